Source: an optimization exercise on an open RTL-to-GDS flow (aim: small area, a short achievable clock period and few clock cycles). Production flows keep margins and buffers that such runs may drop. At most, simulation tests tie the RTL to the original design; equivalence was not proved. Order is by start time. A run may have started before the one above it ended, and the first run may already hold edits. The series may have gaps, and a smaller design here may also do less where the tests do not look. Function not checked in run 2: the RTL went through the layout flow alone. No activity file was given, so power comes from the tool's default toggle rates.

### flow/design.v
module alu(input [31:0]      in1,
	   input [31:0]      in2,
	   input [ 3:0]      ctl,
	   output reg [31:0] out);
   parameter [3:0] ALU_LUI = 4'b0000;
   parameter [3:0] ALU_EQ  = 4'b0010;
   parameter [3:0] ALU_NE  = 4'b0011;
   parameter [3:0] ALU_LT  = 4'b0100;
   parameter [3:0] ALU_GE  = 4'b0101;
   parameter [3:0] ALU_LTU = 4'b0110;
   parameter [3:0] ALU_GEU = 4'b0111;
   parameter [3:0] ALU_ADD = 4'b1000;
   parameter [3:0] ALU_SUB = 4'b1001;
   parameter [3:0] ALU_XOR = 4'b1010;
   parameter [3:0] ALU_OR  = 4'b1011;
   parameter [3:0] ALU_AND = 4'b1100;
   parameter [3:0] ALU_SLL = 4'b1101;
   parameter [3:0] ALU_SRL = 4'b1110;
   parameter [3:0] ALU_SRA = 4'b1111;
   wire signed [31:0] 	 sin1 = in1;
   wire signed [31:0] 	 sin2 = in2;
   always @ ( * ) begin
      case ( ctl )
	ALU_LUI: out = in2;
	ALU_EQ:  out = (in1 == in2) ?  32'b1 : 32'b0;
	ALU_NE:  out = (in1 == in2) ?  32'b0 : 32'b1;
	ALU_LT:  out = (sin1 < sin2) ? 32'b1 : 32'b0;
	ALU_GE:  out = (sin1 < sin2) ? 32'b0 : 32'b1;
	ALU_LTU: out = (in1 < in2) ?   32'b1 : 32'b0;
	ALU_GEU: out = (in1 < in2) ?   32'b0 : 32'b1;
	ALU_ADD: out = sin1 + sin2;
	ALU_SUB: out = sin1 - sin2;
	ALU_XOR: out = in1 ^ in2;
	ALU_OR:  out = in1 | in2;
	ALU_AND: out = in1 & in2;
	ALU_SLL: out = in1 << in2[4:0];
	ALU_SRL: out = in1 >> in2[4:0];
	ALU_SRA: out = sin1 >>> in2[4:0];
	default: out = in2;
      endcase  
   end
endmodule  
module controller(input [3:0]   cstate,
		  input [31:0] 	ir,
		  input [31:0]  addr,
		  input [31:0] 	alu_out,
		  output 	pc_sel,
		  output 	pc_ld,
		  output 	mem_sel,
		  output 	mem_read,
		  output 	mem_write,
		  output [3:0] 	mem_wrbits,
		  output 	ir_ld,
		  output [4:0] 	rs1_addr,
		  output [4:0] 	rs2_addr,
		  output [4:0] 	rd_addr,
		  output [1:0] 	rd_sel,
		  output 	rd_ld,
		  output 	a_ld,
		  output 	b_ld,
		  output 	a_sel,
		  output 	b_sel,
		  output [31:0] imm,
		  output [3:0] 	alu_ctl,
		  output 	c_ld);
	wire [6:0] opcode;
	wire [2:0] funct3;
	wire [6:0] funct7;
	assign opcode = ir[6:0];
	assign funct3 = ir[14:12];
	assign funct7 = ir[31:25];
	wire cs_wb, cs_ex, cs_de, cs_if;
	assign {cs_wb, cs_ex, cs_de, cs_if} = cstate;
	function handle_pc_sel(input [6:0] op, input alu);
		casex(op)
		7'b110X111: handle_pc_sel = 1;
		7'b1100011: handle_pc_sel = alu;
		default:    handle_pc_sel = 0;
		endcase
	endfunction
	assign pc_sel = handle_pc_sel(opcode, alu_out[0]);
	assign pc_ld = cs_wb;
	function handle_mem_sel(input is_cs_if, is_cs_wb, is_ls);
		if (is_cs_if) handle_mem_sel = 0;
		else if (is_cs_wb && is_ls) handle_mem_sel = 1;
	endfunction
	function [3:0] handle_mem_wrbits(input [2:0] f3, input [1:0] mem_l2b);
		case (f3)
		3'b000: handle_mem_wrbits = 4'b0001 << mem_l2b; 
		3'b001: handle_mem_wrbits = 4'b0011 << mem_l2b; 
		3'b010: handle_mem_wrbits = 4'b1111;  
		endcase
	endfunction
	assign mem_sel = handle_mem_sel(cs_if, cs_wb, (opcode == 7'b0000011 || opcode == 7'b0100011));
	assign mem_read = cs_if || (cs_wb && opcode == 7'b0000011);
	assign mem_write = cs_wb && opcode == 7'b0100011;
	assign mem_wrbits = handle_mem_wrbits(funct3, addr[1:0]);
	assign ir_ld = cs_if;
	assign {a_ld, b_ld} = {cs_de, cs_de};
	function [2:0] handle_rd_ld_sel(input is_cs_wb, input [6:0] op);
		if (is_cs_wb) 
			casex (op)
			7'b0X10X11: handle_rd_ld_sel = {1'b1, 2'b10};  
			7'b0000011: handle_rd_ld_sel = {1'b1, 2'b00};  
			7'b110X111: handle_rd_ld_sel = {1'b1, 2'b01};  
			default:    handle_rd_ld_sel = {1'b0, 2'bXX};
			endcase
		else handle_rd_ld_sel = {1'b0, 2'bXX};
	endfunction
	assign rs1_addr = ir[19:15];
	assign rs2_addr = ir[24:20];
	assign rd_addr = ir[11:7];
	assign {rd_ld, rd_sel} = handle_rd_ld_sel(cs_wb, opcode);
	function [31:0] handle_imm(input [31:0] f_ir);
		casex(f_ir[6:0])  
		7'b0010011: if (funct3 == 3'b001 || funct3 == 3'b101) handle_imm = f_ir[31:20] & 5'b11111; 
						else handle_imm = {{20{f_ir[31]}}, f_ir[31:20]};
		7'b0000011: handle_imm = {{20{f_ir[31]}}, f_ir[31:20]};  
		7'b1100111: handle_imm = {{20{f_ir[31]}}, f_ir[31:20]};  
		7'b1110011: handle_imm = {{20{f_ir[31]}}, f_ir[31:20]};  
		7'b0100011: handle_imm = {{20{f_ir[31]}}, f_ir[31:25], f_ir[11:7]};  
		7'b1100011: handle_imm = {{20{f_ir[31]}}, f_ir[31], f_ir[7], f_ir[30:25], f_ir[11:8], 1'b0};  
		7'b0X10111: handle_imm = f_ir[31:12] << 12;  
		7'b1101111: handle_imm = {{11{f_ir[31]}}, f_ir[31], f_ir[19:12], f_ir[20], f_ir[30:21], 1'b0};  
		endcase
	endfunction
	assign imm = handle_imm(ir);
	function [5:0] handle_alu(input is_cs_ex, is_cs_wb, input [6:0] op, input [2:0] f3, input [6:0] f7);
		if (is_cs_ex)
			casex (op)
				7'b0110011: case (f3)
								3'b000: handle_alu = {1'b0, 1'b0, 4'b1000 | f7[5]};  
								3'b100: handle_alu = {1'b0, 1'b0, 4'b1010};  
								3'b110: handle_alu = {1'b0, 1'b0, 4'b1011};  
								3'b111: handle_alu = {1'b0, 1'b0, 4'b1100};  
								3'b001: handle_alu = {1'b0, 1'b0, 4'b1101};  
								3'b101: handle_alu = {1'b0, 1'b0, 4'b1110 | f7[5]};  
								3'b010: handle_alu = {1'b0, 1'b0, 4'b0100};  
								3'b011: handle_alu = {1'b0, 1'b0, 4'b0110};  
								endcase
				7'b0010011: case (f3)
								3'b000: handle_alu = {1'b0, 1'b1, 4'b1000};  
								3'b100: handle_alu = {1'b0, 1'b1, 4'b1010};  
								3'b110: handle_alu = {1'b0, 1'b1, 4'b1011};  
								3'b111: handle_alu = {1'b0, 1'b1, 4'b1100};  
								3'b001: handle_alu = {1'b0, 1'b1, 4'b1101};  
								3'b101: handle_alu = {1'b0, 1'b1, 4'b1110 | f7[5]};  
								3'b010: handle_alu = {1'b0, 1'b1, 4'b0100};  
								3'b011: handle_alu = {1'b0, 1'b1, 4'b0110};  
								endcase
				7'b0X00011: handle_alu = {1'b0, 1'b1, 4'b1000};
				7'b1100011: handle_alu = {1'b1, 1'b1, 4'b1000};
				7'b110X111: handle_alu = {op[3], 1'b1, 4'b1000};
				7'b0110111: handle_alu = {1'bX, 1'b1, 4'b0000};
				7'b0010111: handle_alu = {1'b1, 1'b1, 4'b1000};
			endcase
		else if (is_cs_wb)
			case (f3)
			3'b000: handle_alu = {1'b0, 1'b0, 4'b0010};  
			3'b001: handle_alu = {1'b0, 1'b0, 4'b0011};  
			3'b100: handle_alu = {1'b0, 1'b0, 4'b0100};  
			3'b101: handle_alu = {1'b0, 1'b0, 4'b0101};  
			3'b110: handle_alu = {1'b0, 1'b0, 4'b0110};  
			3'b111: handle_alu = {1'b0, 1'b0, 4'b0111};  
			endcase;
	endfunction
	assign {a_sel, b_sel, alu_ctl} = handle_alu(cs_ex, cs_wb, opcode, funct3, funct7);
	assign c_ld = cs_ex;
endmodule  
module reg32(input             clock,
	     input 	       reset,
	     input [31:0]      in,
	     input 	       ld,
	     output reg [31:0] out,
	     input 	       dbg_mode,
	     input [31:0]      dbg_in,
	     input 	       dbg_ld);
   always @ ( posedge clock or negedge reset )
     if ( !reset )
       out <= 32'h0;
     else if ( dbg_mode && dbg_ld )
       out <= dbg_in;
     else if ( !dbg_mode && ld )
       out <= in;
endmodule  
module regfile(input 	     clock,
	       input 	     reset,
	       input [4:0]   rs1_addr,
	       input [4:0]   rs2_addr,
	       input [4:0]   rd_addr,
	       input [31:0]  in,
	       input 	     ld,
	       output [31:0] rs1_out,
	       output [31:0] rs2_out,
	       input 	     dbg_mode,
	       input [31:0]  dbg_in,
	       input [4:0]   dbg_addr,
	       input 	     dbg_ld,
	       output [31:0] dbg_out);
   reg [31:0] reg01;
   reg [31:0] reg02;
   reg [31:0] reg03;
   reg [31:0] reg04;
   reg [31:0] reg05;
   reg [31:0] reg06;
   reg [31:0] reg07;
   reg [31:0] reg08;
   reg [31:0] reg09;
   reg [31:0] reg10;
   reg [31:0] reg11;
   reg [31:0] reg12;
   reg [31:0] reg13;
   reg [31:0] reg14;
   reg [31:0] reg15;
   reg [31:0] reg16;
   reg [31:0] reg17;
   reg [31:0] reg18;
   reg [31:0] reg19;
   reg [31:0] reg20;
   reg [31:0] reg21;
   reg [31:0] reg22;
   reg [31:0] reg23;
   reg [31:0] reg24;
   reg [31:0] reg25;
   reg [31:0] reg26;
   reg [31:0] reg27;
   reg [31:0] reg28;
   reg [31:0] reg29;
   reg [31:0] reg30;
   reg [31:0] reg31;
   function [31:0] select_reg(input [4:0] addr,
			      input [31:0] reg01,
			      input [31:0] reg02,
			      input [31:0] reg03,
			      input [31:0] reg04,
			      input [31:0] reg05,
			      input [31:0] reg06,
			      input [31:0] reg07,
			      input [31:0] reg08,
			      input [31:0] reg09,
			      input [31:0] reg10,
			      input [31:0] reg11,
			      input [31:0] reg12,
			      input [31:0] reg13,
			      input [31:0] reg14,
			      input [31:0] reg15,
			      input [31:0] reg16,
			      input [31:0] reg17,
			      input [31:0] reg18,
			      input [31:0] reg19,
			      input [31:0] reg20,
			      input [31:0] reg21,
			      input [31:0] reg22,
			      input [31:0] reg23,
			      input [31:0] reg24,
			      input [31:0] reg25,
			      input [31:0] reg26,
			      input [31:0] reg27,
			      input [31:0] reg28,
			      input [31:0] reg29,
			      input [31:0] reg30,
			      input [31:0] reg31);
      begin
	 case ( addr )
	   0:  select_reg = 32'b0000_0000_0000_0000_0000_0000_0000_0000;
	   1:  select_reg = reg01;
	   2:  select_reg = reg02;
	   3:  select_reg = reg03;
	   4:  select_reg = reg04;
	   5:  select_reg = reg05;
	   6:  select_reg = reg06;
	   7:  select_reg = reg07;
	   8:  select_reg = reg08;
	   9:  select_reg = reg09;
	   10: select_reg = reg10;
	   11: select_reg = reg11;
	   12: select_reg = reg12;
	   13: select_reg = reg13;
	   14: select_reg = reg14;
	   15: select_reg = reg15;
	   16: select_reg = reg16;
	   17: select_reg = reg17;
	   18: select_reg = reg18;
	   19: select_reg = reg19;
	   20: select_reg = reg20;
	   21: select_reg = reg21;
	   22: select_reg = reg22;
	   23: select_reg = reg23;
	   24: select_reg = reg24;
	   25: select_reg = reg25;
	   26: select_reg = reg26;
	   27: select_reg = reg27;
	   28: select_reg = reg28;
	   29: select_reg = reg29;
	   30: select_reg = reg30;
	   31: select_reg = reg31;
	 endcase  
      end
   endfunction  
   always @ ( negedge reset or posedge clock ) begin
      if ( !reset ) begin
	 reg01 <= 32'h0;
	 reg02 <= 32'h0;
	 reg03 <= 32'h0;
	 reg04 <= 32'h0;
	 reg05 <= 32'h0;
	 reg06 <= 32'h0;
	 reg07 <= 32'h0;
	 reg08 <= 32'h0;
	 reg09 <= 32'h0;
	 reg10 <= 32'h0;
	 reg11 <= 32'h0;
	 reg12 <= 32'h0;
	 reg13 <= 32'h0;
	 reg14 <= 32'h0;
	 reg15 <= 32'h0;
	 reg16 <= 32'h0;
	 reg17 <= 32'h0;
	 reg18 <= 32'h0;
	 reg19 <= 32'h0;
	 reg20 <= 32'h0;
	 reg21 <= 32'h0;
	 reg22 <= 32'h0;
	 reg23 <= 32'h0;
	 reg24 <= 32'h0;
	 reg25 <= 32'h0;
	 reg26 <= 32'h0;
	 reg27 <= 32'h0;
	 reg28 <= 32'h0;
	 reg29 <= 32'h0;
	 reg30 <= 32'h0;
	 reg31 <= 32'h0;
      end
      else if ( dbg_mode && dbg_ld ) begin
	 case ( dbg_addr )
	   0:  ;  
	   1:  reg01 <= dbg_in;
	   2:  reg02 <= dbg_in;
	   3:  reg03 <= dbg_in;
	   4:  reg04 <= dbg_in;
	   5:  reg05 <= dbg_in;
	   6:  reg06 <= dbg_in;
	   7:  reg07 <= dbg_in;
	   8:  reg08 <= dbg_in;
	   9:  reg09 <= dbg_in;
	   10: reg10 <= dbg_in;
	   11: reg11 <= dbg_in;
	   12: reg12 <= dbg_in;
	   13: reg13 <= dbg_in;
	   14: reg14 <= dbg_in;
	   15: reg15 <= dbg_in;
	   16: reg16 <= dbg_in;
	   17: reg17 <= dbg_in;
	   18: reg18 <= dbg_in;
	   19: reg19 <= dbg_in;
	   20: reg20 <= dbg_in;
	   21: reg21 <= dbg_in;
	   22: reg22 <= dbg_in;
	   23: reg23 <= dbg_in;
	   24: reg24 <= dbg_in;
	   25: reg25 <= dbg_in;
	   26: reg26 <= dbg_in;
	   27: reg27 <= dbg_in;
	   28: reg28 <= dbg_in;
	   29: reg29 <= dbg_in;
	   30: reg30 <= dbg_in;
	   31: reg31 <= dbg_in;
	 endcase  
      end
      else if ( !dbg_mode && ld ) begin
	 case ( rd_addr )
	   0:  ;  
	   1:  reg01 <= in;
	   2:  reg02 <= in;
	   3:  reg03 <= in;
	   4:  reg04 <= in;
	   5:  reg05 <= in;
	   6:  reg06 <= in;
	   7:  reg07 <= in;
	   8:  reg08 <= in;
	   9:  reg09 <= in;
	   10: reg10 <= in;
	   11: reg11 <= in;
	   12: reg12 <= in;
	   13: reg13 <= in;
	   14: reg14 <= in;
	   15: reg15 <= in;
	   16: reg16 <= in;
	   17: reg17 <= in;
	   18: reg18 <= in;
	   19: reg19 <= in;
	   20: reg20 <= in;
	   21: reg21 <= in;
	   22: reg22 <= in;
	   23: reg23 <= in;
	   24: reg24 <= in;
	   25: reg25 <= in;
	   26: reg26 <= in;
	   27: reg27 <= in;
	   28: reg28 <= in;
	   29: reg29 <= in;
	   30: reg30 <= in;
	   31: reg31 <= in;
	 endcase  
      end
   end
   assign rs1_out = select_reg(rs1_addr,
			       reg01, reg02, reg03, reg04, reg05, reg06, reg07,
			       reg08, reg09, reg10, reg11, reg12, reg13, reg14,
			       reg15, reg16, reg17, reg18, reg19, reg20, reg21,
			       reg22, reg23, reg24, reg25, reg26, reg27, reg28,
			       reg29, reg30, reg31);
   assign rs2_out = select_reg(rs2_addr,
			       reg01, reg02, reg03, reg04, reg05, reg06, reg07,
			       reg08, reg09, reg10, reg11, reg12, reg13, reg14,
			       reg15, reg16, reg17, reg18, reg19, reg20, reg21,
			       reg22, reg23, reg24, reg25, reg26, reg27, reg28,
			       reg29, reg30, reg31);
   assign dbg_out = select_reg(dbg_addr,
			       reg01, reg02, reg03, reg04, reg05, reg06, reg07,
			       reg08, reg09, reg10, reg11, reg12, reg13, reg14,
			       reg15, reg16, reg17, reg18, reg19, reg20, reg21,
			       reg22, reg23, reg24, reg25, reg26, reg27, reg28,
			       reg29, reg30, reg31);
endmodule  
module ldconv(input [31:0] in,
				  input [31:0] ir,
				  input [1:0] offset,
				  output [31:0] out);
	wire [4:0] shamt_byte = offset << 3;  
	wire [4:0] shamt_half = offset[1] << 4;  
	wire [7:0] byte_v = in >> shamt_byte;
	wire [15:0] half = in >> shamt_half;
	function [31:0] conv(input [2:0] funct3,
								input [7:0] f_byte,
								input [15:0] f_half,
								input [31:0] f_word);
		case(funct3)
		3'b000: conv = {{24{f_byte[7]}}, f_byte[7:0]};    
		3'b001: conv = {{16{f_half[15]}}, f_half[15:0]};  
		3'b010: conv = f_word;  
		3'b100: conv = {24'b0, f_byte};  
		3'b101: conv = {16'b0, f_half};  
		endcase
	endfunction
	assign out = conv(ir[14:12], byte_v, half, in);
endmodule  
module stconv(input [31:0] in,
				  input [31:0] ir,
				  output [31:0] out);
	function [31:0] conv(input [2:0] funct3,
								input [31:0] f_in);
		case(funct3)
		3'b000: conv = {4{f_in[7:0]}};   
		3'b001: conv = {2{f_in[15:0]}};  
		3'b010: conv = f_in;             
		endcase
	endfunction
	assign out = conv(ir[14:12], in);
endmodule  
module kappa3_light_core(input         clock,
			 input 	       reset,
			 output [31:0] mem_addr,
			 output        mem_read,
			 output        mem_write,
			 output [31:0] mem_wrdata,
			 output [3:0]  mem_wrbits,
			 input [31:0]  mem_rddata);
   wire 			       dbg_mode = 1'b0;
   wire [31:0] 			       dbg_in = 32'h0;
   reg 				       cs_wb, cs_ex, cs_de, cs_if;
   always @ ( posedge clock or negedge reset )
     if ( !reset )
       {cs_wb, cs_ex, cs_de, cs_if} <= 4'b0001;
     else
       {cs_wb, cs_ex, cs_de, cs_if} <= {cs_ex, cs_de, cs_if, cs_wb};
   wire [3:0] 			       cstate = {cs_wb, cs_ex, cs_de, cs_if};
   wire [31:0] 			pc_in;        
   wire 			pc_ld;        
   wire [31:0] 			pc;           
   wire [31:0] 			creg;         
   reg32 pc_inst(.clock(clock),
		 .reset(reset),
		 .in(pc_in),
		 .ld(pc_ld),
		 .out(pc),
		 .dbg_mode(dbg_mode),
		 .dbg_in(dbg_in),
		 .dbg_ld(1'b0));
	wire [31:0] pc4;
	assign pc4 = pc + 4;
	wire pc_sel;
	wire [31:0] pc_sel_out;
	assign pc_sel_out = pc_sel == 0 ? pc4 : creg;
	assign pc_in = pc_sel_out;
   wire [31:0] 		 ir_in;       
   wire 		 ir_ld;       
   wire [31:0] 		 ir;          
   reg32 ir_inst(.clock(clock),
		 .reset(reset),
		 .in(ir_in),
		 .ld(ir_ld),
		 .out(ir),
		 .dbg_mode(dbg_mode),
		 .dbg_in(dbg_in),
		 .dbg_ld(1'b0));
   wire [31:0] mem_rddata_w = mem_rddata;
	wire mem_sel;
	wire [31:0] mem_sel_out;
	assign mem_sel_out = (mem_sel == 0) ? pc : creg;
	assign mem_addr = mem_sel_out;
	assign ir_in = mem_rddata_w;
   wire [4:0] 		 rs1_addr;      
   wire [4:0] 		 rs2_addr;      
   wire [4:0] 		 rd_addr;       
   wire [31:0] 		 rd_in;         
   wire                  rd_ld;         
   wire [31:0] 		 rs1;           
   wire [31:0] 		 rs2;           
   wire [31:0] 		 dbg_reg_out;
   regfile regfile_inst(.clock(clock),
			.reset(reset),
			.rs1_addr(rs1_addr),
			.rs2_addr(rs2_addr),
			.rd_addr(rd_addr),
			.in(rd_in),
			.ld(rd_ld),
			.rs1_out(rs1),
			.rs2_out(rs2),
			.dbg_mode(dbg_mode),
			.dbg_in(dbg_in),
			.dbg_addr(5'd0),
			.dbg_ld(1'b0),
			.dbg_out(dbg_reg_out));
   wire                  a_ld;          
   wire [31:0] 		 areg;          
   reg32 areg_inst(.clock(clock),
		   .reset(reset),
		   .in(rs1),
		   .ld(a_ld),
		   .out(areg),
		   .dbg_mode(dbg_mode),
		   .dbg_in(dbg_in),
		   .dbg_ld(1'b0));
   wire                  b_ld;          
   wire [31:0] 		 breg;          
   reg32 breg_inst(.clock(clock),
		   .reset(reset),
		   .in(rs2),
		   .ld(b_ld),
		   .out(breg),
		   .dbg_mode(dbg_mode),
		   .dbg_in(dbg_in),
		   .dbg_ld(1'b0));
	wire a_sel;
	wire [31:0] a_sel_out;
	assign a_sel_out = (a_sel == 0) ? areg : pc;
	wire b_sel;
	wire [31:0] imm;
	wire [31:0] b_sel_out;
	assign b_sel_out = (b_sel == 0) ? breg : imm;
	wire [3:0] alu_ctl;
   wire [31:0] alu_out;       
   alu alu_inst(.in1(a_sel_out), .in2(b_sel_out), .ctl(alu_ctl), .out(alu_out));
   wire                  c_ld;          
   reg32 creg_inst(.clock(clock),
		   .reset(reset),
		   .in(alu_out),
		   .ld(c_ld),
		   .out(creg),
		   .dbg_mode(dbg_mode),
		   .dbg_in(dbg_in),
		   .dbg_ld(1'b0));
	stconv stconv_inst(.in(breg), .ir(ir), .out(mem_wrdata));
	wire [31:0] ldconv_out;
	wire [1:0] offset;
	ldconv ldconv_inst(.in(mem_rddata_w), .ir(ir), .offset(offset), .out(ldconv_out));
	assign offset = mem_sel_out[1:0];
	wire [1:0] rd_sel;
	wire [31:0] rd_sel_out;
	function [31:0] handle_rd_sel_out(input [1:0] sel, input [31:0] f_ldconv_out, f_pc4, f_creg);
	case(sel)
	2'b00: handle_rd_sel_out = f_ldconv_out;
	2'b01: handle_rd_sel_out = f_pc4;
	2'b10: handle_rd_sel_out = f_creg;
	endcase
	endfunction
	assign rd_sel_out = handle_rd_sel_out(rd_sel, ldconv_out, pc4, creg);
	assign rd_in = rd_sel_out;
	controller controller_inst(
		.cstate(cstate),
		.ir(ir),
		.addr(creg),
		.alu_out(alu_out),
		.pc_sel(pc_sel),
		.pc_ld(pc_ld),
		.mem_sel(mem_sel),
		.mem_read(mem_read),
		.mem_write(mem_write),
		.mem_wrbits(mem_wrbits),
		.ir_ld(ir_ld),
		.rs1_addr(rs1_addr),
		.rs2_addr(rs2_addr),
		.rd_addr(rd_addr),
		.rd_sel(rd_sel),
		.rd_ld(rd_ld),
		.a_ld(a_ld),
		.b_ld(b_ld),
		.a_sel(a_sel),
		.b_sel(b_sel),
		.imm(imm),
		.alu_ctl(alu_ctl),
		.c_ld(c_ld));
endmodule  
### flow/run.sh
#!/bin/bash
# synth_recipe.tcl (not shown) runs the flow's synth.tcl, then flattens the netlist and writes it again
# the make line also repeats each setting of config.mk as NAME=value (left out here)
make -C /OpenROAD-flow-scripts/flow DESIGN_CONFIG=/design/flow/config.mk WORK_HOME=/design/flow/orfs CLKGATE_MAP_FILE= SYNTH_SCRIPT=/design/flow/synth_recipe.tcl finish
### flow/config.mk
export PLATFORM = sky130hd
export DESIGN_NAME = kappa3_light_core
export DESIGN_NICKNAME = kappa3_light_core
export VERILOG_FILES = /design/flow/design.v
export SDC_FILE = /design/flow/constraint.sdc
export NUM_CORES = 8
export LEC_CHECK = 0
export CAP_MARGIN = 20
export CORE_MARGIN = 2
export CORE_UTILIZATION = 40
export SLEW_MARGIN = 20
### flow/constraint.sdc
create_clock -name core_clock -period 10.0 [get_ports {clock}]
set_input_delay 2.0000 -clock core_clock [delete_from_list [all_inputs] [get_ports {clock}]]
set_output_delay 2.0000 -clock core_clock [all_outputs]
set_load 0.01 [all_outputs]
==> flow_metrics.py, run 1 <==
metrics = {
    "grt": {
        "grt_max_degree": 159,
        "overflow": 0,
        "grt_pass1_vias": 62468,
        "grt_pass1_wl_um": 506000,
        "grtUsageTotal": 0.429,
        "antenna_found_initial": 22,
    },
    "cts": {
        "clk_pin_slew_ns": 0.06,
        "cts_hold_buf": 0,
        "cts_root_buffer": "clkbuf_16",
        "clk_path_buf_depth": 3,
        "cts.sinks": 1156,
        "cts_tree": "built",
        "cts_buffers": 133,
        "insertion_delay_ns": 0.82,
        "post-cts-setup-buffers": 0,
        "cts-resized-gates": 0,
        "cts_htree_levels": 4,
    },
    "timing": {
        "rsz0062_at_grt": "no",
        "layout_setup_ws_ns": 1.85,
        "fin_crit_sh": 0.815,
        "finalSetupViolCount": 0,
        "finalMaxSlewViolations": 0,
        "period_needed_ns": 8.15,
        "worstMarginPinSlew_ns": 1.38,
        "max_freq_mhz": 123,
        "skew_ns": 0.0675,
        "hold_viol": 0,
        "setup_tns_ns": 0,
        "maxSlewHeadroom": 0.0682,
    },
    "yosys": {
        "yosysMostFrequentCell": "nand2_1",
        "synth_cells": 7456,
        "synthArstFlopShare": 1.00,
        "synth_area_um2": 65100,
        "ys_top_cells_by_count": "1,296 x nand2_1, 1,164 x o21ai_0, 1,155 x dfrtp_1",
        "yosysSeqAreaShare": 0.444,
        "synth_top_cell_by_area": "dfrtp_1",
        "postSynthRegisterBits": 1156,
        "avgSynthCellArea_um2": 8.74,
        "synth_cell_types": 89,
        "ys_top_cells_by_area": "dfrtp_1 44%, o21ai_0 8.9%, nand2_1 7.5%",
        "synth_flop_cell": "dfrtp_1",
        "ys_warn_count": 7,
        "yosysTopAreaCellShare": 0.444,
        "synth_edf_count": 0,
    },
    "critical_path": {
        "arrival_ns": 8.84,
        "crit_type": "register to register",
        "crit_fanout": 21,
        "start_kind": "register",
        "cp_data_required_time_ns": 10.69,
        "worstSetupEndpointType": "register",
    },
    "drt": {
        "wirelength_um": 369000,
        "detail-route-antenna-nets": 0,
        "dr.pass1.iters": 10,
        "route.vias.total": 68642,
        "wl_per_cell_um": 38.8,
        "viasPerCell": 7.23,
        "route.detailed.drc": 0,
        "drt_iter0_drc": 13904,
    },
    "finish": {
        "area_growth_pct": 12.8,
        "fillers": 15813,
        "drive_above_1_share": 0.0905,
        "final_util": 0.453,
        "final_nets": 7325,
    },
    "die": {
        "num_rows": 148,
        "dieArea_um2": 166000,
        "initial_core_util": 0.402,
        "die_w_um": 408,
        "core_um2": 162000,
        "ios": 104,
        "die_h_um": 408,
    },
    "placement": {
        "gp_congestion": 1.05,
        "dpl.hpwl_um": 226000,
        "port_buffers": 103,
        "place_ws_ns": 2.02,
    },
    "status": {
        "status": "complete, no violations",
    },
    "flow_run": {
        "cap_viol_max_count": 0,
    },
    "hold_path": {
        "hold_path_class": "register to register",
    },
}
-- layout by cell type, fill, tap and decap left out, types with 17 or more instances in the layout --
| cell | count |
|---|---|
| clkbuf_8 | 24 |
| o221ai_1 | 22 |
| nand2_1 | 1265 |
| o22ai_1 | 87 |
| and3_1 | 28 |
| and2_1 | 21 |
| nand3_1 | 187 |
| a221oi_1 | 291 |
| dfrtp_1 | 1153 |
| nand2b_1 | 23 |
| a21o_1 | 39 |
| mux2_2 | 61 |
| nor2b_1 | 17 |
| nor2_1 | 151 |
| diode_2 | 20 |
| clkbuf_16 | 135 |
| a222oi_1 | 65 |
| mux2i_1 | 196 |
| xnor2_1 | 40 |
| a22oi_1 | 444 |
| nand4_1 | 119 |
| nor4_1 | 26 |
| nor2_4 | 63 |
| o211ai_1 | 47 |
| inv_1 | 180 |
| clkdlybuf4s50_1 | 102 |
| a21oi_1 | 223 |
| a211oi_1 | 33 |
| a31oi_1 | 38 |
| clkinv_2 | 22 |
| buf_4 | 199 |
| clkbuf_1 | 28 |
| ha_1 | 100 |
| nand2_4 | 31 |
| a22o_1 | 259 |
| nor3_1 | 91 |
| o21ai_0 | 1156 |
-- critical path: stages, from the launching register on --
cell	delay, ns
dfrtp_1	0.77
and4b_1	0.48
and3_1	0.34
or2_2	0.27
o21bai_1	0.15
a21bo_2	0.32
a21oi_1	0.39
a21oi_1	0.12
a21oi_1	0.30
inv_1	0.10
ha_1	0.44
nor4_1	0.82
nand3b_1	0.26
nor4_1	0.76
o22ai_1	0.14
o21a_1	0.21
a311o_1	0.34
a211o_1	0.31
o21ai_2	0.92
a21oi_2	0.25
mux2_1	0.37
-- layout make-up --
| type | instances | area, um^2 | share of cell area |
|---|---|---|---|
| Multi-Input combinational cell | 5397 | 33700 | 0.458 |
| Sequential cell | 1156 | 28900 | 0.394 |
| Clock buffer | 187 | 3810 | 0.0519 |
| Tap cell | 2175 | 2720 | 0.0370 |
| Timing Repair Buffer | 313 | 2710 | 0.0368 |
| Clock inverter | 53 | 842 | 0.0115 |
| Inverter | 188 | 706 | 0.00961 |
| Antenna cell | 20 | 50.0 | 0.000681 |
-- path summary, 6_finish.rpt --
kind                                               startpoint                                 end  slack [ns]  cells past startpoint
setup / recovery                   ir_inst.out[2]$_DFFE_PN0P_          pc_inst.out[0]$_DFFE_PN0P_        1.85                     20
hold / removal             regfile_inst.reg16[19]$_DFFE_PN0P_  regfile_inst.reg16[19]$_DFFE_PN0P_        0.51                      2
setup reg to reg                   ir_inst.out[2]$_DFFE_PN0P_          pc_inst.out[0]$_DFFE_PN0P_        1.85                     20
hold reg to reg            regfile_inst.reg16[19]$_DFFE_PN0P_  regfile_inst.reg16[19]$_DFFE_PN0P_        0.51                      2
max in group asynchronous                               reset  regfile_inst.reg29[28]$_DFFE_PN0P_        6.65                      3
min in group asynchronous                               reset  regfile_inst.reg30[20]$_DFFE_PN0P_        1.16                      1
-- cell families (layout without fill, tap and decap cells) --
logic type	Yosys count	after routing	synth area share
fa+ha+maj	102	102	0.0198
buf+inv	903	741	0.0534
mux	272	272	0.0448
flops	1156	1156	0.444
compound gates	2871	2871	0.292
other cells	0	20	0
simple gates	2104	2104	0.140
xor+xnor	48	48	0.00645
-- per-layer routing --
layer / vias to the layer above / wire length [um] / track usage
met2: 6430 / 143000 / 0.575
li1: 27089 / - / -
met5: - / 149 / 0.00172
met3: 1768 / 57100 / 0.179
met4: 20 / 30000 / 0.272
met1: 33335 / 138000 / 0.563
-- stage by stage --
stage | hold WS (ns) | instance area [um^2] | cells
5_1_grt | 0.533 | 73400 | 9469
3_5_place_dp | 0.495 | 68700 | 9227
3_3_place_gp | 0.486 | 68600 | 9224
2_1_floorplan | 0.353 | 65100 | 7456
6_report | 0.508 | 73500 | 9489
4_1_cts | 0.509 | 73400 | 9467
Testbench counts, summed over its fixed seeds: cycles 2,195,520.
Power of run 1 is not shown: the default activity estimate is doubtful for this run.
==> run 2, diff against run 1 <==
==> flow/design.v (replaced) <==
module alu(input [31:0]      in1,
	   input [31:0]      in2,
	   input [2:0] 	     f3,
	   input 	     alt,
	   input 	     sub_cmp,
	   output reg [31:0] out,
	   output 	     eq,
	   output 	     lt,
	   output 	     ltu);
   wire 		     sub = sub_cmp | alt;
   wire [32:0] 		     sum = {1'b0, in1} + {1'b0, in2 ^ {32{sub}}} + {32'h0, sub};
   assign eq = (in1 == in2);
   assign ltu = ~sum[32];
   assign lt = (in1[31] ^ in2[31]) ? in1[31] : sum[31];
   wire [31:0] 		     shl = in1 << in2[4:0];
   wire [31:0] 		     shr = $signed({alt & in1[31], in1}) >>> in2[4:0];
   always @ ( * )
     case ( f3 )
       3'b000: out = sum[31:0];
       3'b001: out = shl;
       3'b010: out = {31'h0, lt};
       3'b011: out = {31'h0, ltu};
       3'b100: out = in1 ^ in2;
       3'b101: out = shr;
       3'b110: out = in1 | in2;
       default: out = in1 & in2;
     endcase
endmodule  
module controller(input [31:0]  ir,
		  output 	is_r,       
		  output 	is_i,       
		  output 	is_ld,      
		  output 	is_st,      
		  output 	is_br,      
		  output 	is_jal,     
		  output 	is_jalr,    
		  output 	is_lui,     
		  output 	is_auipc,   
		  output 	use_rs1,    
		  output 	use_rs2,    
		  output 	wr_rd,      
		  output [31:0] imm_b_op,   
		  output [11:0] imm_agu,    
		  output [2:0] 	f3,         
		  output 	alt,        
		  output [13:0] br_off,     
		  output 	pred);      
   wire [4:0] op = ir[6:2];
   assign is_r     = (op == 5'b01100);
   assign is_i     = (op == 5'b00100);
   assign is_ld    = (op == 5'b00000);
   assign is_st    = (op == 5'b01000);
   assign is_br    = (op == 5'b11000);
   assign is_jal   = (op == 5'b11011);
   assign is_jalr  = (op == 5'b11001);
   assign is_lui   = (op == 5'b01101);
   assign is_auipc = (op == 5'b00101);
   assign use_rs1 = is_r | is_i | is_ld | is_st | is_br | is_jalr;
   assign use_rs2 = is_r | is_st | is_br;
   assign wr_rd = (is_r | is_i | is_lui | is_auipc | is_jal | is_jalr) & (ir[11:7] != 5'd0);
   wire [31:0] imm_i = {{20{ir[31]}}, ir[31:20]};
   wire [31:0] imm_u = {ir[31:12], 12'h0};
   assign imm_b_op = (is_lui | is_auipc) ? imm_u : imm_i;
   assign imm_agu = is_st ? {ir[31:25], ir[11:7]} : ir[31:20];
   assign f3 = (is_lui | is_auipc) ? 3'b000 : ir[14:12];
   assign alt = ir[30] & (is_r | (is_i & (ir[14:12] == 3'b101)));
   wire [13:0] off_b = {{4{ir[31]}}, ir[7], ir[30:25], ir[11:9]};
   wire [13:0] off_j = {ir[15:12], ir[20], ir[30:22]};
   assign br_off = ir[2] ? off_j : off_b;
   assign pred = is_jal | (is_br & ir[31]);
endmodule  
module reg32(input             clock,
	     input 	       reset,
	     input [31:0]      in,
	     input 	       ld,
	     output reg [31:0] out);
   always @ ( posedge clock or negedge reset )
     if ( !reset )
       out <= 32'h0;
     else if ( ld )
       out <= in;
endmodule  
module regfile(input         clock,
	       input [4:0]   rs1_addr,
	       input [4:0]   rs2_addr,
	       input [4:0]   rd_addr,
	       input [31:0]  in,
	       input 	     ld,
	       output [31:0] rs1_out,
	       output [31:0] rs2_out);
   reg [31:0] regs [1:31];
   genvar i;
   generate
      for (i = 1; i < 32; i = i + 1) begin : g_reg
	 always @ ( posedge clock )
	   if ( ld && rd_addr == i )
	     regs[i] <= in;
      end
   endgenerate
   reg [31:0] r1, r2;
   integer j;
   always @ ( * ) begin
      r1 = 32'h0;
      r2 = 32'h0;
      for (j = 1; j < 32; j = j + 1) begin
	 r1 = r1 | ({32{rs1_addr == j}} & regs[j]);
	 r2 = r2 | ({32{rs2_addr == j}} & regs[j]);
      end
   end
   assign rs1_out = r1;
   assign rs2_out = r2;
endmodule  
module ldconv(input [31:0]  in,
	      input [2:0]   f3,
	      input [1:0]   offset,
	      output [31:0] out);
   wire [7:0]  byte_v = offset[1] ? (offset[0] ? in[31:24] : in[23:16])
			          : (offset[0] ? in[15:8] : in[7:0]);
   wire [15:0] half = offset[1] ? in[31:16] : in[15:0];
   wire        bsign = byte_v[7] & ~f3[2];
   wire        hsign = half[15] & ~f3[2];
   assign out = f3[1] ? in :
		f3[0] ? {{16{hsign}}, half} :
		{{24{bsign}}, byte_v};
endmodule  
module stconv(input [31:0]  in,
	      input [1:0]   f3,
	      output [31:0] out);
   assign out = f3[1] ? in : f3[0] ? {2{in[15:0]}} : {4{in[7:0]}};
endmodule  
module stbits(input [1:0]  f3,
	      input [1:0]  offset,
	      output [3:0] bits);
   assign bits = f3[1] ? 4'b1111 :
		 f3[0] ? (offset[1] ? 4'b1100 : 4'b0011) :
		 (4'b0001 << offset);
endmodule  
module kappa3_light_core(input         clock,
			 input 	       reset,
			 output [31:0] mem_addr,
			 output        mem_read,
			 output        mem_write,
			 output [31:0] mem_wrdata,
			 output [3:0]  mem_wrbits,
			 input [31:0]  mem_rddata);
   reg 		init;           
   reg [4:0] 	clr;            
   reg 		m_ld, m_st;     
   reg [15:2] 	fpc;            
   reg 		e_valid;        
   reg [31:0] 	e_a, e_b;
   reg [11:0] 	e_imm;
   reg [2:0] 	e_f3;
   reg 		e_alt, e_cmp;
   reg [4:0] 	e_rd, e_rs1, e_rs2;
   reg 		e_wr, e_ld, e_st, e_br, e_jalr, e_link, e_pred;
   reg [15:2] 	e_altpc;
   reg [31:0] 	daddr;
   reg [31:0] 	wdata;
   reg [2:0] 	m_f3;
   reg [4:0] 	m_rd;
   wire 	m_cyc = m_ld | m_st;
   wire 	fd_go = ~init & ~m_cyc;
   wire 	e_go = e_valid & fd_go;
   wire [31:0] 	ir = mem_rddata;
   wire 	is_r, is_i, is_ld, is_st, is_br, is_jal, is_jalr, is_lui, is_auipc;
   wire 	use_rs1, use_rs2, wr_rd, alt, pred;
   wire [31:0] 	imm_b_op;
   wire [11:0] 	imm_agu;
   wire [2:0] 	f3;
   wire [13:0] 	br_off;
   controller controller_inst(.ir(ir),
			      .is_r(is_r), .is_i(is_i), .is_ld(is_ld), .is_st(is_st),
			      .is_br(is_br), .is_jal(is_jal), .is_jalr(is_jalr),
			      .is_lui(is_lui), .is_auipc(is_auipc),
			      .use_rs1(use_rs1), .use_rs2(use_rs2), .wr_rd(wr_rd),
			      .imm_b_op(imm_b_op), .imm_agu(imm_agu),
			      .f3(f3), .alt(alt), .br_off(br_off), .pred(pred));
   wire [4:0] 	rs1_addr = ir[19:15];
   wire [4:0] 	rs2_addr = ir[24:20];
   wire [31:0] 	rf_rs1, rf_rs2;
   wire [4:0] 	rf_waddr;
   wire [31:0] 	rf_wdata;
   wire 	rf_we;
   regfile regfile_inst(.clock(clock),
			.rs1_addr(rs1_addr), .rs2_addr(rs2_addr),
			.rd_addr(rf_waddr), .in(rf_wdata), .ld(rf_we),
			.rs1_out(rf_rs1), .rs2_out(rf_rs2));
   wire [31:0] 	alu_out;
   wire 	eq, lt, ltu;
   alu alu_inst(.in1(e_a), .in2(e_b), .f3(e_f3), .alt(e_alt), .sub_cmp(e_cmp),
		.out(alu_out), .eq(eq), .lt(lt), .ltu(ltu));
   wire [31:0] 	e_result = e_link ? {16'h0, e_altpc, 2'b00} : alu_out;
   wire [31:0] 	agu = e_a + {{20{e_imm[11]}}, e_imm};
   wire 	taken = e_f3[2] ? ((e_f3[1] ? ltu : lt) ^ e_f3[0]) : (eq ^ e_f3[0]);
   wire 	mispredict = e_go & e_br & (taken ^ e_pred);
   wire 	jump_reg = e_go & e_jalr;
   wire 	redirect = mispredict | jump_reg;
   wire 	fwd_ok = e_go & e_wr;
   wire [31:0] 	op1 = (fwd_ok && e_rd == rs1_addr) ? e_result : rf_rs1;
   wire [31:0] 	op2 = (fwd_ok && e_rd == rs2_addr) ? e_result : rf_rs2;
   wire [15:2] 	fpc_inc = fpc + 14'd1;
   wire [15:2] 	fpc_tgt = fpc + br_off;
   wire [31:0] 	ld_data;
   ldconv ldconv_inst(.in(mem_rddata), .f3(m_f3), .offset(daddr[1:0]), .out(ld_data));
   wire 	ld_wr = m_ld & (m_rd != 5'd0);
   assign rf_we = init | ld_wr | (e_go & e_wr);
   assign rf_waddr = init ? clr : m_ld ? m_rd : e_rd;
   assign rf_wdata = m_ld ? ld_data : init ? 32'h0 : e_result;
   always @ ( posedge clock or negedge reset )
     if ( !reset ) begin
	init <= 1'b1;
	clr <= 5'd31;
	m_ld <= 1'b0;
	m_st <= 1'b0;
	fpc <= 14'h0;
	e_valid <= 1'b0;
     end
     else begin
	if ( init ) begin
	   clr <= clr - 5'd1;
	   if ( clr == 5'd1 )
	     init <= 1'b0;
	end
	m_ld <= e_go & e_ld;
	m_st <= e_go & e_st;
	if ( redirect )
	  fpc <= e_jalr ? agu[15:2] : e_altpc;
	else if ( fd_go )
	  fpc <= pred ? fpc_tgt : fpc_inc;
	if ( fd_go )
	  e_valid <= ~redirect;
     end
   always @ ( posedge clock ) begin
      if ( fd_go ) begin
	 e_a <= use_rs1 ? op1 : is_auipc ? {16'h0, fpc, 2'b00} : 32'h0;
	 e_b <= use_rs2 ? op2 : imm_b_op;
	 e_imm <= imm_agu;
	 e_f3 <= f3;
	 e_alt <= alt;
	 e_cmp <= is_br | ((is_r | is_i) & (f3[2:1] == 2'b01));
	 e_rd <= ir[11:7];
	 e_rs1 <= use_rs1 ? rs1_addr : 5'd0;
	 e_rs2 <= use_rs2 ? rs2_addr : 5'd0;
	 e_wr <= wr_rd;
	 e_ld <= is_ld;
	 e_st <= is_st;
	 e_br <= is_br;
	 e_jalr <= is_jalr;
	 e_link <= is_jal | is_jalr;
	 e_pred <= pred;
	 e_altpc <= (is_br & ~ir[31]) ? fpc_tgt : fpc_inc;
      end
      else if ( ld_wr ) begin
	 if ( e_rs1 == m_rd )
	   e_a <= ld_data;
	 if ( e_rs2 == m_rd )
	   e_b <= ld_data;
      end
      if ( e_go ) begin
	 daddr <= agu;
	 wdata <= e_b;
	 m_f3 <= e_f3;
	 m_rd <= e_rd;
      end
   end
   wire [31:0] 	st_data;
   stconv stconv_inst(.in(wdata), .f3(m_f3[1:0]), .out(st_data));
   stbits stbits_inst(.f3(m_f3[1:0]), .offset(daddr[1:0]), .bits(mem_wrbits));
   assign mem_addr = m_cyc ? daddr : {16'h0, fpc, 2'b00};
   assign mem_read = ~init & ~m_st;
   assign mem_write = m_st;
   assign mem_wrdata = st_data;
endmodule  
==> run 2 against run 1 <==
  * First-iteration DRC count fell by 9.4%
  * Worst hold slack got worse by 0.028 ns
  * Worst setup slack better by 2.0 ns
  * Wire length fell by 15%
  * Highest routed layer unchanged
  * Synthesized cell count decreased by 31%
  * Register-to-register slack better by 2.4 ns
  * Utilization grew 0.87 points
  * Sequential share of layout area is 11 points higher
  * Area after synthesis decreased by 4.4%
  * Non-clock buffer count down 2
  * Sequential cell count increased by 48
==> flow_metrics.py, run 2 <==
metrics = {
    "finish": {
        "largest_reg_flops": 992,
        "fin_cells": 7406,
        "area_growth_pct": 14.4,
        "drive_above_1_share": 0.128,
        "final_cell_mix": "1,181 x edfxtp_1, 754 x a22oi_1, 379 x nand2_1, 301 x nor2_1, 235 x a21oi_1",
        "layout_commonest_cell": "edfxtp_1",
        "final_nets": 5433,
        "top_register": "regfile_inst.regs",
    },
    "drt": {
        "dr_wl_met2_um": 128000,
        "wl_met3_um": 51700,
        "wirelength_um": 314000,
        "detail-route-antenna-nets": 0,
        "topRoutingLayerUsed": "met5",
        "route.vias.total": 54991,
        "drt_iter0_drc": 12594,
        "wl_per_cell_um": 42.3,
        "viasPerCell": 7.43,
        "met1Wirelength_um": 104000,
        "dr.pass1.iters": 13,
        "route.detailed.drc": 0,
    },
    "cts": {
        "cts_root_buffer": "clkbuf_16",
        "cts_buffers": 131,
        "clk_pin_slew_ns": 0.05,
        "cts.sinks": 1204,
        "insertion_delay_ns": 0.82,
        "cts_tree": "built",
        "cts-resized-gates": 0,
        "clk_path_buf_depth": 3,
        "cts_hold_buf": 0,
        "post-cts-setup-buffers": 0,
        "cts_htree_levels": 4,
    },
    "placement": {
        "dpl.hpwl_um": 188000,
        "port_buffers": 103,
        "dp.cells": 7162,
        "gp_congestion": 1.02,
    },
    "yosys": {
        "yosysMostFrequentCell": "edfxtp_1",
        "synth_flop_cell": "edfxtp_1",
        "synth_mux_area_frac": 0.0433,
        "synth_cell_types": 88,
        "yosysTopAreaCellShare": 0.569,
        "postSynthRegisterBits": 1204,
        "ys_top_cells_by_area": "edfxtp_1 57%, a22oi_1 9.1%, ha_1 2.9%",
        "synth_top_cell_by_area": "edfxtp_1",
        "synth_top_family_by_area": "compound AO/OA/AOI/OAI gates",
        "synth_cells": 5181,
        "synth_compound_area_frac": 0.204,
        "synthAdderAreaFrac": 0.0297,
        "avgSynthCellArea_um2": 12.0,
        "ys_warn_count": 4,
        "yosysSeqAreaShare": 0.579,
        "synth-xor-area-share": 0.0184,
        "synth_edf_count": 1181,
        "synth_simple_gate_area_frac": 0.0952,
        "synth_area_um2": 62300,
        "synthArstFlopShare": 0.0191,
        "ys_top_cells_by_count": "1,181 x edfxtp_1, 754 x a22oi_1, 398 x nor2_1",
    },
    "critical_path": {
        "worstReg2RegStart": "e_alt$_DFFE_PP_",
        "crit_type": "input port to register",
        "arrival_ns": 6.64,
        "crit_top_cell": "o21ai_0",
        "start_kind": "input port",
        "cp_top_family": "simple AND/OR/NAND/NOR gates",
        "reg2reg_setup_slack_ns": 4.22,
        "worst-path-stages": 11,
        "reg2regPathDepth": 14,
        "worstSetupEndpointType": "register",
        "crit_buf_inv": 2,
        "path_cells": "clkdlybuf4s50_1, nand2b_1, nor2_4, buf_4, a22o_1, a221oi_1, nand4_1, nor4_1, nand2_1, o21ai_0, o21ai_0",
        "cpPeakStageDelay_ns": 1.02,
        "cp_data_required_time_ns": 10.51,
        "r2r_end": "regfile_inst.regs[14][28]$_DFFE_PP_",
        "crit_fanout": 19,
        "crit_slowest_cell": "nor4_1",
    },
    "timing": {
        "finalSetupViolCount": 0,
        "skew_ns": 0.0558,
        "holdWs_ns": 0.481,
        "hold_viol": 0,
        "max_freq_mhz": 163,
        "maxSlewHeadroom": 0.0954,
        "worstMarginPinSlew_ns": 1.34,
        "rsz0062_at_grt": "no",
        "period_needed_ns": 6.13,
        "fin_crit_sh": 0.613,
        "setup_tns_ns": 0,
        "finalMaxSlewViolations": 0,
    },
    "grt": {
        "grt_max_degree": 74,
        "antenna_found_initial": 13,
        "grt_pass1_vias": 51922,
        "overflow": 0,
        "grt_pass1_wl_um": 423000,
        "grtUsageTotal": 0.385,
    },
    "die": {
        "num_rows": 144,
        "die_w_um": 399,
        "ios": 104,
        "core_um2": 154000,
        "initial_core_util": 0.403,
        "die_h_um": 399,
        "dieArea_um2": 159000,
    },
    "power": {
        "vdd_ir_drop_max_v": 0.000204,
        "power_mw": 23.0,
        "p_leak_nw": 24.2,
        "powerDensity_nw_per_um2": 322,
    },
    "hold_path": {
        "hold_path_class": "register to register",
        "whs_endpoint": "m_st$_DFF_PN0_",
        "holdPathStages": 1,
        "hold_start": "e_st$_DFFE_PP_",
    },
    "status": {
        "status": "complete, no violations",
    },
    "flow_run": {
        "cap_viol_max_count": 0,
    },
}
==> run 2: changes by cell type in the layout (fill, tap and decap cells not counted), moves of 58 or more <==
cell / before / now
edfxtp_1: 0 / 1181
dfrtp_1: 1153 / 17
o21ai_0: 1156 / 183
nand2_1: 1265 / 379
a22oi_1: 444 / 754
a221oi_1: 291 / 110
a22o_1: 259 / 92
nor2_1: 151 / 301
mux2i_1: 196 / 69
inv_1: 180 / 104
o22ai_1: 87 / 11
nand3_1: 187 / 117
mux4_2: 8 / 66
==> run 2: stage by stage <==
stage / setup WS [ns] / area (um^2) / util
CTS: 4.23 / 71200 / 0.461
global route: 4.01 / 71300 / 0.461
floorplan: 4.65 / 62300 / -
detailed placement: 3.53 / 66800 / 0.432
global placement: 3.52 / 66800 / 0.432
finish: 3.87 / 71300 / 0.462
==> run 2: kinds of logic after synthesis <==
| kind of cell | after synthesis |
|---|---|
| xor gates and xnor gates | 131 |
| muxes | 181 |
| and+or+nand+nor | 1279 |
| AOI/OAI and AO/OA | 1759 |
| buffers and inverters | 481 |
| DFF | 1204 |
| adders and majority gates | 146 |
==> run 2: area by class of cell <==
cell class                      count  area [um^2]
Tap cell                         2044         2560
Inverter                          109          412
Clock inverter                     82          995
Clock buffer                      154         3400
Timing Repair Buffer              311         2600
Multi-Input combinational cell   3496        25300
Sequential cell                  1204        36000
Fill cell                       13839        83100
Antenna cell                        6         15.0
==> run 2: power breakdown <==
part	total, mW	internal (mW)	switching [mW]	leakage (nW)
sequential	8.19	7.31	0.878	11.2
clock	5.05	2.88	2.17	2.10
combinational	9.73	3.19	6.54	10.9
total	23.0	13.4	9.59	24.2
==> run 2: how the worst max path moves through the flow <==
stage / start / to / slack (ns)
final: mem_rddata[15] / e_a[23]$_DFFE_PP_ / 3.87
after global routing: mem_rddata[15] / e_a[23]$_DFFE_PP_ / 4.01
after CTS: e_alt$_DFFE_PP_ / regfile_inst.regs[17][28]$_DFFE_PP_ / 4.23
after detailed placement: mem_rddata[15] / e_a[23]$_DFFE_PP_ / 3.53
after global placement: mem_rddata[15] / e_a[23]$_DFFE_PP_ / 3.52
after floorplan: e_b[1]$_DFFE_PP_ / regfile_inst.regs[10][14]$_DFFE_PP_ / 4.65
==> run 2: metal layers <==
layer	track usage	vias to the layer above
met1	0.460	26420
met2	0.554	5775
met4	0.269	16
li1	-	20987
met3	0.168	1793
met5	0.00151	-
==> run 3, diff against run 2 <==
==> flow/design.v (replaced) <==
module alu(input [31:0]  in1,
	   input [31:0]  in2,
	   input 	 cin,
	   input [4:0] 	 shamt,
	   input [8:0] 	 op,      
	   input 	 sra,     
	   input [31:0]  link,    
	   output [31:0] out,
	   output 	 eq,
	   output 	 lt,
	   output 	 ltu);
   wire [32:0] 	 sum = {1'b0, in1} + {1'b0, in2} + {32'h0, cin};
   assign eq = &(in1 ^ in2);
   assign ltu = ~sum[32];
   assign lt = (in1[31] ^ ~in2[31]) ? in1[31] : sum[31];
   wire [31:0] 	 shl = in1 << shamt;
   wire signed [32:0] sx = {sra & in1[31], in1};
   wire [32:0] 	 shr33 = sx >>> shamt;
   wire [31:0] 	 shr = shr33[31:0];
   assign out = ({32{op[0]}} & sum[31:0])
     | ({32{op[1]}} & shl)
     | {31'h0, op[2] & lt}
     | {31'h0, op[3] & ltu}
     | ({32{op[4]}} & (in1 ^ in2))
     | ({32{op[5]}} & shr)
     | ({32{op[6]}} & (in1 | in2))
     | ({32{op[7]}} & (in1 & in2))
     | ({32{op[8]}} & link);
endmodule  
module controller(input [31:0]  ir,
		  output 	is_ld,      
		  output 	is_st,      
		  output 	is_br,      
		  output 	is_jal,     
		  output 	is_jalr,    
		  output 	is_auipc,   
		  output 	use_rs1,    
		  output 	use_rs2,    
		  output 	wr_rd,      
		  output [31:0] imm_b_op,   
		  output [11:0] imm_agu,    
		  output [8:0] 	alu_op,     
		  output 	inv_b,      
		  output 	sra,        
		  output [5:0] 	mis,        
		  output [13:0] br_off,     
		  output 	pred);      
   wire [4:0] op = ir[6:2];
   wire [2:0] f3 = ir[14:12];
   wire       is_r     = (op == 5'b01100);
   wire       is_i     = (op == 5'b00100);
   wire       is_lui   = (op == 5'b01101);
   assign is_ld    = (op == 5'b00000);
   assign is_st    = (op == 5'b01000);
   assign is_br    = (op == 5'b11000);
   assign is_jal   = (op == 5'b11011);
   assign is_jalr  = (op == 5'b11001);
   assign is_auipc = (op == 5'b00101);
   assign use_rs1 = is_r | is_i | is_ld | is_st | is_br | is_jalr;
   assign use_rs2 = is_r | is_st | is_br;
   assign wr_rd = (is_r | is_i | is_lui | is_auipc | is_jal | is_jalr) & (ir[11:7] != 5'd0);
   wire [31:0] imm_i = {{20{ir[31]}}, ir[31:20]};
   wire [31:0] imm_u = {ir[31:12], 12'h0};
   assign imm_b_op = (is_lui | is_auipc) ? imm_u : imm_i;
   assign imm_agu = is_st ? {ir[31:25], ir[11:7]} : ir[31:20];
   wire       alu = is_r | is_i;
   wire       sub = is_r & ir[30] & (f3 == 3'b000);
   assign inv_b = sub | is_br | (alu & f3[2:1] == 2'b01);
   assign alu_op[0] = (alu & f3 == 3'b000) | is_lui | is_auipc;
   assign alu_op[1] = alu & f3 == 3'b001;
   assign alu_op[2] = alu & f3 == 3'b010;
   assign alu_op[3] = alu & f3 == 3'b011;
   assign alu_op[4] = alu & f3 == 3'b100;
   assign alu_op[5] = alu & f3 == 3'b101;
   assign alu_op[6] = alu & f3 == 3'b110;
   assign alu_op[7] = alu & f3 == 3'b111;
   assign alu_op[8] = is_jal | is_jalr;
   assign sra = ir[30];
   assign pred = is_jal | (is_br & ir[31]);
   wire       bt = is_br & ir[31];     
   wire       bn = is_br & ~ir[31];    
   assign mis[0] = (f3 == 3'b000 & bn) | (f3 == 3'b001 & bt);   
   assign mis[1] = (f3 == 3'b000 & bt) | (f3 == 3'b001 & bn);   
   assign mis[2] = (f3 == 3'b100 & bn) | (f3 == 3'b101 & bt);   
   assign mis[3] = (f3 == 3'b100 & bt) | (f3 == 3'b101 & bn);   
   assign mis[4] = (f3 == 3'b110 & bn) | (f3 == 3'b111 & bt);   
   assign mis[5] = (f3 == 3'b110 & bt) | (f3 == 3'b111 & bn);   
   wire [13:0] off_b = {{4{ir[31]}}, ir[7], ir[30:25], ir[11:9]};
   wire [13:0] off_j = {ir[15:12], ir[20], ir[30:22]};
   assign br_off = ir[2] ? off_j : off_b;
endmodule  
module reg32(input             clock,
	     input 	       reset,
	     input [31:0]      in,
	     input 	       ld,
	     output reg [31:0] out);
   always @ ( posedge clock or negedge reset )
     if ( !reset )
       out <= 32'h0;
     else if ( ld )
       out <= in;
endmodule  
module regfile(input         clock,
	       input [4:0]   rs1_addr,
	       input [4:0]   rs2_addr,
	       input [4:0]   rd_addr,
	       input [31:0]  in,
	       input 	     ld,
	       output [31:0] rs1_out,
	       output [31:0] rs2_out);
   reg [31:0] regs [1:31];
   genvar i;
   generate
      for (i = 1; i < 32; i = i + 1) begin : g_reg
	 always @ ( posedge clock )
	   if ( ld && rd_addr == i )
	     regs[i] <= in;
      end
   endgenerate
   reg [31:0] r1, r2;
   integer j;
   always @ ( * ) begin
      r1 = 32'h0;
      r2 = 32'h0;
      for (j = 1; j < 32; j = j + 1) begin
	 r1 = r1 | ({32{rs1_addr == j}} & regs[j]);
	 r2 = r2 | ({32{rs2_addr == j}} & regs[j]);
      end
   end
   assign rs1_out = r1;
   assign rs2_out = r2;
endmodule  
module ldconv(input [31:0]  in,
	      input [2:0]   f3,
	      input [1:0]   offset,
	      output [31:0] out);
   wire [7:0]  byte_v = offset[1] ? (offset[0] ? in[31:24] : in[23:16])
			          : (offset[0] ? in[15:8] : in[7:0]);
   wire [15:0] half = offset[1] ? in[31:16] : in[15:0];
   wire        bsign = byte_v[7] & ~f3[2];
   wire        hsign = half[15] & ~f3[2];
   assign out = f3[1] ? in :
		f3[0] ? {{16{hsign}}, half} :
		{{24{bsign}}, byte_v};
endmodule  
module stconv(input [31:0]  in,
	      input [1:0]   f3,
	      output [31:0] out);
   assign out = f3[1] ? in : f3[0] ? {2{in[15:0]}} : {4{in[7:0]}};
endmodule  
module stbits(input [1:0]  f3,
	      input [1:0]  offset,
	      output [3:0] bits);
   assign bits = f3[1] ? 4'b1111 :
		 f3[0] ? (offset[1] ? 4'b1100 : 4'b0011) :
		 (4'b0001 << offset);
endmodule  
module kappa3_light_core(input         clock,
			 input 	       reset,
			 output [31:0] mem_addr,
			 output        mem_read,
			 output        mem_write,
			 output [31:0] mem_wrdata,
			 output [3:0]  mem_wrbits,
			 input [31:0]  mem_rddata);
   reg 		init;           
   reg [4:0] 	clr;            
   reg 		m_ld, m_st;     
   reg [15:2] 	fpc;            
   reg 		e_valid;        
   reg [31:0] 	e_a, e_b;
   reg [11:0] 	e_imm;
   reg [8:0] 	e_op;
   reg 		e_cin;
   reg [4:0] 	e_shamt;
   reg 		e_sra;
   reg [5:0] 	e_mis;
   reg [2:0] 	e_f3;
   reg [4:0] 	e_rd, e_rs1, e_rs2;
   reg 		e_wr, e_ld, e_st, e_jalr;
   reg [15:2] 	e_altpc;
   reg [16:0] 	maddr;
   reg 		mread;
   reg [31:0] 	wdata;
   reg [3:0] 	wbits;
   reg [2:0] 	m_f3;
   reg [4:0] 	m_rd;
   wire 	m_cyc = m_ld | m_st;
   wire 	fd_go = ~init & ~m_cyc;
   wire 	e_go = e_valid & fd_go;
   wire [31:0] 	ir = mem_rddata;
   wire 	is_ld, is_st, is_br, is_jal, is_jalr, is_auipc;
   wire 	use_rs1, use_rs2, wr_rd, sra, pred;
   wire [31:0] 	imm_b_op;
   wire [11:0] 	imm_agu;
   wire [8:0] 	alu_op;
   wire 	inv_b;
   wire [5:0] 	mis;
   wire [13:0] 	br_off;
   controller controller_inst(.ir(ir),
			      .is_ld(is_ld), .is_st(is_st), .is_br(is_br),
			      .is_jal(is_jal), .is_jalr(is_jalr), .is_auipc(is_auipc),
			      .use_rs1(use_rs1), .use_rs2(use_rs2), .wr_rd(wr_rd),
			      .imm_b_op(imm_b_op), .imm_agu(imm_agu),
			      .alu_op(alu_op), .inv_b(inv_b), .sra(sra), .mis(mis),
			      .br_off(br_off), .pred(pred));
   wire [4:0] 	rs1_addr = ir[19:15];
   wire [4:0] 	rs2_addr = ir[24:20];
   wire [31:0] 	rf_rs1, rf_rs2;
   wire [4:0] 	rf_waddr;
   wire [31:0] 	rf_wdata;
   wire 	rf_we;
   regfile regfile_inst(.clock(clock),
			.rs1_addr(rs1_addr), .rs2_addr(rs2_addr),
			.rd_addr(rf_waddr), .in(rf_wdata), .ld(rf_we),
			.rs1_out(rf_rs1), .rs2_out(rf_rs2));
   wire [31:0] 	e_result;
   wire 	eq, lt, ltu;
   alu alu_inst(.in1(e_a), .in2(e_b), .cin(e_cin), .shamt(e_shamt), .op(e_op), .sra(e_sra),
		.link({16'h0, e_altpc, 2'b00}),
		.out(e_result), .eq(eq), .lt(lt), .ltu(ltu));
   wire [16:0] 	agu = e_a[16:0] + {{5{e_imm[11]}}, e_imm};
   wire 	mispredict = e_go & ((e_mis[0] & eq) | (e_mis[1] & ~eq) |
				     (e_mis[2] & lt) | (e_mis[3] & ~lt) |
				     (e_mis[4] & ltu) | (e_mis[5] & ~ltu));
   wire 	jump_reg = e_go & e_jalr;
   wire 	fwd_ok = e_go & e_wr;
   wire [31:0] 	op1 = (fwd_ok && e_rd == rs1_addr) ? e_result : rf_rs1;
   wire [31:0] 	op2 = (fwd_ok && e_rd == rs2_addr) ? e_result : rf_rs2;
   wire [15:2] 	fpc_inc = fpc + 14'd1;
   wire [15:2] 	fpc_tgt = fpc + br_off;
   wire [31:0] 	ld_data;
   ldconv ldconv_inst(.in(mem_rddata), .f3(m_f3), .offset(maddr[1:0]), .out(ld_data));
   wire 	ld_wr = m_ld & (m_rd != 5'd0);
   assign rf_we = init | ld_wr | (e_go & e_wr);
   assign rf_waddr = init ? clr : m_ld ? m_rd : e_rd;
   assign rf_wdata = m_ld ? ld_data : init ? 32'h0 : e_result;
   wire 	m_next_ld = e_go & e_ld;
   wire 	m_next_st = e_go & e_st;
   wire [15:2] 	fpc_seq = jump_reg ? agu[15:2] :
		fd_go ? (pred ? fpc_tgt : fpc_inc) : fpc;
   wire [16:0] 	maddr_seq = (m_next_ld | m_next_st) ? agu : {1'b0, fpc_seq, 2'b00};
   wire [15:2] 	fpc_next = mispredict ? e_altpc : fpc_seq;
   wire [16:0] 	maddr_next = mispredict ? {1'b0, e_altpc, 2'b00} : maddr_seq;
   wire [31:0] 	st_data;
   wire [3:0] 	st_bits;
   stconv stconv_inst(.in(e_b), .f3(e_f3[1:0]), .out(st_data));
   stbits stbits_inst(.f3(e_f3[1:0]), .offset(agu[1:0]), .bits(st_bits));
   always @ ( posedge clock or negedge reset )
     if ( !reset ) begin
	init <= 1'b1;
	clr <= 5'd31;
	m_ld <= 1'b0;
	m_st <= 1'b0;
	mread <= 1'b0;
	maddr <= 17'h0;
	fpc <= 14'h0;
	e_valid <= 1'b0;
     end
     else begin
	if ( init ) begin
	   clr <= clr - 5'd1;
	   if ( clr == 5'd1 )
	     init <= 1'b0;
	end
	m_ld <= m_next_ld;
	m_st <= m_next_st;
	mread <= ~m_next_st & (~init | clr == 5'd1);
	fpc <= fpc_next;
	maddr <= maddr_next;
	if ( fd_go )
	  e_valid <= ~(mispredict | jump_reg);
     end
   always @ ( posedge clock ) begin
      if ( fd_go ) begin
	 e_a <= use_rs1 ? op1 : is_auipc ? {16'h0, fpc, 2'b00} : 32'h0;
	 e_b <= use_rs2 ? (inv_b ? ~op2 : op2) : (inv_b ? ~imm_b_op : imm_b_op);
	 e_shamt <= use_rs2 ? op2[4:0] : imm_b_op[4:0];
	 e_cin <= inv_b;
	 e_imm <= imm_agu;
	 e_op <= alu_op;
	 e_sra <= sra;
	 e_mis <= mis;
	 e_f3 <= ir[14:12];
	 e_rd <= ir[11:7];
	 e_rs1 <= use_rs1 ? rs1_addr : 5'd0;
	 e_rs2 <= use_rs2 ? rs2_addr : 5'd0;
	 e_wr <= wr_rd;
	 e_ld <= is_ld;
	 e_st <= is_st;
	 e_jalr <= is_jalr;
	 e_altpc <= (is_br & ~ir[31]) ? fpc_tgt : fpc_inc;
      end
      else if ( ld_wr ) begin
	 if ( e_rs1 == m_rd )
	   e_a <= ld_data;
	 if ( e_rs2 == m_rd ) begin
	    e_b <= e_cin ? ~ld_data : ld_data;
	    e_shamt <= ld_data[4:0];
	 end
      end
      if ( e_go ) begin
	 wdata <= st_data;
	 wbits <= st_bits;
	 m_f3 <= e_f3;
	 m_rd <= e_rd;
      end
   end
   assign mem_addr = {15'h0, maddr};
   assign mem_read = mread;
   assign mem_write = m_st;
   assign mem_wrdata = wdata;
   assign mem_wrbits = wbits;
endmodule  
==> flow/flow/run.sh (new file) <==
#!/bin/bash
# Layout flow: the standard synthesis (standard.sh synth, unchanged), then
# the standard ORFS steps (standard.sh) with two changes:
#  - the port buffers are buf_4 cells instead of the cell buffer_ports picks
#    by default (a slow delay cell on this platform);
#  - timing repair aims for a larger setup margin, on the worst endpoints only.
# make's output goes to flow_synth.log and flow_layout.log, each ORFS step's
# to orfs/logs/.
set -euo pipefail
cd "$(dirname "$0")/.."
bash standard.sh synth > flow_synth.log 2>&1
bash standard.sh "BUFFER_PORTS_ARGS=-buffer_cell sky130_fd_sc_hd__buf_4" \
     SETUP_SLACK_MARGIN=6.5 TNS_END_PERCENT=5 finish > flow_layout.log 2>&1
==> flow/standard.sh (new file) <==
#!/bin/bash
# synth_recipe.tcl (not shown) runs the flow's synth.tcl, then flattens the netlist and writes it again
# the make line also repeats each setting of config.mk as NAME=value (left out here)
make -C /OpenROAD-flow-scripts/flow DESIGN_CONFIG=/design/flow/config.mk WORK_HOME=/design/flow/orfs CLKGATE_MAP_FILE= SYNTH_SCRIPT=/design/flow/synth_recipe.tcl "${@:-finish}"
removed: flow/run.sh
==> run 3 against run 2 <==
  * Cell count increased by 4.3%
  * Cell area increased by 7.9%
  * Die area decreased by 0.55%
  * Largest cell class unchanged
  * Clock skew rose by 0.0034 ns
  * Still clean on timing, DRC and antenna
  * Critical path type is now register to register
  * Register-to-register slack better by 1.3 ns
  * Sequential cell count up 6
==> flow_metrics.py, run 3 <==
metrics = {
    "yosys": {
        "ys_top_cells_by_count": "1,169 x edfxtp_1, 879 x a22oi_1, 507 x nand2_1",
        "postSynthRegisterBits": 1210,
        "yosysTopAreaCellShare": 0.567,
        "synth_edf_count": 1169,
        "synthArstFlopShare": 0.0339,
        "synth_cells": 5191,
        "synth_area_um2": 61900,
        "ys_top_cells_by_area": "edfxtp_1 57%, a22oi_1 11%, nand2_1 3.1%",
        "avgSynthCellArea_um2": 11.9,
        "synth_cell_types": 87,
        "ys_warn_count": 3,
        "synth_flop_cell": "edfxtp_1",
        "yosysMostFrequentCell": "edfxtp_1",
        "synth_top_cell_by_area": "edfxtp_1",
        "yosysSeqAreaShare": 0.583,
    },
    "placement": {
        "dp.cells": 7124,
        "dpl.hpwl_um": 178000,
        "dpl-instance-area_um2": 66000,
        "gp_congestion": 1.00,
        "port_buffers": 88,
    },
    "cts": {
        "cts_buffers": 130,
        "cts_root_buffer": "clkbuf_16",
        "insertion_delay_ns": 0.82,
        "clk_pin_slew_ns": 0.07,
        "cts_htree_levels": 4,
        "cts_hold_buf": 0,
        "cts.sinks": 1210,
        "clk_path_buf_depth": 3,
        "cts_tree": "built",
    },
    "critical_path": {
        "cp_data_required_time_ns": 10.66,
        "crit_type": "register to register",
        "r2r_end": "maddr[13]$_DFF_PN0_",
        "start_kind": "register",
        "cpPeakStageDelay_ns": 0.43,
        "crit_slowest_cell": "fa_2",
        "worstReg2RegStart": "e_b[4]$_DFFE_PP_",
        "cp_top_family": "compound AO/OA/AOI/OAI gates",
        "reg2regPathDepth": 20,
        "crit_top_cell": "o211ai_1",
        "worstSetupEndpointType": "register",
        "reg2reg_setup_slack_ns": 5.50,
        "crit_start": "e_b[4]$_DFFE_PP_",
        "arrival_ns": 5.16,
        "crit_fanout": 8,
        "crit_buf_inv": 4,
        "path_cells": "buf_6, buf_8, ha_4, o211ai_1, o211ai_1, a32oi_2, a211oi_4, o311a_1, or2_4, a21oi_2, o21ai_1, nand3_1, nand2_2, fa_2, buf_4, mux2i_2, nand2_1, o21a_4, buf_12, mux2_2",
    },
    "finish": {
        "top_register": "regfile_inst.regs",
        "design_area_um2": 76900,
        "layout_commonest_cell": "edfxtp_1",
        "area_growth_pct": 24.1,
        "drive_above_1_share": 0.236,
        "final_nets": 5700,
        "largest_reg_flops": 992,
        "fin_cells": 7725,
        "final_cell_mix": "1,169 x edfxtp_1, 862 x a22oi_1, 495 x nand2_1, 415 x buf_4, 213 x nor2_1",
        "fillers": 13260,
    },
    "die": {
        "num_rows": 144,
        "core_um2": 154000,
        "die_w_um": 398,
        "initial_core_util": 0.403,
        "ios": 104,
        "dieArea_um2": 158000,
        "die_h_um": 398,
    },
    "timing": {
        "setup_tns_ns": 0,
        "finalSetupViolCount": 0,
        "holdWs_ns": 0.431,
        "fin_crit_sh": 0.450,
        "finalMaxSlewViolations": 0,
        "max_freq_mhz": 222,
        "skew_ns": 0.0593,
        "maxSlewHeadroom": 0.191,
        "worstMarginPinSlew_ns": 1.21,
        "period_needed_ns": 4.50,
        "rsz0062_at_grt": "yes",
        "hold_viol": 0,
    },
    "drt": {
        "wl_per_cell_um": 41.3,
        "detail-route-antenna-nets": 0,
        "drt_iter0_drc": 13723,
        "viasPerCell": 7.42,
        "dr.pass1.iters": 31,
        "route.detailed.drc": 0,
        "wirelength_um": 319000,
        "route.vias.total": 57346,
    },
    "grt": {
        "overflow": 0,
        "antenna_found_initial": 13,
        "grtUsageTotal": 0.376,
        "grt_pass1_vias": 51242,
        "grt_pass1_wl_um": 414000,
        "grt_max_degree": 68,
    },
    "flow_run": {
        "cap_viol_max_count": 0,
    },
    "hold_path": {
        "holdPathStages": 0,
        "whs_endpoint": "m_f3[2]$_DFFE_PP_",
        "hold_path_class": "register to register",
        "hold_start": "e_f3[2]$_DFFE_PP_",
    },
    "power": {
        "p_leak_nw": 26.6,
        "powerDensity_nw_per_um2": 324,
        "power_mw": 24.9,
        "vdd_ir_drop_max_v": 0.000219,
    },
    "status": {
        "status": "complete, no violations",
    },
}
==> run 3: cell count changes in the layout (fill, tap and decap cells not counted), sizes merged, moves of 66 or more <==
cell / delta
a22o: -72
a22oi: +124
nand2: +128
nor2: -81
buf: +395
a221oi: -66
clkdlybuf4s50: -103
==> run 3: layout make-up <==
class	instances	area [um^2]	area share
antenna	13	32.5	0.000423
clock buffer	146	3330	0.0434
clock inverter	89	1160	0.0151
inverter	105	424	0.00552
multi-input combinational	3491	26300	0.342
sequential	1210	36100	0.470
tap	2044	2560	0.0333
timing repair buffer	626	6910	0.0899
timing repair inverter	1	11.3	0.000146
==> run 3: worst max-delay path by stage <==
| stage | endpoint | slack (ns) | cells after the start |
|---|---|---|---|
| 2_1_floorplan | maddr[15]$_DFF_PN0_ | 5.30 | 15 |
| 3_3_place_gp | e_b[8]$_DFFE_PP_ | 3.97 | 11 |
| 3_5_place_dp | e_b[8]$_DFFE_PP_ | 4.02 | 11 |
| 4_1_cts | e_a[10]$_DFFE_PP_ | 5.63 | 13 |
| 5_1_grt | maddr[13]$_DFF_PN0_ | 5.41 | 20 |
| 6_report | maddr[13]$_DFF_PN0_ | 5.50 | 20 |
==> run 3: metal layers <==
metal	vias up	global-route usage	wire (um)
met3	2081	0.169	55200
li1	21409	-	-
met1	27371	0.459	104000
met2	6454	0.535	127000
met4	31	0.250	31500
met5	-	0.00726	957
==> run 3: power by group <==
group          internal (mW)  switching, mW
combinational           3.88           7.36
clock                   2.90           2.23
sequential              7.91          0.629
total                   14.7           10.2
==> run 3: logic make-up after synthesis <==
group,synth area share
xor gates and xnor gates,0.0178
AOI/OAI and AO/OA,0.195
and+or+nand+nor,0.0977
adders and majority gates,0.0210
DFF,0.583
buffers and inverters,0.0329
muxes,0.0523
other,0.0000605
==> run 3: timing repair <==
action | 4_1_cts | 5_1_grt
setup buffers | 118 | 204
gates resized for setup | 177 | 468
endpoints found under the setup margin | 2137 | 2139
gates cloned | 5 | 26
pin swaps | 55 | 127
==> run 3: through the flow <==
stage	utilization	worst slack [ns]
after floorplan	-	5.30
after global placement	0.429	3.97
after detailed placement	0.429	4.02
after CTS	0.470	5.63
after global routing	0.499	5.41
final	0.500	5.50
Testbench counts for the RTL of run 3, summed over its fixed seeds: cycles 656,146.
==> run 4, diff against run 3 <==
--- a/flow/design.v
+++ b/flow/design.v
@@ -10,13 +10,14 @@
 	   output 	 lt,
 	   output 	 ltu);
-   wire [32:0] 	 sum = {1'b0, in1} + {1'b0, in2} + {32'h0, cin};
+   wire [33:0] 	 sum2;
+   adder34 add_inst(.a({1'b0, in1, 1'b1}), .b({1'b0, in2, cin}), .s(sum2));
+   wire [31:0] 	 sum = sum2[32:1];
+   wire 	 cout = sum2[33];
    assign eq = &(in1 ^ in2);
-   assign ltu = ~sum[32];
+   assign ltu = ~cout;
    assign lt = (in1[31] ^ ~in2[31]) ? in1[31] : sum[31];
-   wire [31:0] 	 shl = in1 << shamt;
-   wire signed [32:0] sx = {sra & in1[31], in1};
-   wire [32:0] 	 shr33 = sx >>> shamt;
-   wire [31:0] 	 shr = shr33[31:0];
-   assign out = ({32{op[0]}} & sum[31:0])
+   wire [31:0] 	 shl, shr;
+   shifter shift_inst(.in(in1), .shamt(shamt), .sra(sra), .shl(shl), .shr(shr));
+   assign out = ({32{op[0]}} & sum)
      | ({32{op[1]}} & shl)
      | {31'h0, op[2] & lt}
@@ -28,4 +29,19 @@
      | ({32{op[8]}} & link);
 endmodule  
+module adder34(input [33:0]  a,
+	       input [33:0]  b,
+	       output [33:0] s);
+   assign s = a + b;
+endmodule  
+module shifter(input [31:0]  in,
+	       input [4:0]   shamt,
+	       input 	     sra,
+	       output [31:0] shl,
+	       output [31:0] shr);
+   wire signed [32:0] sx = {sra & in[31], in};
+   wire [32:0] 	      r = sx >>> shamt;
+   assign shl = in << shamt;
+   assign shr = r[31:0];
+endmodule  
 module controller(input [31:0]  ir,
 		  output 	is_ld,      
@@ -107,28 +123,79 @@
 	       input [31:0]  in,
 	       input 	     ld,
-	       output [31:0] rs1_out,
-	       output [31:0] rs2_out);
-   reg [31:0] regs [1:31];
-   genvar i;
+	       output [31:0] rs1_out_n,
+	       output [31:0] rs2_out_n);
+   wire [32*32-1:0]  q;
+   wire [31:1] 	     we, sel1, sel2;
+   decode5 wdec(.a(rd_addr), .en(ld), .y(we));
+   decode5 r1dec(.a(rs1_addr), .en(1'b1), .y(sel1));
+   decode5 r2dec(.a(rs2_addr), .en(1'b1), .y(sel2));
+   genvar i, b;
    generate
       for (i = 1; i < 32; i = i + 1) begin : g_reg
-	 always @ ( posedge clock )
-	   if ( ld && rd_addr == i )
-	     regs[i] <= in;
+	 reg32e r(.clock(clock), .ld(we[i]), .in(in), .out(q[32*i +: 32]));
+      end
+      for (b = 0; b < 32; b = b + 1) begin : g_rd
+	 wire [31:1] d;
+	 for (i = 1; i < 32; i = i + 1) begin : g_d
+	    assign d[i] = q[32*i + b];
+	 end
+	 rdmux31 m1(.d(d), .s(sel1), .y_n(rs1_out_n[b]));
+	 rdmux31 m2(.d(d), .s(sel2), .y_n(rs2_out_n[b]));
+      end
+   endgenerate
+endmodule  
+module reg32e(input             clock,
+	      input 		ld,
+	      input [31:0] 	in,
+	      output reg [31:0] out);
+   always @ ( posedge clock )
+     if ( ld )
+       out <= in;
+endmodule  
+module decode5(input [4:0]   a,
+	       input 	     en,
+	       output [31:1] y);
+   wire [3:0] lo = {a[1] & a[0], a[1] & ~a[0], ~a[1] & a[0], ~a[1] & ~a[0]};
+   wire [7:0] hi = {8{en}} & (8'h01 << a[4:2]);
+   genvar i;
+   generate
+      for (i = 1; i < 32; i = i + 1) begin : g_y
+	 assign y[i] = hi[i / 4] & lo[i % 4];
       end
    endgenerate
-   reg [31:0] r1, r2;
-   integer j;
-   always @ ( * ) begin
-      r1 = 32'h0;
-      r2 = 32'h0;
-      for (j = 1; j < 32; j = j + 1) begin
-	 r1 = r1 | ({32{rs1_addr == j}} & regs[j]);
-	 r2 = r2 | ({32{rs2_addr == j}} & regs[j]);
+endmodule  
+module rdmux31(input [31:1] d,
+	       input [31:1] s,
+	       output 	    y_n);
+   wire [10:0] t;
+   genvar k;
+   generate
+      for (k = 0; k < 10; k = k + 1) begin : g_t
+	 aoi222 g(.a0(s[3*k+1]), .b0(d[3*k+1]), .a1(s[3*k+2]), .b1(d[3*k+2]),
+		  .a2(s[3*k+3]), .b2(d[3*k+3]), .y(t[k]));
       end
-   end
-   assign rs1_out = r1;
-   assign rs2_out = r2;
+   endgenerate
+   nand2g g10(.a(s[31]), .b(d[31]), .y(t[10]));
+   wire [2:0] u;
+   nand4g g11(.a(t[0]), .b(t[1]), .c(t[2]), .d(t[3]), .y(u[0]));
+   nand4g g12(.a(t[4]), .b(t[5]), .c(t[6]), .d(t[7]), .y(u[1]));
+   nand3g g13(.a(t[8]), .b(t[9]), .c(t[10]), .y(u[2]));
+   nor3g g14(.a(u[0]), .b(u[1]), .c(u[2]), .y(y_n));
 endmodule  
+module aoi222(input a0, b0, a1, b1, a2, b2, output y);
+   assign y = ~((a0 & b0) | (a1 & b1) | (a2 & b2));
+endmodule
+module nand2g(input a, b, output y);
+   assign y = ~(a & b);
+endmodule
+module nand3g(input a, b, c, output y);
+   assign y = ~(a & b & c);
+endmodule
+module nand4g(input a, b, c, d, output y);
+   assign y = ~(a & b & c & d);
+endmodule
+module nor3g(input a, b, c, output y);
+   assign y = ~(a | b | c);
+endmodule
 module ldconv(input [31:0]  in,
 	      input [2:0]   f3,
@@ -207,5 +274,5 @@
    wire [4:0] 	rs1_addr = ir[19:15];
    wire [4:0] 	rs2_addr = ir[24:20];
-   wire [31:0] 	rf_rs1, rf_rs2;
+   wire [31:0] 	rf_rs1_n, rf_rs2_n;
    wire [4:0] 	rf_waddr;
    wire [31:0] 	rf_wdata;
@@ -214,5 +281,7 @@
 			.rs1_addr(rs1_addr), .rs2_addr(rs2_addr),
 			.rd_addr(rf_waddr), .in(rf_wdata), .ld(rf_we),
-			.rs1_out(rf_rs1), .rs2_out(rf_rs2));
+			.rs1_out_n(rf_rs1_n), .rs2_out_n(rf_rs2_n));
+   wire [31:0] 	rf_rs1 = ~rf_rs1_n;
+   wire [31:0] 	rf_rs2 = ~rf_rs2_n;
    wire [31:0] 	e_result;
    wire 	eq, lt, ltu;
@@ -220,5 +289,6 @@
 		.link({16'h0, e_altpc, 2'b00}),
 		.out(e_result), .eq(eq), .lt(lt), .ltu(ltu));
-   wire [16:0] 	agu = e_a[16:0] + {{5{e_imm[11]}}, e_imm};
+   wire [16:0] 	agu;
+   add17 agu_inst(.a(e_a[16:0]), .b({{5{e_imm[11]}}, e_imm}), .s(agu));
    wire 	mispredict = e_go & ((e_mis[0] & eq) | (e_mis[1] & ~eq) |
 				     (e_mis[2] & lt) | (e_mis[3] & ~lt) |
@@ -229,5 +299,6 @@
    wire [31:0] 	op2 = (fwd_ok && e_rd == rs2_addr) ? e_result : rf_rs2;
    wire [15:2] 	fpc_inc = fpc + 14'd1;
-   wire [15:2] 	fpc_tgt = fpc + br_off;
+   wire [15:2] 	fpc_tgt;
+   add14 tgt_inst(.a(fpc), .b(br_off), .s(fpc_tgt));
    wire [31:0] 	ld_data;
    ldconv ldconv_inst(.in(mem_rddata), .f3(m_f3), .offset(maddr[1:0]), .out(ld_data));
@@ -253,6 +324,4 @@
 	m_ld <= 1'b0;
 	m_st <= 1'b0;
-	mread <= 1'b0;
-	maddr <= 17'h0;
 	fpc <= 14'h0;
 	e_valid <= 1'b0;
@@ -266,11 +335,13 @@
 	m_ld <= m_next_ld;
 	m_st <= m_next_st;
-	mread <= ~m_next_st & (~init | clr == 5'd1);
 	fpc <= fpc_next;
-	maddr <= maddr_next;
 	if ( fd_go )
 	  e_valid <= ~(mispredict | jump_reg);
      end
    always @ ( posedge clock ) begin
+      mread <= ~m_next_st & (~init | clr == 5'd1);
+      maddr <= maddr_next;
+   end
+   always @ ( posedge clock ) begin
       if ( fd_go ) begin
 	 e_a <= use_rs1 ? op1 : is_auipc ? {16'h0, fpc, 2'b00} : 32'h0;
@@ -313,2 +384,12 @@
    assign mem_wrbits = wbits;
 endmodule  
+module add14(input [13:0]  a,
+	     input [13:0]  b,
+	     output [13:0] s);
+   assign s = a + b;
+endmodule  
+module add17(input [16:0]  a,
+	     input [16:0]  b,
+	     output [16:0] s);
+   assign s = a + b;
+endmodule  
--- a/flow/config.mk
+++ b/flow/config.mk
@@ -9,3 +9,7 @@
 export CORE_MARGIN = 2
 export CORE_UTILIZATION = 40
+export CTS_BUF_LIST = sky130_fd_sc_hd__clkbuf_16
+export CTS_CLUSTER_DIAMETER = 80
+export CTS_CLUSTER_SIZE = 24
 export SLEW_MARGIN = 20
+export SYNTH_HIERARCHICAL = 1
==> run 4 against run 3 <==
  * Still clean
  * Maximum frequency grew 6.2%
  * Utilization down 2.4 points
  * Sequential power down 4.9%
  * Cell count fell by 5.8%
  * Cell area shrank 3.5%
  * First-iteration DRC count down 11%
  * Via count decreased by 6.7%
  * Clock skew is 0.0081 ns lower
  * Non-clock buffer count is 56 lower
  * Worst hold slack better by 0.0058 ns
  * Critical path type is now input port to register
  * Largest cell class unchanged
==> flow_metrics.py, run 4 <==
metrics = {
    "critical_path": {
        "reg2reg_setup_slack_ns": 5.84,
        "cpPeakStageDelay_ns": 0.56,
        "crit_buf_inv": 3,
        "worstSetupEndpointType": "register",
        "crit_type": "input port to register",
        "crit_fanout": 32,
        "cp_top_family": "simple AND/OR/NAND/NOR gates",
        "r2r_end": "e_b[4]$_DFFE_PP_",
        "start_kind": "input port",
        "crit_slowest_cell": "a222oi_1",
        "worstReg2RegStart": "e_a[20]$_DFFE_PP_",
        "reg2regPathDepth": 13,
        "path_cells": "buf_16, or2_4, buf_4, nor2_4, buf_12, a222oi_1, nand4_1, nor3_2, xor2_1, a221o_1, o21ai_1",
        "cp_data_required_time_ns": 10.45,
        "arrival_ns": 4.69,
    },
    "yosys": {
        "avgSynthCellArea_um2": 13.3,
        "ys_warn_count": 8,
        "synth_cells": 4722,
        "synth_area_um2": 62700,
    },
    "cts": {
        "cts_buffers": 69,
        "cts_tree": "built",
        "cts_hold_buf": 0,
        "cts_root_buffer": "clkbuf_16",
        "clk_path_buf_depth": 3,
        "insertion_delay_ns": 0.75,
        "clk_pin_slew_ns": 0.10,
        "cts.sinks": 1211,
        "cts_htree_levels": 3,
    },
    "timing": {
        "finalMaxSlewViolations": 0,
        "hold_viol": 0,
        "maxSlewHeadroom": 0.309,
        "worstMarginPinSlew_ns": 1.04,
        "period_needed_ns": 4.23,
        "max_freq_mhz": 236,
        "setup_tns_ns": 0,
        "finalSetupViolCount": 0,
        "skew_ns": 0.0511,
        "fin_crit_sh": 0.423,
        "rsz0062_at_grt": "yes",
    },
    "drt": {
        "route.detailed.drc": 0,
        "dr.pass1.iters": 14,
        "viasPerCell": 7.36,
        "wirelength_um": 281000,
        "route.vias.total": 53521,
        "drt_iter0_drc": 12262,
        "detail-route-antenna-nets": 0,
        "wl_per_cell_um": 38.6,
    },
    "power": {
        "power_mw": 23.6,
        "p_leak_nw": 25.0,
        "vdd_ir_drop_max_v": 0.000236,
        "powerDensity_nw_per_um2": 319,
    },
    "grt": {
        "grtUsageTotal": 0.331,
        "grt_max_degree": 84,
        "grt_pass1_vias": 48577,
        "overflow": 0,
        "grt_pass1_wl_um": 375000,
        "antenna_found_initial": 12,
    },
    "die": {
        "die_w_um": 400,
        "die_h_um": 400,
        "dieArea_um2": 160000,
        "num_rows": 145,
        "ios": 104,
        "core_um2": 156000,
        "initial_core_util": 0.402,
    },
    "placement": {
        "gp_congestion": 0.999,
        "dp.cells": 6829,
        "dpl-instance-area_um2": 66900,
        "dpl.hpwl_um": 161000,
        "port_buffers": 88,
    },
    "finish": {
        "area_growth_pct": 18.3,
        "layout_commonest_cell": "edfxtp_1",
        "design_area_um2": 74200,
        "final_cell_mix": "1,170 x edfxtp_1, 649 x a222oi_1, 420 x buf_4, 297 x nand2_1, 166 x nand4_1",
        "final_nets": 5342,
        "fin_cells": 7274,
        "fillers": 13562,
        "largest_reg_flops": 992,
        "top_register": "regfile_inst.g.r.out",
        "drive_above_1_share": 0.220,
    },
    "flow_run": {
        "cap_viol_max_count": 0,
    },
    "hold_path": {
        "hold_start": "e_f3[2]$_DFFE_PN_",
        "whs_endpoint": "m_f3[2]$_DFFE_PN_",
        "holdPathStages": 0,
        "hold_path_class": "register to register",
    },
    "status": {
        "status": "complete, no violations",
    },
}
## run 4: through the flow
step | util | setup WS [ns] | hold slack (ns)
after global routing | 0.476 | 5.76 | 0.446
after floorplan | - | 5.53 | 0.400
after global placement | 0.428 | 4.51 | 0.403
after detailed placement | 0.429 | 4.45 | 0.410
after CTS | 0.464 | 6.05 | 0.433
final | 0.476 | 5.77 | 0.436
## run 4: power by group
group	switching (mW)	internal [mW]	total, mW
Combinational	7.96	4.38	12.3
Clock	1.82	1.36	3.18
Sequential	0.585	7.53	8.12
## run 4: worst reg2reg max path, delay by kind of cell (launching register included)
family          cells  cell delay (ns)
compound gates      6             1.92
buf+inv             2             0.32
mux                 4             1.14
simple gates        1             0.15
flops               1             0.48
## run 4: worst max-delay path by stage
stage / startpoint / end / slack (ns) / cells after the start
floorplan: mem_rddata[2] / fpc[12]$_DFF_PN0_ / 5.53 / 14
global placement: mem_rddata[23] / e_shamt[1]$_DFFE_PP_ / 4.51 / 10
detailed placement: mem_rddata[23] / e_b[14]$_DFFE_PP_ / 4.45 / 9
CTS: mem_rddata[2] / fpc[12]$_DFF_PN0_ / 6.05 / 14
global route: e_b[0]$_DFFE_PP_ / e_b[0]$_DFFE_PP_ / 5.76 / 20
finish: mem_rddata[22] / e_b[24]$_DFFE_PP_ / 5.77 / 11
## run 4: area by class of cell
cell class                 count  area [um^2]  share of cell area
clock buffer                  71         1780              0.0239
inverter                     136          528             0.00711
antenna                        3         7.51            0.000101
timing repair buffer         570         6030              0.0812
sequential                  1211        36100               0.486
tap                         2058         2570              0.0347
clock inverter                37          410             0.00553
multi-input combinational   3188        26800               0.361
## run 4: routing by layer
metal	wire, um	vias up	track usage
met5	52	-	0.00121
met4	26200	10	0.237
met2	118000	4882	0.491
li1	-	21123	-
met3	42700	1070	0.0995
met1	93400	26436	0.410
## run 4: what timing repair did
action | 4_1_cts | 5_1_grt
cloned | 26 | 20
endpoints found under the setup margin | 2092 | 2090
buffers inserted | 184 | 104
pin swaps | 114 | 93
gates resized for setup | 241 | 126
Testbench counts for the RTL of run 4, summed over its fixed seeds: cycles 656,146.
==> run 5, diff against run 4 <==
--- a/flow/design.v
+++ b/flow/design.v
@@ -5,4 +5,5 @@
 	   input [8:0] 	 op,      
 	   input 	 sra,     
+	   input 	 left,    
 	   input [31:0]  link,    
 	   output [31:0] out,
@@ -18,5 +19,5 @@
    assign lt = (in1[31] ^ ~in2[31]) ? in1[31] : sum[31];
    wire [31:0] 	 shl, shr;
-   shifter shift_inst(.in(in1), .shamt(shamt), .sra(sra), .shl(shl), .shr(shr));
+   shifter shift_inst(.in(in1), .shamt(shamt), .sra(sra), .left(left), .shl(shl), .shr(shr));
    assign out = ({32{op[0]}} & sum)
      | ({32{op[1]}} & shl)
@@ -37,10 +38,33 @@
 	       input [4:0]   shamt,
 	       input 	     sra,
+	       input 	     left,
 	       output [31:0] shl,
 	       output [31:0] shr);
-   wire signed [32:0] sx = {sra & in[31], in};
-   wire [32:0] 	      r = sx >>> shamt;
-   assign shl = in << shamt;
-   assign shr = r[31:0];
+   wire [31:0] x [0:5];
+   wire        sfill = sra & in[31];    
+   genvar i, k;
+   generate
+      for (i = 0; i < 32; i = i + 1) begin : g_in
+	 mux2ig m(.a0(in[i]), .a1(in[31 - i]), .s(left), .y(x[0][i]));
+      end
+      for (k = 0; k < 5; k = k + 1) begin : g_lvl
+	 wire fill = ((k % 2) == 0) ? ~sfill : sfill;
+	 for (i = 0; i < 32; i = i + 1) begin : g_bit
+	    if (i + (1 << k) < 32) begin : g_m
+	       mux2ig m(.a0(x[k][i]), .a1(x[k][i + (1 << k)]), .s(shamt[k]), .y(x[k+1][i]));
+	    end
+	    else begin : g_f
+	       mux2ig m(.a0(x[k][i]), .a1(fill), .s(shamt[k]), .y(x[k+1][i]));
+	    end
+	 end
+      end
+      for (i = 0; i < 32; i = i + 1) begin : g_out
+	 assign shr[i] = x[5][i];
+	 assign shl[i] = x[5][31 - i];
+      end
+   endgenerate
+endmodule  
+module mux2ig(input a0, a1, s, output y);
+   assign y = ~(s ? a1 : a0);
 endmodule  
 module controller(input [31:0]  ir,
@@ -92,5 +116,5 @@
    assign alu_op[7] = alu & f3 == 3'b111;
    assign alu_op[8] = is_jal | is_jalr;
-   assign sra = ir[30];
+   assign sra = ir[30] & f3[2];
    assign pred = is_jal | (is_br & ir[31]);
    wire       bt = is_br & ir[31];     
@@ -123,6 +147,6 @@
 	       input [31:0]  in,
 	       input 	     ld,
-	       output [31:0] rs1_out_n,
-	       output [31:0] rs2_out_n);
+	       output [31:0] rs1_out,
+	       output [31:0] rs2_out);
    wire [32*32-1:0]  q;
    wire [31:1] 	     we, sel1, sel2;
@@ -140,6 +164,6 @@
 	    assign d[i] = q[32*i + b];
 	 end
-	 rdmux31 m1(.d(d), .s(sel1), .y_n(rs1_out_n[b]));
-	 rdmux31 m2(.d(d), .s(sel2), .y_n(rs2_out_n[b]));
+	 rdmux31 m1(.d(d), .s(sel1), .y(rs1_out[b]));
+	 rdmux31 m2(.d(d), .s(sel2), .y(rs2_out[b]));
       end
    endgenerate
@@ -167,5 +191,5 @@
 module rdmux31(input [31:1] d,
 	       input [31:1] s,
-	       output 	    y_n);
+	       output 	    y);
    wire [10:0] t;
    genvar k;
@@ -177,9 +201,17 @@
    endgenerate
    nand2g g10(.a(s[31]), .b(d[31]), .y(t[10]));
-   wire [2:0] u;
-   nand4g g11(.a(t[0]), .b(t[1]), .c(t[2]), .d(t[3]), .y(u[0]));
-   nand4g g12(.a(t[4]), .b(t[5]), .c(t[6]), .d(t[7]), .y(u[1]));
-   nand3g g13(.a(t[8]), .b(t[9]), .c(t[10]), .y(u[2]));
-   nor3g g14(.a(u[0]), .b(u[1]), .c(u[2]), .y(y_n));
+   wire [5:0] u;    
+   wire [2:0] v;    
+   genvar j;
+   generate
+      for (j = 0; j < 5; j = j + 1) begin : g_u
+	 nand2g g(.a(t[2*j]), .b(t[2*j+1]), .y(u[j]));
+      end
+   endgenerate
+   inv1g g15(.a(t[10]), .y(u[5]));
+   nor2g g16(.a(u[0]), .b(u[1]), .y(v[0]));
+   nor2g g17(.a(u[2]), .b(u[3]), .y(v[1]));
+   nor2g g18(.a(u[4]), .b(u[5]), .y(v[2]));
+   nand3g g19(.a(v[0]), .b(v[1]), .c(v[2]), .y(y));
 endmodule  
 module aoi222(input a0, b0, a1, b1, a2, b2, output y);
@@ -195,4 +227,10 @@
    assign y = ~(a & b & c & d);
 endmodule
+module nor2g(input a, b, output y);
+   assign y = ~(a | b);
+endmodule
+module inv1g(input a, output y);
+   assign y = ~a;
+endmodule
 module nor3g(input a, b, c, output y);
    assign y = ~(a | b | c);
@@ -241,5 +279,5 @@
    reg 		e_cin;
    reg [4:0] 	e_shamt;
-   reg 		e_sra;
+   reg 		e_sra, e_left;
    reg [5:0] 	e_mis;
    reg [2:0] 	e_f3;
@@ -247,4 +285,9 @@
    reg 		e_wr, e_ld, e_st, e_jalr;
    reg [15:2] 	e_altpc;
+   reg 		e_fa;           
+   reg 		e_fbt, e_fbn;   
+   reg [31:0] 	r_q;            
+   reg [4:0] 	w_rd;
+   reg 		w_valid;        
    reg [16:0] 	maddr;
    reg 		mread;
@@ -274,5 +317,5 @@
    wire [4:0] 	rs1_addr = ir[19:15];
    wire [4:0] 	rs2_addr = ir[24:20];
-   wire [31:0] 	rf_rs1_n, rf_rs2_n;
+   wire [31:0] 	rf_rs1, rf_rs2;
    wire [4:0] 	rf_waddr;
    wire [31:0] 	rf_wdata;
@@ -281,21 +324,25 @@
 			.rs1_addr(rs1_addr), .rs2_addr(rs2_addr),
 			.rd_addr(rf_waddr), .in(rf_wdata), .ld(rf_we),
-			.rs1_out_n(rf_rs1_n), .rs2_out_n(rf_rs2_n));
-   wire [31:0] 	rf_rs1 = ~rf_rs1_n;
-   wire [31:0] 	rf_rs2 = ~rf_rs2_n;
+			.rs1_out(rf_rs1), .rs2_out(rf_rs2));
    wire [31:0] 	e_result;
    wire 	eq, lt, ltu;
-   alu alu_inst(.in1(e_a), .in2(e_b), .cin(e_cin), .shamt(e_shamt), .op(e_op), .sra(e_sra),
+   wire [31:0] 	a_in = e_fa ? r_q : e_a;
+   wire [31:0] 	b_in = ({32{e_fbt}} & r_q) | ({32{e_fbn}} & ~r_q) |
+		({32{~(e_fbt | e_fbn)}} & e_b);
+   wire [4:0] 	sh_in = (e_fbt | e_fbn) ? r_q[4:0] : e_shamt;
+   alu alu_inst(.in1(a_in), .in2(b_in), .cin(e_cin), .shamt(sh_in), .op(e_op), .sra(e_sra), .left(e_left),
 		.link({16'h0, e_altpc, 2'b00}),
 		.out(e_result), .eq(eq), .lt(lt), .ltu(ltu));
    wire [16:0] 	agu;
-   add17 agu_inst(.a(e_a[16:0]), .b({{5{e_imm[11]}}, e_imm}), .s(agu));
+   add17 agu_inst(.a(a_in[16:0]), .b({{5{e_imm[11]}}, e_imm}), .s(agu));
    wire 	mispredict = e_go & ((e_mis[0] & eq) | (e_mis[1] & ~eq) |
 				     (e_mis[2] & lt) | (e_mis[3] & ~lt) |
 				     (e_mis[4] & ltu) | (e_mis[5] & ~ltu));
    wire 	jump_reg = e_go & e_jalr;
+   wire 	wbf1 = w_valid & (w_rd == rs1_addr);
+   wire 	wbf2 = w_valid & (w_rd == rs2_addr);
    wire 	fwd_ok = e_go & e_wr;
-   wire [31:0] 	op1 = (fwd_ok && e_rd == rs1_addr) ? e_result : rf_rs1;
-   wire [31:0] 	op2 = (fwd_ok && e_rd == rs2_addr) ? e_result : rf_rs2;
+   wire 	fa = fwd_ok & use_rs1 & (e_rd == rs1_addr);
+   wire 	fb = fwd_ok & use_rs2 & (e_rd == rs2_addr);
    wire [15:2] 	fpc_inc = fpc + 14'd1;
    wire [15:2] 	fpc_tgt;
@@ -304,17 +351,26 @@
    ldconv ldconv_inst(.in(mem_rddata), .f3(m_f3), .offset(maddr[1:0]), .out(ld_data));
    wire 	ld_wr = m_ld & (m_rd != 5'd0);
-   assign rf_we = init | ld_wr | (e_go & e_wr);
-   assign rf_waddr = init ? clr : m_ld ? m_rd : e_rd;
-   assign rf_wdata = m_ld ? ld_data : init ? 32'h0 : e_result;
+   assign rf_we = init | ld_wr | w_valid;
+   assign rf_waddr = init ? clr : m_ld ? m_rd : w_rd;
+   assign rf_wdata = m_ld ? ld_data : init ? 32'h0 : r_q;
    wire 	m_next_ld = e_go & e_ld;
    wire 	m_next_st = e_go & e_st;
-   wire [15:2] 	fpc_seq = jump_reg ? agu[15:2] :
-		fd_go ? (pred ? fpc_tgt : fpc_inc) : fpc;
-   wire [16:0] 	maddr_seq = (m_next_ld | m_next_st) ? agu : {1'b0, fpc_seq, 2'b00};
+   wire 	s_jr = jump_reg;
+   wire 	s_hold = ~jump_reg & ~fd_go;
+   wire 	s_tgt = ~jump_reg & fd_go & pred;
+   wire 	s_inc = ~jump_reg & fd_go & ~pred;
+   wire [15:2] 	fpc_seq = ({14{s_jr}} & agu[15:2]) | ({14{s_hold}} & fpc) |
+		({14{s_tgt}} & fpc_tgt) | ({14{s_inc}} & fpc_inc);
+   wire 	m_next = m_next_ld | m_next_st;
+   wire 	a_agu = m_next | jump_reg;
+   wire [16:0] 	maddr_seq = ({17{a_agu}} & agu) |
+		({17{~m_next & s_hold}} & {1'b0, fpc, 2'b00}) |
+		({17{~m_next & s_tgt}} & {1'b0, fpc_tgt, 2'b00}) |
+		({17{~m_next & s_inc}} & {1'b0, fpc_inc, 2'b00});
    wire [15:2] 	fpc_next = mispredict ? e_altpc : fpc_seq;
    wire [16:0] 	maddr_next = mispredict ? {1'b0, e_altpc, 2'b00} : maddr_seq;
    wire [31:0] 	st_data;
    wire [3:0] 	st_bits;
-   stconv stconv_inst(.in(e_b), .f3(e_f3[1:0]), .out(st_data));
+   stconv stconv_inst(.in(b_in), .f3(e_f3[1:0]), .out(st_data));
    stbits stbits_inst(.f3(e_f3[1:0]), .offset(agu[1:0]), .bits(st_bits));
    always @ ( posedge clock or negedge reset )
@@ -344,12 +400,37 @@
    end
    always @ ( posedge clock ) begin
+      r_q <= e_result;
+      w_rd <= e_rd;
+      w_valid <= e_go & e_wr;
+   end
+   wire 	fix_a = ~fd_go & ld_wr & (e_rs1 == m_rd);
+   wire 	fix_b = ~fd_go & ld_wr & (e_rs2 == m_rd);
+   wire 	sa_rf = fd_go & use_rs1 & ~wbf1;
+   wire [31:0] 	a_other = fd_go ? (use_rs1 ? r_q : (is_auipc ? {16'h0, fpc, 2'b00} : 32'h0)) : ld_data;
+   wire [31:0] 	a_next = sa_rf ? rf_rs1 : a_other;
+   wire 	sb_rf = fd_go & use_rs2 & ~wbf2;
+   wire 	sb_rft = sb_rf & ~inv_b;
+   wire 	sb_rfn = sb_rf & inv_b;
+   wire [31:0] 	b_oth0 = fd_go ? (use_rs2 ? r_q : imm_b_op) : ld_data;
+   wire 	b_oth_inv = fd_go ? inv_b : e_cin;
+   wire [31:0] 	b_other = b_oth0 ^ {32{b_oth_inv}};
+   wire [31:0] 	b_next = ({32{sb_rft}} & rf_rs2) | ({32{sb_rfn}} & ~rf_rs2) |
+		({32{~sb_rf}} & b_other);
+   wire [4:0] 	sh_next = sb_rf ? rf_rs2[4:0] : b_oth0[4:0];
+   always @ ( posedge clock ) begin
+      if ( fd_go | fix_a )
+	e_a <= a_next;
+      if ( fd_go | fix_b ) begin
+	 e_b <= b_next;
+	 e_shamt <= sh_next;
+      end
+   end
+   always @ ( posedge clock ) begin
       if ( fd_go ) begin
-	 e_a <= use_rs1 ? op1 : is_auipc ? {16'h0, fpc, 2'b00} : 32'h0;
-	 e_b <= use_rs2 ? (inv_b ? ~op2 : op2) : (inv_b ? ~imm_b_op : imm_b_op);
-	 e_shamt <= use_rs2 ? op2[4:0] : imm_b_op[4:0];
 	 e_cin <= inv_b;
 	 e_imm <= imm_agu;
 	 e_op <= alu_op;
 	 e_sra <= sra;
+	 e_left <= alu_op[1];
 	 e_mis <= mis;
 	 e_f3 <= ir[14:12];
@@ -362,12 +443,7 @@
 	 e_jalr <= is_jalr;
 	 e_altpc <= (is_br & ~ir[31]) ? fpc_tgt : fpc_inc;
-      end
-      else if ( ld_wr ) begin
-	 if ( e_rs1 == m_rd )
-	   e_a <= ld_data;
-	 if ( e_rs2 == m_rd ) begin
-	    e_b <= e_cin ? ~ld_data : ld_data;
-	    e_shamt <= ld_data[4:0];
-	 end
+	 e_fa <= fa;
+	 e_fbt <= fb & ~inv_b;
+	 e_fbn <= fb & inv_b;
       end
       if ( e_go ) begin
--- a/flow/flow/run.sh
+++ b/flow/flow/run.sh
@@ -11,3 +11,3 @@
 bash standard.sh synth > flow_synth.log 2>&1
 bash standard.sh "BUFFER_PORTS_ARGS=-buffer_cell sky130_fd_sc_hd__buf_4" \
-     SETUP_SLACK_MARGIN=6.5 TNS_END_PERCENT=5 finish > flow_layout.log 2>&1
+     SETUP_SLACK_MARGIN=6.0 TNS_END_PERCENT=5 finish > flow_layout.log 2>&1
--- a/flow/config.mk
+++ b/flow/config.mk
@@ -6,10 +6,10 @@
 export NUM_CORES = 8
 export LEC_CHECK = 0
-export CAP_MARGIN = 20
+export CAP_MARGIN = 25
 export CORE_MARGIN = 2
-export CORE_UTILIZATION = 40
+export CORE_UTILIZATION = 50
 export CTS_BUF_LIST = sky130_fd_sc_hd__clkbuf_16
 export CTS_CLUSTER_DIAMETER = 80
 export CTS_CLUSTER_SIZE = 24
-export SLEW_MARGIN = 20
+export SLEW_MARGIN = 25
 export SYNTH_HIERARCHICAL = 1
==> run 5 against run 4 <==
  * Via count down 5.4%
  * Count of clock-buffer cells in the layout up 4
  * Wire length down 8.7%
  * Largest cell class unchanged
  * Highest routed layer unchanged
==> flow_metrics.py, run 5 <==
metrics = {
    "grt": {
        "grt_pass1_vias": 47391,
        "overflow": 0,
        "grt_max_degree": 79,
        "met1_usage": 0.482,
        "met3_usage": 0.0871,
        "antenna_found_initial": 9,
        "grtUsageTotal": 0.388,
        "grt-busiest-layer": "met2",
        "met2_usage": 0.597,
        "grt_pass1_wl_um": 353000,
    },
    "cts": {
        "clk_pin_slew_ns": 0.10,
        "cts_root_buffer": "clkbuf_16",
        "cts_tree": "built",
        "cts_buffers": 74,
        "cts_hold_buf": 0,
        "insertion_delay_ns": 0.74,
        "clk_path_buf_depth": 3,
        "cts_htree_levels": 3,
        "cts.sinks": 1252,
    },
    "placement": {
        "dpl.hpwl_um": 159000,
        "port_buffers": 88,
        "dp.cells": 6709,
        "place_ws_ns": 2.75,
        "gp_congestion": 0.968,
    },
    "hold_path": {
        "hold_path_class": "register to register",
    },
    "timing": {
        "finalSetupViolCount": 0,
        "rsz0062_at_grt": "yes",
        "skew_ns": 0.0444,
        "max_freq_mhz": 221,
        "fin_crit_sh": 0.452,
        "holdWs_ns": 0.434,
        "period_needed_ns": 4.52,
        "setup_tns_ns": 0,
        "hold_viol": 0,
        "maxSlewHeadroom": 0.282,
        "worstMarginPinSlew_ns": 1.07,
        "layout_setup_ws_ns": 5.48,
        "finalMaxSlewViolations": 0,
    },
    "critical_path": {
        "cp_data_required_time_ns": 10.44,
        "arrival_ns": 4.96,
        "start_kind": "input port",
        "crit_fanout": 31,
        "worstSetupEndpointType": "register",
        "crit_type": "input port to register",
    },
    "drt": {
        "viasPerCell": 7.27,
        "route.detailed.drc": 0,
        "wirelength_um": 256000,
        "wl_per_cell_um": 36.8,
        "route.vias.total": 50650,
        "detail-route-antenna-nets": 0,
        "drt_iter0_drc": 10398,
        "dr.pass1.iters": 13,
    },
    "finish": {
        "fin_cells": 6970,
        "final_nets": 5438,
        "largest_reg_flops": 992,
        "top_register": "regfile_inst.g.r.out",
        "final_cell_mix": "1,172 x edfxtp_1, 650 x a222oi_1, 584 x nand2_1, 351 x buf_4, 291 x nor2_1",
        "drive_above_1_share": 0.188,
        "area_growth_pct": 13.5,
        "layout_commonest_cell": "edfxtp_1",
    },
    "die": {
        "dieArea_um2": 129000,
        "initial_core_util": 0.502,
        "die_w_um": 359,
        "core_um2": 125000,
        "ios": 104,
        "die_h_um": 359,
        "num_rows": 130,
    },
    "power": {
        "p_leak_nw": 26.4,
        "vdd_ir_drop_max_v": 0.000186,
        "powerDensity_nw_per_um2": 301,
    },
    "yosys": {
        "synth_area_um2": 62900,
        "ys_warn_count": 9,
        "synth_cells": 4976,
        "avgSynthCellArea_um2": 12.6,
    },
    "flow_run": {
        "cap_viol_max_count": 0,
    },
    "status": {
        "status": "complete, no violations",
    },
}
-- run 5: final cells by class --
cell class / count / area (um^2)
Multi-Input combinational cell: 3387 / 26200
Timing Repair inverter: 2 / 15.0
Antenna cell: 9 / 22.5
Timing Repair Buffer: 391 / 3270
Fill cell: 10344 / 53800
Tap cell: 1650 / 2060
Sequential cell: 1252 / 36900
Inverter: 164 / 629
Clock buffer: 75 / 1880
Clock inverter: 40 / 455
-- run 5: final timing paths --
check / startpoint / to / slack, ns / cells past startpoint
setup / recovery: mem_rddata[20] / e_b[11]$_DFFE_PP_ / 5.48 / 10
hold / removal: e_f3[2]$_DFFE_PP_ / m_f3[2]$_DFFE_PN_ / 0.43 / 0
setup reg to reg: e_fbn$_DFFE_PP_ / maddr[6]$_DFF_P_ / 5.68 / 20
hold reg to reg: e_f3[2]$_DFFE_PP_ / m_f3[2]$_DFFE_PN_ / 0.43 / 0
max in group asynchronous: reset / fpc[8]$_DFF_PN0_ / 8.47 / 1
min in group asynchronous: reset / m_ld$_DFF_PN0_ / 1.21 / 1
-- run 5: timing repair --
action / 4_1_cts / 5_1_grt
endpoints found under the setup margin: 129 / 165
resized for setup: 225 / 106
gates cloned: 7 / 0
pin swaps: 44 / 63
setup buffers: 87 / 41
-- run 5: power by group --
group          internal (mW)  switching, mW
sequential              6.73          0.606
combinational           4.26           6.51
clock                   1.49           1.89
-- run 5: worst max-delay path, cell delays in order --
cell,delay [ns]
buf_4,0.39
nand4bb_2,0.31
nor2_2,0.11
buf_4,0.30
a222oi_1,0.39
nand2_1,0.12
nor2_1,0.69
nand3_1,0.31
xnor2_1,0.20
o21ai_0,0.08
-- run 5: per-layer routing --
metal  wire (um)  share of wire
met2      114000           0.45
met1       89400           0.35
met3       30600           0.12
met5          38        0.00015
met4       22200          0.087
-- run 5: stage by stage --
step                power [mW]  instance area, um^2  utilization
finish                    21.5                71400        0.570
global route              22.2                71400        0.570
CTS                       20.7                70500        0.563
detailed placement        16.2                66400        0.530
global placement          16.2                66400        0.530
floorplan                 13.3                63300            -
Testbench counts for the RTL of run 5, summed over its fixed seeds: cycles 656,146.
==> run 6, diff against run 5 <==
--- a/flow/flow/run.sh
+++ b/flow/flow/run.sh
@@ -11,3 +11,3 @@
 bash standard.sh synth > flow_synth.log 2>&1
 bash standard.sh "BUFFER_PORTS_ARGS=-buffer_cell sky130_fd_sc_hd__buf_4" \
-     SETUP_SLACK_MARGIN=6.0 TNS_END_PERCENT=5 finish > flow_layout.log 2>&1
+     SETUP_SLACK_MARGIN=6.5 TNS_END_PERCENT=5 finish > flow_layout.log 2>&1
--- a/flow/config.mk
+++ b/flow/config.mk
@@ -8,5 +8,5 @@
 export CAP_MARGIN = 25
 export CORE_MARGIN = 2
-export CORE_UTILIZATION = 50
+export CORE_UTILIZATION = 40
 export CTS_BUF_LIST = sky130_fd_sc_hd__clkbuf_16
 export CTS_CLUSTER_DIAMETER = 80
==> run 6 against run 5 <==
  * Largest power group unchanged
  * Critical path depth up 11
  * Register-to-register slack worse by 0.04 ns
  * Clock skew is 0.0077 ns higher
  * Highest routed layer unchanged
  * Combinational power is essentially flat
  * Sequential power grew 1%
==> flow_metrics.py, run 6 <==
metrics = {
    "die": {
        "die_h_um": 401,
        "dieArea_um2": 160000,
        "ios": 104,
        "initial_core_util": 0.403,
        "die_w_um": 401,
        "num_rows": 145,
        "core_um2": 156000,
    },
    "grt": {
        "grt_max_degree": 83,
        "grt_pass1_vias": 47623,
        "met3_usage": 0.0953,
        "antenna_found_initial": 16,
        "grtUsageTotal": 0.321,
        "grt-busiest-layer": "met2",
        "grt_pass1_wl_um": 368000,
        "met2_usage": 0.467,
        "overflow": 0,
        "met1_usage": 0.419,
    },
    "critical_path": {
        "crit_type": "register to register",
        "arrival_ns": 4.97,
        "reg2reg_setup_slack_ns": 5.64,
        "cpPeakStageDelay_ns": 0.57,
        "start_kind": "register",
        "reg2regPathDepth": 21,
        "cp_data_required_time_ns": 10.61,
        "worst-path-stages": 21,
        "crit_slowest_cell": "or4b_4",
        "path_cells": "buf_12, clkinvlp_4, buf_4, buf_6, a21oi_1, a21oi_2, ha_4, nand4_1, nor2b_1, or4b_4, a31oi_4, o21ai_2, a21oi_2, xnor2_2, inv_2, mux2i_2, nand3_4, nand2_8, buf_12, nand2_1, o32a_1",
        "crit_buf_inv": 6,
        "cp_top_family": "simple AND/OR/NAND/NOR gates",
        "crit_fanout": 11,
        "worstSetupEndpointType": "register",
        "worstReg2RegStart": "e_fbn$_DFFE_PP_",
        "crit_start": "e_fbn$_DFFE_PP_",
        "r2r_end": "fpc[9]$_DFF_PN0_",
    },
    "placement": {
        "port_buffers": 88,
        "gp_congestion": 0.962,
        "place_ws_ns": 3.61,
        "dpl.hpwl_um": 159000,
    },
    "drt": {
        "route.detailed.drc": 0,
        "viasPerCell": 6.99,
        "detail-route-antenna-nets": 0,
        "route.vias.total": 51730,
        "dr.pass1.iters": 14,
        "wirelength_um": 268000,
        "drt_iter0_drc": 11418,
        "wl_per_cell_um": 36.2,
    },
    "finish": {
        "area_growth_pct": 17.3,
        "final_cell_mix": "1,172 x edfxtp_1, 650 x a222oi_1, 579 x nand2_1, 297 x nor2_1, 276 x buf_4",
        "largest_reg_flops": 992,
        "layout_commonest_cell": "edfxtp_1",
        "final_nets": 5463,
        "top_register": "regfile_inst.g.r.out",
        "drive_above_1_share": 0.195,
    },
    "flow_run": {
        "cap_viol_max_count": 0,
    },
    "cts": {
        "cts_tree": "built",
        "cts_htree_levels": 3,
        "cts.sinks": 1252,
        "cts_root_buffer": "clkbuf_16",
        "cts_hold_buf": 0,
        "cts_buffers": 79,
        "clk_pin_slew_ns": 0.09,
        "clk_path_buf_depth": 3,
        "insertion_delay_ns": 0.74,
    },
    "timing": {
        "hold_viol": 0,
        "finalMaxSlewViolations": 0,
        "maxSlewHeadroom": 0.257,
        "max_freq_mhz": 229,
        "worstMarginPinSlew_ns": 1.10,
        "rsz0062_at_grt": "yes",
        "fin_crit_sh": 0.436,
        "period_needed_ns": 4.36,
        "setup_tns_ns": 0,
        "finalSetupViolCount": 0,
        "skew_ns": 0.0520,
        "layout_setup_ws_ns": 5.64,
    },
    "power": {
        "p_leak_nw": 27.0,
        "powerDensity_nw_per_um2": 297,
        "vdd_ir_drop_max_v": 0.000229,
    },
    "hold_path": {
        "whs_endpoint": "m_f3[2]$_DFFE_PN_",
        "hold_path_class": "register to register",
        "holdPathStages": 0,
        "hold_start": "e_f3[2]$_DFFE_PP_",
    },
    "status": {
        "status": "complete, no violations",
    },
    "yosys": {
        "synth_area_um2": 62900,
        "synth_cells": 4976,
        "avgSynthCellArea_um2": 12.6,
        "ys_warn_count": 9,
    },
}
-- run 6: metal layers --
| layer | routed length, um | up-vias |
|---|---|---|
| li1 | - | 20970 |
| met1 | 95600 | 25706 |
| met2 | 112000 | 4275 |
| met3 | 39700 | 769 |
| met4 | 20800 | 10 |
| met5 | 59 | - |
-- run 6: report_power, final --
group	switching [mW]	internal [mW]	leakage [nW]
clock	1.95	1.61	1.26
combinational	6.66	4.25	14.0
sequential	0.680	6.73	11.7
total	9.29	12.6	27.0
-- run 6: timing repair --
action / in CTS / in global routing
pin swaps: 141 / 24
gates cloned: 35 / 1
buffers inserted: 115 / 19
resized for setup: 442 / 62
endpoints found under the setup margin: 861 / 909
-- run 6: final cells by class --
cell class,instances,area [um^2]
Sequential cell,1252,36900
Tap cell,2058,2570
Fill cell,13658,82400
Inverter,164,637
Timing Repair Buffer,395,4210
Clock inverter,45,513
Multi-Input combinational cell,3405,26900
Antenna cell,3,7.51
Clock buffer,82,2050
-- run 6: worst register-to-register path: cells and delay by family, from the launching register on --
kind | cells | cell delay [ns]
flip-flops | 1 | 0.44
buffers and inverters | 6 | 0.73
AND/OR/NAND/NOR | 6 | 1.23
AO/OA/AOI/OAI | 6 | 1.18
multiplexers | 1 | 0.26
adder cells (fa/ha/maj) | 1 | 0.28
XOR/XNOR | 1 | 0.14
-- run 6: worst max path at each step --
stage | endpoint | slack [ns]
detailed placement | fpc[9]$_DFF_PN0_ | 3.61
finish | fpc[9]$_DFF_PN0_ | 5.64
global placement | fpc[9]$_DFF_PN0_ | 3.74
CTS | maddr[2]$_DFF_P_ | 5.72
global route | maddr[2]$_DFF_P_ | 5.53
floorplan | maddr[12]$_DFF_P_ | 5.76
-- run 6: stage by stage --
step / util / power [mW] / hold slack [ns] / area, um^2 / instances
final: 0.473 / 21.9 / 0.436 / 73800 / 7404
after global routing: 0.472 / 22.6 / 0.464 / 73800 / 7401
after CTS: 0.469 / 21.1 / 0.440 / 73300 / 7381
after detailed placement: 0.430 / 16.3 / 0.412 / 67100 / 7104
after global placement: 0.430 / 16.3 / 0.406 / 67100 / 7103
after floorplan: - / 13.3 / 0.400 / 63700 / 5024
==> run 7, diff against run 6 <==
--- a/flow/design.v
+++ b/flow/design.v
@@ -3,16 +3,16 @@
 	   input 	 cin,
 	   input [4:0] 	 shamt,
-	   input [8:0] 	 op,      
+	   input [9:0] 	 op,      
 	   input 	 sra,     
 	   input 	 left,    
 	   input [31:0]  link,    
+	   input [31:0]  stdata,  
 	   output [31:0] out,
 	   output 	 eq,
 	   output 	 lt,
 	   output 	 ltu);
-   wire [33:0] 	 sum2;
-   adder34 add_inst(.a({1'b0, in1, 1'b1}), .b({1'b0, in2, cin}), .s(sum2));
-   wire [31:0] 	 sum = sum2[32:1];
-   wire 	 cout = sum2[33];
+   wire [31:0] 	 sum;
+   wire 	 cout;
+   ksadd32 add_inst(.a(in1), .b(in2), .cin(cin), .s(sum), .cout(cout));
    assign eq = &(in1 ^ in2);
    assign ltu = ~cout;
@@ -28,10 +28,6 @@
      | ({32{op[6]}} & (in1 | in2))
      | ({32{op[7]}} & (in1 & in2))
-     | ({32{op[8]}} & link);
-endmodule  
-module adder34(input [33:0]  a,
-	       input [33:0]  b,
-	       output [33:0] s);
-   assign s = a + b;
+     | ({32{op[8]}} & link)
+     | ({32{op[9]}} & stdata);
 endmodule  
 module shifter(input [31:0]  in,
@@ -68,4 +64,892 @@
    assign y = ~(s ? a1 : a0);
 endmodule  
+module and2g(input a, b, output y);
+   assign y = a & b;
+endmodule
+module xor2g(input a, b, output y);
+   assign y = a ^ b;
+endmodule
+module xnor2g(input a, b, output y);
+   assign y = ~(a ^ b);
+endmodule
+module a21oig(input a1, a2, b1, output y);
+   assign y = ~((a1 & a2) | b1);
+endmodule
+module o21aig(input a1, a2, b1, output y);
+   assign y = ~((a1 | a2) & b1);
+endmodule
+module ksadd32(input [31:0] a, input [31:0] b, input cin, output [31:0] s, output cout);
+   wire g1;
+   wire p3;
+   wire g5;
+   wire p7;
+   wire g9;
+   wire p11;
+   wire g13;
+   wire p15;
+   wire g17;
+   wire p19;
+   wire g21;
+   wire p23;
+   wire g25;
+   wire p27;
+   wire g29;
+   wire p31;
+   wire g33;
+   wire p35;
+   wire g37;
+   wire p39;
+   wire g41;
+   wire p43;
+   wire g45;
+   wire p47;
+   wire g49;
+   wire p51;
+   wire g53;
+   wire p55;
+   wire g57;
+   wire p59;
+   wire g61;
+   wire p63;
+   wire g65;
+   wire p67;
+   wire g69;
+   wire p71;
+   wire g73;
+   wire p75;
+   wire g77;
+   wire p79;
+   wire g81;
+   wire p83;
+   wire g85;
+   wire p87;
+   wire g89;
+   wire p91;
+   wire g93;
+   wire p95;
+   wire g97;
+   wire p99;
+   wire g101;
+   wire p103;
+   wire g105;
+   wire p107;
+   wire g109;
+   wire p111;
+   wire g113;
+   wire p115;
+   wire g117;
+   wire p119;
+   wire g121;
+   wire p123;
+   wire g125;
+   wire p127;
+   wire G129;
+   wire G131;
+   wire P133;
+   wire G135;
+   wire P137;
+   wire G139;
+   wire P141;
+   wire G143;
+   wire P145;
+   wire G147;
+   wire P149;
+   wire G151;
+   wire P153;
+   wire G155;
+   wire P157;
+   wire G159;
+   wire P161;
+   wire G163;
+   wire P165;
+   wire G167;
+   wire P169;
+   wire G171;
+   wire P173;
+   wire G175;
+   wire P177;
+   wire G179;
+   wire P181;
+   wire G183;
+   wire P185;
+   wire G187;
+   wire P189;
+   wire G191;
+   wire P193;
+   wire G195;
+   wire P197;
+   wire G199;
+   wire P201;
+   wire G203;
+   wire P205;
+   wire G207;
+   wire P209;
+   wire G211;
+   wire P213;
+   wire G215;
+   wire P217;
+   wire G219;
+   wire P221;
+   wire G223;
+   wire P225;
+   wire G227;
+   wire P229;
+   wire G231;
+   wire P233;
+   wire G235;
+   wire P237;
+   wire G239;
+   wire P241;
+   wire G243;
+   wire P245;
+   wire G247;
+   wire P249;
+   wire G251;
+   wire P253;
+   wire n255;
+   wire G257;
+   wire G259;
+   wire G261;
+   wire P263;
+   wire G265;
+   wire P267;
+   wire G269;
+   wire P271;
+   wire G273;
+   wire P275;
+   wire G277;
+   wire P279;
+   wire G281;
+   wire P283;
+   wire G285;
+   wire P287;
+   wire G289;
+   wire P291;
+   wire G293;
+   wire P295;
+   wire G297;
+   wire P299;
+   wire G301;
+   wire P303;
+   wire G305;
+   wire P307;
+   wire G309;
+   wire P311;
+   wire G313;
+   wire P315;
+   wire G317;
+   wire P319;
+   wire G321;
+   wire P323;
+   wire G325;
+   wire P327;
+   wire G329;
+   wire P331;
+   wire G333;
+   wire P335;
+   wire G337;
+   wire P339;
+   wire G341;
+   wire P343;
+   wire G345;
+   wire P347;
+   wire G349;
+   wire P351;
+   wire G353;
+   wire P355;
+   wire G357;
+   wire P359;
+   wire G361;
+   wire P363;
+   wire G365;
+   wire P367;
+   wire G369;
+   wire P371;
+   wire G373;
+   wire P375;
+   wire G377;
+   wire n379;
+   wire G381;
+   wire G383;
+   wire G385;
+   wire G387;
+   wire P389;
+   wire G391;
+   wire P393;
+   wire G395;
+   wire P397;
+   wire G399;
+   wire P401;
+   wire G403;
+   wire P405;
+   wire G407;
+   wire P409;
+   wire G411;
+   wire P413;
+   wire G415;
+   wire P417;
+   wire G419;
+   wire P421;
+   wire G423;
+   wire P425;
+   wire G427;
+   wire P429;
+   wire G431;
+   wire P433;
+   wire G435;
+   wire P437;
+   wire G439;
+   wire P441;
+   wire G443;
+   wire P445;
+   wire G447;
+   wire P449;
+   wire G451;
+   wire P453;
+   wire G455;
+   wire P457;
+   wire G459;
+   wire P461;
+   wire G463;
+   wire P465;
+   wire G467;
+   wire P469;
+   wire G471;
+   wire P473;
+   wire G475;
+   wire P477;
+   wire G479;
+   wire P481;
+   wire G483;
+   wire P485;
+   wire G487;
+   wire G489;
+   wire n491;
+   wire G493;
+   wire n495;
+   wire G497;
+   wire G499;
+   wire G501;
+   wire G503;
+   wire G505;
+   wire G507;
+   wire P509;
+   wire G511;
+   wire P513;
+   wire G515;
+   wire P517;
+   wire G519;
+   wire P521;
+   wire G523;
+   wire P525;
+   wire G527;
+   wire P529;
+   wire G531;
+   wire P533;
+   wire G535;
+   wire P537;
+   wire G539;
+   wire P541;
+   wire G543;
+   wire P545;
+   wire G547;
+   wire P549;
+   wire G551;
+   wire P553;
+   wire G555;
+   wire P557;
+   wire G559;
+   wire P561;
+   wire G563;
+   wire P565;
+   wire G567;
+   wire P569;
+   wire G571;
+   wire P573;
+   wire G575;
+   wire G577;
+   wire G579;
+   wire G581;
+   wire n583;
+   wire G585;
+   wire n587;
+   wire G589;
+   wire n591;
+   wire G593;
+   wire n595;
+   wire G597;
+   wire G599;
+   wire G601;
+   wire G603;
+   wire G605;
+   wire G607;
+   wire G609;
+   wire G611;
+   wire G613;
+   wire G615;
+   wire P617;
+   wire G619;
+   and2g u2(.a(a[0]), .b(b[0]), .y(g1));
+   xor2g u4(.a(a[0]), .b(b[0]), .y(p3));
+   and2g u6(.a(a[1]), .b(b[1]), .y(g5));
+   xor2g u8(.a(a[1]), .b(b[1]), .y(p7));
+   and2g u10(.a(a[2]), .b(b[2]), .y(g9));
+   xor2g u12(.a(a[2]), .b(b[2]), .y(p11));
+   and2g u14(.a(a[3]), .b(b[3]), .y(g13));
+   xor2g u16(.a(a[3]), .b(b[3]), .y(p15));
+   and2g u18(.a(a[4]), .b(b[4]), .y(g17));
+   xor2g u20(.a(a[4]), .b(b[4]), .y(p19));
+   and2g u22(.a(a[5]), .b(b[5]), .y(g21));
+   xor2g u24(.a(a[5]), .b(b[5]), .y(p23));
+   and2g u26(.a(a[6]), .b(b[6]), .y(g25));
+   xor2g u28(.a(a[6]), .b(b[6]), .y(p27));
+   and2g u30(.a(a[7]), .b(b[7]), .y(g29));
+   xor2g u32(.a(a[7]), .b(b[7]), .y(p31));
+   and2g u34(.a(a[8]), .b(b[8]), .y(g33));
+   xor2g u36(.a(a[8]), .b(b[8]), .y(p35));
+   and2g u38(.a(a[9]), .b(b[9]), .y(g37));
+   xor2g u40(.a(a[9]), .b(b[9]), .y(p39));
+   and2g u42(.a(a[10]), .b(b[10]), .y(g41));
+   xor2g u44(.a(a[10]), .b(b[10]), .y(p43));
+   and2g u46(.a(a[11]), .b(b[11]), .y(g45));
+   xor2g u48(.a(a[11]), .b(b[11]), .y(p47));
+   and2g u50(.a(a[12]), .b(b[12]), .y(g49));
+   xor2g u52(.a(a[12]), .b(b[12]), .y(p51));
+   and2g u54(.a(a[13]), .b(b[13]), .y(g53));
+   xor2g u56(.a(a[13]), .b(b[13]), .y(p55));
+   and2g u58(.a(a[14]), .b(b[14]), .y(g57));
+   xor2g u60(.a(a[14]), .b(b[14]), .y(p59));
+   and2g u62(.a(a[15]), .b(b[15]), .y(g61));
+   xor2g u64(.a(a[15]), .b(b[15]), .y(p63));
+   and2g u66(.a(a[16]), .b(b[16]), .y(g65));
+   xor2g u68(.a(a[16]), .b(b[16]), .y(p67));
+   and2g u70(.a(a[17]), .b(b[17]), .y(g69));
+   xor2g u72(.a(a[17]), .b(b[17]), .y(p71));
+   and2g u74(.a(a[18]), .b(b[18]), .y(g73));
+   xor2g u76(.a(a[18]), .b(b[18]), .y(p75));
+   and2g u78(.a(a[19]), .b(b[19]), .y(g77));
+   xor2g u80(.a(a[19]), .b(b[19]), .y(p79));
+   and2g u82(.a(a[20]), .b(b[20]), .y(g81));
+   xor2g u84(.a(a[20]), .b(b[20]), .y(p83));
+   and2g u86(.a(a[21]), .b(b[21]), .y(g85));
+   xor2g u88(.a(a[21]), .b(b[21]), .y(p87));
+   and2g u90(.a(a[22]), .b(b[22]), .y(g89));
+   xor2g u92(.a(a[22]), .b(b[22]), .y(p91));
+   and2g u94(.a(a[23]), .b(b[23]), .y(g93));
+   xor2g u96(.a(a[23]), .b(b[23]), .y(p95));
+   and2g u98(.a(a[24]), .b(b[24]), .y(g97));
+   xor2g u100(.a(a[24]), .b(b[24]), .y(p99));
+   and2g u102(.a(a[25]), .b(b[25]), .y(g101));
+   xor2g u104(.a(a[25]), .b(b[25]), .y(p103));
+   and2g u106(.a(a[26]), .b(b[26]), .y(g105));
+   xor2g u108(.a(a[26]), .b(b[26]), .y(p107));
+   and2g u110(.a(a[27]), .b(b[27]), .y(g109));
+   xor2g u112(.a(a[27]), .b(b[27]), .y(p111));
+   and2g u114(.a(a[28]), .b(b[28]), .y(g113));
+   xor2g u116(.a(a[28]), .b(b[28]), .y(p115));
+   and2g u118(.a(a[29]), .b(b[29]), .y(g117));
+   xor2g u120(.a(a[29]), .b(b[29]), .y(p119));
+   and2g u122(.a(a[30]), .b(b[30]), .y(g121));
+   xor2g u124(.a(a[30]), .b(b[30]), .y(p123));
+   and2g u126(.a(a[31]), .b(b[31]), .y(g125));
+   xor2g u128(.a(a[31]), .b(b[31]), .y(p127));
+   a21oig u130(.a1(p3), .a2(cin), .b1(g1), .y(G129));
+   a21oig u132(.a1(p7), .a2(g1), .b1(g5), .y(G131));
+   nand2g u134(.a(p7), .b(p3), .y(P133));
+   a21oig u136(.a1(p11), .a2(g5), .b1(g9), .y(G135));
+   nand2g u138(.a(p11), .b(p7), .y(P137));
+   a21oig u140(.a1(p15), .a2(g9), .b1(g13), .y(G139));
+   nand2g u142(.a(p15), .b(p11), .y(P141));
+   a21oig u144(.a1(p19), .a2(g13), .b1(g17), .y(G143));
+   nand2g u146(.a(p19), .b(p15), .y(P145));
+   a21oig u148(.a1(p23), .a2(g17), .b1(g21), .y(G147));
+   nand2g u150(.a(p23), .b(p19), .y(P149));
+   a21oig u152(.a1(p27), .a2(g21), .b1(g25), .y(G151));
+   nand2g u154(.a(p27), .b(p23), .y(P153));
+   a21oig u156(.a1(p31), .a2(g25), .b1(g29), .y(G155));
+   nand2g u158(.a(p31), .b(p27), .y(P157));
+   a21oig u160(.a1(p35), .a2(g29), .b1(g33), .y(G159));
+   nand2g u162(.a(p35), .b(p31), .y(P161));
+   a21oig u164(.a1(p39), .a2(g33), .b1(g37), .y(G163));
+   nand2g u166(.a(p39), .b(p35), .y(P165));
+   a21oig u168(.a1(p43), .a2(g37), .b1(g41), .y(G167));
+   nand2g u170(.a(p43), .b(p39), .y(P169));
+   a21oig u172(.a1(p47), .a2(g41), .b1(g45), .y(G171));
+   nand2g u174(.a(p47), .b(p43), .y(P173));
+   a21oig u176(.a1(p51), .a2(g45), .b1(g49), .y(G175));
+   nand2g u178(.a(p51), .b(p47), .y(P177));
+   a21oig u180(.a1(p55), .a2(g49), .b1(g53), .y(G179));
+   nand2g u182(.a(p55), .b(p51), .y(P181));
+   a21oig u184(.a1(p59), .a2(g53), .b1(g57), .y(G183));
+   nand2g u186(.a(p59), .b(p55), .y(P185));
+   a21oig u188(.a1(p63), .a2(g57), .b1(g61), .y(G187));
+   nand2g u190(.a(p63), .b(p59), .y(P189));
+   a21oig u192(.a1(p67), .a2(g61), .b1(g65), .y(G191));
+   nand2g u194(.a(p67), .b(p63), .y(P193));
+   a21oig u196(.a1(p71), .a2(g65), .b1(g69), .y(G195));
+   nand2g u198(.a(p71), .b(p67), .y(P197));
+   a21oig u200(.a1(p75), .a2(g69), .b1(g73), .y(G199));
+   nand2g u202(.a(p75), .b(p71), .y(P201));
+   a21oig u204(.a1(p79), .a2(g73), .b1(g77), .y(G203));
+   nand2g u206(.a(p79), .b(p75), .y(P205));
+   a21oig u208(.a1(p83), .a2(g77), .b1(g81), .y(G207));
+   nand2g u210(.a(p83), .b(p79), .y(P209));
+   a21oig u212(.a1(p87), .a2(g81), .b1(g85), .y(G211));
+   nand2g u214(.a(p87), .b(p83), .y(P213));
+   a21oig u216(.a1(p91), .a2(g85), .b1(g89), .y(G215));
+   nand2g u218(.a(p91), .b(p87), .y(P217));
+   a21oig u220(.a1(p95), .a2(g89), .b1(g93), .y(G219));
+   nand2g u222(.a(p95), .b(p91), .y(P221));
+   a21oig u224(.a1(p99), .a2(g93), .b1(g97), .y(G223));
+   nand2g u226(.a(p99), .b(p95), .y(P225));
+   a21oig u228(.a1(p103), .a2(g97), .b1(g101), .y(G227));
+   nand2g u230(.a(p103), .b(p99), .y(P229));
+   a21oig u232(.a1(p107), .a2(g101), .b1(g105), .y(G231));
+   nand2g u234(.a(p107), .b(p103), .y(P233));
+   a21oig u236(.a1(p111), .a2(g105), .b1(g109), .y(G235));
+   nand2g u238(.a(p111), .b(p107), .y(P237));
+   a21oig u240(.a1(p115), .a2(g109), .b1(g113), .y(G239));
+   nand2g u242(.a(p115), .b(p111), .y(P241));
+   a21oig u244(.a1(p119), .a2(g113), .b1(g117), .y(G243));
+   nand2g u246(.a(p119), .b(p115), .y(P245));
+   a21oig u248(.a1(p123), .a2(g117), .b1(g121), .y(G247));
+   nand2g u250(.a(p123), .b(p119), .y(P249));
+   a21oig u252(.a1(p127), .a2(g121), .b1(g125), .y(G251));
+   nand2g u254(.a(p127), .b(p123), .y(P253));
+   inv1g u256(.a(cin), .y(n255));
+   o21aig u258(.a1(P133), .a2(n255), .b1(G131), .y(G257));
+   o21aig u260(.a1(P137), .a2(G129), .b1(G135), .y(G259));
+   o21aig u262(.a1(P141), .a2(G131), .b1(G139), .y(G261));
+   nor2g u264(.a(P141), .b(P133), .y(P263));
+   o21aig u266(.a1(P145), .a2(G135), .b1(G143), .y(G265));
+   nor2g u268(.a(P145), .b(P137), .y(P267));
+   o21aig u270(.a1(P149), .a2(G139), .b1(G147), .y(G269));
+   nor2g u272(.a(P149), .b(P141), .y(P271));
+   o21aig u274(.a1(P153), .a2(G143), .b1(G151), .y(G273));
+   nor2g u276(.a(P153), .b(P145), .y(P275));
+   o21aig u278(.a1(P157), .a2(G147), .b1(G155), .y(G277));
+   nor2g u280(.a(P157), .b(P149), .y(P279));
+   o21aig u282(.a1(P161), .a2(G151), .b1(G159), .y(G281));
+   nor2g u284(.a(P161), .b(P153), .y(P283));
+   o21aig u286(.a1(P165), .a2(G155), .b1(G163), .y(G285));
+   nor2g u288(.a(P165), .b(P157), .y(P287));
+   o21aig u290(.a1(P169), .a2(G159), .b1(G167), .y(G289));
+   nor2g u292(.a(P169), .b(P161), .y(P291));
+   o21aig u294(.a1(P173), .a2(G163), .b1(G171), .y(G293));
+   nor2g u296(.a(P173), .b(P165), .y(P295));
+   o21aig u298(.a1(P177), .a2(G167), .b1(G175), .y(G297));
+   nor2g u300(.a(P177), .b(P169), .y(P299));
+   o21aig u302(.a1(P181), .a2(G171), .b1(G179), .y(G301));
+   nor2g u304(.a(P181), .b(P173), .y(P303));
+   o21aig u306(.a1(P185), .a2(G175), .b1(G183), .y(G305));
+   nor2g u308(.a(P185), .b(P177), .y(P307));
+   o21aig u310(.a1(P189), .a2(G179), .b1(G187), .y(G309));
+   nor2g u312(.a(P189), .b(P181), .y(P311));
+   o21aig u314(.a1(P193), .a2(G183), .b1(G191), .y(G313));
+   nor2g u316(.a(P193), .b(P185), .y(P315));
+   o21aig u318(.a1(P197), .a2(G187), .b1(G195), .y(G317));
+   nor2g u320(.a(P197), .b(P189), .y(P319));
+   o21aig u322(.a1(P201), .a2(G191), .b1(G199), .y(G321));
+   nor2g u324(.a(P201), .b(P193), .y(P323));
+   o21aig u326(.a1(P205), .a2(G195), .b1(G203), .y(G325));
+   nor2g u328(.a(P205), .b(P197), .y(P327));
+   o21aig u330(.a1(P209), .a2(G199), .b1(G207), .y(G329));
+   nor2g u332(.a(P209), .b(P201), .y(P331));
+   o21aig u334(.a1(P213), .a2(G203), .b1(G211), .y(G333));
+   nor2g u336(.a(P213), .b(P205), .y(P335));
+   o21aig u338(.a1(P217), .a2(G207), .b1(G215), .y(G337));
+   nor2g u340(.a(P217), .b(P209), .y(P339));
+   o21aig u342(.a1(P221), .a2(G211), .b1(G219), .y(G341));
+   nor2g u344(.a(P221), .b(P213), .y(P343));
+   o21aig u346(.a1(P225), .a2(G215), .b1(G223), .y(G345));
+   nor2g u348(.a(P225), .b(P217), .y(P347));
+   o21aig u350(.a1(P229), .a2(G219), .b1(G227), .y(G349));
+   nor2g u352(.a(P229), .b(P221), .y(P351));
+   o21aig u354(.a1(P233), .a2(G223), .b1(G231), .y(G353));
+   nor2g u356(.a(P233), .b(P225), .y(P355));
+   o21aig u358(.a1(P237), .a2(G227), .b1(G235), .y(G357));
+   nor2g u360(.a(P237), .b(P229), .y(P359));
+   o21aig u362(.a1(P241), .a2(G231), .b1(G239), .y(G361));
+   nor2g u364(.a(P241), .b(P233), .y(P363));
+   o21aig u366(.a1(P245), .a2(G235), .b1(G243), .y(G365));
+   nor2g u368(.a(P245), .b(P237), .y(P367));
+   o21aig u370(.a1(P249), .a2(G239), .b1(G247), .y(G369));
+   nor2g u372(.a(P249), .b(P241), .y(P371));
+   o21aig u374(.a1(P253), .a2(G243), .b1(G251), .y(G373));
+   nor2g u376(.a(P253), .b(P245), .y(P375));
+   a21oig u378(.a1(P263), .a2(cin), .b1(G261), .y(G377));
+   inv1g u380(.a(G129), .y(n379));
+   a21oig u382(.a1(P267), .a2(n379), .b1(G265), .y(G381));
+   a21oig u384(.a1(P271), .a2(G257), .b1(G269), .y(G383));
+   a21oig u386(.a1(P275), .a2(G259), .b1(G273), .y(G385));
+   a21oig u388(.a1(P279), .a2(G261), .b1(G277), .y(G387));
+   nand2g u390(.a(P279), .b(P263), .y(P389));
+   a21oig u392(.a1(P283), .a2(G265), .b1(G281), .y(G391));
+   nand2g u394(.a(P283), .b(P267), .y(P393));
+   a21oig u396(.a1(P287), .a2(G269), .b1(G285), .y(G395));
+   nand2g u398(.a(P287), .b(P271), .y(P397));
+   a21oig u400(.a1(P291), .a2(G273), .b1(G289), .y(G399));
+   nand2g u402(.a(P291), .b(P275), .y(P401));
+   a21oig u404(.a1(P295), .a2(G277), .b1(G293), .y(G403));
+   nand2g u406(.a(P295), .b(P279), .y(P405));
+   a21oig u408(.a1(P299), .a2(G281), .b1(G297), .y(G407));
+   nand2g u410(.a(P299), .b(P283), .y(P409));
+   a21oig u412(.a1(P303), .a2(G285), .b1(G301), .y(G411));
+   nand2g u414(.a(P303), .b(P287), .y(P413));
+   a21oig u416(.a1(P307), .a2(G289), .b1(G305), .y(G415));
+   nand2g u418(.a(P307), .b(P291), .y(P417));
+   a21oig u420(.a1(P311), .a2(G293), .b1(G309), .y(G419));
+   nand2g u422(.a(P311), .b(P295), .y(P421));
+   a21oig u424(.a1(P315), .a2(G297), .b1(G313), .y(G423));
+   nand2g u426(.a(P315), .b(P299), .y(P425));
+   a21oig u428(.a1(P319), .a2(G301), .b1(G317), .y(G427));
+   nand2g u430(.a(P319), .b(P303), .y(P429));
+   a21oig u432(.a1(P323), .a2(G305), .b1(G321), .y(G431));
+   nand2g u434(.a(P323), .b(P307), .y(P433));
+   a21oig u436(.a1(P327), .a2(G309), .b1(G325), .y(G435));
+   nand2g u438(.a(P327), .b(P311), .y(P437));
+   a21oig u440(.a1(P331), .a2(G313), .b1(G329), .y(G439));
+   nand2g u442(.a(P331), .b(P315), .y(P441));
+   a21oig u444(.a1(P335), .a2(G317), .b1(G333), .y(G443));
+   nand2g u446(.a(P335), .b(P319), .y(P445));
+   a21oig u448(.a1(P339), .a2(G321), .b1(G337), .y(G447));
+   nand2g u450(.a(P339), .b(P323), .y(P449));
+   a21oig u452(.a1(P343), .a2(G325), .b1(G341), .y(G451));
+   nand2g u454(.a(P343), .b(P327), .y(P453));
+   a21oig u456(.a1(P347), .a2(G329), .b1(G345), .y(G455));
+   nand2g u458(.a(P347), .b(P331), .y(P457));
+   a21oig u460(.a1(P351), .a2(G333), .b1(G349), .y(G459));
+   nand2g u462(.a(P351), .b(P335), .y(P461));
+   a21oig u464(.a1(P355), .a2(G337), .b1(G353), .y(G463));
+   nand2g u466(.a(P355), .b(P339), .y(P465));
+   a21oig u468(.a1(P359), .a2(G341), .b1(G357), .y(G467));
+   nand2g u470(.a(P359), .b(P343), .y(P469));
+   a21oig u472(.a1(P363), .a2(G345), .b1(G361), .y(G471));
+   nand2g u474(.a(P363), .b(P347), .y(P473));
+   a21oig u476(.a1(P367), .a2(G349), .b1(G365), .y(G475));
+   nand2g u478(.a(P367), .b(P351), .y(P477));
+   a21oig u480(.a1(P371), .a2(G353), .b1(G369), .y(G479));
+   nand2g u482(.a(P371), .b(P355), .y(P481));
+   a21oig u484(.a1(P375), .a2(G357), .b1(G373), .y(G483));
+   nand2g u486(.a(P375), .b(P359), .y(P485));
+   o21aig u488(.a1(P389), .a2(n255), .b1(G387), .y(G487));
+   o21aig u490(.a1(P393), .a2(G129), .b1(G391), .y(G489));
+   inv1g u492(.a(G257), .y(n491));
+   o21aig u494(.a1(P397), .a2(n491), .b1(G395), .y(G493));
+   inv1g u496(.a(G259), .y(n495));
+   o21aig u498(.a1(P401), .a2(n495), .b1(G399), .y(G497));
+   o21aig u500(.a1(P405), .a2(G377), .b1(G403), .y(G499));
+   o21aig u502(.a1(P409), .a2(G381), .b1(G407), .y(G501));
+   o21aig u504(.a1(P413), .a2(G383), .b1(G411), .y(G503));
+   o21aig u506(.a1(P417), .a2(G385), .b1(G415), .y(G505));
+   o21aig u508(.a1(P421), .a2(G387), .b1(G419), .y(G507));
+   nor2g u510(.a(P421), .b(P389), .y(P509));
+   o21aig u512(.a1(P425), .a2(G391), .b1(G423), .y(G511));
+   nor2g u514(.a(P425), .b(P393), .y(P513));
+   o21aig u516(.a1(P429), .a2(G395), .b1(G427), .y(G515));
+   nor2g u518(.a(P429), .b(P397), .y(P517));
+   o21aig u520(.a1(P433), .a2(G399), .b1(G431), .y(G519));
+   nor2g u522(.a(P433), .b(P401), .y(P521));
+   o21aig u524(.a1(P437), .a2(G403), .b1(G435), .y(G523));
+   nor2g u526(.a(P437), .b(P405), .y(P525));
+   o21aig u528(.a1(P441), .a2(G407), .b1(G439), .y(G527));
+   nor2g u530(.a(P441), .b(P409), .y(P529));
+   o21aig u532(.a1(P445), .a2(G411), .b1(G443), .y(G531));
+   nor2g u534(.a(P445), .b(P413), .y(P533));
+   o21aig u536(.a1(P449), .a2(G415), .b1(G447), .y(G535));
+   nor2g u538(.a(P449), .b(P417), .y(P537));
+   o21aig u540(.a1(P453), .a2(G419), .b1(G451), .y(G539));
+   nor2g u542(.a(P453), .b(P421), .y(P541));
+   o21aig u544(.a1(P457), .a2(G423), .b1(G455), .y(G543));
+   nor2g u546(.a(P457), .b(P425), .y(P545));
+   o21aig u548(.a1(P461), .a2(G427), .b1(G459), .y(G547));
+   nor2g u550(.a(P461), .b(P429), .y(P549));
+   o21aig u552(.a1(P465), .a2(G431), .b1(G463), .y(G551));
+   nor2g u554(.a(P465), .b(P433), .y(P553));
+   o21aig u556(.a1(P469), .a2(G435), .b1(G467), .y(G555));
+   nor2g u558(.a(P469), .b(P437), .y(P557));
+   o21aig u560(.a1(P473), .a2(G439), .b1(G471), .y(G559));
+   nor2g u562(.a(P473), .b(P441), .y(P561));
+   o21aig u564(.a1(P477), .a2(G443), .b1(G475), .y(G563));
+   nor2g u566(.a(P477), .b(P445), .y(P565));
+   o21aig u568(.a1(P481), .a2(G447), .b1(G479), .y(G567));
+   nor2g u570(.a(P481), .b(P449), .y(P569));
+   o21aig u572(.a1(P485), .a2(G451), .b1(G483), .y(G571));
+   nor2g u574(.a(P485), .b(P453), .y(P573));
+   a21oig u576(.a1(P509), .a2(cin), .b1(G507), .y(G575));
+   a21oig u578(.a1(P513), .a2(n379), .b1(G511), .y(G577));
+   a21oig u580(.a1(P517), .a2(G257), .b1(G515), .y(G579));
+   a21oig u582(.a1(P521), .a2(G259), .b1(G519), .y(G581));
+   inv1g u584(.a(G377), .y(n583));
+   a21oig u586(.a1(P525), .a2(n583), .b1(G523), .y(G585));
+   inv1g u588(.a(G381), .y(n587));
+   a21oig u590(.a1(P529), .a2(n587), .b1(G527), .y(G589));
+   inv1g u592(.a(G383), .y(n591));
+   a21oig u594(.a1(P533), .a2(n591), .b1(G531), .y(G593));
+   inv1g u596(.a(G385), .y(n595));
+   a21oig u598(.a1(P537), .a2(n595), .b1(G535), .y(G597));
+   a21oig u600(.a1(P541), .a2(G487), .b1(G539), .y(G599));
+   a21oig u602(.a1(P545), .a2(G489), .b1(G543), .y(G601));
+   a21oig u604(.a1(P549), .a2(G493), .b1(G547), .y(G603));
+   a21oig u606(.a1(P553), .a2(G497), .b1(G551), .y(G605));
+   a21oig u608(.a1(P557), .a2(G499), .b1(G555), .y(G607));
+   a21oig u610(.a1(P561), .a2(G501), .b1(G559), .y(G609));
+   a21oig u612(.a1(P565), .a2(G503), .b1(G563), .y(G611));
+   a21oig u614(.a1(P569), .a2(G505), .b1(G567), .y(G613));
+   a21oig u616(.a1(P573), .a2(G507), .b1(G571), .y(G615));
+   nand2g u618(.a(P573), .b(P509), .y(P617));
+   o21aig u620(.a1(P617), .a2(n255), .b1(G615), .y(G619));
+   xor2g u621(.a(p3), .b(cin), .y(s[0]));
+   xnor2g u622(.a(p7), .b(G129), .y(s[1]));
+   xor2g u623(.a(p11), .b(G257), .y(s[2]));
+   xor2g u624(.a(p15), .b(G259), .y(s[3]));
+   xnor2g u625(.a(p19), .b(G377), .y(s[4]));
+   xnor2g u626(.a(p23), .b(G381), .y(s[5]));
+   xnor2g u627(.a(p27), .b(G383), .y(s[6]));
+   xnor2g u628(.a(p31), .b(G385), .y(s[7]));
+   xor2g u629(.a(p35), .b(G487), .y(s[8]));
+   xor2g u630(.a(p39), .b(G489), .y(s[9]));
+   xor2g u631(.a(p43), .b(G493), .y(s[10]));
+   xor2g u632(.a(p47), .b(G497), .y(s[11]));
+   xor2g u633(.a(p51), .b(G499), .y(s[12]));
+   xor2g u634(.a(p55), .b(G501), .y(s[13]));
+   xor2g u635(.a(p59), .b(G503), .y(s[14]));
+   xor2g u636(.a(p63), .b(G505), .y(s[15]));
+   xnor2g u637(.a(p67), .b(G575), .y(s[16]));
+   xnor2g u638(.a(p71), .b(G577), .y(s[17]));
+   xnor2g u639(.a(p75), .b(G579), .y(s[18]));
+   xnor2g u640(.a(p79), .b(G581), .y(s[19]));
+   xnor2g u641(.a(p83), .b(G585), .y(s[20]));
+   xnor2g u642(.a(p87), .b(G589), .y(s[21]));
+   xnor2g u643(.a(p91), .b(G593), .y(s[22]));
+   xnor2g u644(.a(p95), .b(G597), .y(s[23]));
+   xnor2g u645(.a(p99), .b(G599), .y(s[24]));
+   xnor2g u646(.a(p103), .b(G601), .y(s[25]));
+   xnor2g u647(.a(p107), .b(G603), .y(s[26]));
+   xnor2g u648(.a(p111), .b(G605), .y(s[27]));
+   xnor2g u649(.a(p115), .b(G607), .y(s[28]));
+   xnor2g u650(.a(p119), .b(G609), .y(s[29]));
+   xnor2g u651(.a(p123), .b(G611), .y(s[30]));
+   xnor2g u652(.a(p127), .b(G613), .y(s[31]));
+   assign cout = G619;
+endmodule  
+module ksadd14(input [13:0] a, input [13:0] b, output [13:0] s);
+   wire g1;
+   wire p3;
+   wire g5;
+   wire p7;
+   wire g9;
+   wire p11;
+   wire g13;
+   wire p15;
+   wire g17;
+   wire p19;
+   wire g21;
+   wire p23;
+   wire g25;
+   wire p27;
+   wire g29;
+   wire p31;
+   wire g33;
+   wire p35;
+   wire g37;
+   wire p39;
+   wire g41;
+   wire p43;
+   wire g45;
+   wire p47;
+   wire g49;
+   wire p51;
+   wire g53;
+   wire p55;
+   wire G57;
+   wire G59;
+   wire P61;
+   wire G63;
+   wire P65;
+   wire G67;
+   wire P69;
+   wire G71;
+   wire P73;
+   wire G75;
+   wire P77;
+   wire G79;
+   wire P81;
+   wire G83;
+   wire P85;
+   wire G87;
+   wire P89;
+   wire G91;
+   wire P93;
+   wire G95;
+   wire P97;
+   wire G99;
+   wire P101;
+   wire G103;
+   wire P105;
+   wire n107;
+   wire G109;
+   wire G111;
+   wire G113;
+   wire P115;
+   wire G117;
+   wire P119;
+   wire G121;
+   wire P123;
+   wire G125;
+   wire P127;
+   wire G129;
+   wire P131;
+   wire G133;
+   wire P135;
+   wire G137;
+   wire P139;
+   wire G141;
+   wire P143;
+   wire G145;
+   wire P147;
+   wire G149;
+   wire P151;
+   wire G153;
+   wire n155;
+   wire G157;
+   wire G159;
+   wire G161;
+   wire G163;
+   wire P165;
+   wire G167;
+   wire P169;
+   wire G171;
+   wire P173;
+   wire G175;
+   wire P177;
+   wire G179;
+   wire P181;
+   wire G183;
+   wire P185;
+   wire G187;
+   wire G189;
+   wire n191;
+   wire G193;
+   wire n195;
+   wire G197;
+   wire G199;
+   wire G201;
+   and2g u2(.a(a[0]), .b(b[0]), .y(g1));
+   xor2g u4(.a(a[0]), .b(b[0]), .y(p3));
+   and2g u6(.a(a[1]), .b(b[1]), .y(g5));
+   xor2g u8(.a(a[1]), .b(b[1]), .y(p7));
+   and2g u10(.a(a[2]), .b(b[2]), .y(g9));
+   xor2g u12(.a(a[2]), .b(b[2]), .y(p11));
+   and2g u14(.a(a[3]), .b(b[3]), .y(g13));
+   xor2g u16(.a(a[3]), .b(b[3]), .y(p15));
+   and2g u18(.a(a[4]), .b(b[4]), .y(g17));
+   xor2g u20(.a(a[4]), .b(b[4]), .y(p19));
+   and2g u22(.a(a[5]), .b(b[5]), .y(g21));
+   xor2g u24(.a(a[5]), .b(b[5]), .y(p23));
+   and2g u26(.a(a[6]), .b(b[6]), .y(g25));
+   xor2g u28(.a(a[6]), .b(b[6]), .y(p27));
+   and2g u30(.a(a[7]), .b(b[7]), .y(g29));
+   xor2g u32(.a(a[7]), .b(b[7]), .y(p31));
+   and2g u34(.a(a[8]), .b(b[8]), .y(g33));
+   xor2g u36(.a(a[8]), .b(b[8]), .y(p35));
+   and2g u38(.a(a[9]), .b(b[9]), .y(g37));
+   xor2g u40(.a(a[9]), .b(b[9]), .y(p39));
+   and2g u42(.a(a[10]), .b(b[10]), .y(g41));
+   xor2g u44(.a(a[10]), .b(b[10]), .y(p43));
+   and2g u46(.a(a[11]), .b(b[11]), .y(g45));
+   xor2g u48(.a(a[11]), .b(b[11]), .y(p47));
+   and2g u50(.a(a[12]), .b(b[12]), .y(g49));
+   xor2g u52(.a(a[12]), .b(b[12]), .y(p51));
+   and2g u54(.a(a[13]), .b(b[13]), .y(g53));
+   xor2g u56(.a(a[13]), .b(b[13]), .y(p55));
+   a21oig u58(.a1(p7), .a2(g1), .b1(g5), .y(G57));
+   a21oig u60(.a1(p11), .a2(g5), .b1(g9), .y(G59));
+   nand2g u62(.a(p11), .b(p7), .y(P61));
+   a21oig u64(.a1(p15), .a2(g9), .b1(g13), .y(G63));
+   nand2g u66(.a(p15), .b(p11), .y(P65));
+   a21oig u68(.a1(p19), .a2(g13), .b1(g17), .y(G67));
+   nand2g u70(.a(p19), .b(p15), .y(P69));
+   a21oig u72(.a1(p23), .a2(g17), .b1(g21), .y(G71));
+   nand2g u74(.a(p23), .b(p19), .y(P73));
+   a21oig u76(.a1(p27), .a2(g21), .b1(g25), .y(G75));
+   nand2g u78(.a(p27), .b(p23), .y(P77));
+   a21oig u80(.a1(p31), .a2(g25), .b1(g29), .y(G79));
+   nand2g u82(.a(p31), .b(p27), .y(P81));
+   a21oig u84(.a1(p35), .a2(g29), .b1(g33), .y(G83));
+   nand2g u86(.a(p35), .b(p31), .y(P85));
+   a21oig u88(.a1(p39), .a2(g33), .b1(g37), .y(G87));
+   nand2g u90(.a(p39), .b(p35), .y(P89));
+   a21oig u92(.a1(p43), .a2(g37), .b1(g41), .y(G91));
+   nand2g u94(.a(p43), .b(p39), .y(P93));
+   a21oig u96(.a1(p47), .a2(g41), .b1(g45), .y(G95));
+   nand2g u98(.a(p47), .b(p43), .y(P97));
+   a21oig u100(.a1(p51), .a2(g45), .b1(g49), .y(G99));
+   nand2g u102(.a(p51), .b(p47), .y(P101));
+   a21oig u104(.a1(p55), .a2(g49), .b1(g53), .y(G103));
+   nand2g u106(.a(p55), .b(p51), .y(P105));
+   inv1g u108(.a(g1), .y(n107));
+   o21aig u110(.a1(P61), .a2(n107), .b1(G59), .y(G109));
+   o21aig u112(.a1(P65), .a2(G57), .b1(G63), .y(G111));
+   o21aig u114(.a1(P69), .a2(G59), .b1(G67), .y(G113));
+   nor2g u116(.a(P69), .b(P61), .y(P115));
+   o21aig u118(.a1(P73), .a2(G63), .b1(G71), .y(G117));
+   nor2g u120(.a(P73), .b(P65), .y(P119));
+   o21aig u122(.a1(P77), .a2(G67), .b1(G75), .y(G121));
+   nor2g u124(.a(P77), .b(P69), .y(P123));
+   o21aig u126(.a1(P81), .a2(G71), .b1(G79), .y(G125));
+   nor2g u128(.a(P81), .b(P73), .y(P127));
+   o21aig u130(.a1(P85), .a2(G75), .b1(G83), .y(G129));
+   nor2g u132(.a(P85), .b(P77), .y(P131));
+   o21aig u134(.a1(P89), .a2(G79), .b1(G87), .y(G133));
+   nor2g u136(.a(P89), .b(P81), .y(P135));
+   o21aig u138(.a1(P93), .a2(G83), .b1(G91), .y(G137));
+   nor2g u140(.a(P93), .b(P85), .y(P139));
+   o21aig u142(.a1(P97), .a2(G87), .b1(G95), .y(G141));
+   nor2g u144(.a(P97), .b(P89), .y(P143));
+   o21aig u146(.a1(P101), .a2(G91), .b1(G99), .y(G145));
+   nor2g u148(.a(P101), .b(P93), .y(P147));
+   o21aig u150(.a1(P105), .a2(G95), .b1(G103), .y(G149));
+   nor2g u152(.a(P105), .b(P97), .y(P151));
+   a21oig u154(.a1(P115), .a2(g1), .b1(G113), .y(G153));
+   inv1g u156(.a(G57), .y(n155));
+   a21oig u158(.a1(P119), .a2(n155), .b1(G117), .y(G157));
+   a21oig u160(.a1(P123), .a2(G109), .b1(G121), .y(G159));
+   a21oig u162(.a1(P127), .a2(G111), .b1(G125), .y(G161));
+   a21oig u164(.a1(P131), .a2(G113), .b1(G129), .y(G163));
+   nand2g u166(.a(P131), .b(P115), .y(P165));
+   a21oig u168(.a1(P135), .a2(G117), .b1(G133), .y(G167));
+   nand2g u170(.a(P135), .b(P119), .y(P169));
+   a21oig u172(.a1(P139), .a2(G121), .b1(G137), .y(G171));
+   nand2g u174(.a(P139), .b(P123), .y(P173));
+   a21oig u176(.a1(P143), .a2(G125), .b1(G141), .y(G175));
+   nand2g u178(.a(P143), .b(P127), .y(P177));
+   a21oig u180(.a1(P147), .a2(G129), .b1(G145), .y(G179));
+   nand2g u182(.a(P147), .b(P131), .y(P181));
+   a21oig u184(.a1(P151), .a2(G133), .b1(G149), .y(G183));
+   nand2g u186(.a(P151), .b(P135), .y(P185));
+   o21aig u188(.a1(P165), .a2(n107), .b1(G163), .y(G187));
+   o21aig u190(.a1(P169), .a2(G57), .b1(G167), .y(G189));
+   inv1g u192(.a(G109), .y(n191));
+   o21aig u194(.a1(P173), .a2(n191), .b1(G171), .y(G193));
+   inv1g u196(.a(G111), .y(n195));
+   o21aig u198(.a1(P177), .a2(n195), .b1(G175), .y(G197));
+   o21aig u200(.a1(P181), .a2(G153), .b1(G179), .y(G199));
+   o21aig u202(.a1(P185), .a2(G157), .b1(G183), .y(G201));
+   assign s[0] = p3;
+   xor2g u203(.a(p7), .b(g1), .y(s[1]));
+   xnor2g u204(.a(p11), .b(G57), .y(s[2]));
+   xor2g u205(.a(p15), .b(G109), .y(s[3]));
+   xor2g u206(.a(p19), .b(G111), .y(s[4]));
+   xnor2g u207(.a(p23), .b(G153), .y(s[5]));
+   xnor2g u208(.a(p27), .b(G157), .y(s[6]));
+   xnor2g u209(.a(p31), .b(G159), .y(s[7]));
+   xnor2g u210(.a(p35), .b(G161), .y(s[8]));
+   xor2g u211(.a(p39), .b(G187), .y(s[9]));
+   xor2g u212(.a(p43), .b(G189), .y(s[10]));
+   xor2g u213(.a(p47), .b(G193), .y(s[11]));
+   xor2g u214(.a(p51), .b(G197), .y(s[12]));
+   xor2g u215(.a(p55), .b(G199), .y(s[13]));
+endmodule  
 module controller(input [31:0]  ir,
 		  output 	is_ld,      
@@ -80,5 +964,5 @@
 		  output [31:0] imm_b_op,   
 		  output [11:0] imm_agu,    
-		  output [8:0] 	alu_op,     
+		  output [9:0] 	alu_op,     
 		  output 	inv_b,      
 		  output 	sra,        
@@ -116,4 +1000,5 @@
    assign alu_op[7] = alu & f3 == 3'b111;
    assign alu_op[8] = is_jal | is_jalr;
+   assign alu_op[9] = is_st;
    assign sra = ir[30] & f3[2];
    assign pred = is_jal | (is_br & ir[31]);
@@ -147,9 +1032,12 @@
 	       input [31:0]  in,
 	       input 	     ld,
+	       input 	     clear,    
 	       output [31:0] rs1_out,
 	       output [31:0] rs2_out);
    wire [32*32-1:0]  q;
    wire [31:1] 	     we, sel1, sel2;
-   decode5 wdec(.a(rd_addr), .en(ld), .y(we));
+   wire [31:1] 	     wsel;
+   decode5 wdec(.a(rd_addr), .en(ld), .y(wsel));
+   assign we = wsel | {31{clear}};
    decode5 r1dec(.a(rs1_addr), .en(1'b1), .y(sel1));
    decode5 r2dec(.a(rs2_addr), .en(1'b1), .y(sel2));
@@ -270,5 +1158,4 @@
 			 input [31:0]  mem_rddata);
    reg 		init;           
-   reg [4:0] 	clr;            
    reg 		m_ld, m_st;     
    reg [15:2] 	fpc;            
@@ -276,5 +1163,5 @@
    reg [31:0] 	e_a, e_b;
    reg [11:0] 	e_imm;
-   reg [8:0] 	e_op;
+   reg [9:0] 	e_op;
    reg 		e_cin;
    reg [4:0] 	e_shamt;
@@ -292,5 +1179,4 @@
    reg [16:0] 	maddr;
    reg 		mread;
-   reg [31:0] 	wdata;
    reg [3:0] 	wbits;
    reg [2:0] 	m_f3;
@@ -304,5 +1190,5 @@
    wire [31:0] 	imm_b_op;
    wire [11:0] 	imm_agu;
-   wire [8:0] 	alu_op;
+   wire [9:0] 	alu_op;
    wire 	inv_b;
    wire [5:0] 	mis;
@@ -323,7 +1209,8 @@
    regfile regfile_inst(.clock(clock),
 			.rs1_addr(rs1_addr), .rs2_addr(rs2_addr),
-			.rd_addr(rf_waddr), .in(rf_wdata), .ld(rf_we),
+			.rd_addr(rf_waddr), .in(rf_wdata), .ld(rf_we), .clear(init),
 			.rs1_out(rf_rs1), .rs2_out(rf_rs2));
    wire [31:0] 	e_result;
+   wire [31:0] 	st_data;
    wire 	eq, lt, ltu;
    wire [31:0] 	a_in = e_fa ? r_q : e_a;
@@ -332,5 +1219,5 @@
    wire [4:0] 	sh_in = (e_fbt | e_fbn) ? r_q[4:0] : e_shamt;
    alu alu_inst(.in1(a_in), .in2(b_in), .cin(e_cin), .shamt(sh_in), .op(e_op), .sra(e_sra), .left(e_left),
-		.link({16'h0, e_altpc, 2'b00}),
+		.link({16'h0, e_altpc, 2'b00}), .stdata(st_data),
 		.out(e_result), .eq(eq), .lt(lt), .ltu(ltu));
    wire [16:0] 	agu;
@@ -347,10 +1234,10 @@
    wire [15:2] 	fpc_inc = fpc + 14'd1;
    wire [15:2] 	fpc_tgt;
-   add14 tgt_inst(.a(fpc), .b(br_off), .s(fpc_tgt));
+   ksadd14 tgt_inst(.a(fpc), .b(br_off), .s(fpc_tgt));
    wire [31:0] 	ld_data;
    ldconv ldconv_inst(.in(mem_rddata), .f3(m_f3), .offset(maddr[1:0]), .out(ld_data));
    wire 	ld_wr = m_ld & (m_rd != 5'd0);
-   assign rf_we = init | ld_wr | w_valid;
-   assign rf_waddr = init ? clr : m_ld ? m_rd : w_rd;
+   assign rf_we = ld_wr | w_valid;
+   assign rf_waddr = m_ld ? m_rd : w_rd;
    assign rf_wdata = m_ld ? ld_data : init ? 32'h0 : r_q;
    wire 	m_next_ld = e_go & e_ld;
@@ -370,5 +1257,4 @@
    wire [15:2] 	fpc_next = mispredict ? e_altpc : fpc_seq;
    wire [16:0] 	maddr_next = mispredict ? {1'b0, e_altpc, 2'b00} : maddr_seq;
-   wire [31:0] 	st_data;
    wire [3:0] 	st_bits;
    stconv stconv_inst(.in(b_in), .f3(e_f3[1:0]), .out(st_data));
@@ -377,5 +1263,4 @@
      if ( !reset ) begin
 	init <= 1'b1;
-	clr <= 5'd31;
 	m_ld <= 1'b0;
 	m_st <= 1'b0;
@@ -384,9 +1269,5 @@
      end
      else begin
-	if ( init ) begin
-	   clr <= clr - 5'd1;
-	   if ( clr == 5'd1 )
-	     init <= 1'b0;
-	end
+	init <= 1'b0;
 	m_ld <= m_next_ld;
 	m_st <= m_next_st;
@@ -396,5 +1277,5 @@
      end
    always @ ( posedge clock ) begin
-      mread <= ~m_next_st & (~init | clr == 5'd1);
+      mread <= ~m_next_st;
       maddr <= maddr_next;
    end
@@ -448,5 +1329,4 @@
       end
       if ( e_go ) begin
-	 wdata <= st_data;
 	 wbits <= st_bits;
 	 m_f3 <= e_f3;
@@ -457,12 +1337,7 @@
    assign mem_read = mread;
    assign mem_write = m_st;
-   assign mem_wrdata = wdata;
+   assign mem_wrdata = r_q;
    assign mem_wrbits = wbits;
 endmodule  
-module add14(input [13:0]  a,
-	     input [13:0]  b,
-	     output [13:0] s);
-   assign s = a + b;
-endmodule  
 module add17(input [16:0]  a,
 	     input [16:0]  b,
--- a/flow/flow/run.sh
+++ b/flow/flow/run.sh
@@ -11,3 +11,3 @@
 bash standard.sh synth > flow_synth.log 2>&1
 bash standard.sh "BUFFER_PORTS_ARGS=-buffer_cell sky130_fd_sc_hd__buf_4" \
-     SETUP_SLACK_MARGIN=6.5 TNS_END_PERCENT=5 finish > flow_layout.log 2>&1
+     SETUP_SLACK_MARGIN=6.0 TNS_END_PERCENT=5 finish > flow_layout.log 2>&1
--- a/flow/config.mk
+++ b/flow/config.mk
@@ -8,5 +8,5 @@
 export CAP_MARGIN = 25
 export CORE_MARGIN = 2
-export CORE_UTILIZATION = 40
+export CORE_UTILIZATION = 50
 export CTS_BUF_LIST = sky130_fd_sc_hd__clkbuf_16
 export CTS_CLUSTER_DIAMETER = 80
==> run 7 against run 6 <==
  * Still clean on timing, DRC and antenna
  * Worst hold slack about the same
  * Total power down 21%
  * Worst setup slack gained 0.091 ns
  * Global-route usage rose by 7.7 points
  * Utilization up 9.6 points
  * Via count fell by 1.7%
  * First-iteration DRC count decreased by 12%
  * Cell count decreased by 5.1%
==> flow_metrics.py, run 7 <==
metrics = {
    "status": {
        "status": "complete, no violations",
    },
    "placement": {
        "dpl.hpwl_um": 168000,
        "gp_congestion": 0.983,
        "dp.cells": 6788,
        "port_buffers": 88,
    },
    "finish": {
        "largest_reg_flops": 992,
        "layout_commonest_cell": "edfxtp_1",
        "final_nets": 5473,
        "fillers": 10314,
        "top_register": "regfile_inst.g.r.out",
        "final_cell_mix": "1,141 x edfxtp_1, 641 x a222oi_1, 615 x nand2_1, 304 x buf_4, 291 x nor2_1",
        "area_growth_pct": 12.7,
        "fin_cells": 7030,
        "drive_above_1_share": 0.195,
    },
    "power": {
        "pwr-share-seq": 0.447,
        "p_switching_mw": 6.79,
        "powerDensity_nw_per_um2": 245,
        "clkPwrFrac": 0.187,
        "p_leak_nw": 26.8,
        "p_sw_frac": 0.394,
        "vdd_ir_drop_max_v": 0.000193,
        "p_comb_frac": 0.366,
        "p_int_mw": 10.5,
    },
    "cts": {
        "cts.sinks": 1216,
        "cts_buffers": 71,
        "cts_htree_levels": 3,
        "cts_hold_buf": 0,
        "clk_pin_slew_ns": 0.09,
        "cts_root_buffer": "clkbuf_16",
        "clk_path_buf_depth": 3,
        "insertion_delay_ns": 0.72,
        "cts_tree": "built",
    },
    "critical_path": {
        "reg2regPathDepth": 16,
        "arrival_ns": 4.68,
        "crit_type": "input port to register",
        "worstReg2RegStart": "e_fbn$_DFFE_PP_",
        "cp_data_required_time_ns": 10.41,
        "crit_fanout": 32,
        "reg2reg_setup_slack_ns": 5.90,
        "start_kind": "input port",
        "crit_start": "mem_rddata[23]",
        "worstSetupEndpointType": "register",
    },
    "grt": {
        "antenna_found_initial": 9,
        "grt_pass1_wl_um": 357000,
        "grt_max_degree": 70,
        "grtUsageTotal": 0.397,
        "grt_pass1_vias": 46392,
        "overflow": 0,
    },
    "yosys": {
        "avgSynthCellArea_um2": 12.2,
        "ys_warn_count": 9,
        "synth_cells": 5114,
        "synth_area_um2": 62600,
    },
    "timing": {
        "period_needed_ns": 4.27,
        "finalMaxSlewViolations": 0,
        "rsz0062_at_grt": "yes",
        "maxSlewHeadroom": 0.225,
        "max_freq_mhz": 234,
        "fin_crit_sh": 0.427,
        "holdWs_ns": 0.436,
        "worstMarginPinSlew_ns": 1.16,
        "setup_tns_ns": 0,
        "skew_ns": 0.0571,
        "finalSetupViolCount": 0,
        "hold_viol": 0,
    },
    "die": {
        "die_h_um": 358,
        "die_w_um": 358,
        "core_um2": 124000,
        "num_rows": 129,
        "ios": 104,
        "dieArea_um2": 128000,
        "initial_core_util": 0.505,
    },
    "drt": {
        "dr.pass1.iters": 13,
        "drt_iter0_drc": 10087,
        "wirelength_um": 262000,
        "wl_per_cell_um": 37.2,
        "route.detailed.drc": 0,
        "viasPerCell": 7.24,
        "route.vias.total": 50876,
        "detail-route-antenna-nets": 0,
    },
    "hold_path": {
        "hold_path_class": "register to register",
        "holdPathStages": 0,
        "hold_start": "e_f3[2]$_DFFE_PP_",
    },
    "flow_run": {
        "cap_viol_max_count": 0,
    },
}
## run 7: changes by cell type in the layout (fill, tap and decap cells not counted), moves of 28 or more
cell	delta
a22oi_1	+93
a21oi_2	+85
nand2_1	+36
a21oi_1	-30
o21ai_1	+54
buf_4	+28
and2_1	+43
inv_1	+29
buf_12	-31
nor2_2	+77
nand3_1	-52
nor2_4	-87
edfxtp_1	-31
o21ai_0	+30
## run 7: path summary, 6_finish.rpt
check,end
max,e_b[4]$_DFFE_PP_
min,m_f3[2]$_DFFE_PN_
max reg2reg,r_q[30]$_DFF_P_
min reg2reg,m_f3[2]$_DFFE_PN_
max in group asynchronous,init$_DFF_PN1_
min in group asynchronous,fpc[8]$_DFF_PN0_
## run 7: stage by stage
step                 util  worst slack (ns)  power, mW  area [um^2]
global placement    0.527              3.83       13.2        65400
detailed placement  0.527              3.67       13.2        65400
CTS                 0.559              5.84       16.8        69300
global route        0.568              5.84       17.8        70500
finish              0.568              5.73       17.2        70500
floorplan               -              5.71       10.9        62900
## run 7: routing by layer
layer	track usage	vias to the layer above	share of wire
li1	-	21022	-
met1	0.530	25226	0.36
met2	0.594	4006	0.43
met3	0.0941	618	0.13
met4	0.232	4	0.073
met5	0	-	0.000099
## run 7: layout make-up
class,count,area (um^2),share of cell area
Clock buffer,74,1850,0.0263
Sequential cell,1216,35900,0.509
Antenna cell,3,7.51,0.000107
Tap cell,1637,2050,0.0291
Multi-Input combinational cell,3535,26700,0.379
Timing Repair Buffer,341,2910,0.0413
Clock inverter,32,359,0.00510
Inverter,192,733,0.0104
## run 7: power groups by stage
stage               registers, mW  clock network [mW]  logic [mW]
floorplan                    7.44                   0        3.50
global placement             7.71                   0        5.48
detailed placement           7.76                   0        5.47
CTS                          7.65                3.24        5.87
global route                 7.78                3.41        6.59
finish                       7.70                3.23        6.31
## run 7: critical path, stage by stage
cell	delay, ns
buf_6	0.24
nand2b_4	0.28
buf_12	0.13
nor2_2	0.03
buf_4	0.27
a222oi_1	0.40
nand2_1	0.21
nor2_1	0.44
nand3_1	0.31
xnor2_1	0.20
o21ai_0	0.10
## run 7: repair_timing
action | in CTS | in global routing
buffers inserted | 67 | 49
gates resized for setup | 215 | 143
setup endpoints to repair | 116 | 109
pin swaps | 41 | 46
gates cloned | 11 | 3
Testbench counts for the RTL of run 7, summed over its fixed seeds: cycles 653,986.
==> run 8, diff against run 7 <==
--- a/flow/design.v
+++ b/flow/design.v
@@ -1172,6 +1172,4 @@
    reg 		e_wr, e_ld, e_st, e_jalr;
    reg [15:2] 	e_altpc;
-   reg 		e_fa;           
-   reg 		e_fbt, e_fbn;   
    reg [31:0] 	r_q;            
    reg [4:0] 	w_rd;
@@ -1214,8 +1212,7 @@
    wire [31:0] 	st_data;
    wire 	eq, lt, ltu;
-   wire [31:0] 	a_in = e_fa ? r_q : e_a;
-   wire [31:0] 	b_in = ({32{e_fbt}} & r_q) | ({32{e_fbn}} & ~r_q) |
-		({32{~(e_fbt | e_fbn)}} & e_b);
-   wire [4:0] 	sh_in = (e_fbt | e_fbn) ? r_q[4:0] : e_shamt;
+   wire [31:0] 	a_in = e_a;
+   wire [31:0] 	b_in = e_b;
+   wire [4:0] 	sh_in = e_shamt;
    alu alu_inst(.in1(a_in), .in2(b_in), .cin(e_cin), .shamt(sh_in), .op(e_op), .sra(e_sra), .left(e_left),
 		.link({16'h0, e_altpc, 2'b00}), .stdata(st_data),
@@ -1230,6 +1227,6 @@
    wire 	wbf2 = w_valid & (w_rd == rs2_addr);
    wire 	fwd_ok = e_go & e_wr;
-   wire 	fa = fwd_ok & use_rs1 & (e_rd == rs1_addr);
-   wire 	fb = fwd_ok & use_rs2 & (e_rd == rs2_addr);
+   wire 	fa = fwd_ok & (e_rd == rs1_addr);
+   wire 	fb = fwd_ok & (e_rd == rs2_addr);
    wire [15:2] 	fpc_inc = fpc + 14'd1;
    wire [15:2] 	fpc_tgt;
@@ -1287,16 +1284,16 @@
    wire 	fix_a = ~fd_go & ld_wr & (e_rs1 == m_rd);
    wire 	fix_b = ~fd_go & ld_wr & (e_rs2 == m_rd);
-   wire 	sa_rf = fd_go & use_rs1 & ~wbf1;
+   wire 	sa_ex = fd_go & use_rs1 & fa;
+   wire 	sa_rf = fd_go & use_rs1 & ~fa & ~wbf1;
    wire [31:0] 	a_other = fd_go ? (use_rs1 ? r_q : (is_auipc ? {16'h0, fpc, 2'b00} : 32'h0)) : ld_data;
-   wire [31:0] 	a_next = sa_rf ? rf_rs1 : a_other;
-   wire 	sb_rf = fd_go & use_rs2 & ~wbf2;
-   wire 	sb_rft = sb_rf & ~inv_b;
-   wire 	sb_rfn = sb_rf & inv_b;
+   wire [31:0] 	a_next = sa_rf ? rf_rs1 : sa_ex ? e_result : a_other;
+   wire 	sb_ex = fd_go & use_rs2 & fb;
+   wire 	sb_rf = fd_go & use_rs2 & ~fb & ~wbf2;
    wire [31:0] 	b_oth0 = fd_go ? (use_rs2 ? r_q : imm_b_op) : ld_data;
    wire 	b_oth_inv = fd_go ? inv_b : e_cin;
    wire [31:0] 	b_other = b_oth0 ^ {32{b_oth_inv}};
-   wire [31:0] 	b_next = ({32{sb_rft}} & rf_rs2) | ({32{sb_rfn}} & ~rf_rs2) |
-		({32{~sb_rf}} & b_other);
-   wire [4:0] 	sh_next = sb_rf ? rf_rs2[4:0] : b_oth0[4:0];
+   wire [31:0] 	b_late = sb_rf ? rf_rs2 : e_result;
+   wire [31:0] 	b_next = (sb_rf | sb_ex) ? (b_late ^ {32{inv_b}}) : b_other;
+   wire [4:0] 	sh_next = sb_rf ? rf_rs2[4:0] : sb_ex ? e_result[4:0] : b_oth0[4:0];
    always @ ( posedge clock ) begin
       if ( fd_go | fix_a )
@@ -1324,7 +1321,4 @@
 	 e_jalr <= is_jalr;
 	 e_altpc <= (is_br & ~ir[31]) ? fpc_tgt : fpc_inc;
-	 e_fa <= fa;
-	 e_fbt <= fb & ~inv_b;
-	 e_fbn <= fb & inv_b;
       end
       if ( e_go ) begin
==> run 8 against run 7 <==
  * Sequential share of layout area decreased by 0.26 points
  * Critical path depth shrank 1
  * First-iteration DRC count increased by 17%
  * Critical endpoint is now e_a[9]$_DFFE_PP_
  * Maximum frequency grew 3.5%
  * Combinational power shrank 35%
  * Global-route usage down 1.7 points
  * Worst hold slack gained 0.0083 ns
  * Still clean on timing, DRC and antenna
  * Register-to-register slack improved by 0.16 ns
  * Wire length shrank 2.2%
  * Cell count grew 1.4%
  * Via count increased by 1.3%
  * Utilization decreased by 0.58 points
==> flow_metrics.py, run 8 <==
metrics = {
    "timing": {
        "rsz0062_at_grt": "yes",
        "worstMarginPinSlew_ns": 1.12,
        "skew_ns": 0.0435,
        "maxSlewHeadroom": 0.250,
        "finalMaxSlewViolations": 0,
        "fin_crit_sh": 0.412,
        "period_needed_ns": 4.12,
        "max_freq_mhz": 243,
        "hold_viol": 0,
        "finalSetupViolCount": 0,
        "setup_tns_ns": 0,
    },
    "critical_path": {
        "cp_top_family": "simple AND/OR/NAND/NOR gates",
        "start_kind": "input port",
        "cpPeakStageDelay_ns": 0.42,
        "crit_fanout": 32,
        "cp_data_required_time_ns": 10.44,
        "r2r_end": "e_a[3]$_DFFE_PP_",
        "worstSetupEndpointType": "register",
        "crit_buf_inv": 2,
        "crit_slowest_cell": "a222oi_1",
        "path_cells": "buf_4, nand2b_4, nor2_2, buf_4, a222oi_1, nand2_1, nor2_2, nand3_1, mux2i_1, a21oi_1",
        "reg2regPathDepth": 10,
        "arrival_ns": 4.57,
        "crit_type": "input port to register",
        "reg2reg_setup_slack_ns": 6.06,
        "worstReg2RegStart": "m_ld$_DFF_PN0_",
    },
    "cts": {
        "clk_path_buf_depth": 3,
        "cts_hold_buf": 0,
        "cts_htree_levels": 3,
        "insertion_delay_ns": 0.72,
        "cts_buffers": 70,
        "clk_pin_slew_ns": 0.10,
        "cts.sinks": 1213,
        "cts_root_buffer": "clkbuf_16",
        "cts_tree": "built",
    },
    "grt": {
        "grtUsageTotal": 0.380,
        "met2_usage": 0.599,
        "overflow": 0,
        "grt-busiest-layer": "met2",
        "grt_max_degree": 103,
        "grt_pass1_wl_um": 354000,
        "antenna_found_initial": 8,
        "grt_pass1_vias": 47477,
        "met1_usage": 0.479,
        "met3_usage": 0.0903,
    },
    "yosys": {
        "ys_warn_count": 9,
        "synth_area_um2": 63300,
        "synth_cells": 5221,
        "avgSynthCellArea_um2": 12.1,
    },
    "power": {
        "p_comb_frac": 0.273,
        "p_leak_nw": 27.4,
        "p_int_mw": 9.62,
        "vdd_ir_drop_max_v": 0.000147,
        "pwr-share-seq": 0.511,
        "p_switching_mw": 5.43,
        "clkPwrFrac": 0.217,
        "powerDensity_nw_per_um2": 213,
        "p_sw_frac": 0.361,
        "power_mw": 15.1,
    },
    "finish": {
        "fillers": 10487,
        "drive_above_1_share": 0.161,
        "largest_reg_flops": 992,
        "area_growth_pct": 11.6,
        "top_register": "regfile_inst.g.r.out",
        "design_area_um2": 70700,
        "layout_commonest_cell": "edfxtp_1",
        "final_nets": 5552,
        "final_cell_mix": "1,138 x edfxtp_1, 646 x a222oi_1, 581 x nand2_1, 344 x nor2_1, 333 x mux2i_1",
        "fin_cells": 7128,
    },
    "drt": {
        "route.vias.total": 51560,
        "dr.pass1.iters": 15,
        "route.detailed.drc": 0,
        "wl_per_cell_um": 35.9,
        "detail-route-antenna-nets": 0,
        "drt_iter0_drc": 11823,
        "wirelength_um": 256000,
        "viasPerCell": 7.23,
    },
    "status": {
        "status": "complete, no violations",
    },
    "die": {
        "core_um2": 126000,
        "num_rows": 130,
        "ios": 104,
        "initial_core_util": 0.504,
        "die_w_um": 360,
        "dieArea_um2": 129000,
        "die_h_um": 360,
    },
    "hold_path": {
        "hold_path_class": "register to register",
        "holdPathStages": 0,
        "whs_endpoint": "m_f3[2]$_DFFE_PN_",
        "hold_start": "e_f3[2]$_DFFE_PP_",
    },
    "placement": {
        "gp_congestion": 1.01,
        "dpl.hpwl_um": 167000,
        "dp.cells": 6927,
        "port_buffers": 88,
        "dpl-instance-area_um2": 66700,
    },
    "flow_run": {
        "cap_viol_max_count": 0,
    },
}
-- run 8: cell types whose count changed in the layout (fill, tap and decap cells not counted), moves of 20 or more --
cell	delta
a211oi_1	+30
a21oi_1	-32
a21oi_2	-20
a22oi_1	+25
a31oi_1	+26
mux2_2	-71
mux2i_1	+94
nand2_1	-34
nand2b_1	+123
nor2_1	+53
nor2_2	-34
nor2_4	+23
o21ai_0	-56
xnor2_1	-20
-- run 8: timing repair --
item	in CTS	in global routing
setup endpoints to repair	101	99
pin swaps	18	39
gates resized for setup	97	136
endpoints found under the hold margin	0	0
cloned	3	1
setup buffers	33	50
-- run 8: layer usage --
| layer | wire [um] | share of wire |
|---|---|---|
| met5 | 45 | 0.00018 |
| met2 | 116000 | 0.45 |
| met1 | 90000 | 0.35 |
| met4 | 18300 | 0.072 |
| met3 | 31200 | 0.12 |
-- run 8: worst max path at each step --
stage / from / end / slack (ns) / cells after the start
2_1_floorplan: mem_rddata[16] / e_a[2]$_DFFE_PP_ / 5.98 / 8
3_3_place_gp: mem_rddata[23] / e_b[1]$_DFFE_PP_ / 4.47 / 11
3_5_place_dp: mem_rddata[23] / e_b[11]$_DFFE_PP_ / 4.45 / 11
4_1_cts: mem_rddata[20] / e_b[29]$_DFFE_PP_ / 5.92 / 12
5_1_grt: mem_rddata[18] / e_a[6]$_DFFE_PP_ / 5.89 / 10
6_report: mem_rddata[18] / e_a[9]$_DFFE_PP_ / 5.88 / 10
-- run 8: metrics by stage --
step | hold slack, ns | setup slack, ns | utilization
floorplan | 0.400 | 5.98 | -
global placement | 0.410 | 4.47 | 0.530
detailed placement | 0.413 | 4.45 | 0.531
CTS | 0.446 | 5.92 | 0.555
global route | 0.449 | 5.89 | 0.563
finish | 0.445 | 5.88 | 0.563
-- run 8: final cells by class --
type                            count  area (um^2)  area share
Timing Repair Buffer              331         2850      0.0404
Sequential cell                  1213        35800       0.506
Multi-Input combinational cell   3632        27000       0.382
Tap cell                         1650         2060      0.0292
Clock inverter                     36          419     0.00593
Inverter                          188          711      0.0101
Clock buffer                       74         1850      0.0262
Antenna cell                        4         10.0    0.000142
-- run 8: power groups by stage --
stage / Clock [mW] / Sequential (mW) / Combinational (mW)
5_1_grt: 3.44 / 7.74 / 4.31
2_1_floorplan: 0 / 7.44 / 2.40
3_3_place_gp: 0 / 7.74 / 3.79
6_report: 3.26 / 7.69 / 4.11
4_1_cts: 3.27 / 7.65 / 3.87
3_5_place_dp: 0 / 7.77 / 3.82
Testbench counts for the RTL of run 8, summed over its fixed seeds: cycles 653,986.
==> run 9, diff against run 8 <==
--- a/flow/design.v
+++ b/flow/design.v
@@ -1037,9 +1037,7 @@
    wire [32*32-1:0]  q;
    wire [31:1] 	     we, sel1, sel2;
-   wire [31:1] 	     wsel;
-   decode5 wdec(.a(rd_addr), .en(ld), .y(wsel));
-   assign we = wsel | {31{clear}};
-   decode5 r1dec(.a(rs1_addr), .en(1'b1), .y(sel1));
-   decode5 r2dec(.a(rs2_addr), .en(1'b1), .y(sel2));
+   decode5 wdec(.a(rd_addr), .en(ld), .all(clear), .y(we));
+   decode5 r1dec(.a(rs1_addr), .en(1'b1), .all(1'b0), .y(sel1));
+   decode5 r2dec(.a(rs2_addr), .en(1'b1), .all(1'b0), .y(sel2));
    genvar i, b;
    generate
@@ -1067,7 +1065,8 @@
 module decode5(input [4:0]   a,
 	       input 	     en,
+	       input 	     all,
 	       output [31:1] y);
-   wire [3:0] lo = {a[1] & a[0], a[1] & ~a[0], ~a[1] & a[0], ~a[1] & ~a[0]};
-   wire [7:0] hi = {8{en}} & (8'h01 << a[4:2]);
+   wire [3:0] lo = {4{all}} | {a[1] & a[0], a[1] & ~a[0], ~a[1] & a[0], ~a[1] & ~a[0]};
+   wire [7:0] hi = {8{all}} | ({8{en}} & (8'h01 << a[4:2]));
    genvar i;
    generate
@@ -1169,9 +1168,9 @@
    reg [5:0] 	e_mis;
    reg [2:0] 	e_f3;
-   reg [4:0] 	e_rd, e_rs1, e_rs2;
+   reg [4:0] 	e_rd;
    reg 		e_wr, e_ld, e_st, e_jalr;
    reg [15:2] 	e_altpc;
    reg [31:0] 	r_q;            
-   reg [4:0] 	w_rd;
+   reg [4:0] 	w_rd;           
    reg 		w_valid;        
    reg [16:0] 	maddr;
@@ -1179,8 +1178,20 @@
    reg [3:0] 	wbits;
    reg [2:0] 	m_f3;
-   reg [4:0] 	m_rd;
-   wire 	m_cyc = m_ld | m_st;
-   wire 	fd_go = ~init & ~m_cyc;
-   wire 	e_go = e_valid & fd_go;
+   wire 	m_next;         
+   wire 	e_go_next;
+   wire 	fix_a_next, fix_b_next, rf_we_next;
+   wire 	fd_go_e, fd_go_f, fd_go_v;
+   wire 	e_go_1, e_go_2;
+   wire 	en_a, en_b, fix_a, fix_b, rf_we;
+   ctlff c_fd_e(.clock(clock), .reset(reset), .d(~m_next), .q(fd_go_e));
+   ctlff c_fd_f(.clock(clock), .reset(reset), .d(~m_next), .q(fd_go_f));
+   ctlff c_fd_v(.clock(clock), .reset(reset), .d(~m_next), .q(fd_go_v));
+   ctlff c_eg_1(.clock(clock), .reset(reset), .d(e_go_next), .q(e_go_1));
+   ctlff c_eg_2(.clock(clock), .reset(reset), .d(e_go_next), .q(e_go_2));
+   ctlff c_en_a(.clock(clock), .reset(reset), .d(~m_next | fix_a_next), .q(en_a));
+   ctlff c_en_b(.clock(clock), .reset(reset), .d(~m_next | fix_b_next), .q(en_b));
+   ctlff c_fx_a(.clock(clock), .reset(reset), .d(fix_a_next), .q(fix_a));
+   ctlff c_fx_b(.clock(clock), .reset(reset), .d(fix_b_next), .q(fix_b));
+   ctlff c_rfwe(.clock(clock), .reset(reset), .d(rf_we_next), .q(rf_we));
    wire [31:0] 	ir = mem_rddata;
    wire 	is_ld, is_st, is_br, is_jal, is_jalr, is_auipc;
@@ -1202,29 +1213,24 @@
    wire [4:0] 	rs2_addr = ir[24:20];
    wire [31:0] 	rf_rs1, rf_rs2;
-   wire [4:0] 	rf_waddr;
    wire [31:0] 	rf_wdata;
-   wire 	rf_we;
    regfile regfile_inst(.clock(clock),
 			.rs1_addr(rs1_addr), .rs2_addr(rs2_addr),
-			.rd_addr(rf_waddr), .in(rf_wdata), .ld(rf_we), .clear(init),
+			.rd_addr(w_rd), .in(rf_wdata), .ld(rf_we), .clear(init),
 			.rs1_out(rf_rs1), .rs2_out(rf_rs2));
    wire [31:0] 	e_result;
    wire [31:0] 	st_data;
    wire 	eq, lt, ltu;
-   wire [31:0] 	a_in = e_a;
-   wire [31:0] 	b_in = e_b;
-   wire [4:0] 	sh_in = e_shamt;
-   alu alu_inst(.in1(a_in), .in2(b_in), .cin(e_cin), .shamt(sh_in), .op(e_op), .sra(e_sra), .left(e_left),
+   alu alu_inst(.in1(e_a), .in2(e_b), .cin(e_cin), .shamt(e_shamt), .op(e_op), .sra(e_sra), .left(e_left),
 		.link({16'h0, e_altpc, 2'b00}), .stdata(st_data),
 		.out(e_result), .eq(eq), .lt(lt), .ltu(ltu));
    wire [16:0] 	agu;
-   add17 agu_inst(.a(a_in[16:0]), .b({{5{e_imm[11]}}, e_imm}), .s(agu));
-   wire 	mispredict = e_go & ((e_mis[0] & eq) | (e_mis[1] & ~eq) |
-				     (e_mis[2] & lt) | (e_mis[3] & ~lt) |
-				     (e_mis[4] & ltu) | (e_mis[5] & ~ltu));
-   wire 	jump_reg = e_go & e_jalr;
+   add17 agu_inst(.a(e_a[16:0]), .b({{5{e_imm[11]}}, e_imm}), .s(agu));
+   wire 	mispredict = e_go_1 & ((e_mis[0] & eq) | (e_mis[1] & ~eq) |
+				       (e_mis[2] & lt) | (e_mis[3] & ~lt) |
+				       (e_mis[4] & ltu) | (e_mis[5] & ~ltu));
+   wire 	jump_reg = e_go_1 & e_jalr;
    wire 	wbf1 = w_valid & (w_rd == rs1_addr);
    wire 	wbf2 = w_valid & (w_rd == rs2_addr);
-   wire 	fwd_ok = e_go & e_wr;
+   wire 	fwd_ok = e_go_2 & e_wr;
    wire 	fa = fwd_ok & (e_rd == rs1_addr);
    wire 	fb = fwd_ok & (e_rd == rs2_addr);
@@ -1234,17 +1240,20 @@
    wire [31:0] 	ld_data;
    ldconv ldconv_inst(.in(mem_rddata), .f3(m_f3), .offset(maddr[1:0]), .out(ld_data));
-   wire 	ld_wr = m_ld & (m_rd != 5'd0);
-   assign rf_we = ld_wr | w_valid;
-   assign rf_waddr = m_ld ? m_rd : w_rd;
-   assign rf_wdata = m_ld ? ld_data : init ? 32'h0 : r_q;
-   wire 	m_next_ld = e_go & e_ld;
-   wire 	m_next_st = e_go & e_st;
+   assign rf_wdata = m_ld ? ld_data : (r_q & {32{~init}});
+   wire 	m_next_ld = e_go_2 & e_ld;
+   wire 	m_next_st = e_go_2 & e_st;
+   assign m_next = m_next_ld | m_next_st;
+   wire 	e_valid_next = fd_go_v ? ~(mispredict | jump_reg) : e_valid;
+   assign e_go_next = e_valid_next & ~m_next;
+   wire 	ld_rd_nz = (e_rd != 5'd0);
+   assign fix_a_next = m_next_ld & ld_rd_nz & use_rs1 & (rs1_addr == e_rd);
+   assign fix_b_next = m_next_ld & ld_rd_nz & use_rs2 & (rs2_addr == e_rd);
+   assign rf_we_next = e_go_2 & (e_wr | (e_ld & ld_rd_nz));
    wire 	s_jr = jump_reg;
-   wire 	s_hold = ~jump_reg & ~fd_go;
-   wire 	s_tgt = ~jump_reg & fd_go & pred;
-   wire 	s_inc = ~jump_reg & fd_go & ~pred;
+   wire 	s_hold = ~jump_reg & ~fd_go_f;
+   wire 	s_tgt = ~jump_reg & fd_go_f & pred;
+   wire 	s_inc = ~jump_reg & fd_go_f & ~pred;
    wire [15:2] 	fpc_seq = ({14{s_jr}} & agu[15:2]) | ({14{s_hold}} & fpc) |
 		({14{s_tgt}} & fpc_tgt) | ({14{s_inc}} & fpc_inc);
-   wire 	m_next = m_next_ld | m_next_st;
    wire 	a_agu = m_next | jump_reg;
    wire [16:0] 	maddr_seq = ({17{a_agu}} & agu) |
@@ -1255,5 +1264,5 @@
    wire [16:0] 	maddr_next = mispredict ? {1'b0, e_altpc, 2'b00} : maddr_seq;
    wire [3:0] 	st_bits;
-   stconv stconv_inst(.in(b_in), .f3(e_f3[1:0]), .out(st_data));
+   stconv stconv_inst(.in(e_b), .f3(e_f3[1:0]), .out(st_data));
    stbits stbits_inst(.f3(e_f3[1:0]), .offset(agu[1:0]), .bits(st_bits));
    always @ ( posedge clock or negedge reset )
@@ -1270,6 +1279,5 @@
 	m_st <= m_next_st;
 	fpc <= fpc_next;
-	if ( fd_go )
-	  e_valid <= ~(mispredict | jump_reg);
+	e_valid <= e_valid_next;
      end
    always @ ( posedge clock ) begin
@@ -1280,24 +1288,23 @@
       r_q <= e_result;
       w_rd <= e_rd;
-      w_valid <= e_go & e_wr;
+      w_valid <= e_go_2 & e_wr;
    end
-   wire 	fix_a = ~fd_go & ld_wr & (e_rs1 == m_rd);
-   wire 	fix_b = ~fd_go & ld_wr & (e_rs2 == m_rd);
-   wire 	sa_ex = fd_go & use_rs1 & fa;
-   wire 	sa_rf = fd_go & use_rs1 & ~fa & ~wbf1;
-   wire [31:0] 	a_other = fd_go ? (use_rs1 ? r_q : (is_auipc ? {16'h0, fpc, 2'b00} : 32'h0)) : ld_data;
-   wire [31:0] 	a_next = sa_rf ? rf_rs1 : sa_ex ? e_result : a_other;
-   wire 	sb_ex = fd_go & use_rs2 & fb;
-   wire 	sb_rf = fd_go & use_rs2 & ~fb & ~wbf2;
-   wire [31:0] 	b_oth0 = fd_go ? (use_rs2 ? r_q : imm_b_op) : ld_data;
-   wire 	b_oth_inv = fd_go ? inv_b : e_cin;
-   wire [31:0] 	b_other = b_oth0 ^ {32{b_oth_inv}};
+   wire 	sa_ex = use_rs1 & fa;
+   wire 	sa_rf = use_rs1 & ~fa & ~wbf1;
+   wire [31:0] 	a_other = use_rs1 ? r_q : (is_auipc ? {16'h0, fpc, 2'b00} : 32'h0);
+   wire [31:0] 	a_fd = sa_rf ? rf_rs1 : sa_ex ? e_result : a_other;
+   wire [31:0] 	a_next = fix_a ? ld_data : a_fd;
+   wire 	sb_ex = use_rs2 & fb;
+   wire 	sb_rf = use_rs2 & ~fb & ~wbf2;
+   wire [31:0] 	b_oth0 = use_rs2 ? r_q : imm_b_op;
    wire [31:0] 	b_late = sb_rf ? rf_rs2 : e_result;
-   wire [31:0] 	b_next = (sb_rf | sb_ex) ? (b_late ^ {32{inv_b}}) : b_other;
-   wire [4:0] 	sh_next = sb_rf ? rf_rs2[4:0] : sb_ex ? e_result[4:0] : b_oth0[4:0];
+   wire [31:0] 	b_fd = ((sb_rf | sb_ex) ? b_late : b_oth0) ^ {32{inv_b}};
+   wire [31:0] 	b_next = fix_b ? (ld_data ^ {32{e_cin}}) : b_fd;
+   wire [4:0] 	sh_fd = sb_rf ? rf_rs2[4:0] : sb_ex ? e_result[4:0] : b_oth0[4:0];
+   wire [4:0] 	sh_next = fix_b ? ld_data[4:0] : sh_fd;
    always @ ( posedge clock ) begin
-      if ( fd_go | fix_a )
+      if ( en_a )
 	e_a <= a_next;
-      if ( fd_go | fix_b ) begin
+      if ( en_b ) begin
 	 e_b <= b_next;
 	 e_shamt <= sh_next;
@@ -1305,5 +1312,5 @@
    end
    always @ ( posedge clock ) begin
-      if ( fd_go ) begin
+      if ( fd_go_e ) begin
 	 e_cin <= inv_b;
 	 e_imm <= imm_agu;
@@ -1314,6 +1321,4 @@
 	 e_f3 <= ir[14:12];
 	 e_rd <= ir[11:7];
-	 e_rs1 <= use_rs1 ? rs1_addr : 5'd0;
-	 e_rs2 <= use_rs2 ? rs2_addr : 5'd0;
 	 e_wr <= wr_rd;
 	 e_ld <= is_ld;
@@ -1322,8 +1327,7 @@
 	 e_altpc <= (is_br & ~ir[31]) ? fpc_tgt : fpc_inc;
       end
-      if ( e_go ) begin
+      if ( e_go_2 ) begin
 	 wbits <= st_bits;
 	 m_f3 <= e_f3;
-	 m_rd <= e_rd;
       end
    end
@@ -1334,4 +1338,14 @@
    assign mem_wrbits = wbits;
 endmodule  
+module ctlff(input     clock,
+	     input     reset,
+	     input     d,
+	     output reg q);
+   always @ ( posedge clock or negedge reset )
+     if ( !reset )
+       q <= 1'b0;
+     else
+       q <= d;
+endmodule  
 module add17(input [16:0]  a,
 	     input [16:0]  b,
==> run 9 against run 8 <==
  * Clock skew up 0.0014 ns
  * Count of clock-buffer cells in the layout shrank 3
  * Non-clock buffer count increased by 39
  * Register-to-register slack got worse by 0.14 ns
==> flow_metrics.py, run 9 <==
metrics = {
    "critical_path": {
        "arrival_ns": 4.70,
        "crit_fanout": 16,
        "worstSetupEndpointType": "register",
        "worstReg2RegStart": "e_a[31]$_DFFE_PP_",
        "crit_type": "input port to register",
        "reg2reg_setup_slack_ns": 5.92,
        "start_kind": "input port",
        "r2r_end": "e_a[14]$_DFFE_PP_",
        "reg2regPathDepth": 10,
        "cp_data_required_time_ns": 10.45,
    },
    "power": {
        "pwr-share-seq": 0.475,
        "p_leak_nw": 26.4,
        "p_int_mw": 9.77,
        "clkPwrFrac": 0.198,
        "p_switching_mw": 6.25,
        "power_mw": 16.0,
        "p_comb_frac": 0.326,
        "p_sw_frac": 0.390,
        "vdd_ir_drop_max_v": 0.000196,
        "powerDensity_nw_per_um2": 224,
    },
    "drt": {
        "route.vias.total": 51089,
        "detail-route-antenna-nets": 0,
        "route.detailed.drc": 0,
        "wl_per_cell_um": 37.2,
        "wirelength_um": 260000,
        "drt_iter0_drc": 11517,
        "dr.pass1.iters": 14,
        "viasPerCell": 7.33,
    },
    "hold_path": {
        "hold_start": "e_f3[2]$_DFFE_PP_",
        "hold_path_class": "register to register",
        "whs_endpoint": "m_f3[2]$_DFFE_PP_",
        "holdPathStages": 0,
    },
    "grt": {
        "antenna_found_initial": 5,
        "grtUsageTotal": 0.393,
        "grt_pass1_wl_um": 353000,
        "grt_pass1_vias": 46569,
        "overflow": 0,
        "grt_max_degree": 66,
    },
    "yosys": {
        "avgSynthCellArea_um2": 12.4,
        "synth_cells": 5006,
        "synth_area_um2": 61800,
        "ys_warn_count": 10,
    },
    "cts": {
        "cts_tree": "built",
        "cts_buffers": 69,
        "cts_root_buffer": "clkbuf_16",
        "clk_pin_slew_ns": 0.11,
        "insertion_delay_ns": 0.70,
        "cts.sinks": 1208,
        "cts_hold_buf": 0,
        "cts_htree_levels": 3,
        "clk_path_buf_depth": 3,
    },
    "status": {
        "status": "complete, no violations",
    },
    "timing": {
        "skew_ns": 0.0449,
        "fin_crit_sh": 0.425,
        "worstMarginPinSlew_ns": 1.15,
        "hold_viol": 0,
        "maxSlewHeadroom": 0.230,
        "finalSetupViolCount": 0,
        "finalMaxSlewViolations": 0,
        "setup_tns_ns": 0,
        "max_freq_mhz": 235,
        "period_needed_ns": 4.25,
        "rsz0062_at_grt": "yes",
    },
    "die": {
        "num_rows": 129,
        "core_um2": 123000,
        "die_w_um": 356,
        "die_h_um": 356,
        "ios": 104,
        "initial_core_util": 0.502,
        "dieArea_um2": 127000,
    },
    "placement": {
        "dp.cells": 6728,
        "gp_congestion": 1.02,
        "dpl.hpwl_um": 164000,
        "dpl-instance-area_um2": 65900,
        "port_buffers": 88,
    },
    "finish": {
        "final_cell_mix": "1,124 x edfxtp_1, 641 x a222oi_1, 627 x nand2_1, 282 x buf_4, 246 x mux2i_1",
        "layout_commonest_cell": "edfxtp_1",
        "largest_reg_flops": 992,
        "design_area_um2": 71500,
        "fin_cells": 6972,
        "area_growth_pct": 15.5,
        "top_register": "regfile_inst.g.r.out",
        "drive_above_1_share": 0.198,
        "final_nets": 5400,
    },
    "flow_run": {
        "cap_viol_max_count": 0,
    },
}
run 9: cell type report:
class                      count  area [um^2]
fill                        9981        51700
sequential                  1208        35600
multi-input combinational   3438        27200
timing repair buffer         370         3670
tap                         1637         2050
clock buffer                  71         1780
inverter                     197          739
clock inverter                36          379
antenna                       15         37.5
run 9: power groups by stage:
| stage | combinational, mW | sequential [mW] | clock (mW) |
|---|---|---|---|
| floorplan | 2.50 | 7.57 | 0 |
| global placement | 4.68 | 7.70 | 0 |
| detailed placement | 4.72 | 7.72 | 0 |
| CTS | 4.87 | 7.59 | 3.18 |
| global route | 5.39 | 7.65 | 3.34 |
| finish | 5.23 | 7.61 | 3.18 |
run 9: metrics by stage:
| step | util | hold WS [ns] | worst slack, ns |
|---|---|---|---|
| final | 0.580 | 0.437 | 5.75 |
| after CTS | 0.565 | 0.438 | 5.66 |
| after global placement | 0.534 | 0.406 | 4.10 |
| after global routing | 0.580 | 0.442 | 5.81 |
| after detailed placement | 0.535 | 0.412 | 4.05 |
| after floorplan | - | 0.400 | 5.78 |
run 9: routing by layer:
layer / part of all wire / track usage / up-vias
li1: - / - / 20965
met1: 0.35 / 0.508 / 25359
met2: 0.44 / 0.588 / 4012
met3: 0.13 / 0.0921 / 749
met4: 0.084 / 0.270 / 4
met5: 0.000085 / 0 / -
run 9: timing repair:
item                                    CTS  global route
pin swaps                                41            96
resized for setup                       211           244
endpoints found under the setup margin  103           103
buffers inserted                         52            55
cloned                                    8             7
run 9: critical path, stage by stage:
cell,delay [ns]
buf_16,0.12
nand4b_1,0.17
buf_12,0.16
buf_4,0.12
o21ai_4,0.17
a222oi_1,0.44
nand2_1,0.22
nor2_4,0.25
nand3_1,0.24
o32ai_2,0.36
a211oi_1,0.09
a211o_1,0.31
run 9: how the worst max path moves through the flow:
stage / cells past startpoint / from / slack (ns) / endpoint
floorplan: 10 / mem_rddata[24] / 5.78 / e_b[4]$_DFFE_PP_
global placement: 11 / mem_rddata[2] / 4.10 / e_b[27]$_DFFE_PP_
detailed placement: 11 / mem_rddata[2] / 4.05 / e_b[24]$_DFFE_PP_
CTS: 11 / mem_rddata[19] / 5.66 / e_a[19]$_DFFE_PP_
global route: 13 / mem_rddata[22] / 5.81 / e_b[12]$_DFFE_PP_
finish: 12 / mem_rddata[24] / 5.75 / e_b[9]$_DFFE_PP_
Testbench counts for the RTL of run 9, summed over its fixed seeds: cycles 653,986.
==> run 10, diff against run 9 <==
==> flow/flow/run.sh (replaced) <==
#!/bin/bash
# Layout flow: the standard synthesis (standard.sh synth, unchanged), then
# the standard ORFS steps (standard.sh) with three changes:
#  - the port buffers are buf_4 cells instead of the cell buffer_ports picks
#    by default (a slow delay cell on this platform);
#  - timing repair aims for a larger setup margin, on the worst endpoints only;
#  - clock tree synthesis inserts no dummy loads (same buffers and clustering
#    as config.mk's CTS settings).
# make's output goes to flow_synth.log and flow_layout.log, each ORFS step's
# to orfs/logs/.
set -euo pipefail
cd "$(dirname "$0")/.."
bash standard.sh synth > flow_synth.log 2>&1
bash standard.sh "BUFFER_PORTS_ARGS=-buffer_cell sky130_fd_sc_hd__buf_4" \
     SETUP_SLACK_MARGIN=6.0 TNS_END_PERCENT=5 \
     "CTS_ARGS=-sink_clustering_enable -repair_clock_nets -buf_list sky130_fd_sc_hd__clkbuf_16 -sink_clustering_size 24 -sink_clustering_max_diameter 80 -dont_use_dummy_load" \
     finish > flow_layout.log 2>&1
--- a/flow/config.mk
+++ b/flow/config.mk
@@ -8,8 +8,9 @@
 export CAP_MARGIN = 25
 export CORE_MARGIN = 2
-export CORE_UTILIZATION = 50
+export CORE_UTILIZATION = 60
 export CTS_BUF_LIST = sky130_fd_sc_hd__clkbuf_16
 export CTS_CLUSTER_DIAMETER = 80
 export CTS_CLUSTER_SIZE = 24
+export PLACE_DENSITY = 0.7
 export SLEW_MARGIN = 25
 export SYNTH_HIERARCHICAL = 1
==> run 10 against run 9 <==
  * Cell area shrank 1.8%
  * Via count increased by 0.60%
  * Maximum frequency down 0.35%
  * Critical path type unchanged
  * Critical endpoint is now e_a[5]$_DFFE_PP_
  * Highest routed layer unchanged
==> flow_metrics.py, run 10 <==
metrics = {
    "die": {
        "die_h_um": 325,
        "core_um2": 102000,
        "ios": 104,
        "dieArea_um2": 106000,
        "num_rows": 117,
        "initial_core_util": 0.606,
        "die_w_um": 325,
    },
    "cts": {
        "clk_path_buf_depth": 3,
        "cts_tree": "built",
        "cts_buffers": 60,
        "insertion_delay_ns": 0.74,
        "cts_root_buffer": "clkbuf_16",
        "cts_htree_levels": 2,
        "cts.sinks": 1208,
        "cts_hold_buf": 0,
        "clk_pin_slew_ns": 0.10,
    },
    "critical_path": {
        "worstSetupEndpointType": "register",
        "crit_fanout": 32,
        "start_kind": "input port",
        "arrival_ns": 4.69,
        "cp_data_required_time_ns": 10.42,
        "crit_type": "input port to register",
    },
    "drt": {
        "wl_per_cell_um": 37.5,
        "viasPerCell": 7.75,
        "wirelength_um": 249000,
        "dr.pass1.iters": 14,
        "route.detailed.drc": 0,
        "route.vias.total": 51393,
        "detail-route-antenna-nets": 0,
        "drt_iter0_drc": 12953,
    },
    "power": {
        "vdd_ir_drop_max_v": 0.000184,
        "power_mw": 15.4,
        "powerDensity_nw_per_um2": 219,
        "p_leak_nw": 25.9,
    },
    "finish": {
        "final_cell_mix": "1,124 x edfxtp_1, 641 x a222oi_1, 620 x nand2_1, 275 x buf_4, 254 x mux2i_1",
        "final_nets": 5377,
        "largest_reg_flops": 992,
        "layout_commonest_cell": "edfxtp_1",
        "top_register": "regfile_inst.g.r.out",
        "drive_above_1_share": 0.189,
        "area_growth_pct": 13.4,
    },
    "grt": {
        "grt_pass1_vias": 46861,
        "grt_max_degree": 66,
        "overflow": 0,
        "grtUsageTotal": 0.453,
        "antenna_found_initial": 4,
        "grt_pass1_wl_um": 344000,
    },
    "timing": {
        "maxSlewHeadroom": 0.252,
        "fin_crit_sh": 0.427,
        "setup_tns_ns": 0,
        "max_freq_mhz": 234,
        "finalSetupViolCount": 0,
        "period_needed_ns": 4.27,
        "hold_viol": 0,
        "rsz0062_at_grt": "yes",
        "skew_ns": 0.105,
        "finalMaxSlewViolations": 0,
        "worstMarginPinSlew_ns": 1.12,
    },
    "yosys": {
        "synth_area_um2": 61800,
        "ys_warn_count": 10,
        "synth_cells": 5006,
        "avgSynthCellArea_um2": 12.4,
    },
    "placement": {
        "gp_congestion": 1.00,
        "port_buffers": 88,
        "dpl.hpwl_um": 160000,
    },
    "flow_run": {
        "cap_viol_max_count": 0,
    },
    "hold_path": {
        "hold_path_class": "register to register",
    },
    "status": {
        "status": "complete, no violations",
    },
}
-- run 10: per-layer routing --
metal,vias to the layer above,global-route usage,share of wire
met5,-,0,0.00033
met2,4832,0.678,0.43
met4,4,0.313,0.091
met3,897,0.116,0.15
met1,24832,0.581,0.33
li1,20828,-,-
-- run 10: final timing paths --
path	from	end	slack [ns]	depth (start not counted)
max	mem_rddata[16]	e_a[5]$_DFFE_PP_	5.73	11
min in group asynchronous	reset	fpc[7]$_DFF_PN0_	1.23	1
max reg2reg	e_a[0]$_DFFE_PP_	e_a[14]$_DFFE_PP_	5.84	12
min	e_f3[2]$_DFFE_PP_	m_f3[2]$_DFFE_PP_	0.42	0
min reg2reg	e_f3[2]$_DFFE_PP_	m_f3[2]$_DFFE_PP_	0.42	0
max in group asynchronous	reset	m_ld$_DFF_PN0_	8.38	1
-- run 10: cell type report --
cell class | count | area, um^2
Antenna cell | 5 | 12.5
Clock buffer | 60 | 1500
Fill cell | 7322 | 31900
Inverter | 197 | 739
Multi-Input combinational cell | 3437 | 27100
Sequential cell | 1208 | 35600
Tap cell | 1368 | 1710
Timing Repair Buffer | 357 | 3490
-- run 10: what timing repair did --
action / CTS / global route
setup endpoints to repair: 103 / 101
endpoints found under the hold margin: 0 / 0
pin swaps: 50 / 125
gates cloned: 4 / 4
resized for setup: 265 / 176
setup buffers: 42 / 62
-- run 10: worst max-delay path, cell delays in order --
cell,delay [ns]
buf_4,0.24
o21ba_4,0.27
buf_4,0.15
a21oi_4,0.03
buf_4,0.28
a222oi_1,0.42
nand2_1,0.10
nor2_1,0.58
nand3_1,0.27
o21ai_0,0.21
a221oi_1,0.10
-- run 10: metrics by stage --
stage	hold slack (ns)	util	instances	area, um^2	setup WS [ns]
finish	0.419	0.687	6632	70100	5.73
floorplan	0.400	-	5061	62600	5.78
global placement	0.405	0.641	6450	65400	4.31
global route	0.439	0.687	6627	70100	5.86
detailed placement	0.407	0.642	6455	65500	4.32
CTS	0.421	0.673	6561	68600	5.87
-- run 10: power by group --
part           internal [mW]  switching [mW]  total (mW)  leakage, nW
Clock                   1.06            1.55        2.61        0.739
Combinational           1.42            3.71        5.13         12.5
Sequential              6.95           0.688        7.64         12.6
Total                   9.44            5.94        15.4         25.9
==> run 11, diff against run 10 <==
--- a/flow/design.v
+++ b/flow/design.v
@@ -968,5 +968,6 @@
 		  output 	sra,        
 		  output [5:0] 	mis,        
-		  output [13:0] br_off,     
+		  output [13:0] off_b,      
+		  output [13:0] off_j,      
 		  output 	pred);      
    wire [4:0] op = ir[6:2];
@@ -1011,7 +1012,6 @@
    assign mis[4] = (f3 == 3'b110 & bn) | (f3 == 3'b111 & bt);   
    assign mis[5] = (f3 == 3'b110 & bt) | (f3 == 3'b111 & bn);   
-   wire [13:0] off_b = {{4{ir[31]}}, ir[7], ir[30:25], ir[11:9]};
-   wire [13:0] off_j = {ir[15:12], ir[20], ir[30:22]};
-   assign br_off = ir[2] ? off_j : off_b;
+   assign off_b = {{4{ir[31]}}, ir[7], ir[30:25], ir[11:9]};
+   assign off_j = {ir[15:12], ir[20], ir[30:22]};
 endmodule  
 module reg32(input             clock,
@@ -1160,9 +1160,9 @@
    reg [15:2] 	fpc;            
    reg 		e_valid;        
-   reg [31:0] 	e_a, e_b;
+   wire [31:0] 	e_a, e_b;       
    reg [11:0] 	e_imm;
    reg [9:0] 	e_op;
    reg 		e_cin;
-   reg [4:0] 	e_shamt;
+   wire [4:0] 	e_shamt;
    reg 		e_sra, e_left;
    reg [5:0] 	e_mis;
@@ -1202,5 +1202,5 @@
    wire 	inv_b;
    wire [5:0] 	mis;
-   wire [13:0] 	br_off;
+   wire [13:0] 	off_b, off_j;
    controller controller_inst(.ir(ir),
 			      .is_ld(is_ld), .is_st(is_st), .is_br(is_br),
@@ -1209,5 +1209,5 @@
 			      .imm_b_op(imm_b_op), .imm_agu(imm_agu),
 			      .alu_op(alu_op), .inv_b(inv_b), .sra(sra), .mis(mis),
-			      .br_off(br_off), .pred(pred));
+			      .off_b(off_b), .off_j(off_j), .pred(pred));
    wire [4:0] 	rs1_addr = ir[19:15];
    wire [4:0] 	rs2_addr = ir[24:20];
@@ -1226,7 +1226,7 @@
    wire [16:0] 	agu;
    add17 agu_inst(.a(e_a[16:0]), .b({{5{e_imm[11]}}, e_imm}), .s(agu));
-   wire 	mispredict = e_go_1 & ((e_mis[0] & eq) | (e_mis[1] & ~eq) |
-				       (e_mis[2] & lt) | (e_mis[3] & ~lt) |
-				       (e_mis[4] & ltu) | (e_mis[5] & ~ltu));
+   wire 	mispredict, mispredict_v;
+   mispred mp_f(.m(e_mis), .eq(eq), .lt(lt), .ltu(ltu), .go(e_go_1), .y(mispredict));
+   mispred mp_v(.m(e_mis), .eq(eq), .lt(lt), .ltu(ltu), .go(e_go_1), .y(mispredict_v));
    wire 	jump_reg = e_go_1 & e_jalr;
    wire 	wbf1 = w_valid & (w_rd == rs1_addr);
@@ -1236,6 +1236,7 @@
    wire 	fb = fwd_ok & (e_rd == rs2_addr);
    wire [15:2] 	fpc_inc = fpc + 14'd1;
-   wire [15:2] 	fpc_tgt;
-   ksadd14 tgt_inst(.a(fpc), .b(br_off), .s(fpc_tgt));
+   wire [15:2] 	tgt_b, tgt_j;
+   ksadd14 tgt_b_inst(.a(fpc), .b(off_b), .s(tgt_b));
+   ksadd14 tgt_j_inst(.a(fpc), .b(off_j), .s(tgt_j));
    wire [31:0] 	ld_data;
    ldconv ldconv_inst(.in(mem_rddata), .f3(m_f3), .offset(maddr[1:0]), .out(ld_data));
@@ -1244,5 +1245,5 @@
    wire 	m_next_st = e_go_2 & e_st;
    assign m_next = m_next_ld | m_next_st;
-   wire 	e_valid_next = fd_go_v ? ~(mispredict | jump_reg) : e_valid;
+   wire 	e_valid_next = fd_go_v ? ~(mispredict_v | jump_reg) : e_valid;
    assign e_go_next = e_valid_next & ~m_next;
    wire 	ld_rd_nz = (e_rd != 5'd0);
@@ -1252,12 +1253,14 @@
    wire 	s_jr = jump_reg;
    wire 	s_hold = ~jump_reg & ~fd_go_f;
-   wire 	s_tgt = ~jump_reg & fd_go_f & pred;
+   wire 	s_tj = ~jump_reg & fd_go_f & is_jal;
+   wire 	s_tb = ~jump_reg & fd_go_f & pred & ~is_jal;
    wire 	s_inc = ~jump_reg & fd_go_f & ~pred;
    wire [15:2] 	fpc_seq = ({14{s_jr}} & agu[15:2]) | ({14{s_hold}} & fpc) |
-		({14{s_tgt}} & fpc_tgt) | ({14{s_inc}} & fpc_inc);
+		({14{s_tj}} & tgt_j) | ({14{s_tb}} & tgt_b) | ({14{s_inc}} & fpc_inc);
    wire 	a_agu = m_next | jump_reg;
    wire [16:0] 	maddr_seq = ({17{a_agu}} & agu) |
 		({17{~m_next & s_hold}} & {1'b0, fpc, 2'b00}) |
-		({17{~m_next & s_tgt}} & {1'b0, fpc_tgt, 2'b00}) |
+		({17{~m_next & s_tj}} & {1'b0, tgt_j, 2'b00}) |
+		({17{~m_next & s_tb}} & {1'b0, tgt_b, 2'b00}) |
 		({17{~m_next & s_inc}} & {1'b0, fpc_inc, 2'b00});
    wire [15:2] 	fpc_next = mispredict ? e_altpc : fpc_seq;
@@ -1303,12 +1306,7 @@
    wire [4:0] 	sh_fd = sb_rf ? rf_rs2[4:0] : sb_ex ? e_result[4:0] : b_oth0[4:0];
    wire [4:0] 	sh_next = fix_b ? ld_data[4:0] : sh_fd;
-   always @ ( posedge clock ) begin
-      if ( en_a )
-	e_a <= a_next;
-      if ( en_b ) begin
-	 e_b <= b_next;
-	 e_shamt <= sh_next;
-      end
-   end
+   dffq #(32) q_a(.clock(clock), .d(en_a ? a_next : e_a), .q(e_a));
+   dffq #(32) q_b(.clock(clock), .d(en_b ? b_next : e_b), .q(e_b));
+   dffq #(5) q_sh(.clock(clock), .d(en_b ? sh_next : e_shamt), .q(e_shamt));
    always @ ( posedge clock ) begin
       if ( fd_go_e ) begin
@@ -1325,5 +1323,5 @@
 	 e_st <= is_st;
 	 e_jalr <= is_jalr;
-	 e_altpc <= (is_br & ~ir[31]) ? fpc_tgt : fpc_inc;
+	 e_altpc <= (is_br & ~ir[31]) ? tgt_b : fpc_inc;
       end
       if ( e_go_2 ) begin
@@ -1338,4 +1336,18 @@
    assign mem_wrbits = wbits;
 endmodule  
+module mispred(input [5:0] m,
+	       input 	   eq, lt, ltu,
+	       input 	   go,
+	       output 	   y);
+   assign y = go & ((m[0] & eq) | (m[1] & ~eq) | (m[2] & lt) | (m[3] & ~lt) |
+		    (m[4] & ltu) | (m[5] & ~ltu));
+endmodule  
+module dffq #(parameter W = 1)
+   (input              clock,
+    input [W-1:0]      d,
+    output reg [W-1:0] q);
+   always @ ( posedge clock )
+     q <= d;
+endmodule  
 module ctlff(input     clock,
 	     input     reset,
==> run 11 against run 10 <==
  * Still clean on timing, DRC and antenna
  * Sequential share of layout area fell by 0.35 points
  * Cell count grew 3.8%
  * Die area up 0.45%
  * Wire length is 5.5% higher
==> flow_metrics.py, run 11 <==
metrics = {
    "yosys": {
        "yosysMostFrequentCell": "edfxtp_1",
        "synth_cells": 5284,
        "postSynthRegisterBits": 1208,
        "yosysTopAreaCellShare": 0.510,
        "avgSynthCellArea_um2": 11.8,
        "synth_edf_count": 1055,
        "synth_area_um2": 62100,
        "synth_flop_cell": "edfxtp_1",
        "synth_cell_types": 93,
        "synthArstFlopShare": 0.0232,
        "synth_top_cell_by_area": "edfxtp_1",
        "ys_top_cells_by_count": "1,055 x edfxtp_1, 663 x nand2_1, 650 x a222oi_1",
        "ys_warn_count": 12,
        "yosysSeqAreaShare": 0.561,
        "ys_top_cells_by_area": "edfxtp_1 51%, a222oi_1 10%, dfxtp_1 4.0%",
    },
    "finish": {
        "fillers": 7780,
        "largest_reg_flops": 992,
        "drive_above_1_share": 0.164,
        "fin_cells": 6884,
        "final_nets": 5611,
        "layout_commonest_cell": "edfxtp_1",
        "final_cell_mix": "1,055 x edfxtp_1, 654 x nand2_1, 650 x a222oi_1, 285 x buf_4, 250 x nor2_1",
        "design_area_um2": 69300,
        "final_util": 0.673,
        "top_register": "regfile_inst.g.r.out",
        "area_growth_pct": 11.6,
    },
    "power": {
        "p_int_mw": 9.28,
        "p_switching_mw": 6.22,
        "vdd_ir_drop_max_v": 0.000186,
        "p_comb_frac": 0.353,
        "p_sw_frac": 0.401,
        "power_mw": 15.5,
        "p_leak_nw": 25.5,
        "powerDensity_nw_per_um2": 224,
        "clkPwrFrac": 0.166,
        "pwr-share-seq": 0.480,
    },
    "critical_path": {
        "arrival_ns": 4.84,
        "start_kind": "input port",
        "crit_start": "mem_rddata[17]",
        "cp_data_required_time_ns": 10.52,
        "crit_type": "input port to register",
        "crit_fanout": 32,
        "worstSetupEndpointType": "register",
        "worstReg2RegStart": "e_cin$_DFFE_PP_",
    },
    "die": {
        "initial_core_util": 0.603,
        "die_h_um": 326,
        "core_um2": 103000,
        "num_rows": 118,
        "ios": 104,
        "dieArea_um2": 106000,
        "die_w_um": 326,
    },
    "grt": {
        "grt_pass1_wl_um": 361000,
        "antenna_found_initial": 10,
        "grtUsageTotal": 0.477,
        "overflow": 0,
        "grt_pass1_vias": 48226,
        "grt_max_degree": 66,
    },
    "placement": {
        "gp_congestion": 1.06,
        "port_buffers": 88,
        "place_ws_ns": 4.49,
        "dpl.hpwl_um": 172000,
        "dp.cells": 6729,
        "dpl-instance-area_um2": 65900,
    },
    "timing": {
        "finalSetupViolCount": 0,
        "maxSlewHeadroom": 0.237,
        "fin_crit_sh": 0.433,
        "rsz0062_at_grt": "yes",
        "finalMaxSlewViolations": 0,
        "period_needed_ns": 4.33,
        "hold_viol": 0,
        "worstMarginPinSlew_ns": 1.14,
        "holdWs_ns": 0.424,
        "layout_setup_ws_ns": 5.67,
        "setup_tns_ns": 0,
        "max_freq_mhz": 231,
        "skew_ns": 0.110,
    },
    "cts": {
        "cts_htree_levels": 2,
        "cts_buffers": 58,
        "clk_path_buf_depth": 3,
        "cts_root_buffer": "clkbuf_16",
        "cts.sinks": 1208,
        "insertion_delay_ns": 0.75,
        "clk_pin_slew_ns": 0.08,
        "cts_tree": "built",
    },
    "drt": {
        "detail-route-antenna-nets": 0,
        "route.vias.total": 53407,
        "dr.pass1.iters": 14,
        "wl_per_cell_um": 38.2,
        "drt_iter0_drc": 13587,
        "wirelength_um": 263000,
        "route.detailed.drc": 0,
        "viasPerCell": 7.76,
    },
    "flow_run": {
        "cap_viol_max_count": 0,
    },
    "hold_path": {
        "hold_start": "e_f3[2]$_DFFE_PP_",
        "hold_path_class": "register to register",
    },
    "status": {
        "status": "complete, no violations",
    },
}
run 11: cell types whose count changed in the layout (fill, tap and decap cells not counted), sizes merged, moves of 29 or more:
cell,change
a21oi,+92
dfxtp,+69
edfxtp,-69
nand3,+61
nor2b,+39
o21a,+33
o21ai,+90
o32ai,-29
run 11: critical path: stages:
cell and delay (ns):
buf_4 0.29, nand4bb_2 0.30, a21oi_2 0.08, buf_4 0.26, a222oi_1 0.47, nand2_1 0.26, nor2_1 0.37, nand3_1 0.25
o21ai_0 0.35, o21ai_0 0.15
run 11: kinds of logic (layout without fill, tap and decap cells):
family / Yosys count / after routing / synth area share
other: 3 / 69 / 0.000181
and+or+nand+nor: 1485 / 1485 / 0.109
buffers and inverters: 460 / 599 / 0.0362
AOI/OAI and AO/OA: 1574 / 1589 / 0.203
adders and majority gates: 82 / 82 / 0.0166
xor gates and xnor gates: 198 / 198 / 0.0279
muxes: 274 / 274 / 0.0454
DFF: 1208 / 1208 / 0.561
run 11: area by class of cell:
class                           count  area [um^2]  share of cell area
Clock buffer                       58         1450              0.0209
Sequential cell                  1208        34900               0.504
Multi-Input combinational cell   3686        27300               0.393
Tap cell                         1380         1730              0.0249
Antenna cell                       11         27.5            0.000397
Inverter                          211          793              0.0114
Timing Repair Buffer              330         3140              0.0452
run 11: Yosys stat by module, one instance, submodules excluded, excerpt:
module             cell area [um^2]  cells inside  flip-flops and latches
ldconv                          742            98                       0
aoi222                         10.0             1                       0
stbits                         43.8             7                       0
kappa3_light_core              9530          1166                     137
and2g                          6.26             1                       0
controller                      918           152                       0
xor2g                          8.76             1                       0
reg32e                          961            32                      32
run 11: path summary, 6_finish.rpt:
path | end | slack (ns) | cells past startpoint
max | q_a.q[28]$_DFF_P_ | 5.67 | 10
min | m_f3[2]$_DFFE_PP_ | 0.42 | 0
min reg2reg | m_f3[2]$_DFFE_PP_ | 0.42 | 0
max in group asynchronous | init$_DFF_PN1_ | 8.41 | 1
max reg2reg | fpc[6]$_DFF_PN0_ | 5.93 | 14
min in group asynchronous | fpc[9]$_DFF_PN0_ | 1.22 | 1
run 11: what timing repair did:
item	4_1_cts	5_1_grt
hold buffers	0	0
buffers inserted	26	42
endpoints found under the hold margin	0	0
pin swaps	19	46
endpoints found under the setup margin	112	99
cloned	14	2
resized for setup	85	142
run 11: layer usage:
metal,track usage,part of all wire,vias up
li1,-,-,21568
met1,0.602,0.33,25626
met2,0.696,0.42,5163
met3,0.132,0.15,1048
met4,0.375,0.10,2
met5,0.00754,0.00042,-
run 11: power by group through the flow:
stage / logic [mW] / registers (mW) / clock network (mW)
2_1_floorplan: 2.83 / 7.30 / 0
3_3_place_gp: 5.00 / 7.49 / 0
3_5_place_dp: 5.06 / 7.51 / 0
4_1_cts: 5.13 / 7.40 / 2.55
5_1_grt: 5.63 / 7.46 / 2.72
6_report: 5.48 / 7.45 / 2.58
Testbench counts for the RTL of run 11, summed over its fixed seeds: cycles 653,986.
==> run 12, diff against run 11 <==
--- a/flow/flow/run.sh
+++ b/flow/flow/run.sh
@@ -13,5 +13,5 @@
 bash standard.sh synth > flow_synth.log 2>&1
 bash standard.sh "BUFFER_PORTS_ARGS=-buffer_cell sky130_fd_sc_hd__buf_4" \
-     SETUP_SLACK_MARGIN=6.0 TNS_END_PERCENT=5 \
+     SETUP_SLACK_MARGIN=6.5 TNS_END_PERCENT=5 \
      "CTS_ARGS=-sink_clustering_enable -repair_clock_nets -buf_list sky130_fd_sc_hd__clkbuf_16 -sink_clustering_size 24 -sink_clustering_max_diameter 80 -dont_use_dummy_load" \
      finish > flow_layout.log 2>&1
==> run 12 against run 11 <==
  * Still clean on timing, DRC and antenna
  * Area after synthesis stayed put
  * Maximum frequency rose by 8.8%
  * Critical path depth is 4 higher
  * Cell area grew 4.5%
  * Register-to-register slack improved by 0.19 ns
  * Sequential share of layout area shrank 2.2 points
  * Sequential cell count is the same
  * Largest cell class unchanged
  * Largest power group unchanged
  * Highest routed layer unchanged
==> flow_metrics.py, run 12 <==
metrics = {
    "status": {
        "status": "complete, no violations",
    },
    "timing": {
        "maxSlewHeadroom": 0.234,
        "setup_tns_ns": 0,
        "fin_crit_sh": 0.398,
        "rsz0062_at_grt": "yes",
        "period_needed_ns": 3.98,
        "max_freq_mhz": 251,
        "finalMaxSlewViolations": 0,
        "hold_viol": 0,
        "finalSetupViolCount": 0,
        "skew_ns": 0.151,
        "worstMarginPinSlew_ns": 1.12,
    },
    "cts": {
        "cts_hold_buf": 0,
        "cts_tree": "built",
        "clk_path_buf_depth": 3,
        "cts_root_buffer": "clkbuf_16",
        "insertion_delay_ns": 0.78,
        "cts.sinks": 1208,
        "cts_buffers": 60,
        "clk_pin_slew_ns": 0.08,
        "cts_htree_levels": 2,
    },
    "hold_path": {
        "holdPathStages": 0,
        "hold_path_class": "register to register",
        "hold_start": "e_f3[2]$_DFFE_PP_",
        "whs_endpoint": "m_f3[2]$_DFFE_PP_",
    },
    "yosys": {
        "synth_flop_cell": "edfxtp_1",
        "yosysMostFrequentCell": "edfxtp_1",
        "ys_top_cells_by_area": "edfxtp_1 51%, a222oi_1 10%, dfxtp_1 4.0%",
        "yosysTopAreaCellShare": 0.510,
        "synth_cells": 5284,
        "synthArstFlopShare": 0.0232,
        "yosysSeqAreaShare": 0.561,
        "ys_warn_count": 12,
        "synth_edf_count": 1055,
        "synth_top_cell_by_area": "edfxtp_1",
        "ys_top_cells_by_count": "1,055 x edfxtp_1, 663 x nand2_1, 650 x a222oi_1",
        "synth_area_um2": 62100,
        "synth_cell_types": 93,
        "avgSynthCellArea_um2": 11.8,
        "postSynthRegisterBits": 1208,
    },
    "placement": {
        "gp_congestion": 1.05,
        "dpl.hpwl_um": 171000,
        "port_buffers": 88,
    },
    "critical_path": {
        "crit_fanout": 11,
        "crit_type": "input port to register",
        "start_kind": "input port",
        "arrival_ns": 4.59,
        "cp_data_required_time_ns": 10.62,
        "reg2reg_setup_slack_ns": 6.12,
        "reg2regPathDepth": 14,
        "r2r_end": "q_b.q[25]$_DFF_P_",
        "worstReg2RegStart": "e_op[1]$_DFFE_PP_",
        "worstSetupEndpointType": "register",
    },
    "grt": {
        "antenna_found_initial": 3,
        "grt_pass1_wl_um": 363000,
        "grt_pass1_vias": 48885,
        "grtUsageTotal": 0.479,
        "overflow": 0,
        "grt_max_degree": 66,
    },
    "die": {
        "core_um2": 103000,
        "dieArea_um2": 106000,
        "die_h_um": 326,
        "initial_core_util": 0.603,
        "ios": 104,
        "die_w_um": 326,
        "num_rows": 118,
    },
    "power": {
        "vdd_ir_drop_max_v": 0.000215,
        "powerDensity_nw_per_um2": 217,
        "p_leak_nw": 26.6,
    },
    "finish": {
        "largest_reg_flops": 992,
        "final_cell_mix": "1,055 x edfxtp_1, 650 x a222oi_1, 646 x nand2_1, 294 x buf_4, 206 x mux2i_1",
        "layout_commonest_cell": "edfxtp_1",
        "area_growth_pct": 16.6,
        "top_register": "regfile_inst.g.r.out",
        "final_nets": 5707,
        "drive_above_1_share": 0.212,
        "final_util": 0.703,
    },
    "flow_run": {
        "cap_viol_max_count": 0,
    },
    "drt": {
        "drt_iter0_drc": 13607,
        "met1Wirelength_um": 85600,
        "wirelength_um": 268000,
        "route.vias.total": 54158,
        "wl_met3_um": 40300,
        "dr_wl_met2_um": 113000,
        "wl_per_cell_um": 38.4,
        "viasPerCell": 7.77,
        "route.detailed.drc": 0,
        "dr.pass1.iters": 17,
        "detail-route-antenna-nets": 0,
        "topRoutingLayerUsed": "met5",
    },
}
run 12: cell types whose count changed in the layout (fill, tap and decap cells not counted), sizes merged:
cell / previous run / this run
diode: 11 / 5
bufbuf: 0 / 2
clkbuf: 60 / 73
buf: 328 / 423
a21oi: 276 / 270
o21ai: 327 / 319
run 12: area by class of cell:
cell class,count,area (um^2)
Sequential cell,1208,34900
Multi-Input combinational cell,3672,28500
Clock buffer,60,1500
Tap cell,1380,1730
Timing Repair Buffer,438,4970
Inverter,211,797
Fill cell,7343,30600
Antenna cell,5,12.5
run 12: critical path: stages:
cell,delay (ns)
buf_16,0.12
nand2b_4,0.16
buf_12,0.15
o21ai_4,0.08
buf_12,0.15
buf_12,0.13
buf_12,0.14
a222oi_1,0.34
nand2_1,0.18
nor2_1,0.32
nand3_1,0.14
or3_1,0.39
a21o_1,0.20
nand3_1,0.07
run 12: worst max-delay path by stage:
stage,startpoint,end,slack [ns],cells after the start
detailed placement,mem_rddata[2],q_b.q[20]$_DFF_P_,4.69,12
floorplan,mem_rddata[24],q_sh.q[0]$_DFF_P_,5.92,10
global placement,mem_rddata[2],q_b.q[20]$_DFF_P_,4.77,12
finish,mem_rddata[21],q_b.q[10]$_DFF_P_,6.02,14
CTS,mem_rddata[21],q_b.q[28]$_DFF_P_,6.25,12
global route,mem_rddata[23],q_b.q[30]$_DFF_P_,6.03,11
run 12: logic make-up (layout without fill, tap and decap cells):
family,count (synthesis),after routing,synth area share
AOI/OAI and AO/OA,1574,1575,0.203
and+or+nand+nor,1485,1485,0.109
DFF,1208,1208,0.561
buffers and inverters,460,709,0.0362
muxes,274,274,0.0454
xor gates and xnor gates,198,198,0.0279
adders and majority gates,82,82,0.0166
other,3,63,0.000181
run 12: Yosys stat by module, one instance, submodules excluded, a selection:
module | flops+latches | times used | area [um^2]
stconv | 0 | 1 | 449
a21oig | 0 | 120 | 8.76
and2g | 0 | 58 | 6.26
ksadd14 | 0 | 2 | 7.51
kappa3_light_core | 137 | 1 | 9530
aoi222 | 0 | 640 | 10.0
alu | 0 | 1 | 2510
stbits | 0 | 1 | 43.8
inv1g | 0 | 80 | 3.75
shifter | 0 | 1 | 250
run 12: what timing repair did:
action,CTS,global route
setup endpoints to repair,275,702
resized for setup,428,245
gates cloned,10,15
pin swaps,100,174
buffers inserted,88,55
run 12: power breakdown:
group          switching (mW)  internal, mW  leakage [nW]
Clock                    1.56          1.06         0.739
Combinational            4.05          1.64          13.4
Sequential              0.679          6.75          12.5
run 12: routing by layer:
layer  track usage  vias up
li1              -    21725
met1         0.594    26050
met2         0.701     5231
met3         0.142     1146
met4         0.379        6
met5        0.0111        -
run 12: metrics by stage:
step | instances | setup slack [ns] | hold WS [ns] | cell area [um^2] | power [mW]
final | 6974 | 6.02 | 0.441 | 72400 | 15.7
after global routing | 6969 | 6.03 | 0.441 | 72400 | 16.1
after CTS | 6899 | 6.25 | 0.438 | 70600 | 15.2
after detailed placement | 6741 | 4.69 | 0.423 | 66100 | 12.5
after global placement | 6729 | 4.77 | 0.407 | 65800 | 12.4
after floorplan | 5339 | 5.92 | 0.400 | 63100 | 10.1
==> run 13, diff against run 12 <==
--- a/flow/config.mk
+++ b/flow/config.mk
@@ -8,9 +8,8 @@
 export CAP_MARGIN = 25
 export CORE_MARGIN = 2
-export CORE_UTILIZATION = 60
+export CORE_UTILIZATION = 50
 export CTS_BUF_LIST = sky130_fd_sc_hd__clkbuf_16
 export CTS_CLUSTER_DIAMETER = 80
 export CTS_CLUSTER_SIZE = 24
-export PLACE_DENSITY = 0.7
 export SLEW_MARGIN = 25
 export SYNTH_HIERARCHICAL = 1
==> run 13 against run 12 <==
  * Still clean
  * Critical path depth fell by 2
  * Clock power rose by 7%
  * Area after synthesis unchanged
==> flow_metrics.py, run 13 <==
metrics = {
    "yosys": {
        "synthArstFlopShare": 0.0232,
        "ys_top_cells_by_area": "edfxtp_1 51%, a222oi_1 10%, dfxtp_1 4.0%",
        "synth_top_cell_by_area": "edfxtp_1",
        "yosysMostFrequentCell": "edfxtp_1",
        "synth_cell_types": 93,
        "ys_top_cells_by_count": "1,055 x edfxtp_1, 663 x nand2_1, 650 x a222oi_1",
        "synth_flop_cell": "edfxtp_1",
        "synth_cells": 5284,
        "avgSynthCellArea_um2": 11.8,
        "yosysTopAreaCellShare": 0.510,
        "postSynthRegisterBits": 1208,
        "synth_area_um2": 62100,
        "synth_edf_count": 1055,
        "ys_warn_count": 12,
        "yosysSeqAreaShare": 0.561,
    },
    "critical_path": {
        "crit_start": "mem_rddata[24]",
        "worstReg2RegStart": "q_a.q[11]$_DFF_P_",
        "crit_slowest_cell": "a222oi_1",
        "crit_fanout": 8,
        "start_kind": "input port",
        "cp_data_required_time_ns": 10.62,
        "cpPeakStageDelay_ns": 0.44,
        "crit_type": "input port to register",
        "path_cells": "buf_16, nand4bb_4, buf_6, o21ai_4, clkbuf_16, a222oi_1, nand2_1, nor2_4, nand3_2, or3_4, a21o_1, nand3_1",
        "worstSetupEndpointType": "register",
        "arrival_ns": 4.67,
    },
    "finish": {
        "drive_above_1_share": 0.223,
        "final_nets": 5780,
        "largest_reg_flops": 992,
        "final_cell_mix": "1,055 x edfxtp_1, 650 x a222oi_1, 633 x nand2_1, 323 x buf_4, 231 x mux2i_1",
        "top_register": "regfile_inst.g.r.out",
        "design_area_um2": 73900,
        "layout_commonest_cell": "edfxtp_1",
        "area_growth_pct": 18.9,
        "final_util": 0.598,
    },
    "timing": {
        "finalMaxSlewViolations": 0,
        "skew_ns": 0.111,
        "finalSetupViolCount": 0,
        "maxSlewHeadroom": 0.333,
        "fin_crit_sh": 0.405,
        "rsz0062_at_grt": "yes",
        "hold_viol": 0,
        "max_freq_mhz": 247,
        "holdWs_ns": 0.444,
        "worstMarginPinSlew_ns": 1.00,
        "period_needed_ns": 4.05,
        "setup_tns_ns": 0,
    },
    "die": {
        "initial_core_util": 0.503,
        "ios": 104,
        "die_w_um": 357,
        "die_h_um": 357,
        "num_rows": 129,
        "dieArea_um2": 127000,
        "core_um2": 123000,
    },
    "grt": {
        "grt_pass1_wl_um": 373000,
        "overflow": 0,
        "met1_usage": 0.528,
        "grt-busiest-layer": "met2",
        "met2_usage": 0.631,
        "grtUsageTotal": 0.417,
        "antenna_found_initial": 3,
        "met3_usage": 0.0945,
        "grt_pass1_vias": 48475,
        "grt_max_degree": 66,
    },
    "drt": {
        "route.vias.total": 53720,
        "viasPerCell": 7.35,
        "dr.pass1.iters": 13,
        "detail-route-antenna-nets": 0,
        "wl_per_cell_um": 38.5,
        "route.detailed.drc": 0,
        "wirelength_um": 281000,
        "drt_iter0_drc": 12170,
    },
    "cts": {
        "cts_htree_levels": 3,
        "clk_path_buf_depth": 3,
        "insertion_delay_ns": 0.71,
        "cts_tree": "built",
        "cts.sinks": 1208,
        "cts_root_buffer": "clkbuf_16",
        "clk_pin_slew_ns": 0.10,
        "cts_buffers": 67,
    },
    "flow_run": {
        "cap_viol_max_count": 0,
    },
    "status": {
        "status": "complete, no violations",
    },
    "power": {
        "powerDensity_nw_per_um2": 219,
        "p_leak_nw": 27.0,
        "power_mw": 16.2,
        "vdd_ir_drop_max_v": 0.000225,
    },
    "placement": {
        "gp_congestion": 1.00,
        "dpl-instance-area_um2": 66700,
        "port_buffers": 88,
        "dpl.hpwl_um": 178000,
    },
    "hold_path": {
        "hold_path_class": "register to register",
        "hold_start": "e_st$_DFFE_PP_",
    },
}
-- run 13: per-module statistics from Yosys (local to each module, per instance), excerpt --
module,times used,cells inside,cell area (um^2)
nor2g,256,1,3.75
mispred,2,5,40.0
aoi222,640,1,10.0
regfile,1,2,7.51
reg32e,31,32,961
ldconv,1,98,742
nand3g,64,1,5.00
xor2g,87,1,8.76
shifter,1,34,250
o21aig,89,1,5.00
add17,1,100,762
ctlff,10,1,25.0
nand2g,473,1,3.75
-- run 13: cell type report --
type,count,area [um^2]
Antenna cell,9,22.5
Inverter,211,797
Clock buffer,67,1680
Multi-Input combinational cell,3691,29000
Fill cell,9881,49600
Tap cell,1637,2050
Timing Repair Buffer,485,5410
Sequential cell,1208,34900
-- run 13: logic make-up (layout without fill, tap and decap cells) --
family,Yosys count,in the layout,synth area share
AOI/OAI and AO/OA,1574,1594,0.203
and+or+nand+nor,1485,1485,0.109
DFF,1208,1208,0.561
buffers and inverters,460,763,0.0362
muxes,274,274,0.0454
xor gates and xnor gates,198,198,0.0279
adders and majority gates,82,82,0.0166
other,3,67,0.000181
-- run 13: layer usage --
metal / share of wire / up-vias
met3: 0.13 / 903
li1: - / 21915
met1: 0.34 / 26348
met4: 0.090 / 0
met5: 0 / -
met2: 0.44 / 4554
-- run 13: path summary, 6_finish.rpt --
| check | depth (start not counted) | slack, ns | end |
|---|---|---|---|
| worst max-delay path | 12 | 5.95 | q_b.q[5]$_DFF_P_ |
| max in group asynchronous | 1 | 8.36 | c_fd_f.q$_DFF_PN0_ |
| worst min-delay path | 1 | 0.44 | mread$_DFF_P_ |
| min in group asynchronous | 1 | 1.28 | fpc[11]$_DFF_PN0_ |
| worst max register to register | 15 | 6.14 | maddr[13]$_DFF_P_ |
| worst min register to register | 1 | 0.44 | mread$_DFF_P_ |
-- run 13: metrics by stage --
stage                     cells  worst slack (ns)
final                      7308              5.95
after global routing       7299              6.01
after CTS                  7168              6.08
after detailed placement   6999              4.58
after global placement     6974              4.61
after floorplan            5339              5.92
-- run 13: timing repair --
item | CTS | global route
cloned | 14 | 30
resized for setup | 353 | 318
hold buffers | 0 | 0
setup buffers | 88 | 100
pin swaps | 66 | 261
endpoints found under the setup margin | 704 | 852
-- run 13: power breakdown --
part / leakage, nW / internal, mW / switching (mW)
sequential: 12.5 / 6.75 / 0.678
combinational: 13.7 / 1.70 / 4.22
clock: 0.826 / 1.20 / 1.61
total: 27.0 / 9.64 / 6.51
-- run 13: critical path: cells and delay by family --
kind / cells / cell delay, ns
simple gates: 6 / 1.44
buf+inv: 3 / 0.47
compound gates: 3 / 0.74
==> run 14, diff against run 13 <==
--- a/flow/flow/run.sh
+++ b/flow/flow/run.sh
@@ -13,5 +13,5 @@
 bash standard.sh synth > flow_synth.log 2>&1
 bash standard.sh "BUFFER_PORTS_ARGS=-buffer_cell sky130_fd_sc_hd__buf_4" \
-     SETUP_SLACK_MARGIN=6.5 TNS_END_PERCENT=5 \
+     SETUP_SLACK_MARGIN=6.25 TNS_END_PERCENT=5 \
      "CTS_ARGS=-sink_clustering_enable -repair_clock_nets -buf_list sky130_fd_sc_hd__clkbuf_16 -sink_clustering_size 24 -sink_clustering_max_diameter 80 -dont_use_dummy_load" \
      finish > flow_layout.log 2>&1
--- a/flow/config.mk
+++ b/flow/config.mk
@@ -8,8 +8,9 @@
 export CAP_MARGIN = 25
 export CORE_MARGIN = 2
-export CORE_UTILIZATION = 50
+export CORE_UTILIZATION = 60
 export CTS_BUF_LIST = sky130_fd_sc_hd__clkbuf_16
 export CTS_CLUSTER_DIAMETER = 80
 export CTS_CLUSTER_SIZE = 24
+export PLACE_DENSITY = 0.7
 export SLEW_MARGIN = 25
 export SYNTH_HIERARCHICAL = 1
==> run 14 against run 13 <==
  * Total power fell by 3.3%
  * Cell area fell by 4.4%
  * Maximum frequency fell by 0.39%
  * Cell count fell by 5.2%
  * Non-clock buffer count fell by 102
  * Combinational power fell by 6.2%
  * Sequential cell count did not move
  * Worst hold slack improved by 0.017 ns
  * Clock power fell by 6%
  * Sequential power barely moved
  * Count of clock-buffer cells in the layout fell by 6
  * Critical endpoint is now q_a.q[24]$_DFF_P_
  * Largest power group unchanged
==> flow_metrics.py, run 14 <==
metrics = {
    "status": {
        "status": "complete, no violations",
    },
    "flow_run": {
        "cap_viol_max_count": 0,
    },
    "drt": {
        "dr.pass1.iters": 15,
        "wl_per_cell_um": 37.9,
        "detail-route-antenna-nets": 0,
        "wirelength_um": 262000,
        "drt_iter0_drc": 13641,
        "viasPerCell": 7.79,
        "route.vias.total": 53971,
        "route.detailed.drc": 0,
    },
    "yosys": {
        "postSynthRegisterBits": 1208,
        "ys_top_cells_by_count": "1,055 x edfxtp_1, 663 x nand2_1, 650 x a222oi_1",
        "synth_flop_cell": "edfxtp_1",
        "yosysTopAreaCellShare": 0.510,
        "synthArstFlopShare": 0.0232,
        "synth_cell_types": 93,
        "synth_edf_count": 1055,
        "synth_cells": 5284,
        "ys_top_cells_by_area": "edfxtp_1 51%, a222oi_1 10%, dfxtp_1 4.0%",
        "synth_area_um2": 62100,
        "avgSynthCellArea_um2": 11.8,
        "yosysMostFrequentCell": "edfxtp_1",
        "ys_warn_count": 12,
        "synth_top_cell_by_area": "edfxtp_1",
        "yosysSeqAreaShare": 0.561,
    },
    "timing": {
        "period_needed_ns": 4.06,
        "finalMaxSlewViolations": 0,
        "skew_ns": 0.0876,
        "fin_crit_sh": 0.406,
        "finalSetupViolCount": 0,
        "worstMarginPinSlew_ns": 1.09,
        "setup_tns_ns": 0,
        "holdWs_ns": 0.461,
        "hold_viol": 0,
        "max_freq_mhz": 246,
        "maxSlewHeadroom": 0.276,
        "rsz0062_at_grt": "yes",
    },
    "placement": {
        "gp_congestion": 1.04,
        "dpl.hpwl_um": 170000,
        "port_buffers": 88,
        "dpl-instance-area_um2": 65800,
    },
    "cts": {
        "cts_buffers": 61,
        "cts_root_buffer": "clkbuf_16",
        "clk_path_buf_depth": 3,
        "cts_htree_levels": 2,
        "insertion_delay_ns": 0.74,
        "cts.sinks": 1208,
        "clk_pin_slew_ns": 0.09,
        "cts_hold_buf": 0,
        "cts_tree": "built",
    },
    "critical_path": {
        "crit_slowest_cell": "a222oi_1",
        "arrival_ns": 4.59,
        "cp_data_required_time_ns": 10.52,
        "start_kind": "input port",
        "reg2reg_setup_slack_ns": 6.19,
        "reg2regPathDepth": 12,
        "cpPeakStageDelay_ns": 0.51,
        "crit_fanout": 32,
        "r2r_end": "q_b.q[14]$_DFF_P_",
        "crit_start": "mem_rddata[15]",
        "crit_type": "input port to register",
        "worstSetupEndpointType": "register",
        "worstReg2RegStart": "e_cin$_DFFE_PP_",
        "cp-endpoint": "q_a.q[24]$_DFF_P_",
        "path_cells": "buf_4, nand2b_4, o21ai_2, buf_4, a222oi_1, nand2_1, nor2_2, nand3_1, o21ai_0, o21ai_0",
    },
    "hold_path": {
        "holdPathStages": 0,
        "hold_path_class": "register to register",
    },
    "power": {
        "vdd_ir_drop_max_v": 0.000204,
        "pwr-share-seq": 0.475,
        "power_mw": 15.6,
        "powerDensity_nw_per_um2": 221,
        "clkPwrFrac": 0.169,
        "p_sw_frac": 0.399,
        "p_comb_frac": 0.355,
        "p_leak_nw": 26.0,
        "p_int_mw": 9.38,
        "p_switching_mw": 6.24,
    },
    "die": {
        "dieArea_um2": 106000,
        "num_rows": 118,
        "initial_core_util": 0.603,
        "die_h_um": 326,
        "core_um2": 103000,
        "die_w_um": 326,
        "ios": 104,
    },
    "finish": {
        "design_area_um2": 70600,
        "top_register": "regfile_inst.g.r.out",
        "regArea_um2": 34900,
        "largest_reg_flops": 992,
        "final_cell_mix": "1,055 x edfxtp_1, 651 x nand2_1, 650 x a222oi_1, 289 x buf_4, 220 x mux2i_1",
        "drive_above_1_share": 0.191,
        "final_nets": 5659,
        "area_growth_pct": 13.6,
        "final_util": 0.685,
        "layout_commonest_cell": "edfxtp_1",
        "fillers": 7688,
        "multiInputGateArea_um2": 27700,
    },
    "grt": {
        "overflow": 0,
        "grt_pass1_wl_um": 362000,
        "grt_max_degree": 66,
        "grtUsageTotal": 0.475,
        "antenna_found_initial": 11,
        "grt_pass1_vias": 49112,
    },
}
run 14: per-module statistics from Yosys (local to each module, per instance), excerpt:
| module | area, um^2 | cells | copies in the design | flip-flops and latches |
|---|---|---|---|---|
| mispred | 40.0 | 5 | 2 | 0 |
| aoi222 | 10.0 | 1 | 640 | 0 |
| mux2ig | 10.0 | 1 | 192 | 0 |
| inv1g | 3.75 | 1 | 80 | 0 |
| ldconv | 742 | 98 | 1 | 0 |
| xor2g | 8.76 | 1 | 87 | 0 |
| xnor2g | 8.76 | 1 | 31 | 0 |
| a21oig | 8.76 | 1 | 120 | 0 |
| shifter | 250 | 34 | 1 | 0 |
| ctlff | 25.0 | 1 | 10 | 1 |
| alu | 2510 | 358 | 1 | 0 |
| ksadd14 | 7.51 | 1 | 2 | 0 |
run 14: final cells by class:
cell class	instances	area share
Sequential cell	1208	0.495
Multi-Input combinational cell	3678	0.393
Timing Repair Buffer	383	0.0550
Tap cell	1380	0.0245
Clock buffer	61	0.0216
Inverter	211	0.0113
Antenna cell	6	0.000213
run 14: per-layer routing:
| metal | GRT usage | share of wire | vias up | routed length, um |
|---|---|---|---|---|
| met4 | 0.379 | 0.10 | 4 | 27400 |
| met1 | 0.610 | 0.32 | 25778 | 84900 |
| met3 | 0.115 | 0.15 | 1125 | 39800 |
| met2 | 0.692 | 0.42 | 5414 | 110000 |
| li1 | - | - | 21650 | - |
| met5 | 0 | 0.00010 | - | 27 |
run 14: through the flow:
step,setup WS (ns),cells
3_3_place_gp,4.73,6726
5_1_grt,5.96,6921
2_1_floorplan,5.91,5339
4_1_cts,6.19,6883
6_report,5.94,6927
3_5_place_dp,4.81,6734
run 14: power by group through the flow:
| stage | Sequential (mW) | Combinational (mW) | Clock, mW |
|---|---|---|---|
| 2_1_floorplan | 7.30 | 2.83 | 0 |
| 3_3_place_gp | 7.46 | 4.99 | 0 |
| 3_5_place_dp | 7.48 | 5.05 | 0 |
| 5_1_grt | 7.44 | 5.70 | 2.78 |
| 6_report | 7.42 | 5.55 | 2.64 |
| 4_1_cts | 7.38 | 5.23 | 2.61 |
run 14: critical path: cells and delay by family:
family,cells,cell delay [ns]
AND/OR/NAND/NOR,4,1.13
AO/OA/AOI/OAI,4,0.91
buffers and inverters,2,0.51
run 14: repair_timing:
action | 4_1_cts | 5_1_grt
cloned | 13 | 9
resized for setup | 330 | 132
setup buffers | 75 | 29
hold endpoints to repair | 0 | 0
pin swaps | 97 | 84
setup endpoints to repair | 105 | 150
run 14: cells by family after synthesis:
family | after synthesis | share of synthesized area
AOI/OAI and AO/OA | 1574 | 0.203
and+or+nand+nor | 1485 | 0.109
DFF | 1208 | 0.561
buffers and inverters | 460 | 0.0362
muxes | 274 | 0.0454
xor gates and xnor gates | 198 | 0.0279
adders and majority gates | 82 | 0.0166
other | 3 | 0.000181
run 14: worst min path at each step:
stage / start / end / slack (ns)
after global routing: e_f3[2]$_DFFE_PP_ / m_f3[2]$_DFFE_PP_ / 0.47
final: e_f3[2]$_DFFE_PP_ / m_f3[2]$_DFFE_PP_ / 0.46
after detailed placement: e_f3[2]$_DFFE_PP_ / m_f3[2]$_DFFE_PP_ / 0.41
after global placement: e_f3[2]$_DFFE_PP_ / m_f3[2]$_DFFE_PP_ / 0.40
after CTS: e_f3[2]$_DFFE_PP_ / m_f3[2]$_DFFE_PP_ / 0.47
after floorplan: e_f3[2]$_DFFE_PP_ / m_f3[2]$_DFFE_PP_ / 0.40
--- run 15: outline of the changes from run 14 ---
flow/design.v: 1366 -> 1430 lines; modules unchanged: 28
  alu: edited, 32 -> 32 lines
  ksadd32s: new, 719 lines, shown in part
  kappa3_light_core: edited, 188 -> 188 lines
  removed: ksadd32
==> module alu, changes in run 15 <==
@@ -14,8 +14,8 @@
    wire [31:0] 	 sum;
    wire 	 cout;
-   ksadd32 add_inst(.a(in1), .b(in2), .cin(cin), .s(sum), .cout(cout));
-   assign eq = &(in1 ^ in2);
+   ksadd32s add_inst(.a(in1), .b(in2), .sub(cin), .s(sum), .cout(cout));
+   assign eq = (in1 == in2);
    assign ltu = ~cout;
-   assign lt = (in1[31] ^ ~in2[31]) ? in1[31] : sum[31];
+   assign lt = (in1[31] ^ in2[31]) ? in1[31] : sum[31];
    wire [31:0] 	 shl, shr;
    shifter shift_inst(.in(in1), .shamt(shamt), .sra(sra), .left(left), .shl(shl), .shr(shr));
==> module ksadd32s as of run 15, first 124 of 719 lines <==
module ksadd32s(input [31:0] a, input [31:0] b, input sub, output [31:0] s, output cout);
   wire bx1;
   wire g3;
   wire p5;
   wire bx7;
   wire g9;
   wire p11;
   wire bx13;
   wire g15;
   wire p17;
   wire bx19;
   wire g21;
   wire p23;
   wire bx25;
   wire g27;
   wire p29;
   wire bx31;
   wire g33;
   wire p35;
   wire bx37;
   wire g39;
   wire p41;
   wire bx43;
   wire g45;
   wire p47;
   wire bx49;
   wire g51;
   wire p53;
   wire bx55;
   wire g57;
   wire p59;
   wire bx61;
   wire g63;
   wire p65;
   wire bx67;
   wire g69;
   wire p71;
   wire bx73;
   wire g75;
   wire p77;
   wire bx79;
   wire g81;
   wire p83;
   wire bx85;
   wire g87;
   wire p89;
   wire bx91;
   wire g93;
   wire p95;
   wire bx97;
   wire g99;
   wire p101;
   wire bx103;
   wire g105;
   wire p107;
   wire bx109;
   wire g111;
   wire p113;
   wire bx115;
   wire g117;
   wire p119;
   wire bx121;
   wire g123;
   wire p125;
   wire bx127;
   wire g129;
   wire p131;
   wire bx133;
   wire g135;
   wire p137;
   wire bx139;
   wire g141;
   wire p143;
   wire bx145;
   wire g147;
   wire p149;
   wire bx151;
   wire g153;
   wire p155;
   wire bx157;
   wire g159;
   wire p161;
   wire bx163;
   wire g165;
   wire p167;
   wire bx169;
   wire g171;
   wire p173;
   wire bx175;
   wire g177;
   wire p179;
   wire bx181;
   wire g183;
   wire p185;
   wire bx187;
   wire g189;
   wire p191;
   wire G193;
   wire G195;
   wire P197;
   wire G199;
   wire P201;
   wire G203;
   wire P205;
   wire G207;
   wire P209;
   wire G211;
   wire P213;
   wire G215;
   wire P217;
   wire G219;
   wire P221;
   wire G223;
   wire P225;
   wire G227;
   wire P229;
   wire G231;
   wire P233;
   wire G235;
   wire P237;
   wire G239;
   wire P241;
   wire G243;
   wire P245;
==> module kappa3_light_core, changes in run 15 <==
@@ -153,6 +153,6 @@
    wire [31:0] 	b_oth0 = use_rs2 ? r_q : imm_b_op;
    wire [31:0] 	b_late = sb_rf ? rf_rs2 : e_result;
-   wire [31:0] 	b_fd = ((sb_rf | sb_ex) ? b_late : b_oth0) ^ {32{inv_b}};
-   wire [31:0] 	b_next = fix_b ? (ld_data ^ {32{e_cin}}) : b_fd;
+   wire [31:0] 	b_fd = (sb_rf | sb_ex) ? b_late : b_oth0;
+   wire [31:0] 	b_next = fix_b ? ld_data : b_fd;
    wire [4:0] 	sh_fd = sb_rf ? rf_rs2[4:0] : sb_ex ? e_result[4:0] : b_oth0[4:0];
    wire [4:0] 	sh_next = fix_b ? ld_data[4:0] : sh_fd;
--- a/flow/flow/run.sh
+++ b/flow/flow/run.sh
@@ -13,5 +13,5 @@
 bash standard.sh synth > flow_synth.log 2>&1
 bash standard.sh "BUFFER_PORTS_ARGS=-buffer_cell sky130_fd_sc_hd__buf_4" \
-     SETUP_SLACK_MARGIN=6.25 TNS_END_PERCENT=5 \
+     SETUP_SLACK_MARGIN=6.5 TNS_END_PERCENT=5 \
      "CTS_ARGS=-sink_clustering_enable -repair_clock_nets -buf_list sky130_fd_sc_hd__clkbuf_16 -sink_clustering_size 24 -sink_clustering_max_diameter 80 -dont_use_dummy_load" \
      finish > flow_layout.log 2>&1
==> run 15 against run 14 <==
  * Still clean
  * Critical path depth grew 1
  * Sequential power grew 0.5%
  * Worst setup slack gained 0.16 ns
  * Register-to-register slack gained 0.02 ns
  * Utilization grew 2.4 points
  * Largest cell class unchanged
==> flow_metrics.py, run 15 <==
metrics = {
    "hold_path": {
        "whs_endpoint": "m_f3[2]$_DFFE_PP_",
        "hold_start": "e_f3[2]$_DFFE_PP_",
        "hold_path_class": "register to register",
        "holdPathStages": 0,
    },
    "yosys": {
        "yosysMostFrequentCell": "edfxtp_1",
        "yosysSeqAreaShare": 0.563,
        "avgSynthCellArea_um2": 11.9,
        "synth_flop_cell": "edfxtp_1",
        "ys_warn_count": 12,
        "synth_edf_count": 1055,
        "synth_top_cell_by_area": "edfxtp_1",
        "synth_cells": 5193,
        "synth_area_um2": 62000,
        "yosysTopAreaCellShare": 0.511,
        "postSynthRegisterBits": 1208,
        "synthArstFlopShare": 0.0232,
        "ys_top_cells_by_area": "edfxtp_1 51%, a222oi_1 10%, dfxtp_1 4.0%",
        "synth_cell_types": 104,
        "ys_top_cells_by_count": "1,055 x edfxtp_1, 647 x a222oi_1, 635 x nand2_1",
    },
    "die": {
        "num_rows": 117,
        "initial_core_util": 0.607,
        "die_w_um": 325,
        "dieArea_um2": 106000,
        "ios": 104,
        "die_h_um": 325,
        "core_um2": 102000,
    },
    "finish": {
        "layout_commonest_cell": "edfxtp_1",
        "top_register": "regfile_inst.g.r.out",
        "area_growth_pct": 16.8,
        "design_area_um2": 72400,
        "drive_above_1_share": 0.228,
        "final_nets": 5630,
        "final_util": 0.709,
        "fillers": 7214,
        "final_cell_mix": "1,055 x edfxtp_1, 647 x a222oi_1, 605 x nand2_1, 320 x buf_4, 228 x mux2i_1",
        "largest_reg_flops": 992,
    },
    "cts": {
        "cts_buffers": 61,
        "cts_htree_levels": 2,
        "cts.sinks": 1208,
        "clk_pin_slew_ns": 0.11,
        "cts_root_buffer": "clkbuf_16",
        "clk_path_buf_depth": 3,
        "insertion_delay_ns": 0.75,
        "cts_tree": "built",
        "cts_hold_buf": 0,
    },
    "timing": {
        "maxSlewHeadroom": 0.244,
        "hold_viol": 0,
        "period_needed_ns": 3.90,
        "skew_ns": 0.0771,
        "worstMarginPinSlew_ns": 1.13,
        "rsz0062_at_grt": "yes",
        "fin_crit_sh": 0.390,
        "finalMaxSlewViolations": 0,
        "setup_tns_ns": 0,
        "max_freq_mhz": 256,
        "finalSetupViolCount": 0,
    },
    "power": {
        "p_int_mw": 9.59,
        "pwr-share-seq": 0.467,
        "clkPwrFrac": 0.165,
        "vdd_ir_drop_max_v": 0.000197,
        "powerDensity_nw_per_um2": 220,
        "power_mw": 16.0,
        "p_switching_mw": 6.38,
        "p_comb_frac": 0.368,
        "p_leak_nw": 26.7,
        "p_sw_frac": 0.400,
    },
    "grt": {
        "grt_max_degree": 67,
        "overflow": 0,
        "grtUsageTotal": 0.471,
        "antenna_found_initial": 6,
        "grt_pass1_wl_um": 359000,
        "grt_pass1_vias": 49004,
    },
    "drt": {
        "detail-route-antenna-nets": 0,
        "route.vias.total": 53991,
        "wirelength_um": 262000,
        "dr.pass1.iters": 14,
        "wl_per_cell_um": 38.0,
        "drt_iter0_drc": 14034,
        "viasPerCell": 7.84,
        "route.detailed.drc": 0,
    },
    "placement": {
        "gp_congestion": 1.07,
        "dpl-instance-area_um2": 65900,
        "dpl.hpwl_um": 165000,
        "port_buffers": 88,
    },
    "critical_path": {
        "start_kind": "input port",
        "reg2reg_setup_slack_ns": 6.21,
        "crit_type": "input port to register",
        "cp_top_family": "simple AND/OR/NAND/NOR gates",
        "arrival_ns": 4.50,
        "crit_top_cell": "nand3_1",
        "path_cells": "buf_8, nand2b_4, buf_12, o21ai_4, buf_6, a222oi_1, nand2_1, nor2_2, nand3_1, nand3_1, a31oi_1",
        "reg2regPathDepth": 16,
        "worstReg2RegStart": "e_cin$_DFFE_PP_",
        "cp_data_required_time_ns": 10.60,
        "crit_fanout": 32,
        "worstSetupEndpointType": "register",
        "cpPeakStageDelay_ns": 0.46,
        "crit_buf_inv": 3,
        "crit_slowest_cell": "a222oi_1",
        "r2r_end": "q_sh.q[0]$_DFF_P_",
    },
    "status": {
        "status": "complete, no violations",
    },
    "flow_run": {
        "cap_viol_max_count": 0,
    },
}
run 15: changes by cell type in the layout (fill, tap and decap cells not counted), moves of 31 or more:
| cell | change |
|---|---|
| o21a_1 | -36 |
| o21ai_0 | -32 |
| buf_4 | +31 |
| nor2b_1 | -32 |
| nand3_1 | -45 |
| o21ai_1 | -49 |
| xor2_1 | -44 |
| nand2_1 | -46 |
| o22ai_1 | +33 |
run 15: worst max path at each step:
| stage | startpoint | end | cells past startpoint | slack (ns) |
|---|---|---|---|---|
| floorplan | e_cin$_DFFE_PP_ | maddr[10]$_DFF_P_ | 15 | 6.02 |
| global placement | mem_rddata[3] | q_b.q[17]$_DFF_P_ | 10 | 4.80 |
| detailed placement | mem_rddata[15] | q_a.q[30]$_DFF_P_ | 10 | 4.76 |
| CTS | mem_rddata[18] | q_a.q[22]$_DFF_P_ | 12 | 6.32 |
| global route | q_b.q[12]$_DFF_P_ | maddr[4]$_DFF_P_ | 16 | 6.14 |
| finish | mem_rddata[20] | q_b.q[28]$_DFF_P_ | 11 | 6.10 |
run 15: layout make-up:
class                      count  area (um^2)  area share
antenna                        5         12.5    0.000173
clock buffer                  61         1530      0.0211
inverter                     214          837      0.0116
multi-input combinational   3586        28900       0.398
sequential                  1208        34900       0.482
tap                         1368         1710      0.0236
timing repair buffer         442         4570      0.0631
timing repair inverter         1         11.3    0.000155
run 15: logic make-up after synthesis:
logic type	synth area share
other	0.000182
buffers and inverters	0.0371
AO/OA/AOI/OAI	0.204
XOR/XNOR	0.0281
adder cells (fa/ha/maj)	0.0167
flip-flops	0.563
multiplexers	0.0464
AND/OR/NAND/NOR	0.105
run 15: power by group through the flow:
| stage | Clock, mW | Sequential [mW] | Combinational (mW) |
|---|---|---|---|
| floorplan | 0 | 7.34 | 2.91 |
| global placement | 0 | 7.47 | 5.04 |
| detailed placement | 0 | 7.49 | 5.10 |
| CTS | 2.62 | 7.40 | 5.41 |
| global route | 2.78 | 7.47 | 6.01 |
| finish | 2.64 | 7.46 | 5.87 |
run 15: Yosys stat by module (local to each module, per instance), a selection:
module	times used	cell area, um^2	flip-flops and latches	cells inside
aoi222	640	10.0	0	1
controller	1	915	0	151
decode5	3	275	0	47
mux2ig	192	10.0	0	1
nand3g	64	5.00	0	1
shifter	1	250	0	34
stbits	1	43.8	0	7
stconv	1	449	0	53
run 15: timing repair:
action                                  CTS  global route
pin swaps                               132            98
endpoints found under the setup margin  126           537
gates resized for setup                 440           230
cloned                                   11            10
setup buffers                           105            45
run 15: metrics by stage:
step,instances,worst slack [ns],hold WS [ns]
2_1_floorplan,5248,6.02,0.400
6_report,6885,6.10,0.430
3_5_place_dp,6648,4.76,0.407
3_3_place_gp,6646,4.80,0.406
5_1_grt,6880,6.14,0.430
4_1_cts,6825,6.32,0.429
run 15: routing by layer:
layer,vias to the layer above,share of wire,global-route usage
li1,21508,-,-
met1,25907,0.32,0.585
met3,1180,0.17,0.167
met2,5386,0.41,0.668
met4,10,0.11,0.372
met5,-,0.00095,0.00861
Testbench counts for the RTL of run 15, summed over its fixed seeds: cycles 653,986.
==> run 16, diff against run 15 <==
--- a/flow/design.v
+++ b/flow/design.v
@@ -1100,8 +1100,10 @@
 	       output [31:0] rs2_out);
    wire [32*32-1:0]  q;
-   wire [31:1] 	     we, sel1, sel2;
+   wire [31:1] 	     we, sel1l, sel1h, sel2l, sel2h;
    decode5 wdec(.a(rd_addr), .en(ld), .all(clear), .y(we));
-   decode5 r1dec(.a(rs1_addr), .en(1'b1), .all(1'b0), .y(sel1));
-   decode5 r2dec(.a(rs2_addr), .en(1'b1), .all(1'b0), .y(sel2));
+   decode5 r1decl(.a(rs1_addr), .en(1'b1), .all(1'b0), .y(sel1l));
+   decode5 r1dech(.a(rs1_addr), .en(1'b1), .all(1'b0), .y(sel1h));
+   decode5 r2decl(.a(rs2_addr), .en(1'b1), .all(1'b0), .y(sel2l));
+   decode5 r2dech(.a(rs2_addr), .en(1'b1), .all(1'b0), .y(sel2h));
    genvar i, b;
    generate
@@ -1114,6 +1116,8 @@
 	    assign d[i] = q[32*i + b];
 	 end
-	 rdmux31 m1(.d(d), .s(sel1), .y(rs1_out[b]));
-	 rdmux31 m2(.d(d), .s(sel2), .y(rs2_out[b]));
+	 wire [31:1] s1 = (b < 16) ? sel1l : sel1h;
+	 wire [31:1] s2 = (b < 16) ? sel2l : sel2h;
+	 rdmux31 m1(.d(d), .s(s1), .y(rs1_out[b]));
+	 rdmux31 m2(.d(d), .s(s2), .y(rs2_out[b]));
       end
    endgenerate
==> run 16 against run 15 <==
  * Sequential share of layout area fell by 0.41 points
  * Total power fell by 1.4%
  * Area after synthesis rose by 0.89%
  * Synthesized cell count rose by 1.8%
  * Register-to-register slack got worse by 0.04 ns
  * Sequential power rose by 1%
  * Critical path type unchanged
  * Largest cell class unchanged
==> flow_metrics.py, run 16 <==
metrics = {
    "yosys": {
        "yosysMostFrequentCell": "edfxtp_1",
        "ys_top_cells_by_area": "edfxtp_1 51%, a222oi_1 10%, dfxtp_1 4.0%",
        "yosysSeqAreaShare": 0.558,
        "synthArstFlopShare": 0.0232,
        "synth_area_um2": 62600,
        "ys_warn_count": 12,
        "avgSynthCellArea_um2": 11.8,
        "synth_cell_types": 104,
        "synth_flop_cell": "edfxtp_1",
        "yosysTopAreaCellShare": 0.506,
        "synth_cells": 5287,
        "postSynthRegisterBits": 1208,
        "synth_top_cell_by_area": "edfxtp_1",
        "synth_edf_count": 1055,
        "ys_top_cells_by_count": "1,055 x edfxtp_1, 647 x a222oi_1, 635 x nand2_1",
    },
    "critical_path": {
        "arrival_ns": 4.48,
        "cp_data_required_time_ns": 10.56,
        "crit_type": "input port to register",
        "crit_fanout": 21,
        "start_kind": "input port",
        "worstSetupEndpointType": "register",
    },
    "placement": {
        "gp_congestion": 1.07,
        "port_buffers": 88,
        "place_ws_ns": 4.83,
        "dp.cells": 6714,
        "dpl-instance-area_um2": 65900,
        "dpl.hpwl_um": 162000,
    },
    "drt": {
        "wl_met3_um": 41500,
        "drt_iter0_drc": 14154,
        "route.vias.total": 55293,
        "dr.pass1.iters": 14,
        "dr_wl_met2_um": 108000,
        "met1Wirelength_um": 83700,
        "detail-route-antenna-nets": 0,
        "topRoutingLayerUsed": "met5",
        "wirelength_um": 256000,
        "wl_per_cell_um": 36.0,
        "route.detailed.drc": 0,
        "viasPerCell": 7.79,
    },
    "finish": {
        "layout_commonest_cell": "edfxtp_1",
        "multiInputGateArea_um2": 29300,
        "fillers": 7175,
        "area_growth_pct": 16.8,
        "final_util": 0.706,
        "final_nets": 5821,
        "final_cell_mix": "1,055 x edfxtp_1, 647 x a222oi_1, 629 x nand2_1, 429 x buf_4, 259 x nor2_1",
        "largest_reg_flops": 992,
        "top_register": "regfile_inst.g.r.out",
        "design_area_um2": 73100,
        "regArea_um2": 34900,
        "fin_cells": 7096,
        "drive_above_1_share": 0.222,
    },
    "grt": {
        "grt_pass1_vias": 50261,
        "grt_max_degree": 67,
        "overflow": 0,
        "grtUsageTotal": 0.449,
        "antenna_found_initial": 9,
        "grt_pass1_wl_um": 349000,
    },
    "timing": {
        "skew_ns": 0.128,
        "hold_viol": 0,
        "layout_setup_ws_ns": 6.08,
        "holdWs_ns": 0.368,
        "period_needed_ns": 3.92,
        "finalMaxSlewViolations": 0,
        "worstMarginPinSlew_ns": 1.08,
        "finalSetupViolCount": 0,
        "max_freq_mhz": 255,
        "fin_crit_sh": 0.392,
        "maxSlewHeadroom": 0.280,
        "rsz0062_at_grt": "yes",
        "setup_tns_ns": 0,
    },
    "cts": {
        "clk_pin_slew_ns": 0.11,
        "clk_path_buf_depth": 3,
        "insertion_delay_ns": 0.77,
        "cts_buffers": 61,
        "cts_root_buffer": "clkbuf_16",
        "cts_hold_buf": 0,
        "cts_tree": "built",
        "cts.sinks": 1208,
        "cts_htree_levels": 2,
    },
    "power": {
        "p_leak_nw": 27.2,
        "powerDensity_nw_per_um2": 215,
        "power_mw": 15.7,
        "vdd_ir_drop_max_v": 0.000283,
    },
    "status": {
        "status": "complete, no violations",
    },
    "die": {
        "die_h_um": 327,
        "initial_core_util": 0.604,
        "core_um2": 103000,
        "num_rows": 118,
        "dieArea_um2": 107000,
        "die_w_um": 327,
        "ios": 104,
    },
    "hold_path": {
        "hold_path_class": "register to register",
    },
    "flow_run": {
        "cap_viol_max_count": 0,
    },
}
-- run 16: where the power goes --
group | leakage, nW | switching [mW] | internal, mW
logic | 14.0 | 3.83 | 1.71
registers | 12.5 | 0.786 | 6.77
clock network | 0.752 | 1.57 | 1.08
total | 27.2 | 6.19 | 9.55
-- run 16: cell families (layout without fill, tap and decap cells) --
group | after synthesis | after routing | synth area share
other | 3 | 95 | 0.000180
AOI/OAI and AO/OA | 1617 | 1631 | 0.208
buffers and inverters | 465 | 785 | 0.0373
and+or+nand+nor | 1435 | 1438 | 0.107
adders and majority gates | 82 | 82 | 0.0165
muxes | 280 | 280 | 0.0460
DFF | 1208 | 1208 | 0.558
xor gates and xnor gates | 197 | 197 | 0.0278
-- run 16: layer usage --
layer,GRT usage,vias to the layer above
met5,0,-
met3,0.131,1264
li1,-,22096
met2,0.669,5486
met4,0.282,4
met1,0.581,26443
-- run 16: cell type report --
type	count	area share
tap	1380	0.0236
antenna	13	0.000445
timing repair inverter	2	0.000445
sequential	1208	0.478
timing repair buffer	506	0.0647
clock buffer	61	0.0209
inverter	216	0.0115
multi-input combinational	3710	0.401
-- run 16: per-module statistics from Yosys, one instance, submodules excluded, excerpt --
module,flip-flops and latches,cells inside,times used
ldconv,0,98,1
alu,0,358,1
xnor2g,0,1,31
mux2ig,0,1,192
a21oig,0,1,120
o21aig,0,1,89
shifter,0,34,1
inv1g,0,1,80
reg32e,32,32,31
ksadd14,0,1,2
regfile,0,2,1
nand2g,0,1,473
nor2g,0,1,256
xor2g,0,1,119
aoi222,0,1,640
add17,0,100,1
-- run 16: worst paths after layout --
path	start	end	slack (ns)	cells past startpoint
min in group asynchronous	reset	c_rfwe.q$_DFF_PN0_	1.24	1
setup reg to reg	q_a.q[20]$_DFF_P_	maddr[14]$_DFF_P_	6.17	12
max in group asynchronous	reset	fpc[7]$_DFF_PN0_	8.31	1
setup / recovery	mem_rddata[18]	q_a.q[12]$_DFF_P_	6.08	10
hold / removal	e_f3[2]$_DFFE_PP_	m_f3[2]$_DFFE_PP_	0.37	0
hold reg to reg	e_f3[2]$_DFFE_PP_	m_f3[2]$_DFFE_PP_	0.37	0
-- run 16: repair_timing --
item,4_1_cts,5_1_grt
endpoints found under the hold margin,0,0
setup endpoints to repair,451,331
gates cloned,9,20
pin swaps,69,87
gates resized for setup,353,124
setup buffers,155,124
-- run 16: worst max-delay path, stage by stage --
cell	delay (ns)
buf_12	0.23
nand4bb_4	0.31
a21oi_4	0.16
buf_4	0.23
a222oi_1	0.38
nand2_1	0.17
nor2_2	0.26
nand3_2	0.19
nor4b_4	0.38
o31ai_1	0.12
Testbench counts for the RTL of run 16, summed over its fixed seeds: cycles 653,986.
==> run 17, diff against run 16 <==
--- a/flow/design.v
+++ b/flow/design.v
@@ -1100,10 +1100,8 @@
 	       output [31:0] rs2_out);
    wire [32*32-1:0]  q;
-   wire [31:1] 	     we, sel1l, sel1h, sel2l, sel2h;
+   wire [31:1] 	     we, sel1, sel2;
    decode5 wdec(.a(rd_addr), .en(ld), .all(clear), .y(we));
-   decode5 r1decl(.a(rs1_addr), .en(1'b1), .all(1'b0), .y(sel1l));
-   decode5 r1dech(.a(rs1_addr), .en(1'b1), .all(1'b0), .y(sel1h));
-   decode5 r2decl(.a(rs2_addr), .en(1'b1), .all(1'b0), .y(sel2l));
-   decode5 r2dech(.a(rs2_addr), .en(1'b1), .all(1'b0), .y(sel2h));
+   decode5 r1dec(.a(rs1_addr), .en(1'b1), .all(1'b0), .y(sel1));
+   decode5 r2dec(.a(rs2_addr), .en(1'b1), .all(1'b0), .y(sel2));
    genvar i, b;
    generate
@@ -1116,8 +1114,6 @@
 	    assign d[i] = q[32*i + b];
 	 end
-	 wire [31:1] s1 = (b < 16) ? sel1l : sel1h;
-	 wire [31:1] s2 = (b < 16) ? sel2l : sel2h;
-	 rdmux31 m1(.d(d), .s(s1), .y(rs1_out[b]));
-	 rdmux31 m2(.d(d), .s(s2), .y(rs2_out[b]));
+	 rdmux31 m1(.d(d), .s(sel1), .y(rs1_out[b]));
+	 rdmux31 m2(.d(d), .s(sel2), .y(rs2_out[b]));
       end
    endgenerate
--- a/flow/config.mk
+++ b/flow/config.mk
@@ -13,4 +13,4 @@
 export CTS_CLUSTER_SIZE = 24
 export PLACE_DENSITY = 0.7
-export SLEW_MARGIN = 25
+export SLEW_MARGIN = 40
 export SYNTH_HIERARCHICAL = 1
==> run 17 against run 16 <==
  * Still clean on timing, DRC and antenna
  * Wire length rose by 2.9%
  * Clock power hardly changed
  * Cell area down 0.55%
  * Clock skew fell by 0.027 ns
  * Count of clock-buffer cells in the layout unchanged
  * Critical path type unchanged
  * Largest cell class unchanged
  * Highest routed layer unchanged
==> flow_metrics.py, run 17 <==
metrics = {
    "cts": {
        "clk_pin_slew_ns": 0.10,
        "cts.sinks": 1208,
        "cts_buffers": 61,
        "cts_htree_levels": 2,
        "cts_root_buffer": "clkbuf_16",
        "clk_path_buf_depth": 3,
        "insertion_delay_ns": 0.77,
        "cts_tree": "built",
    },
    "drt": {
        "wirelength_um": 263000,
        "detail-route-antenna-nets": 0,
        "route.vias.total": 54247,
        "viasPerCell": 7.84,
        "dr.pass1.iters": 19,
        "route.detailed.drc": 0,
        "wl_per_cell_um": 38.0,
        "drt_iter0_drc": 13976,
    },
    "power": {
        "p_sw_frac": 0.400,
        "vdd_ir_drop_max_v": 0.000194,
        "p_int_mw": 9.60,
        "clkPwrFrac": 0.166,
        "powerDensity_nw_per_um2": 220,
        "p_leak_nw": 27.0,
        "p_comb_frac": 0.368,
        "p_switching_mw": 6.39,
        "pwr-share-seq": 0.467,
    },
    "critical_path": {
        "crit_slowest_cell": "nor2_1",
        "path_cells": "buf_16, nand2b_4, buf_4, buf_4, o21ai_4, buf_12, a222oi_1, nand2_1, nor2_1, nand3_1, nand3_1, a31oi_1",
        "reg2regPathDepth": 12,
        "worst-path-stages": 12,
        "crit_buf_inv": 4,
        "cp_data_required_time_ns": 10.57,
        "cp_top_family": "simple AND/OR/NAND/NOR gates",
        "crit_fanout": 32,
        "cpPeakStageDelay_ns": 0.64,
        "crit_type": "input port to register",
        "worstSetupEndpointType": "register",
        "arrival_ns": 4.51,
        "start_kind": "input port",
    },
    "die": {
        "core_um2": 102000,
        "die_h_um": 325,
        "num_rows": 117,
        "dieArea_um2": 106000,
        "ios": 104,
        "initial_core_util": 0.607,
        "die_w_um": 325,
    },
    "finish": {
        "final_nets": 5658,
        "layout_commonest_cell": "edfxtp_1",
        "final_cell_mix": "1,055 x edfxtp_1, 647 x a222oi_1, 603 x nand2_1, 342 x buf_4, 233 x mux2i_1",
        "largest_reg_flops": 992,
        "top_register": "regfile_inst.g.r.out",
        "fin_cells": 6916,
        "final_util": 0.712,
        "area_growth_pct": 17.2,
        "drive_above_1_share": 0.227,
    },
    "timing": {
        "fin_crit_sh": 0.393,
        "skew_ns": 0.102,
        "finalSetupViolCount": 0,
        "rsz0062_at_grt": "yes",
        "setup_tns_ns": 0,
        "period_needed_ns": 3.93,
        "maxSlewHeadroom": 0.371,
        "max_freq_mhz": 254,
        "finalMaxSlewViolations": 0,
        "holdWs_ns": 0.425,
        "hold_viol": 0,
        "worstMarginPinSlew_ns": 0.917,
    },
    "grt": {
        "grt_pass1_wl_um": 357000,
        "grt_pass1_vias": 48447,
        "grt_max_degree": 67,
        "antenna_found_initial": 8,
        "overflow": 0,
        "grtUsageTotal": 0.468,
    },
    "yosys": {
        "synth_flop_cell": "edfxtp_1",
        "yosysMostFrequentCell": "edfxtp_1",
        "synth_area_um2": 62000,
        "synth_top_cell_by_area": "edfxtp_1",
        "yosysSeqAreaShare": 0.563,
        "ys_top_cells_by_count": "1,055 x edfxtp_1, 647 x a222oi_1, 635 x nand2_1",
        "ys_top_cells_by_area": "edfxtp_1 51%, a222oi_1 10%, dfxtp_1 4.0%",
        "ys_warn_count": 12,
        "synthArstFlopShare": 0.0232,
        "synth_cells": 5193,
        "yosysTopAreaCellShare": 0.511,
        "postSynthRegisterBits": 1208,
        "synth_edf_count": 1055,
        "avgSynthCellArea_um2": 11.9,
        "synth_cell_types": 104,
    },
    "placement": {
        "port_buffers": 88,
        "gp_congestion": 1.07,
        "dp.cells": 6651,
        "dpl.hpwl_um": 165000,
    },
    "hold_path": {
        "hold_path_class": "register to register",
        "holdPathStages": 0,
    },
    "flow_run": {
        "cap_viol_max_count": 0,
    },
    "status": {
        "status": "complete, no violations",
    },
}
run 17: changes by cell type after synthesis, sizes merged, moves of 4 or more:
cell,before,now
clkbuf,98,94
nor2,349,345
nand2b,52,48
nand4b,16,10
a21oi,300,268
o21ai,275,247
nand4bb,15,9
run 17: per-layer routing:
layer	GRT usage	share of wire	up-vias
li1	-	-	21558
met1	0.588	0.32	26064
met2	0.672	0.41	5452
met3	0.159	0.17	1163
met4	0.345	0.10	10
met5	0.00634	0.00054	-
run 17: metrics by stage:
stage / area [um^2] / setup slack, ns / power, mW
after global placement: 65900 / 4.80 / 12.5
after global routing: 72700 / 6.07 / 16.3
after floorplan: 63100 / 6.02 / 10.2
after detailed placement: 66000 / 4.78 / 12.6
after CTS: 70500 / 6.24 / 15.4
final: 72700 / 6.07 / 16.0
run 17: power by group through the flow:
stage,Clock [mW],Combinational [mW],Sequential [mW]
floorplan,0,2.91,7.34
global placement,0,5.04,7.47
detailed placement,0,5.10,7.49
CTS,2.62,5.40,7.40
global route,2.79,6.01,7.47
finish,2.65,5.88,7.46
run 17: area by class of cell:
cell class | count | area (um^2)
well taps | 1368 | 1710
flip-flops and latches | 1208 | 34900
diodes | 8 | 20.0
fillers | 7147 | 29500
multi-input cells | 3588 | 28800
clock buffers | 61 | 1530
repair buffers | 469 | 4920
inverters | 214 | 838
run 17: repair_timing:
item | in CTS | in global routing
buffers inserted | 103 | 68
gates resized for setup | 384 | 270
pin swaps | 86 | 113
setup endpoints to repair | 127 | 384
cloned | 7 | 18
hold buffers | 0 | 0
run 17: kinds of logic after synthesis:
logic type | after synthesis | synth area share
DFF | 1208 | 0.563
muxes | 280 | 0.0464
xor gates and xnor gates | 197 | 0.0281
AOI/OAI and AO/OA | 1553 | 0.204
buffers and inverters | 457 | 0.0371
adders and majority gates | 82 | 0.0167
other | 3 | 0.000182
and+or+nand+nor | 1413 | 0.105
run 17: modules after synthesis, one instance, submodules excluded, a selection:
module | times used | cells | area (um^2) | flip-flops and latches
nand2g | 473 | 1 | 3.75 | 0
inv1g | 80 | 1 | 3.75 | 0
xor2g | 119 | 1 | 8.76 | 0
a21oig | 120 | 1 | 8.76 | 0
ctlff | 10 | 1 | 25.0 | 1
add17 | 1 | 100 | 762 | 0
reg32e | 31 | 32 | 961 | 32
kappa3_light_core | 1 | 1044 | 9130 | 137
xnor2g | 31 | 1 | 8.76 | 0
mux2ig | 192 | 1 | 10.0 | 0
controller | 1 | 151 | 915 | 0
stconv | 1 | 53 | 449 | 0
run 17: path summary, 6_finish.rpt:
path | start | end | slack [ns]
max in group asynchronous | reset | fpc[4]$_DFF_PN0_ | 8.38
min reg2reg | e_f3[2]$_DFFE_PP_ | m_f3[2]$_DFFE_PP_ | 0.43
min in group asynchronous | reset | fpc[6]$_DFF_PN0_ | 1.21
max | mem_rddata[20] | q_b.q[22]$_DFF_P_ | 6.07
max reg2reg | q_a.q[0]$_DFF_P_ | q_a.q[10]$_DFF_P_ | 6.12
min | e_f3[2]$_DFFE_PP_ | m_f3[2]$_DFFE_PP_ | 0.43
Testbench counts for the RTL of run 17, summed over its fixed seeds: cycles 653,986.
==> run 18, diff against run 17 <==
--- a/flow/design.v
+++ b/flow/design.v
@@ -1227,5 +1227,4 @@
    reg [11:0] 	e_imm;
    reg [9:0] 	e_op;
-   reg 		e_cin;
    wire [4:0] 	e_shamt;
    reg 		e_sra, e_left;
@@ -1285,5 +1284,7 @@
    wire [31:0] 	st_data;
    wire 	eq, lt, ltu;
-   alu alu_inst(.in1(e_a), .in2(e_b), .cin(e_cin), .shamt(e_shamt), .op(e_op), .sra(e_sra), .left(e_left),
+   wire 	e_sub;
+   dffe1 q_sub(.clock(clock), .en(fd_go_e), .d(inv_b), .q(e_sub));
+   alu alu_inst(.in1(e_a), .in2(e_b), .cin(e_sub), .shamt(e_shamt), .op(e_op), .sra(e_sra), .left(e_left),
 		.link({16'h0, e_altpc, 2'b00}), .stdata(st_data),
 		.out(e_result), .eq(eq), .lt(lt), .ltu(ltu));
@@ -1328,6 +1329,15 @@
 		({17{~m_next & s_tb}} & {1'b0, tgt_b, 2'b00}) |
 		({17{~m_next & s_inc}} & {1'b0, fpc_inc, 2'b00});
-   wire [15:2] 	fpc_next = mispredict ? e_altpc : fpc_seq;
-   wire [16:0] 	maddr_next = mispredict ? {1'b0, e_altpc, 2'b00} : maddr_seq;
+   wire [15:2] 	fpc_next;
+   wire [16:2] 	maddr_next_hi;
+   genvar k;
+   generate
+      for (k = 2; k < 16; k = k + 1) begin : g_npc
+	 mux2g mf(.a0(fpc_seq[k]), .a1(e_altpc[k]), .s(mispredict), .y(fpc_next[k]));
+	 mux2g mm(.a0(maddr_seq[k]), .a1(e_altpc[k]), .s(mispredict), .y(maddr_next_hi[k]));
+      end
+   endgenerate
+   assign maddr_next_hi[16] = ~mispredict & maddr_seq[16];
+   wire [16:0] 	maddr_next = {maddr_next_hi, maddr_seq[1:0] & {2{~mispredict}}};
    wire [3:0] 	st_bits;
    stconv stconv_inst(.in(e_b), .f3(e_f3[1:0]), .out(st_data));
@@ -1375,5 +1385,4 @@
    always @ ( posedge clock ) begin
       if ( fd_go_e ) begin
-	 e_cin <= inv_b;
 	 e_imm <= imm_agu;
 	 e_op <= alu_op;
@@ -1407,4 +1416,15 @@
 		    (m[4] & ltu) | (m[5] & ~ltu));
 endmodule  
+module mux2g(input a0, a1, s, output y);
+   assign y = s ? a1 : a0;
+endmodule  
+module dffe1(input     clock,
+	     input     en,
+	     input     d,
+	     output reg q);
+   always @ ( posedge clock )
+     if ( en )
+       q <= d;
+endmodule  
 module dffq #(parameter W = 1)
    (input              clock,
--- a/flow/config.mk
+++ b/flow/config.mk
@@ -13,4 +13,4 @@
 export CTS_CLUSTER_SIZE = 24
 export PLACE_DENSITY = 0.7
-export SLEW_MARGIN = 40
+export SLEW_MARGIN = 25
 export SYNTH_HIERARCHICAL = 1
==> run 18 against run 17 <==
  * Critical endpoint is now q_a.q[7]$_DFF_P_
  * Utilization rose by 0.89 points
  * Via count about the same
  * Worst setup slack worse by 0.029 ns
  * Critical path depth rose by 1
  * Clock skew up 0.035 ns
  * Clock power about the same
  * Die area barely moved
  * Synthesized cell count is essentially flat
==> flow_metrics.py, run 18 <==
metrics = {
    "status": {
        "status": "complete, no violations",
    },
    "critical_path": {
        "path_cells": "buf_6, buf_16, xor2_4, xor2_2, nand2_2, o21ai_4, a21oi_4, buf_4, xnor2_1, a22oi_1, nand4_1, a221oi_2, o21ai_1",
        "crit_slowest_cell": "nand4_1",
        "arrival_ns": 4.54,
        "cpPeakStageDelay_ns": 0.68,
        "worstSetupEndpointType": "register",
        "crit_type": "register to register",
        "crit_buf_inv": 3,
        "worstReg2RegStart": "q_sub.q$_DFFE_PP_",
        "start_kind": "register",
        "reg2regPathDepth": 13,
        "cp_data_required_time_ns": 10.58,
        "crit_fanout": 9,
        "r2r_end": "q_a.q[7]$_DFF_P_",
        "cp_top_family": "compound AO/OA/AOI/OAI gates",
        "crit_start": "q_sub.q$_DFFE_PP_",
        "reg2reg_setup_slack_ns": 6.04,
        "cp-endpoint": "q_a.q[7]$_DFF_P_",
        "worst-path-stages": 13,
    },
    "grt": {
        "grtUsageTotal": 0.471,
        "overflow": 0,
        "grt_max_degree": 65,
        "grt_pass1_wl_um": 359000,
        "antenna_found_initial": 15,
        "grt_pass1_vias": 49383,
    },
    "die": {
        "num_rows": 117,
        "ios": 104,
        "core_um2": 102000,
        "dieArea_um2": 106000,
        "die_h_um": 325,
        "die_w_um": 325,
        "initial_core_util": 0.607,
    },
    "yosys": {
        "yosysMostFrequentCell": "edfxtp_1",
        "yosysSeqAreaShare": 0.563,
        "synth_flop_cell": "edfxtp_1",
        "ys_top_cells_by_area": "edfxtp_1 51%, a222oi_1 11%, nand2_1 4.2%",
        "synth_cell_types": 88,
        "ys_warn_count": 13,
        "synthArstFlopShare": 0.0232,
        "synth_edf_count": 1055,
        "synth_cells": 5198,
        "avgSynthCellArea_um2": 11.9,
        "postSynthRegisterBits": 1208,
        "ys_top_cells_by_count": "1,055 x edfxtp_1, 696 x nand2_1, 652 x a222oi_1",
        "yosysTopAreaCellShare": 0.511,
        "synth_top_cell_by_area": "edfxtp_1",
        "synth_area_um2": 62000,
    },
    "cts": {
        "insertion_delay_ns": 0.76,
        "cts_buffers": 60,
        "cts_hold_buf": 0,
        "clk_path_buf_depth": 3,
        "cts_tree": "built",
        "clk_pin_slew_ns": 0.10,
        "cts_htree_levels": 2,
        "cts_root_buffer": "clkbuf_16",
        "cts.sinks": 1208,
    },
    "drt": {
        "route.detailed.drc": 0,
        "dr.pass1.iters": 14,
        "route.vias.total": 54275,
        "drt_iter0_drc": 14002,
        "detail-route-antenna-nets": 0,
        "wl_per_cell_um": 37.9,
        "wirelength_um": 264000,
        "viasPerCell": 7.80,
    },
    "placement": {
        "place_ws_ns": 4.74,
        "dpl-instance-area_um2": 65800,
        "dp.cells": 6656,
        "gp_congestion": 1.05,
        "port_buffers": 88,
        "dpl.hpwl_um": 162000,
    },
    "timing": {
        "skew_ns": 0.137,
        "max_freq_mhz": 252,
        "holdWs_ns": 0.370,
        "maxSlewHeadroom": 0.187,
        "worstMarginPinSlew_ns": 1.19,
        "setup_tns_ns": 0,
        "period_needed_ns": 3.96,
        "finalSetupViolCount": 0,
        "fin_crit_sh": 0.396,
        "hold_viol": 0,
        "finalMaxSlewViolations": 0,
        "layout_setup_ws_ns": 6.04,
        "rsz0062_at_grt": "yes",
    },
    "power": {
        "powerDensity_nw_per_um2": 218,
        "p_leak_nw": 27.2,
        "power_mw": 16.1,
        "vdd_ir_drop_max_v": 0.000184,
    },
    "finish": {
        "area_growth_pct": 18.8,
        "final_util": 0.720,
        "largest_reg_flops": 992,
        "top_register": "regfile_inst.g.r.out",
        "layout_commonest_cell": "edfxtp_1",
        "fin_cells": 6956,
        "final_nets": 5695,
        "final_cell_mix": "1,055 x edfxtp_1, 666 x nand2_1, 652 x a222oi_1, 372 x buf_4, 206 x mux2i_1",
        "design_area_um2": 73600,
        "fillers": 7053,
        "drive_above_1_share": 0.238,
    },
    "flow_run": {
        "cap_viol_max_count": 0,
    },
    "hold_path": {
        "hold_path_class": "register to register",
    },
}
-- run 18: final cells by class --
type | count | area, um^2 | share of cell area
diodes | 11 | 27.5 | 0.000374
clock buffers | 60 | 1500 | 0.0204
inverters | 196 | 736 | 0.0100
multi-input cells | 3605 | 29300 | 0.399
flip-flops and latches | 1208 | 34900 | 0.474
well taps | 1368 | 1710 | 0.0233
repair buffers | 508 | 5390 | 0.0732
-- run 18: cell families after synthesis --
kind of cell	count (synthesis)	synth area share
simple gates	1418	0.104
other cells	3	0.000182
mux	277	0.0482
compound gates	1567	0.205
xor+xnor	199	0.0281
flops	1208	0.563
buf+inv	444	0.0346
fa+ha+maj	82	0.0167
-- run 18: per-module statistics from Yosys, one instance, submodules excluded, excerpt --
module	flip-flops and latches	cells inside	area, um^2	copies in the design
stbits	0	7	43.8	1
inv1g	0	1	3.75	80
shifter	0	34	250	1
aoi222	0	1	10.0	640
and2g	0	1	6.26	58
regfile	0	2	7.51	1
add17	0	100	762	1
-- run 18: timing repair --
action / CTS / global route
cloned: 11 / 22
gates resized for setup: 553 / 213
pin swaps: 143 / 142
buffers inserted: 145 / 50
endpoints found under the setup margin: 185 / 260
-- run 18: layer usage --
layer	vias to the layer above	GRT usage	wire [um]	share of wire
met2	5274	0.685	111000	0.42
li1	21672	-	-	-
met5	-	0	80	0.00030
met3	1116	0.152	41700	0.16
met1	26201	0.592	85500	0.32
met4	12	0.344	25300	0.096
-- run 18: worst register-to-register path, cell delays in order, from the launching register on --
cell	delay, ns
edfxtp_1	0.37
buf_6	0.18
buf_16	0.23
xor2_4	0.20
xor2_2	0.26
nand2_2	0.12
o21ai_4	0.24
a21oi_4	0.09
buf_4	0.16
xnor2_1	0.18
a22oi_1	0.63
nand4_1	0.68
a221oi_2	0.49
o21ai_1	0.11
-- run 18: how the worst min path moves through the flow --
stage                      startpoint                 to  slack [ns]  depth (start not counted)
floorplan           e_f3[2]$_DFFE_PP_  m_f3[2]$_DFFE_PP_        0.40                          0
global placement    e_f3[2]$_DFFE_PP_  m_f3[2]$_DFFE_PP_        0.41                          0
detailed placement  e_f3[2]$_DFFE_PP_  m_f3[2]$_DFFE_PP_        0.44                          0
CTS                 e_f3[2]$_DFFE_PP_  m_f3[2]$_DFFE_PP_        0.37                          0
global route        e_f3[2]$_DFFE_PP_  m_f3[2]$_DFFE_PP_        0.39                          0
finish              e_f3[2]$_DFFE_PP_  m_f3[2]$_DFFE_PP_        0.37                          0
-- run 18: power by group --
part | switching (mW) | total (mW) | leakage [nW] | internal [mW]
registers | 0.671 | 7.40 | 12.5 | 6.73
clock network | 1.56 | 2.62 | 0.739 | 1.06
logic | 4.14 | 6.04 | 14.0 | 1.90
total | 6.37 | 16.1 | 27.2 | 9.69
Testbench counts for the RTL of run 18, summed over its fixed seeds: cycles 653,986.
==> run 19, diff against run 18 <==
--- a/flow/flow/run.sh
+++ b/flow/flow/run.sh
@@ -13,5 +13,5 @@
 bash standard.sh synth > flow_synth.log 2>&1
 bash standard.sh "BUFFER_PORTS_ARGS=-buffer_cell sky130_fd_sc_hd__buf_4" \
-     SETUP_SLACK_MARGIN=6.5 TNS_END_PERCENT=5 \
+     SETUP_SLACK_MARGIN=6.75 TNS_END_PERCENT=5 \
      "CTS_ARGS=-sink_clustering_enable -repair_clock_nets -buf_list sky130_fd_sc_hd__clkbuf_16 -sink_clustering_size 24 -sink_clustering_max_diameter 80 -dont_use_dummy_load" \
      finish > flow_layout.log 2>&1
==> run 19 against run 18 <==
  * Total power up 0.63%
  * Critical path type is now input port to register
  * Critical endpoint is now q_a.q[4]$_DFF_P_
  * Highest routed layer unchanged
  * Count of clock-buffer cells in the layout up 1
  * Clock skew up 0.00078 ns
==> flow_metrics.py, run 19 <==
metrics = {
    "finish": {
        "final_util": 0.728,
        "fin_cells": 6984,
        "final_cell_mix": "1,055 x edfxtp_1, 664 x nand2_1, 652 x a222oi_1, 371 x buf_4, 199 x mux2i_1",
        "layout_commonest_cell": "edfxtp_1",
        "area_growth_pct": 20.0,
        "drive_above_1_share": 0.243,
        "top_register": "regfile_inst.g.r.out",
        "final_nets": 5726,
        "largest_reg_flops": 992,
    },
    "timing": {
        "holdWs_ns": 0.430,
        "worstMarginPinSlew_ns": 1.19,
        "maxSlewHeadroom": 0.185,
        "rsz0062_at_grt": "yes",
        "finalSetupViolCount": 0,
        "period_needed_ns": 4.02,
        "layout_setup_ws_ns": 5.98,
        "skew_ns": 0.138,
        "finalMaxSlewViolations": 0,
        "setup_tns_ns": 0,
        "fin_crit_sh": 0.402,
        "max_freq_mhz": 249,
        "hold_viol": 0,
    },
    "critical_path": {
        "reg2regPathDepth": 16,
        "start_kind": "input port",
        "crit_type": "input port to register",
        "worstReg2RegStart": "q_sub.q$_DFFE_PP_",
        "r2r_end": "maddr[7]$_DFF_P_",
        "arrival_ns": 4.57,
        "crit_start": "mem_rddata[18]",
        "crit_fanout": 16,
        "reg2reg_setup_slack_ns": 6.11,
        "cp-endpoint": "q_a.q[4]$_DFF_P_",
        "worstSetupEndpointType": "register",
        "cp_data_required_time_ns": 10.56,
    },
    "cts": {
        "clk_path_buf_depth": 3,
        "cts_hold_buf": 0,
        "cts.sinks": 1208,
        "cts_tree": "built",
        "cts_htree_levels": 2,
        "cts_root_buffer": "clkbuf_16",
        "cts_buffers": 61,
        "clk_pin_slew_ns": 0.09,
        "insertion_delay_ns": 0.77,
    },
    "drt": {
        "wirelength_um": 271000,
        "dr.pass1.iters": 14,
        "wl_per_cell_um": 38.8,
        "route.detailed.drc": 0,
        "viasPerCell": 7.85,
        "route.vias.total": 54820,
        "detail-route-antenna-nets": 0,
        "drt_iter0_drc": 14125,
    },
    "yosys": {
        "synth_cell_types": 88,
        "ys_top_cells_by_count": "1,055 x edfxtp_1, 696 x nand2_1, 652 x a222oi_1",
        "synth_flop_cell": "edfxtp_1",
        "ys_warn_count": 13,
        "synth_cells": 5198,
        "avgSynthCellArea_um2": 11.9,
        "synthArstFlopShare": 0.0232,
        "yosysTopAreaCellShare": 0.511,
        "synth_edf_count": 1055,
        "synth_top_cell_by_area": "edfxtp_1",
        "ys_top_cells_by_area": "edfxtp_1 51%, a222oi_1 11%, nand2_1 4.2%",
        "yosysMostFrequentCell": "edfxtp_1",
        "yosysSeqAreaShare": 0.563,
        "postSynthRegisterBits": 1208,
        "synth_area_um2": 62000,
    },
    "die": {
        "ios": 104,
        "initial_core_util": 0.607,
        "die_w_um": 325,
        "num_rows": 117,
        "dieArea_um2": 106000,
        "die_h_um": 325,
        "core_um2": 102000,
    },
    "power": {
        "p_int_mw": 9.73,
        "pwr-share-seq": 0.459,
        "p_sw_frac": 0.398,
        "p_leak_nw": 27.5,
        "p_switching_mw": 6.43,
        "powerDensity_nw_per_um2": 217,
        "clkPwrFrac": 0.163,
        "vdd_ir_drop_max_v": 0.000181,
        "p_comb_frac": 0.378,
    },
    "placement": {
        "dp.cells": 6645,
        "gp_congestion": 1.07,
        "port_buffers": 88,
        "place_ws_ns": 4.80,
        "dpl.hpwl_um": 163000,
    },
    "flow_run": {
        "cap_viol_max_count": 0,
    },
    "hold_path": {
        "hold_path_class": "register to register",
    },
    "grt": {
        "overflow": 0,
        "grtUsageTotal": 0.492,
        "grt_pass1_wl_um": 373000,
        "grt_pass1_vias": 50704,
        "antenna_found_initial": 10,
        "grt_max_degree": 65,
    },
    "status": {
        "status": "complete, no violations",
    },
}
[run 19: cell counts after synthesis]
Identical to the previous run, type by type.
[run 19: metrics by stage]
step / cell area [um^2] / power, mW
2_1_floorplan: 62900 / 10.2
3_3_place_gp: 65700 / 12.4
3_5_place_dp: 66000 / 12.5
4_1_cts: 73100 / 15.5
5_1_grt: 74400 / 16.5
6_report: 74400 / 16.2
[run 19: cell families (layout without fill, tap and decap cells)]
| kind of cell | count (synthesis) | in the layout | share of synthesized area |
|---|---|---|---|
| other | 3 | 66 | 0.000182 |
| AO/OA/AOI/OAI | 1567 | 1580 | 0.205 |
| adder cells (fa/ha/maj) | 82 | 82 | 0.0167 |
| XOR/XNOR | 199 | 199 | 0.0281 |
| buffers and inverters | 444 | 786 | 0.0346 |
| flip-flops | 1208 | 1208 | 0.563 |
| multiplexers | 277 | 277 | 0.0482 |
| AND/OR/NAND/NOR | 1418 | 1418 | 0.104 |
[run 19: routing by layer]
layer  share of wire  track usage
met1            0.32        0.608
met2            0.42        0.718
met3            0.16        0.165
met4            0.10        0.369
met5         0.00057      0.00408
[run 19: repair_timing]
item                       in CTS  in global routing
gates resized for setup       584                159
buffers inserted              177                 46
cloned                         41                  6
setup endpoints to repair     939                923
pin swaps                     172                141
[run 19: worst min-delay path by stage]
stage | start | endpoint | slack (ns) | depth (start not counted)
2_1_floorplan | e_f3[2]$_DFFE_PP_ | m_f3[2]$_DFFE_PP_ | 0.40 | 0
5_1_grt | e_f3[2]$_DFFE_PP_ | m_f3[2]$_DFFE_PP_ | 0.45 | 0
3_5_place_dp | e_f3[2]$_DFFE_PP_ | m_f3[2]$_DFFE_PP_ | 0.42 | 0
3_3_place_gp | e_f3[2]$_DFFE_PP_ | m_f3[2]$_DFFE_PP_ | 0.40 | 0
6_report | e_f3[2]$_DFFE_PP_ | m_f3[2]$_DFFE_PP_ | 0.43 | 0
4_1_cts | e_f3[2]$_DFFE_PP_ | m_f3[2]$_DFFE_PP_ | 0.43 | 0
[run 19: per-module statistics from Yosys, one instance, submodules excluded, a selection]
module	cell area [um^2]	cells inside	flops+latches	times used
regfile	7.51	2	0	1
aoi222	10.0	1	0	640
inv1g	3.75	1	0	80
add17	762	100	0	1
alu	2510	358	0	1
xnor2g	8.76	1	0	31
[run 19: critical path: stages]
cell	delay [ns]
buf_12	0.14
nand4b_1	0.19
buf_12	0.15
o21ai_4	0.10
buf_12	0.18
a222oi_1	0.51
nand2_1	0.25
nor2_4	0.47
nand3_4	0.17
o31ai_4	0.25
o21ai_1	0.10
[run 19: layout make-up]
cell class,instances,area (um^2)
timing repair buffer,529,5970
multi-input combinational,3614,29500
clock buffer,61,1530
sequential,1208,34900
inverter,196,739
antenna,8,20.0
tap,1368,1710
fill,6849,27800
[run 19: power by group through the flow]
stage	sequential, mW	clock (mW)	combinational, mW
after floorplan	7.28	0	2.96
after global placement	7.41	0	5.02
after detailed placement	7.43	0	5.10
after CTS	7.35	2.61	5.59
after global routing	7.43	2.77	6.25
final	7.41	2.63	6.11
==> run 20, diff against run 19 <==
--- a/flow/design.v
+++ b/flow/design.v
@@ -1310,6 +1310,9 @@
    wire 	m_next_st = e_go_2 & e_st;
    assign m_next = m_next_ld | m_next_st;
-   wire 	e_valid_next = fd_go_v ? ~(mispredict_v | jump_reg) : e_valid;
-   assign e_go_next = e_valid_next & ~m_next;
+   wire 	v_base = fd_go_v ? ~jump_reg : e_valid;
+   wire 	e_valid_next, e_go_next_g;
+   nor2g g_ev(.a(mispredict_v), .b(~v_base), .y(e_valid_next));
+   nor2g g_eg(.a(mispredict_v), .b(~(v_base & ~m_next)), .y(e_go_next_g));
+   assign e_go_next = e_go_next_g;
    wire 	ld_rd_nz = (e_rd != 5'd0);
    assign fix_a_next = m_next_ld & ld_rd_nz & use_rs1 & (rs1_addr == e_rd);
@@ -1370,17 +1373,33 @@
    wire 	sa_rf = use_rs1 & ~fa & ~wbf1;
    wire [31:0] 	a_other = use_rs1 ? r_q : (is_auipc ? {16'h0, fpc, 2'b00} : 32'h0);
-   wire [31:0] 	a_fd = sa_rf ? rf_rs1 : sa_ex ? e_result : a_other;
-   wire [31:0] 	a_next = fix_a ? ld_data : a_fd;
    wire 	sb_ex = use_rs2 & fb;
    wire 	sb_rf = use_rs2 & ~fb & ~wbf2;
    wire [31:0] 	b_oth0 = use_rs2 ? r_q : imm_b_op;
-   wire [31:0] 	b_late = sb_rf ? rf_rs2 : e_result;
-   wire [31:0] 	b_fd = (sb_rf | sb_ex) ? b_late : b_oth0;
-   wire [31:0] 	b_next = fix_b ? ld_data : b_fd;
-   wire [4:0] 	sh_fd = sb_rf ? rf_rs2[4:0] : sb_ex ? e_result[4:0] : b_oth0[4:0];
-   wire [4:0] 	sh_next = fix_b ? ld_data[4:0] : sh_fd;
-   dffq #(32) q_a(.clock(clock), .d(en_a ? a_next : e_a), .q(e_a));
-   dffq #(32) q_b(.clock(clock), .d(en_b ? b_next : e_b), .q(e_b));
-   dffq #(5) q_sh(.clock(clock), .d(en_b ? sh_next : e_shamt), .q(e_shamt));
+   wire 	s_arf = en_a & ~fix_a & sa_rf;
+   wire 	s_aex = en_a & ~fix_a & sa_ex;
+   wire 	s_brf = en_b & ~fix_b & sb_rf;
+   wire 	s_bex = en_b & ~fix_b & sb_ex;
+   wire [31:0] 	a_rest = ~en_a ? e_a : fix_a ? ld_data : (sa_rf | sa_ex) ? 32'h0 : a_other;
+   wire [31:0] 	b_rest = ~en_b ? e_b : fix_b ? ld_data : (sb_rf | sb_ex) ? 32'h0 : b_oth0;
+   wire [4:0] 	sh_rest = ~en_b ? e_shamt : fix_b ? ld_data[4:0] : (sb_rf | sb_ex) ? 5'h0 :
+		b_oth0[4:0];
+   wire [31:0] 	d_a, d_b;
+   wire [4:0] 	d_sh;
+   genvar i;
+   generate
+      for (i = 0; i < 32; i = i + 1) begin : g_op
+	 ao221g ga(.a1(s_arf), .a2(rf_rs1[i]), .b1(s_aex), .b2(e_result[i]),
+		   .c(a_rest[i]), .y(d_a[i]));
+	 ao221g gb(.a1(s_brf), .a2(rf_rs2[i]), .b1(s_bex), .b2(e_result[i]),
+		   .c(b_rest[i]), .y(d_b[i]));
+      end
+      for (i = 0; i < 5; i = i + 1) begin : g_sh
+	 ao221g gs(.a1(s_brf), .a2(rf_rs2[i]), .b1(s_bex), .b2(e_result[i]),
+		   .c(sh_rest[i]), .y(d_sh[i]));
+      end
+   endgenerate
+   dffq #(32) q_a(.clock(clock), .d(d_a), .q(e_a));
+   dffq #(32) q_b(.clock(clock), .d(d_b), .q(e_b));
+   dffq #(5) q_sh(.clock(clock), .d(d_sh), .q(e_shamt));
    always @ ( posedge clock ) begin
       if ( fd_go_e ) begin
@@ -1416,4 +1435,7 @@
 		    (m[4] & ltu) | (m[5] & ~ltu));
 endmodule  
+module ao221g(input a1, a2, b1, b2, c, output y);
+   assign y = (a1 & a2) | (b1 & b2) | c;
+endmodule  
 module mux2g(input a0, a1, s, output y);
    assign y = s ? a1 : a0;
--- a/flow/flow/run.sh
+++ b/flow/flow/run.sh
@@ -13,5 +13,5 @@
 bash standard.sh synth > flow_synth.log 2>&1
 bash standard.sh "BUFFER_PORTS_ARGS=-buffer_cell sky130_fd_sc_hd__buf_4" \
-     SETUP_SLACK_MARGIN=6.75 TNS_END_PERCENT=5 \
+     SETUP_SLACK_MARGIN=6.5 TNS_END_PERCENT=5 \
      "CTS_ARGS=-sink_clustering_enable -repair_clock_nets -buf_list sky130_fd_sc_hd__clkbuf_16 -sink_clustering_size 24 -sink_clustering_max_diameter 80 -dont_use_dummy_load" \
      finish > flow_layout.log 2>&1
==> run 20 against run 19 <==
  * Wire length fell by 3.2%
  * Synthesized cell count fell by 0.90%
  * Utilization fell by 2.7 points
  * Cell area fell by 3.9%
  * First-iteration DRC count rose by 2.3%
  * Largest power group unchanged
  * Clock power fell by 2%
==> flow_metrics.py, run 20 <==
metrics = {
    "status": {
        "status": "complete, no violations",
    },
    "power": {
        "p_sw_frac": 0.402,
        "p_switching_mw": 6.54,
        "powerDensity_nw_per_um2": 228,
        "pwr-share-seq": 0.462,
        "clkPwrFrac": 0.159,
        "p_leak_nw": 26.5,
        "vdd_ir_drop_max_v": 0.000219,
        "p_comb_frac": 0.380,
        "p_int_mw": 9.73,
    },
    "cts": {
        "cts_buffers": 58,
        "insertion_delay_ns": 0.75,
        "clk_path_buf_depth": 3,
        "cts_root_buffer": "clkbuf_16",
        "cts_tree": "built",
        "cts.sinks": 1208,
        "cts_htree_levels": 2,
        "clk_pin_slew_ns": 0.10,
    },
    "yosys": {
        "ys_warn_count": 13,
        "synth_area_um2": 61900,
        "synth_mux_area_frac": 0.0488,
        "synthArstFlopShare": 0.0232,
        "synth_edf_count": 1055,
        "synth_cell_types": 92,
        "synth_compound_area_frac": 0.200,
        "avgSynthCellArea_um2": 12.0,
        "synth_top_cell_by_area": "edfxtp_1",
        "synth_simple_gate_area_frac": 0.108,
        "ys_top_cells_by_count": "1,055 x edfxtp_1, 721 x nand2_1, 645 x a222oi_1",
        "synth_cells": 5151,
        "ys_top_cells_by_area": "edfxtp_1 51%, a222oi_1 10%, nand2_1 4.4%",
        "synthAdderAreaFrac": 0.0167,
        "synth_top_family_by_area": "compound AO/OA/AOI/OAI gates",
        "synth_flop_cell": "edfxtp_1",
        "postSynthRegisterBits": 1208,
        "yosysTopAreaCellShare": 0.512,
        "yosysMostFrequentCell": "edfxtp_1",
        "yosysSeqAreaShare": 0.564,
        "synth-xor-area-share": 0.0280,
    },
    "hold_path": {
        "hold_start": "e_f3[2]$_DFFE_PP_",
        "hold_path_class": "register to register",
    },
    "critical_path": {
        "arrival_ns": 4.49,
        "worstReg2RegStart": "q_sub.q$_DFFE_PP_",
        "crit_slowest_cell": "edfxtp_1",
        "crit_start": "q_sub.q$_DFFE_PP_",
        "cp_top_family": "compound AO/OA/AOI/OAI gates",
        "crit_type": "register to register",
        "cpPeakStageDelay_ns": 0.42,
        "crit_buf_inv": 4,
        "worstSetupEndpointType": "register",
        "crit_fanout": 8,
        "cp_data_required_time_ns": 10.57,
        "path_cells": "buf_12, clkbuf_16, xor2_4, xor2_2, buf_4, a21oi_4, o21ai_2, a21oi_2, o21ai_2, a21oi_2, xnor2_2, mux2_4, mux2i_2, a31oi_4, clkbuf_16, mux2_4",
        "start_kind": "register",
    },
    "drt": {
        "detail-route-antenna-nets": 0,
        "wl_per_cell_um": 38.2,
        "drt_iter0_drc": 14454,
        "route.vias.total": 53958,
        "route.detailed.drc": 0,
        "viasPerCell": 7.85,
        "dr.pass1.iters": 14,
        "wirelength_um": 262000,
    },
    "grt": {
        "grt_max_degree": 98,
        "overflow": 0,
        "grtUsageTotal": 0.464,
        "grt_pass1_wl_um": 353000,
        "grt_pass1_vias": 47118,
        "antenna_found_initial": 16,
    },
    "placement": {
        "dpl.hpwl_um": 168000,
        "port_buffers": 88,
        "gp_congestion": 1.04,
        "place_ws_ns": 4.75,
        "dpl-instance-area_um2": 65600,
    },
    "die": {
        "die_w_um": 325,
        "core_um2": 102000,
        "ios": 104,
        "initial_core_util": 0.606,
        "dieArea_um2": 106000,
        "num_rows": 117,
        "die_h_um": 325,
    },
    "timing": {
        "hold_viol": 0,
        "fin_crit_sh": 0.392,
        "layout_setup_ws_ns": 6.08,
        "finalMaxSlewViolations": 0,
        "skew_ns": 0.0977,
        "maxSlewHeadroom": 0.241,
        "rsz0062_at_grt": "yes",
        "finalSetupViolCount": 0,
        "max_freq_mhz": 255,
        "period_needed_ns": 3.92,
        "worstMarginPinSlew_ns": 1.14,
        "setup_tns_ns": 0,
    },
    "finish": {
        "area_growth_pct": 15.6,
        "design_area_um2": 71500,
        "top_register": "regfile_inst.g.r.out",
        "drive_above_1_share": 0.210,
        "final_nets": 5612,
        "largest_reg_flops": 992,
        "layout_commonest_cell": "edfxtp_1",
        "final_util": 0.701,
        "final_cell_mix": "1,055 x edfxtp_1, 712 x nand2_1, 645 x a222oi_1, 330 x buf_4, 227 x nor2_1",
    },
    "flow_run": {
        "cap_viol_max_count": 0,
    },
}
[run 20: changes by cell type after synthesis, sizes merged, moves of 33 or more]
cell and change:
a21oi -39, nor2 +41, o22ai -33, a221o +68, o31ai -58
[run 20: metrics by stage]
step,instances,power [mW],hold WS (ns)
CTS,6714,15.5,0.471
finish,6877,16.3,0.461
global placement,6627,12.8,0.424
global route,6865,16.6,0.481
detailed placement,6634,12.9,0.433
floorplan,5206,10.5,0.400
[run 20: cells by family (layout without fill, tap and decap cells)]
family	count (synthesis)	count (layout)
xor+xnor	198	198
flops	1208	1208
compound gates	1480	1480
buf+inv	419	704
other cells	3	73
mux	280	280
simple gates	1481	1484
fa+ha+maj	82	82
[run 20: layout make-up]
type | instances | area (um^2)
Tap cell | 1368 | 1710
Antenna cell | 15 | 37.5
Timing Repair Buffer | 451 | 4670
Multi-Input combinational cell | 3582 | 28000
Inverter | 195 | 732
Fill cell | 7205 | 30500
Sequential cell | 1208 | 34900
Clock buffer | 58 | 1450
[run 20: timing repair]
item                                    CTS  global route
buffers inserted                         20           120
pin swaps                                15           159
gates resized for setup                 177           375
endpoints found under the setup margin  362           677
gates cloned                              2            28
hold buffers                              0             0
[run 20: Yosys stat by module (local to each module, per instance), a selection]
module	cells inside	flip-flops and latches	area, um^2	copies in the design
aoi222	1	0	10.0	640
mux2g	1	0	15.0	28
mispred	5	0	40.0	2
and2g	1	0	6.26	58
xnor2g	1	0	8.76	31
ksadd14	1	0	7.51	2
controller	151	0	915	1
reg32e	32	32	961	31
o21aig	1	0	5.00	89
xor2g	1	0	8.76	119
dffe1	1	1	30.0	1
add17	100	0	762	1
[run 20: path summary, 6_finish.rpt]
| check | end | slack, ns | cells after the start |
|---|---|---|---|
| worst max-delay path | maddr[13]$_DFF_P_ | 6.08 | 16 |
| worst min-delay path | m_f3[2]$_DFFE_PP_ | 0.46 | 0 |
| worst max register to register | maddr[13]$_DFF_P_ | 6.08 | 16 |
| worst min register to register | m_f3[2]$_DFFE_PP_ | 0.46 | 0 |
| max in group asynchronous | init$_DFF_PN1_ | 8.34 | 1 |
| min in group asynchronous | fpc[13]$_DFF_PN0_ | 1.27 | 1 |
[run 20: worst register-to-register path: stages (launching register included)]
cell       delay [ns]
edfxtp_1         0.42
buf_12           0.18
clkbuf_16        0.20
xor2_4           0.21
xor2_2           0.18
buf_4            0.17
a21oi_4          0.16
o21ai_2          0.10
a21oi_2          0.20
o21ai_2          0.10
a21oi_2          0.25
xnor2_2          0.18
mux2_4           0.34
mux2i_2          0.18
a31oi_4          0.38
clkbuf_16        0.27
mux2_4           0.31
[run 20: power by group through the flow]
stage,Combinational [mW],Clock (mW),Sequential (mW)
floorplan,3.12,0,7.35
global placement,5.33,0,7.51
detailed placement,5.40,0,7.53
CTS,5.52,2.56,7.43
global route,6.33,2.73,7.51
finish,6.18,2.58,7.51
[run 20: layer usage]
metal	GRT usage	up-vias	wire, um	part of all wire
met1	0.614	25866	85000	0.32
met5	0	-	162	0.00062
met4	0.318	12	24100	0.092
li1	-	21449	-	-
met3	0.141	1057	44800	0.17
met2	0.658	5574	108000	0.41
Testbench counts for the RTL of run 20, summed over its fixed seeds: cycles 653,986.
==> run 21, diff against run 20 <==
==> flow/design.v: back to that of run 15 <==
--- a/flow/flow/run.sh
+++ b/flow/flow/run.sh
@@ -13,5 +13,5 @@
 bash standard.sh synth > flow_synth.log 2>&1
 bash standard.sh "BUFFER_PORTS_ARGS=-buffer_cell sky130_fd_sc_hd__buf_4" \
-     SETUP_SLACK_MARGIN=6.5 TNS_END_PERCENT=5 \
+     SETUP_SLACK_MARGIN=6.25 TNS_END_PERCENT=5 \
      "CTS_ARGS=-sink_clustering_enable -repair_clock_nets -buf_list sky130_fd_sc_hd__clkbuf_16 -sink_clustering_size 24 -sink_clustering_max_diameter 80 -dont_use_dummy_load" \
      finish > flow_layout.log 2>&1
==> run 21 against run 20 <==
  * Still clean on timing, DRC and antenna
  * Utilization shrank 0.61 points
  * Worst hold slack worse by 0.021 ns
  * Total power down 3.1%
  * Non-clock buffer count down 45
  * Worst setup slack lost 0.18 ns
  * Count of clock-buffer cells in the layout up 1
  * Combinational power down 7.3%
  * Cell count decreased by 0.16%
  * Register-to-register slack is essentially flat
  * Highest routed layer unchanged
==> flow_metrics.py, run 21 <==
metrics = {
    "cts": {
        "cts_buffers": 59,
        "clk_path_buf_depth": 3,
        "cts_htree_levels": 2,
        "insertion_delay_ns": 0.76,
        "clk_pin_slew_ns": 0.09,
        "cts_tree": "built",
        "cts_root_buffer": "clkbuf_16",
        "cts.sinks": 1208,
        "cts_hold_buf": 0,
    },
    "grt": {
        "overflow": 0,
        "grt_pass1_wl_um": 360000,
        "grt_max_degree": 67,
        "grtUsageTotal": 0.475,
        "grt_pass1_vias": 48708,
        "antenna_found_initial": 16,
    },
    "critical_path": {
        "cp_top_family": "simple AND/OR/NAND/NOR gates",
        "reg2reg_setup_slack_ns": 6.09,
        "r2r_end": "maddr[2]$_DFF_P_",
        "crit_slowest_cell": "nor2_1",
        "arrival_ns": 4.68,
        "path_cells": "buf_6, a21oi_4, buf_8, buf_4, a21oi_4, buf_12, a222oi_1, nand2_1, nor2_1, nand3_1, nand3_1, a31oi_1",
        "reg2regPathDepth": 18,
        "crit_fanout": 13,
        "worstReg2RegStart": "e_cin$_DFFE_PP_",
        "cp_data_required_time_ns": 10.57,
        "cpPeakStageDelay_ns": 0.45,
        "crit_type": "input port to register",
        "worstSetupEndpointType": "register",
        "crit_buf_inv": 4,
        "start_kind": "input port",
    },
    "yosys": {
        "synth_top_cell_by_area": "edfxtp_1",
        "synthArstFlopShare": 0.0232,
        "yosysSeqAreaShare": 0.563,
        "ys_top_cells_by_count": "1,055 x edfxtp_1, 647 x a222oi_1, 635 x nand2_1",
        "synth_cells": 5193,
        "yosysTopAreaCellShare": 0.511,
        "synth_edf_count": 1055,
        "synth_area_um2": 62000,
        "yosysMostFrequentCell": "edfxtp_1",
        "ys_warn_count": 12,
        "synth_cell_types": 104,
        "ys_top_cells_by_area": "edfxtp_1 51%, a222oi_1 10%, dfxtp_1 4.0%",
        "synth_flop_cell": "edfxtp_1",
        "postSynthRegisterBits": 1208,
        "avgSynthCellArea_um2": 11.9,
    },
    "finish": {
        "area_growth_pct": 14.5,
        "final_util": 0.695,
        "final_cell_mix": "1,055 x edfxtp_1, 647 x a222oi_1, 623 x nand2_1, 313 x buf_4, 239 x mux2i_1",
        "final_nets": 5613,
        "drive_above_1_share": 0.199,
        "layout_commonest_cell": "edfxtp_1",
        "top_register": "regfile_inst.g.r.out",
        "largest_reg_flops": 992,
    },
    "timing": {
        "fin_crit_sh": 0.410,
        "finalSetupViolCount": 0,
        "finalMaxSlewViolations": 0,
        "rsz0062_at_grt": "yes",
        "maxSlewHeadroom": 0.271,
        "setup_tns_ns": 0,
        "period_needed_ns": 4.10,
        "skew_ns": 0.102,
        "worstMarginPinSlew_ns": 1.09,
        "hold_viol": 0,
        "max_freq_mhz": 244,
    },
    "die": {
        "initial_core_util": 0.607,
        "core_um2": 102000,
        "ios": 104,
        "die_h_um": 325,
        "num_rows": 117,
        "die_w_um": 325,
        "dieArea_um2": 106000,
    },
    "drt": {
        "wl_per_cell_um": 38.1,
        "route.detailed.drc": 0,
        "wirelength_um": 262000,
        "dr.pass1.iters": 14,
        "drt_iter0_drc": 13607,
        "route.vias.total": 53495,
        "detail-route-antenna-nets": 0,
        "viasPerCell": 7.79,
    },
    "power": {
        "powerDensity_nw_per_um2": 222,
        "p_leak_nw": 26.3,
        "vdd_ir_drop_max_v": 0.000237,
    },
    "hold_path": {
        "whs_endpoint": "m_f3[2]$_DFFE_PP_",
        "hold_path_class": "register to register",
        "holdPathStages": 0,
        "hold_start": "e_f3[2]$_DFFE_PP_",
    },
    "placement": {
        "gp_congestion": 1.02,
        "port_buffers": 88,
        "dpl.hpwl_um": 164000,
    },
    "status": {
        "status": "complete, no violations",
    },
    "flow_run": {
        "cap_viol_max_count": 0,
    },
}
==> run 21: cells by family after synthesis <==
group	synth area share
and+or+nand+nor	0.105
DFF	0.563
AOI/OAI and AO/OA	0.204
other	0.000182
muxes	0.0464
buffers and inverters	0.0371
adders and majority gates	0.0167
xor gates and xnor gates	0.0281
==> run 21: what timing repair did <==
action	in CTS	in global routing
pin swaps	72	53
setup endpoints to repair	106	103
buffers inserted	91	49
resized for setup	250	127
cloned	26	4
==> run 21: through the flow <==
stage	total power, mW	hold slack, ns	worst slack [ns]	cell area [um^2]	cells
floorplan	10.2	0.400	6.02	63100	5248
global placement	12.6	0.408	4.65	65700	6621
detailed placement	12.6	0.407	4.75	65900	6632
CTS	15.3	0.439	6.18	69900	6808
global route	16.0	0.458	6.04	71000	6863
finish	15.8	0.440	5.90	71000	6866
==> run 21: layer usage <==
layer / GRT usage / vias to the layer above / routed length (um)
met5: 0.0145 / - / 313
met4: 0.364 / 16 / 25800
met3: 0.146 / 1088 / 40200
met2: 0.699 / 5105 / 111000
met1: 0.587 / 25767 / 84200
li1: - / 21519 / -
==> run 21: worst max-delay path by stage <==
stage,from,end,slack [ns],cells after the start
final,mem_rddata[20],q_b.q[21]$_DFF_P_,5.90,12
after CTS,mem_rddata[16],q_a.q[26]$_DFF_P_,6.18,11
after floorplan,mem_rddata[4],fpc[13]$_DFF_PN0_,6.02,10
after global placement,mem_rddata[2],q_b.q[31]$_DFF_P_,4.65,10
after global routing,e_cin$_DFFE_PP_,maddr[5]$_DFF_P_,6.04,19
after detailed placement,mem_rddata[22],q_sh.q[2]$_DFF_P_,4.75,10
==> run 21: per-module statistics from Yosys, one instance, submodules excluded, excerpt <==
module / times used / cells / cell area [um^2] / flops+latches
kappa3_light_core: 1 / 1044 / 9130 / 137
add17: 1 / 100 / 762 / 0
shifter: 1 / 34 / 250 / 0
ctlff: 10 / 1 / 25.0 / 1
mux2ig: 192 / 1 / 10.0 / 0
xor2g: 119 / 1 / 8.76 / 0
xnor2g: 31 / 1 / 8.76 / 0
and2g: 58 / 1 / 6.26 / 0
o21aig: 89 / 1 / 5.00 / 0
nor2g: 256 / 1 / 3.75 / 0
inv1g: 80 / 1 / 3.75 / 0
==> run 21: layout make-up <==
cell class | count | area (um^2)
clock buffer | 59 | 1480
fill | 7387 | 31200
tap | 1368 | 1710
multi-input combinational | 3608 | 28100
sequential | 1208 | 34900
inverter | 214 | 816
timing repair buffer | 406 | 3960
antenna | 3 | 7.51
==> run 21: power breakdown <==
part           total [mW]  internal [mW]  switching, mW
Clock                2.59           1.05           1.54
Sequential           7.45           6.77          0.679
Combinational        5.73           1.64           4.09
Testbench counts for the RTL of run 21, summed over its fixed seeds: cycles 653,986.
==> run 22, diff against run 21 <==
--- a/flow/design.v
+++ b/flow/design.v
@@ -20,14 +20,25 @@
    wire [31:0] 	 shl, shr;
    shifter shift_inst(.in(in1), .shamt(shamt), .sra(sra), .left(left), .shl(shl), .shr(shr));
-   assign out = ({32{op[0]}} & sum)
-     | ({32{op[1]}} & shl)
-     | {31'h0, op[2] & lt}
-     | {31'h0, op[3] & ltu}
-     | ({32{op[4]}} & (in1 ^ in2))
-     | ({32{op[5]}} & shr)
+   wire [31:0] 	 early = ({32{op[4]}} & (in1 ^ in2))
      | ({32{op[6]}} & (in1 | in2))
      | ({32{op[7]}} & (in1 & in2))
      | ({32{op[8]}} & link)
      | ({32{op[9]}} & stdata);
+   wire [31:0] 	 late_n;
+   genvar i;
+   generate
+      for (i = 0; i < 32; i = i + 1) begin : g_res
+	 aoi222g g(.a0(op[0]), .b0(sum[i]), .a1(op[1]), .b1(shl[i]),
+		   .a2(op[5]), .b2(shr[i]), .y(late_n[i]));
+	 if (i == 0) begin : g_b0
+	    wire cmp_n;
+	    aoi22g gc(.a0(op[2]), .b0(lt), .a1(op[3]), .b1(ltu), .y(cmp_n));
+	    nand3g go(.a(late_n[0]), .b(cmp_n), .c(~early[0]), .y(out[0]));
+	 end
+	 else begin : g_bn
+	    nand2g go(.a(late_n[i]), .b(~early[i]), .y(out[i]));
+	 end
+      end
+   endgenerate
 endmodule  
 module shifter(input [31:0]  in,
@@ -61,4 +72,10 @@
    endgenerate
 endmodule  
+module aoi222g(input a0, b0, a1, b1, a2, b2, output y);
+   assign y = ~((a0 & b0) | (a1 & b1) | (a2 & b2));
+endmodule  
+module aoi22g(input a0, b0, a1, b1, output y);
+   assign y = ~((a0 & b0) | (a1 & b1));
+endmodule  
 module mux2ig(input a0, a1, s, output y);
    assign y = ~(s ? a1 : a0);
@@ -1227,5 +1244,4 @@
    reg [11:0] 	e_imm;
    reg [9:0] 	e_op;
-   reg 		e_cin;
    wire [4:0] 	e_shamt;
    reg 		e_sra, e_left;
@@ -1285,5 +1301,7 @@
    wire [31:0] 	st_data;
    wire 	eq, lt, ltu;
-   alu alu_inst(.in1(e_a), .in2(e_b), .cin(e_cin), .shamt(e_shamt), .op(e_op), .sra(e_sra), .left(e_left),
+   wire 	e_sub;
+   dffe1 q_sub(.clock(clock), .en(fd_go_e), .d(inv_b), .q(e_sub));
+   alu alu_inst(.in1(e_a), .in2(e_b), .cin(e_sub), .shamt(e_shamt), .op(e_op), .sra(e_sra), .left(e_left),
 		.link({16'h0, e_altpc, 2'b00}), .stdata(st_data),
 		.out(e_result), .eq(eq), .lt(lt), .ltu(ltu));
@@ -1309,6 +1327,9 @@
    wire 	m_next_st = e_go_2 & e_st;
    assign m_next = m_next_ld | m_next_st;
-   wire 	e_valid_next = fd_go_v ? ~(mispredict_v | jump_reg) : e_valid;
-   assign e_go_next = e_valid_next & ~m_next;
+   wire 	v_base = fd_go_v ? ~jump_reg : e_valid;
+   wire 	e_valid_next, e_go_next_g;
+   nor2g g_ev(.a(mispredict_v), .b(~v_base), .y(e_valid_next));
+   nor2g g_eg(.a(mispredict_v), .b(~(v_base & ~m_next)), .y(e_go_next_g));
+   assign e_go_next = e_go_next_g;
    wire 	ld_rd_nz = (e_rd != 5'd0);
    assign fix_a_next = m_next_ld & ld_rd_nz & use_rs1 & (rs1_addr == e_rd);
@@ -1328,6 +1349,15 @@
 		({17{~m_next & s_tb}} & {1'b0, tgt_b, 2'b00}) |
 		({17{~m_next & s_inc}} & {1'b0, fpc_inc, 2'b00});
-   wire [15:2] 	fpc_next = mispredict ? e_altpc : fpc_seq;
-   wire [16:0] 	maddr_next = mispredict ? {1'b0, e_altpc, 2'b00} : maddr_seq;
+   wire [15:2] 	fpc_next;
+   wire [16:2] 	maddr_next_hi;
+   genvar k;
+   generate
+      for (k = 2; k < 16; k = k + 1) begin : g_npc
+	 mux2g mf(.a0(fpc_seq[k]), .a1(e_altpc[k]), .s(mispredict), .y(fpc_next[k]));
+	 mux2g mm(.a0(maddr_seq[k]), .a1(e_altpc[k]), .s(mispredict), .y(maddr_next_hi[k]));
+      end
+   endgenerate
+   assign maddr_next_hi[16] = ~mispredict & maddr_seq[16];
+   wire [16:0] 	maddr_next = {maddr_next_hi, maddr_seq[1:0] & {2{~mispredict}}};
    wire [3:0] 	st_bits;
    stconv stconv_inst(.in(e_b), .f3(e_f3[1:0]), .out(st_data));
@@ -1360,20 +1390,35 @@
    wire 	sa_rf = use_rs1 & ~fa & ~wbf1;
    wire [31:0] 	a_other = use_rs1 ? r_q : (is_auipc ? {16'h0, fpc, 2'b00} : 32'h0);
-   wire [31:0] 	a_fd = sa_rf ? rf_rs1 : sa_ex ? e_result : a_other;
-   wire [31:0] 	a_next = fix_a ? ld_data : a_fd;
    wire 	sb_ex = use_rs2 & fb;
    wire 	sb_rf = use_rs2 & ~fb & ~wbf2;
    wire [31:0] 	b_oth0 = use_rs2 ? r_q : imm_b_op;
-   wire [31:0] 	b_late = sb_rf ? rf_rs2 : e_result;
-   wire [31:0] 	b_fd = (sb_rf | sb_ex) ? b_late : b_oth0;
-   wire [31:0] 	b_next = fix_b ? ld_data : b_fd;
-   wire [4:0] 	sh_fd = sb_rf ? rf_rs2[4:0] : sb_ex ? e_result[4:0] : b_oth0[4:0];
-   wire [4:0] 	sh_next = fix_b ? ld_data[4:0] : sh_fd;
-   dffq #(32) q_a(.clock(clock), .d(en_a ? a_next : e_a), .q(e_a));
-   dffq #(32) q_b(.clock(clock), .d(en_b ? b_next : e_b), .q(e_b));
-   dffq #(5) q_sh(.clock(clock), .d(en_b ? sh_next : e_shamt), .q(e_shamt));
+   wire 	s_arf = en_a & ~fix_a & sa_rf;
+   wire 	s_aex = en_a & ~fix_a & sa_ex;
+   wire 	s_brf = en_b & ~fix_b & sb_rf;
+   wire 	s_bex = en_b & ~fix_b & sb_ex;
+   wire [31:0] 	a_rest = ~en_a ? e_a : fix_a ? ld_data : (sa_rf | sa_ex) ? 32'h0 : a_other;
+   wire [31:0] 	b_rest = ~en_b ? e_b : fix_b ? ld_data : (sb_rf | sb_ex) ? 32'h0 : b_oth0;
+   wire [4:0] 	sh_rest = ~en_b ? e_shamt : fix_b ? ld_data[4:0] : (sb_rf | sb_ex) ? 5'h0 :
+		b_oth0[4:0];
+   wire [31:0] 	d_a, d_b;
+   wire [4:0] 	d_sh;
+   genvar i;
+   generate
+      for (i = 0; i < 32; i = i + 1) begin : g_op
+	 ao221g ga(.a1(s_arf), .a2(rf_rs1[i]), .b1(s_aex), .b2(e_result[i]),
+		   .c(a_rest[i]), .y(d_a[i]));
+	 ao221g gb(.a1(s_brf), .a2(rf_rs2[i]), .b1(s_bex), .b2(e_result[i]),
+		   .c(b_rest[i]), .y(d_b[i]));
+      end
+      for (i = 0; i < 5; i = i + 1) begin : g_sh
+	 ao221g gs(.a1(s_brf), .a2(rf_rs2[i]), .b1(s_bex), .b2(e_result[i]),
+		   .c(sh_rest[i]), .y(d_sh[i]));
+      end
+   endgenerate
+   dffq #(32) q_a(.clock(clock), .d(d_a), .q(e_a));
+   dffq #(32) q_b(.clock(clock), .d(d_b), .q(e_b));
+   dffq #(5) q_sh(.clock(clock), .d(d_sh), .q(e_shamt));
    always @ ( posedge clock ) begin
       if ( fd_go_e ) begin
-	 e_cin <= inv_b;
 	 e_imm <= imm_agu;
 	 e_op <= alu_op;
@@ -1407,4 +1452,18 @@
 		    (m[4] & ltu) | (m[5] & ~ltu));
 endmodule  
+module ao221g(input a1, a2, b1, b2, c, output y);
+   assign y = (a1 & a2) | (b1 & b2) | c;
+endmodule  
+module mux2g(input a0, a1, s, output y);
+   assign y = s ? a1 : a0;
+endmodule  
+module dffe1(input     clock,
+	     input     en,
+	     input     d,
+	     output reg q);
+   always @ ( posedge clock )
+     if ( en )
+       q <= d;
+endmodule  
 module dffq #(parameter W = 1)
    (input              clock,
--- a/flow/flow/run.sh
+++ b/flow/flow/run.sh
@@ -13,5 +13,5 @@
 bash standard.sh synth > flow_synth.log 2>&1
 bash standard.sh "BUFFER_PORTS_ARGS=-buffer_cell sky130_fd_sc_hd__buf_4" \
-     SETUP_SLACK_MARGIN=6.25 TNS_END_PERCENT=5 \
+     SETUP_SLACK_MARGIN=6.5 TNS_END_PERCENT=5 \
      "CTS_ARGS=-sink_clustering_enable -repair_clock_nets -buf_list sky130_fd_sc_hd__clkbuf_16 -sink_clustering_size 24 -sink_clustering_max_diameter 80 -dont_use_dummy_load" \
      finish > flow_layout.log 2>&1
==> run 22 against run 21 <==
  * First-iteration DRC count increased by 5.6%
  * Critical path depth up 2
  * Synthesized cell count shrank 0.98%
  * Maximum frequency rose by 5.4%
  * Sequential power is 1% higher
  * Critical endpoint is now q_a.q[16]$_DFF_P_
  * Highest routed layer unchanged
==> flow_metrics.py, run 22 <==
metrics = {
    "timing": {
        "rsz0062_at_grt": "yes",
        "finalMaxSlewViolations": 0,
        "max_freq_mhz": 257,
        "skew_ns": 0.112,
        "fin_crit_sh": 0.389,
        "hold_viol": 0,
        "setup_tns_ns": 0,
        "finalSetupViolCount": 0,
        "maxSlewHeadroom": 0.170,
        "period_needed_ns": 3.89,
        "worstMarginPinSlew_ns": 1.25,
    },
    "critical_path": {
        "start_kind": "register",
        "crit_fanout": 5,
        "worstSetupEndpointType": "register",
        "cp_data_required_time_ns": 10.60,
        "crit_slowest_cell": "a222oi_1",
        "cpPeakStageDelay_ns": 0.97,
        "arrival_ns": 4.50,
        "path_cells": "buf_6, clkbuf_16, xor2_4, xor2_4, nand2_1, nor2_4, nand2_1, nor2_2, a21oi_2, xnor2_1, a222oi_1, nand2_1, buf_4, a221o_1",
        "crit_type": "register to register",
        "crit_top_cell": "nand2_1",
    },
    "yosys": {
        "postSynthRegisterBits": 1208,
        "ys_warn_count": 13,
        "yosysTopAreaCellShare": 0.510,
        "yosysMostFrequentCell": "edfxtp_1",
        "yosysSeqAreaShare": 0.561,
        "synth_edf_count": 1055,
        "synth_area_um2": 62200,
        "synth_top_cell_by_area": "edfxtp_1",
        "avgSynthCellArea_um2": 12.1,
        "synth_cells": 5142,
        "synth_flop_cell": "edfxtp_1",
        "ys_top_cells_by_count": "1,055 x edfxtp_1, 784 x nand2_1, 676 x a222oi_1",
        "synthArstFlopShare": 0.0232,
        "ys_top_cells_by_area": "edfxtp_1 51%, a222oi_1 11%, nand2_1 4.7%",
        "synth_cell_types": 96,
    },
    "drt": {
        "route.detailed.drc": 0,
        "viasPerCell": 7.84,
        "drt_iter0_drc": 14367,
        "wl_per_cell_um": 38.4,
        "detail-route-antenna-nets": 0,
        "dr.pass1.iters": 14,
        "route.vias.total": 53708,
        "wirelength_um": 263000,
    },
    "status": {
        "status": "complete, no violations",
    },
    "grt": {
        "overflow": 0,
        "grt_pass1_wl_um": 359000,
        "antenna_found_initial": 13,
        "grt_pass1_vias": 49355,
        "grt_max_degree": 98,
        "grtUsageTotal": 0.473,
    },
    "flow_run": {
        "cap_viol_max_count": 0,
    },
    "finish": {
        "area_growth_pct": 15.3,
        "final_cell_mix": "1,055 x edfxtp_1, 759 x nand2_1, 676 x a222oi_1, 306 x buf_4, 234 x nor2_1",
        "top_register": "regfile_inst.g.r.out",
        "final_util": 0.694,
        "drive_above_1_share": 0.231,
        "fillers": 7279,
        "layout_commonest_cell": "edfxtp_1",
        "largest_reg_flops": 992,
        "final_nets": 5587,
    },
    "placement": {
        "port_buffers": 88,
        "gp_congestion": 1.02,
        "dpl.hpwl_um": 161000,
    },
    "hold_path": {
        "hold_path_class": "register to register",
    },
    "die": {
        "core_um2": 103000,
        "dieArea_um2": 106000,
        "initial_core_util": 0.602,
        "ios": 104,
        "num_rows": 118,
        "die_h_um": 326,
        "die_w_um": 326,
    },
    "power": {
        "powerDensity_nw_per_um2": 226,
        "p_leak_nw": 26.6,
        "vdd_ir_drop_max_v": 0.000225,
    },
    "cts": {
        "cts_root_buffer": "clkbuf_16",
        "cts_buffers": 61,
        "clk_pin_slew_ns": 0.09,
        "insertion_delay_ns": 0.77,
        "cts.sinks": 1208,
        "clk_path_buf_depth": 3,
        "cts_tree": "built",
        "cts_htree_levels": 2,
    },
}
[run 22: cell types whose count changed after synthesis, sizes merged, moves of 28 or more]
| cell | change |
|---|---|
| o22ai | -32 |
| mux2 | +32 |
| a21oi | -75 |
| a221o | +68 |
| inv | -48 |
| clkbuf | -34 |
| a22oi | -99 |
| o21ai | +34 |
| mux2i | -32 |
| or3 | -28 |
| nand2 | +169 |
| a222oi | +29 |
| nand2b | +28 |
[run 22: layer usage]
metal,track usage,vias up,share of wire
met5,0,-,0.00035
met4,0.386,14,0.11
met3,0.167,1280,0.16
met2,0.679,5431,0.42
met1,0.577,25621,0.32
li1,-,21362,-
[run 22: path summary, 6_finish.rpt]
check,from,to,slack [ns],cells after the start
worst max-delay path,q_sub.q$_DFFE_PP_,q_a.q[16]$_DFF_P_,6.11,14
worst min-delay path,e_f3[2]$_DFFE_PP_,m_f3[2]$_DFFE_PP_,0.42,0
worst max register to register,q_sub.q$_DFFE_PP_,q_a.q[16]$_DFF_P_,6.11,14
worst min register to register,e_f3[2]$_DFFE_PP_,m_f3[2]$_DFFE_PP_,0.42,0
max in group asynchronous,reset,init$_DFF_PN1_,8.38,1
min in group asynchronous,reset,fpc[12]$_DFF_PN0_,1.23,1
[run 22: timing repair]
action / 4_1_cts / 5_1_grt
hold buffers: 0 / 0
setup endpoints to repair: 487 / 658
gates resized for setup: 353 / 284
pin swaps: 50 / 110
gates cloned: 6 / 10
setup buffers: 75 / 69
[run 22: final cells by class]
type / instances / area (um^2) / share of cell area
repair buffers: 425 / 4070 / 0.0568
inverters: 165 / 622 / 0.00868
diodes: 4 / 10.0 / 0.000140
clock buffers: 61 / 1530 / 0.0213
multi-input cells: 3610 / 28800 / 0.402
well taps: 1380 / 1730 / 0.0241
flip-flops and latches: 1208 / 34900 / 0.487
[run 22: kinds of logic (layout without fill, tap and decap cells)]
family	Yosys count	after routing	share of synthesized area
buf+inv	380	651	0.0328
fa+ha+maj	82	82	0.0166
flops	1208	1208	0.561
other cells	3	62	0.000181
xor+xnor	198	198	0.0279
simple gates	1533	1534	0.110
mux	280	280	0.0486
compound gates	1458	1458	0.202
[run 22: power by group]
group | switching (mW) | internal, mW
combinational | 4.06 | 1.97
clock | 1.57 | 1.08
sequential | 0.776 | 6.77
total | 6.41 | 9.82
[run 22: worst max-delay path, delay by kind of cell, from the launching register on]
family                    cells  cell delay (ns)
xor gates and xnor gates      3             0.71
AOI/OAI and AO/OA             3             1.34
buffers and inverters         3             0.57
and+or+nand+nor               5             0.75
DFF                           1             0.44
[run 22: per-stage QoR]
| stage | power, mW | setup slack (ns) | instances | area (um^2) | hold slack [ns] |
|---|---|---|---|---|---|
| 6_report | 16.2 | 6.11 | 6853 | 71700 | 0.424 |
| 3_3_place_gp | 12.7 | 4.93 | 6627 | 65600 | 0.404 |
| 4_1_cts | 15.6 | 6.30 | 6769 | 69600 | 0.423 |
| 3_5_place_dp | 12.8 | 4.88 | 6627 | 65600 | 0.407 |
| 5_1_grt | 16.6 | 6.13 | 6849 | 71700 | 0.435 |
| 2_1_floorplan | 10.5 | 5.43 | 5197 | 62600 | 0.400 |
[run 22: Yosys stat by module, one instance, submodules excluded, excerpt]
| module | cell area [um^2] | flip-flops and latches | cells |
|---|---|---|---|
| ksadd14 | 7.51 | 0 | 1 |
| kappa3_light_core | 7830 | 136 | 902 |
| stconv | 449 | 0 | 53 |
| shifter | 250 | 0 | 34 |
| alu | 2370 | 0 | 284 |
| o21aig | 5.00 | 0 | 1 |
| mispred | 40.0 | 0 | 5 |
| ao221g | 10.0 | 0 | 1 |
| stbits | 43.8 | 0 | 7 |
| aoi22g | 12.5 | 0 | 1 |
Testbench counts for the RTL of run 22, summed over its fixed seeds: cycles 653,986.
==> run 23, diff against run 22 <==
--- a/flow/design.v
+++ b/flow/design.v
@@ -20,25 +20,14 @@
    wire [31:0] 	 shl, shr;
    shifter shift_inst(.in(in1), .shamt(shamt), .sra(sra), .left(left), .shl(shl), .shr(shr));
-   wire [31:0] 	 early = ({32{op[4]}} & (in1 ^ in2))
+   assign out = ({32{op[0]}} & sum)
+     | ({32{op[1]}} & shl)
+     | {31'h0, op[2] & lt}
+     | {31'h0, op[3] & ltu}
+     | ({32{op[4]}} & (in1 ^ in2))
+     | ({32{op[5]}} & shr)
      | ({32{op[6]}} & (in1 | in2))
      | ({32{op[7]}} & (in1 & in2))
      | ({32{op[8]}} & link)
      | ({32{op[9]}} & stdata);
-   wire [31:0] 	 late_n;
-   genvar i;
-   generate
-      for (i = 0; i < 32; i = i + 1) begin : g_res
-	 aoi222g g(.a0(op[0]), .b0(sum[i]), .a1(op[1]), .b1(shl[i]),
-		   .a2(op[5]), .b2(shr[i]), .y(late_n[i]));
-	 if (i == 0) begin : g_b0
-	    wire cmp_n;
-	    aoi22g gc(.a0(op[2]), .b0(lt), .a1(op[3]), .b1(ltu), .y(cmp_n));
-	    nand3g go(.a(late_n[0]), .b(cmp_n), .c(~early[0]), .y(out[0]));
-	 end
-	 else begin : g_bn
-	    nand2g go(.a(late_n[i]), .b(~early[i]), .y(out[i]));
-	 end
-      end
-   endgenerate
 endmodule  
 module shifter(input [31:0]  in,
@@ -72,10 +61,4 @@
    endgenerate
 endmodule  
-module aoi222g(input a0, b0, a1, b1, a2, b2, output y);
-   assign y = ~((a0 & b0) | (a1 & b1) | (a2 & b2));
-endmodule  
-module aoi22g(input a0, b0, a1, b1, output y);
-   assign y = ~((a0 & b0) | (a1 & b1));
-endmodule  
 module mux2ig(input a0, a1, s, output y);
    assign y = ~(s ? a1 : a0);
--- a/flow/flow/run.sh
+++ b/flow/flow/run.sh
@@ -13,5 +13,5 @@
 bash standard.sh synth > flow_synth.log 2>&1
 bash standard.sh "BUFFER_PORTS_ARGS=-buffer_cell sky130_fd_sc_hd__buf_4" \
-     SETUP_SLACK_MARGIN=6.5 TNS_END_PERCENT=5 \
+     SETUP_SLACK_MARGIN=6.25 TNS_END_PERCENT=5 \
      "CTS_ARGS=-sink_clustering_enable -repair_clock_nets -buf_list sky130_fd_sc_hd__clkbuf_16 -sink_clustering_size 24 -sink_clustering_max_diameter 80 -dont_use_dummy_load" \
      finish > flow_layout.log 2>&1
==> run 23 against run 22 <==
  * Total power is 1.1% lower
  * Count of clock-buffer cells in the layout shrank 1
  * Non-clock buffer count shrank 37
  * Global-route usage is 0.70 points lower
  * Die area fell by 0.50%
  * Maximum frequency down 2.4%
  * Cell area decreased by 2.0%
  * Area after synthesis fell by 0.51%
  * Clock skew rose by 0.029 ns
  * Sequential power shrank 1%
  * Critical endpoint is now q_a.q[17]$_DFF_P_
  * Highest routed layer unchanged
==> flow_metrics.py, run 23 <==
metrics = {
    "status": {
        "status": "complete, no violations",
    },
    "timing": {
        "finalMaxSlewViolations": 0,
        "hold_viol": 0,
        "layout_setup_ws_ns": 6.01,
        "worstMarginPinSlew_ns": 1.13,
        "finalSetupViolCount": 0,
        "skew_ns": 0.141,
        "fin_crit_sh": 0.399,
        "period_needed_ns": 3.99,
        "maxSlewHeadroom": 0.236,
        "max_freq_mhz": 251,
        "holdWs_ns": 0.419,
        "rsz0062_at_grt": "yes",
        "setup_tns_ns": 0,
    },
    "grt": {
        "grt_max_degree": 98,
        "grt_pass1_vias": 48904,
        "antenna_found_initial": 15,
        "overflow": 0,
        "grtUsageTotal": 0.466,
        "grt_pass1_wl_um": 355000,
    },
    "die": {
        "num_rows": 117,
        "dieArea_um2": 106000,
        "die_h_um": 325,
        "ios": 104,
        "die_w_um": 325,
        "initial_core_util": 0.606,
        "core_um2": 102000,
    },
    "yosys": {
        "yosysSeqAreaShare": 0.564,
        "yosysMostFrequentCell": "edfxtp_1",
        "synth_top_cell_by_area": "edfxtp_1",
        "yosysTopAreaCellShare": 0.512,
        "synth_cells": 5151,
        "synth_flop_cell": "edfxtp_1",
        "avgSynthCellArea_um2": 12.0,
        "ys_top_cells_by_count": "1,055 x edfxtp_1, 721 x nand2_1, 645 x a222oi_1",
        "synth_edf_count": 1055,
        "synth_area_um2": 61900,
        "ys_top_cells_by_area": "edfxtp_1 51%, a222oi_1 10%, nand2_1 4.4%",
        "ys_warn_count": 13,
        "synth_cell_types": 92,
        "synthArstFlopShare": 0.0232,
        "postSynthRegisterBits": 1208,
    },
    "placement": {
        "place_ws_ns": 4.79,
        "gp_congestion": 1.04,
        "port_buffers": 88,
        "dpl.hpwl_um": 165000,
    },
    "drt": {
        "route.detailed.drc": 0,
        "wirelength_um": 256000,
        "detail-route-antenna-nets": 0,
        "wl_per_cell_um": 37.7,
        "viasPerCell": 7.85,
        "dr.pass1.iters": 15,
        "drt_iter0_drc": 14241,
        "route.vias.total": 53366,
    },
    "finish": {
        "fillers": 7342,
        "final_nets": 5550,
        "layout_commonest_cell": "edfxtp_1",
        "area_growth_pct": 13.5,
        "drive_above_1_share": 0.203,
        "top_register": "regfile_inst.g.r.out",
        "final_cell_mix": "1,055 x edfxtp_1, 705 x nand2_1, 645 x a222oi_1, 346 x buf_4, 226 x nor2_1",
        "final_util": 0.688,
        "largest_reg_flops": 992,
    },
    "critical_path": {
        "arrival_ns": 4.56,
        "worstSetupEndpointType": "register",
        "start_kind": "input port",
        "reg2reg_setup_slack_ns": 6.17,
        "crit_type": "input port to register",
        "cp_data_required_time_ns": 10.57,
        "crit_fanout": 32,
    },
    "power": {
        "powerDensity_nw_per_um2": 229,
        "vdd_ir_drop_max_v": 0.000213,
        "power_mw": 16.1,
        "p_leak_nw": 25.9,
    },
    "cts": {
        "insertion_delay_ns": 0.78,
        "clk_pin_slew_ns": 0.08,
        "cts_buffers": 60,
        "cts_htree_levels": 2,
        "clk_path_buf_depth": 3,
        "cts_tree": "built",
        "cts_root_buffer": "clkbuf_16",
        "cts.sinks": 1208,
    },
    "flow_run": {
        "cap_viol_max_count": 0,
    },
    "hold_path": {
        "hold_path_class": "register to register",
    },
}
==> run 23: cell types whose count changed after synthesis, sizes merged, moves of 15 or more <==
cell    delta
a221oi    -24
a222oi    -31
a22oi    +122
buf       -15
clkbuf    +24
inv       +30
nand2     -84
nand4     +31
o211ai    -23
==> run 23: final timing paths <==
| path | startpoint | endpoint | cells past startpoint |
|---|---|---|---|
| worst min-delay path | e_f3[2]$_DFFE_PP_ | m_f3[2]$_DFFE_PP_ | 0 |
| worst max-delay path | mem_rddata[19] | q_a.q[17]$_DFF_P_ | 10 |
| max in group asynchronous | reset | init$_DFF_PN1_ | 1 |
| worst min register to register | e_f3[2]$_DFFE_PP_ | m_f3[2]$_DFFE_PP_ | 0 |
| min in group asynchronous | reset | fpc[13]$_DFF_PN0_ | 1 |
| worst max register to register | q_sub.q$_DFFE_PP_ | fpc[5]$_DFF_PN0_ | 16 |
==> run 23: logic make-up (layout without fill, tap and decap cells) <==
logic type | Yosys count | in the layout | share of synthesized area
simple gates | 1481 | 1483 | 0.108
mux | 280 | 280 | 0.0488
flops | 1208 | 1208 | 0.564
buf+inv | 419 | 643 | 0.0340
xor+xnor | 198 | 198 | 0.0280
compound gates | 1480 | 1480 | 0.200
fa+ha+maj | 82 | 82 | 0.0167
other cells | 3 | 60 | 0.000182
==> run 23: worst max-delay path: stages <==
cell and delay, ns:
buf_4 0.24, nand4b_1 0.15, buf_4 0.16, o21ai_2 0.09, buf_4 0.28, a222oi_1 0.42, nand2_1 0.22, nor2_2 0.24
nand3_1 0.30, a221o_1 0.40
==> run 23: per-module statistics from Yosys (local to each module, per instance), excerpt <==
module | cells inside | cell area, um^2 | flops+latches
kappa3_light_core | 902 | 7830 | 136
reg32e | 32 | 961 | 32
ldconv | 98 | 742 | 0
stconv | 53 | 449 | 0
stbits | 7 | 43.8 | 0
ctlff | 1 | 25.0 | 1
aoi222 | 1 | 10.0 | 0
mux2ig | 1 | 10.0 | 0
xor2g | 1 | 8.76 | 0
ksadd14 | 1 | 7.51 | 0
and2g | 1 | 6.26 | 0
nor2g | 1 | 3.75 | 0
==> run 23: per-layer routing <==
metal  part of all wire  vias up  track usage
met4               0.10       18        0.348
met2               0.42     5443        0.684
met5            0.00067        -            0
li1                   -    21275            -
met1               0.31    25350        0.572
met3               0.16     1280        0.157
==> run 23: where the power goes <==
part           switching [mW]  leakage [nW]  internal, mW  total [mW]
Clock                    1.55         0.739          1.06        2.61
Combinational            4.12          12.7          1.86        5.98
Sequential              0.695          12.5          6.77        7.46
Total                    6.36          25.9          9.69        16.1
==> run 23: repair_timing <==
item                                    4_1_cts  5_1_grt
endpoints found under the setup margin      104      104
hold buffers                                  0        0
resized for setup                           216      218
pin swaps                                    31       91
cloned                                        5        4
setup buffers                                51       47
==> run 23: area by class of cell <==
cell class	instances	area [um^2]	area share
diodes	2	5.00	0.0000713
clock buffers	60	1500	0.0214
multi-input cells	3581	28100	0.400
inverters	195	732	0.0104
well taps	1368	1710	0.0244
flip-flops and latches	1208	34900	0.497
repair buffers	388	3280	0.0467
==> run 23: metrics by stage <==
| step | instances | cell area (um^2) |
|---|---|---|
| 2_1_floorplan | 5206 | 62100 |
| 3_3_place_gp | 6633 | 65500 |
| 3_5_place_dp | 6633 | 65500 |
| 4_1_cts | 6749 | 68600 |
| 5_1_grt | 6800 | 70200 |
| 6_report | 6802 | 70200 |
Testbench counts for the RTL of run 23, summed over its fixed seeds: cycles 653,986.
==> run 24, diff against run 23 <==
--- a/flow/flow/run.sh
+++ b/flow/flow/run.sh
@@ -13,5 +13,5 @@
 bash standard.sh synth > flow_synth.log 2>&1
 bash standard.sh "BUFFER_PORTS_ARGS=-buffer_cell sky130_fd_sc_hd__buf_4" \
-     SETUP_SLACK_MARGIN=6.25 TNS_END_PERCENT=5 \
+     SETUP_SLACK_MARGIN=6.5 TNS_END_PERCENT=5 \
      "CTS_ARGS=-sink_clustering_enable -repair_clock_nets -buf_list sky130_fd_sc_hd__clkbuf_16 -sink_clustering_size 24 -sink_clustering_max_diameter 80 -dont_use_dummy_load" \
      finish > flow_layout.log 2>&1
--- a/flow/config.mk
+++ b/flow/config.mk
@@ -8,9 +8,9 @@
 export CAP_MARGIN = 25
 export CORE_MARGIN = 2
-export CORE_UTILIZATION = 60
+export CORE_UTILIZATION = 55
 export CTS_BUF_LIST = sky130_fd_sc_hd__clkbuf_16
 export CTS_CLUSTER_DIAMETER = 80
 export CTS_CLUSTER_SIZE = 24
-export PLACE_DENSITY = 0.7
+export PLACE_DENSITY = 0.66
 export SLEW_MARGIN = 25
 export SYNTH_HIERARCHICAL = 1
==> run 24 against run 23 <==
  * Clock power grew 7.7%
  * Sequential power grew 0.5%
  * Sequential share of layout area shrank 0.58 points
  * Global-route usage shrank 2.4 points
  * First-iteration DRC count shrank 14%
  * Sequential cell count is the same
  * Via count shrank 1.2%
  * Cell count grew 2.5%
  * Cell area grew 1.2%
  * Register-to-register slack lost 0.08 ns
  * Largest cell class unchanged
  * Largest power group unchanged
==> flow_metrics.py, run 24 <==
metrics = {
    "placement": {
        "dp.cells": 6759,
        "dpl-instance-area_um2": 65600,
        "port_buffers": 88,
        "dpl.hpwl_um": 171000,
        "gp_congestion": 1.05,
        "place_ws_ns": 4.49,
    },
    "cts": {
        "clk_path_buf_depth": 3,
        "cts_htree_levels": 3,
        "cts_root_buffer": "clkbuf_16",
        "cts_tree": "built",
        "clk_pin_slew_ns": 0.09,
        "insertion_delay_ns": 0.69,
        "cts_buffers": 68,
        "cts_hold_buf": 0,
        "cts.sinks": 1208,
    },
    "grt": {
        "grt_pass1_wl_um": 364000,
        "grt_max_degree": 98,
        "antenna_found_initial": 7,
        "grtUsageTotal": 0.442,
        "grt_pass1_vias": 48386,
        "overflow": 0,
    },
    "finish": {
        "fin_cells": 6974,
        "area_growth_pct": 14.9,
        "final_cell_mix": "1,055 x edfxtp_1, 694 x nand2_1, 645 x a222oi_1, 339 x buf_4, 226 x nor2_1",
        "drive_above_1_share": 0.215,
        "fillers": 8690,
        "multiInputGateArea_um2": 28100,
        "final_util": 0.634,
        "regArea_um2": 34900,
        "layout_commonest_cell": "edfxtp_1",
        "largest_reg_flops": 992,
        "design_area_um2": 71100,
        "top_register": "regfile_inst.g.r.out",
        "final_nets": 5589,
    },
    "power": {
        "vdd_ir_drop_max_v": 0.000200,
        "clkPwrFrac": 0.173,
        "p_leak_nw": 26.2,
        "p_comb_frac": 0.366,
        "powerDensity_nw_per_um2": 229,
        "p_switching_mw": 6.40,
        "p_int_mw": 9.86,
        "p_sw_frac": 0.393,
        "pwr-share-seq": 0.461,
    },
    "critical_path": {
        "crit_fanout": 32,
        "crit_start": "mem_rddata[24]",
        "reg2reg_setup_slack_ns": 6.09,
        "worstSetupEndpointType": "register",
        "crit_type": "input port to register",
        "arrival_ns": 4.47,
        "start_kind": "input port",
        "cp_data_required_time_ns": 10.54,
        "reg2regPathDepth": 10,
        "worstReg2RegStart": "q_b.q[0]$_DFF_P_",
    },
    "yosys": {
        "synth_compound_area_frac": 0.200,
        "ys_top_cells_by_count": "1,055 x edfxtp_1, 721 x nand2_1, 645 x a222oi_1",
        "synth-xor-area-share": 0.0280,
        "ys_top_cells_by_area": "edfxtp_1 51%, a222oi_1 10%, nand2_1 4.4%",
        "synth_flop_cell": "edfxtp_1",
        "yosysSeqAreaShare": 0.564,
        "synth_top_cell_by_area": "edfxtp_1",
        "synthAdderAreaFrac": 0.0167,
        "synthArstFlopShare": 0.0232,
        "yosysTopAreaCellShare": 0.512,
        "synth_mux_area_frac": 0.0488,
        "yosysMostFrequentCell": "edfxtp_1",
        "ys_warn_count": 13,
        "synth_cells": 5151,
        "synth_top_family_by_area": "compound AO/OA/AOI/OAI gates",
        "synth_edf_count": 1055,
        "synth_area_um2": 61900,
        "avgSynthCellArea_um2": 12.0,
        "synth_cell_types": 92,
        "postSynthRegisterBits": 1208,
        "synth_simple_gate_area_frac": 0.108,
    },
    "hold_path": {
        "holdPathStages": 0,
        "hold_start": "e_f3[2]$_DFFE_PP_",
        "hold_path_class": "register to register",
    },
    "die": {
        "initial_core_util": 0.552,
        "die_h_um": 339,
        "die_w_um": 339,
        "num_rows": 123,
        "ios": 104,
        "core_um2": 112000,
        "dieArea_um2": 115000,
    },
    "timing": {
        "finalSetupViolCount": 0,
        "maxSlewHeadroom": 0.266,
        "setup_tns_ns": 0,
        "hold_viol": 0,
        "period_needed_ns": 3.92,
        "finalMaxSlewViolations": 0,
        "layout_setup_ws_ns": 6.08,
        "max_freq_mhz": 255,
        "rsz0062_at_grt": "yes",
        "worstMarginPinSlew_ns": 1.10,
        "skew_ns": 0.127,
        "fin_crit_sh": 0.392,
    },
    "status": {
        "status": "complete, no violations",
    },
    "drt": {
        "dr.pass1.iters": 17,
        "wirelength_um": 265000,
        "route.detailed.drc": 0,
        "viasPerCell": 7.56,
        "drt_iter0_drc": 12280,
        "wl_per_cell_um": 38.0,
        "detail-route-antenna-nets": 0,
        "route.vias.total": 52745,
    },
    "flow_run": {
        "cap_viol_max_count": 0,
    },
}
==> run 24: cell counts after synthesis <==
No cell type changed its count.
==> run 24: stage by stage <==
stage / power (mW) / hold slack, ns
2_1_floorplan: 10.5 / 0.400
3_3_place_gp: 12.8 / 0.434
3_5_place_dp: 12.8 / 0.423
4_1_cts: 15.7 / 0.447
5_1_grt: 16.7 / 0.450
6_report: 16.3 / 0.440
==> run 24: power groups by stage <==
stage          clock network, mW  logic, mW  registers, mW
2_1_floorplan                  0       3.12           7.35
3_5_place_dp                   0       5.31           7.54
4_1_cts                     2.81       5.50           7.43
5_1_grt                     2.98       6.16           7.52
3_3_place_gp                   0       5.28           7.52
6_report                    2.81       5.95           7.50
==> run 24: worst paths after layout <==
| check | endpoint |
|---|---|
| max | q_b.q[25]$_DFF_P_ |
| min | m_f3[2]$_DFFE_PP_ |
| max reg2reg | q_a.q[14]$_DFF_P_ |
| min reg2reg | m_f3[2]$_DFFE_PP_ |
| max in group asynchronous | c_en_b.q$_DFF_PN0_ |
| min in group asynchronous | fpc[7]$_DFF_PN0_ |
==> run 24: cell type report <==
| class | instances | share of cell area |
|---|---|---|
| inverter | 195 | 0.0103 |
| timing repair buffer | 420 | 0.0528 |
| clock buffer | 68 | 0.0239 |
| sequential | 1208 | 0.491 |
| multi-input combinational | 3580 | 0.395 |
| tap | 1500 | 0.0264 |
| antenna | 3 | 0.000106 |
==> run 24: modules after synthesis (local to each module, per instance), a selection <==
module   flops+latches  cell area, um^2
alu                  0             2510
reg32e              32              961
ldconv               0              742
decode5              0              275
shifter              0              250
stbits               0             43.8
mispred              0             40.0
ctlff                1             25.0
mux2ig               0             10.0
aoi222               0             10.0
ao221g               0             10.0
and2g                0             6.26
inv1g                0             3.75
==> run 24: cell families (layout without fill, tap and decap cells) <==
group           count (synthesis)  in the layout
simple gates                 1481           1482
compound gates               1480           1480
flops                        1208           1208
buf+inv                       419            683
mux                           280            280
xor+xnor                      198            198
fa+ha+maj                      82             82
other cells                     3             61
==> run 24: layer usage <==
| layer | track usage | vias up | part of all wire |
|---|---|---|---|
| met2 | 0.657 | 4787 | 0.43 |
| met3 | 0.130 | 1100 | 0.15 |
| met4 | 0.331 | 12 | 0.10 |
| li1 | - | 21372 | - |
| met5 | 0.000408 | - | 0.00029 |
| met1 | 0.546 | 25474 | 0.33 |
==> run 24: critical path: stages <==
cell      delay, ns
buf_8          0.21
nand4b_1       0.26
buf_4          0.16
o21ai_2        0.06
buf_6          0.22
a222oi_1       0.39
nand2_1        0.24
nor2_1         0.27
nand3_2        0.21
a221o_1        0.35
==> run 24: what timing repair did <==
item	CTS	global route
cloned	4	3
pin swaps	45	90
resized for setup	264	274
setup buffers	57	80
setup endpoints to repair	248	638
==> run 25, diff against run 24 <==
--- a/flow/design.v
+++ b/flow/design.v
@@ -20,14 +20,25 @@
    wire [31:0] 	 shl, shr;
    shifter shift_inst(.in(in1), .shamt(shamt), .sra(sra), .left(left), .shl(shl), .shr(shr));
-   assign out = ({32{op[0]}} & sum)
-     | ({32{op[1]}} & shl)
-     | {31'h0, op[2] & lt}
-     | {31'h0, op[3] & ltu}
-     | ({32{op[4]}} & (in1 ^ in2))
-     | ({32{op[5]}} & shr)
+   wire [31:0] 	 early = ({32{op[4]}} & (in1 ^ in2))
      | ({32{op[6]}} & (in1 | in2))
      | ({32{op[7]}} & (in1 & in2))
      | ({32{op[8]}} & link)
      | ({32{op[9]}} & stdata);
+   wire [31:0] 	 late_n;
+   genvar i;
+   generate
+      for (i = 0; i < 32; i = i + 1) begin : g_res
+	 aoi222g g(.a0(op[0]), .b0(sum[i]), .a1(op[1]), .b1(shl[i]),
+		   .a2(op[5]), .b2(shr[i]), .y(late_n[i]));
+	 if (i == 0) begin : g_b0
+	    wire cmp_n;
+	    aoi22g gc(.a0(op[2]), .b0(lt), .a1(op[3]), .b1(ltu), .y(cmp_n));
+	    nand3g go(.a(late_n[0]), .b(cmp_n), .c(~early[0]), .y(out[0]));
+	 end
+	 else begin : g_bn
+	    nand2g go(.a(late_n[i]), .b(~early[i]), .y(out[i]));
+	 end
+      end
+   endgenerate
 endmodule  
 module shifter(input [31:0]  in,
@@ -61,4 +72,10 @@
    endgenerate
 endmodule  
+module aoi222g(input a0, b0, a1, b1, a2, b2, output y);
+   assign y = ~((a0 & b0) | (a1 & b1) | (a2 & b2));
+endmodule  
+module aoi22g(input a0, b0, a1, b1, output y);
+   assign y = ~((a0 & b0) | (a1 & b1));
+endmodule  
 module mux2ig(input a0, a1, s, output y);
    assign y = ~(s ? a1 : a0);
--- a/flow/config.mk
+++ b/flow/config.mk
@@ -8,9 +8,9 @@
 export CAP_MARGIN = 25
 export CORE_MARGIN = 2
-export CORE_UTILIZATION = 55
+export CORE_UTILIZATION = 60
 export CTS_BUF_LIST = sky130_fd_sc_hd__clkbuf_16
 export CTS_CLUSTER_DIAMETER = 80
 export CTS_CLUSTER_SIZE = 24
-export PLACE_DENSITY = 0.66
-export SLEW_MARGIN = 25
+export PLACE_DENSITY = 0.7
+export SLEW_MARGIN = 40
 export SYNTH_HIERARCHICAL = 1
==> run 25 against run 24 <==
  * Synthesized cell count down 0.17%
  * Wire length down 0.15%
  * Sequential cell count unchanged
  * Combinational power up 2%
  * Clock power down 6%
  * First-iteration DRC count up 17%
  * Worst setup slack better by 0.11 ns
  * Register-to-register slack better by 0.17 ns
  * Total power up 0.18%
  * Sequential share of layout area down 0.69 points
  * Utilization up 6.5 points
  * Critical path type unchanged
  * Critical endpoint is now q_b.q[18]$_DFF_P_
  * Largest cell class unchanged
==> flow_metrics.py, run 25 <==
metrics = {
    "yosys": {
        "synth_top_cell_by_area": "edfxtp_1",
        "ys_warn_count": 13,
        "yosysTopAreaCellShare": 0.510,
        "ys_top_cells_by_count": "1,055 x edfxtp_1, 784 x nand2_1, 676 x a222oi_1",
        "synth_cells": 5142,
        "yosysSeqAreaShare": 0.561,
        "synth_flop_cell": "edfxtp_1",
        "synth_edf_count": 1055,
        "yosysMostFrequentCell": "edfxtp_1",
        "postSynthRegisterBits": 1208,
        "synth_area_um2": 62200,
        "ys_top_cells_by_area": "edfxtp_1 51%, a222oi_1 11%, nand2_1 4.7%",
        "avgSynthCellArea_um2": 12.1,
        "synthArstFlopShare": 0.0232,
        "synth_cell_types": 96,
    },
    "critical_path": {
        "reg2reg_setup_slack_ns": 6.26,
        "cp_data_required_time_ns": 10.59,
        "crit_top_cell": "buf_6",
        "crit_type": "input port to register",
        "worstSetupEndpointType": "register",
        "crit_start": "mem_rddata[22]",
        "crit_slowest_cell": "a222oi_1",
        "cpPeakStageDelay_ns": 0.56,
        "r2r_end": "q_sh.q[4]$_DFF_P_",
        "worst-path-stages": 9,
        "crit_fanout": 32,
        "arrival_ns": 4.40,
        "worstReg2RegStart": "q_sub.q$_DFFE_PP_",
        "start_kind": "input port",
        "cp_top_family": "compound AO/OA/AOI/OAI gates",
        "reg2regPathDepth": 13,
        "crit_buf_inv": 2,
        "path_cells": "buf_6, nand4bb_2, a21oi_2, buf_6, a222oi_1, nand2_1, nor2_2, nand3_1, a221o_1",
        "cp-endpoint": "q_b.q[18]$_DFF_P_",
    },
    "cts": {
        "insertion_delay_ns": 0.77,
        "cts_root_buffer": "clkbuf_16",
        "cts.sinks": 1208,
        "cts_htree_levels": 2,
        "clk_pin_slew_ns": 0.10,
        "cts_tree": "built",
        "clk_path_buf_depth": 3,
        "cts_buffers": 61,
    },
    "drt": {
        "drt_iter0_drc": 14335,
        "viasPerCell": 7.88,
        "wl_per_cell_um": 38.5,
        "route.vias.total": 54137,
        "route.detailed.drc": 0,
        "detail-route-antenna-nets": 0,
        "dr.pass1.iters": 14,
        "wirelength_um": 264000,
    },
    "power": {
        "p_int_mw": 9.85,
        "vdd_ir_drop_max_v": 0.000207,
        "p_sw_frac": 0.395,
        "power_mw": 16.3,
        "pwr-share-seq": 0.464,
        "p_leak_nw": 26.7,
        "clkPwrFrac": 0.163,
        "powerDensity_nw_per_um2": 226,
        "p_comb_frac": 0.374,
        "p_switching_mw": 6.44,
    },
    "die": {
        "die_h_um": 326,
        "dieArea_um2": 106000,
        "core_um2": 103000,
        "num_rows": 118,
        "die_w_um": 326,
        "ios": 104,
        "initial_core_util": 0.602,
    },
    "timing": {
        "skew_ns": 0.123,
        "finalMaxSlewViolations": 0,
        "period_needed_ns": 3.81,
        "layout_setup_ws_ns": 6.19,
        "hold_viol": 0,
        "finalSetupViolCount": 0,
        "max_freq_mhz": 262,
        "fin_crit_sh": 0.381,
        "holdWs_ns": 0.426,
        "maxSlewHeadroom": 0.353,
        "setup_tns_ns": 0,
        "rsz0062_at_grt": "yes",
        "worstMarginPinSlew_ns": 0.971,
    },
    "placement": {
        "dpl-instance-area_um2": 65700,
        "port_buffers": 88,
        "dpl.hpwl_um": 161000,
        "dp.cells": 6632,
        "gp_congestion": 1.02,
        "place_ws_ns": 5.00,
    },
    "finish": {
        "top_register": "regfile_inst.g.r.out",
        "largest_reg_flops": 992,
        "final_cell_mix": "1,055 x edfxtp_1, 763 x nand2_1, 676 x a222oi_1, 318 x buf_4, 224 x nor2_1",
        "design_area_um2": 72100,
        "final_util": 0.699,
        "fin_cells": 6872,
        "area_growth_pct": 16.0,
        "final_nets": 5603,
        "drive_above_1_share": 0.236,
        "layout_commonest_cell": "edfxtp_1",
    },
    "hold_path": {
        "hold_path_class": "register to register",
    },
    "grt": {
        "grt_max_degree": 98,
        "grt_pass1_vias": 49705,
        "grt_pass1_wl_um": 359000,
        "grtUsageTotal": 0.473,
        "antenna_found_initial": 14,
        "overflow": 0,
    },
    "flow_run": {
        "cap_viol_max_count": 0,
    },
    "status": {
        "status": "complete, no violations",
    },
}
## run 25: what timing repair did
item | CTS | global route
pin swaps | 71 | 129
setup endpoints to repair | 383 | 559
hold buffers | 0 | 0
resized for setup | 346 | 314
buffers inserted | 84 | 63
gates cloned | 5 | 13
## run 25: routing by layer
metal  routed length [um]  GRT usage  vias to the layer above
li1                     -          -                    21395
met1                84400      0.580                    25940
met2               110000      0.682                     5456
met3                41500      0.157                     1332
met4                28000      0.388                       14
met5                   88          0                        -
## run 25: per-module statistics from Yosys (local to each module, per instance), excerpt
| module | cells | area (um^2) |
|---|---|---|
| controller | 151 | 915 |
| nand2g | 1 | 3.75 |
| reg32e | 32 | 961 |
| ctlff | 1 | 25.0 |
| aoi222g | 1 | 10.0 |
| xor2g | 1 | 8.76 |
| aoi222 | 1 | 10.0 |
| mux2ig | 1 | 10.0 |
| ldconv | 98 | 742 |
| o21aig | 1 | 5.00 |
| dffe1 | 1 | 30.0 |
| stbits | 7 | 43.8 |
| and2g | 1 | 6.26 |
| alu | 284 | 2370 |
## run 25: cell type report
class	instances	area [um^2]
Sequential cell	1208	34900
Fill cell	7224	31100
Multi-Input combinational cell	3610	29000
Timing Repair Buffer	441	4310
Tap cell	1380	1730
Clock buffer	61	1530
Inverter	165	622
Antenna cell	7	17.5
## run 25: worst min path at each step
stage	end	from	cells after the start
finish	m_f3[2]$_DFFE_PP_	e_f3[2]$_DFFE_PP_	0
global route	m_f3[2]$_DFFE_PP_	e_f3[2]$_DFFE_PP_	0
CTS	m_f3[2]$_DFFE_PP_	e_f3[2]$_DFFE_PP_	0
detailed placement	m_f3[2]$_DFFE_PP_	e_f3[2]$_DFFE_PP_	0
global placement	m_f3[2]$_DFFE_PP_	e_f3[2]$_DFFE_PP_	0
floorplan	m_f3[2]$_DFFE_PP_	e_f3[2]$_DFFE_PP_	0
## run 25: cell families (layout without fill, tap and decap cells)
group | Yosys count | in the layout | share of synthesized area
adders and majority gates | 82 | 82 | 0.0166
and+or+nand+nor | 1533 | 1534 | 0.110
DFF | 1208 | 1208 | 0.561
muxes | 280 | 280 | 0.0486
other | 3 | 65 | 0.000181
buffers and inverters | 380 | 667 | 0.0328
AOI/OAI and AO/OA | 1458 | 1458 | 0.202
xor gates and xnor gates | 198 | 198 | 0.0279
## run 25: power by group through the flow
stage	sequential (mW)	clock [mW]	combinational, mW
detailed placement	7.57	0	5.25
global route	7.57	2.78	6.27
finish	7.55	2.65	6.09
global placement	7.54	0	5.19
floorplan	7.35	0	3.14
CTS	7.49	2.62	5.57
Testbench counts for the RTL of run 25, summed over its fixed seeds: cycles 653,986.
==> run 26, diff against run 25 <==
--- a/flow/config.mk
+++ b/flow/config.mk
@@ -8,9 +8,9 @@
 export CAP_MARGIN = 25
 export CORE_MARGIN = 2
-export CORE_UTILIZATION = 60
+export CORE_UTILIZATION = 55
 export CTS_BUF_LIST = sky130_fd_sc_hd__clkbuf_16
 export CTS_CLUSTER_DIAMETER = 80
 export CTS_CLUSTER_SIZE = 24
-export PLACE_DENSITY = 0.7
-export SLEW_MARGIN = 40
+export PLACE_DENSITY = 0.66
+export SLEW_MARGIN = 25
 export SYNTH_HIERARCHICAL = 1
==> run 26 against run 25 <==
  * Highest routed layer unchanged
  * Clock power barely moved
  * First-iteration DRC count is 7.9% lower
  * Still clean on timing, DRC and antenna
  * Utilization decreased by 6.9 points
  * Largest power group unchanged
==> flow_metrics.py, run 26 <==
metrics = {
    "status": {
        "status": "complete, no violations",
    },
    "yosys": {
        "postSynthRegisterBits": 1208,
        "synth_cell_types": 96,
        "synth_flop_cell": "edfxtp_1",
        "synth_top_cell_by_area": "edfxtp_1",
        "synth_edf_count": 1055,
        "ys_warn_count": 13,
        "yosysTopAreaCellShare": 0.510,
        "ys_top_cells_by_area": "edfxtp_1 51%, a222oi_1 11%, nand2_1 4.7%",
        "yosysSeqAreaShare": 0.561,
        "synth_area_um2": 62200,
        "synthArstFlopShare": 0.0232,
        "synth_cells": 5142,
        "yosysMostFrequentCell": "edfxtp_1",
        "ys_top_cells_by_count": "1,055 x edfxtp_1, 784 x nand2_1, 676 x a222oi_1",
        "avgSynthCellArea_um2": 12.1,
    },
    "die": {
        "initial_core_util": 0.553,
        "num_rows": 123,
        "core_um2": 112000,
        "die_w_um": 340,
        "die_h_um": 340,
        "ios": 104,
        "dieArea_um2": 116000,
    },
    "timing": {
        "skew_ns": 0.144,
        "period_needed_ns": 3.95,
        "setup_tns_ns": 0,
        "hold_viol": 0,
        "finalSetupViolCount": 0,
        "holdWs_ns": 0.433,
        "finalMaxSlewViolations": 0,
        "maxSlewHeadroom": 0.257,
        "max_freq_mhz": 253,
        "fin_crit_sh": 0.395,
        "rsz0062_at_grt": "yes",
        "worstMarginPinSlew_ns": 1.11,
    },
    "finish": {
        "largest_reg_flops": 992,
        "final_cell_mix": "1,055 x edfxtp_1, 766 x nand2_1, 676 x a222oi_1, 290 x buf_4, 260 x nor2_1",
        "drive_above_1_share": 0.213,
        "top_register": "regfile_inst.g.r.out",
        "layout_commonest_cell": "edfxtp_1",
        "area_growth_pct": 13.8,
        "fin_cells": 6925,
        "final_nets": 5538,
        "final_util": 0.630,
    },
    "critical_path": {
        "worstReg2RegStart": "q_sub.q$_DFFE_PP_",
        "r2r_end": "q_a.q[28]$_DFF_P_",
        "crit_slowest_cell": "a222oi_1",
        "arrival_ns": 4.54,
        "crit_fanout": 10,
        "reg2reg_setup_slack_ns": 6.05,
        "cp_data_required_time_ns": 10.59,
        "cp_top_family": "compound AO/OA/AOI/OAI gates",
        "crit_buf_inv": 1,
        "path_cells": "clkbuf_16, xor2_2, xor2_2, nand2_1, o21ai_1, a21oi_2, o21ai_1, a21oi_2, xnor2_1, a222oi_1, nand2_1, a221o_1",
        "crit_type": "register to register",
        "cpPeakStageDelay_ns": 0.71,
        "start_kind": "register",
        "worstSetupEndpointType": "register",
        "reg2regPathDepth": 12,
    },
    "power": {
        "pwr-share-seq": 0.469,
        "vdd_ir_drop_max_v": 0.000186,
        "p_leak_nw": 26.2,
        "p_comb_frac": 0.365,
        "p_sw_frac": 0.392,
        "p_int_mw": 9.71,
        "p_switching_mw": 6.26,
        "powerDensity_nw_per_um2": 226,
        "clkPwrFrac": 0.166,
    },
    "cts": {
        "cts_root_buffer": "clkbuf_16",
        "insertion_delay_ns": 0.76,
        "cts_tree": "built",
        "cts_buffers": 61,
        "clk_path_buf_depth": 3,
        "cts.sinks": 1208,
        "cts_htree_levels": 2,
        "clk_pin_slew_ns": 0.10,
    },
    "hold_path": {
        "hold_start": "e_f3[2]$_DFFE_PP_",
        "holdPathStages": 0,
        "hold_path_class": "register to register",
        "whs_endpoint": "m_f3[2]$_DFFE_PP_",
    },
    "drt": {
        "route.vias.total": 53097,
        "dr_wl_met2_um": 112000,
        "wl_met3_um": 39600,
        "detail-route-antenna-nets": 0,
        "wirelength_um": 264000,
        "route.detailed.drc": 0,
        "dr.pass1.iters": 15,
        "topRoutingLayerUsed": "met5",
        "met1Wirelength_um": 87000,
        "drt_iter0_drc": 13203,
        "wl_per_cell_um": 38.2,
        "viasPerCell": 7.67,
    },
    "grt": {
        "grt_max_degree": 98,
        "overflow": 0,
        "grtUsageTotal": 0.433,
        "grt_pass1_wl_um": 359000,
        "grt_pass1_vias": 49490,
        "antenna_found_initial": 11,
    },
    "placement": {
        "gp_congestion": 0.997,
        "port_buffers": 88,
        "dp.cells": 6752,
        "dpl.hpwl_um": 163000,
    },
    "flow_run": {
        "cap_viol_max_count": 0,
    },
}
-- run 26: cell counts after synthesis --
No cell type changed its count.
-- run 26: cells by family after synthesis --
family	Yosys count	share of synthesized area
AND/OR/NAND/NOR	1533	0.110
AO/OA/AOI/OAI	1458	0.202
flip-flops	1208	0.561
buffers and inverters	380	0.0328
multiplexers	280	0.0486
XOR/XNOR	198	0.0279
adder cells (fa/ha/maj)	82	0.0166
other	3	0.000181
-- run 26: per-module statistics from Yosys, one instance, submodules excluded, excerpt --
module	copies in the design	cells	flops+latches	cell area, um^2
ksadd14	2	1	0	7.51
dffe1	1	1	1	30.0
decode5	3	47	0	275
mispred	2	5	0	40.0
nand2g	504	1	0	3.75
ao221g	69	1	0	10.0
xor2g	119	1	0	8.76
regfile	1	2	0	7.51
aoi222g	32	1	0	10.0
controller	1	151	0	915
xnor2g	31	1	0	8.76
stbits	1	7	0	43.8
aoi222	640	1	0	10.0
nand3g	65	1	0	5.00
ldconv	1	98	0	742
kappa3_light_core	1	902	136	7830
-- run 26: worst max path at each step --
stage	endpoint	cells after the start	from	slack [ns]
final	q_a.q[28]$_DFF_P_	12	q_sub.q$_DFFE_PP_	6.05
after global routing	q_a.q[12]$_DFF_P_	13	q_sub.q$_DFFE_PP_	6.08
after CTS	q_a.q[12]$_DFF_P_	13	q_sub.q$_DFFE_PP_	6.17
after detailed placement	q_b.q[1]$_DFF_P_	9	mem_rddata[20]	4.99
after global placement	q_sh.q[4]$_DFF_P_	9	mem_rddata[20]	5.02
after floorplan	fpc[10]$_DFF_PN0_	12	q_sub.q$_DFFE_PP_	5.43
-- run 26: per-stage QoR --
stage	worst slack [ns]	cell area, um^2	power (mW)
final	6.05	70800	16.0
after global routing	6.08	70700	16.4
after CTS	6.17	68400	15.4
after detailed placement	4.99	65800	12.8
after global placement	5.02	65800	12.7
after floorplan	5.43	62600	10.5
-- run 26: area by class of cell --
cell class | count | area, um^2
fill | 8711 | 41600
sequential | 1208 | 34900
multi-input combinational | 3610 | 28300
timing repair buffer | 376 | 3500
tap | 1500 | 1880
clock buffer | 61 | 1530
inverter | 165 | 622
antenna | 5 | 12.5
-- run 26: worst reg2reg max path, stage by stage (launching register included) --
cell       delay (ns)
edfxtp_1         0.47
clkbuf_16        0.24
xor2_2           0.32
xor2_2           0.32
nand2_1          0.17
o21ai_1          0.37
a21oi_2          0.11
o21ai_1          0.18
a21oi_2          0.06
xnor2_1          0.13
a222oi_1         0.71
nand2_1          0.40
a221o_1          0.38
-- run 26: per-layer routing --
metal | GRT usage | vias to the layer above
li1 | - | 21265
met1 | 0.535 | 25543
met2 | 0.635 | 5042
met3 | 0.136 | 1235
met4 | 0.328 | 12
met5 | 0.0106 | -
-- run 26: repair_timing --
item / 4_1_cts / 5_1_grt
cloned: 0 / 14
setup buffers: 29 / 64
pin swaps: 23 / 105
setup endpoints to repair: 267 / 530
hold buffers: 0 / 0
resized for setup: 163 / 298
-- run 26: power by group through the flow --
stage	clock network [mW]	logic [mW]	registers, mW
after floorplan	0	3.14	7.35
after global placement	0	5.20	7.51
after detailed placement	0	5.25	7.52
after CTS	2.64	5.37	7.41
after global routing	2.81	6.03	7.52
final	2.65	5.82	7.49
==> run 27, diff against run 26 <==
--- a/flow/design.v
+++ b/flow/design.v
@@ -20,25 +20,14 @@
    wire [31:0] 	 shl, shr;
    shifter shift_inst(.in(in1), .shamt(shamt), .sra(sra), .left(left), .shl(shl), .shr(shr));
-   wire [31:0] 	 early = ({32{op[4]}} & (in1 ^ in2))
+   assign out = ({32{op[0]}} & sum)
+     | ({32{op[1]}} & shl)
+     | {31'h0, op[2] & lt}
+     | {31'h0, op[3] & ltu}
+     | ({32{op[4]}} & (in1 ^ in2))
+     | ({32{op[5]}} & shr)
      | ({32{op[6]}} & (in1 | in2))
      | ({32{op[7]}} & (in1 & in2))
      | ({32{op[8]}} & link)
      | ({32{op[9]}} & stdata);
-   wire [31:0] 	 late_n;
-   genvar i;
-   generate
-      for (i = 0; i < 32; i = i + 1) begin : g_res
-	 aoi222g g(.a0(op[0]), .b0(sum[i]), .a1(op[1]), .b1(shl[i]),
-		   .a2(op[5]), .b2(shr[i]), .y(late_n[i]));
-	 if (i == 0) begin : g_b0
-	    wire cmp_n;
-	    aoi22g gc(.a0(op[2]), .b0(lt), .a1(op[3]), .b1(ltu), .y(cmp_n));
-	    nand3g go(.a(late_n[0]), .b(cmp_n), .c(~early[0]), .y(out[0]));
-	 end
-	 else begin : g_bn
-	    nand2g go(.a(late_n[i]), .b(~early[i]), .y(out[i]));
-	 end
-      end
-   endgenerate
 endmodule  
 module shifter(input [31:0]  in,
@@ -72,10 +61,4 @@
    endgenerate
 endmodule  
-module aoi222g(input a0, b0, a1, b1, a2, b2, output y);
-   assign y = ~((a0 & b0) | (a1 & b1) | (a2 & b2));
-endmodule  
-module aoi22g(input a0, b0, a1, b1, output y);
-   assign y = ~((a0 & b0) | (a1 & b1));
-endmodule  
 module mux2ig(input a0, a1, s, output y);
    assign y = ~(s ? a1 : a0);
--- a/flow/config.mk
+++ b/flow/config.mk
@@ -8,9 +8,9 @@
 export CAP_MARGIN = 25
 export CORE_MARGIN = 2
-export CORE_UTILIZATION = 55
+export CORE_UTILIZATION = 60
 export CTS_BUF_LIST = sky130_fd_sc_hd__clkbuf_16
 export CTS_CLUSTER_DIAMETER = 80
 export CTS_CLUSTER_SIZE = 24
-export PLACE_DENSITY = 0.66
-export SLEW_MARGIN = 25
+export PLACE_DENSITY = 0.7
+export SLEW_MARGIN = 40
 export SYNTH_HIERARCHICAL = 1
==> run 27 against run 26 <==
  * Total power up 1.6%
  * Largest cell class unchanged
  * Still clean on timing, DRC and antenna
  * Via count is 0.50% higher
  * Cell count decreased by 1.2%
  * Critical path type unchanged
==> flow_metrics.py, run 27 <==
metrics = {
    "status": {
        "status": "complete, no violations",
    },
    "cts": {
        "clk_path_buf_depth": 3,
        "clk_pin_slew_ns": 0.10,
        "cts_hold_buf": 0,
        "cts_root_buffer": "clkbuf_16",
        "cts.sinks": 1208,
        "cts_buffers": 59,
        "cts_htree_levels": 2,
        "cts_tree": "built",
        "insertion_delay_ns": 0.74,
    },
    "die": {
        "initial_core_util": 0.606,
        "ios": 104,
        "dieArea_um2": 106000,
        "num_rows": 117,
        "die_w_um": 325,
        "core_um2": 102000,
        "die_h_um": 325,
    },
    "yosys": {
        "ys_top_cells_by_count": "1,055 x edfxtp_1, 721 x nand2_1, 645 x a222oi_1",
        "synth_area_um2": 61900,
        "postSynthRegisterBits": 1208,
        "ys_warn_count": 13,
        "yosysTopAreaCellShare": 0.512,
        "synth_flop_cell": "edfxtp_1",
        "synth_edf_count": 1055,
        "synth_cell_types": 92,
        "yosysMostFrequentCell": "edfxtp_1",
        "ys_top_cells_by_area": "edfxtp_1 51%, a222oi_1 10%, nand2_1 4.4%",
        "avgSynthCellArea_um2": 12.0,
        "synth_cells": 5151,
        "yosysSeqAreaShare": 0.564,
        "synth_top_cell_by_area": "edfxtp_1",
        "synthArstFlopShare": 0.0232,
    },
    "placement": {
        "dp.cells": 6642,
        "gp_congestion": 1.04,
        "dpl.hpwl_um": 168000,
        "port_buffers": 88,
    },
    "critical_path": {
        "start_kind": "register",
        "reg2reg_setup_slack_ns": 6.04,
        "r2r_end": "maddr[5]$_DFF_P_",
        "worstSetupEndpointType": "register",
        "crit_type": "register to register",
        "crit_fanout": 8,
        "cp_data_required_time_ns": 10.56,
        "worstReg2RegStart": "q_sub.q$_DFFE_PP_",
        "arrival_ns": 4.52,
        "reg2regPathDepth": 15,
    },
    "timing": {
        "max_freq_mhz": 253,
        "skew_ns": 0.109,
        "fin_crit_sh": 0.396,
        "setup_tns_ns": 0,
        "finalMaxSlewViolations": 0,
        "rsz0062_at_grt": "yes",
        "worstMarginPinSlew_ns": 1.01,
        "period_needed_ns": 3.96,
        "maxSlewHeadroom": 0.326,
        "finalSetupViolCount": 0,
        "hold_viol": 0,
    },
    "power": {
        "vdd_ir_drop_max_v": 0.000185,
        "powerDensity_nw_per_um2": 229,
        "p_leak_nw": 26.3,
    },
    "finish": {
        "final_nets": 5583,
        "layout_commonest_cell": "edfxtp_1",
        "fin_cells": 6845,
        "largest_reg_flops": 992,
        "area_growth_pct": 14.7,
        "drive_above_1_share": 0.205,
        "final_cell_mix": "1,055 x edfxtp_1, 710 x nand2_1, 645 x a222oi_1, 325 x buf_4, 237 x nor2_1",
        "fillers": 7348,
        "top_register": "regfile_inst.g.r.out",
    },
    "grt": {
        "grt_pass1_vias": 47161,
        "grtUsageTotal": 0.462,
        "antenna_found_initial": 16,
        "overflow": 0,
        "grt_pass1_wl_um": 350000,
        "grt_max_degree": 98,
    },
    "drt": {
        "wl_per_cell_um": 37.8,
        "route.detailed.drc": 0,
        "detail-route-antenna-nets": 0,
        "viasPerCell": 7.80,
        "wirelength_um": 259000,
        "route.vias.total": 53362,
        "dr.pass1.iters": 15,
        "drt_iter0_drc": 13727,
    },
    "flow_run": {
        "cap_viol_max_count": 0,
    },
    "hold_path": {
        "whs_endpoint": "m_f3[2]$_DFFE_PP_",
        "holdPathStages": 0,
        "hold_path_class": "register to register",
        "hold_start": "e_f3[2]$_DFFE_PP_",
    },
}
-- run 27: timing repair --
| item | 4_1_cts | 5_1_grt |
|---|---|---|
| resized for setup | 126 | 348 |
| gates cloned | 1 | 17 |
| setup endpoints to repair | 279 | 652 |
| buffers inserted | 13 | 100 |
| pin swaps | 5 | 100 |
-- run 27: how the worst max path moves through the flow --
stage,start,to,slack (ns),cells past startpoint
global route,q_sub.q$_DFFE_PP_,maddr[4]$_DFF_P_,6.02,15
CTS,mem_rddata[18],q_a.q[0]$_DFF_P_,6.09,9
detailed placement,mem_rddata[21],q_b.q[13]$_DFF_P_,4.77,9
finish,q_sub.q$_DFFE_PP_,maddr[5]$_DFF_P_,6.04,15
floorplan,q_sub.q$_DFFE_PP_,fpc[10]$_DFF_PN0_,5.44,12
global placement,mem_rddata[21],q_b.q[13]$_DFF_P_,4.77,9
-- run 27: modules after synthesis (local to each module, per instance), a selection --
| module | flip-flops and latches | cells inside | copies in the design |
|---|---|---|---|
| ldconv | 0 | 98 | 1 |
| mux2g | 0 | 1 | 28 |
| ao221g | 0 | 1 | 69 |
| mux2ig | 0 | 1 | 192 |
| xor2g | 0 | 1 | 119 |
| a21oig | 0 | 1 | 120 |
| regfile | 0 | 2 | 1 |
| ksadd14 | 0 | 1 | 2 |
| nand3g | 0 | 1 | 64 |
| nor2g | 0 | 1 | 258 |
-- run 27: layer usage --
layer  vias up  track usage  share of wire
li1      21341            -              -
met1     25693        0.606           0.33
met2      5348        0.658           0.41
met3       966        0.148           0.17
met4        14        0.306          0.090
met5         -            0        0.00066
-- run 27: report_power, final --
group | internal, mW | leakage, nW | total [mW] | switching (mW)
logic | 1.92 | 13.1 | 6.13 | 4.21
registers | 6.77 | 12.5 | 7.50 | 0.734
clock network | 1.05 | 0.727 | 2.60 | 1.55
-- run 27: kinds of logic after synthesis --
group | count (synthesis) | synth area share
other | 3 | 0.000182
AND/OR/NAND/NOR | 1481 | 0.108
multiplexers | 280 | 0.0488
adder cells (fa/ha/maj) | 82 | 0.0167
XOR/XNOR | 198 | 0.0280
buffers and inverters | 419 | 0.0340
AO/OA/AOI/OAI | 1480 | 0.200
flip-flops | 1208 | 0.564
-- run 27: cell type report --
cell class | instances | area [um^2] | share of cell area
multi-input combinational | 3580 | 27900 | 0.394
inverter | 195 | 732 | 0.0103
sequential | 1208 | 34900 | 0.492
tap | 1368 | 1710 | 0.0241
timing repair buffer | 423 | 4130 | 0.0582
clock buffer | 59 | 1480 | 0.0208
antenna | 12 | 30.0 | 0.000423
-- run 27: per-stage QoR --
stage               cell area (um^2)  worst slack, ns  utilization  hold slack (ns)  total power [mW]
detailed placement             65700             4.77        0.644            0.430              12.9
finish                         70900             6.04        0.695            0.472              16.2
CTS                            67900             6.09        0.666            0.470              15.5
global route                   70900             6.02        0.695            0.481              16.6
floorplan                      62300             5.44            -            0.400              10.5
global placement               65400             4.77        0.641            0.424              12.8
-- run 27: worst max-delay path, stage by stage (launching register included) --
cell,delay (ns)
edfxtp_1,0.51
buf_12,0.20
buf_16,0.20
xor2_2,0.24
xor2_2,0.30
nand2_2,0.13
o21ai_4,0.22
a21oi_4,0.10
o21ai_2,0.19
a21oi_2,0.12
xnor2_2,0.21
mux2_4,0.34
mux2i_2,0.17
a31oi_4,0.34
clkbuf_16,0.26
mux2_4,0.31
Testbench counts for the RTL of run 27, summed over its fixed seeds: cycles 653,986.
==> run 28, diff against run 27 <==
--- a/flow/design.v
+++ b/flow/design.v
@@ -20,14 +20,25 @@
    wire [31:0] 	 shl, shr;
    shifter shift_inst(.in(in1), .shamt(shamt), .sra(sra), .left(left), .shl(shl), .shr(shr));
-   assign out = ({32{op[0]}} & sum)
-     | ({32{op[1]}} & shl)
-     | {31'h0, op[2] & lt}
-     | {31'h0, op[3] & ltu}
-     | ({32{op[4]}} & (in1 ^ in2))
-     | ({32{op[5]}} & shr)
+   wire [31:0] 	 early = ({32{op[4]}} & (in1 ^ in2))
      | ({32{op[6]}} & (in1 | in2))
      | ({32{op[7]}} & (in1 & in2))
      | ({32{op[8]}} & link)
      | ({32{op[9]}} & stdata);
+   wire [31:0] 	 late_n;
+   genvar i;
+   generate
+      for (i = 0; i < 32; i = i + 1) begin : g_res
+	 aoi222g g(.a0(op[0]), .b0(sum[i]), .a1(op[1]), .b1(shl[i]),
+		   .a2(op[5]), .b2(shr[i]), .y(late_n[i]));
+	 if (i == 0) begin : g_b0
+	    wire cmp_n;
+	    aoi22g gc(.a0(op[2]), .b0(lt), .a1(op[3]), .b1(ltu), .y(cmp_n));
+	    nand3g go(.a(late_n[0]), .b(cmp_n), .c(~early[0]), .y(out[0]));
+	 end
+	 else begin : g_bn
+	    nand2g go(.a(late_n[i]), .b(~early[i]), .y(out[i]));
+	 end
+      end
+   endgenerate
 endmodule  
 module shifter(input [31:0]  in,
@@ -61,4 +72,10 @@
    endgenerate
 endmodule  
+module aoi222g(input a0, b0, a1, b1, a2, b2, output y);
+   assign y = ~((a0 & b0) | (a1 & b1) | (a2 & b2));
+endmodule  
+module aoi22g(input a0, b0, a1, b1, output y);
+   assign y = ~((a0 & b0) | (a1 & b1));
+endmodule  
 module mux2ig(input a0, a1, s, output y);
    assign y = ~(s ? a1 : a0);
--- a/flow/config.mk
+++ b/flow/config.mk
@@ -13,4 +13,4 @@
 export CTS_CLUSTER_SIZE = 24
 export PLACE_DENSITY = 0.7
-export SLEW_MARGIN = 40
+export SLEW_MARGIN = 55
 export SYNTH_HIERARCHICAL = 1
==> run 28 against run 27 <==
  * Global-route usage rose by 1.1 points
  * Count of clock-buffer cells in the layout is 2 higher
  * Synthesized cell count down 0.17%
  * Sequential share of layout area fell by 0.48 points
  * Worst hold slack lost 0.036 ns
  * First-iteration DRC count grew 2.8%
  * Critical path type is now input port to register
  * Critical endpoint is now q_b.q[15]$_DFF_P_
==> flow_metrics.py, run 28 <==
metrics = {
    "yosys": {
        "synth_cell_types": 96,
        "synth_top_cell_by_area": "edfxtp_1",
        "synthArstFlopShare": 0.0232,
        "yosysTopAreaCellShare": 0.510,
        "synth_flop_cell": "edfxtp_1",
        "synth_cells": 5142,
        "ys_warn_count": 13,
        "yosysMostFrequentCell": "edfxtp_1",
        "ys_top_cells_by_count": "1,055 x edfxtp_1, 784 x nand2_1, 676 x a222oi_1",
        "postSynthRegisterBits": 1208,
        "ys_top_cells_by_area": "edfxtp_1 51%, a222oi_1 11%, nand2_1 4.7%",
        "yosysSeqAreaShare": 0.561,
        "avgSynthCellArea_um2": 12.1,
        "synth_area_um2": 62200,
        "synth_edf_count": 1055,
    },
    "timing": {
        "setup_tns_ns": 0,
        "finalMaxSlewViolations": 0,
        "maxSlewHeadroom": 0.513,
        "skew_ns": 0.111,
        "finalSetupViolCount": 0,
        "rsz0062_at_grt": "yes",
        "fin_crit_sh": 0.383,
        "hold_viol": 0,
        "period_needed_ns": 3.83,
        "worstMarginPinSlew_ns": 0.731,
        "max_freq_mhz": 261,
    },
    "cts": {
        "cts_tree": "built",
        "clk_path_buf_depth": 3,
        "insertion_delay_ns": 0.77,
        "cts_buffers": 61,
        "clk_pin_slew_ns": 0.08,
        "cts.sinks": 1208,
        "cts_htree_levels": 2,
        "cts_hold_buf": 0,
        "cts_root_buffer": "clkbuf_16",
    },
    "placement": {
        "dp.cells": 6641,
        "gp_congestion": 1.02,
        "dpl.hpwl_um": 161000,
        "port_buffers": 88,
    },
    "finish": {
        "top_register": "regfile_inst.g.r.out",
        "final_util": 0.695,
        "largest_reg_flops": 992,
        "drive_above_1_share": 0.231,
        "layout_commonest_cell": "edfxtp_1",
        "fillers": 7226,
        "area_growth_pct": 15.3,
        "final_cell_mix": "1,055 x edfxtp_1, 766 x nand2_1, 676 x a222oi_1, 290 x buf_4, 233 x nor2_1",
        "fin_cells": 6863,
        "final_nets": 5596,
    },
    "grt": {
        "grt_max_degree": 98,
        "grt_pass1_vias": 49851,
        "antenna_found_initial": 14,
        "grt_pass1_wl_um": 360000,
        "overflow": 0,
        "grtUsageTotal": 0.473,
    },
    "die": {
        "core_um2": 103000,
        "ios": 104,
        "initial_core_util": 0.602,
        "die_h_um": 326,
        "dieArea_um2": 106000,
        "die_w_um": 326,
        "num_rows": 118,
    },
    "drt": {
        "drt_iter0_drc": 14106,
        "route.vias.total": 53579,
        "wl_per_cell_um": 38.2,
        "wirelength_um": 262000,
        "dr.pass1.iters": 14,
        "route.detailed.drc": 0,
        "detail-route-antenna-nets": 0,
        "viasPerCell": 7.81,
    },
    "hold_path": {
        "hold_path_class": "register to register",
        "hold_start": "e_f3[2]$_DFFE_PP_",
        "holdPathStages": 0,
    },
    "critical_path": {
        "worstSetupEndpointType": "register",
        "arrival_ns": 4.40,
        "crit_start": "mem_rddata[20]",
        "worstReg2RegStart": "q_sub.q$_DFFE_PP_",
        "crit_fanout": 32,
        "start_kind": "input port",
        "cp_data_required_time_ns": 10.57,
        "reg2regPathDepth": 17,
        "crit_type": "input port to register",
    },
    "power": {
        "p_int_mw": 9.80,
        "vdd_ir_drop_max_v": 0.000220,
        "p_leak_nw": 26.6,
        "p_comb_frac": 0.370,
        "pwr-share-seq": 0.466,
        "powerDensity_nw_per_um2": 226,
        "clkPwrFrac": 0.164,
        "p_switching_mw": 6.37,
        "p_sw_frac": 0.394,
    },
    "flow_run": {
        "cap_viol_max_count": 0,
    },
    "status": {
        "status": "complete, no violations",
    },
}
-- run 28: cell count changes after synthesis, sizes merged, moves of 15 or more --
cell | before | now
a22oi | 147 | 25
nand2 | 721 | 805
a222oi | 645 | 676
nand4 | 57 | 26
inv | 195 | 165
a221oi | 3 | 27
clkbuf | 84 | 60
o211ai | 4 | 27
buf | 138 | 153
-- run 28: worst paths after layout --
kind,to,slack [ns]
max in group asynchronous,m_ld$_DFF_PN0_,8.36
min,m_f3[2]$_DFFE_PP_,0.44
max,q_b.q[15]$_DFF_P_,6.17
min in group asynchronous,e_valid$_DFF_PN0_,1.25
min reg2reg,m_f3[2]$_DFFE_PP_,0.44
max reg2reg,maddr[10]$_DFF_P_,6.20
-- run 28: cell families (layout without fill, tap and decap cells) --
| logic type | Yosys count | after routing | synth area share |
|---|---|---|---|
| compound gates | 1458 | 1458 | 0.202 |
| xor+xnor | 198 | 198 | 0.0279 |
| fa+ha+maj | 82 | 82 | 0.0166 |
| buf+inv | 380 | 660 | 0.0328 |
| flops | 1208 | 1208 | 0.561 |
| mux | 280 | 280 | 0.0486 |
| other cells | 3 | 63 | 0.000181 |
| simple gates | 1533 | 1534 | 0.110 |
-- run 28: layer usage --
metal | part of all wire | global-route usage
met4 | 0.10 | 0.379
met1 | 0.32 | 0.579
met5 | 0.00035 | 0.00266
met3 | 0.16 | 0.156
met2 | 0.42 | 0.688
-- run 28: final cells by class --
| type | count | area, um^2 | share of cell area |
|---|---|---|---|
| flip-flops and latches | 1208 | 34900 | 0.487 |
| multi-input cells | 3610 | 28600 | 0.399 |
| repair buffers | 434 | 4290 | 0.0598 |
| well taps | 1380 | 1730 | 0.0241 |
| clock buffers | 61 | 1530 | 0.0213 |
| inverters | 165 | 622 | 0.00867 |
| diodes | 5 | 12.5 | 0.000175 |
-- run 28: worst max-delay path, stage by stage --
cell and delay (ns):
buf_8 0.16, nand2b_4 0.26, o21ai_4 0.06, buf_4 0.29, a222oi_1 0.52, nand2_1 0.16
nor2_1 0.22, nand3_2 0.25, a221o_1 0.37
-- run 28: power groups by stage --
stage	clock, mW	sequential, mW	combinational (mW)
global route	2.77	7.56	6.18
global placement	0	7.54	5.19
detailed placement	0	7.56	5.26
CTS	2.62	7.48	5.55
finish	2.65	7.54	5.99
floorplan	0	7.35	3.14
-- run 28: modules after synthesis (local to each module, per instance), excerpt --
module	times used	cell area, um^2
decode5	3	275
regfile	1	7.51
stconv	1	449
mux2g	28	15.0
reg32e	31	961
ldconv	1	742
dffe1	1	30.0
-- run 28: metrics by stage --
stage	cell area [um^2]	hold slack (ns)	power, mW	worst slack, ns
floorplan	62600	0.400	10.5	5.43
global placement	65600	0.404	12.7	4.93
detailed placement	65900	0.408	12.8	5.06
CTS	69800	0.437	15.6	6.30
global route	71700	0.452	16.5	6.15
finish	71700	0.436	16.2	6.17
-- run 28: what timing repair did --
item	CTS	global route
endpoints found under the hold margin	0	0
pin swaps	60	87
buffers inserted	71	63
setup endpoints to repair	125	210
cloned	5	11
resized for setup	337	231
Testbench counts for the RTL of run 28, summed over its fixed seeds: cycles 653,986.
==> run 29, diff against run 28 <==
--- a/flow/config.mk
+++ b/flow/config.mk
@@ -6,5 +6,5 @@
 export NUM_CORES = 8
 export LEC_CHECK = 0
-export CAP_MARGIN = 25
+export CAP_MARGIN = 35
 export CORE_MARGIN = 2
 export CORE_UTILIZATION = 60
@@ -13,4 +13,4 @@
 export CTS_CLUSTER_SIZE = 24
 export PLACE_DENSITY = 0.7
-export SLEW_MARGIN = 55
+export SLEW_MARGIN = 40
 export SYNTH_HIERARCHICAL = 1
==> run 29 against run 28 <==
  * Die area stayed put
  * Critical path depth did not move
  * Clock power about the same
  * Wire length increased by 0.92%
  * First-iteration DRC count up 1.6%
  * Worst setup slack better by 0.017 ns
  * Area after synthesis did not move
  * Via count is 1.0% higher
  * Maximum frequency increased by 0.46%
  * Worst hold slack got worse by 0.0099 ns
  * Sequential power is essentially flat
==> flow_metrics.py, run 29 <==
metrics = {
    "finish": {
        "final_cell_mix": "1,055 x edfxtp_1, 763 x nand2_1, 676 x a222oi_1, 318 x buf_4, 224 x nor2_1",
        "final_nets": 5603,
        "top_register": "regfile_inst.g.r.out",
        "area_growth_pct": 16.0,
        "layout_commonest_cell": "edfxtp_1",
        "drive_above_1_share": 0.236,
        "largest_reg_flops": 992,
    },
    "critical_path": {
        "crit_type": "input port to register",
        "crit_slowest_cell": "a222oi_1",
        "crit_fanout": 32,
        "worstReg2RegStart": "q_sub.q$_DFFE_PP_",
        "cp_data_required_time_ns": 10.59,
        "cp-endpoint": "q_b.q[18]$_DFF_P_",
        "start_kind": "input port",
        "reg2reg_setup_slack_ns": 6.26,
        "reg2regPathDepth": 13,
        "worstSetupEndpointType": "register",
        "crit_top_cell": "buf_6",
        "cpPeakStageDelay_ns": 0.56,
        "r2r_end": "q_sh.q[4]$_DFF_P_",
        "path_cells": "buf_6, nand4bb_2, a21oi_2, buf_6, a222oi_1, nand2_1, nor2_2, nand3_1, a221o_1",
        "arrival_ns": 4.40,
        "crit_start": "mem_rddata[22]",
    },
    "drt": {
        "route.detailed.drc": 0,
        "drt_iter0_drc": 14335,
        "detail-route-antenna-nets": 0,
        "route.vias.total": 54137,
        "viasPerCell": 7.88,
        "wirelength_um": 264000,
        "wl_per_cell_um": 38.5,
        "dr.pass1.iters": 14,
    },
    "status": {
        "status": "complete, no violations",
    },
    "timing": {
        "max_freq_mhz": 262,
        "worstMarginPinSlew_ns": 0.971,
        "maxSlewHeadroom": 0.353,
        "skew_ns": 0.123,
        "finalSetupViolCount": 0,
        "period_needed_ns": 3.81,
        "finalMaxSlewViolations": 0,
        "rsz0062_at_grt": "yes",
        "setup_tns_ns": 0,
        "hold_viol": 0,
        "holdWs_ns": 0.426,
        "fin_crit_sh": 0.381,
    },
    "yosys": {
        "synth_cell_types": 96,
        "synth_cells": 5142,
        "synthAdderAreaFrac": 0.0166,
        "synthArstFlopShare": 0.0232,
        "postSynthRegisterBits": 1208,
        "synth_top_cell_by_area": "edfxtp_1",
        "ys_top_cells_by_area": "edfxtp_1 51%, a222oi_1 11%, nand2_1 4.7%",
        "ys_top_cells_by_count": "1,055 x edfxtp_1, 784 x nand2_1, 676 x a222oi_1",
        "synth_compound_area_frac": 0.202,
        "synth-xor-area-share": 0.0279,
        "synth_mux_area_frac": 0.0486,
        "synth_area_um2": 62200,
        "synth_simple_gate_area_frac": 0.110,
        "synth_edf_count": 1055,
        "ys_warn_count": 13,
        "yosysSeqAreaShare": 0.561,
        "synth_flop_cell": "edfxtp_1",
        "avgSynthCellArea_um2": 12.1,
        "yosysTopAreaCellShare": 0.510,
        "synth_top_family_by_area": "compound AO/OA/AOI/OAI gates",
        "yosysMostFrequentCell": "edfxtp_1",
    },
    "die": {
        "die_h_um": 326,
        "num_rows": 118,
        "initial_core_util": 0.602,
        "ios": 104,
        "core_um2": 103000,
        "die_w_um": 326,
        "dieArea_um2": 106000,
    },
    "power": {
        "vdd_ir_drop_max_v": 0.000207,
        "powerDensity_nw_per_um2": 226,
        "p_leak_nw": 26.7,
    },
    "cts": {
        "cts_tree": "built",
        "insertion_delay_ns": 0.77,
        "cts_root_buffer": "clkbuf_16",
        "clk_path_buf_depth": 3,
        "clk_pin_slew_ns": 0.10,
        "cts_htree_levels": 2,
        "cts.sinks": 1208,
        "cts_buffers": 61,
    },
    "placement": {
        "port_buffers": 88,
        "dpl.hpwl_um": 161000,
        "gp_congestion": 1.02,
    },
    "hold_path": {
        "holdPathStages": 0,
        "hold_path_class": "register to register",
        "hold_start": "e_f3[2]$_DFFE_PP_",
    },
    "grt": {
        "grt_pass1_wl_um": 359000,
        "overflow": 0,
        "grt_pass1_vias": 49705,
        "antenna_found_initial": 14,
        "grtUsageTotal": 0.473,
        "grt_max_degree": 98,
    },
    "flow_run": {
        "cap_viol_max_count": 0,
    },
}
## run 29: cell types whose count changed in the layout (fill, tap and decap cells not counted), sizes merged
cell | before | now
clkdlybuf4s15 | 1 | 0
clkbuf | 76 | 73
diode | 5 | 7
buf | 418 | 429
## run 29: through the flow
step                      power (mW)  worst slack [ns]  instance area [um^2]   util  std cells
after detailed placement        12.8              5.00                 65700  0.637       6632
after CTS                       15.7              6.24                 69800  0.676       6782
after global routing            16.6              6.17                 72100  0.699       6866
after floorplan                 10.5              5.43                 62600      -       5197
after global placement          12.7              4.93                 65600  0.636       6627
final                           16.3              6.19                 72100  0.699       6872
## run 29: cells by family after synthesis
| group | count (synthesis) |
|---|---|
| AOI/OAI and AO/OA | 1458 |
| xor gates and xnor gates | 198 |
| adders and majority gates | 82 |
| buffers and inverters | 380 |
| DFF | 1208 |
| muxes | 280 |
| other | 3 |
| and+or+nand+nor | 1533 |
## run 29: worst max-delay path, delay by kind of cell
family	cells	cell delay [ns]
and+or+nand+nor	4	0.89
buffers and inverters	2	0.43
AOI/OAI and AO/OA	3	0.99
## run 29: layout make-up
class	count	area, um^2
antenna	7	17.5
clock buffer	61	1530
fill	7224	31100
inverter	165	622
multi-input combinational	3610	29000
sequential	1208	34900
tap	1380	1730
timing repair buffer	441	4310
## run 29: report_power, final
part	internal (mW)	leakage (nW)	switching, mW
logic	2.00	13.5	4.09
registers	6.77	12.5	0.782
clock network	1.08	0.752	1.57
## run 29: routing by layer
layer,share of wire,track usage
met1,0.32,0.580
met2,0.42,0.682
met3,0.16,0.157
met4,0.11,0.388
met5,0.00033,0
## run 29: worst min-delay path by stage
stage,end
4_1_cts,m_f3[2]$_DFFE_PP_
3_3_place_gp,m_f3[2]$_DFFE_PP_
3_5_place_dp,m_f3[2]$_DFFE_PP_
6_report,m_f3[2]$_DFFE_PP_
5_1_grt,m_f3[2]$_DFFE_PP_
2_1_floorplan,m_f3[2]$_DFFE_PP_
## run 29: repair_timing
action,CTS,global route
resized for setup,346,314
pin swaps,71,129
hold buffers,0,0
cloned,5,13
setup endpoints to repair,383,559
buffers inserted,84,63
## run 29: Yosys stat by module, one instance, submodules excluded, excerpt
module | cells | flip-flops and latches
mux2g | 1 | 0
a21oig | 1 | 0
aoi222g | 1 | 0
controller | 151 | 0
add17 | 100 | 0
inv1g | 1 | 0
shifter | 34 | 0
ldconv | 98 | 0
stconv | 53 | 0
ksadd14 | 1 | 0
xnor2g | 1 | 0
and2g | 1 | 0
kappa3_light_core | 902 | 136
decode5 | 47 | 0
aoi22g | 1 | 0
nand2g | 1 | 0
==> run 30, diff against run 29 <==
--- a/flow/flow/run.sh
+++ b/flow/flow/run.sh
@@ -13,5 +13,5 @@
 bash standard.sh synth > flow_synth.log 2>&1
 bash standard.sh "BUFFER_PORTS_ARGS=-buffer_cell sky130_fd_sc_hd__buf_4" \
-     SETUP_SLACK_MARGIN=6.5 TNS_END_PERCENT=5 \
+     SETUP_SLACK_MARGIN=6.25 TNS_END_PERCENT=5 \
      "CTS_ARGS=-sink_clustering_enable -repair_clock_nets -buf_list sky130_fd_sc_hd__clkbuf_16 -sink_clustering_size 24 -sink_clustering_max_diameter 80 -dont_use_dummy_load" \
      finish > flow_layout.log 2>&1
--- a/flow/config.mk
+++ b/flow/config.mk
@@ -6,5 +6,5 @@
 export NUM_CORES = 8
 export LEC_CHECK = 0
-export CAP_MARGIN = 35
+export CAP_MARGIN = 25
 export CORE_MARGIN = 2
 export CORE_UTILIZATION = 60
==> run 30 against run 29 <==
  * Clock skew down 0.0055 ns
  * Critical path type unchanged
  * Area after synthesis unchanged
  * Critical path depth up 1
  * Worst setup slack worse by 0.18 ns
  * Count of clock-buffer cells in the layout down 2
  * Via count down 2.1%
  * Cell count down 0.54%
  * Utilization down 1.2 points
  * Global-route usage down 1.8 points
  * Still clean
  * Non-clock buffer count down 36
  * First-iteration DRC count down 12%
  * Maximum frequency down 4.4%
==> flow_metrics.py, run 30 <==
metrics = {
    "status": {
        "status": "complete, no violations",
    },
    "timing": {
        "hold_viol": 0,
        "setup_tns_ns": 0,
        "rsz0062_at_grt": "yes",
        "fin_crit_sh": 0.399,
        "max_freq_mhz": 251,
        "finalSetupViolCount": 0,
        "maxSlewHeadroom": 0.309,
        "period_needed_ns": 3.99,
        "layout_setup_ws_ns": 6.01,
        "skew_ns": 0.117,
        "finalMaxSlewViolations": 0,
        "worstMarginPinSlew_ns": 1.03,
    },
    "critical_path": {
        "cp_data_required_time_ns": 10.60,
        "worstSetupEndpointType": "register",
        "worstReg2RegStart": "q_sub.q$_DFFE_PP_",
        "r2r_end": "q_b.q[30]$_DFF_P_",
        "crit_type": "input port to register",
        "reg2regPathDepth": 14,
        "start_kind": "input port",
        "reg2reg_setup_slack_ns": 6.07,
        "crit_fanout": 32,
        "arrival_ns": 4.59,
        "crit_start": "mem_rddata[21]",
        "cp-endpoint": "q_b.q[4]$_DFF_P_",
    },
    "power": {
        "powerDensity_nw_per_um2": 226,
        "vdd_ir_drop_max_v": 0.000255,
        "p_leak_nw": 26.2,
    },
    "placement": {
        "port_buffers": 88,
        "gp_congestion": 1.06,
        "dp.cells": 6652,
        "place_ws_ns": 4.73,
        "dpl.hpwl_um": 163000,
    },
    "yosys": {
        "synth_flop_cell": "edfxtp_1",
        "yosysSeqAreaShare": 0.561,
        "synth_cell_types": 96,
        "synthArstFlopShare": 0.0232,
        "yosysTopAreaCellShare": 0.510,
        "synth_area_um2": 62200,
        "avgSynthCellArea_um2": 12.1,
        "synth_edf_count": 1055,
        "postSynthRegisterBits": 1208,
        "ys_top_cells_by_count": "1,055 x edfxtp_1, 784 x nand2_1, 676 x a222oi_1",
        "synth_top_cell_by_area": "edfxtp_1",
        "ys_warn_count": 13,
        "ys_top_cells_by_area": "edfxtp_1 51%, a222oi_1 11%, nand2_1 4.7%",
        "synth_cells": 5142,
        "yosysMostFrequentCell": "edfxtp_1",
    },
    "finish": {
        "area_growth_pct": 14.0,
        "final_cell_mix": "1,055 x edfxtp_1, 757 x nand2_1, 676 x a222oi_1, 321 x buf_4, 214 x nor2_1",
        "fin_cells": 6835,
        "drive_above_1_share": 0.226,
        "largest_reg_flops": 992,
        "layout_commonest_cell": "edfxtp_1",
        "top_register": "regfile_inst.g.r.out",
        "fillers": 7317,
        "final_util": 0.687,
        "final_nets": 5565,
    },
    "drt": {
        "dr.pass1.iters": 15,
        "wirelength_um": 252000,
        "detail-route-antenna-nets": 0,
        "wl_per_cell_um": 36.9,
        "drt_iter0_drc": 12578,
        "viasPerCell": 7.75,
        "route.vias.total": 52982,
        "route.detailed.drc": 0,
    },
    "flow_run": {
        "cap_viol_max_count": 0,
    },
    "grt": {
        "grt_pass1_vias": 48388,
        "overflow": 0,
        "antenna_found_initial": 12,
        "grt_pass1_wl_um": 347000,
        "grt_max_degree": 98,
        "grtUsageTotal": 0.455,
    },
    "die": {
        "die_h_um": 326,
        "num_rows": 118,
        "core_um2": 103000,
        "dieArea_um2": 106000,
        "initial_core_util": 0.602,
        "die_w_um": 326,
        "ios": 104,
    },
    "cts": {
        "cts_root_buffer": "clkbuf_16",
        "clk_pin_slew_ns": 0.09,
        "clk_path_buf_depth": 3,
        "cts_htree_levels": 2,
        "cts_buffers": 59,
        "insertion_delay_ns": 0.76,
        "cts_tree": "built",
        "cts.sinks": 1208,
    },
    "hold_path": {
        "hold_path_class": "register to register",
    },
}
==> run 30: worst max-delay path, cell delays in order <==
cell and delay [ns]:
buf_4 0.19, a21oi_2 0.19, buf_6 0.22, a21oi_4 0.04
buf_4 0.27, a222oi_1 0.39, nand2_1 0.15, nor2_1 0.52
nand3_2 0.22, a221o_1 0.36
==> run 30: timing repair <==
item,in CTS,in global routing
cloned,3,3
gates resized for setup,224,279
setup endpoints to repair,123,119
setup buffers,42,62
hold buffers,0,0
endpoints found under the hold margin,0,0
pin swaps,32,104
==> run 30: stage by stage <==
stage	area [um^2]	hold WS [ns]	total power, mW
floorplan	62400	0.400	10.5
global placement	65700	0.427	12.7
detailed placement	65900	0.406	12.8
CTS	68900	0.421	15.4
global route	70900	0.436	16.4
finish	70900	0.429	16.0
==> run 30: worst min-delay path by stage <==
stage	startpoint	to	slack, ns	cells after the start
floorplan	e_f3[2]$_DFFE_PP_	m_f3[2]$_DFFE_PP_	0.40	0
global placement	e_f3[2]$_DFFE_PP_	m_f3[2]$_DFFE_PP_	0.43	0
detailed placement	e_f3[2]$_DFFE_PP_	m_f3[2]$_DFFE_PP_	0.41	0
CTS	e_f3[2]$_DFFE_PP_	m_f3[2]$_DFFE_PP_	0.42	0
global route	e_f3[2]$_DFFE_PP_	m_f3[2]$_DFFE_PP_	0.44	0
finish	e_f3[2]$_DFFE_PP_	m_f3[2]$_DFFE_PP_	0.43	0
==> run 30: cell families (layout without fill, tap and decap cells) <==
logic type                 count (synthesis)  count (layout)  synth area share
adders and majority gates                 82              82            0.0166
and+or+nand+nor                         1533            1534             0.110
muxes                                    280             280            0.0486
other                                      3              66          0.000181
DFF                                     1208            1208             0.561
AOI/OAI and AO/OA                       1458            1458             0.202
buffers and inverters                    380             629            0.0328
xor gates and xnor gates                 198             198            0.0279
==> run 30: where the power goes <==
part           switching (mW)  leakage (nW)  internal (mW)  total, mW
sequential              0.701          12.5           6.77       7.47
combinational            4.09          13.0           1.87       5.97
clock                    1.55         0.727           1.05       2.59
==> run 30: layout make-up <==
type	count	area, um^2	share of cell area
sequential	1208	34900	0.492
timing repair buffer	405	3470	0.0490
inverter	165	622	0.00877
antenna	8	20.0	0.000282
multi-input combinational	3610	28700	0.404
clock buffer	59	1480	0.0208
tap	1380	1730	0.0244
==> run 30: Yosys stat by module, one instance, submodules excluded, excerpt <==
module	cell area [um^2]	flops+latches	copies in the design	cells
alu	2370	0	1	284
reg32e	961	32	31	32
add17	762	0	1	100
stconv	449	0	1	53
decode5	275	0	3	47
shifter	250	0	1	34
stbits	43.8	0	1	7
ctlff	25.0	1	10	1
aoi222g	10.0	0	32	1
ao221g	10.0	0	69	1
aoi222	10.0	0	640	1
xnor2g	8.76	0	31	1
regfile	7.51	0	1	2
nor2g	3.75	0	258	1
==> run 30: routing by layer <==
| layer | part of all wire | up-vias | GRT usage |
|---|---|---|---|
| met5 | 0.00031 | - | 0 |
| met4 | 0.093 | 12 | 0.321 |
| met3 | 0.17 | 1088 | 0.155 |
| met2 | 0.42 | 5038 | 0.666 |
| met1 | 0.32 | 25527 | 0.569 |
| li1 | - | 21317 | - |
==> run 31, diff against run 30 <==
--- a/flow/flow/run.sh
+++ b/flow/flow/run.sh
@@ -13,5 +13,5 @@
 bash standard.sh synth > flow_synth.log 2>&1
 bash standard.sh "BUFFER_PORTS_ARGS=-buffer_cell sky130_fd_sc_hd__buf_4" \
-     SETUP_SLACK_MARGIN=6.25 TNS_END_PERCENT=5 \
+     SETUP_SLACK_MARGIN=6.5 TNS_END_PERCENT=5 \
      "CTS_ARGS=-sink_clustering_enable -repair_clock_nets -buf_list sky130_fd_sc_hd__clkbuf_16 -sink_clustering_size 24 -sink_clustering_max_diameter 80 -dont_use_dummy_load" \
      finish > flow_layout.log 2>&1
--- a/flow/config.mk
+++ b/flow/config.mk
@@ -8,9 +8,9 @@
 export CAP_MARGIN = 25
 export CORE_MARGIN = 2
-export CORE_UTILIZATION = 60
+export CORE_UTILIZATION = 63
 export CTS_BUF_LIST = sky130_fd_sc_hd__clkbuf_16
 export CTS_CLUSTER_DIAMETER = 80
 export CTS_CLUSTER_SIZE = 24
-export PLACE_DENSITY = 0.7
+export PLACE_DENSITY = 0.72
 export SLEW_MARGIN = 40
 export SYNTH_HIERARCHICAL = 1
==> run 31 against run 30 <==
  * Still clean on timing, DRC and antenna
  * Count of clock-buffer cells in the layout increased by 2
  * Clock power increased by 2%
  * Utilization increased by 4.6 points
  * First-iteration DRC count increased by 7.6%
  * Via count increased by 1.3%
  * Non-clock buffer count increased by 33
  * Critical endpoint is now q_b.q[16]$_DFF_P_
  * Largest cell class unchanged
==> flow_metrics.py, run 31 <==
metrics = {
    "critical_path": {
        "worstSetupEndpointType": "register",
        "cp_top_family": "compound AO/OA/AOI/OAI gates",
        "arrival_ns": 4.48,
        "worstReg2RegStart": "e_op[1]$_DFFE_PP_",
        "crit_top_cell": "buf_4",
        "crit_type": "input port to register",
        "cp_data_required_time_ns": 10.58,
        "cpPeakStageDelay_ns": 0.52,
        "reg2regPathDepth": 11,
        "crit_buf_inv": 3,
        "start_kind": "input port",
        "r2r_end": "q_b.q[7]$_DFF_P_",
        "reg2reg_setup_slack_ns": 6.15,
        "path_cells": "buf_8, nand4b_1, buf_4, a21oi_2, buf_4, a222oi_1, nand2_1, nor2_1, nand3_1, a221o_1",
        "crit_slowest_cell": "a222oi_1",
        "crit_fanout": 32,
    },
    "grt": {
        "grt_max_degree": 98,
        "antenna_found_initial": 14,
        "grt_pass1_vias": 48542,
        "grt_pass1_wl_um": 353000,
        "grtUsageTotal": 0.485,
        "overflow": 0,
    },
    "yosys": {
        "synthAdderAreaFrac": 0.0166,
        "synth_compound_area_frac": 0.202,
        "synth_flop_cell": "edfxtp_1",
        "synth_simple_gate_area_frac": 0.110,
        "ys_warn_count": 13,
        "yosysSeqAreaShare": 0.561,
        "synth_area_um2": 62200,
        "synth_mux_area_frac": 0.0486,
        "synth_cell_types": 96,
        "yosysMostFrequentCell": "edfxtp_1",
        "synth-xor-area-share": 0.0279,
        "avgSynthCellArea_um2": 12.1,
        "synthArstFlopShare": 0.0232,
        "ys_top_cells_by_count": "1,055 x edfxtp_1, 784 x nand2_1, 676 x a222oi_1",
        "postSynthRegisterBits": 1208,
        "ys_top_cells_by_area": "edfxtp_1 51%, a222oi_1 11%, nand2_1 4.7%",
        "synth_cells": 5142,
        "synth_top_cell_by_area": "edfxtp_1",
        "yosysTopAreaCellShare": 0.510,
        "synth_top_family_by_area": "compound AO/OA/AOI/OAI gates",
        "synth_edf_count": 1055,
    },
    "die": {
        "die_w_um": 318,
        "dieArea_um2": 101000,
        "die_h_um": 318,
        "core_um2": 98100,
        "num_rows": 115,
        "ios": 104,
        "initial_core_util": 0.634,
    },
    "drt": {
        "wl_per_cell_um": 38.1,
        "route.vias.total": 53665,
        "dr.pass1.iters": 14,
        "detail-route-antenna-nets": 0,
        "route.detailed.drc": 0,
        "drt_iter0_drc": 13538,
        "viasPerCell": 7.92,
        "wirelength_um": 258000,
    },
    "finish": {
        "fin_cells": 6779,
        "area_growth_pct": 15.7,
        "layout_commonest_cell": "edfxtp_1",
        "regArea_um2": 34900,
        "final_nets": 5601,
        "final_cell_mix": "1,055 x edfxtp_1, 753 x nand2_1, 676 x a222oi_1, 316 x buf_4, 215 x nor2_1",
        "fillers": 6586,
        "drive_above_1_share": 0.241,
        "largest_reg_flops": 992,
        "final_util": 0.733,
        "top_register": "regfile_inst.g.r.out",
        "multiInputGateArea_um2": 29100,
    },
    "cts": {
        "insertion_delay_ns": 0.76,
        "cts_root_buffer": "clkbuf_16",
        "cts_buffers": 61,
        "clk_path_buf_depth": 3,
        "cts.sinks": 1208,
        "cts_htree_levels": 2,
        "cts_tree": "built",
        "clk_pin_slew_ns": 0.11,
    },
    "hold_path": {
        "holdPathStages": 0,
        "whs_endpoint": "m_f3[2]$_DFFE_PP_",
        "hold_path_class": "register to register",
        "hold_start": "e_f3[2]$_DFFE_PP_",
    },
    "timing": {
        "fin_crit_sh": 0.390,
        "hold_viol": 0,
        "period_needed_ns": 3.90,
        "max_freq_mhz": 257,
        "rsz0062_at_grt": "yes",
        "maxSlewHeadroom": 0.299,
        "worstMarginPinSlew_ns": 1.05,
        "skew_ns": 0.135,
        "finalMaxSlewViolations": 0,
        "finalSetupViolCount": 0,
        "setup_tns_ns": 0,
    },
    "placement": {
        "gp_congestion": 1.03,
        "port_buffers": 88,
        "dp.cells": 6540,
        "dpl.hpwl_um": 163000,
    },
    "power": {
        "vdd_ir_drop_max_v": 0.000212,
        "p_leak_nw": 26.7,
        "powerDensity_nw_per_um2": 226,
    },
    "status": {
        "status": "complete, no violations",
    },
    "flow_run": {
        "cap_viol_max_count": 0,
    },
}
[run 31: cell counts after synthesis]
No cell type changed its count.
[run 31: per-stage QoR]
stage / total power, mW / setup WS (ns) / instance area [um^2] / hold slack [ns]
finish: 16.3 / 6.10 / 71900 / 0.405
global placement: 12.7 / 4.98 / 65500 / 0.405
detailed placement: 12.8 / 4.92 / 65600 / 0.407
CTS: 15.6 / 6.25 / 69200 / 0.406
floorplan: 10.5 / 5.43 / 62600 / 0.400
global route: 16.6 / 6.02 / 71900 / 0.410
[run 31: Yosys stat by module, one instance, submodules excluded, excerpt]
| module | flip-flops and latches | copies in the design |
|---|---|---|
| aoi222 | 0 | 640 |
| aoi22g | 0 | 1 |
| ctlff | 1 | 10 |
| decode5 | 0 | 3 |
| mux2g | 0 | 28 |
| mux2ig | 0 | 192 |
| xnor2g | 0 | 31 |
[run 31: final cells by class]
class | instances | area share
multi-input combinational | 3611 | 0.404
tap | 1287 | 0.0224
inverter | 165 | 0.00864
sequential | 1208 | 0.485
antenna | 9 | 0.000313
timing repair buffer | 438 | 0.0580
clock buffer | 61 | 0.0212
[run 31: worst max path at each step]
stage | startpoint | endpoint | slack (ns) | cells after the start
after floorplan | q_sub.q$_DFFE_PP_ | fpc[10]$_DFF_PN0_ | 5.43 | 12
after global placement | mem_rddata[17] | q_a.q[13]$_DFF_P_ | 4.98 | 7
after detailed placement | mem_rddata[15] | q_a.q[6]$_DFF_P_ | 4.92 | 9
after CTS | q_sub.q$_DFFE_PP_ | q_b.q[26]$_DFF_P_ | 6.25 | 15
after global routing | mem_rddata[26] | fpc[15]$_DFF_PN0_ | 6.02 | 12
final | mem_rddata[24] | q_b.q[16]$_DFF_P_ | 6.10 | 10
[run 31: power breakdown]
group / total [mW] / switching [mW] / leakage (nW) / internal, mW
sequential: 7.55 / 0.783 / 12.5 / 6.77
combinational: 6.10 / 4.12 / 13.4 / 1.98
clock: 2.63 / 1.55 / 0.752 / 1.08
total: 16.3 / 6.46 / 26.7 / 9.83
[run 31: kinds of logic (layout without fill, tap and decap cells)]
| logic type | after synthesis | count (layout) |
|---|---|---|
| AO/OA/AOI/OAI | 1458 | 1458 |
| XOR/XNOR | 198 | 198 |
| adder cells (fa/ha/maj) | 82 | 82 |
| buffers and inverters | 380 | 664 |
| flip-flops | 1208 | 1208 |
| multiplexers | 280 | 280 |
| other | 3 | 67 |
| AND/OR/NAND/NOR | 1533 | 1535 |
[run 31: worst register-to-register path, stage by stage, from the launching register on]
cell and delay, ns:
edfxtp_1 0.46, buf_12 0.19, clkbuf_16 0.20, mux2i_1 0.23, mux2i_1 0.15, mux2i_1 0.29
mux2i_1 0.16, mux2i_1 0.24, mux2i_1 0.13, a222oi_1 0.90, nand2_1 0.42, a221o_1 0.38
[run 31: timing repair]
| action | in CTS | in global routing |
|---|---|---|
| gates resized for setup | 284 | 396 |
| setup buffers | 72 | 75 |
| endpoints found under the hold margin | 0 | 0 |
| pin swaps | 71 | 120 |
| endpoints found under the setup margin | 440 | 677 |
| cloned | 5 | 13 |
| hold buffers | 0 | 0 |
[run 31: routing by layer]
layer	share of wire	track usage	vias to the layer above	routed length [um]
met4	0.10	0.353	18	25900
met5	0.00081	0.00898	-	208
li1	-	-	21422	-
met1	0.32	0.604	25716	81800
met3	0.16	0.152	1278	41100
met2	0.42	0.716	5231	109000
==> run 32, diff against run 31 <==
--- a/flow/design.v
+++ b/flow/design.v
@@ -20,25 +20,14 @@
    wire [31:0] 	 shl, shr;
    shifter shift_inst(.in(in1), .shamt(shamt), .sra(sra), .left(left), .shl(shl), .shr(shr));
-   wire [31:0] 	 early = ({32{op[4]}} & (in1 ^ in2))
+   assign out = ({32{op[0]}} & sum)
+     | ({32{op[1]}} & shl)
+     | {31'h0, op[2] & lt}
+     | {31'h0, op[3] & ltu}
+     | ({32{op[4]}} & (in1 ^ in2))
+     | ({32{op[5]}} & shr)
      | ({32{op[6]}} & (in1 | in2))
      | ({32{op[7]}} & (in1 & in2))
      | ({32{op[8]}} & link)
      | ({32{op[9]}} & stdata);
-   wire [31:0] 	 late_n;
-   genvar i;
-   generate
-      for (i = 0; i < 32; i = i + 1) begin : g_res
-	 aoi222g g(.a0(op[0]), .b0(sum[i]), .a1(op[1]), .b1(shl[i]),
-		   .a2(op[5]), .b2(shr[i]), .y(late_n[i]));
-	 if (i == 0) begin : g_b0
-	    wire cmp_n;
-	    aoi22g gc(.a0(op[2]), .b0(lt), .a1(op[3]), .b1(ltu), .y(cmp_n));
-	    nand3g go(.a(late_n[0]), .b(cmp_n), .c(~early[0]), .y(out[0]));
-	 end
-	 else begin : g_bn
-	    nand2g go(.a(late_n[i]), .b(~early[i]), .y(out[i]));
-	 end
-      end
-   endgenerate
 endmodule  
 module shifter(input [31:0]  in,
@@ -72,10 +61,4 @@
    endgenerate
 endmodule  
-module aoi222g(input a0, b0, a1, b1, a2, b2, output y);
-   assign y = ~((a0 & b0) | (a1 & b1) | (a2 & b2));
-endmodule  
-module aoi22g(input a0, b0, a1, b1, output y);
-   assign y = ~((a0 & b0) | (a1 & b1));
-endmodule  
 module mux2ig(input a0, a1, s, output y);
    assign y = ~(s ? a1 : a0);
--- a/flow/config.mk
+++ b/flow/config.mk
@@ -8,9 +8,9 @@
 export CAP_MARGIN = 25
 export CORE_MARGIN = 2
-export CORE_UTILIZATION = 63
+export CORE_UTILIZATION = 60
 export CTS_BUF_LIST = sky130_fd_sc_hd__clkbuf_16
 export CTS_CLUSTER_DIAMETER = 80
 export CTS_CLUSTER_SIZE = 24
-export PLACE_DENSITY = 0.72
-export SLEW_MARGIN = 40
+export PLACE_DENSITY = 0.7
+export SLEW_MARGIN = 55
 export SYNTH_HIERARCHICAL = 1
==> run 32 against run 31 <==
  * Maximum frequency increased by 1.4%
  * Sequential share of layout area increased by 0.33 points
  * Register-to-register slack improved by 0.04 ns
  * Global-route usage decreased by 1.3 points
==> flow_metrics.py, run 32 <==
metrics = {
    "critical_path": {
        "r2r_end": "q_b.q[11]$_DFF_P_",
        "reg2reg_setup_slack_ns": 6.19,
        "crit_slowest_cell": "a221o_1",
        "cp_data_required_time_ns": 10.58,
        "worstReg2RegStart": "q_a.q[2]$_DFF_P_",
        "worstSetupEndpointType": "register",
        "crit_fanout": 26,
        "start_kind": "input port",
        "crit_type": "input port to register",
        "path_cells": "buf_8, nand2b_4, buf_4, o21ai_2, buf_6, a222oi_1, nand2_1, nor2_1, nand3_1, a221o_1",
        "cp-endpoint": "q_a.q[27]$_DFF_P_",
        "cp_top_family": "simple AND/OR/NAND/NOR gates",
        "worst-path-stages": 10,
        "cpPeakStageDelay_ns": 0.35,
        "crit_buf_inv": 3,
        "arrival_ns": 4.42,
        "reg2regPathDepth": 11,
        "crit_start": "mem_rddata[15]",
    },
    "placement": {
        "dpl.hpwl_um": 169000,
        "port_buffers": 88,
        "gp_congestion": 1.04,
    },
    "yosys": {
        "synth_edf_count": 1055,
        "ys_top_cells_by_count": "1,055 x edfxtp_1, 721 x nand2_1, 645 x a222oi_1",
        "yosysMostFrequentCell": "edfxtp_1",
        "synth_top_cell_by_area": "edfxtp_1",
        "yosysSeqAreaShare": 0.564,
        "ys_warn_count": 13,
        "avgSynthCellArea_um2": 12.0,
        "ys_top_cells_by_area": "edfxtp_1 51%, a222oi_1 10%, nand2_1 4.4%",
        "synthArstFlopShare": 0.0232,
        "synth_flop_cell": "edfxtp_1",
        "synth_area_um2": 61900,
        "yosysTopAreaCellShare": 0.512,
        "synth_cells": 5151,
        "synth_cell_types": 92,
        "postSynthRegisterBits": 1208,
    },
    "cts": {
        "insertion_delay_ns": 0.78,
        "cts_tree": "built",
        "cts_buffers": 60,
        "cts_root_buffer": "clkbuf_16",
        "cts_htree_levels": 2,
        "cts_hold_buf": 0,
        "clk_pin_slew_ns": 0.08,
        "cts.sinks": 1208,
        "clk_path_buf_depth": 3,
    },
    "die": {
        "core_um2": 102000,
        "num_rows": 117,
        "ios": 104,
        "die_w_um": 325,
        "initial_core_util": 0.606,
        "dieArea_um2": 106000,
        "die_h_um": 325,
    },
    "finish": {
        "drive_above_1_share": 0.219,
        "top_register": "regfile_inst.g.r.out",
        "fillers": 7185,
        "final_nets": 5614,
        "layout_commonest_cell": "edfxtp_1",
        "area_growth_pct": 15.5,
        "largest_reg_flops": 992,
        "final_cell_mix": "1,055 x edfxtp_1, 707 x nand2_1, 645 x a222oi_1, 348 x buf_4, 219 x nor2_1",
    },
    "power": {
        "p_leak_nw": 26.4,
        "vdd_ir_drop_max_v": 0.000197,
        "powerDensity_nw_per_um2": 230,
    },
    "status": {
        "status": "complete, no violations",
    },
    "timing": {
        "hold_viol": 0,
        "skew_ns": 0.153,
        "worstMarginPinSlew_ns": 0.747,
        "finalMaxSlewViolations": 0,
        "rsz0062_at_grt": "yes",
        "holdWs_ns": 0.450,
        "max_freq_mhz": 260,
        "fin_crit_sh": 0.384,
        "period_needed_ns": 3.84,
        "finalSetupViolCount": 0,
        "maxSlewHeadroom": 0.502,
        "setup_tns_ns": 0,
    },
    "hold_path": {
        "hold_start": "e_f3[2]$_DFFE_PP_",
        "hold_path_class": "register to register",
    },
    "drt": {
        "detail-route-antenna-nets": 0,
        "viasPerCell": 7.79,
        "route.detailed.drc": 0,
        "dr.pass1.iters": 22,
        "wirelength_um": 258000,
        "drt_iter0_drc": 13621,
        "wl_per_cell_um": 37.6,
        "route.vias.total": 53555,
    },
    "grt": {
        "grt_pass1_vias": 48355,
        "grt_pass1_wl_um": 358000,
        "grt_max_degree": 98,
        "overflow": 0,
        "antenna_found_initial": 16,
        "grtUsageTotal": 0.472,
    },
    "flow_run": {
        "cap_viol_max_count": 0,
    },
}
-- run 32: how the worst min path moves through the flow --
stage                        endpoint  slack (ns)  cells past startpoint
floorplan           m_f3[2]$_DFFE_PP_        0.40                      0
global placement    m_f3[2]$_DFFE_PP_        0.42                      0
detailed placement  m_f3[2]$_DFFE_PP_        0.42                      0
CTS                 m_f3[2]$_DFFE_PP_        0.44                      0
global route        m_f3[2]$_DFFE_PP_        0.44                      0
finish              m_f3[2]$_DFFE_PP_        0.45                      0
-- run 32: worst reg2reg max path, stage by stage (launching register included) --
cell     delay [ns]
dfxtp_1        0.79
buf_4          0.35
and2_1         0.26
a21oi_4        0.06
o21ai_4        0.09
buf_4          0.18
inv_1          0.05
o21ai_1        0.32
xor2_2         0.24
a22oi_1        0.26
nand4_1        0.53
a221o_1        0.48
-- run 32: cell type report --
class                      instances  area, um^2  area share
clock buffer                      60        1500      0.0210
sequential                      1208       34900       0.489
multi-input combinational       3580       28400       0.397
antenna                            8        20.0    0.000280
tap                             1368        1710      0.0239
timing repair buffer             453        4200      0.0588
inverter                         195         732      0.0102
-- run 32: modules after synthesis (local to each module, per instance), excerpt --
module      cell area [um^2]  cells
mux2g                   15.0      1
reg32e                   961     32
decode5                  275     47
shifter                  250     34
xor2g                   8.76      1
controller               915    151
inv1g                   3.75      1
aoi222                  10.0      1
nor2g                   3.75      1
mispred                 40.0      5
nand3g                  5.00      1
xnor2g                  8.76      1
ldconv                   742     98
stconv                   449     53
o21aig                  5.00      1
a21oig                  8.76      1
-- run 32: power breakdown --
part / internal, mW / switching, mW / leakage [nW]
Clock: 1.06 / 1.57 / 0.739
Sequential: 6.77 / 0.744 / 12.5
Combinational: 2.01 / 4.28 / 13.2
-- run 32: cells by family (layout without fill, tap and decap cells) --
family | count (synthesis) | in the layout | synth area share
adder cells (fa/ha/maj) | 82 | 82 | 0.0167
buffers and inverters | 419 | 708 | 0.0340
XOR/XNOR | 198 | 198 | 0.0280
AND/OR/NAND/NOR | 1481 | 1482 | 0.108
multiplexers | 280 | 280 | 0.0488
flip-flops | 1208 | 1208 | 0.564
other | 3 | 66 | 0.000182
AO/OA/AOI/OAI | 1480 | 1480 | 0.200
-- run 32: repair_timing --
| item | 4_1_cts | 5_1_grt |
|---|---|---|
| gates resized for setup | 418 | 114 |
| cloned | 6 | 3 |
| pin swaps | 88 | 68 |
| setup buffers | 91 | 46 |
| setup endpoints to repair | 128 | 120 |
-- run 32: through the flow --
step	utilization	power, mW	worst slack (ns)	cells	instance area (um^2)
6_report	0.700	16.4	6.16	6872	71500
5_1_grt	0.700	16.8	6.22	6866	71500
4_1_cts	0.689	15.8	6.38	6814	70300
3_5_place_dp	0.646	13.0	4.86	6657	65900
3_3_place_gp	0.641	12.8	4.77	6627	65400
2_1_floorplan	-	10.5	5.44	5206	62300
-- run 32: routing by layer --
layer	vias up	GRT usage	share of wire
met4	18	0.317	0.090
met1	25868	0.607	0.33
met2	5272	0.675	0.41
met5	-	0	0.00045
met3	977	0.164	0.17
li1	21420	-	-
Testbench counts for the RTL of run 32, summed over its fixed seeds: cycles 653,986.
==> run 33, diff against run 32 <==
--- a/flow/design.v
+++ b/flow/design.v
@@ -20,14 +20,25 @@
    wire [31:0] 	 shl, shr;
    shifter shift_inst(.in(in1), .shamt(shamt), .sra(sra), .left(left), .shl(shl), .shr(shr));
-   assign out = ({32{op[0]}} & sum)
-     | ({32{op[1]}} & shl)
-     | {31'h0, op[2] & lt}
-     | {31'h0, op[3] & ltu}
-     | ({32{op[4]}} & (in1 ^ in2))
-     | ({32{op[5]}} & shr)
+   wire [31:0] 	 early = ({32{op[4]}} & (in1 ^ in2))
      | ({32{op[6]}} & (in1 | in2))
      | ({32{op[7]}} & (in1 & in2))
      | ({32{op[8]}} & link)
      | ({32{op[9]}} & stdata);
+   wire [31:0] 	 late_n;
+   genvar i;
+   generate
+      for (i = 0; i < 32; i = i + 1) begin : g_res
+	 aoi222g g(.a0(op[0]), .b0(sum[i]), .a1(op[1]), .b1(shl[i]),
+		   .a2(op[5]), .b2(shr[i]), .y(late_n[i]));
+	 if (i == 0) begin : g_b0
+	    wire cmp_n;
+	    aoi22g gc(.a0(op[2]), .b0(lt), .a1(op[3]), .b1(ltu), .y(cmp_n));
+	    nand3g go(.a(late_n[0]), .b(cmp_n), .c(~early[0]), .y(out[0]));
+	 end
+	 else begin : g_bn
+	    nand2g go(.a(late_n[i]), .b(~early[i]), .y(out[i]));
+	 end
+      end
+   endgenerate
 endmodule  
 module shifter(input [31:0]  in,
@@ -61,4 +72,10 @@
    endgenerate
 endmodule  
+module aoi222g(input a0, b0, a1, b1, a2, b2, output y);
+   assign y = ~((a0 & b0) | (a1 & b1) | (a2 & b2));
+endmodule  
+module aoi22g(input a0, b0, a1, b1, output y);
+   assign y = ~((a0 & b0) | (a1 & b1));
+endmodule  
 module mux2ig(input a0, a1, s, output y);
    assign y = ~(s ? a1 : a0);
--- a/flow/flow/run.sh
+++ b/flow/flow/run.sh
@@ -13,5 +13,5 @@
 bash standard.sh synth > flow_synth.log 2>&1
 bash standard.sh "BUFFER_PORTS_ARGS=-buffer_cell sky130_fd_sc_hd__buf_4" \
-     SETUP_SLACK_MARGIN=6.5 TNS_END_PERCENT=5 \
+     SETUP_SLACK_MARGIN=6.5 TNS_END_PERCENT=3 \
      "CTS_ARGS=-sink_clustering_enable -repair_clock_nets -buf_list sky130_fd_sc_hd__clkbuf_16 -sink_clustering_size 24 -sink_clustering_max_diameter 80 -dont_use_dummy_load" \
      finish > flow_layout.log 2>&1
--- a/flow/config.mk
+++ b/flow/config.mk
@@ -13,4 +13,4 @@
 export CTS_CLUSTER_SIZE = 24
 export PLACE_DENSITY = 0.7
-export SLEW_MARGIN = 55
+export SLEW_MARGIN = 40
 export SYNTH_HIERARCHICAL = 1
==> run 33 against run 32 <==
  * Still clean
  * Non-clock buffer count is 12 lower
  * Die area rose by 0.50%
  * Via count is 0.39% lower
  * Synthesized cell count decreased by 0.17%
  * Critical path depth stayed put
  * Maximum frequency fell by 3.4%
  * Total power is 2.6% lower
  * Wire length decreased by 3.4%
  * Largest cell class unchanged
==> flow_metrics.py, run 33 <==
metrics = {
    "power": {
        "powerDensity_nw_per_um2": 224,
        "p_leak_nw": 26.6,
        "power_mw": 16.0,
        "vdd_ir_drop_max_v": 0.000253,
    },
    "grt": {
        "grt_pass1_vias": 48197,
        "antenna_found_initial": 15,
        "grtUsageTotal": 0.448,
        "overflow": 0,
        "grt_max_degree": 98,
        "grt_pass1_wl_um": 344000,
    },
    "critical_path": {
        "crit_top_cell": "buf_4",
        "crit_buf_inv": 3,
        "reg2regPathDepth": 14,
        "crit_fanout": 32,
        "worstSetupEndpointType": "register",
        "cp_top_family": "compound AO/OA/AOI/OAI gates",
        "start_kind": "input port",
        "crit_type": "input port to register",
        "arrival_ns": 4.53,
        "cp_data_required_time_ns": 10.55,
        "cpPeakStageDelay_ns": 0.56,
        "worst-path-stages": 10,
        "crit_slowest_cell": "a222oi_1",
        "path_cells": "buf_6, nand4b_1, buf_4, a21oi_4, buf_4, a222oi_1, nand2_1, nor2_4, nand3_1, a221o_1",
    },
    "placement": {
        "port_buffers": 88,
        "dpl.hpwl_um": 160000,
        "gp_congestion": 1.11,
    },
    "die": {
        "num_rows": 118,
        "initial_core_util": 0.602,
        "ios": 104,
        "die_h_um": 326,
        "core_um2": 103000,
        "die_w_um": 326,
        "dieArea_um2": 106000,
    },
    "timing": {
        "finalMaxSlewViolations": 0,
        "finalSetupViolCount": 0,
        "fin_crit_sh": 0.398,
        "worstMarginPinSlew_ns": 0.928,
        "skew_ns": 0.128,
        "maxSlewHeadroom": 0.380,
        "rsz0062_at_grt": "yes",
        "hold_viol": 0,
        "max_freq_mhz": 251,
        "period_needed_ns": 3.98,
        "setup_tns_ns": 0,
    },
    "drt": {
        "viasPerCell": 7.77,
        "wl_per_cell_um": 36.3,
        "dr.pass1.iters": 14,
        "drt_iter0_drc": 13318,
        "wirelength_um": 250000,
        "route.detailed.drc": 0,
        "detail-route-antenna-nets": 0,
        "route.vias.total": 53348,
    },
    "cts": {
        "cts_tree": "built",
        "cts.sinks": 1208,
        "clk_pin_slew_ns": 0.10,
        "clk_path_buf_depth": 3,
        "cts_htree_levels": 2,
        "cts_hold_buf": 0,
        "cts_root_buffer": "clkbuf_16",
        "cts_buffers": 60,
        "insertion_delay_ns": 0.76,
    },
    "yosys": {
        "synth_cells": 5142,
        "synth_mux_area_frac": 0.0486,
        "yosysTopAreaCellShare": 0.510,
        "synth_edf_count": 1055,
        "ys_warn_count": 13,
        "yosysMostFrequentCell": "edfxtp_1",
        "synthAdderAreaFrac": 0.0166,
        "synth_area_um2": 62200,
        "synth-xor-area-share": 0.0279,
        "synthArstFlopShare": 0.0232,
        "postSynthRegisterBits": 1208,
        "avgSynthCellArea_um2": 12.1,
        "synth_compound_area_frac": 0.202,
        "yosysSeqAreaShare": 0.561,
        "ys_top_cells_by_count": "1,055 x edfxtp_1, 784 x nand2_1, 676 x a222oi_1",
        "synth_top_family_by_area": "compound AO/OA/AOI/OAI gates",
        "synth_top_cell_by_area": "edfxtp_1",
        "synth_flop_cell": "edfxtp_1",
        "synth_simple_gate_area_frac": 0.110,
        "synth_cell_types": 96,
        "ys_top_cells_by_area": "edfxtp_1 51%, a222oi_1 11%, nand2_1 4.7%",
    },
    "hold_path": {
        "holdPathStages": 0,
        "hold_path_class": "register to register",
    },
    "finish": {
        "drive_above_1_share": 0.226,
        "final_nets": 5602,
        "top_register": "regfile_inst.g.r.out",
        "final_cell_mix": "1,055 x edfxtp_1, 755 x nand2_1, 676 x a222oi_1, 347 x buf_4, 240 x nor2_1",
        "area_growth_pct": 15.1,
        "layout_commonest_cell": "edfxtp_1",
        "final_util": 0.693,
        "largest_reg_flops": 992,
    },
    "status": {
        "status": "complete, no violations",
    },
    "flow_run": {
        "cap_viol_max_count": 0,
    },
}
## run 33: cells by family after synthesis
| kind of cell | after synthesis |
|---|---|
| compound gates | 1458 |
| xor+xnor | 198 |
| fa+ha+maj | 82 |
| buf+inv | 380 |
| flops | 1208 |
| mux | 280 |
| other cells | 3 |
| simple gates | 1533 |
## run 33: through the flow
step	std cells	area [um^2]	setup WS, ns	hold WS [ns]
floorplan	5197	62600	5.43	0.400
CTS	6793	69800	6.22	0.443
global route	6866	71500	6.05	0.445
global placement	6632	65600	4.92	0.402
detailed placement	6636	65700	4.89	0.424
finish	6868	71500	6.02	0.444
## run 33: final cells by class
type                            instances  area [um^2]
Antenna cell                            4         10.0
Clock buffer                           60         1500
Fill cell                            7375        31700
Inverter                              165          622
Multi-Input combinational cell       3610        28700
Sequential cell                      1208        34900
Tap cell                             1380         1730
Timing Repair Buffer                  441         4060
## run 33: Yosys stat by module, one instance, submodules excluded, a selection
| module | flip-flops and latches | times used |
|---|---|---|
| controller | 0 | 1 |
| shifter | 0 | 1 |
| stconv | 0 | 1 |
| dffe1 | 1 | 1 |
| o21aig | 0 | 89 |
| nand3g | 0 | 65 |
| ksadd14 | 0 | 2 |
| nand2g | 0 | 504 |
| mux2ig | 0 | 192 |
| aoi22g | 0 | 1 |
| a21oig | 0 | 120 |
## run 33: final timing paths
path / from / endpoint / slack, ns
max: mem_rddata[19] / q_a.q[16]$_DFF_P_ / 6.02
min: e_f3[2]$_DFFE_PP_ / m_f3[2]$_DFFE_PP_ / 0.44
max reg2reg: q_sub.q$_DFFE_PP_ / q_a.q[8]$_DFF_P_ / 6.10
min reg2reg: e_f3[2]$_DFFE_PP_ / m_f3[2]$_DFFE_PP_ / 0.44
max in group asynchronous: reset / m_ld$_DFF_PN0_ / 8.34
min in group asynchronous: reset / fpc[4]$_DFF_PN0_ / 1.25
## run 33: worst reg2reg max path: stages, from the launching register on
cell,delay [ns]
edfxtp_1,0.52
buf_12,0.22
buf_4,0.17
xor2_4,0.20
xor2_4,0.21
buf_4,0.16
a21oi_2,0.22
o21ai_1,0.15
a21oi_2,0.18
o21ai_1,0.14
xor2_1,0.21
a222oi_1,0.73
nand2_1,0.11
buf_4,0.20
a221o_1,0.36
## run 33: metal layers
metal / vias up / global-route usage / part of all wire
li1: 21386 / - / -
met1: 25667 / 0.575 / 0.33
met2: 5186 / 0.674 / 0.43
met3: 1093 / 0.130 / 0.15
met4: 16 / 0.271 / 0.085
met5: - / 0.00665 / 0.00080
## run 33: where the power goes
part | internal, mW | switching (mW)
Combinational | 1.94 | 3.98
Clock | 1.06 | 1.53
Sequential | 6.77 | 0.733
## run 33: timing repair
item                       4_1_cts  5_1_grt
setup endpoints to repair      184      324
cloned                           8        5
resized for setup              312      222
pin swaps                       90       88
setup buffers                   89       59
Testbench counts for the RTL of run 33, summed over its fixed seeds: cycles 653,986.
==> run 34, diff against run 33 <==
--- a/flow/design.v
+++ b/flow/design.v
@@ -20,25 +20,14 @@
    wire [31:0] 	 shl, shr;
    shifter shift_inst(.in(in1), .shamt(shamt), .sra(sra), .left(left), .shl(shl), .shr(shr));
-   wire [31:0] 	 early = ({32{op[4]}} & (in1 ^ in2))
+   assign out = ({32{op[0]}} & sum)
+     | ({32{op[1]}} & shl)
+     | {31'h0, op[2] & lt}
+     | {31'h0, op[3] & ltu}
+     | ({32{op[4]}} & (in1 ^ in2))
+     | ({32{op[5]}} & shr)
      | ({32{op[6]}} & (in1 | in2))
      | ({32{op[7]}} & (in1 & in2))
      | ({32{op[8]}} & link)
      | ({32{op[9]}} & stdata);
-   wire [31:0] 	 late_n;
-   genvar i;
-   generate
-      for (i = 0; i < 32; i = i + 1) begin : g_res
-	 aoi222g g(.a0(op[0]), .b0(sum[i]), .a1(op[1]), .b1(shl[i]),
-		   .a2(op[5]), .b2(shr[i]), .y(late_n[i]));
-	 if (i == 0) begin : g_b0
-	    wire cmp_n;
-	    aoi22g gc(.a0(op[2]), .b0(lt), .a1(op[3]), .b1(ltu), .y(cmp_n));
-	    nand3g go(.a(late_n[0]), .b(cmp_n), .c(~early[0]), .y(out[0]));
-	 end
-	 else begin : g_bn
-	    nand2g go(.a(late_n[i]), .b(~early[i]), .y(out[i]));
-	 end
-      end
-   endgenerate
 endmodule  
 module shifter(input [31:0]  in,
@@ -72,10 +61,4 @@
    endgenerate
 endmodule  
-module aoi222g(input a0, b0, a1, b1, a2, b2, output y);
-   assign y = ~((a0 & b0) | (a1 & b1) | (a2 & b2));
-endmodule  
-module aoi22g(input a0, b0, a1, b1, output y);
-   assign y = ~((a0 & b0) | (a1 & b1));
-endmodule  
 module mux2ig(input a0, a1, s, output y);
    assign y = ~(s ? a1 : a0);
--- a/flow/flow/run.sh
+++ b/flow/flow/run.sh
@@ -13,5 +13,5 @@
 bash standard.sh synth > flow_synth.log 2>&1
 bash standard.sh "BUFFER_PORTS_ARGS=-buffer_cell sky130_fd_sc_hd__buf_4" \
-     SETUP_SLACK_MARGIN=6.5 TNS_END_PERCENT=3 \
+     SETUP_SLACK_MARGIN=6.5 TNS_END_PERCENT=5 \
      "CTS_ARGS=-sink_clustering_enable -repair_clock_nets -buf_list sky130_fd_sc_hd__clkbuf_16 -sink_clustering_size 24 -sink_clustering_max_diameter 80 -dont_use_dummy_load" \
      finish > flow_layout.log 2>&1
--- a/flow/config.mk
+++ b/flow/config.mk
@@ -13,4 +13,4 @@
 export CTS_CLUSTER_SIZE = 24
 export PLACE_DENSITY = 0.7
-export SLEW_MARGIN = 40
+export SLEW_MARGIN = 70
 export SYNTH_HIERARCHICAL = 1
==> run 34 against run 33 <==
  * Still clean on timing, DRC and antenna
  * Clock skew fell by 0.033 ns
  * Via count fell by 0.37%
  * First-iteration DRC count rose by 3.6%
  * Sequential share of layout area fell by 0.12 points
==> flow_metrics.py, run 34 <==
metrics = {
    "status": {
        "status": "complete, no violations",
    },
    "yosys": {
        "ys_top_cells_by_count": "1,055 x edfxtp_1, 721 x nand2_1, 645 x a222oi_1",
        "ys_warn_count": 13,
        "synth_flop_cell": "edfxtp_1",
        "avgSynthCellArea_um2": 12.0,
        "yosysTopAreaCellShare": 0.512,
        "yosysMostFrequentCell": "edfxtp_1",
        "synth_cell_types": 92,
        "postSynthRegisterBits": 1208,
        "synth_edf_count": 1055,
        "synth_top_cell_by_area": "edfxtp_1",
        "ys_top_cells_by_area": "edfxtp_1 51%, a222oi_1 10%, nand2_1 4.4%",
        "yosysSeqAreaShare": 0.564,
        "synth_area_um2": 61900,
        "synth_cells": 5151,
        "synthArstFlopShare": 0.0232,
    },
    "die": {
        "num_rows": 117,
        "core_um2": 102000,
        "initial_core_util": 0.606,
        "die_h_um": 325,
        "dieArea_um2": 106000,
        "die_w_um": 325,
        "ios": 104,
    },
    "finish": {
        "final_cell_mix": "1,055 x edfxtp_1, 709 x nand2_1, 645 x a222oi_1, 289 x buf_4, 227 x nor2_1",
        "area_growth_pct": 16.1,
        "top_register": "regfile_inst.g.r.out",
        "largest_reg_flops": 992,
        "fin_cells": 6900,
        "final_nets": 5641,
        "layout_commonest_cell": "edfxtp_1",
        "drive_above_1_share": 0.230,
    },
    "critical_path": {
        "cpPeakStageDelay_ns": 0.49,
        "crit_slowest_cell": "a222oi_1",
        "cp_data_required_time_ns": 10.63,
        "worstSetupEndpointType": "register",
        "crit_fanout": 16,
        "path_cells": "buf_16, a21oi_4, buf_6, buf_12, buf_12, a21oi_4, clkbuf_16, a222oi_1, nand2_1, nor2_2, nand3_1, a221o_1",
        "arrival_ns": 4.54,
        "crit_type": "input port to register",
        "cp_top_family": "compound AO/OA/AOI/OAI gates",
        "start_kind": "input port",
        "crit_buf_inv": 5,
    },
    "drt": {
        "detail-route-antenna-nets": 0,
        "route.vias.total": 53150,
        "viasPerCell": 7.70,
        "route.detailed.drc": 0,
        "wirelength_um": 257000,
        "drt_iter0_drc": 13798,
        "dr.pass1.iters": 14,
        "wl_per_cell_um": 37.2,
    },
    "timing": {
        "period_needed_ns": 3.91,
        "finalSetupViolCount": 0,
        "finalMaxSlewViolations": 0,
        "skew_ns": 0.0942,
        "setup_tns_ns": 0,
        "maxSlewHeadroom": 0.648,
        "fin_crit_sh": 0.391,
        "max_freq_mhz": 256,
        "rsz0062_at_grt": "yes",
        "layout_setup_ws_ns": 6.09,
        "hold_viol": 0,
        "worstMarginPinSlew_ns": 0.527,
    },
    "power": {
        "p_sw_frac": 0.399,
        "p_comb_frac": 0.388,
        "vdd_ir_drop_max_v": 0.000197,
        "p_switching_mw": 6.57,
        "powerDensity_nw_per_um2": 229,
        "pwr-share-seq": 0.455,
        "clkPwrFrac": 0.157,
        "p_int_mw": 9.91,
        "p_leak_nw": 26.7,
    },
    "grt": {
        "grt_max_degree": 81,
        "antenna_found_initial": 12,
        "grt_pass1_vias": 47724,
        "overflow": 0,
        "grt_pass1_wl_um": 353000,
        "grtUsageTotal": 0.465,
    },
    "cts": {
        "cts_buffers": 58,
        "cts_tree": "built",
        "cts_root_buffer": "clkbuf_16",
        "cts_htree_levels": 2,
        "insertion_delay_ns": 0.75,
        "cts_hold_buf": 0,
        "cts.sinks": 1208,
        "clk_pin_slew_ns": 0.10,
        "clk_path_buf_depth": 3,
    },
    "placement": {
        "place_ws_ns": 5.07,
        "dpl.hpwl_um": 172000,
        "dp.cells": 6727,
        "gp_congestion": 1.04,
        "port_buffers": 88,
    },
    "flow_run": {
        "cap_viol_max_count": 0,
    },
    "hold_path": {
        "hold_path_class": "register to register",
    },
}
## run 34: cell types whose count changed after synthesis, moves of 24 or more
cell / delta
a22oi_1: +123
nand2_1: -63
a222oi_1: -31
inv_1: +31
nand4_1: +31
a221oi_2: -24
clkbuf_1: +24
## run 34: final timing paths
| path | to | slack (ns) | from | depth (start not counted) |
|---|---|---|---|---|
| worst max-delay path | q_a.q[7]$_DFF_P_ | 6.09 | mem_rddata[15] | 12 |
| worst min-delay path | m_f3[2]$_DFFE_PP_ | 0.48 | e_f3[2]$_DFFE_PP_ | 0 |
| worst max register to register | maddr[13]$_DFF_P_ | 6.16 | q_sub.q$_DFFE_PP_ | 16 |
| worst min register to register | m_f3[2]$_DFFE_PP_ | 0.48 | e_f3[2]$_DFFE_PP_ | 0 |
| max in group asynchronous | init$_DFF_PN1_ | 8.49 | reset | 1 |
| min in group asynchronous | m_st$_DFF_PN0_ | 1.19 | reset | 1 |
## run 34: modules after synthesis, one instance, submodules excluded, excerpt
module / flip-flops and latches / cell area (um^2) / copies in the design / cells inside
xnor2g: 0 / 8.76 / 31 / 1
ldconv: 0 / 742 / 1 / 98
alu: 0 / 2510 / 1 / 358
stconv: 0 / 449 / 1 / 53
mux2ig: 0 / 10.0 / 192 / 1
dffe1: 1 / 30.0 / 1 / 1
regfile: 0 / 7.51 / 1 / 2
and2g: 0 / 6.26 / 58 / 1
## run 34: cell families (layout without fill, tap and decap cells)
| kind of cell | Yosys count | count (layout) | synth area share |
|---|---|---|---|
| xor gates and xnor gates | 198 | 198 | 0.0280 |
| other | 3 | 67 | 0.000182 |
| buffers and inverters | 419 | 736 | 0.0340 |
| DFF | 1208 | 1208 | 0.564 |
| AOI/OAI and AO/OA | 1480 | 1480 | 0.200 |
| and+or+nand+nor | 1481 | 1481 | 0.108 |
| adders and majority gates | 82 | 82 | 0.0167 |
| muxes | 280 | 280 | 0.0488 |
## run 34: power groups by stage
stage	clock network (mW)	registers, mW	logic, mW
final	2.58	7.50	6.40
after global routing	2.73	7.51	6.57
after CTS	2.55	7.42	5.77
after detailed placement	0	7.53	5.71
after global placement	0	7.51	5.33
after floorplan	0	7.35	3.12
## run 34: through the flow
stage                      util  area, um^2  total power [mW]  hold slack, ns
after floorplan               -       62300              10.5           0.400
after detailed placement  0.661       67400              13.2           0.433
after global routing      0.704       71800              16.8           0.481
final                     0.704       71800              16.5           0.484
after CTS                 0.679       69300              15.7           0.470
after global placement    0.641       65400              12.8           0.424
## run 34: metal layers
| metal | wire, um | up-vias | track usage |
|---|---|---|---|
| met4 | 22400 | 10 | 0.310 |
| met1 | 84900 | 25595 | 0.611 |
| li1 | - | 21483 | - |
| met3 | 42400 | 910 | 0.144 |
| met5 | 87 | - | 0 |
| met2 | 107000 | 5152 | 0.665 |
## run 34: cell type report
cell class | instances | area (um^2)
Sequential cell | 1208 | 35000
Fill cell | 7220 | 30200
Multi-Input combinational cell | 3579 | 28200
Timing Repair Buffer | 483 | 4770
Tap cell | 1368 | 1710
Clock buffer | 58 | 1450
Inverter | 195 | 732
Antenna cell | 9 | 22.5
## run 34: what timing repair did
item	in CTS	in global routing
pin swaps	7	97
gates resized for setup	79	237
setup endpoints to repair	111	141
gates cloned	1	9
buffers inserted	9	77
Testbench counts for the RTL of run 34, summed over its fixed seeds: cycles 653,986.
==> run 35, diff against run 34 <==
--- a/flow/design.v
+++ b/flow/design.v
@@ -20,14 +20,25 @@
    wire [31:0] 	 shl, shr;
    shifter shift_inst(.in(in1), .shamt(shamt), .sra(sra), .left(left), .shl(shl), .shr(shr));
-   assign out = ({32{op[0]}} & sum)
-     | ({32{op[1]}} & shl)
-     | {31'h0, op[2] & lt}
-     | {31'h0, op[3] & ltu}
-     | ({32{op[4]}} & (in1 ^ in2))
-     | ({32{op[5]}} & shr)
+   wire [31:0] 	 early = ({32{op[4]}} & (in1 ^ in2))
      | ({32{op[6]}} & (in1 | in2))
      | ({32{op[7]}} & (in1 & in2))
      | ({32{op[8]}} & link)
      | ({32{op[9]}} & stdata);
+   wire [31:0] 	 late_n;
+   genvar i;
+   generate
+      for (i = 0; i < 32; i = i + 1) begin : g_res
+	 aoi222g g(.a0(op[0]), .b0(sum[i]), .a1(op[1]), .b1(shl[i]),
+		   .a2(op[5]), .b2(shr[i]), .y(late_n[i]));
+	 if (i == 0) begin : g_b0
+	    wire cmp_n;
+	    aoi22g gc(.a0(op[2]), .b0(lt), .a1(op[3]), .b1(ltu), .y(cmp_n));
+	    nand3g go(.a(late_n[0]), .b(cmp_n), .c(~early[0]), .y(out[0]));
+	 end
+	 else begin : g_bn
+	    nand2g go(.a(late_n[i]), .b(~early[i]), .y(out[i]));
+	 end
+      end
+   endgenerate
 endmodule  
 module shifter(input [31:0]  in,
@@ -61,4 +72,10 @@
    endgenerate
 endmodule  
+module aoi222g(input a0, b0, a1, b1, a2, b2, output y);
+   assign y = ~((a0 & b0) | (a1 & b1) | (a2 & b2));
+endmodule  
+module aoi22g(input a0, b0, a1, b1, output y);
+   assign y = ~((a0 & b0) | (a1 & b1));
+endmodule  
 module mux2ig(input a0, a1, s, output y);
    assign y = ~(s ? a1 : a0);
==> run 35 against run 34 <==
  * Maximum frequency is 2.2% higher
  * Utilization is 1.3 points higher
  * Worst setup slack better by 0.085 ns
  * Largest cell class unchanged
==> flow_metrics.py, run 35 <==
metrics = {
    "finish": {
        "area_growth_pct": 19.0,
        "final_nets": 5705,
        "multiInputGateArea_um2": 29200,
        "largest_reg_flops": 992,
        "top_register": "regfile_inst.g.r.out",
        "fin_cells": 6978,
        "final_cell_mix": "1,055 x edfxtp_1, 755 x nand2_1, 676 x a222oi_1, 292 x buf_4, 220 x nor2_1",
        "layout_commonest_cell": "edfxtp_1",
        "final_util": 0.717,
        "drive_above_1_share": 0.258,
        "regArea_um2": 35000,
        "fillers": 7035,
    },
    "grt": {
        "antenna_found_initial": 13,
        "grt_pass1_wl_um": 364000,
        "grt_max_degree": 64,
        "grt_pass1_vias": 50482,
        "grtUsageTotal": 0.478,
        "overflow": 0,
    },
    "cts": {
        "cts_tree": "built",
        "clk_path_buf_depth": 3,
        "cts_hold_buf": 0,
        "insertion_delay_ns": 0.79,
        "cts_root_buffer": "clkbuf_16",
        "cts_htree_levels": 2,
        "cts.sinks": 1208,
        "cts_buffers": 61,
        "clk_pin_slew_ns": 0.10,
    },
    "yosys": {
        "synth_simple_gate_area_frac": 0.110,
        "synth_flop_cell": "edfxtp_1",
        "synthArstFlopShare": 0.0232,
        "synthAdderAreaFrac": 0.0166,
        "yosysMostFrequentCell": "edfxtp_1",
        "synth_mux_area_frac": 0.0486,
        "yosysTopAreaCellShare": 0.510,
        "synth_compound_area_frac": 0.202,
        "ys_top_cells_by_count": "1,055 x edfxtp_1, 784 x nand2_1, 676 x a222oi_1",
        "synth_top_family_by_area": "compound AO/OA/AOI/OAI gates",
        "synth_cells": 5142,
        "avgSynthCellArea_um2": 12.1,
        "synth_top_cell_by_area": "edfxtp_1",
        "synth-xor-area-share": 0.0279,
        "ys_top_cells_by_area": "edfxtp_1 51%, a222oi_1 11%, nand2_1 4.7%",
        "ys_warn_count": 13,
        "synth_cell_types": 96,
        "yosysSeqAreaShare": 0.561,
        "synth_area_um2": 62200,
        "synth_edf_count": 1055,
        "postSynthRegisterBits": 1208,
    },
    "timing": {
        "rsz0062_at_grt": "yes",
        "hold_viol": 0,
        "finalMaxSlewViolations": 0,
        "period_needed_ns": 3.83,
        "max_freq_mhz": 261,
        "setup_tns_ns": 0,
        "finalSetupViolCount": 0,
        "maxSlewHeadroom": 0.657,
        "skew_ns": 0.152,
        "layout_setup_ws_ns": 6.17,
        "fin_crit_sh": 0.383,
        "worstMarginPinSlew_ns": 0.514,
    },
    "placement": {
        "gp_congestion": 1.02,
        "dpl.hpwl_um": 164000,
        "place_ws_ns": 5.13,
        "port_buffers": 88,
        "dp.cells": 6696,
    },
    "drt": {
        "wl_per_cell_um": 38.2,
        "route.detailed.drc": 0,
        "dr.pass1.iters": 14,
        "drt_iter0_drc": 13815,
        "route.vias.total": 55000,
        "wirelength_um": 267000,
        "detail-route-antenna-nets": 0,
        "viasPerCell": 7.88,
    },
    "critical_path": {
        "arrival_ns": 4.43,
        "cp_top_family": "compound AO/OA/AOI/OAI gates",
        "path_cells": "buf_8, nand2b_4, o21ai_2, clkbuf_8, a222oi_1, nand2_1, nor2_2, nand3_1, a221o_1",
        "r2r_end": "fpc[12]$_DFF_PN0_",
        "crit_slowest_cell": "a222oi_1",
        "crit_fanout": 32,
        "crit_type": "input port to register",
        "start_kind": "input port",
        "worstSetupEndpointType": "register",
        "cp-endpoint": "q_b.q[18]$_DFF_P_",
        "crit_buf_inv": 2,
        "crit_start": "mem_rddata[20]",
        "worst-path-stages": 9,
        "reg2regPathDepth": 16,
        "cpPeakStageDelay_ns": 0.58,
        "cp_data_required_time_ns": 10.61,
        "worstReg2RegStart": "q_sub.q$_DFFE_PP_",
        "reg2reg_setup_slack_ns": 6.24,
    },
    "die": {
        "core_um2": 103000,
        "ios": 104,
        "initial_core_util": 0.602,
        "die_w_um": 326,
        "num_rows": 118,
        "die_h_um": 326,
        "dieArea_um2": 106000,
    },
    "power": {
        "p_leak_nw": 27.5,
        "powerDensity_nw_per_um2": 224,
        "vdd_ir_drop_max_v": 0.000214,
    },
    "flow_run": {
        "cap_viol_max_count": 0,
    },
    "hold_path": {
        "hold_start": "e_f3[2]$_DFFE_PP_",
        "hold_path_class": "register to register",
    },
    "status": {
        "status": "complete, no violations",
    },
}
run 35: cell types whose count changed after synthesis, moves of 8 or more:
cell      delta
inv_1       -31
a222oi_1    +31
o211ai_2    +20
a22oi_1    -123
nand2_2     +21
nand2_1     +63
a211oi_2     +8
clkbuf_1    -24
nand4_1     -31
a221oi_2    +24
o21ai_1      +9
run 35: per-module statistics from Yosys (local to each module, per instance), excerpt:
module             times used  cells  cell area [um^2]  flops+latches
dffe1                       1      1              30.0              1
kappa3_light_core           1    902              7830            136
ldconv                      1     98               742              0
mispred                     2      5              40.0              0
o21aig                     89      1              5.00              0
regfile                     1      2              7.51              0
stconv                      1     53               449              0
run 35: worst min path at each step:
stage	cells past startpoint	end	slack, ns
final	0	m_f3[2]$_DFFE_PP_	0.44
after global routing	0	m_f3[2]$_DFFE_PP_	0.45
after CTS	0	m_f3[2]$_DFFE_PP_	0.44
after detailed placement	0	m_f3[2]$_DFFE_PP_	0.41
after global placement	0	m_f3[2]$_DFFE_PP_	0.40
after floorplan	0	m_f3[2]$_DFFE_PP_	0.40
run 35: where the power goes:
part / internal [mW] / switching [mW]
Sequential: 6.78 / 0.750
Combinational: 2.19 / 4.21
Clock: 1.08 / 1.57
run 35: kinds of logic (layout without fill, tap and decap cells):
kind of cell,after synthesis,count (layout)
xor+xnor,198,198
simple gates,1533,1534
mux,280,280
flops,1208,1208
compound gates,1458,1458
other cells,3,69
buf+inv,380,769
fa+ha+maj,82,82
run 35: cell type report:
type | count | share of cell area
clock buffer | 61 | 0.0206
tap | 1380 | 0.0233
antenna | 11 | 0.000372
sequential | 1208 | 0.473
multi-input combinational | 3610 | 0.395
timing repair buffer | 543 | 0.0796
inverter | 165 | 0.00844
run 35: through the flow:
| step | instance area, um^2 | hold slack (ns) | total power [mW] |
|---|---|---|---|
| after floorplan | 62600 | 0.400 | 10.5 |
| after global placement | 65600 | 0.404 | 12.7 |
| final | 74000 | 0.437 | 16.6 |
| after detailed placement | 67400 | 0.408 | 13.1 |
| after CTS | 71600 | 0.436 | 15.9 |
| after global routing | 74000 | 0.453 | 16.9 |
run 35: what timing repair did:
action | 4_1_cts | 5_1_grt
cloned | 7 | 12
gates resized for setup | 343 | 208
setup buffers | 96 | 71
pin swaps | 71 | 114
endpoints found under the setup margin | 125 | 244
run 35: worst reg2reg max path, delay by kind of cell, from the launching register on:
kind	cells	cell delay [ns]
AOI/OAI and AO/OA	6	1.10
xor gates and xnor gates	3	0.60
buffers and inverters	4	0.71
DFF	1	0.43
muxes	3	0.84
run 35: layer usage:
metal,up-vias,track usage,wire length (um)
met5,-,0.00887,215
met4,14,0.370,28300
met3,1452,0.166,42100
met2,5579,0.696,111000
met1,26336,0.583,84800
li1,21619,-,-
Testbench counts for the RTL of run 35, summed over its fixed seeds: cycles 653,986.

-- separate check: timing with driven ports --
Ports are ideal in the flow. The routed layouts listed here were re-timed in OpenROAD.
Step 1 assumes that a clkbuf_16 drives the clock port and a buf_2 every other input.
Step 2, shift: input delay + t, output delay - t, t = (earliest + latest rising clock arrival at the registers) / 2. This alone moves slack from input paths to output paths.
Slacks: no drivers / after step 1 / after step 2; pairs: no drivers / after step 1.
run | t, ns | setup slack, ns | worst setup path after step 2 | worst register clock-pin slew, ns
run 1 | 0.869 | 1.850 / 1.850 / 1.850 | register to register | 0.07 / 0.07
run 2 | 0.869 | 3.866 / 3.924 / 3.055 | input to register | 0.07 / 0.07
run 3 | 0.873 | 5.502 / 5.502 / 4.752 | input to register | 0.07 / 0.07
run 4 | 0.806 | 5.766 / 5.724 / 4.917 | input to register | 0.10 / 0.10
run 5 | 0.790 | 5.480 / 5.529 / 4.739 | input to register | 0.10 / 0.10
run 6 | 0.794 | 5.640 / 5.640 / 4.855 | input to register | 0.10 / 0.10
run 7 | 0.760 | 5.731 / 5.683 / 4.924 | input to register | 0.10 / 0.10
run 8 | 0.787 | 5.877 / 5.905 / 5.118 | input to register | 0.10 / 0.10
run 9 | 0.760 | 5.746 / 5.529 / 4.769 | input to register | 0.11 / 0.11
run 10 | 0.762 | 5.731 / 5.744 / 4.982 | input to register | 0.11 / 0.11
run 11 | 0.766 | 5.673 / 5.718 / 4.952 | input to register | 0.11 / 0.11
run 12 | 0.776 | 6.023 / 5.876 / 5.100 | input to register | 0.11 / 0.11
run 13 | 0.727 | 5.954 / 5.845 / 5.118 | input to register | 0.11 / 0.11
run 14 | 0.776 | 5.939 / 5.902 / 5.126 | input to register | 0.11 / 0.11
run 15 | 0.767 | 6.098 / 6.098 / 5.331 | input to register | 0.11 / 0.11
run 16 | 0.792 | 6.084 / 5.797 / 5.005 | input to register | 0.11 / 0.11
run 17 | 0.786 | 6.066 / 5.947 / 5.161 | input to register | 0.11 / 0.11
run 18 | 0.758 | 6.037 / 5.912 / 5.154 | input to register | 0.10 / 0.10
run 19 | 0.775 | 5.983 / 5.808 / 5.032 | input to register | 0.10 / 0.10
run 20 | 0.774 | 6.077 / 5.976 / 5.201 | input to register | 0.10 / 0.10
run 21 | 0.770 | 5.895 / 5.886 / 5.116 | input to register | 0.10 / 0.10
run 22 | 0.791 | 6.106 / 6.106 / 5.448 | input to register | 0.11 / 0.11
run 23 | 0.783 | 6.011 / 6.050 / 5.267 | input to register | 0.11 / 0.11
run 24 | 0.706 | 6.078 / 6.068 / 5.362 | input to register | 0.10 / 0.10
run 25 | 0.780 | 6.185 / 6.219 / 5.439 | input to register | 0.11 / 0.11
run 26 | 0.761 | 6.049 / 6.049 / 5.306 | input to register | 0.11 / 0.11
run 27 | 0.758 | 6.041 / 5.998 / 5.241 | input to register | 0.10 / 0.10
run 28 | 0.783 | 6.168 / 6.191 / 5.407 | input to register | 0.11 / 0.11
run 29 | 0.780 | 6.185 / 6.219 / 5.439 | input to register | 0.11 / 0.11
run 30 | 0.775 | 6.009 / 6.055 / 5.280 | input to register | 0.11 / 0.11
run 31 | 0.776 | 6.104 / 6.123 / 5.347 | input to register | 0.11 / 0.11
run 32 | 0.779 | 6.157 / 6.142 / 5.362 | input to register | 0.10 / 0.10
run 33 | 0.761 | 6.020 / 6.051 / 5.290 | input to register | 0.10 / 0.10
run 34 | 0.774 | 6.090 / 6.026 / 5.251 | input to register | 0.10 / 0.10
run 35 | 0.793 | 6.175 / 6.203 / 5.410 | input to register | 0.11 / 0.11
After both steps setup and hold are still met in every run listed. For run 16, which loses most, drivers alone change the setup slack by -0.287 ns; drivers and shift together by -1.079 ns.
